This is an optimization exercise on Yosys and OpenROAD, whose aim is small area, a short achievable clock period and few clock cycles, not a production implementation.
Where RTL was checked, it was by simulation tests only, not by an equivalence proof against the original.
The runs stand in the order in which they began. Some may have run side by side, so a run need not build on the results above it, and the first need not be the original design.
The series may have gaps, and a smaller design here may also do less where the tests do not look.
Only the layout flow was run in runs 5 to 12 and 25; the RTL was not checked for function there.

$ cat flow/config.mk
export PLATFORM = sky130hd
export DESIGN_NAME = ddr_rw
export DESIGN_NICKNAME = ddr_rw
export VERILOG_FILES = /design/flow/design.v
export SDC_FILE = /design/flow/constraint.sdc
export NUM_CORES = 4
export LEC_CHECK = 0
export CAP_MARGIN = 20
export CORE_MARGIN = 2
export CORE_UTILIZATION = 40
export PLACE_DENSITY = 0.6
export SLEW_MARGIN = 20
$ cat flow/constraint.sdc
create_clock -name core_clock -period 8.0 [get_ports {c3_clk0}]
set_input_delay 1.6000 -clock core_clock [delete_from_list [all_inputs] [get_ports {c3_clk0}]]
set_output_delay 1.6000 -clock core_clock [all_outputs]
set_load 0.01 [all_outputs]
$ cat flow/design.v
`timescale 1ns / 1ps
module ddr_rw
(
   input               c3_clk0,
   input               c3_rst0,                
   input               pic_store_done,         
   output reg          lbp_finish,             
   output reg          c3_p0_cmd_en,
   output reg [2:0]    c3_p0_cmd_instr,
   output reg [5:0]    c3_p0_cmd_bl,
   output reg [29:0]   c3_p0_cmd_byte_addr,
   input               c3_p0_cmd_full,
   output reg          c3_p0_wr_en,
   output reg [15:0]   c3_p0_wr_mask,
   output reg [127:0]  c3_p0_wr_data,
   input               c3_p0_wr_full,
   output              c3_p0_rd_en,
   input  [127:0]      c3_p0_rd_data,
   input               c3_p0_rd_empty
);
reg [5:0] ddr_write_state;
parameter write_idle=6'b000000;
parameter write_exd_idle=6'b100000;
parameter write_exd_fifo=6'b100001;
parameter write_exd_done=6'b100010;
parameter write_exdcmd=6'b100100;
parameter read_exd_idle=6'b100110;
parameter read_exdcmd_start=6'b100111;
parameter read_exdcmd=6'b101000;
parameter read_exd_done=6'b101010;
parameter read_exd_stay=6'b101100;
reg            c3_p0_lbprd_en;
assign c3_p0_rd_en = c3_p0_lbprd_en;
wire pic_store_done_w = pic_store_done;
parameter exd_n = 15;    
parameter exd_m = 126;   
reg [31:0] exd_i;
reg [31:0] exd_j;
reg exd_rd_on;
reg exd_rd_off;
reg exd_wr_on;
reg exd_wr_off;
reg exd_rd_flag;
reg exd_rd_flag1;
reg exd_wr_flag;
reg exd_wr_flag1;
reg [29:0] exd_ddr_addr [3:0];
reg [127:0] exd_ddr_data [3:0];
reg [4:0] exd_code_data [17:0];
reg [5:0] exd_code_datwo [17:0];
reg [4:0] exd_code_dathree [17:0];
reg [15:0] exd_code_cnt;
reg [7:0] exd_cnt;
reg exd_cal_sign;
reg [3:0] exd_wr_cnt;
reg exd_rd_state;
reg exd_wr_state;
reg exd_wr_data_on;
reg exd_wr_data_off;
reg [4:0] i_B;
reg [5:0] i_G;
reg [4:0] i_R;
reg [4:0] j_B;
reg [5:0] j_G;
reg [4:0] j_R;
reg [4:0] u_B;
reg [5:0] u_G;
reg [4:0] u_R;
reg [31:0] exd_addr;
reg [15:0] exdt_code_cnt;
reg [127:0] exd_line [3:0];
reg [127:0] exd_line_one;
reg [127:0] exd_line_two;
reg [127:0] exd_line_three;
reg [127:0] exd_line_four;
reg [127:0] exdt_ddr_addr [3:0];
reg [7:0] delay_cnt;
always @(posedge c3_clk0)
begin
  if(c3_rst0) begin
     c3_p0_wr_en<=1'b0;
     c3_p0_wr_mask<=16'd0;
     c3_p0_wr_data<=128'd0;
     c3_p0_cmd_en<=1'b0;
     c3_p0_cmd_instr<=3'd0;
     c3_p0_cmd_bl<=6'd0;
     c3_p0_cmd_byte_addr<=30'd0;
     ddr_write_state<=write_idle;
     exd_ddr_data[0] <= 128'd0;
     exd_ddr_data[1] <= 128'd0;
     exd_ddr_data[2] <= 128'd0;
     exd_ddr_data[3] <= 128'd0;
     exd_rd_off <= 1'b0;
     exd_cnt <= 8'd0;
     exd_wr_cnt <= 4'd0;
     exd_wr_off <= 1'b0;
     c3_p0_lbprd_en <= 0;
     delay_cnt <= 8'd0;
  end
  else begin
  case(ddr_write_state)
    write_idle:begin
            c3_p0_wr_en<=1'b0;
            c3_p0_wr_mask<=16'd0;
            if(pic_store_done_w)
            begin
               if(lbp_finish == 1'b0)
               begin
                  if(exd_wr_on == 1'b1)
                  begin
                     delay_cnt <= 0;
                     exd_wr_off <= 1'b0;
                     ddr_write_state<=write_exd_idle;
                  end
                  else if(exd_rd_on == 1'b1)
                  begin
                     delay_cnt <= 0;
                     exd_rd_off <= 1'b0;
                     ddr_write_state<=read_exd_idle;
                  end
               end
            end
    end
    read_exd_idle:begin
            c3_p0_cmd_en<=1'b0;
            c3_p0_cmd_instr<=3'd0;
            c3_p0_cmd_bl<=6'd0;
            c3_p0_lbprd_en <= 0;
            if(exd_cnt <= 3)
            begin
               ddr_write_state<=read_exdcmd_start;
               delay_cnt <= 0;
            end
            else if(exd_cnt > 3)
            begin
               exd_rd_off <= 1'b1;
               exd_cnt <= 0;
               ddr_write_state<=write_idle;
               delay_cnt <= 0;
            end
    end
    read_exdcmd_start:begin
            c3_p0_cmd_byte_addr <= 30'd16 + exd_ddr_addr[exd_cnt];
            c3_p0_cmd_en<=1'b0;
            c3_p0_cmd_instr<=3'b001;               
            c3_p0_cmd_bl<=6'd0;                    
            ddr_write_state<=read_exdcmd;
    end
    read_exdcmd:begin
            if (!c3_p0_cmd_full)
            begin
               exd_cnt <= exd_cnt + 1;
               c3_p0_cmd_en<=1'b1;
               ddr_write_state<=read_exd_done;
            end
    end
    read_exd_done:begin
            c3_p0_cmd_en<=1'b0;
            if (!c3_p0_rd_empty)
            begin
               c3_p0_lbprd_en <= 1;
               ddr_write_state<=read_exd_stay;
            end
    end
    read_exd_stay:begin
            c3_p0_lbprd_en <= 0;
            c3_p0_cmd_en<=1'b0;
            exd_ddr_data[exd_cnt-1] <= c3_p0_rd_data;
            ddr_write_state<=read_exd_idle;
    end
    write_exd_idle:begin
            c3_p0_wr_en<=1'b0;
            c3_p0_wr_mask<=16'd0;
            c3_p0_cmd_en <= 0;
            c3_p0_cmd_instr <= 0;
            c3_p0_cmd_bl <= 0;
            c3_p0_cmd_byte_addr <=0;
            if(delay_cnt <= 2)
            begin
               delay_cnt <= delay_cnt + 1;
            end
            else begin
               if(exd_wr_cnt < 4)
               begin
                  delay_cnt <= 0;
                  ddr_write_state <= write_exd_fifo;
               end
               else begin
                  delay_cnt <= 0;
                  exd_wr_off <= 1'b1;
                  exd_wr_cnt <= 0;
                  ddr_write_state<=write_idle;
               end
            end
    end
    write_exd_fifo:begin
            if(!c3_p0_wr_full) begin
               c3_p0_wr_en<=1'b1;
               c3_p0_wr_data <= exd_line[exd_wr_cnt];
               c3_p0_cmd_instr<=3'b010;                   
               c3_p0_cmd_bl<=6'd0;                        
               c3_p0_cmd_byte_addr<= exdt_ddr_addr[exd_wr_cnt];
               ddr_write_state <= write_exdcmd;
            end
    end
    write_exdcmd:begin
            c3_p0_wr_en<=1'b0;
            if (!c3_p0_cmd_full)
            begin
               c3_p0_cmd_en<=1'b1;
               ddr_write_state<=write_exd_done;
            end
    end
    write_exd_done:begin
            c3_p0_cmd_en<=1'b0;
            ddr_write_state<=write_exd_idle;
            exd_wr_cnt <= exd_wr_cnt + 1;
    end
    default:begin
            c3_p0_wr_en<=1'b0;
            c3_p0_cmd_en<=1'b0;
            c3_p0_cmd_instr<=3'd0;
            c3_p0_cmd_bl<=6'd0;
            ddr_write_state<=write_idle;
    end
  endcase
  end
end
always @(posedge c3_clk0)
begin
	if(c3_rst0)
	begin
		exd_i <= 32'd0;
		exd_j <= 32'd0;
		i_B <= 5'd0;
		i_G <= 6'd0;
		i_R <= 5'd0;
		j_B <= 5'd0;
		j_G <= 6'd0;
		j_R <= 5'd0;
		u_B <= 5'd0;
		u_G <= 6'd0;
		u_R <= 5'd0;
		exd_addr <= 266512;
		exdt_code_cnt <= 9;
		exd_line[0] <= 0;
		exd_line[1] <= 0;
		exd_line[2] <= 0;
		exd_line[3] <= 0;
		exd_line_one <= 0;
		exd_line_two <= 0;
		exd_line_three <= 0;
		exd_line_four <= 0;
		exd_rd_on <= 1'b0;
		exd_rd_flag <= 1'b0;
		exd_rd_flag1 <= 1'b0;
		exd_wr_flag <= 1'b1;
		exd_wr_flag1 <= 1'b0;
		exd_ddr_addr[0] <= 30'd0;
		exd_ddr_addr[1] <= 30'd0;
		exd_ddr_addr[2] <= 30'd0;
		exd_ddr_addr[3] <= 30'd0;
		exd_code_cnt <= 16'd0;
		exd_wr_data_on <= 1'b0;
		exd_wr_data_off <= 1'b0;
		exd_cal_sign <= 1'b0;
		exd_wr_on <= 1'b0;
		lbp_finish <= 1'b0;
		exd_rd_state <= 1'b0;
		exd_wr_state <= 1'b0;
	end
	else begin
	   if(pic_store_done_w)
		begin
		   if(exd_i <= exd_m && exd_wr_flag == 1'b1 && exd_j < exd_n)
			begin
				exd_ddr_addr[2] <= (exd_i<<11) + (exd_j<<4);
				exd_ddr_addr[3] <= (exd_i<<11) + ((exd_j+1)<<4);
				exd_ddr_addr[0] <= ((exd_i+1)<<11) + (exd_j<<4);
				exd_ddr_addr[1] <= ((exd_i+1)<<11) + ((exd_j+1)<<4);
				exd_rd_on <= 1'b1;
				exd_rd_state <= 1'b1;
				exd_wr_flag <= 1'b0;
			end
			else if(exd_i <= exd_m && exd_wr_flag == 1'b1 && exd_j == exd_n)
			begin
			   exd_ddr_addr[2] <= (exd_i<<11) + (exd_j<<4);
				exd_ddr_addr[3] <= (exd_i<<11) + ((exd_j)<<4);
				exd_ddr_addr[0] <= ((exd_i+1)<<11) + (exd_j<<4);
				exd_ddr_addr[1] <= ((exd_i+1)<<11) + ((exd_j)<<4);
				exd_rd_on <= 1'b1;
				exd_rd_state <= 1'b1;
				exd_wr_flag <= 1'b0;
			end
			else if(exd_i > exd_m && exd_wr_flag == 1'b1 && exd_j <= exd_n)
			begin
				exd_j <= exd_j + 1;
				exd_i <= 32'd0;
				exd_wr_flag <= 1'b1;
				exd_addr <= 266512 + ((exd_j+1)<<5);
				exd_code_cnt <= 16'd0;
				exdt_code_cnt <= 9;
				exd_line[0] <= 0;
				exd_line[1] <= 0;
				exd_line[2] <= 0;
				exd_line[3] <= 0;
				exd_line_one <= 0;
				exd_line_two <= 0;
				exd_line_three <= 0;
				exd_line_four <= 0;
				exdt_ddr_addr[0] <= 0;
				exdt_ddr_addr[1] <= 0;
				exdt_ddr_addr[2] <= 0;
				exdt_ddr_addr[3] <= 0;
				i_B <= 5'd0;
		      i_G <= 6'd0;
		      i_R <= 5'd0;
		      j_B <= 5'd0;
		      j_G <= 6'd0;
		      j_R <= 5'd0;
				u_B <= 5'd0;
				u_G <= 6'd0;
				u_R <= 5'd0;
            exd_ddr_addr[0] <= 30'd0;
		      exd_ddr_addr[1] <= 30'd0;
		      exd_ddr_addr[2] <= 30'd0;
		      exd_ddr_addr[3] <= 30'd0;
			end
			else if(exd_j > exd_n)
			begin
			   lbp_finish <= 1'b1;
			end
			if(exd_cnt == 1)
			begin
			   exd_rd_on <= 1'b0;
			end
			if(exd_wr_cnt == 2)
			begin
			   exd_wr_on <= 1'b0;
			end
         exd_rd_flag1 <= exd_rd_off;
			if(!exd_rd_flag1 && exd_rd_off)
			begin
				exd_rd_flag <= 1'b1;
				exd_rd_state <= 1'b0;
				exd_code_data[0] <= (exd_ddr_data[0]>>112); 
				exd_code_data[1] <= (exd_ddr_data[0]>>96);
				exd_code_data[2] <= (exd_ddr_data[0]>>80);
				exd_code_data[3] <= (exd_ddr_data[0]>>64);
				exd_code_data[4] <= (exd_ddr_data[0]>>48);
				exd_code_data[5] <= (exd_ddr_data[0]>>32);
				exd_code_data[6] <= (exd_ddr_data[0]>>16);
				exd_code_data[7] <= exd_ddr_data[0];
				exd_code_data[8] <= (exd_ddr_data[1]>>112);
				exd_code_data[9] <= (exd_ddr_data[2]>>112);
				exd_code_data[10] <= (exd_ddr_data[2]>>96);
				exd_code_data[11] <= (exd_ddr_data[2]>>80);
				exd_code_data[12] <= (exd_ddr_data[2]>>64);
				exd_code_data[13] <= (exd_ddr_data[2]>>48);
				exd_code_data[14] <= (exd_ddr_data[2]>>32);
				exd_code_data[15] <= (exd_ddr_data[2]>>16);
				exd_code_data[16] <= exd_ddr_data[2];
				exd_code_data[17] <= (exd_ddr_data[3]>>112);
				exd_code_datwo[0] <= (exd_ddr_data[0]>>117); 
				exd_code_datwo[1] <= (exd_ddr_data[0]>>101);
				exd_code_datwo[2] <= (exd_ddr_data[0]>>85);
				exd_code_datwo[3] <= (exd_ddr_data[0]>>69);
				exd_code_datwo[4] <= (exd_ddr_data[0]>>53);
				exd_code_datwo[5] <= (exd_ddr_data[0]>>37);
				exd_code_datwo[6] <= (exd_ddr_data[0]>>21);
				exd_code_datwo[7] <= (exd_ddr_data[0]>>5);
				exd_code_datwo[8] <= (exd_ddr_data[1]>>117);
				exd_code_datwo[9] <= (exd_ddr_data[2]>>117);
				exd_code_datwo[10] <= (exd_ddr_data[2]>>101);
				exd_code_datwo[11] <= (exd_ddr_data[2]>>85);
				exd_code_datwo[12] <= (exd_ddr_data[2]>>69);
				exd_code_datwo[13] <= (exd_ddr_data[2]>>53);
				exd_code_datwo[14] <= (exd_ddr_data[2]>>37);
				exd_code_datwo[15] <= (exd_ddr_data[2]>>21);
				exd_code_datwo[16] <= (exd_ddr_data[2]>>5);
				exd_code_datwo[17] <= (exd_ddr_data[3]>>117);
				exd_code_dathree[0] <= (exd_ddr_data[0]>>123); 
				exd_code_dathree[1] <= (exd_ddr_data[0]>>107);
				exd_code_dathree[2] <= (exd_ddr_data[0]>>91);
				exd_code_dathree[3] <= (exd_ddr_data[0]>>75);
				exd_code_dathree[4] <= (exd_ddr_data[0]>>59);
				exd_code_dathree[5] <= (exd_ddr_data[0]>>43);
				exd_code_dathree[6] <= (exd_ddr_data[0]>>27);
				exd_code_dathree[7] <= (exd_ddr_data[0]>>11);
				exd_code_dathree[8] <= (exd_ddr_data[1]>>123);
				exd_code_dathree[9] <= (exd_ddr_data[2]>>123);
				exd_code_dathree[10] <= (exd_ddr_data[2]>>107);
				exd_code_dathree[11] <= (exd_ddr_data[2]>>91);
				exd_code_dathree[12] <= (exd_ddr_data[2]>>75);
				exd_code_dathree[13] <= (exd_ddr_data[2]>>59);
				exd_code_dathree[14] <= (exd_ddr_data[2]>>43);
				exd_code_dathree[15] <= (exd_ddr_data[2]>>27);
				exd_code_dathree[16] <= (exd_ddr_data[2]>>11);
				exd_code_dathree[17] <= (exd_ddr_data[3]>>123);
			end
			if(exd_rd_flag == 1'b1)
			begin
			   if(exd_code_cnt <= 7)
			   begin
					i_B <= (exd_code_data[exd_code_cnt]>>1) + (exd_code_data[exdt_code_cnt]>>1);
					i_G <= (exd_code_datwo[exd_code_cnt]>>1) + (exd_code_datwo[exdt_code_cnt]>>1);
					i_R <= (exd_code_dathree[exd_code_cnt]>>1) + (exd_code_dathree[exdt_code_cnt]>>1);
					j_B <= (exd_code_data[exd_code_cnt]>>2) + (exd_code_data[exd_code_cnt+1]>>2) + (exd_code_data[exdt_code_cnt]>>2) + (exd_code_data[exdt_code_cnt+1]>>2);
					j_G <= (exd_code_datwo[exd_code_cnt]>>2) + (exd_code_datwo[exd_code_cnt+1]>>2) + (exd_code_datwo[exdt_code_cnt]>>2) + (exd_code_datwo[exdt_code_cnt+1]>>2);
					j_R <= (exd_code_dathree[exd_code_cnt]>>2) + (exd_code_dathree[exd_code_cnt+1]>>2) + (exd_code_dathree[exdt_code_cnt]>>2) + (exd_code_dathree[exdt_code_cnt+1]>>2);
					u_B <= (exd_code_data[exdt_code_cnt]>>1) + (exd_code_data[exdt_code_cnt+1]>>1);
               u_G <= (exd_code_datwo[exdt_code_cnt]>>1) + (exd_code_datwo[exdt_code_cnt+1]>>1);
					u_R <= (exd_code_dathree[exdt_code_cnt]>>1) + (exd_code_dathree[exdt_code_cnt+1]>>1);
					exd_rd_flag <= 1'b0;
					exd_cal_sign <= 1'b1;
				end
				else begin
				   exd_code_cnt <= 0;
					exdt_code_cnt <= 9;
				   exd_wr_on <= 1'b1;
					exd_wr_state <= 1'b1;
					exd_line[0] <= exd_line_one;
					exd_line[1] <= exd_line_two;
					exd_line[2] <= exd_line_three;
					exd_line[3] <= exd_line_four;
					exdt_ddr_addr[0] <= exd_addr;
				   exdt_ddr_addr[1] <= exd_addr + 16;
				   exdt_ddr_addr[2] <= exd_addr + 2048;
				   exdt_ddr_addr[3] <= exd_addr + 2064;
					exd_addr <= exd_addr + 4096;
				   exd_rd_flag <= 1'b0;
				   exd_cal_sign <= 1'b0;
				end
			end
			if(exd_cal_sign == 1'b1)
		   begin
			    if(exd_code_cnt <= 3)
			    begin
			    exd_line_one <= {exd_line_one[95:0],exd_code_dathree[exdt_code_cnt],exd_code_datwo[exdt_code_cnt],exd_code_data[exdt_code_cnt],u_R,u_G,u_B}; 
				 exd_line_three <= {exd_line_three[95:0],i_R,i_G,i_B,j_R,j_G,j_B}; 
				 end
				 else begin
				 exd_line_two <= {exd_line_two[95:0],exd_code_dathree[exdt_code_cnt],exd_code_datwo[exdt_code_cnt],exd_code_data[exdt_code_cnt],u_R,u_G,u_B}; 
				 exd_line_four <= {exd_line_four[95:0],i_R,i_G,i_B,j_R,j_G,j_B}; 
				 end
				 exd_cal_sign <= 1'b0;
				 exd_wr_data_on <= 1'b1;
				 exd_code_cnt <= exd_code_cnt + 1;
             exdt_code_cnt <= exdt_code_cnt + 1;
		   end
			if(exd_wr_data_on == 1'b1)
			begin
				exd_wr_data_on <= 1'b0;
				exd_wr_data_off <= 1'b1;
			end
			if(exd_wr_data_off == 1'b1)
			begin
				exd_wr_data_off <= 1'b0;
				exd_rd_flag <= 1'b1;
			end
			exd_wr_flag1 <= exd_wr_off;
			if(!exd_wr_flag1 && exd_wr_off)
			begin
			   exd_wr_flag <= 1'b1;
				exd_wr_state <= 1'b0;
				exd_i <= exd_i + 1;
			end
		end
	end
end
endmodule
$ cat flow/run.sh
#!/bin/bash
# synth_recipe.tcl (not shown) runs the flow's synth.tcl, then flattens the netlist and writes it again
# the make line also repeats each setting of config.mk as NAME=value (left out here)
make -C /OpenROAD-flow-scripts/flow DESIGN_CONFIG=/design/flow/config.mk WORK_HOME=/design/flow/orfs CLKGATE_MAP_FILE= SYNTH_SCRIPT=/design/flow/synth_recipe.tcl finish
==> flow_summary.yaml, run 1 <==
detailed_routing:
  top_layer: "met5"
  route.met2.wl_mm: 148
  wl_mm: 340
  drt_iter0_drc: 9959
  routed_via_density: 6.14
  wl_per_cell_um: 27.7
  drc_errors: 0
  met3_length_mm: 30.7
  ant_nets: 0
  num_vias: 75382
  drtPass1Iterations: 10
  routedLengthMet1_mm: 148
floorplan:
  core-area_um2: 227000
  rows: 175
  die_y_um: 483
  start_util: 0.403
  fp.dieW_um: 483
  dieArea_um2: 233000
  io_pins: 321
global_routing:
  antenna_found_initial: 18
  grt_usage: 0.284
  overflow: 0
  grt_max_degree: 204
  grt_pass1_wl_mm: 498
  grt_pass1_vias: 70626
critical_path:
  r2r-start: "exd_code_cnt[3]"
  arrival_ns: 6.62
  cp_data_required_time_ns: 8.77
  crit_type: "reg -> reg"
  setup.worst_path.start: "exd_code_cnt[3]"
  worstPathMaxFanout: 19
  r2r_slack_ns: 2.16
  cp-start-kind: "flop"
  endpoint_kind: "flop"
synth:
  synthSimpleGateAreaFrac: 0.145
  synth_warnings: 7
  ys_top_cells_by_count: "nor2_1, dfxtp_1, a22oi_1, edfxtp_1, clkbuf_1"
  synthAdderAreaFrac: 0.0258
  synth-compound-area-share: 0.213
  synth_area_leaders: "dfxtp_1, edfxtp_1, a22oi_1, nor2_1, a21oi_1"
  seq_area_frac_synth: 0.551
  synthMostInstantiatedCell: "nor2_1"
  synth_top_family_by_area: "compound AO/OA/AOI/OAI gates"
  synthMuxAreaShare: 0.00642
  synthesis.area_um2: 91600
  synth_cells: 9164
  yosysTopAreaCell: "dfxtp_1"
  async_flop_share: 0
  synth_top_area_share: 0.323
  ys_seq_elements: 2173
  synth-xor-area-share: 0.0211
  synth_edf_count: 696
  synth_area_per_cell_um2: 10.0
  synth_cell_types: 93
  synth-main-ff-cell: "dfxtp_1"
clock_network:
  path_clk_slew_ns: 0.06
  postCtsSetupBuffers: 0
  cts_buffer_depth: 3
  cts.hold.buffers_added: 0
  insertion_delay_ns: 0.92
  clock_tree.htree_level_count: 4
  cts_root_buffer: "clkbuf_16"
  clock_sinks: 2173
  cts_tree: "yes"
  numCtsBuffers: 220
  cts-resized-gates: 0
sta:
  fin_tns_setup_ns: 0
  finalClockSkew_ns: 0.124
  setup_viol: 0
  timing.final.crit_period_ns: 5.84
  finalCritPeriodShare: 0.731
  slew_headroom: 0.192
  worstMarginPinSlew_ns: 1.21
  max_freq_mhz: 171
  timing.final.max_slew_violations: 0
  hold_violations: 0
  setup_ws_ns: 2.16
  rsz0062_at_grt: "no"
  holdWs_ns: 0.365
run_status:
  outcome: "finished clean"
finish:
  syn2layout_area_growth_pct: 14.3
  drive_gt1_frac: 0.0650
  finalNetCount: 9384
  multiInputGateArea_um2: 38300
  final-seq-area_um2: 50500
  final_util: 0.460
  fillerInstances: 21053
min_path:
  min_from: "exd_ddr_data[2][87]"
  hp-class: "reg -> reg"
placed_design:
  gp_congestion: 0.984
  portBuffers: 297
  dp_slack_ns: 2.07
  dp_hpwl_mm: 223
run:
  maxCapViolations: 0
-- logic make-up after synthesis --
logic type / Yosys count
and+or+nand+nor: 2979
AOI/OAI and AO/OA: 2697
DFF: 2173
buffers and inverters: 866
xor gates and xnor gates: 221
adders and majority gates: 171
muxes: 56
other: 1
-- per-layer routing --
layer / GRT usage / up-vias
li1: - / 33632
met5: 0 / -
met3: 0.0576 / 579
met4: 0.110 / 18
met1: 0.406 / 37516
met2: 0.421 / 3637
-- sequential cells by signal, summed over array words and instances (netlist names), 16 cells and up --
name	flops
exd_code_data	90
exd_code_dathree	90
exd_code_cnt	16
exd_i	32
exd_line_three	128
exd_line	512
exd_line_two	128
exdt_ddr_addr	120
exd_ddr_addr	90
exd_line_four	128
exd_j	32
exd_ddr_data	288
exd_code_datwo	108
c3_p0_wr_data	128
exd_line_one	128
exd_addr	30
c3_p0_cmd_byte_addr	30
-- area by class of cell --
| cell class | count | share of cell area |
|---|---|---|
| well taps | 3009 | 0.0360 |
| clock buffers | 304 | 0.0590 |
| multi-input cells | 6147 | 0.366 |
| inverters | 86 | 0.00308 |
| repair buffers | 451 | 0.0418 |
| clock inverters | 99 | 0.0122 |
| diodes | 9 | 0.000215 |
| flip-flops and latches | 2173 | 0.482 |
-- cells in the final DEF, fill, tap and decap left out, drive strengths merged, types with 32 or more instances in the layout --
cell type      instances
a22o                 209
nor2                1736
nand2                372
xnor2                134
buf                  156
a21o                  50
a222oi               218
mux2i                 34
a221oi               104
xor2                  87
o21ai                213
ha                   141
clkdlybuf4s50        295
nor3                 100
nor4                  32
and2                 319
clkinv                68
a21oi                510
clkbuf               304
edfxtp               696
nand3                126
and3                  59
nor2b                 36
dfxtp               1477
a22oi               1203
inv                   93
nand4                 86
-- final timing paths --
check                          endpoint  depth (start not counted)
setup / recovery                 j_B[3]                         20
hold / removal    exd_code_datwo[11][2]                          0
setup reg to reg                 j_B[3]                         20
hold reg to reg   exd_code_datwo[11][2]                          0
-- worst max-delay path, stage by stage, from the launching register on --
cell and delay, ns:
dfxtp_1 0.78, nand2_1 0.31, nor2_1 0.29, ha_1 0.26, nand2_1 0.14, nor2_1 0.84
or4_1 0.26, nor3_2 0.04, buf_4 0.20, nor4_1 0.36, a21oi_1 0.12, fa_1 0.54
inv_1 0.05, fa_1 0.44, inv_1 0.08, ha_1 0.17, inv_1 0.07, fa_1 0.44
xnor2_1 0.14, a22oi_1 0.15, nor2_1 0.05
-- per-stage QoR --
step	cells	cell area [µm²]
2_1_floorplan	9186	91700
4_1_cts	12269	105000
6_report	12278	105000
3_5_place_dp	11866	97200
5_1_grt	12271	105000
3_3_place_gp	11863	97100
Testbench counts, summed over its fixed seeds: cycles 2,111,502.
Power of run 1 is not shown: the default activity estimate is doubtful for this run.
==> run 2: changes to the inputs <==
==> flow/design.v (replaced) <==
`timescale 1ns / 1ps
module ddr_rw
(
   input               c3_clk0,
   input               c3_rst0,                
   input               pic_store_done,         
   output reg          lbp_finish,             
   output reg          c3_p0_cmd_en,
   output reg [2:0]    c3_p0_cmd_instr,
   output reg [5:0]    c3_p0_cmd_bl,
   output reg [29:0]   c3_p0_cmd_byte_addr,
   input               c3_p0_cmd_full,
   output reg          c3_p0_wr_en,
   output reg [15:0]   c3_p0_wr_mask,
   output reg [127:0]  c3_p0_wr_data,
   input               c3_p0_wr_full,
   output reg          c3_p0_rd_en,
   input  [127:0]      c3_p0_rd_data,
   input               c3_p0_rd_empty
);
function [12:0] hp;
   input [15:0] p;
   hp = {p[15:12], p[10:6], p[4:1]};
endfunction
function [15:0] add2;
   input [12:0] x;
   input [12:0] y;
   add2 = {{1'b0, x[12:9]} + {1'b0, y[12:9]},
           {1'b0, x[8:4]}  + {1'b0, y[8:4]},
           {1'b0, x[3:0]}  + {1'b0, y[3:0]}};
endfunction
function [15:0] add4;
   input [12:0] a;
   input [12:0] b;
   input [12:0] c;
   input [12:0] d;
   add4 = {{2'b0, a[12:10]} + {2'b0, b[12:10]} + {2'b0, c[12:10]} + {2'b0, d[12:10]},
           {2'b0, a[8:5]}   + {2'b0, b[8:5]}   + {2'b0, c[8:5]}   + {2'b0, d[8:5]},
           {2'b0, a[3:1]}   + {2'b0, b[3:1]}   + {2'b0, c[3:1]}   + {2'b0, d[3:1]}};
endfunction
localparam PH_O0 = 3'd0,    
           PH_LD = 3'd1,    
           PH_O1 = 3'd2,    
           PH_E0 = 3'd3,    
           PH_E1 = 3'd4;    
reg        run;
reg [2:0]  ph;
reg [3:0]  dj;
reg [6:0]  dr;
reg        ddone;
reg        ld1;
reg [1:0]  pc;
reg [3:0]  rj;
reg [6:0]  rr;
reg        rdone;
reg [6:0]  ocnt;       
reg [3:0]  wj;
reg [8:0]  wrow;       
reg        wdone;
reg [63:0] pa;         
reg [63:0] tw;         
reg [51:0] pb;         
reg [12:0] p8;         
wire [15:0] hd [0:7];
genvar g;
generate for (g = 0; g < 8; g = g + 1) begin : hdsplit
   assign hd[g] = c3_p0_rd_data[127-16*g -: 16];
end endgenerate
wire hsel = (ph == PH_O1) || (ph == PH_E1);    
wire esel = (ph == PH_E0) || (ph == PH_E1);    
wire [12:0] xh [0:4];
wire [15:0] xf [0:3];
wire [12:0] yh [0:4];
generate for (g = 0; g < 4; g = g + 1) begin : win
   assign xf[g] = hsel ? tw[63-16*g -: 16] : pa[63-16*g -: 16];
   assign xh[g] = hsel ? pb[51-13*g -: 13] : hp(pa[63-16*g -: 16]);
   assign yh[g] = hsel ? hp(tw[63-16*g -: 16]) : hp(hd[g]);
end endgenerate
assign xh[4] = hsel ? p8 : hp(tw[63:48]);
assign yh[4] = hsel ? hp(hd[0]) : hp(hd[4]);
wire [127:0] word;
generate for (g = 0; g < 4; g = g + 1) begin : slot
   wire [15:0] a = add2(xh[g], esel ? xh[g+1] : yh[g]);
   wire [15:0] c = add4(xh[g], xh[g+1], yh[g], yh[g+1]);
   assign word[127-32*g -: 32] = esel ? {xf[g], a} : {a, c};
end endgenerate
wire hv  = !c3_p0_rd_empty && !c3_p0_rd_en;         
wire cr  = !pc[1] && !c3_p0_wr_full;                
wire act = run && !ddone;
wire can    = run && !lbp_finish && !wdone && !c3_p0_cmd_full && !c3_p0_cmd_en;
wire want_w = (pc != 2'd0);
wire want_r = !rdone && (ocnt <= 7'd62);
wire push_r = can && want_r && (!want_w || ocnt < 7'd32);
wire push_w = can && want_w && !push_r;
wire grp_done = act && ((ph == PH_O1 && hv && dr != 7'd0) || ph == PH_E1);
always @(posedge c3_clk0) begin
   if (c3_rst0) begin
      run <= 1'b0;
      lbp_finish <= 1'b0;
      ph <= PH_O0;
      dj <= 4'd0;
      dr <= 7'd0;
      ddone <= 1'b0;
      ld1 <= 1'b0;
      pc <= 2'd0;
      rj <= 4'd0;
      rr <= 7'd0;
      rdone <= 1'b0;
      ocnt <= 7'd0;
      wj <= 4'd0;
      wrow <= 9'd130;
      wdone <= 1'b0;
      c3_p0_cmd_en <= 1'b0;
      c3_p0_wr_en <= 1'b0;
      c3_p0_rd_en <= 1'b0;
   end else begin
      run <= pic_store_done;
      if (c3_p0_cmd_en && wdone)
         lbp_finish <= 1'b1;
      c3_p0_cmd_en <= push_r || push_w;
      if (push_r) begin
         rr <= rr + 7'd1;
         if (rr == 7'd127) begin
            rj <= rj + 4'd1;
            if (rj == 4'd15)
               rdone <= 1'b1;
         end
      end
      if (push_w) begin
         if (wrow == 9'd383) begin
            wrow <= 9'd130;
            wj <= wj + 4'd1;
            if (wj == 4'd15)
               wdone <= 1'b1;
         end else
            wrow <= wrow + 9'd1;
      end
      ocnt <= ocnt + (push_r ? ((rj == 4'd15) ? 7'd1 : 7'd2) : 7'd0) - {6'd0, c3_p0_rd_en};
      pc <= pc + {1'b0, grp_done} - {1'b0, push_w};
      c3_p0_wr_en <= 1'b0;
      c3_p0_rd_en <= 1'b0;
      ld1 <= 1'b0;
      if (act) begin
         case (ph)
            PH_O0: if (hv && (dr == 7'd0 || cr)) begin
               c3_p0_wr_en <= (dr != 7'd0);
               c3_p0_rd_en <= (dj != 4'd15);
               ph <= PH_LD;
            end
            PH_LD: ph <= PH_O1;
            PH_O1: if (hv) begin
               c3_p0_wr_en <= (dr != 7'd0);
               c3_p0_rd_en <= 1'b1;
               ld1 <= 1'b1;
               if (dr == 7'd127) begin
                  dr <= 7'd0;
                  dj <= dj + 4'd1;
                  if (dj == 4'd15)
                     ddone <= 1'b1;
                  ph <= PH_O0;
               end else
                  ph <= PH_E0;
            end
            PH_E0: if (cr) begin
               c3_p0_wr_en <= 1'b1;
               ph <= PH_E1;
            end
            default: begin
               c3_p0_wr_en <= 1'b1;
               dr <= dr + 7'd1;
               ph <= PH_O0;
            end
         endcase
      end
   end
end
always @(posedge c3_clk0) begin
   c3_p0_cmd_instr <= push_r ? 3'b001 : 3'b010;
   c3_p0_cmd_bl <= {5'd0, !(push_r && rj == 4'd15)};
   if (push_r)
      c3_p0_cmd_byte_addr <= {10'd0, 2'd0, rr, 2'd0, ({1'b0, rj} + 5'd1), 4'd0};
   else
      c3_p0_cmd_byte_addr <= {10'd0, wrow, 1'b0, wj[3], !wj[3], wj[2:0], 1'b1, 4'd0};
   c3_p0_wr_mask <= 16'd0;
   c3_p0_wr_data <= word;
   if (ph == PH_LD) begin
      pa <= c3_p0_rd_data[127:64];
      tw <= c3_p0_rd_data[63:0];
   end
   if (ld1) begin
      p8 <= hp(hd[0]);
      pb <= {hp(tw[63:48]), hp(tw[47:32]), hp(tw[31:16]), hp(tw[15:0])};
   end
end
endmodule
==> run 2 against run 1 <==
Net effect: still clean on timing, DRC and antenna; core utilization grew 4.7 points; flip-flop and latch count shrank 1778; sequential share of layout area shrank 9.7 points; critical path type unchanged; highest routed layer unchanged.
==> flow_summary.yaml, run 2 <==
critical_path:
  path_cells: "nand2b_1 > a21o_4 > buf_4 > nand2_1 > a21boi_0 > inv_1 > fa_1 > inv_1 > fa_1 > inv_1 > ha_1 > inv_1 > fa_1 > xor2_1 > o21ai_0"
  cpMaxStageDelayCell: "dfxtp_1"
  cp-start-kind: "flop"
  endpoint_kind: "flop"
  worstPathMaxFanout: 50
  rr_endpoint: "c3_p0_wr_data[99]"
  arrival_ns: 5.65
  r2r_slack_ns: 2.84
  crit_path_frequent_cell: "inv_1"
  crit_type: "reg -> reg"
  worst_path_largest_cell_delay_ns: 0.73
  reg2reg_depth: 15
  cp_data_required_time_ns: 8.49
  r2r-start: "ph[2]"
placed_design:
  dp_hpwl_mm: 39.4
  gp_congestion: 0.836
  portBuffers: 283
finish:
  largest-register: "c3_p0_wr_data"
  final_common_cell: "nand2_1"
  finalNetCount: 2606
  fillerInstances: 4575
  largest_reg_flops: 128
  drive_gt1_frac: 0.0550
  syn2layout_area_growth_pct: 24.8
  layout_common_cells: "nand2_1, clkdlybuf4s50_1, dfxtp_1"
  largestRegisters: "c3_p0_wr_data: 128 flops, pa: 64 flops, tw: 64 flops"
global_routing:
  overflow: 0
  use_met2: 0.337
  grt_pass1_wl_mm: 85.0
  grt_usage: 0.205
  grt_util_met3: 0.0421
  grt_pass1_vias: 15182
  grt_max_degree: 134
  busiest_layer: "met2"
  met1_usage: 0.271
  antenna_found_initial: 6
detailed_routing:
  wl_mm: 54.6
  wl_per_cell_um: 18.4
  drc_errors: 0
  num_vias: 14864
  drtPass1Iterations: 5
  ant_nets: 0
  drt_iter0_drc: 883
  routed_via_density: 5.01
clock_network:
  cts.hold.buffers_added: 0
  postCtsSetupBuffers: 0
  clock_tree.htree_level_count: 2
  cts_root_buffer: "clkbuf_16"
  path_clk_slew_ns: 0.06
  cts_buffer_depth: 3
  cts-resized-gates: 0
  clock_sinks: 395
  numCtsBuffers: 46
  cts_tree: "yes"
  insertion_delay_ns: 0.59
sta:
  finalCritPeriodShare: 0.645
  timing.final.max_slew_violations: 0
  timing.final.crit_period_ns: 5.16
  worstMarginPinSlew_ns: 1.03
  fin_tns_setup_ns: 0
  setup_viol: 0
  hold_violations: 0
  max_freq_mhz: 194
  slew_headroom: 0.311
  rsz0062_at_grt: "no"
  finalClockSkew_ns: 0.0178
floorplan:
  start_util: 0.407
  io_pins: 321
  rows: 82
  core-area_um2: 50400
  fp.dieW_um: 230
  dieArea_um2: 53100
  die_y_um: 230
min_path:
  min_from: "rj[0]"
  whs_path_depth: 1
  hp-class: "reg -> reg"
  whs_endpoint: "c3_p0_cmd_byte_addr[4]"
synth:
  yosysTopAreaCell: "edfxtp_1"
  synth_top_area_share: 0.283
  synth_cells: 1988
  ys_seq_elements: 395
  synth_cell_types: 65
  synth-main-ff-cell: "dfxtp_1"
  seq_area_frac_synth: 0.480
  async_flop_share: 0
  synth_warnings: 1
  ys_top_cells_by_count: "nand2_1, dfxtp_1, edfxtp_1, inv_1, ha_1"
  synthMostInstantiatedCell: "nand2_1"
  synthesis.area_um2: 20500
  synth_area_per_cell_um2: 10.3
  synth_area_leaders: "edfxtp_1, dfxtp_1, fa_1, ha_1, nand2_1"
  synth_edf_count: 193
run:
  maxCapViolations: 0
run_status:
  outcome: "finished clean"
## run 2: how the worst max path moves through the flow
stage | from | end | slack, ns | depth (start not counted)
after floorplan | ph[0] | pa[0] | 1.74 | 3
after global placement | ph[2] | c3_p0_wr_data[99] | 2.92 | 15
after detailed placement | ph[2] | c3_p0_wr_data[99] | 2.85 | 15
after CTS | ph[2] | c3_p0_wr_data[99] | 2.82 | 15
after global routing | ph[2] | c3_p0_wr_data[99] | 2.49 | 15
final | ph[2] | c3_p0_wr_data[99] | 2.84 | 15
## run 2: logic make-up after synthesis
kind of cell,Yosys count,synth area share
buffers and inverters,300,0.0624
multiplexers,44,0.0240
flip-flops,395,0.480
AND/OR/NAND/NOR,626,0.133
other,1,0.000183
adder cells (fa/ha/maj),219,0.168
XOR/XNOR,71,0.0303
AO/OA/AOI/OAI,332,0.102
## run 2: worst max-delay path, delay by kind of cell (launching register included)
kind / cells / cell delay [ns]
fa+ha+maj: 4 / 1.56
xor+xnor: 1 / 0.17
compound gates: 3 / 1.30
buf+inv: 5 / 0.79
flops: 1 / 0.73
simple gates: 2 / 0.50
## run 2: routing by layer
| metal | vias up | wire, µm |
|---|---|---|
| met3 | 91 | 3080 |
| met2 | 400 | 25700 |
| met4 | 10 | 1410 |
| met1 | 7166 | 24400 |
| li1 | 7197 | - |
| met5 | - | 63 |
## run 2: final cells by class
type / count / area, µm² / share of cell area
Timing Repair Buffer: 297 / 2960 / 0.116
Antenna cell: 1 / 2.50 / 0.0000978
Tap cell: 672 / 841 / 0.0329
Inverter: 184 / 691 / 0.0270
Sequential cell: 395 / 9840 / 0.385
Clock inverter: 26 / 368 / 0.0144
Clock buffer: 60 / 1310 / 0.0511
Multi-Input combinational cell: 1329 / 9560 / 0.374
## run 2: metrics by stage
step / area, µm² / hold WS (ns) / setup slack, ns / utilization / cells
4_1_cts: 25600 / 0.433 / 2.82 / 0.508 / 2963
6_report: 25600 / 0.430 / 2.84 / 0.508 / 2964
3_5_place_dp: 23900 / 0.417 / 2.85 / 0.474 / 2877
5_1_grt: 25600 / 0.452 / 2.49 / 0.508 / 2964
2_1_floorplan: 20600 / 0.399 / 1.74 / - / 2024
3_3_place_gp: 23900 / 0.420 / 2.92 / 0.474 / 2877
Testbench counts for the RTL of run 2, summed over its fixed seeds: cycles 79,443.
Power of run 2 is not shown: the default activity estimate is doubtful for this run.
==> run 3: changes to the inputs <==
--- a/flow/config.mk
+++ b/flow/config.mk
@@ -5,8 +5,10 @@
 export SDC_FILE = /design/flow/constraint.sdc
 export NUM_CORES = 4
 export LEC_CHECK = 0
+export ABC_CLOCK_PERIOD_IN_PS = 3000
 export CAP_MARGIN = 20
 export CORE_MARGIN = 2
 export CORE_UTILIZATION = 40
 export PLACE_DENSITY = 0.6
+export SETUP_SLACK_MARGIN = 5
 export SLEW_MARGIN = 20
==> run 3 against run 2 <==
Net effect: still clean on timing, DRC and antenna; first-iteration DRC count increased by 8.2%; non-clock buffer count up 232; core utilization up 8.4 points; synthesized cell count did not move; via count up 10%; critical path depth decreased by 3; synthesized area unchanged; global-route usage up 3.4 points; register-to-register slack improved by 1.6 ns; final area grew 17%; hold slack gained 0.0097 ns; largest cell class is now multi-input gates.
==> flow_summary.yaml, run 3 <==
finish:
  largest_reg_flops: 128
  largestRegisters: "c3_p0_wr_data: 128 flops, pa: 64 flops, tw: 64 flops"
  final_cells: 3197
  largest-register: "c3_p0_wr_data"
  drive_gt1_frac: 0.281
  layout_common_cells: "nand2_1, dfxtp_1, edfxtp_1"
  syn2layout_area_growth_pct: 45.6
  finalNetCount: 2840
  final_common_cell: "nand2_1"
critical_path:
  arrival_ns: 3.99
  cp-start-kind: "primary input"
  worstPathMaxFanout: 2
  endpoint_kind: "flop"
  setup.worst_path.start: "c3_p0_rd_data[73]"
  r2r-start: "ph[1]"
  rr_endpoint: "c3_p0_wr_data[74]"
  r2r_slack_ns: 4.49
  reg2reg_depth: 16
  crit_type: "in -> reg"
  cp_data_required_time_ns: 8.46
  endpoint: "c3_p0_wr_data[9]"
detailed_routing:
  num_vias: 16397
  drc_errors: 0
  drt_iter0_drc: 955
  routed_via_density: 5.13
  drtPass1Iterations: 5
  wl_per_cell_um: 20.6
  wl_mm: 65.7
  ant_nets: 0
sta:
  slew_headroom: 0.349
  max_freq_mhz: 283
  worstMarginPinSlew_ns: 0.975
  hold_violations: 0
  rsz0062_at_grt: "yes"
  finalCritPeriodShare: 0.441
  timing.final.crit_period_ns: 3.53
  finalClockSkew_ns: 0.0185
  setup_viol: 0
  fin_tns_setup_ns: 0
  timing.final.max_slew_violations: 0
global_routing:
  grt_usage: 0.239
  overflow: 0
  grt_pass1_wl_mm: 96.5
  grt_pass1_vias: 16699
  grt_max_degree: 129
  antenna_found_initial: 8
synth:
  ys_seq_elements: 395
  synthAdderAreaFrac: 0.168
  synth_warnings: 1
  synthesis.area_um2: 20500
  synth-xor-area-share: 0.0303
  synthSimpleGateAreaFrac: 0.133
  synth_cell_types: 65
  synthMostInstantiatedCell: "nand2_1"
  synth_edf_count: 193
  synth_top_family_by_area: "adder cells"
  synth_cells: 1988
  ys_top_cells_by_count: "nand2_1, dfxtp_1, edfxtp_1, inv_1, ha_1"
  synth_area_per_cell_um2: 10.3
  synth-main-ff-cell: "dfxtp_1"
  seq_area_frac_synth: 0.480
  synth_area_leaders: "edfxtp_1, dfxtp_1, fa_1, ha_1, nand2_1"
  yosysTopAreaCell: "edfxtp_1"
  synth_top_area_share: 0.283
  synthMuxAreaShare: 0.0240
  synth-compound-area-share: 0.102
  async_flop_share: 0
placed_design:
  portBuffers: 283
  dp_hpwl_mm: 39.2
  gp_congestion: 0.884
  place_inst: 2877
clock_network:
  insertion_delay_ns: 0.59
  clock_tree.htree_level_count: 2
  cts_root_buffer: "clkbuf_16"
  numCtsBuffers: 45
  cts_tree: "yes"
  path_clk_slew_ns: 0.06
  clock_sinks: 395
  cts_buffer_depth: 3
  cts.hold.buffers_added: 0
floorplan:
  die_y_um: 230
  fp.dieW_um: 230
  start_util: 0.407
  io_pins: 321
  core-area_um2: 50400
  dieArea_um2: 53100
  rows: 82
run_status:
  outcome: "finished clean"
run:
  maxCapViolations: 0
min_path:
  hp-class: "reg -> reg"
## run 3: cell counts after synthesis
Identical to the previous run, type by type.
## run 3: final cells by class
class | count | area [µm²]
repair buffers | 529 | 5490
well taps | 672 | 841
clock inverters | 16 | 158
diodes | 1 | 2.50
clock buffers | 68 | 1330
multi-input cells | 1332 | 11500
flip-flops and latches | 395 | 9860
inverters | 184 | 698
fillers | 4201 | 20500
## run 3: worst min-delay path by stage
stage	from	endpoint	slack, ns	depth (start not counted)
2_1_floorplan	rj[0]	c3_p0_cmd_byte_addr[4]	0.40	1
3_3_place_gp	rj[0]	c3_p0_cmd_byte_addr[4]	0.42	1
3_5_place_dp	rj[0]	c3_p0_cmd_byte_addr[4]	0.42	1
4_1_cts	rj[0]	c3_p0_cmd_byte_addr[4]	0.44	1
5_1_grt	rj[0]	c3_p0_cmd_byte_addr[4]	0.46	1
6_report	rj[0]	c3_p0_cmd_byte_addr[4]	0.44	1
## run 3: per-layer routing
layer	track usage	wire, µm	up-vias
met5	0	77	-
met4	0.0927	2300	12
met3	0.0606	4590	143
met2	0.383	30700	543
met1	0.310	28100	8021
li1	-	-	7678
## run 3: per-stage QoR
step	area, µm²	setup slack, ns	hold slack (ns)	util
finish	29800	4.47	0.439	0.592
CTS	28500	4.48	0.438	0.565
floorplan	21300	3.71	0.399	-
detailed placement	24600	2.83	0.423	0.488
global route	29800	4.37	0.455	0.592
global placement	24600	2.99	0.425	0.488
## run 3: critical path, stage by stage
cell	delay, ns
buf_2	0.13
a21boi_4	0.19
inv_2	0.07
fa_1	0.57
inv_2	0.05
fa_1	0.52
inv_1	0.06
ha_1	0.26
a21o_1	0.17
a21oi_2	0.13
xor2_1	0.17
o21ai_1	0.08
## run 3: repair_timing
action | CTS | global route
resized for setup | 515 | 186
buffers inserted | 136 | 72
endpoints found under the setup margin | 284 | 89
pin swaps | 129 | 130
gates cloned | 24 | 3
## run 3: logic make-up (layout without fill, tap and decap cells)
family,count (synthesis),in the layout
xor gates and xnor gates,71,71
DFF,395,395
adders and majority gates,219,219
buffers and inverters,300,797
muxes,44,44
other,1,38
and+or+nand+nor,626,627
AOI/OAI and AO/OA,332,334
Power of run 3 is not shown: the default activity estimate is doubtful for this run.
==> run 4: changes to the inputs <==
--- a/flow/config.mk
+++ b/flow/config.mk
@@ -5,7 +5,6 @@
 export SDC_FILE = /design/flow/constraint.sdc
 export NUM_CORES = 4
 export LEC_CHECK = 0
-export ABC_CLOCK_PERIOD_IN_PS = 3000
 export CAP_MARGIN = 20
 export CORE_MARGIN = 2
 export CORE_UTILIZATION = 40
==> run 4 against run 3 <==
Net effect: setup slack did not move; clock skew did not move; first-iteration DRC count did not move.
==> flow_summary.yaml, run 4 <==
run_status:
  outcome: "finished clean"
critical_path:
  crit_type: "in -> reg"
  cpLargestDelayFamily: "adder cells"
  cp-start-kind: "primary input"
  cp_data_required_time_ns: 8.46
  worst_path_largest_cell_delay_ns: 0.57
  worstPathMaxFanout: 2
  crit_buf_inv: 4
  setup.worst_path.start: "c3_p0_rd_data[73]"
  r2r_slack_ns: 4.49
  reg2reg_depth: 16
  path_cells: "buf_2 > a21boi_4 > inv_2 > fa_1 > inv_2 > fa_1 > inv_1 > ha_1 > a21o_1 > a21oi_2 > xor2_1 > o21ai_1"
  cp.depth: 12
  r2r-start: "ph[1]"
  cpMaxStageDelayCell: "fa_1"
  endpoint_kind: "flop"
  arrival_ns: 3.99
  endpoint: "c3_p0_wr_data[9]"
  rr_endpoint: "c3_p0_wr_data[74]"
clock_network:
  insertion_delay_ns: 0.59
  cts_buffer_depth: 3
  path_clk_slew_ns: 0.06
  clock_tree.htree_level_count: 2
  cts_root_buffer: "clkbuf_16"
  clock_sinks: 395
  numCtsBuffers: 45
  cts.hold.buffers_added: 0
  cts_tree: "yes"
synth:
  synthesis.area_um2: 20500
  ys_top_cells_by_count: "nand2_1, dfxtp_1, edfxtp_1, inv_1, ha_1"
  yosysTopAreaCell: "edfxtp_1"
  synth_area_per_cell_um2: 10.3
  synth_warnings: 1
  synth-main-ff-cell: "dfxtp_1"
  synth_cells: 1988
  synthMostInstantiatedCell: "nand2_1"
  synth_cell_types: 65
  ys_seq_elements: 395
  synth_area_leaders: "edfxtp_1, dfxtp_1, fa_1, ha_1, nand2_1"
  synth_top_area_share: 0.283
  seq_area_frac_synth: 0.480
  synth_edf_count: 193
  async_flop_share: 0
run:
  maxCapViolations: 0
detailed_routing:
  ant_nets: 0
  drc_errors: 0
  wl_per_cell_um: 20.6
  num_vias: 16397
  drtPass1Iterations: 5
  wl_mm: 65.7
  routed_via_density: 5.13
  drt_iter0_drc: 955
finish:
  finalNetCount: 2840
  syn2layout_area_growth_pct: 45.6
  final_common_cell: "nand2_1"
  drive_gt1_frac: 0.281
  fillerInstances: 4201
  multiInputGateArea_um2: 11500
  largest_reg_flops: 128
  layout_common_cells: "nand2_1, dfxtp_1, edfxtp_1"
  largestRegisters: "c3_p0_wr_data: 128 flops, pa: 64 flops, tw: 64 flops"
  final_util: 0.592
  final-seq-area_um2: 9860
  largest-register: "c3_p0_wr_data"
floorplan:
  fp.dieW_um: 230
  io_pins: 321
  core-area_um2: 50400
  dieArea_um2: 53100
  start_util: 0.407
  die_y_um: 230
  rows: 82
sta:
  worstMarginPinSlew_ns: 0.975
  hold_violations: 0
  setup_viol: 0
  slew_headroom: 0.349
  max_freq_mhz: 283
  rsz0062_at_grt: "yes"
  fin_tns_setup_ns: 0
  timing.final.max_slew_violations: 0
  timing.final.crit_period_ns: 3.53
  finalCritPeriodShare: 0.441
  finalClockSkew_ns: 0.0185
global_routing:
  grt_pass1_vias: 16699
  overflow: 0
  grt_pass1_wl_mm: 96.5
  grt_max_degree: 129
  antenna_found_initial: 8
  grt_usage: 0.239
placed_design:
  dp_hpwl_mm: 39.2
  portBuffers: 283
  gp_congestion: 0.884
min_path:
  hp-class: "reg -> reg"
==> run 4: cell counts after synthesis <==
Identical to the previous run, type by type.
==> run 4: layer usage <==
metal | global-route usage | up-vias | share of wire
met3 | 0.0606 | 143 | 0.070
met1 | 0.310 | 8021 | 0.43
met2 | 0.383 | 543 | 0.47
met4 | 0.0927 | 12 | 0.035
li1 | - | 7678 | -
met5 | 0 | - | 0.0012
==> run 4: final cells by class <==
| class | instances | share of cell area |
|---|---|---|
| multi-input combinational | 1332 | 0.384 |
| sequential | 395 | 0.330 |
| timing repair buffer | 529 | 0.184 |
| clock buffer | 68 | 0.0445 |
| tap | 672 | 0.0282 |
| inverter | 184 | 0.0234 |
| clock inverter | 16 | 0.00529 |
| antenna | 1 | 0.0000839 |
==> run 4: how the worst min path moves through the flow <==
stage                                         to  cells after the start  slack (ns)  startpoint
after floorplan           c3_p0_cmd_byte_addr[4]                      1        0.40       rj[0]
after global placement    c3_p0_cmd_byte_addr[4]                      1        0.42       rj[0]
after detailed placement  c3_p0_cmd_byte_addr[4]                      1        0.42       rj[0]
after CTS                 c3_p0_cmd_byte_addr[4]                      1        0.44       rj[0]
after global routing      c3_p0_cmd_byte_addr[4]                      1        0.46       rj[0]
final                     c3_p0_cmd_byte_addr[4]                      1        0.44       rj[0]
==> run 4: cell families (layout without fill, tap and decap cells) <==
group,count (synthesis),in the layout,synth area share
buffers and inverters,300,797,0.0624
XOR/XNOR,71,71,0.0303
AO/OA/AOI/OAI,332,334,0.102
adder cells (fa/ha/maj),219,219,0.168
other,1,38,0.000183
AND/OR/NAND/NOR,626,627,0.133
multiplexers,44,44,0.0240
flip-flops,395,395,0.480
==> run 4: through the flow <==
step / std cells / setup slack [ns] / hold slack, ns / cell area (µm²)
after floorplan: 2024 / 3.71 / 0.399 / 21300
after global placement: 2877 / 2.99 / 0.425 / 24600
after detailed placement: 2877 / 2.83 / 0.423 / 24600
after CTS: 3121 / 4.48 / 0.438 / 28500
after global routing: 3197 / 4.37 / 0.455 / 29800
final: 3197 / 4.47 / 0.439 / 29800
==> run 4: repair_timing <==
action | CTS | global route
cloned | 24 | 3
resized for setup | 515 | 186
setup endpoints to repair | 284 | 89
pin swaps | 129 | 130
setup buffers | 136 | 72
Power of run 4 is not shown: the default activity estimate is doubtful for this run.
==> run 5: changes to the inputs <==
--- a/flow/design.v
+++ b/flow/design.v
@@ -41,14 +41,14 @@
 localparam PH_O0 = 3'd0,    
            PH_LD = 3'd1,    
            PH_O1 = 3'd2,    
-           PH_E0 = 3'd3,    
-           PH_E1 = 3'd4;    
+           PH_X1 = 3'd3,    
+           PH_E0 = 3'd4,    
+           PH_E1 = 3'd5;    
 reg        run;
 reg [2:0]  ph;
 reg [3:0]  dj;
 reg [6:0]  dr;
 reg        ddone;
-reg        ld1;
 reg [1:0]  pc;
 reg [3:0]  rj;
 reg [6:0]  rr;
@@ -66,18 +66,19 @@
 generate for (g = 0; g < 8; g = g + 1) begin : hdsplit
    assign hd[g] = c3_p0_rd_data[127-16*g -: 16];
 end endgenerate
-wire hsel = (ph == PH_O1) || (ph == PH_E1);    
-wire esel = (ph == PH_E0) || (ph == PH_E1);    
+reg  hsel;             
+reg  esel;             
+reg  [64:0] yq;        
 wire [12:0] xh [0:4];
 wire [15:0] xf [0:3];
 wire [12:0] yh [0:4];
 generate for (g = 0; g < 4; g = g + 1) begin : win
    assign xf[g] = hsel ? tw[63-16*g -: 16] : pa[63-16*g -: 16];
    assign xh[g] = hsel ? pb[51-13*g -: 13] : hp(pa[63-16*g -: 16]);
-   assign yh[g] = hsel ? hp(tw[63-16*g -: 16]) : hp(hd[g]);
+   assign yh[g] = hsel ? hp(tw[63-16*g -: 16]) : yq[64-13*g -: 13];
 end endgenerate
 assign xh[4] = hsel ? p8 : hp(tw[63:48]);
-assign yh[4] = hsel ? hp(hd[0]) : hp(hd[4]);
+assign yh[4] = hsel ? yq[64:52] : yq[12:0];
 wire [127:0] word;
 generate for (g = 0; g < 4; g = g + 1) begin : slot
    wire [15:0] a = add2(xh[g], esel ? xh[g+1] : yh[g]);
@@ -92,16 +93,30 @@
 wire want_r = !rdone && (ocnt <= 7'd62);
 wire push_r = can && want_r && (!want_w || ocnt < 7'd32);
 wire push_w = can && want_w && !push_r;
-wire grp_done = act && ((ph == PH_O1 && hv && dr != 7'd0) || ph == PH_E1);
+reg [2:0] ph_n;
+always @* begin
+   ph_n = ph;
+   if (act)
+      case (ph)
+         PH_O0: if (hv && (dr == 7'd0 || cr)) ph_n = PH_LD;
+         PH_LD: ph_n = PH_O1;
+         PH_O1: if (hv) ph_n = PH_X1;
+         PH_X1: ph_n = (dr == 7'd127) ? PH_O0 : PH_E0;
+         PH_E0: if (cr) ph_n = PH_E1;
+         default: ph_n = (hv && cr) ? PH_LD : PH_O0;
+      endcase
+end
+wire grp_done = act && ((ph == PH_X1 && dr != 7'd0) || ph == PH_E1);
 always @(posedge c3_clk0) begin
    if (c3_rst0) begin
       run <= 1'b0;
       lbp_finish <= 1'b0;
       ph <= PH_O0;
+      hsel <= 1'b0;
+      esel <= 1'b0;
       dj <= 4'd0;
       dr <= 7'd0;
       ddone <= 1'b0;
-      ld1 <= 1'b0;
       pc <= 2'd0;
       rj <= 4'd0;
       rr <= 7'd0;
@@ -137,38 +152,30 @@
       end
       ocnt <= ocnt + (push_r ? ((rj == 4'd15) ? 7'd1 : 7'd2) : 7'd0) - {6'd0, c3_p0_rd_en};
       pc <= pc + {1'b0, grp_done} - {1'b0, push_w};
+      hsel <= (ph_n == PH_X1) || (ph_n == PH_E1);
+      esel <= (ph_n == PH_E0) || (ph_n == PH_E1);
       c3_p0_wr_en <= 1'b0;
       c3_p0_rd_en <= 1'b0;
-      ld1 <= 1'b0;
       if (act) begin
+         ph <= ph_n;
          case (ph)
-            PH_O0: if (hv && (dr == 7'd0 || cr)) begin
+            PH_O0: c3_p0_rd_en <= (ph_n == PH_LD) && (dj != 4'd15);
+            PH_LD: c3_p0_wr_en <= (dr != 7'd0);
+            PH_O1: c3_p0_rd_en <= (ph_n == PH_X1);
+            PH_X1: begin
                c3_p0_wr_en <= (dr != 7'd0);
-               c3_p0_rd_en <= (dj != 4'd15);
-               ph <= PH_LD;
-            end
-            PH_LD: ph <= PH_O1;
-            PH_O1: if (hv) begin
-               c3_p0_wr_en <= (dr != 7'd0);
-               c3_p0_rd_en <= 1'b1;
-               ld1 <= 1'b1;
                if (dr == 7'd127) begin
                   dr <= 7'd0;
                   dj <= dj + 4'd1;
                   if (dj == 4'd15)
                      ddone <= 1'b1;
-                  ph <= PH_O0;
-               end else
-                  ph <= PH_E0;
+               end
             end
-            PH_E0: if (cr) begin
-               c3_p0_wr_en <= 1'b1;
-               ph <= PH_E1;
-            end
+            PH_E0: c3_p0_wr_en <= (ph_n == PH_E1);
             default: begin
                c3_p0_wr_en <= 1'b1;
+               c3_p0_rd_en <= (ph_n == PH_LD) && (dj != 4'd15);
                dr <= dr + 7'd1;
-               ph <= PH_O0;
             end
          endcase
       end
@@ -187,8 +194,9 @@
       pa <= c3_p0_rd_data[127:64];
       tw <= c3_p0_rd_data[63:0];
    end
-   if (ld1) begin
-      p8 <= hp(hd[0]);
+   yq <= {hp(hd[0]), hp(hd[1]), hp(hd[2]), hp(hd[3]), hp(hd[4])};
+   if (ph == PH_X1) begin
+      p8 <= yq[64:52];
       pb <= {hp(tw[63:48]), hp(tw[47:32]), hp(tw[31:16]), hp(tw[15:0])};
    end
 end
--- a/flow/config.mk
+++ b/flow/config.mk
@@ -7,7 +7,7 @@
 export LEC_CHECK = 0
 export CAP_MARGIN = 20
 export CORE_MARGIN = 2
-export CORE_UTILIZATION = 40
-export PLACE_DENSITY = 0.6
+export CORE_UTILIZATION = 60
+export PLACE_DENSITY = 0.7
 export SETUP_SLACK_MARGIN = 5
 export SLEW_MARGIN = 20
==> run 5 against run 4 <==
Net effect: critical path depth is 3 higher; critical path type unchanged; largest cell class is now registers; routed wire length is 11% lower; maximum frequency is 4.0% lower; final cell count is 11% lower; setup slack worse by 0.15 ns.
==> flow_summary.yaml, run 5 <==
synth:
  async_flop_share: 0
  synth-main-ff-cell: "dfxtp_1"
  synth-compound-area-share: 0.0849
  seq_area_frac_synth: 0.510
  synth_area_per_cell_um2: 11.4
  synth_top_area_share: 0.266
  synth_cell_types: 56
  synth_edf_count: 193
  ys_top_cells_by_count: "dfxtp_1, edfxtp_1, inv_1, nand2_1, a21oi_1"
  ys_seq_elements: 458
  synthMuxAreaShare: 0.0706
  synth_cells: 1916
  synthSimpleGateAreaFrac: 0.0919
  yosysTopAreaCell: "edfxtp_1"
  synthAdderAreaFrac: 0.158
  synth_area_leaders: "edfxtp_1, dfxtp_1, fa_1, ha_1, mux2_2"
  synthesis.area_um2: 21800
  synth-xor-area-share: 0.0290
  synth_top_family_by_area: "adder cells"
  synthMostInstantiatedCell: "dfxtp_1"
  synth_warnings: 1
placed_design:
  portBuffers: 283
  dp_hpwl_mm: 34.5
  gp_congestion: 0.849
run:
  maxCapViolations: 0
clock_network:
  cts_root_buffer: "clkbuf_16"
  clock_tree.htree_level_count: 2
  numCtsBuffers: 48
  cts_buffer_depth: 3
  path_clk_slew_ns: 0.06
  clock_sinks: 458
  insertion_delay_ns: 0.57
  cts_tree: "yes"
  cts.hold.buffers_added: 0
finish:
  multiInputGateArea_um2: 10900
  drive_gt1_frac: 0.236
  largest-register: "c3_p0_wr_data"
  final_common_cell: "dfxtp_1"
  layout_common_cells: "dfxtp_1, edfxtp_1, dlygate4sd2_1"
  final-seq-area_um2: 11100
  finalNetCount: 2683
  fillerInstances: 2058
  syn2layout_area_growth_pct: 35.6
  largest_reg_flops: 128
  largestRegisters: "c3_p0_wr_data: 128 flops, pa: 64 flops, tw: 64 flops"
critical_path:
  cp_data_required_time_ns: 8.44
  cp-start-kind: "primary input"
  crit_type: "in -> reg"
  endpoint_kind: "flop"
  worstPathMaxFanout: 2
  path_cells: "buf_6 > or4b_4 > or2_4 > nor2_4 > buf_8 > nand2_4 > ha_4 > buf_4 > inv_2 > ha_4 > a21o_1 > a21oi_2 > buf_4 > xnor2_2 > nor2_1"
  arrival_ns: 4.11
  worst_path_largest_cell_delay_ns: 0.54
  cpMaxStageDelayCell: "or4b_4"
floorplan:
  dieArea_um2: 37800
  rows: 69
  core-area_um2: 35700
  die_y_um: 194
  io_pins: 321
  fp.dieW_um: 194
  start_util: 0.610
sta:
  holdWs_ns: 0.442
  rsz0062_at_grt: "yes"
  hold_violations: 0
  max_freq_mhz: 272
  timing.final.max_slew_violations: 0
  finalCritPeriodShare: 0.459
  timing.final.crit_period_ns: 3.68
  finalClockSkew_ns: 0.0142
  slew_headroom: 0.387
  setup_viol: 0
  worstMarginPinSlew_ns: 0.920
  fin_tns_setup_ns: 0
run_status:
  outcome: "finished clean"
detailed_routing:
  routed_via_density: 5.56
  wl_per_cell_um: 20.7
  ant_nets: 0
  num_vias: 15746
  drt_iter0_drc: 997
  drtPass1Iterations: 6
  wl_mm: 58.6
  drc_errors: 0
global_routing:
  grt_pass1_wl_mm: 88.2
  antenna_found_initial: 9
  grt_max_degree: 110
  grt_pass1_vias: 16289
  overflow: 0
  grt_usage: 0.301
min_path:
  hp-class: "reg -> reg"
## run 5: kinds of logic after synthesis
| kind of cell | count (synthesis) |
|---|---|
| buffers and inverters | 284 |
| adders and majority gates | 219 |
| muxes | 140 |
| and+or+nand+nor | 422 |
| xor gates and xnor gates | 72 |
| DFF | 458 |
| other | 1 |
| AOI/OAI and AO/OA | 320 |
## run 5: critical path: cells and delay by family
kind / cells / cell delay, ns
xor+xnor: 1 / 0.11
compound gates: 2 / 0.35
buf+inv: 5 / 0.50
simple gates: 5 / 1.07
fa+ha+maj: 2 / 0.49
## run 5: final timing paths
| check | startpoint | endpoint | slack (ns) | cells after the start |
|---|---|---|---|---|
| worst max-delay path | c3_p0_cmd_full | ocnt[3] | 4.32 | 15 |
| worst min-delay path | rj[0] | c3_p0_cmd_byte_addr[4] | 0.44 | 1 |
| worst min register to register | rj[0] | c3_p0_cmd_byte_addr[4] | 0.44 | 1 |
| worst max register to register | hsel | c3_p0_wr_data[42] | 4.82 | 14 |
## run 5: cell type report
type | count | area share
Antenna cell | 4 | 0.000339
Inverter | 171 | 0.0223
Multi-Input combinational cell | 1210 | 0.369
Tap cell | 461 | 0.0195
Clock buffer | 62 | 0.0459
Timing Repair Buffer | 441 | 0.157
Sequential cell | 458 | 0.376
Clock inverter | 26 | 0.00894
## run 5: stage by stage
stage | utilization | instance area [µm²] | setup slack, ns | cells
after floorplan | - | 22400 | 3.82 | 1952
after global placement | 0.706 | 25200 | 3.05 | 2592
after detailed placement | 0.706 | 25200 | 2.90 | 2592
after CTS | 0.809 | 28900 | 4.35 | 2787
after global routing | 0.828 | 29500 | 4.27 | 2832
final | 0.828 | 29500 | 4.32 | 2833
## run 5: timing repair
action | CTS | global route
setup endpoints to repair | 303 | 85
pin swaps | 111 | 71
gates cloned | 19 | 1
setup buffers | 88 | 40
resized for setup | 403 | 86
## run 5: layer usage
layer | GRT usage | part of all wire
met2 | 0.512 | 0.50
met4 | 0.111 | 0.034
met5 | 0 | 0.00099
met3 | 0.0710 | 0.069
met1 | 0.376 | 0.40
Power of run 5 is not shown: the default activity estimate is doubtful for this run.
==> run 6: changes to the inputs <==
--- a/flow/config.mk
+++ b/flow/config.mk
@@ -9,5 +9,5 @@
 export CORE_MARGIN = 2
 export CORE_UTILIZATION = 60
 export PLACE_DENSITY = 0.7
-export SETUP_SLACK_MARGIN = 5
+export SETUP_SLACK_MARGIN = 4.5
 export SLEW_MARGIN = 20
==> run 6 against run 5 <==
Net effect: still clean; via count shrank 6.4%; flip-flop and latch count unchanged; register-to-register slack worse by 0.21 ns; synthesized area unchanged; global-route usage is 2.8 points lower; first-iteration DRC count fell by 7.3%; clock-buffer cell count down 2.
==> flow_summary.yaml, run 6 <==
run_status:
  outcome: "finished clean"
detailed_routing:
  wl_per_cell_um: 19.3
  ant_nets: 0
  drc_errors: 0
  routed_via_density: 5.45
  wl_mm: 52.1
  drtPass1Iterations: 6
  num_vias: 14741
  drt_iter0_drc: 924
synth:
  synthesis.area_um2: 21800
  synth_cell_types: 56
  yosysTopAreaCell: "edfxtp_1"
  synth_warnings: 1
  async_flop_share: 0
  synth_edf_count: 193
  ys_top_cells_by_count: "dfxtp_1, edfxtp_1, inv_1, nand2_1, a21oi_1"
  synthMostInstantiatedCell: "dfxtp_1"
  ys_seq_elements: 458
  synth_top_area_share: 0.266
  synth_area_leaders: "edfxtp_1, dfxtp_1, fa_1, ha_1, mux2_2"
  synth_area_per_cell_um2: 11.4
  synth_cells: 1916
  seq_area_frac_synth: 0.510
  synth-main-ff-cell: "dfxtp_1"
global_routing:
  grt_max_degree: 132
  overflow: 0
  grt_usage: 0.274
  antenna_found_initial: 7
  grt_pass1_vias: 14834
  grt_pass1_wl_mm: 80.4
sta:
  worstMarginPinSlew_ns: 1.08
  finalCritPeriodShare: 0.450
  setup_viol: 0
  slew_headroom: 0.277
  max_freq_mhz: 278
  finalClockSkew_ns: 0.0228
  fin_tns_setup_ns: 0
  rsz0062_at_grt: "yes"
  timing.final.max_slew_violations: 0
  hold_violations: 0
  timing.final.crit_period_ns: 3.60
finish:
  fillerInstances: 2428
  largest_reg_flops: 128
  final_common_cell: "clkdlybuf4s50_1"
  largestRegisters: "c3_p0_wr_data: 128 flops, pa: 64 flops, tw: 64 flops"
  layout_common_cells: "clkdlybuf4s50_1, dfxtp_1, edfxtp_1"
  largest-register: "c3_p0_wr_data"
  syn2layout_area_growth_pct: 23.4
  multiInputGateArea_um2: 9780
  finalNetCount: 2554
  drive_gt1_frac: 0.105
  final-seq-area_um2: 11100
critical_path:
  cp-start-kind: "primary input"
  worst_path_largest_cell_delay_ns: 0.53
  cpMaxStageDelayCell: "or4b_4"
  arrival_ns: 4.08
  cp_data_required_time_ns: 8.47
  endpoint_kind: "flop"
  worstPathMaxFanout: 2
  crit_type: "in -> reg"
  path_cells: "buf_6 > or4b_4 > or2_4 > nor2_4 > buf_8 > nand2_4 > ha_4 > fa_2 > nor2b_4 > o21ai_2 > a21boi_2 > mux2i_1 > nand2_1"
clock_network:
  cts_tree: "yes"
  cts_root_buffer: "clkbuf_16"
  insertion_delay_ns: 0.58
  numCtsBuffers: 46
  clock_sinks: 458
  cts.hold.buffers_added: 0
  path_clk_slew_ns: 0.06
  cts_buffer_depth: 3
  clock_tree.htree_level_count: 2
floorplan:
  die_y_um: 194
  start_util: 0.610
  rows: 69
  io_pins: 321
  core-area_um2: 35700
  fp.dieW_um: 194
  dieArea_um2: 37800
run:
  maxCapViolations: 0
placed_design:
  gp_congestion: 0.893
  portBuffers: 283
  dp_hpwl_mm: 36.1
min_path:
  hp-class: "reg -> reg"
-- run 6: cell counts after synthesis --
Identical to the previous run, type by type.
-- run 6: kinds of logic (layout without fill, tap and decap cells) --
kind of cell,Yosys count,after routing,share of synthesized area
xor gates and xnor gates,72,72,0.0290
DFF,458,458,0.510
adders and majority gates,219,219,0.158
muxes,140,140,0.0706
other,1,41,0.000172
AOI/OAI and AO/OA,320,320,0.0849
and+or+nand+nor,422,422,0.0919
buffers and inverters,284,570,0.0555
-- run 6: metal layers --
metal	global-route usage	vias up	wire length (µm)
met5	0	-	30
met4	0.0821	4	1290
met3	0.0637	79	4050
met2	0.423	472	23400
met1	0.387	7131	23300
li1	-	7055	-
-- run 6: per-stage QoR --
| stage | std cells | instance area [µm²] | setup slack [ns] | hold slack, ns | util |
|---|---|---|---|---|---|
| final | 2703 | 26900 | 4.40 | 0.447 | 0.753 |
| after global routing | 2702 | 26900 | 4.31 | 0.472 | 0.753 |
| after CTS | 2690 | 26700 | 4.32 | 0.446 | 0.748 |
| after detailed placement | 2591 | 24900 | 3.02 | 0.432 | 0.699 |
| after global placement | 2591 | 24900 | 3.08 | 0.424 | 0.699 |
| after floorplan | 1952 | 22000 | 3.82 | 0.399 | - |
-- run 6: final timing paths --
| kind | startpoint | end | slack [ns] | cells after the start |
|---|---|---|---|---|
| min | tw[25] | pb[20] | 0.45 | 0 |
| max | c3_p0_cmd_full | ocnt[6] | 4.40 | 13 |
| min reg2reg | tw[25] | pb[20] | 0.45 | 0 |
| max reg2reg | hsel | c3_p0_wr_data[74] | 4.61 | 12 |
-- run 6: critical path: cells and delay by family --
kind | cells | cell delay, ns
adder cells (fa/ha/maj) | 2 | 0.61
AO/OA/AOI/OAI | 2 | 0.27
AND/OR/NAND/NOR | 6 | 1.18
buffers and inverters | 2 | 0.23
multiplexers | 1 | 0.20
-- run 6: cell type report --
type	count	share of cell area
clock inverter	25	0.00801
clock buffer	60	0.0483
antenna	4	0.000373
timing repair buffer	314	0.120
tap	461	0.0215
multi-input combinational	1210	0.364
sequential	458	0.414
inverter	171	0.0242
-- run 6: timing repair --
| action | in CTS | in global routing |
|---|---|---|
| buffers inserted | 12 | 7 |
| cloned | 2 | 2 |
| setup endpoints to repair | 86 | 44 |
| pin swaps | 14 | 7 |
| endpoints found under the hold margin | 0 | 0 |
| gates resized for setup | 22 | 31 |
Power of run 6 is not shown: the default activity estimate is doubtful for this run.
==> run 7: changes to the inputs <==
--- a/flow/design.v
+++ b/flow/design.v
@@ -75,24 +75,29 @@
 generate for (g = 0; g < 4; g = g + 1) begin : win
    assign xf[g] = hsel ? tw[63-16*g -: 16] : pa[63-16*g -: 16];
    assign xh[g] = hsel ? pb[51-13*g -: 13] : hp(pa[63-16*g -: 16]);
-   assign yh[g] = hsel ? hp(tw[63-16*g -: 16]) : yq[64-13*g -: 13];
+   assign yh[g] = yq[64-13*g -: 13];
 end endgenerate
 assign xh[4] = hsel ? p8 : hp(tw[63:48]);
-assign yh[4] = hsel ? yq[64:52] : yq[12:0];
+assign yh[4] = yq[12:0];
 wire [127:0] word;
 generate for (g = 0; g < 4; g = g + 1) begin : slot
-   wire [15:0] a = add2(xh[g], esel ? xh[g+1] : yh[g]);
+   wire [15:0] u = add2(xh[g], xh[g+1]);
+   wire [15:0] v = add2(xh[g], yh[g]);
    wire [15:0] c = add4(xh[g], xh[g+1], yh[g], yh[g+1]);
-   assign word[127-32*g -: 32] = esel ? {xf[g], a} : {a, c};
+   assign word[127-32*g -: 32] = esel ? {xf[g], u} : {v, c};
 end endgenerate
 wire hv  = !c3_p0_rd_empty && !c3_p0_rd_en;         
 wire cr  = !pc[1] && !c3_p0_wr_full;                
 wire act = run && !ddone;
-wire can    = run && !lbp_finish && !wdone && !c3_p0_cmd_full && !c3_p0_cmd_en;
+wire can    = run && !wdone && !c3_p0_cmd_en;
 wire want_w = (pc != 2'd0);
 wire want_r = !rdone && (ocnt <= 7'd62);
-wire push_r = can && want_r && (!want_w || ocnt < 7'd32);
-wire push_w = can && want_w && !push_r;
+wire sel_r  = can && want_r && (!want_w || ocnt < 7'd32);
+wire sel_w  = can && want_w && !sel_r;
+wire push_r = sel_r && !c3_p0_cmd_full;
+wire push_w = sel_w && !c3_p0_cmd_full;
+wire [6:0] ocnt_k = ocnt - {6'd0, c3_p0_rd_en};
+wire [6:0] ocnt_r = ocnt_k + ((rj == 4'd15) ? 7'd1 : 7'd2);
 reg [2:0] ph_n;
 always @* begin
    ph_n = ph;
@@ -107,6 +112,8 @@
       endcase
 end
 wire grp_done = act && ((ph == PH_X1 && dr != 7'd0) || ph == PH_E1);
+wire [1:0] pc_k   = pc + {1'b0, grp_done};
+wire [1:0] pc_w   = pc_k - 2'd1;
 always @(posedge c3_clk0) begin
    if (c3_rst0) begin
       run <= 1'b0;
@@ -150,8 +157,8 @@
          end else
             wrow <= wrow + 9'd1;
       end
-      ocnt <= ocnt + (push_r ? ((rj == 4'd15) ? 7'd1 : 7'd2) : 7'd0) - {6'd0, c3_p0_rd_en};
-      pc <= pc + {1'b0, grp_done} - {1'b0, push_w};
+      ocnt <= push_r ? ocnt_r : ocnt_k;
+      pc <= push_w ? pc_w : pc_k;
       hsel <= (ph_n == PH_X1) || (ph_n == PH_E1);
       esel <= (ph_n == PH_E0) || (ph_n == PH_E1);
       c3_p0_wr_en <= 1'b0;
@@ -182,9 +189,9 @@
    end
 end
 always @(posedge c3_clk0) begin
-   c3_p0_cmd_instr <= push_r ? 3'b001 : 3'b010;
-   c3_p0_cmd_bl <= {5'd0, !(push_r && rj == 4'd15)};
-   if (push_r)
+   c3_p0_cmd_instr <= sel_r ? 3'b001 : 3'b010;
+   c3_p0_cmd_bl <= {5'd0, !(sel_r && rj == 4'd15)};
+   if (sel_r)
       c3_p0_cmd_byte_addr <= {10'd0, 2'd0, rr, 2'd0, ({1'b0, rj} + 5'd1), 4'd0};
    else
       c3_p0_cmd_byte_addr <= {10'd0, wrow, 1'b0, wj[3], !wj[3], wj[2:0], 1'b1, 4'd0};
@@ -194,9 +201,12 @@
       pa <= c3_p0_rd_data[127:64];
       tw <= c3_p0_rd_data[63:0];
    end
-   yq <= {hp(hd[0]), hp(hd[1]), hp(hd[2]), hp(hd[3]), hp(hd[4])};
+   if (ph == PH_O1)
+      yq <= {hp(tw[63:48]), hp(tw[47:32]), hp(tw[31:16]), hp(tw[15:0]), hp(hd[0])};
+   else
+      yq <= {hp(hd[0]), hp(hd[1]), hp(hd[2]), hp(hd[3]), hp(hd[4])};
    if (ph == PH_X1) begin
-      p8 <= yq[64:52];
+      p8 <= yq[12:0];
       pb <= {hp(tw[63:48]), hp(tw[47:32]), hp(tw[31:16]), hp(tw[15:0])};
    end
 end
==> run 7 against run 6 <==
Net effect: still clean on timing, DRC and antenna; maximum frequency up 4.6%; hold slack worse by 0.043 ns; final area up 4.3%; routed wire length up 1.6%; sequential share of layout area down 1.5 points; non-clock buffer count down 11; clock-buffer cell count up 6; critical path depth down 2; flip-flop and latch count up 3; via count up 2.6%; largest cell class unchanged.
==> flow_summary.yaml, run 7 <==
detailed_routing:
  ant_nets: 0
  wl_mm: 52.9
  drt_iter0_drc: 823
  wl_per_cell_um: 18.9
  num_vias: 15121
  routed_via_density: 5.39
  drtPass1Iterations: 5
  drc_errors: 0
synth:
  synth_edf_count: 193
  async_flop_share: 0
  synth-main-ff-cell: "dfxtp_1"
  yosysTopAreaCell: "edfxtp_1"
  synth_warnings: 1
  synthMostInstantiatedCell: "dfxtp_1"
  synth_cells: 1965
  synthesis.area_um2: 23000
  synth_area_leaders: "edfxtp_1, dfxtp_1, fa_1, ha_1, mux2_2"
  ys_top_cells_by_count: "dfxtp_1, edfxtp_1, inv_1, ha_1, a21oi_1"
  ys_seq_elements: 461
  synth_cell_types: 59
  seq_area_frac_synth: 0.485
  synth_top_area_share: 0.252
  synth_area_per_cell_um2: 11.7
critical_path:
  path_cells: "buf_4 > buf_4 > buf_4 > mux2_2 > fa_1 > fa_1 > ha_1 > fa_1 > xor2_1 > nor2_1 > a21oi_1"
  crit_buf_inv: 3
  worstPathMaxFanout: 7
  cpLargestDelayFamily: "adder cells"
  arrival_ns: 3.86
  endpoint_kind: "flop"
  worst_path_largest_cell_delay_ns: 0.49
  crit_type: "reg -> reg"
  cpMaxStageDelayCell: "fa_1"
  cp-start-kind: "flop"
  cp_data_required_time_ns: 8.41
sta:
  worstMarginPinSlew_ns: 1.14
  slew_headroom: 0.243
  timing.final.crit_period_ns: 3.44
  rsz0062_at_grt: "yes"
  finalClockSkew_ns: 0.0151
  timing.final.max_slew_violations: 0
  max_freq_mhz: 290
  finalCritPeriodShare: 0.430
  hold_violations: 0
  setup_viol: 0
  fin_tns_setup_ns: 0
clock_network:
  insertion_delay_ns: 0.58
  numCtsBuffers: 48
  clock_sinks: 461
  cts_root_buffer: "clkbuf_16"
  cts_tree: "yes"
  path_clk_slew_ns: 0.06
  cts_buffer_depth: 3
  clock_tree.htree_level_count: 2
floorplan:
  fp.dieW_um: 200
  die_y_um: 200
  core-area_um2: 37800
  dieArea_um2: 40000
  rows: 71
  io_pins: 321
  start_util: 0.610
finish:
  final_common_cell: "clkdlybuf4s50_1"
  finalNetCount: 2658
  layout_common_cells: "clkdlybuf4s50_1, dfxtp_1, edfxtp_1"
  largestRegisters: "c3_p0_wr_data: 128 flops, yq: 65 flops"
  final_cells: 2805
  drive_gt1_frac: 0.104
  largest_reg_flops: 128
  largest-register: "c3_p0_wr_data"
  syn2layout_area_growth_pct: 21.6
placed_design:
  place_inst: 2702
  portBuffers: 283
  gp_congestion: 0.876
  dp_hpwl_mm: 36.8
global_routing:
  grt_max_degree: 81
  overflow: 0
  grt_usage: 0.265
  grt_pass1_wl_mm: 81.7
  grt_pass1_vias: 15678
  antenna_found_initial: 10
run:
  maxCapViolations: 0
run_status:
  outcome: "finished clean"
min_path:
  hp-class: "reg -> reg"
-- run 7: cell types whose count changed after synthesis, sizes merged, moves of 13 or more --
| cell | delta |
|---|---|
| and2 | +14 |
| ha | +42 |
| nor2b | -13 |
| a21oi | +29 |
| a21o | +17 |
| mux2 | +39 |
| nand2 | -69 |
| xnor2 | +16 |
| xor2 | +20 |
| a31oi | -22 |
| o21ai | -50 |
| nor2 | +22 |
-- run 7: metal layers --
metal  track usage  up-vias  share of wire
met5             0        -         0.0013
met4        0.0765       10          0.022
met2         0.440      344           0.48
li1              -     7260              -
met1         0.356     7423           0.44
met3        0.0514       84          0.054
-- run 7: worst paths after layout --
check,from,to,slack (ns),cells past startpoint
min,yq[0],p8[0],0.40,0
max,hsel,c3_p0_wr_data[3],4.56,11
min reg2reg,yq[0],p8[0],0.40,0
max reg2reg,hsel,c3_p0_wr_data[3],4.56,11
-- run 7: through the flow --
| stage | worst slack (ns) | cell area (µm²) | hold slack [ns] | util |
|---|---|---|---|---|
| 2_1_floorplan | 4.56 | 23200 | 0.386 | - |
| 3_3_place_gp | 3.85 | 26200 | 0.386 | 0.694 |
| 3_5_place_dp | 3.73 | 26200 | 0.392 | 0.694 |
| 4_1_cts | 4.45 | 27900 | 0.406 | 0.739 |
| 5_1_grt | 4.43 | 28000 | 0.423 | 0.742 |
| 6_report | 4.56 | 28000 | 0.405 | 0.742 |
-- run 7: cell families after synthesis --
logic type                 count (synthesis)  synth area share
buffers and inverters                    285            0.0529
AOI/OAI and AO/OA                        299            0.0778
other                                      1          0.000163
xor gates and xnor gates                 108            0.0411
DFF                                      461             0.485
and+or+nand+nor                          361            0.0777
muxes                                    177            0.0833
adders and majority gates                273             0.183
-- run 7: timing repair --
action                                  in CTS  in global routing
buffers inserted                             5                  3
gates resized for setup                     11                  8
pin swaps                                    0                  0
hold buffers                                 0                  0
endpoints found under the setup margin      50                 18
gates cloned                                 1                  1
-- run 7: final cells by class --
type                    count  area [µm²]
diodes                      5        12.5
clock buffers              66        1340
clock inverters            22         223
fillers                  2638        9750
inverters                 182         683
multi-input cells        1255       10900
flip-flops and latches    461       11200
well taps                 511         639
repair buffers            303        3080
Power of run 7 is not shown: the default activity estimate is doubtful for this run.
==> run 8: changes to the inputs <==
--- a/flow/design.v
+++ b/flow/design.v
@@ -81,10 +81,9 @@
 assign yh[4] = yq[12:0];
 wire [127:0] word;
 generate for (g = 0; g < 4; g = g + 1) begin : slot
-   wire [15:0] u = add2(xh[g], xh[g+1]);
-   wire [15:0] v = add2(xh[g], yh[g]);
+   wire [15:0] a = add2(xh[g], esel ? xh[g+1] : yh[g]);
    wire [15:0] c = add4(xh[g], xh[g+1], yh[g], yh[g+1]);
-   assign word[127-32*g -: 32] = esel ? {xf[g], u} : {v, c};
+   assign word[127-32*g -: 32] = esel ? {xf[g], a} : {a, c};
 end endgenerate
 wire hv  = !c3_p0_rd_empty && !c3_p0_rd_en;         
 wire cr  = !pc[1] && !c3_p0_wr_full;                
==> run 8 against run 7 <==
Net effect: sequential share of layout area up 1.8 points; synthesized cell count down 4.7%; highest routed layer unchanged; hold slack better by 0.0013 ns; die area shrank 4.5%.
==> flow_summary.yaml, run 8 <==
synth:
  synthMostInstantiatedCell: "dfxtp_1"
  seq_area_frac_synth: 0.508
  synth-main-ff-cell: "dfxtp_1"
  yosysTopAreaCell: "edfxtp_1"
  synthesis.area_um2: 22000
  synth_edf_count: 193
  ys_top_cells_by_count: "dfxtp_1, edfxtp_1, inv_1, a21oi_1, nor2_1"
  async_flop_share: 0
  synth_area_per_cell_um2: 11.7
  ys_seq_elements: 461
  synth_cells: 1873
  synth_warnings: 1
  synth_cell_types: 52
  synth_top_area_share: 0.264
  synth_area_leaders: "edfxtp_1, dfxtp_1, fa_1, ha_1, mux2_2"
detailed_routing:
  wl_mm: 51.5
  routed_via_density: 5.41
  wl_per_cell_um: 19.3
  drt_iter0_drc: 962
  drc_errors: 0
  num_vias: 14423
  ant_nets: 0
  drtPass1Iterations: 5
global_routing:
  grt_usage: 0.271
  grt_max_degree: 143
  antenna_found_initial: 7
  grt_pass1_wl_mm: 80.0
  overflow: 0
  grt_pass1_vias: 14402
critical_path:
  rr_endpoint: "c3_p0_wr_data[10]"
  cp_data_required_time_ns: 8.42
  crit_type: "reg -> reg"
  r2r_slack_ns: 4.60
  worstPathMaxFanout: 35
  arrival_ns: 3.83
  cp-start-kind: "flop"
  r2r-start: "hsel"
  endpoint_kind: "flop"
  reg2reg_depth: 11
min_path:
  min_from: "yq[9]"
  hp-class: "reg -> reg"
  whs_endpoint: "p8[9]"
  whs_path_depth: 0
sta:
  rsz0062_at_grt: "yes"
  setup_viol: 0
  timing.final.max_slew_violations: 0
  finalClockSkew_ns: 0.0140
  timing.final.crit_period_ns: 3.40
  finalCritPeriodShare: 0.425
  max_freq_mhz: 294
  hold_violations: 0
  fin_tns_setup_ns: 0
  slew_headroom: 0.280
  worstMarginPinSlew_ns: 1.08
clock_network:
  clock_tree.htree_level_count: 2
  numCtsBuffers: 47
  cts_buffer_depth: 3
  insertion_delay_ns: 0.58
  clock_sinks: 461
  cts_root_buffer: "clkbuf_16"
  cts_tree: "yes"
  cts.hold.buffers_added: 0
  path_clk_slew_ns: 0.06
floorplan:
  core-area_um2: 36300
  dieArea_um2: 38200
  start_util: 0.604
  fp.dieW_um: 195
  rows: 70
  die_y_um: 195
  io_pins: 321
finish:
  syn2layout_area_growth_pct: 21.9
  largestRegisters: "c3_p0_wr_data: 128 flops, yq: 65 flops"
  final_common_cell: "clkdlybuf4s50_1"
  fillerInstances: 2549
  finalNetCount: 2497
  drive_gt1_frac: 0.0981
  largest-register: "c3_p0_wr_data"
  largest_reg_flops: 128
  layout_common_cells: "clkdlybuf4s50_1, dfxtp_1, edfxtp_1"
placed_design:
  gp_congestion: 0.870
  dp_hpwl_mm: 36.1
  portBuffers: 283
run_status:
  outcome: "finished clean"
run:
  maxCapViolations: 0
[run 8: cell types whose count changed after synthesis, moves of 7 or more]
cell	before	now
fa_1	105	93
xnor2_1	52	42
nor2b_1	39	46
o21ai_0	31	41
and2_1	21	9
mux2i_1	60	102
xor2_1	56	38
a32oi_1	12	3
nand2_1	83	76
ha_1	168	116
a21oi_1	162	138
nand2b_1	21	7
mux2_2	117	104
buf_1	6	13
[run 8: worst max path at each step]
| stage | startpoint | to | slack [ns] | depth (start not counted) |
|---|---|---|---|---|
| 3_5_place_dp | hsel | c3_p0_wr_data[10] | 3.89 | 11 |
| 5_1_grt | hsel | c3_p0_wr_data[14] | 4.43 | 10 |
| 3_3_place_gp | hsel | c3_p0_wr_data[10] | 4.03 | 11 |
| 6_report | hsel | c3_p0_wr_data[10] | 4.60 | 11 |
| 2_1_floorplan | hsel | c3_p0_wr_data[106] | 4.55 | 12 |
| 4_1_cts | hsel | c3_p0_wr_data[46] | 4.52 | 10 |
[run 8: cell families (layout without fill, tap and decap cells)]
family                   after synthesis  in the layout  synth area share
flip-flops                           461            461             0.508
AND/OR/NAND/NOR                      336            336            0.0741
AO/OA/AOI/OAI                        290            290            0.0786
buffers and inverters                289            571            0.0559
adder cells (fa/ha/maj)              210            210             0.151
multiplexers                         206            206            0.0998
XOR/XNOR                              80             80            0.0319
other                                  1             42          0.000171
[run 8: per-stage QoR]
step / setup slack (ns) / hold slack, ns / cell area (µm²) / util / cells
6_report: 4.60 / 0.406 / 26800 / 0.737 / 2664
4_1_cts: 4.52 / 0.407 / 26700 / 0.735 / 2656
2_1_floorplan: 4.55 / 0.386 / 22100 / - / 1909
3_5_place_dp: 3.89 / 0.392 / 25100 / 0.691 / 2564
5_1_grt: 4.43 / 0.402 / 26800 / 0.737 / 2663
3_3_place_gp: 4.03 / 0.388 / 25100 / 0.691 / 2564
[run 8: critical path: stages, from the launching register on]
cell and delay (ns):
dfxtp_4 0.44, buf_12 0.25, nor2b_1 0.10, a21oi_2 0.24, fa_1 0.50, fa_1 0.54, inv_1 0.05, ha_1 0.23
fa_1 0.42, a21o_1 0.18, a211oi_1 0.23, a31oi_1 0.06
[run 8: final cells by class]
| class | instances | area (µm²) | area share |
|---|---|---|---|
| diodes | 5 | 12.5 | 0.000467 |
| clock buffers | 70 | 1380 | 0.0513 |
| clock inverters | 16 | 130 | 0.00486 |
| inverters | 180 | 676 | 0.0252 |
| multi-input cells | 1159 | 9770 | 0.365 |
| flip-flops and latches | 461 | 11200 | 0.417 |
| well taps | 468 | 586 | 0.0219 |
| repair buffers | 305 | 3070 | 0.115 |
[run 8: timing repair]
item | in CTS | in global routing
gates cloned | 0 | 0
gates resized for setup | 10 | 9
setup buffers | 6 | 3
endpoints found under the hold margin | 0 | 0
setup endpoints to repair | 42 | 39
[run 8: metal layers]
layer	routed length (µm)	track usage	vias up
li1	-	-	6917
met1	24800	0.411	6932
met2	21700	0.391	485
met3	3670	0.0541	87
met4	1330	0.0916	2
met5	16	0	-
Power of run 8 is not shown: the default activity estimate is doubtful for this run.
==> run 9: changes to the inputs <==
==> flow/design.v (replaced) <==
`timescale 1ns / 1ps
module ddr_rw
(
   input               c3_clk0,
   input               c3_rst0,                
   input               pic_store_done,         
   output reg          lbp_finish,             
   output reg          c3_p0_cmd_en,
   output reg [2:0]    c3_p0_cmd_instr,
   output reg [5:0]    c3_p0_cmd_bl,
   output reg [29:0]   c3_p0_cmd_byte_addr,
   input               c3_p0_cmd_full,
   output reg          c3_p0_wr_en,
   output reg [15:0]   c3_p0_wr_mask,
   output reg [127:0]  c3_p0_wr_data,
   input               c3_p0_wr_full,
   output reg          c3_p0_rd_en,
   input  [127:0]      c3_p0_rd_data,
   input               c3_p0_rd_empty
);
function [12:0] hp;
   input [15:0] p;
   hp = {p[15:12], p[10:6], p[4:1]};
endfunction
function [15:0] add2;
   input [12:0] x;
   input [12:0] y;
   add2 = {{1'b0, x[12:9]} + {1'b0, y[12:9]},
           {1'b0, x[8:4]}  + {1'b0, y[8:4]},
           {1'b0, x[3:0]}  + {1'b0, y[3:0]}};
endfunction
function [12:0] qs;
   input [12:0] x;
   input [12:0] y;
   qs = {{1'b0, x[12:10]} + {1'b0, y[12:10]},
         {1'b0, x[8:5]}   + {1'b0, y[8:5]},
         {1'b0, x[3:1]}   + {1'b0, y[3:1]}};
endfunction
function [15:0] add3;
   input [12:0] a;
   input [12:0] b;
   input [12:0] s;
   add3 = {{2'b0, a[12:10]} + {2'b0, b[12:10]} + {1'b0, s[12:9]},
           {2'b0, a[8:5]}   + {2'b0, b[8:5]}   + {1'b0, s[8:4]},
           {2'b0, a[3:1]}   + {2'b0, b[3:1]}   + {1'b0, s[3:0]}};
endfunction
localparam PH_O0 = 3'd0,    
           PH_LD = 3'd1,    
           PH_O1 = 3'd2,    
           PH_X1 = 3'd3,    
           PH_EW = 3'd4,    
           PH_E0 = 3'd5,    
           PH_E1 = 3'd6;    
reg        run;
reg [2:0]  ph;
reg [3:0]  dj;
reg [6:0]  dr;
reg        ddone;
reg [1:0]  pc;
reg [3:0]  rj;
reg [6:0]  rr;
reg        rdone;
reg [6:0]  ocnt;       
reg [3:0]  wj;
reg [8:0]  wrow;       
reg        clast;      
reg [63:0] pa;         
reg [63:0] tw;         
reg [51:0] pb;         
reg [12:0] p8;         
wire [15:0] hd [0:7];
genvar g;
generate for (g = 0; g < 8; g = g + 1) begin : hdsplit
   assign hd[g] = c3_p0_rd_data[127-16*g -: 16];
end endgenerate
reg         hsel;      
reg         esel;      
reg  [51:0] yq;
reg  [51:0] ys;        
wire [12:0] xh [0:4];
wire [15:0] xf [0:3];
generate for (g = 0; g < 4; g = g + 1) begin : win
   assign xf[g] = hsel ? tw[63-16*g -: 16] : pa[63-16*g -: 16];
   assign xh[g] = hsel ? pb[51-13*g -: 13] : hp(pa[63-16*g -: 16]);
end endgenerate
assign xh[4] = hsel ? p8 : hp(tw[63:48]);
wire [127:0] word;
generate for (g = 0; g < 4; g = g + 1) begin : slot
   wire [15:0] a = add2(xh[g], yq[51-13*g -: 13]);
   wire [15:0] c = add3(xh[g], xh[g+1], ys[51-13*g -: 13]);
   assign word[127-32*g -: 32] = esel ? {xf[g], a} : {a, c};
end endgenerate
reg [64:0] yn;
always @* begin
   case (ph)
      PH_O1:        yn = {hp(tw[63:48]), hp(tw[47:32]), hp(tw[31:16]), hp(tw[15:0]), hp(hd[0])};
      PH_X1, PH_EW: yn = {hp(pa[47:32]), hp(pa[31:16]), hp(pa[15:0]), hp(tw[63:48]), 13'd0};
      PH_E0:        yn = {pb[38:0], p8, 13'd0};
      default:      yn = {hp(hd[0]), hp(hd[1]), hp(hd[2]), hp(hd[3]), hp(hd[4])};
   endcase
end
wire hv  = !c3_p0_rd_empty && !c3_p0_rd_en;         
wire cr  = !pc[1] && !c3_p0_wr_full;                
wire act = run && !ddone;
reg [2:0] ph_n;
always @* begin
   ph_n = ph;
   if (act)
      case (ph)
         PH_O0: if (hv && (dr == 7'd0 || cr)) ph_n = PH_LD;
         PH_LD: ph_n = PH_O1;
         PH_O1: if (hv) ph_n = PH_X1;
         PH_X1: ph_n = (dr == 7'd127) ? PH_O0 : (cr ? PH_E0 : PH_EW);
         PH_EW: if (cr) ph_n = PH_E0;
         PH_E0: ph_n = PH_E1;
         default: ph_n = (hv && cr) ? PH_LD : PH_O0;
      endcase
end
wire grp_done = act && ((ph == PH_X1 && dr != 7'd0) || ph == PH_E1);
wire can    = run && !lbp_finish && !c3_p0_cmd_en;
wire want_w = (pc != 2'd0);
wire want_r = !rdone && (ocnt <= 7'd62);
wire sel_r  = can && want_r && (!want_w || ocnt < 7'd32);
wire sel_w  = can && want_w && !sel_r;
wire pushed_r = c3_p0_cmd_en && c3_p0_cmd_instr[0];
wire pushed_w = c3_p0_cmd_en && !c3_p0_cmd_instr[0];
always @(posedge c3_clk0) begin
   if (c3_rst0) begin
      run <= 1'b0;
      lbp_finish <= 1'b0;
      ph <= PH_O0;
      hsel <= 1'b0;
      esel <= 1'b0;
      dj <= 4'd0;
      dr <= 7'd0;
      ddone <= 1'b0;
      pc <= 2'd0;
      rj <= 4'd0;
      rr <= 7'd0;
      rdone <= 1'b0;
      ocnt <= 7'd0;
      wj <= 4'd0;
      wrow <= 9'd130;
      c3_p0_cmd_en <= 1'b0;
      c3_p0_wr_en <= 1'b0;
      c3_p0_rd_en <= 1'b0;
   end else begin
      run <= pic_store_done;
      if (pushed_w && clast)
         lbp_finish <= 1'b1;
      c3_p0_cmd_en <= (sel_r || sel_w) && !c3_p0_cmd_full;
      if (pushed_r) begin
         rr <= rr + 7'd1;
         if (rr == 7'd127) begin
            rj <= rj + 4'd1;
            if (rj == 4'd15)
               rdone <= 1'b1;
         end
      end
      if (pushed_w) begin
         if (wrow == 9'd383) begin
            wrow <= 9'd130;
            wj <= wj + 4'd1;
         end else
            wrow <= wrow + 9'd1;
      end
      ocnt <= ocnt - {6'd0, c3_p0_rd_en} + (pushed_r ? {5'd0, c3_p0_cmd_bl[0] ? 2'd2 : 2'd1} : 7'd0);
      pc <= pc + {1'b0, grp_done} - {1'b0, pushed_w};
      hsel <= (ph_n == PH_X1) || (ph_n == PH_E1);
      esel <= (ph_n == PH_E0) || (ph_n == PH_E1);
      c3_p0_wr_en <= 1'b0;
      c3_p0_rd_en <= 1'b0;
      if (act) begin
         ph <= ph_n;
         case (ph)
            PH_O0: c3_p0_rd_en <= (ph_n == PH_LD) && (dj != 4'd15);
            PH_LD: c3_p0_wr_en <= (dr != 7'd0);
            PH_O1: c3_p0_rd_en <= (ph_n == PH_X1);
            PH_X1: begin
               c3_p0_wr_en <= (dr != 7'd0);
               if (dr == 7'd127) begin
                  dr <= 7'd0;
                  dj <= dj + 4'd1;
                  if (dj == 4'd15)
                     ddone <= 1'b1;
               end
            end
            PH_EW: ;
            PH_E0: c3_p0_wr_en <= 1'b1;
            default: begin
               c3_p0_wr_en <= 1'b1;
               c3_p0_rd_en <= (ph_n == PH_LD) && (dj != 4'd15);
               dr <= dr + 7'd1;
            end
         endcase
      end
   end
end
always @(posedge c3_clk0) begin
   c3_p0_cmd_instr <= sel_r ? 3'b001 : 3'b010;
   c3_p0_cmd_bl <= {5'd0, !(sel_r && rj == 4'd15)};
   if (sel_r)
      c3_p0_cmd_byte_addr <= {10'd0, 2'd0, rr, 2'd0, ({1'b0, rj} + 5'd1), 4'd0};
   else
      c3_p0_cmd_byte_addr <= {10'd0, wrow, 1'b0, wj[3], !wj[3], wj[2:0], 1'b1, 4'd0};
   clast <= (wj == 4'd15) && (wrow == 9'd383);
   c3_p0_wr_mask <= 16'd0;
   c3_p0_wr_data <= word;
   yq <= yn[64:13];
   ys <= {qs(yn[64:52], yn[51:39]), qs(yn[51:39], yn[38:26]), qs(yn[38:26], yn[25:13]), qs(yn[25:13], yn[12:0])};
   if (ph == PH_LD) begin
      pa <= c3_p0_rd_data[127:64];
      tw <= c3_p0_rd_data[63:0];
   end
   if (ph == PH_X1) begin
      p8 <= hp(hd[0]);
      pb <= {hp(tw[63:48]), hp(tw[47:32]), hp(tw[31:16]), hp(tw[15:0])};
   end
end
endmodule
--- a/flow/config.mk
+++ b/flow/config.mk
@@ -9,5 +9,5 @@
 export CORE_MARGIN = 2
 export CORE_UTILIZATION = 60
 export PLACE_DENSITY = 0.7
-export SETUP_SLACK_MARGIN = 4.5
+export SETUP_SLACK_MARGIN = 5
 export SLEW_MARGIN = 20
==> run 9 against run 8 <==
Net effect: still clean; synthesized cell count is 24% higher; first-iteration DRC count up 54%; critical path depth shrank 2; final cell count increased by 18%; highest routed layer unchanged.
==> flow_summary.yaml, run 9 <==
critical_path:
  arrival_ns: 3.45
  r2r-start: "hsel"
  endpoint_kind: "flop"
  worstPathMaxFanout: 3
  cpMaxStageDelayCell: "clkdlybuf4s50_1"
  cp_data_required_time_ns: 8.48
  reg2reg_depth: 8
  cp-start-kind: "primary input"
  crit_type: "in -> reg"
  worst_path_largest_cell_delay_ns: 0.50
  rr_endpoint: "c3_p0_wr_data[14]"
  r2r_slack_ns: 5.10
  path_cells: "clkdlybuf4s50_1 > nand2_1 > o21ai_0 > nand2_1 > o21ai_2 > ha_2 > fa_1 > a21o_1 > a21o_1"
finish:
  largest_reg_flops: 128
  largestRegisters: "c3_p0_wr_data: 128 flops, pa: 64 flops, tw: 64 flops"
  fin_area_um2: 29500
  finalNetCount: 2937
  largest-register: "c3_p0_wr_data"
  layout_common_cells: "dfxtp_1, nand2_1, o21ai_0"
  fillerInstances: 3015
  drive_gt1_frac: 0.0631
  syn2layout_area_growth_pct: 19.8
  final_cells: 3149
  final_common_cell: "dfxtp_1"
detailed_routing:
  drt_iter0_drc: 1485
  routed_via_density: 5.54
  num_vias: 17438
  wl_mm: 61.4
  ant_nets: 0
  drc_errors: 0
  wl_per_cell_um: 19.5
  drtPass1Iterations: 5
clock_network:
  cts_tree: "yes"
  clock_sinks: 500
  cts_buffer_depth: 3
  clock_tree.htree_level_count: 2
  cts_root_buffer: "clkbuf_16"
  insertion_delay_ns: 0.60
  path_clk_slew_ns: 0.06
  numCtsBuffers: 52
synth:
  async_flop_share: 0
  synth_top_family_by_area: "adder cells"
  synth_area_per_cell_um2: 10.6
  synth-main-ff-cell: "dfxtp_1"
  synth_cells: 2321
  synthMostInstantiatedCell: "dfxtp_1"
  seq_area_frac_synth: 0.485
  synth_cell_types: 56
  synthAdderAreaFrac: 0.141
  synth_top_area_share: 0.250
  synthSimpleGateAreaFrac: 0.0955
  synth-compound-area-share: 0.103
  ys_top_cells_by_count: "dfxtp_1, nand2_1, o21ai_0, edfxtp_1, mux2i_1"
  synth_edf_count: 193
  synth_warnings: 1
  synthMuxAreaShare: 0.0890
  synthesis.area_um2: 24600
  ys_seq_elements: 500
  synth-xor-area-share: 0.0320
  synth_area_leaders: "dfxtp_1, edfxtp_1, ha_1, mux2i_1, fa_1"
  yosysTopAreaCell: "dfxtp_1"
run_status:
  outcome: "finished clean"
sta:
  finalCritPeriodShare: 0.371
  max_freq_mhz: 337
  finalClockSkew_ns: 0.0210
  fin_tns_setup_ns: 0
  setup_viol: 0
  rsz0062_at_grt: "yes"
  hold_violations: 0
  worstMarginPinSlew_ns: 1.04
  timing.final.crit_period_ns: 2.97
  timing.final.max_slew_violations: 0
  slew_headroom: 0.306
global_routing:
  antenna_found_initial: 6
  grt_max_degree: 95
  grt_usage: 0.285
  overflow: 0
  grt_pass1_vias: 17337
  grt_pass1_wl_mm: 93.0
floorplan:
  core-area_um2: 40600
  rows: 74
  fp.dieW_um: 207
  dieArea_um2: 42700
  die_y_um: 207
  io_pins: 321
  start_util: 0.606
placed_design:
  dp_hpwl_mm: 42.6
  place_inst: 3047
  gp_congestion: 0.846
  place_area_um2: 27700
  portBuffers: 283
min_path:
  whs_endpoint: "c3_p0_cmd_byte_addr[4]"
  min_from: "rj[0]"
  hp-class: "reg -> reg"
  whs_path_depth: 1
run:
  maxCapViolations: 0
==> run 9: cell count changes after synthesis, sizes merged, moves of 20 or more <==
cell   delta
nor2b    +20
mux2     -65
o21ai   +179
nor2     -36
dfxtp    +39
mux2i    +73
nand2   +206
ha       +38
==> run 9: what timing repair did <==
item / CTS / global route
gates resized for setup: 174 / 34
gates cloned: 0 / 1
buffers inserted: 2 / 0
pin swaps: 1 / 0
setup endpoints to repair: 283 / 46
hold buffers: 0 / 0
==> run 9: kinds of logic (layout without fill, tap and decap cells) <==
group,Yosys count,after routing
AND/OR/NAND/NOR,521,521
flip-flops,500,500
AO/OA/AOI/OAI,451,451
buffers and inverters,313,569
adder cells (fa/ha/maj),231,231
multiplexers,214,214
XOR/XNOR,90,90
other,1,41
==> run 9: critical path, delay by kind of cell <==
| kind | cells | cell delay [ns] |
|---|---|---|
| adders and majority gates | 2 | 0.62 |
| AOI/OAI and AO/OA | 4 | 0.52 |
| buffers and inverters | 1 | 0.50 |
| and+or+nand+nor | 2 | 0.20 |
==> run 9: area by class of cell <==
class,count,area [µm²],area share
clock buffers,81,1600,0.0544
clock inverters,14,145,0.00492
well taps,532,666,0.0226
inverters,173,649,0.0220
flip-flops and latches,500,12000,0.406
multi-input cells,1544,11500,0.391
diodes,4,10.0,0.000339
repair buffers,301,2920,0.0991
==> run 9: how the worst max path moves through the flow <==
| stage | from | end | slack, ns | depth (start not counted) |
|---|---|---|---|---|
| 3_3_place_gp | c3_p0_rd_data[87] | ys[34] | 4.27 | 9 |
| 5_1_grt | hsel | c3_p0_wr_data[14] | 4.95 | 8 |
| 6_report | c3_p0_rd_data[103] | ys[34] | 5.03 | 9 |
| 3_5_place_dp | c3_p0_rd_data[104] | ys[47] | 4.26 | 8 |
| 4_1_cts | ph[0] | ys[21] | 5.00 | 9 |
| 2_1_floorplan | ph[1] | pa[0] | 4.98 | 4 |
==> run 9: through the flow <==
step	utilization	hold WS (ns)	setup WS, ns
finish	0.726	0.451	5.03
detailed placement	0.682	0.422	4.26
global route	0.725	0.483	4.95
global placement	0.682	0.418	4.27
CTS	0.722	0.460	5.00
floorplan	-	0.399	4.98
==> run 9: per-layer routing <==
layer	vias to the layer above	track usage	wire length (µm)
li1	8388	-	-
met1	8398	0.371	26100
met2	533	0.470	29200
met3	113	0.0573	4170
met4	6	0.109	1950
met5	-	0	33
Power of run 9 is not shown: the default activity estimate is doubtful for this run.
==> run 10: changes to the inputs <==
--- a/flow/config.mk
+++ b/flow/config.mk
@@ -9,5 +9,5 @@
 export CORE_MARGIN = 2
 export CORE_UTILIZATION = 60
 export PLACE_DENSITY = 0.7
-export SETUP_SLACK_MARGIN = 5
+export SETUP_SLACK_MARGIN = 4.5
 export SLEW_MARGIN = 20
==> run 10 against run 9 <==
Net effect: non-clock buffer count shrank 2; synthesized cell count is the same; flip-flop and latch count is the same; register-to-register slack lost 0.39 ns; hold slack lost 0.015 ns; first-iteration DRC count shrank 10%; routed wire length shrank 2.2%; clock-buffer cell count shrank 14; critical path depth grew 1; via count shrank 0.57%; clock skew shrank 0.011 ns; global-route usage shrank 0.77 points; critical path type is now reg -> reg; critical endpoint is now ys[47]; largest cell class unchanged; highest routed layer unchanged.
==> flow_summary.yaml, run 10 <==
sta:
  setup_viol: 0
  timing.final.max_slew_violations: 0
  fin_tns_setup_ns: 0
  worstMarginPinSlew_ns: 0.920
  rsz0062_at_grt: "no"
  max_freq_mhz: 304
  finalClockSkew_ns: 0.00987
  slew_headroom: 0.380
  hold_violations: 0
  finalCritPeriodShare: 0.412
  timing.final.crit_period_ns: 3.29
floorplan:
  fp.dieW_um: 207
  rows: 74
  io_pins: 321
  start_util: 0.606
  dieArea_um2: 42700
  core-area_um2: 40600
  die_y_um: 207
detailed_routing:
  drtPass1Iterations: 5
  drc_errors: 0
  wl_per_cell_um: 19.1
  wl_mm: 60.1
  num_vias: 17339
  drt_iter0_drc: 1337
  routed_via_density: 5.50
  ant_nets: 0
clock_network:
  cts_tree: "yes"
  path_clk_slew_ns: 0.06
  clock_tree.htree_level_count: 2
  cts_root_buffer: "clkbuf_16"
  cts_buffer_depth: 3
  insertion_delay_ns: 0.59
  cts.hold.buffers_added: 0
  numCtsBuffers: 53
  clock_sinks: 500
placed_design:
  portBuffers: 283
  dp_hpwl_mm: 42.3
  gp_congestion: 0.859
critical_path:
  cp_data_required_time_ns: 8.53
  arrival_ns: 3.82
  crit_type: "reg -> reg"
  endpoint_kind: "flop"
  worstPathMaxFanout: 49
  cp-start-kind: "flop"
finish:
  finalNetCount: 2936
  syn2layout_area_growth_pct: 19.9
  final_common_cell: "dfxtp_1"
  layout_common_cells: "dfxtp_1, clkdlybuf4s50_1, nand2_1"
  drive_gt1_frac: 0.0586
  largest-register: "c3_p0_wr_data"
  largest_reg_flops: 128
  largestRegisters: "c3_p0_wr_data: 128 flops, pa: 64 flops, tw: 64 flops"
  fillerInstances: 2935
global_routing:
  grt_pass1_wl_mm: 91.0
  grt_max_degree: 86
  grt_pass1_vias: 16969
  antenna_found_initial: 7
  grt_usage: 0.277
  overflow: 0
synth:
  synthMuxAreaShare: 0.0890
  synth-main-ff-cell: "dfxtp_1"
  synth_warnings: 1
  synth-compound-area-share: 0.103
  seq_area_frac_synth: 0.485
  synth_area_leaders: "dfxtp_1, edfxtp_1, ha_1, mux2i_1, fa_1"
  yosysTopAreaCell: "dfxtp_1"
  synthMostInstantiatedCell: "dfxtp_1"
  synth-xor-area-share: 0.0320
  async_flop_share: 0
  synth_top_family_by_area: "adder cells"
  synth_top_area_share: 0.250
  ys_seq_elements: 500
  synth_edf_count: 193
  synthAdderAreaFrac: 0.141
  synth_cell_types: 56
  synthesis.area_um2: 24600
  synthSimpleGateAreaFrac: 0.0955
  ys_top_cells_by_count: "dfxtp_1, nand2_1, o21ai_0, edfxtp_1, mux2i_1"
  synth_area_per_cell_um2: 10.6
  synth_cells: 2321
run_status:
  outcome: "finished clean"
run:
  maxCapViolations: 0
min_path:
  hp-class: "reg -> reg"
run 10: final timing paths:
kind                             from                endpoint  slack (ns)  cells after the start
worst max-delay path            ph[0]                  ys[47]        4.71                     10
worst min-delay path            rj[0]  c3_p0_cmd_byte_addr[4]        0.44                      1
worst max register to register  ph[0]                  ys[47]        4.71                     10
worst min register to register  rj[0]  c3_p0_cmd_byte_addr[4]        0.44                      1
run 10: layout make-up:
type,instances,area [µm²],share of cell area
flip-flops and latches,500,12000,0.405
clock buffers,67,1470,0.0498
diodes,6,15.0,0.000508
well taps,532,666,0.0225
clock inverters,30,283,0.00958
inverters,173,649,0.0220
repair buffers,299,3000,0.101
multi-input cells,1544,11500,0.389
run 10: timing repair:
action / in CTS / in global routing
pin swaps: 0 / 0
setup endpoints to repair: 16 / 15
gates resized for setup: 3 / 2
buffers inserted: 0 / 1
run 10: critical path, stage by stage (launching register included):
cell and delay [ns]:
dfxtp_4 0.70, buf_4 0.70, mux2i_1 0.17, nand2_1 0.09
o21ai_0 0.08, o21ai_0 0.57, inv_1 0.15, fa_1 0.48
nor2b_1 0.11, o21ai_0 0.08, nand2b_1 0.07
run 10: logic make-up after synthesis:
family	Yosys count
AOI/OAI and AO/OA	451
other	1
muxes	214
buffers and inverters	313
xor gates and xnor gates	90
adders and majority gates	231
DFF	500
and+or+nand+nor	521
run 10: through the flow:
stage | cell area, µm² | setup slack (ns) | utilization | hold WS [ns] | cells
2_1_floorplan | 24800 | 4.80 | - | 0.399 | 2357
4_1_cts | 29500 | 4.57 | 0.725 | 0.433 | 3143
3_5_place_dp | 27700 | 4.14 | 0.681 | 0.415 | 3046
3_3_place_gp | 27700 | 4.21 | 0.681 | 0.418 | 3046
5_1_grt | 29500 | 4.52 | 0.726 | 0.453 | 3148
6_report | 29500 | 4.71 | 0.726 | 0.437 | 3151
run 10: layer usage:
metal / share of wire / vias up / GRT usage
li1: - / 8387 / -
met1: 0.42 / 8279 / 0.367
met2: 0.47 / 540 / 0.452
met3: 0.067 / 129 / 0.0505
met4: 0.037 / 4 / 0.113
met5: 0.00050 / - / 0
Power of run 10 is not shown: the default activity estimate is doubtful for this run.
==> run 11: changes to the inputs <==
--- a/flow/config.mk
+++ b/flow/config.mk
@@ -7,7 +7,7 @@
 export LEC_CHECK = 0
 export CAP_MARGIN = 20
 export CORE_MARGIN = 2
-export CORE_UTILIZATION = 60
-export PLACE_DENSITY = 0.7
-export SETUP_SLACK_MARGIN = 4.5
+export CORE_UTILIZATION = 75
+export PLACE_DENSITY = 0.8
+export SETUP_SLACK_MARGIN = 5
 export SLEW_MARGIN = 20
==> run 11 against run 10 <==
Net effect: non-clock buffer count is 3 higher; final cell count is 2.8% lower; clock skew is 0.0045 ns higher; register-to-register slack better by 0.34 ns; routed wire length is 20% higher; clock-buffer cell count is 9 higher; global-route usage is 13 points higher; still clean.
==> flow_summary.yaml, run 11 <==
run_status:
  outcome: "finished clean"
finish:
  fillerInstances: 1305
  largest_reg_flops: 128
  largest-register: "c3_p0_wr_data"
  finalNetCount: 2936
  largestRegisters: "c3_p0_wr_data: 128 flops, pa: 64 flops, tw: 64 flops"
  final-seq-area_um2: 12000
  syn2layout_area_growth_pct: 20.1
  layout_common_cells: "dfxtp_1, nand2_1, o21ai_0"
  drive_gt1_frac: 0.0704
  multiInputGateArea_um2: 11600
  final_common_cell: "dfxtp_1"
synth:
  synth_top_area_share: 0.250
  ys_seq_elements: 500
  synth_area_leaders: "dfxtp_1, edfxtp_1, ha_1, mux2i_1, fa_1"
  async_flop_share: 0
  ys_top_cells_by_count: "dfxtp_1, nand2_1, o21ai_0, edfxtp_1, mux2i_1"
  synth_area_per_cell_um2: 10.6
  synth-main-ff-cell: "dfxtp_1"
  synth_warnings: 1
  synth_cells: 2321
  seq_area_frac_synth: 0.485
  yosysTopAreaCell: "dfxtp_1"
  synthMostInstantiatedCell: "dfxtp_1"
  synth_cell_types: 56
  synth_edf_count: 193
  synthesis.area_um2: 24600
critical_path:
  path_cells: "clkdlybuf4s50_1 > nand2_1 > o21ai_0 > nand2_1 > o21ai_1 > ha_2 > inv_1 > fa_1 > nor2b_1 > o21ai_0 > nand2b_1"
  cpMaxStageDelayCell: "clkdlybuf4s50_1"
  cp_data_required_time_ns: 8.51
  crit_buf_inv: 2
  endpoint_kind: "flop"
  worst_path_largest_cell_delay_ns: 0.53
  arrival_ns: 3.53
  worstPathMaxFanout: 3
  crit_type: "in -> reg"
  cp-start-kind: "primary input"
  cpLargestDelayFamily: "adder cells"
detailed_routing:
  drt_iter0_drc: 2513
  drtPass1Iterations: 8
  routed_via_density: 6.39
  drc_errors: 0
  num_vias: 19574
  wl_per_cell_um: 23.5
  wl_mm: 72.0
  ant_nets: 0
run:
  maxCapViolations: 0
sta:
  slew_headroom: 0.320
  worstMarginPinSlew_ns: 1.02
  max_freq_mhz: 331
  timing.final.crit_period_ns: 3.02
  rsz0062_at_grt: "yes"
  hold_violations: 0
  timing.final.max_slew_violations: 0
  finalClockSkew_ns: 0.0143
  fin_tns_setup_ns: 0
  finalCritPeriodShare: 0.377
  setup_viol: 0
floorplan:
  io_pins: 321
  dieArea_um2: 34300
  core-area_um2: 32500
  rows: 66
  start_util: 0.759
  die_y_um: 185
  fp.dieW_um: 185
global_routing:
  antenna_found_initial: 11
  grt_usage: 0.411
  overflow: 0
  grt_max_degree: 103
  grt_pass1_wl_mm: 108
  grt_pass1_vias: 20040
placed_design:
  dp_hpwl_mm: 43.4
  portBuffers: 283
  gp_congestion: 0.890
clock_network:
  numCtsBuffers: 50
  cts_root_buffer: "clkbuf_16"
  clock_tree.htree_level_count: 2
  cts_buffer_depth: 3
  insertion_delay_ns: 0.58
  clock_sinks: 500
  cts_tree: "yes"
  path_clk_slew_ns: 0.06
min_path:
  hp-class: "reg -> reg"
[run 11: changes by cell type in the layout (fill, tap and decap cells not counted), sizes merged]
cell / before / now
bufbuf: 0 / 2
dlymetal6s2s: 0 / 17
clkbuf: 67 / 76
bufinv: 5 / 4
diode: 6 / 8
buf: 16 / 17
dlygate4sd2: 0 / 142
clkinvlp: 6 / 2
inv: 173 / 172
clkdlybuf4s50: 283 / 124
clkinv: 19 / 13
[run 11: repair_timing]
action,in CTS,in global routing
pin swaps,0,2
cloned,2,0
buffers inserted,3,3
setup endpoints to repair,421,56
hold buffers,0,0
gates resized for setup,182,47
[run 11: routing by layer]
metal / GRT usage / vias up / wire [µm] / share of wire
met2: 0.687 / 1498 / 34900 / 0.48
met3: 0.0983 / 391 / 8070 / 0.11
met5: 0 / - / 55 / 0.00076
li1: - / 8374 / - / -
met1: 0.471 / 9303 / 24200 / 0.34
met4: 0.277 / 8 / 4740 / 0.066
[run 11: stage by stage]
step	cells	area, µm²	utilization	worst slack (ns)	hold slack [ns]
floorplan	2357	24800	-	4.98	0.399
global placement	2952	27600	0.850	4.32	0.416
detailed placement	2952	27600	0.850	4.13	0.423
CTS	3051	29400	0.906	4.95	0.436
global route	3060	29600	0.911	4.90	0.450
finish	3063	29600	0.911	4.98	0.436
[run 11: path summary, 6_finish.rpt]
| path | startpoint | end | slack [ns] | cells after the start |
|---|---|---|---|---|
| setup / recovery | c3_p0_rd_data[103] | ys[47] | 4.98 | 11 |
| setup reg to reg | ph[0] | pa[46] | 5.05 | 3 |
| hold / removal | rj[0] | c3_p0_cmd_byte_addr[4] | 0.44 | 1 |
| hold reg to reg | rj[0] | c3_p0_cmd_byte_addr[4] | 0.44 | 1 |
[run 11: logic make-up (layout without fill, tap and decap cells)]
logic type                 after synthesis  count (layout)  share of synthesized area
xor gates and xnor gates                90              90                     0.0320
DFF                                    500             500                      0.485
muxes                                  214             214                     0.0890
other                                    1              45                   0.000152
and+or+nand+nor                        521             521                     0.0955
buffers and inverters                  313             569                     0.0547
adders and majority gates              231             231                      0.141
AOI/OAI and AO/OA                      451             451                      0.103
[run 11: cell type report]
class | instances | share of cell area
antenna | 8 | 0.000677
inverter | 173 | 0.0220
timing repair buffer | 302 | 0.102
sequential | 500 | 0.405
tap | 442 | 0.0187
clock inverter | 18 | 0.00685
multi-input combinational | 1544 | 0.392
clock buffer | 76 | 0.0533
[run 11: worst reg2reg max path, cell delays in order, from the launching register on]
cell and delay [ns]:
dfxtp_4 0.79, nand2b_1 0.28, nor2_4 0.84, buf_12 0.59
Power of run 11 is not shown: the default activity estimate is doubtful for this run.
==> run 12: changes to the inputs <==
==> flow/flow/run.sh (new file) <==
#!/bin/bash
# Layout flow: the standard ORFS layout (standard.sh, unchanged synthesis),
# with the input and output port buffers inserted before global placement made
# of sky130_fd_sc_hd__buf_1 cells instead of the resizer's default choice.
# Every port still gets its own buffer; later repair may resize them.
set -euo pipefail
export BUFFER_PORTS_ARGS="-buffer_cell sky130_fd_sc_hd__buf_1"
bash standard.sh finish > standard_flow.log 2>&1
==> flow/standard.sh (new file) <==
#!/bin/bash
# synth_recipe.tcl (not shown) runs the flow's synth.tcl, then flattens the netlist and writes it again
# the make line also repeats each setting of config.mk as NAME=value (left out here)
make -C /OpenROAD-flow-scripts/flow DESIGN_CONFIG=/design/flow/config.mk WORK_HOME=/design/flow/orfs CLKGATE_MAP_FILE= SYNTH_SCRIPT=/design/flow/synth_recipe.tcl "${@:-finish}"
--- a/flow/config.mk
+++ b/flow/config.mk
@@ -7,7 +7,7 @@
 export LEC_CHECK = 0
 export CAP_MARGIN = 20
 export CORE_MARGIN = 2
-export CORE_UTILIZATION = 75
-export PLACE_DENSITY = 0.8
+export CORE_UTILIZATION = 60
+export PLACE_DENSITY = 0.7
 export SETUP_SLACK_MARGIN = 5
 export SLEW_MARGIN = 20
removed: flow/run.sh
==> run 12 against run 11 <==
Net effect: critical endpoint is now ys[8]; largest cell class unchanged; hold slack improved by 0.0090 ns; core utilization fell by 23 points; critical path depth down 2; critical path type unchanged.
==> flow_summary.yaml, run 12 <==
run_status:
  outcome: "finished clean"
clock_network:
  cts_root_buffer: "clkbuf_16"
  cts.hold.buffers_added: 0
  path_clk_slew_ns: 0.06
  insertion_delay_ns: 0.60
  clock_sinks: 500
  cts_buffer_depth: 3
  numCtsBuffers: 52
  clock_tree.htree_level_count: 2
  cts_tree: "yes"
sta:
  hold_violations: 0
  rsz0062_at_grt: "yes"
  finalClockSkew_ns: 0.0199
  timing.final.max_slew_violations: 0
  fin_tns_setup_ns: 0
  setup_viol: 0
  slew_headroom: 0.263
  timing.final.crit_period_ns: 2.97
  finalCritPeriodShare: 0.371
  worstMarginPinSlew_ns: 1.11
  max_freq_mhz: 337
critical_path:
  reg2reg_depth: 11
  cp-start-kind: "primary input"
  arrival_ns: 3.50
  worstPathMaxFanout: 3
  cp_data_required_time_ns: 8.53
  rr_endpoint: "ys[8]"
  r2r-start: "ph[0]"
  r2r_slack_ns: 5.04
  endpoint_kind: "flop"
  crit_type: "in -> reg"
placed_design:
  portBuffers: 283
  gp_congestion: 0.860
  dp_hpwl_mm: 41.3
synth:
  synth_area_leaders: "dfxtp_1, edfxtp_1, ha_1, mux2i_1, fa_1"
  synthesis.area_um2: 24600
  ys_seq_elements: 500
  synth_cells: 2321
  synth_warnings: 1
  ys_top_cells_by_count: "dfxtp_1, nand2_1, o21ai_0, edfxtp_1, mux2i_1"
  seq_area_frac_synth: 0.485
  yosysTopAreaCell: "dfxtp_1"
  synth_area_per_cell_um2: 10.6
  async_flop_share: 0
  synthMostInstantiatedCell: "dfxtp_1"
  synth_top_area_share: 0.250
  synth-main-ff-cell: "dfxtp_1"
  synth_edf_count: 193
  synth_cell_types: 56
global_routing:
  grt_util_met3: 0.0532
  use_met2: 0.447
  grt_pass1_vias: 16915
  grt_usage: 0.275
  grt_pass1_wl_mm: 90.4
  overflow: 0
  busiest_layer: "met2"
  antenna_found_initial: 8
  grt_max_degree: 96
  met1_usage: 0.363
floorplan:
  dieArea_um2: 42700
  fp.dieW_um: 207
  die_y_um: 207
  core-area_um2: 40600
  rows: 74
  io_pins: 321
  start_util: 0.606
detailed_routing:
  routed_via_density: 5.49
  drt_iter0_drc: 1227
  wl_per_cell_um: 18.7
  wl_mm: 58.9
  num_vias: 17318
  drtPass1Iterations: 5
  drc_errors: 0
  ant_nets: 0
finish:
  final_util: 0.683
  final_common_cell: "dfxtp_1"
  largest_reg_flops: 128
  syn2layout_area_growth_pct: 12.7
  largestRegisters: "c3_p0_wr_data: 128 flops, pa: 64 flops, tw: 64 flops"
  final-seq-area_um2: 12000
  layout_common_cells: "dfxtp_1, nand2_1, buf_1"
  largest-register: "c3_p0_wr_data"
  drive_gt1_frac: 0.0559
  finalNetCount: 2938
  multiInputGateArea_um2: 11500
  fillerInstances: 3136
min_path:
  whs_endpoint: "c3_p0_cmd_byte_addr[4]"
  hp-class: "reg -> reg"
  min_from: "rj[0]"
  whs_path_depth: 1
run:
  maxCapViolations: 0
[run 12: cell counts after synthesis]
No cell type changed its count.
[run 12: what timing repair did]
action,CTS,global route
gates resized for setup,14,4
setup endpoints to repair,269,11
setup buffers,5,0
[run 12: worst max-delay path by stage]
| stage | endpoint | start | cells past startpoint | slack, ns |
|---|---|---|---|---|
| 2_1_floorplan | pa[0] | ph[1] | 4 | 4.98 |
| 3_3_place_gp | ys[21] | ph[0] | 10 | 4.32 |
| 3_5_place_dp | ys[47] | ph[0] | 10 | 4.16 |
| 4_1_cts | c3_p0_wr_data[78] | hsel | 8 | 5.08 |
| 5_1_grt | ys[21] | ph[0] | 10 | 4.94 |
| 6_report | ys[8] | c3_p0_rd_data[71] | 9 | 5.03 |
[run 12: area by class of cell]
type / instances / area share
clock inverter: 20 / 0.00617
clock buffer: 74 / 0.0532
sequential: 500 / 0.431
tap: 532 / 0.0240
antenna: 8 / 0.000721
inverter: 173 / 0.0234
multi-input combinational: 1544 / 0.414
timing repair buffer: 302 / 0.0479
[run 12: kinds of logic after synthesis]
logic type,count (synthesis),share of synthesized area
XOR/XNOR,90,0.0320
AO/OA/AOI/OAI,451,0.103
multiplexers,214,0.0890
adder cells (fa/ha/maj),231,0.141
buffers and inverters,313,0.0547
AND/OR/NAND/NOR,521,0.0955
flip-flops,500,0.485
other,1,0.000152
[run 12: critical path, cell delays in order]
cell	delay, ns
buf_1	0.22
o21ai_0	0.11
o21ai_0	0.48
ha_1	0.29
inv_1	0.07
fa_1	0.43
nor2b_1	0.14
o21ai_0	0.09
nand2b_1	0.08
[run 12: stage by stage]
| step | cells | hold slack [ns] | worst slack [ns] | area [µm²] |
|---|---|---|---|---|
| after floorplan | 2357 | 0.399 | 4.98 | 24800 |
| after global placement | 3046 | 0.423 | 4.32 | 25900 |
| after detailed placement | 3046 | 0.429 | 4.16 | 25900 |
| after CTS | 3145 | 0.449 | 5.08 | 27700 |
| after global routing | 3147 | 0.461 | 4.94 | 27700 |
| final | 3153 | 0.445 | 5.03 | 27800 |
[run 12: per-layer routing]
layer	share of wire	wire length [µm]
met3	0.073	4280
met1	0.42	24900
met4	0.034	1980
met2	0.47	27700
met5	0.00065	38
Power of run 12 is not shown: the default activity estimate is doubtful for this run.
==> run 13: changes to the inputs <==
--- a/flow/design.v
+++ b/flow/design.v
@@ -90,15 +90,17 @@
    wire [15:0] c = add3(xh[g], xh[g+1], ys[51-13*g -: 13]);
    assign word[127-32*g -: 32] = esel ? {xf[g], a} : {a, c};
 end endgenerate
-reg [64:0] yn;
+reg [51:0] yn;
 always @* begin
    case (ph)
-      PH_O1:        yn = {hp(tw[63:48]), hp(tw[47:32]), hp(tw[31:16]), hp(tw[15:0]), hp(hd[0])};
-      PH_X1, PH_EW: yn = {hp(pa[47:32]), hp(pa[31:16]), hp(pa[15:0]), hp(tw[63:48]), 13'd0};
-      PH_E0:        yn = {pb[38:0], p8, 13'd0};
-      default:      yn = {hp(hd[0]), hp(hd[1]), hp(hd[2]), hp(hd[3]), hp(hd[4])};
+      PH_O1:        yn = {hp(tw[63:48]), hp(tw[47:32]), hp(tw[31:16]), hp(tw[15:0])};
+      PH_X1, PH_EW: yn = {hp(pa[47:32]), hp(pa[31:16]), hp(pa[15:0]), hp(tw[63:48])};
+      PH_E0:        yn = {pb[38:0], p8};
+      default:      yn = {hp(hd[0]), hp(hd[1]), hp(hd[2]), hp(hd[3])};
    endcase
 end
+wire [64:0] ys_w = (ph == PH_O1) ? {hp(tw[63:48]), hp(tw[47:32]), hp(tw[31:16]), hp(tw[15:0]), hp(hd[0])}
+                                 : {hp(hd[0]), hp(hd[1]), hp(hd[2]), hp(hd[3]), hp(hd[4])};
 wire hv  = !c3_p0_rd_empty && !c3_p0_rd_en;         
 wire cr  = !pc[1] && !c3_p0_wr_full;                
 wire act = run && !ddone;
@@ -206,8 +208,8 @@
    clast <= (wj == 4'd15) && (wrow == 9'd383);
    c3_p0_wr_mask <= 16'd0;
    c3_p0_wr_data <= word;
-   yq <= yn[64:13];
-   ys <= {qs(yn[64:52], yn[51:39]), qs(yn[51:39], yn[38:26]), qs(yn[38:26], yn[25:13]), qs(yn[25:13], yn[12:0])};
+   yq <= yn;
+   ys <= {qs(ys_w[64:52], ys_w[51:39]), qs(ys_w[51:39], ys_w[38:26]), qs(ys_w[38:26], ys_w[25:13]), qs(ys_w[25:13], ys_w[12:0])};
    if (ph == PH_LD) begin
       pa <= c3_p0_rd_data[127:64];
       tw <= c3_p0_rd_data[63:0];
==> run 13 against run 12 <==
Net effect: still clean on timing, DRC and antenna; final cell count increased by 0.13%; die area increased by 1.7%; non-clock buffer count increased by 2; final area increased by 1.9%; maximum frequency increased by 1.2%; critical endpoint is now c3_p0_wr_data[99].
==> flow_summary.yaml, run 13 <==
finish:
  largestRegisters: "c3_p0_wr_data: 128 flops, pa: 64 flops, tw: 64 flops"
  fillerInstances: 3183
  multiInputGateArea_um2: 11900
  syn2layout_area_growth_pct: 12.9
  largest-register: "c3_p0_wr_data"
  drive_gt1_frac: 0.0817
  largest_reg_flops: 128
  final-seq-area_um2: 12000
  layout_common_cells: "dfxtp_1, buf_1, nand2_1"
  final_common_cell: "dfxtp_1"
  finalNetCount: 2941
run:
  maxCapViolations: 0
synth:
  synthMostInstantiatedCell: "dfxtp_1"
  synth_cells: 2326
  ys_seq_elements: 500
  synthesis.area_um2: 25000
  synth_area_leaders: "dfxtp_1, edfxtp_1, ha_1, mux2i_1, fa_1"
  async_flop_share: 0
  seq_area_frac_synth: 0.477
  synth-main-ff-cell: "dfxtp_1"
  yosysTopAreaCell: "dfxtp_1"
  ys_top_cells_by_count: "dfxtp_1, nand2_1, o21ai_0, edfxtp_1, mux2i_1"
  synth_top_area_share: 0.245
  synth_warnings: 1
  synth_cell_types: 60
  synth_edf_count: 193
  synth_area_per_cell_um2: 10.8
detailed_routing:
  routedLengthMet1_mm: 27.1
  drt_iter0_drc: 1123
  routed_via_density: 5.55
  top_layer: "met5"
  num_vias: 17525
  route.met2.wl_mm: 29.2
  drtPass1Iterations: 6
  wl_mm: 62.2
  met3_length_mm: 4.45
  wl_per_cell_um: 19.7
  ant_nets: 0
  drc_errors: 0
min_path:
  min_from: "rj[0]"
  hp-class: "reg -> reg"
  whs_path_depth: 1
  whs_endpoint: "c3_p0_cmd_byte_addr[4]"
global_routing:
  antenna_found_initial: 6
  grt_pass1_wl_mm: 96.4
  grt_max_degree: 98
  grt_pass1_vias: 17397
  overflow: 0
  grt_usage: 0.285
critical_path:
  rr_endpoint: "c3_p0_wr_data[99]"
  cp_data_required_time_ns: 8.51
  r2r_slack_ns: 5.07
  crit_type: "reg -> reg"
  cpMaxStageDelayCell: "fa_1"
  worstPathMaxFanout: 77
  reg2reg_depth: 8
  arrival_ns: 3.44
  worst_path_largest_cell_delay_ns: 0.52
  endpoint_kind: "flop"
  cp-start-kind: "flop"
  r2r-start: "hsel"
  crit_path_frequent_cell: "fa_1"
  path_cells: "buf_16 > mux2_2 > fa_1 > ha_1 > inv_1 > fa_1 > xor2_1 > o21ai_0"
placed_design:
  portBuffers: 283
  dp_hpwl_mm: 42.9
  gp_congestion: 0.906
sta:
  rsz0062_at_grt: "yes"
  slew_headroom: 0.302
  finalClockSkew_ns: 0.0154
  timing.final.crit_period_ns: 2.93
  hold_violations: 0
  setup_viol: 0
  max_freq_mhz: 341
  fin_tns_setup_ns: 0
  finalCritPeriodShare: 0.367
  timing.final.max_slew_violations: 0
  worstMarginPinSlew_ns: 1.05
clock_network:
  insertion_delay_ns: 0.61
  path_clk_slew_ns: 0.06
  clock_tree.htree_level_count: 2
  clock_sinks: 500
  numCtsBuffers: 52
  cts_root_buffer: "clkbuf_16"
  cts.hold.buffers_added: 0
  cts_tree: "yes"
  cts_buffer_depth: 3
floorplan:
  start_util: 0.611
  core-area_um2: 41000
  dieArea_um2: 43400
  fp.dieW_um: 208
  io_pins: 321
  die_y_um: 208
  rows: 74
run_status:
  outcome: "finished clean"
run 13: how the worst max path moves through the flow:
stage	start	end	slack [ns]	cells past startpoint
finish	hsel	c3_p0_wr_data[99]	5.07	8
global route	hsel	c3_p0_wr_data[99]	4.98	8
CTS	hsel	c3_p0_wr_data[99]	4.95	8
detailed placement	hsel	c3_p0_wr_data[99]	3.92	8
global placement	hsel	c3_p0_wr_data[99]	4.01	8
floorplan	ph[1]	pa[0]	5.02	4
run 13: through the flow:
step           hold slack, ns  setup WS [ns]   util  std cells  area [µm²]
2_1_floorplan           0.399           5.02      -       2362       25200
3_3_place_gp            0.420           4.01  0.641       3047       26300
3_5_place_dp            0.439           3.92  0.641       3047       26300
4_1_cts                 0.465           4.95  0.689       3151       28200
5_1_grt                 0.484           4.98  0.690       3156       28300
6_report                0.467           5.07  0.690       3157       28300
run 13: kinds of logic after synthesis:
kind of cell | share of synthesized area
simple gates | 0.0925
buf+inv | 0.0552
mux | 0.109
other cells | 0.000150
fa+ha+maj | 0.138
xor+xnor | 0.0315
flops | 0.477
compound gates | 0.0962
run 13: timing repair:
action                     CTS  global route
buffers inserted             5             1
cloned                       1             0
pin swaps                    1             0
gates resized for setup      7             3
setup endpoints to repair  213            36
run 13: critical path, delay by kind of cell (launching register included):
family	cells	cell delay [ns]
adders and majority gates	3	1.14
DFF	1	0.50
muxes	1	0.44
buffers and inverters	2	0.42
AOI/OAI and AO/OA	1	0.17
xor gates and xnor gates	1	0.15
run 13: layout make-up:
class,count,share of cell area
sequential,500,0.423
antenna,5,0.000442
inverter,164,0.0218
multi-input combinational,1554,0.421
clock buffer,66,0.0508
timing repair buffer,304,0.0460
tap,532,0.0235
clock inverter,32,0.0141
run 13: metal layers:
layer	vias up	track usage
li1	8433	-
met1	8455	0.382
met2	545	0.464
met3	90	0.0598
met4	2	0.0896
met5	-	0
Testbench counts for the RTL of run 13, summed over its fixed seeds: cycles 79,446.
Power of run 13 is not shown: the default activity estimate is doubtful for this run.
==> run 14: changes to the inputs <==
--- a/flow/flow/run.sh
+++ b/flow/flow/run.sh
@@ -5,4 +5,4 @@
 # Every port still gets its own buffer; later repair may resize them.
 set -euo pipefail
 export BUFFER_PORTS_ARGS="-buffer_cell sky130_fd_sc_hd__buf_1"
-bash standard.sh finish > standard_flow.log 2>&1
+bash standard.sh SETUP_SLACK_MARGIN=5.6 finish > standard_flow.log 2>&1
==> run 14 against run 13 <==
Net effect: still clean; global-route usage increased by 3.5 points; flip-flop and latch count unchanged; final area increased by 14%; routed wire length increased by 17%; non-clock buffer count increased by 106; sequential share of layout area decreased by 4.7 points; critical path depth increased by 1; register-to-register slack improved by 0.25 ns; critical endpoint is now c3_p0_wr_data[66].
==> flow_summary.yaml, run 14 <==
critical_path:
  worstPathMaxFanout: 7
  rr_endpoint: "c3_p0_wr_data[66]"
  endpoint: "c3_p0_wr_data[66]"
  reg2reg_depth: 9
  arrival_ns: 3.17
  cp-start-kind: "flop"
  crit_type: "reg -> reg"
  r2r-start: "hsel"
  cp_data_required_time_ns: 8.48
  endpoint_kind: "flop"
  r2r_slack_ns: 5.31
  setup.worst_path.start: "hsel"
run:
  maxCapViolations: 0
floorplan:
  rows: 74
  dieArea_um2: 43400
  die_y_um: 208
  core-area_um2: 41000
  fp.dieW_um: 208
  start_util: 0.611
  io_pins: 321
finish:
  finalNetCount: 3049
  syn2layout_area_growth_pct: 28.2
  drive_gt1_frac: 0.295
  largestRegisters: "c3_p0_wr_data: 128 flops, pa: 64 flops, tw: 64 flops"
  final_common_cell: "nand2_1"
  layout_common_cells: "nand2_1, dfxtp_1, edfxtp_1"
  largest-register: "c3_p0_wr_data"
  largest_reg_flops: 128
sta:
  hold_violations: 0
  timing.final.max_slew_violations: 0
  setup_viol: 0
  timing.final.crit_period_ns: 2.69
  finalClockSkew_ns: 0.0110
  worstMarginPinSlew_ns: 0.913
  fin_tns_setup_ns: 0
  finalCritPeriodShare: 0.336
  slew_headroom: 0.391
  max_freq_mhz: 372
  rsz0062_at_grt: "yes"
detailed_routing:
  drc_errors: 0
  wl_per_cell_um: 22.2
  ant_nets: 0
  routed_via_density: 5.76
  wl_mm: 72.6
  num_vias: 18822
  drt_iter0_drc: 1562
  drtPass1Iterations: 5
synth:
  synth_area_per_cell_um2: 10.8
  async_flop_share: 0
  yosysTopAreaCell: "dfxtp_1"
  synth_edf_count: 193
  synth-main-ff-cell: "dfxtp_1"
  synth_cell_types: 60
  ys_seq_elements: 500
  synth_area_leaders: "dfxtp_1, edfxtp_1, ha_1, mux2i_1, fa_1"
  synthesis.area_um2: 25000
  seq_area_frac_synth: 0.477
  synth_top_area_share: 0.245
  synth_cells: 2326
  synth_warnings: 1
  ys_top_cells_by_count: "dfxtp_1, nand2_1, o21ai_0, edfxtp_1, mux2i_1"
  synthMostInstantiatedCell: "dfxtp_1"
clock_network:
  path_clk_slew_ns: 0.06
  cts_tree: "yes"
  clock_sinks: 500
  numCtsBuffers: 54
  insertion_delay_ns: 0.61
  cts_buffer_depth: 3
  cts_root_buffer: "clkbuf_16"
  clock_tree.htree_level_count: 2
placed_design:
  gp_congestion: 0.858
  dp_hpwl_mm: 44.3
  portBuffers: 283
global_routing:
  grt_max_degree: 86
  overflow: 0
  grt_pass1_vias: 18801
  grt_usage: 0.320
  antenna_found_initial: 9
  grt_pass1_wl_mm: 107
min_path:
  hp-class: "reg -> reg"
run_status:
  outcome: "finished clean"
## run 14: cell counts after synthesis
Identical to the previous run, type by type.
## run 14: kinds of logic after synthesis
family,count (synthesis),synth area share
buffers and inverters,309,0.0552
adder cells (fa/ha/maj),231,0.138
AND/OR/NAND/NOR,505,0.0925
XOR/XNOR,90,0.0315
other,1,0.000150
flip-flops,500,0.477
AO/OA/AOI/OAI,427,0.0962
multiplexers,263,0.109
## run 14: final cells by class
type                            instances  area (µm²)
Clock buffer                           77        1510
Antenna cell                            5        12.5
Tap cell                              532         666
Inverter                              164         616
Fill cell                            2589        8900
Clock inverter                         25         243
Sequential cell                       500       12100
Multi-Input combinational cell       1554       13400
Timing Repair Buffer                  410        3580
## run 14: worst min-delay path by stage
stage	from	end	cells after the start
after CTS	rj[0]	c3_p0_cmd_byte_addr[4]	1
after detailed placement	rj[0]	c3_p0_cmd_byte_addr[4]	1
after floorplan	rj[0]	c3_p0_cmd_byte_addr[4]	1
final	rj[0]	c3_p0_cmd_byte_addr[4]	1
after global placement	rj[0]	c3_p0_cmd_byte_addr[4]	1
after global routing	rj[0]	c3_p0_cmd_byte_addr[4]	1
## run 14: what timing repair did
action                                 CTS  global route
endpoints found under the hold margin    0             0
pin swaps                               82            86
cloned                                  15             5
hold buffers                             0             0
resized for setup                      495           197
buffers inserted                        57            35
setup endpoints to repair              527           303
## run 14: metrics by stage
stage | hold slack, ns | setup WS, ns | utilization | cell area (µm²) | cells
5_1_grt | 0.467 | 5.28 | 0.783 | 32100 | 3265
4_1_cts | 0.440 | 5.29 | 0.755 | 31000 | 3222
3_5_place_dp | 0.425 | 4.37 | 0.653 | 26800 | 3048
3_3_place_gp | 0.426 | 4.51 | 0.653 | 26800 | 3048
6_report | 0.444 | 5.31 | 0.783 | 32100 | 3267
2_1_floorplan | 0.399 | 5.02 | - | 25800 | 2362
## run 14: routing by layer
layer  track usage  vias to the layer above  wire length [µm]
li1              -                     8664                 -
met1         0.430                     9135             30100
met2         0.506                      838             33000
met3        0.0762                      175              6730
met4         0.115                       10              2750
met5             0                        -                62
## run 14: critical path, stage by stage (launching register included)
cell and delay [ns]:
dfxtp_4 0.45, buf_12 0.17, buf_16 0.16, mux2_4 0.32
buf_4 0.15, fa_1 0.48, ha_2 0.19, inv_2 0.04
fa_2 0.52, mux2i_1 0.06
Power of run 14 is not shown: the default activity estimate is doubtful for this run.
==> run 15: changes to the inputs <==
--- a/flow/flow/run.sh
+++ b/flow/flow/run.sh
@@ -5,4 +5,4 @@
 # Every port still gets its own buffer; later repair may resize them.
 set -euo pipefail
 export BUFFER_PORTS_ARGS="-buffer_cell sky130_fd_sc_hd__buf_1"
-bash standard.sh SETUP_SLACK_MARGIN=5.6 finish > standard_flow.log 2>&1
+bash standard.sh finish > standard_flow.log 2>&1
--- a/flow/config.mk
+++ b/flow/config.mk
@@ -8,6 +8,7 @@
 export CAP_MARGIN = 20
 export CORE_MARGIN = 2
 export CORE_UTILIZATION = 60
+export CTS_BUF_LIST = sky130_fd_sc_hd__clkbuf_4 sky130_fd_sc_hd__clkbuf_8
 export PLACE_DENSITY = 0.7
 export SETUP_SLACK_MARGIN = 5
 export SLEW_MARGIN = 20
==> run 15 against run 14 <==
Net effect: die area did not move; final area decreased by 12%; synthesized area unchanged; first-iteration DRC count fell by 22%; global-route usage fell by 3.3 points; non-clock buffer count is 103 lower; critical path type is now reg -> out; clock-buffer cell count rose by 60; critical path depth shrank 8.
==> flow_summary.yaml, run 15 <==
floorplan:
  io_pins: 321
  start_util: 0.611
  fp.dieW_um: 208
  die_y_um: 208
  dieArea_um2: 43400
  core-area_um2: 41000
  rows: 74
synth:
  yosysTopAreaCell: "dfxtp_1"
  synthesis.area_um2: 25000
  ys_seq_elements: 500
  synth_edf_count: 193
  synthMostInstantiatedCell: "dfxtp_1"
  seq_area_frac_synth: 0.477
  async_flop_share: 0
  synth_warnings: 1
  synth_top_area_share: 0.245
  synth_area_per_cell_um2: 10.8
  synth_cell_types: 60
  synth_cells: 2326
  synth-main-ff-cell: "dfxtp_1"
  ys_top_cells_by_count: "dfxtp_1, nand2_1, o21ai_0, edfxtp_1, mux2i_1"
  synth_area_leaders: "dfxtp_1, edfxtp_1, ha_1, mux2i_1, fa_1"
global_routing:
  grt_pass1_vias: 17757
  antenna_found_initial: 10
  grt_max_degree: 98
  grt_pass1_wl_mm: 97.1
  grt_usage: 0.287
  overflow: 0
placed_design:
  place_area_um2: 26300
  gp_congestion: 0.906
  dp_hpwl_mm: 42.9
  portBuffers: 283
clock_network:
  path_clk_slew_ns: 0.06
  cts_buffer_depth: 3
  cts_root_buffer: "clkbuf_8"
  numCtsBuffers: 84
  cts_tree: "yes"
  clock_sinks: 500
  insertion_delay_ns: 0.65
  clock_tree.htree_level_count: 3
finish:
  final_common_cell: "dfxtp_1"
  fin_area_um2: 28300
  layout_common_cells: "dfxtp_1, buf_1, nand2_1"
  largest-register: "c3_p0_wr_data"
  syn2layout_area_growth_pct: 13.2
  largestRegisters: "c3_p0_wr_data: 128 flops, pa: 64 flops, tw: 64 flops"
  drive_gt1_frac: 0.107
  largest_reg_flops: 128
  finalNetCount: 2976
sta:
  rsz0062_at_grt: "no"
  timing.final.crit_period_ns: 2.87
  timing.final.max_slew_violations: 0
  worstMarginPinSlew_ns: 0.986
  max_freq_mhz: 349
  fin_tns_setup_ns: 0
  holdWs_ns: 0.453
  finalClockSkew_ns: 0.0185
  slew_headroom: 0.342
  finalCritPeriodShare: 0.358
  setup_viol: 0
  hold_violations: 0
detailed_routing:
  num_vias: 17790
  routed_via_density: 5.52
  wl_per_cell_um: 19.5
  wl_mm: 62.9
  ant_nets: 0
  drc_errors: 0
  drtPass1Iterations: 7
  drt_iter0_drc: 1211
min_path:
  min_from: "rj[0]"
  whs_path_depth: 1
  whs_endpoint: "c3_p0_cmd_byte_addr[4]"
  hp-class: "reg -> reg"
critical_path:
  crit_buf_inv: 1
  path_cells: "buf_1"
  arrival_ns: 1.27
  rr_endpoint: "ys[25]"
  worstPathMaxFanout: 6
  cp-start-kind: "flop"
  worst_path_largest_cell_delay_ns: 0.44
  cp_data_required_time_ns: 6.40
  reg2reg_depth: 8
  cpMaxStageDelayCell: "dfxtp_1"
  r2r_slack_ns: 5.14
  r2r-start: "ph[0]"
  endpoint_kind: "output pin"
  crit_type: "reg -> out"
  cpLargestDelayFamily: "flip-flops"
run:
  maxCapViolations: 0
run_status:
  outcome: "finished clean"
[run 15: cell counts after synthesis]
No cell type changed its count.
[run 15: worst max path at each step]
stage | end | cells past startpoint | from | slack [ns]
floorplan | pa[0] | 4 | ph[1] | 5.02
global placement | c3_p0_wr_data[99] | 8 | hsel | 4.01
detailed placement | c3_p0_wr_data[99] | 8 | hsel | 3.92
CTS | c3_p0_cmd_en | 1 | c3_p0_cmd_en | 5.02
global route | ys[29] | 8 | ph[0] | 5.00
finish | c3_p0_cmd_instr[0] | 1 | c3_p0_cmd_instr[0] | 5.13
[run 15: cell families (layout without fill, tap and decap cells)]
family,count (synthesis),count (layout),share of synthesized area
simple gates,505,506,0.0925
fa+ha+maj,231,231,0.138
buf+inv,309,629,0.0552
xor+xnor,90,90,0.0315
flops,500,500,0.477
other cells,1,44,0.000150
compound gates,427,427,0.0962
mux,263,263,0.109
[run 15: per-stage QoR]
stage,cells,util,setup WS (ns)
floorplan,2362,-,5.02
global placement,3047,0.641,4.01
detailed placement,3047,0.641,3.92
CTS,3209,0.689,5.02
global route,3220,0.691,5.00
finish,3222,0.691,5.13
[run 15: layout make-up]
| class | count | area, µm² |
|---|---|---|
| Antenna cell | 7 | 17.5 |
| Clock buffer | 137 | 1720 |
| Clock inverter | 21 | 110 |
| Fill cell | 3217 | 12700 |
| Inverter | 164 | 616 |
| Multi-Input combinational cell | 1554 | 11900 |
| Sequential cell | 500 | 12000 |
| Tap cell | 532 | 666 |
| Timing Repair Buffer | 307 | 1360 |
[run 15: what timing repair did]
action | 4_1_cts | 5_1_grt
pin swaps | 1 | 1
resized for setup | 7 | 5
setup buffers | 2 | 6
gates cloned | 2 | 0
setup endpoints to repair | 231 | 63
hold buffers | 0 | 0
[run 15: metal layers]
layer | routed length (µm) | global-route usage
met2 | 29000 | 0.457
met1 | 27100 | 0.378
met4 | 2150 | 0.121
met3 | 4650 | 0.0672
met5 | 34 | 0
Power of run 15 is not shown: the default activity estimate is doubtful for this run.
==> run 16: changes to the inputs <==
--- a/flow/config.mk
+++ b/flow/config.mk
@@ -8,7 +8,7 @@
 export CAP_MARGIN = 20
 export CORE_MARGIN = 2
 export CORE_UTILIZATION = 60
-export CTS_BUF_LIST = sky130_fd_sc_hd__clkbuf_4 sky130_fd_sc_hd__clkbuf_8
+export CTS_BUF_LIST = sky130_fd_sc_hd__clkbuf_2 sky130_fd_sc_hd__clkbuf_4
 export PLACE_DENSITY = 0.7
 export SETUP_SLACK_MARGIN = 5
 export SLEW_MARGIN = 20
==> run 16 against run 15 <==
Net effect: non-clock buffer count rose by 3; core utilization rose by 2.2 points; via count rose by 2.1%; critical path depth did not move; clock skew rose by 0.030 ns; maximum frequency fell by 6.4%; final area rose by 3.3%; largest cell class unchanged.
==> flow_summary.yaml, run 16 <==
critical_path:
  cpLargestDelayFamily: "flip-flops"
  rr_endpoint: "c3_p0_wr_data[99]"
  cp-start-kind: "flop"
  path_cells: "buf_6"
  reg2reg_depth: 8
  cpMaxStageDelayCell: "dfxtp_4"
  endpoint: "c3_p0_cmd_instr[0]"
  worstPathMaxFanout: 2
  endpoint_kind: "output pin"
  crit_buf_inv: 1
  r2r_slack_ns: 5.10
  crit_type: "reg -> out"
  setup.worst_path.start: "c3_p0_cmd_instr[0]"
  cp_data_required_time_ns: 6.40
  worst_path_largest_cell_delay_ns: 0.35
  cp.depth: 1
  r2r-start: "hsel"
  arrival_ns: 1.46
floorplan:
  start_util: 0.611
  rows: 74
  dieArea_um2: 43400
  core-area_um2: 41000
  io_pins: 321
  fp.dieW_um: 208
  die_y_um: 208
synth:
  synth_cell_types: 60
  synthSimpleGateAreaFrac: 0.0925
  synth_cells: 2326
  synth-xor-area-share: 0.0315
  synth_area_leaders: "dfxtp_1, edfxtp_1, ha_1, mux2i_1, fa_1"
  yosysTopAreaCell: "dfxtp_1"
  async_flop_share: 0
  synth_edf_count: 193
  synth_top_family_by_area: "adder cells"
  synthMostInstantiatedCell: "dfxtp_1"
  ys_seq_elements: 500
  synth_warnings: 1
  ys_top_cells_by_count: "dfxtp_1, nand2_1, o21ai_0, edfxtp_1, mux2i_1"
  synth_area_per_cell_um2: 10.8
  synth-main-ff-cell: "dfxtp_1"
  synthesis.area_um2: 25000
  synthAdderAreaFrac: 0.138
  synth-compound-area-share: 0.0962
  synthMuxAreaShare: 0.109
  synth_top_area_share: 0.245
  seq_area_frac_synth: 0.477
placed_design:
  dp_hpwl_mm: 42.9
  gp_congestion: 0.906
  portBuffers: 283
  dp_slack_ns: 3.92
sta:
  setup_ws_ns: 4.94
  holdWs_ns: 0.452
  timing.final.crit_period_ns: 3.06
  hold_violations: 0
  max_freq_mhz: 326
  finalCritPeriodShare: 0.383
  worstMarginPinSlew_ns: 1.12
  rsz0062_at_grt: "yes"
  timing.final.max_slew_violations: 0
  setup_viol: 0
  fin_tns_setup_ns: 0
  finalClockSkew_ns: 0.0480
  slew_headroom: 0.251
detailed_routing:
  drt_iter0_drc: 1419
  ant_nets: 0
  drc_errors: 0
  routed_via_density: 5.48
  wl_mm: 64.1
  wl_per_cell_um: 19.3
  drtPass1Iterations: 5
  num_vias: 18166
finish:
  fillerInstances: 3117
  layout_common_cells: "nand2_1, dfxtp_1, o21ai_0"
  final_util: 0.714
  largest-register: "c3_p0_wr_data"
  largest_reg_flops: 128
  drive_gt1_frac: 0.216
  finalNetCount: 3028
  syn2layout_area_growth_pct: 16.8
  final-seq-area_um2: 12100
  final_common_cell: "nand2_1"
  multiInputGateArea_um2: 11900
  largestRegisters: "c3_p0_wr_data: 128 flops, pa: 64 flops, tw: 64 flops"
clock_network:
  path_clk_slew_ns: 0.06
  cts_root_buffer: "clkbuf_4"
  clock_tree.htree_level_count: 4
  cts_buffer_depth: 3
  insertion_delay_ns: 1.00
  clock_sinks: 500
  cts_tree: "yes"
  numCtsBuffers: 133
  cts.hold.buffers_added: 0
min_path:
  hp-class: "reg -> reg"
global_routing:
  grt_usage: 0.296
  grt_max_degree: 98
  overflow: 0
  grt_pass1_vias: 18304
  antenna_found_initial: 10
  grt_pass1_wl_mm: 98.9
run:
  maxCapViolations: 0
run_status:
  outcome: "finished clean"
-- run 16: worst min path at each step --
stage / start / slack (ns) / to / cells past startpoint
CTS: rj[0] / 0.45 / c3_p0_cmd_byte_addr[4] / 1
global route: rj[0] / 0.47 / c3_p0_cmd_byte_addr[4] / 1
detailed placement: rj[0] / 0.44 / c3_p0_cmd_byte_addr[4] / 1
finish: rj[0] / 0.45 / c3_p0_cmd_byte_addr[4] / 1
floorplan: rj[0] / 0.40 / c3_p0_cmd_byte_addr[4] / 1
global placement: rj[0] / 0.42 / c3_p0_cmd_byte_addr[4] / 1
-- run 16: cells by family (layout without fill, tap and decap cells) --
logic type / Yosys count / count (layout)
simple gates: 505 / 506
flops: 500 / 500
compound gates: 427 / 427
buf+inv: 309 / 715
mux: 263 / 263
fa+ha+maj: 231 / 231
xor+xnor: 90 / 90
other cells: 1 / 50
-- run 16: metal layers --
| layer | global-route usage | vias up | part of all wire |
|---|---|---|---|
| met4 | 0.123 | 4 | 0.027 |
| li1 | - | 8713 | - |
| met3 | 0.0878 | 104 | 0.085 |
| met2 | 0.471 | 663 | 0.47 |
| met5 | 0 | - | 0.00037 |
| met1 | 0.379 | 8682 | 0.42 |
-- run 16: timing repair --
item | 4_1_cts | 5_1_grt
gates resized for setup | 280 | 69
buffers inserted | 7 | 4
endpoints found under the setup margin | 379 | 270
pin swaps | 1 | 1
cloned | 2 | 0
-- run 16: layout make-up --
type	instances	share of cell area
inverter	164	0.0210
multi-input combinational	1554	0.407
clock inverter	34	0.0103
antenna	13	0.00111
tap	532	0.0227
sequential	500	0.413
timing repair buffer	310	0.0723
clock buffer	207	0.0531
-- run 16: per-stage QoR --
step / cells / instance area [µm²]
after floorplan: 2362 / 25200
after global placement: 3047 / 26300
after detailed placement: 3047 / 26300
after CTS: 3297 / 28900
after global routing: 3307 / 29300
final: 3314 / 29300
Power of run 16 is not shown: the default activity estimate is doubtful for this run.
==> run 17: changes to the inputs <==
==> flow/config.mk (replaced) <==
export PLATFORM = sky130hd
export DESIGN_NAME = ddr_rw
export DESIGN_NICKNAME = ddr_rw
export VERILOG_FILES = /design/flow/design.v
export SDC_FILE = /design/flow/constraint.sdc
export NUM_CORES = 4
export LEC_CHECK = 0
export ABC_AREA = 1
export CAP_MARGIN = 20
export CORE_MARGIN = 2
export CORE_UTILIZATION = 60
export CTS_BUF_LIST = sky130_fd_sc_hd__clkbuf_4 sky130_fd_sc_hd__clkbuf_8
export PLACE_DENSITY = 0.7
export SETUP_SLACK_MARGIN = 5
export SLEW_MARGIN = 20
==> run 17 against run 16 <==
Net effect: non-clock buffer count down 7; flip-flop and latch count unchanged; maximum frequency up 5.5%; critical path depth unchanged; final cell count down 0.48%; synthesized area down 6.6%; global-route usage up 0.60 points; register-to-register slack better by 0.09 ns; synthesized cell count up 3.1%; hold slack better by 0.0014 ns; first-iteration DRC count down 5.2%; clock-buffer cell count down 74; critical endpoint is now c3_p0_rd_en.
==> flow_summary.yaml, run 17 <==
run_status:
  outcome: "finished clean"
detailed_routing:
  num_vias: 18033
  ant_nets: 0
  drtPass1Iterations: 7
  routed_via_density: 5.47
  wl_mm: 62.4
  drc_errors: 0
  drt_iter0_drc: 1345
  wl_per_cell_um: 18.9
critical_path:
  worst_path_largest_cell_delay_ns: 0.47
  arrival_ns: 1.30
  crit_type: "reg -> out"
  cpLargestDelayFamily: "flip-flops"
  cp_data_required_time_ns: 6.40
  path_cells: "buf_1"
  r2r-start: "hsel"
  endpoint_kind: "output pin"
  worstPathMaxFanout: 4
  r2r_slack_ns: 5.19
  cp-start-kind: "flop"
  reg2reg_depth: 13
  crit_buf_inv: 1
  rr_endpoint: "c3_p0_wr_data[74]"
  cpMaxStageDelayCell: "dfxtp_1"
sta:
  worstMarginPinSlew_ns: 1.06
  timing.final.max_slew_violations: 0
  setup_viol: 0
  fin_tns_setup_ns: 0
  hold_violations: 0
  finalClockSkew_ns: 0.0262
  max_freq_mhz: 344
  slew_headroom: 0.293
  finalCritPeriodShare: 0.363
  rsz0062_at_grt: "no"
  timing.final.crit_period_ns: 2.90
clock_network:
  cts_tree: "yes"
  cts_root_buffer: "clkbuf_8"
  cts_buffer_depth: 3
  numCtsBuffers: 83
  clock_sinks: 500
  path_clk_slew_ns: 0.06
  insertion_delay_ns: 0.65
  clock_tree.htree_level_count: 3
  cts.hold.buffers_added: 0
finish:
  final_common_cell: "nand2_1"
  fillerInstances: 3138
  layout_common_cells: "nand2_1, dfxtp_1, buf_1"
  syn2layout_area_growth_pct: 14.1
  drive_gt1_frac: 0.0814
  largest-register: "c3_p0_wr_data"
  largest_reg_flops: 128
  finalNetCount: 3070
  largestRegisters: "c3_p0_wr_data: 128 flops, pa: 64 flops, tw: 64 flops"
global_routing:
  grt_max_degree: 102
  grt_usage: 0.302
  grt_pass1_wl_mm: 95.1
  antenna_found_initial: 7
  overflow: 0
  grt_pass1_vias: 18149
synth:
  async_flop_share: 0
  synth_cell_types: 48
  synth_edf_count: 193
  synth_area_leaders: "dfxtp_1, edfxtp_1, nand2_1, ha_1, fa_1"
  yosysTopAreaCell: "dfxtp_1"
  synth_top_area_share: 0.263
  ys_seq_elements: 500
  synth_warnings: 1
  ys_top_cells_by_count: "nand2_1, dfxtp_1, inv_1, o21ai_0, edfxtp_1"
  synth_cells: 2397
  synthMostInstantiatedCell: "nand2_1"
  synth-main-ff-cell: "dfxtp_1"
  synthesis.area_um2: 23400
  synth_area_per_cell_um2: 9.76
  seq_area_frac_synth: 0.511
placed_design:
  portBuffers: 283
  dp_hpwl_mm: 41.7
  gp_congestion: 0.924
floorplan:
  die_y_um: 201
  core-area_um2: 38600
  dieArea_um2: 40600
  fp.dieW_um: 201
  rows: 72
  io_pins: 321
  start_util: 0.607
run:
  maxCapViolations: 0
min_path:
  whs_endpoint: "pb[22]"
  min_from: "tw[28]"
  hp-class: "reg -> reg"
  whs_path_depth: 0
==> run 17: worst max-delay path by stage <==
stage	start	end	slack, ns	cells after the start
3_5_place_dp	hsel	c3_p0_wr_data[74]	4.25	15
5_1_grt	hsel	c3_p0_wr_data[74]	5.01	13
4_1_cts	hsel	c3_p0_wr_data[74]	4.98	13
2_1_floorplan	ph[2]	pa[0]	5.10	3
6_report	c3_p0_rd_en	c3_p0_rd_en	5.10	1
3_3_place_gp	hsel	c3_p0_wr_data[74]	4.33	15
==> run 17: cell type report <==
class | count | area (µm²) | share of cell area
clock buffers | 133 | 1610 | 0.0604
clock inverters | 22 | 139 | 0.00520
diodes | 5 | 12.5 | 0.000469
flip-flops and latches | 500 | 11900 | 0.448
repair inverters | 1 | 8.76 | 0.000328
inverters | 287 | 1090 | 0.0410
multi-input cells | 1529 | 9900 | 0.371
repair buffers | 303 | 1330 | 0.0498
well taps | 518 | 648 | 0.0243
==> run 17: logic make-up after synthesis <==
| kind of cell | Yosys count | synth area share |
|---|---|---|
| fa+ha+maj | 231 | 0.148 |
| mux | 8 | 0.00342 |
| buf+inv | 406 | 0.0733 |
| flops | 500 | 0.511 |
| simple gates | 737 | 0.130 |
| compound gates | 458 | 0.114 |
| other cells | 1 | 0.000160 |
| xor+xnor | 56 | 0.0210 |
==> run 17: layer usage <==
metal / global-route usage / vias up / wire, µm
met4: 0.153 / 4 / 2850
met1: 0.388 / 8498 / 25300
li1: - / 8508 / -
met3: 0.0637 / 175 / 5420
met2: 0.487 / 848 / 28800
met5: 0 / - / 21
==> run 17: through the flow <==
step	setup WS [ns]	hold WS, ns	area (µm²)	std cells	utilization
CTS	4.98	0.451	26600	3287	0.689
finish	5.10	0.454	26700	3298	0.692
detailed placement	4.25	0.434	24700	3127	0.641
floorplan	5.10	0.405	23500	2433	-
global placement	4.33	0.429	24700	3127	0.641
global route	5.01	0.469	26700	3296	0.692
==> run 17: timing repair <==
| item | in CTS | in global routing |
|---|---|---|
| pin swaps | 1 | 0 |
| gates resized for setup | 10 | 8 |
| setup endpoints to repair | 123 | 33 |
| gates cloned | 3 | 2 |
| buffers inserted | 2 | 4 |
Power of run 17 is not shown: the default activity estimate is doubtful for this run.
==> run 18: changes to the inputs <==
--- a/flow/design.v
+++ b/flow/design.v
@@ -57,7 +57,7 @@
 reg [6:0]  dr;
 reg        ddone;
 reg [1:0]  pc;
-reg [3:0]  rj;
+reg [4:0]  rj;         
 reg [6:0]  rr;
 reg        rdone;
 reg [6:0]  ocnt;       
@@ -90,17 +90,15 @@
    wire [15:0] c = add3(xh[g], xh[g+1], ys[51-13*g -: 13]);
    assign word[127-32*g -: 32] = esel ? {xf[g], a} : {a, c};
 end endgenerate
-reg [51:0] yn;
+reg [64:0] yn;
 always @* begin
    case (ph)
-      PH_O1:        yn = {hp(tw[63:48]), hp(tw[47:32]), hp(tw[31:16]), hp(tw[15:0])};
-      PH_X1, PH_EW: yn = {hp(pa[47:32]), hp(pa[31:16]), hp(pa[15:0]), hp(tw[63:48])};
-      PH_E0:        yn = {pb[38:0], p8};
-      default:      yn = {hp(hd[0]), hp(hd[1]), hp(hd[2]), hp(hd[3])};
+      PH_O1:        yn = {hp(tw[63:48]), hp(tw[47:32]), hp(tw[31:16]), hp(tw[15:0]), hp(hd[0])};
+      PH_X1, PH_EW: yn = {hp(pa[47:32]), hp(pa[31:16]), hp(pa[15:0]), hp(tw[63:48]), 13'd0};
+      PH_E0:        yn = {pb[38:0], p8, 13'd0};
+      default:      yn = {hp(hd[0]), hp(hd[1]), hp(hd[2]), hp(hd[3]), hp(hd[4])};
    endcase
 end
-wire [64:0] ys_w = (ph == PH_O1) ? {hp(tw[63:48]), hp(tw[47:32]), hp(tw[31:16]), hp(tw[15:0]), hp(hd[0])}
-                                 : {hp(hd[0]), hp(hd[1]), hp(hd[2]), hp(hd[3]), hp(hd[4])};
 wire hv  = !c3_p0_rd_empty && !c3_p0_rd_en;         
 wire cr  = !pc[1] && !c3_p0_wr_full;                
 wire act = run && !ddone;
@@ -137,7 +135,7 @@
       dr <= 7'd0;
       ddone <= 1'b0;
       pc <= 2'd0;
-      rj <= 4'd0;
+      rj <= 5'd1;
       rr <= 7'd0;
       rdone <= 1'b0;
       ocnt <= 7'd0;
@@ -154,8 +152,8 @@
       if (pushed_r) begin
          rr <= rr + 7'd1;
          if (rr == 7'd127) begin
-            rj <= rj + 4'd1;
-            if (rj == 4'd15)
+            rj <= rj + 5'd1;
+            if (rj == 5'd16)
                rdone <= 1'b1;
          end
       end
@@ -200,16 +198,16 @@
 end
 always @(posedge c3_clk0) begin
    c3_p0_cmd_instr <= sel_r ? 3'b001 : 3'b010;
-   c3_p0_cmd_bl <= {5'd0, !(sel_r && rj == 4'd15)};
+   c3_p0_cmd_bl <= {5'd0, !(sel_r && rj[4])};
    if (sel_r)
-      c3_p0_cmd_byte_addr <= {10'd0, 2'd0, rr, 2'd0, ({1'b0, rj} + 5'd1), 4'd0};
+      c3_p0_cmd_byte_addr <= {10'd0, 2'd0, rr, 2'd0, rj, 4'd0};
    else
       c3_p0_cmd_byte_addr <= {10'd0, wrow, 1'b0, wj[3], !wj[3], wj[2:0], 1'b1, 4'd0};
    clast <= (wj == 4'd15) && (wrow == 9'd383);
    c3_p0_wr_mask <= 16'd0;
    c3_p0_wr_data <= word;
-   yq <= yn;
-   ys <= {qs(ys_w[64:52], ys_w[51:39]), qs(ys_w[51:39], ys_w[38:26]), qs(ys_w[38:26], ys_w[25:13]), qs(ys_w[25:13], ys_w[12:0])};
+   yq <= yn[64:13];
+   ys <= {qs(yn[64:52], yn[51:39]), qs(yn[51:39], yn[38:26]), qs(yn[38:26], yn[25:13]), qs(yn[25:13], yn[12:0])};
    if (ph == PH_LD) begin
       pa <= c3_p0_rd_data[127:64];
       tw <= c3_p0_rd_data[63:0];
--- a/flow/config.mk
+++ b/flow/config.mk
@@ -5,7 +5,6 @@
 export SDC_FILE = /design/flow/constraint.sdc
 export NUM_CORES = 4
 export LEC_CHECK = 0
-export ABC_AREA = 1
 export CAP_MARGIN = 20
 export CORE_MARGIN = 2
 export CORE_UTILIZATION = 60
==> run 18 against run 17 <==
Net effect: clock-buffer cell count is 16 lower; synthesized area is 1.5% higher; core utilization is 0.52 points higher; die area is 1.5% higher; first-iteration DRC count is 17% lower; hold slack better by 0.017 ns; clock skew is 0.00070 ns lower; global-route usage is 1.3 points lower; sequential share of layout area is 0.54 points lower; register-to-register slack worse by 0.04 ns.
==> flow_summary.yaml, run 18 <==
run_status:
  outcome: "finished clean"
placed_design:
  dp_hpwl_mm: 41.3
  portBuffers: 283
  dp_slack_ns: 4.10
  gp_congestion: 0.895
clock_network:
  path_clk_slew_ns: 0.06
  cts_tree: "yes"
  cts_buffer_depth: 3
  numCtsBuffers: 82
  cts_root_buffer: "clkbuf_8"
  insertion_delay_ns: 0.63
  clock_tree.htree_level_count: 3
  clock_sinks: 501
  cts.hold.buffers_added: 0
sta:
  timing.final.max_slew_violations: 0
  setup_ws_ns: 5.11
  finalCritPeriodShare: 0.362
  worstMarginPinSlew_ns: 1.07
  holdWs_ns: 0.470
  finalClockSkew_ns: 0.0255
  timing.final.crit_period_ns: 2.89
  setup_viol: 0
  fin_tns_setup_ns: 0
  max_freq_mhz: 346
  slew_headroom: 0.289
  rsz0062_at_grt: "no"
  hold_violations: 0
detailed_routing:
  wl_per_cell_um: 20.2
  drt_iter0_drc: 1118
  drtPass1Iterations: 5
  routed_via_density: 5.67
  wl_mm: 59.9
  drc_errors: 0
  ant_nets: 0
  num_vias: 16769
critical_path:
  endpoint_kind: "output pin"
  crit_buf_inv: 1
  worst_path_largest_cell_delay_ns: 0.48
  cpMaxStageDelayCell: "dfxtp_1"
  cp-start-kind: "flop"
  arrival_ns: 1.29
  cpLargestDelayFamily: "flip-flops"
  cp_data_required_time_ns: 6.40
  r2r-start: "ph[1]"
  setup.worst_path.start: "c3_p0_cmd_en"
  path_cells: "buf_1"
  worstPathMaxFanout: 6
  crit_type: "reg -> out"
finish:
  largest-register: "c3_p0_wr_data"
  largest_reg_flops: 128
  final_common_cell: "dfxtp_1"
  syn2layout_area_growth_pct: 14.0
  drive_gt1_frac: 0.101
  largestRegisters: "c3_p0_wr_data: 128 flops, pa: 64 flops, tw: 64 flops"
  finalNetCount: 2733
  layout_common_cells: "dfxtp_1, buf_1, edfxtp_1"
synth:
  synth_cell_types: 63
  synth-main-ff-cell: "dfxtp_1"
  async_flop_share: 0
  synth_area_leaders: "dfxtp_1, edfxtp_1, ha_1, fa_1, mux2i_1"
  synth_area_per_cell_um2: 11.5
  synthMostInstantiatedCell: "dfxtp_1"
  synth_warnings: 1
  seq_area_frac_synth: 0.504
  ys_seq_elements: 501
  synth_top_area_share: 0.260
  synth_edf_count: 193
  yosysTopAreaCell: "dfxtp_1"
  ys_top_cells_by_count: "dfxtp_1, edfxtp_1, inv_1, ha_1, a21oi_1"
  synth_cells: 2065
  synthesis.area_um2: 23700
min_path:
  min_from: "rj[4]"
  hp-class: "reg -> reg"
floorplan:
  die_y_um: 203
  dieArea_um2: 41200
  core-area_um2: 38800
  fp.dieW_um: 203
  io_pins: 321
  start_util: 0.612
  rows: 72
global_routing:
  grt_usage: 0.290
  grt_max_degree: 82
  overflow: 0
  grt_pass1_vias: 16608
  grt_pass1_wl_mm: 91.7
  antenna_found_initial: 7
run:
  maxCapViolations: 0
## run 18: worst paths after layout
kind | endpoint | slack (ns) | depth (start not counted)
setup / recovery | c3_p0_cmd_en | 5.11 | 1
hold / removal | c3_p0_cmd_bl[0] | 0.47 | 1
setup reg to reg | ys[47] | 5.15 | 7
hold reg to reg | c3_p0_cmd_bl[0] | 0.47 | 1
## run 18: final cells by class
cell class	instances	area, µm²
inverters	181	679
clock buffers	117	1470
well taps	518	648
fillers	2985	11700
clock inverters	37	289
diodes	5	12.5
multi-input cells	1294	10700
flip-flops and latches	501	12000
repair buffers	307	1340
## run 18: routing by layer
| layer | wire [µm] | global-route usage | up-vias |
|---|---|---|---|
| met5 | 11 | 0 | - |
| li1 | - | - | 7864 |
| met4 | 1680 | 0.115 | 2 |
| met3 | 5710 | 0.0770 | 107 |
| met1 | 26300 | 0.409 | 8091 |
| met2 | 26200 | 0.425 | 705 |
## run 18: through the flow
stage                     area [µm²]   util  instances
final                          27100  0.698       2960
after global routing           27100  0.697       2959
after CTS                      27000  0.695       2948
after detailed placement       25100  0.645       2784
after global placement         25100  0.645       2784
after floorplan                23900      -       2101
## run 18: timing repair
item / in CTS / in global routing
setup buffers: 5 / 6
pin swaps: 2 / 0
gates resized for setup: 16 / 12
cloned: 5 / 0
endpoints found under the setup margin: 223 / 48
## run 18: cells by family (layout without fill, tap and decap cells)
logic type,Yosys count,count (layout),synth area share
DFF,501,501,0.504
AOI/OAI and AO/OA,449,449,0.128
and+or+nand+nor,347,352,0.0724
buffers and inverters,311,642,0.0568
adders and majority gates,232,232,0.147
muxes,136,136,0.0595
xor gates and xnor gates,88,88,0.0325
other,1,42,0.000158
Testbench counts for the RTL of run 18, summed over its fixed seeds: cycles 79,446.
Power of run 18 is not shown: the default activity estimate is doubtful for this run.
==> run 19: changes to the inputs <==
--- a/flow/config.mk
+++ b/flow/config.mk
@@ -5,6 +5,7 @@
 export SDC_FILE = /design/flow/constraint.sdc
 export NUM_CORES = 4
 export LEC_CHECK = 0
+export ABC_AREA = 1
 export CAP_MARGIN = 20
 export CORE_MARGIN = 2
 export CORE_UTILIZATION = 60
@@ -12,3 +13,4 @@
 export PLACE_DENSITY = 0.7
 export SETUP_SLACK_MARGIN = 5
 export SLEW_MARGIN = 20
+export TNS_END_PERCENT = 0
==> run 19 against run 18 <==
Net effect: still clean on timing, DRC and antenna; final cell count is 9.5% higher; setup slack worse by 0.087 ns; die area is 2.9% lower; synthesized cell count is 13% higher; critical endpoint is now ys[34].
==> flow_summary.yaml, run 19 <==
finish:
  drive_gt1_frac: 0.0797
  fillerInstances: 2979
  multiInputGateArea_um2: 9450
  largestRegisters: "c3_p0_wr_data: 128 flops, pa: 64 flops, tw: 64 flops"
  layout_common_cells: "nand2_1, inv_1, dfxtp_1"
  final_common_cell: "nand2_1"
  syn2layout_area_growth_pct: 14.8
  largest-register: "c3_p0_wr_data"
  finalNetCount: 3020
  final-seq-area_um2: 12000
  largest_reg_flops: 128
detailed_routing:
  drtPass1Iterations: 6
  drc_errors: 0
  wl_per_cell_um: 19.4
  routed_via_density: 5.51
  ant_nets: 0
  wl_mm: 63.0
  drt_iter0_drc: 1424
  num_vias: 17848
floorplan:
  start_util: 0.610
  die_y_um: 200
  dieArea_um2: 40000
  io_pins: 321
  rows: 71
  core-area_um2: 37800
  fp.dieW_um: 200
critical_path:
  worstPathMaxFanout: 43
  endpoint_kind: "flop"
  r2r_slack_ns: 5.02
  cp-start-kind: "flop"
  reg2reg_depth: 13
  arrival_ns: 3.49
  cp_data_required_time_ns: 8.51
  crit_type: "reg -> reg"
synth:
  synth-compound-area-share: 0.111
  synth_warnings: 1
  synthMostInstantiatedCell: "nand2_1"
  synth_area_leaders: "dfxtp_1, edfxtp_1, ha_1, nand2_1, fa_1"
  synth_cells: 2340
  synth_area_per_cell_um2: 9.85
  synth_edf_count: 193
  synth-xor-area-share: 0.0201
  synthMuxAreaShare: 0.00348
  synth-main-ff-cell: "dfxtp_1"
  async_flop_share: 0
  synth_cell_types: 47
  ys_top_cells_by_count: "nand2_1, inv_1, dfxtp_1, o21ai_0, edfxtp_1"
  synthAdderAreaFrac: 0.151
  synthesis.area_um2: 23000
  ys_seq_elements: 501
  synth_top_family_by_area: "adder cells"
  synth_top_area_share: 0.268
  synthSimpleGateAreaFrac: 0.116
  seq_area_frac_synth: 0.519
  yosysTopAreaCell: "dfxtp_1"
min_path:
  whs_path_depth: 0
  hp-class: "reg -> reg"
global_routing:
  grt_usage: 0.315
  antenna_found_initial: 9
  grt_pass1_vias: 17563
  overflow: 0
  grt_max_degree: 77
  grt_pass1_wl_mm: 95.0
run:
  maxCapViolations: 0
clock_network:
  cts.hold.buffers_added: 0
  insertion_delay_ns: 0.64
  cts_buffer_depth: 3
  numCtsBuffers: 83
  clock_sinks: 501
  cts_tree: "yes"
  path_clk_slew_ns: 0.05
  cts_root_buffer: "clkbuf_8"
  clock_tree.htree_level_count: 3
sta:
  setup_viol: 0
  max_freq_mhz: 336
  hold_violations: 0
  fin_tns_setup_ns: 0
  timing.final.max_slew_violations: 0
  timing.final.crit_period_ns: 2.98
  rsz0062_at_grt: "yes"
  finalClockSkew_ns: 0.0224
  slew_headroom: 0.382
  worstMarginPinSlew_ns: 0.926
  finalCritPeriodShare: 0.373
run_status:
  outcome: "finished clean"
placed_design:
  gp_congestion: 0.966
  portBuffers: 283
  dp_hpwl_mm: 43.5
run 19: area by class of cell:
| type | count | share of cell area |
|---|---|---|
| Sequential cell | 501 | 0.453 |
| Multi-Input combinational cell | 1441 | 0.357 |
| Clock buffer | 132 | 0.0597 |
| Timing Repair Buffer | 307 | 0.0544 |
| Inverter | 320 | 0.0474 |
| Tap cell | 511 | 0.0242 |
| Clock inverter | 21 | 0.00379 |
| Antenna cell | 7 | 0.000662 |
run 19: path summary, 6_finish.rpt:
kind | start | end
worst min register to register | tw[29] | pb[23]
worst min-delay path | tw[29] | pb[23]
worst max register to register | ph[0] | ys[34]
worst max-delay path | ph[0] | ys[34]
run 19: kinds of logic after synthesis:
kind of cell | after synthesis
compound gates | 462
simple gates | 649
buf+inv | 434
fa+ha+maj | 232
flops | 501
mux | 8
xor+xnor | 53
other cells | 1
run 19: critical path: stages (launching register included):
cell and delay [ns]:
dfxtp_1 0.40, inv_1 0.14, nand2_1 0.17, nor2_4 0.07
inv_8 0.21, nand3_4 0.20, clkinv_8 0.17, buf_12 0.26
nand2_1 0.08, nand3_1 0.23, ha_1 0.22, inv_1 0.06
fa_1 0.39, o21ai_0 0.25
run 19: stage by stage:
stage,utilization,cells,setup WS (ns),hold slack [ns],cell area (µm²)
after floorplan,-,2376,4.82,0.407,23200
after global placement,0.646,3069,3.71,0.429,24400
after detailed placement,0.646,3069,3.59,0.434,24400
after CTS,0.696,3228,4.88,0.448,26300
after global routing,0.700,3236,4.91,0.462,26400
final,0.700,3240,5.02,0.447,26400
run 19: per-layer routing:
layer / global-route usage / wire, µm / vias to the layer above
li1: - / - / 8341
met1: 0.428 / 26000 / 8474
met2: 0.478 / 27800 / 885
met3: 0.0879 / 7010 / 140
met4: 0.131 / 2070 / 8
met5: 0 / 51 / -
run 19: repair_timing:
item	4_1_cts	5_1_grt
pin swaps	0	1
setup buffers	4	2
gates cloned	2	3
gates resized for setup	29	20
endpoints found under the setup margin	238	109
Power of run 19 is not shown: the default activity estimate is doubtful for this run.
==> run 20: changes to the inputs <==
--- a/flow/config.mk
+++ b/flow/config.mk
@@ -6,11 +6,10 @@
 export NUM_CORES = 4
 export LEC_CHECK = 0
 export ABC_AREA = 1
-export CAP_MARGIN = 20
+export CAP_MARGIN = 0
 export CORE_MARGIN = 2
 export CORE_UTILIZATION = 60
 export CTS_BUF_LIST = sky130_fd_sc_hd__clkbuf_4 sky130_fd_sc_hd__clkbuf_8
 export PLACE_DENSITY = 0.7
 export SETUP_SLACK_MARGIN = 5
-export SLEW_MARGIN = 20
-export TNS_END_PERCENT = 0
+export SLEW_MARGIN = 0
==> run 20 against run 19 <==
Net effect: die area is the same; clock-buffer cell count is 3 lower; synthesized cell count is the same; sequential share of layout area shrank 0.21 points; non-clock buffer count decreased by 4; still clean on timing, DRC and antenna; clock skew grew 0.0036 ns; critical path depth is the same; critical endpoint is now ys[18].
==> flow_summary.yaml, run 20 <==
min_path:
  hp-class: "reg -> reg"
  whs_path_depth: 0
  min_from: "tw[1]"
  whs_endpoint: "pb[0]"
finish:
  fillerInstances: 2975
  largest-register: "c3_p0_wr_data"
  layout_common_cells: "nand2_1, inv_1, dfxtp_1"
  drive_gt1_frac: 0.0874
  largest_reg_flops: 128
  largestRegisters: "c3_p0_wr_data: 128 flops, pa: 64 flops, tw: 64 flops"
  final_common_cell: "nand2_1"
  multiInputGateArea_um2: 9490
  finalNetCount: 3019
  final-seq-area_um2: 12000
  syn2layout_area_growth_pct: 15.3
placed_design:
  gp_congestion: 0.919
  dp_slack_ns: 3.77
  portBuffers: 283
  dp_hpwl_mm: 42.9
synth:
  synth_area_leaders: "dfxtp_1, edfxtp_1, ha_1, nand2_1, fa_1"
  synth_cell_types: 47
  yosysTopAreaCell: "dfxtp_1"
  ys_seq_elements: 501
  synth_top_area_share: 0.268
  synthMostInstantiatedCell: "nand2_1"
  async_flop_share: 0
  seq_area_frac_synth: 0.519
  synth_cells: 2340
  synth_edf_count: 193
  ys_top_cells_by_count: "nand2_1, inv_1, dfxtp_1, o21ai_0, edfxtp_1"
  synth_area_per_cell_um2: 9.85
  synthesis.area_um2: 23000
  synth-main-ff-cell: "dfxtp_1"
  synth_warnings: 1
clock_network:
  cts_buffer_depth: 3
  cts_tree: "yes"
  clock_sinks: 501
  cts_root_buffer: "clkbuf_8"
  clock_tree.htree_level_count: 3
  path_clk_slew_ns: 0.07
  cts.hold.buffers_added: 0
  numCtsBuffers: 83
  insertion_delay_ns: 0.63
detailed_routing:
  drc_errors: 0
  ant_nets: 0
  top_layer: "met5"
  wl_mm: 63.8
  drt_iter0_drc: 1653
  routedLengthMet1_mm: 26.3
  drtPass1Iterations: 6
  routed_via_density: 5.49
  met3_length_mm: 6.76
  wl_per_cell_um: 19.7
  route.met2.wl_mm: 28.8
  num_vias: 17787
critical_path:
  cp_data_required_time_ns: 8.52
  worstPathMaxFanout: 32
  r2r-start: "ph[2]"
  arrival_ns: 3.40
  crit_type: "reg -> reg"
  endpoint_kind: "flop"
  r2r_slack_ns: 5.12
  rr_endpoint: "ys[18]"
  reg2reg_depth: 13
  cp-start-kind: "flop"
sta:
  fin_tns_setup_ns: 0
  max_freq_mhz: 347
  setup_ws_ns: 5.12
  finalCritPeriodShare: 0.361
  setup_viol: 0
  slew_headroom: 0.254
  timing.final.max_slew_violations: 0
  hold_violations: 0
  timing.final.crit_period_ns: 2.88
  worstMarginPinSlew_ns: 1.12
  finalClockSkew_ns: 0.0260
  rsz0062_at_grt: "no"
floorplan:
  rows: 71
  core-area_um2: 37800
  die_y_um: 200
  fp.dieW_um: 200
  io_pins: 321
  start_util: 0.610
  dieArea_um2: 40000
global_routing:
  grt_max_degree: 84
  grt_pass1_wl_mm: 94.2
  grt_usage: 0.312
  overflow: 0
  antenna_found_initial: 12
  grt_pass1_vias: 17256
run_status:
  outcome: "finished clean"
run:
  maxCapViolations: 0
-- run 20: area by class of cell --
type,instances,share of cell area
sequential,501,0.451
clock inverter,25,0.00650
tap,511,0.0241
timing repair buffer,303,0.0514
clock buffer,129,0.0612
timing repair inverter,3,0.00118
multi-input combinational,1441,0.357
inverter,320,0.0472
antenna,8,0.000753
-- run 20: timing repair --
action / 4_1_cts / 5_1_grt
hold endpoints to repair: 0 / 0
gates cloned: 2 / 5
setup endpoints to repair: 210 / 31
gates resized for setup: 26 / 19
pin swaps: 0 / 1
setup buffers: 2 / 3
-- run 20: kinds of logic after synthesis --
group           synth area share
other cells             0.000163
mux                      0.00348
flops                      0.519
fa+ha+maj                  0.151
simple gates               0.116
xor+xnor                  0.0201
buf+inv                   0.0786
compound gates             0.111
-- run 20: how the worst max path moves through the flow --
stage,from,endpoint,slack [ns],depth (start not counted)
final,ph[2],ys[18],5.12,13
after global routing,hsel,c3_p0_wr_data[106],5.00,15
after CTS,ph[0],ys[34],5.05,14
after detailed placement,hsel,c3_p0_wr_data[105],3.77,12
after global placement,hsel,c3_p0_wr_data[105],3.91,12
after floorplan,ph[2],ys[18],4.94,14
-- run 20: critical path, cell delays in order, from the launching register on --
cell	delay, ns
dfxtp_2	0.34
inv_2	0.07
nor2_1	0.15
inv_2	0.08
nor2_2	0.11
buf_8	0.32
inv_4	0.24
o22ai_1	0.39
a21oi_1	0.07
nand2_1	0.17
ha_2	0.21
inv_1	0.05
fa_2	0.51
inv_1	0.03
-- run 20: stage by stage --
| step | util | hold WS (ns) | instance area (µm²) | std cells |
|---|---|---|---|---|
| after CTS | 0.699 | 0.446 | 26400 | 3225 |
| final | 0.704 | 0.448 | 26600 | 3241 |
| after global placement | 0.647 | 0.432 | 24400 | 3067 |
| after floorplan | - | 0.407 | 23200 | 2376 |
| after global routing | 0.704 | 0.453 | 26600 | 3238 |
| after detailed placement | 0.647 | 0.434 | 24400 | 3067 |
-- run 20: routing by layer --
| layer | vias up | track usage |
|---|---|---|
| li1 | 8342 | - |
| met1 | 8417 | 0.432 |
| met2 | 901 | 0.481 |
| met3 | 119 | 0.0711 |
| met4 | 8 | 0.117 |
| met5 | - | 0 |
Power of run 20 is not shown: the default activity estimate is doubtful for this run.
==> run 21: changes to the inputs <==
--- a/flow/config.mk
+++ b/flow/config.mk
@@ -6,10 +6,10 @@
 export NUM_CORES = 4
 export LEC_CHECK = 0
 export ABC_AREA = 1
-export CAP_MARGIN = 0
+export CAP_MARGIN = 20
 export CORE_MARGIN = 2
 export CORE_UTILIZATION = 60
 export CTS_BUF_LIST = sky130_fd_sc_hd__clkbuf_4 sky130_fd_sc_hd__clkbuf_8
 export PLACE_DENSITY = 0.7
 export SETUP_SLACK_MARGIN = 5
-export SLEW_MARGIN = 0
+export SLEW_MARGIN = 20
==> run 21 against run 20 <==
Net effect: non-clock buffer count unchanged; die area unchanged; still clean on timing, DRC and antenna; flip-flop and latch count did not move; synthesized area unchanged; final cell count unchanged; final area did not move; clock-buffer cell count unchanged; critical path depth is the same; sequential share of layout area unchanged; hold slack unchanged; setup slack did not move.
==> flow_summary.yaml, run 21 <==
run_status:
  outcome: "finished clean"
sta:
  rsz0062_at_grt: "no"
  finalClockSkew_ns: 0.0260
  fin_tns_setup_ns: 0
  setup_viol: 0
  timing.final.crit_period_ns: 2.88
  max_freq_mhz: 347
  finalCritPeriodShare: 0.361
  worstMarginPinSlew_ns: 1.12
  hold_violations: 0
  timing.final.max_slew_violations: 0
  slew_headroom: 0.254
  setup_ws_ns: 5.12
detailed_routing:
  drtPass1Iterations: 6
  wl_mm: 63.8
  ant_nets: 0
  num_vias: 17787
  drt_iter0_drc: 1653
  drc_errors: 0
  wl_per_cell_um: 19.7
  routed_via_density: 5.49
finish:
  largest_reg_flops: 128
  multiInputGateArea_um2: 9490
  finalNetCount: 3019
  fin_area_um2: 26600
  layout_common_cells: "nand2_1, inv_1, dfxtp_1"
  final-seq-area_um2: 12000
  largest-register: "c3_p0_wr_data"
  fillerInstances: 2975
  syn2layout_area_growth_pct: 15.3
  drive_gt1_frac: 0.0874
  final_common_cell: "nand2_1"
  largestRegisters: "c3_p0_wr_data: 128 flops, pa: 64 flops, tw: 64 flops"
floorplan:
  die_y_um: 200
  core-area_um2: 37800
  dieArea_um2: 40000
  start_util: 0.610
  io_pins: 321
  rows: 71
  fp.dieW_um: 200
min_path:
  hp-class: "reg -> reg"
synth:
  synth_edf_count: 193
  synth_top_area_share: 0.268
  synth_warnings: 1
  synth-main-ff-cell: "dfxtp_1"
  synthMostInstantiatedCell: "nand2_1"
  seq_area_frac_synth: 0.519
  synthesis.area_um2: 23000
  synth_area_leaders: "dfxtp_1, edfxtp_1, ha_1, nand2_1, fa_1"
  synth_area_per_cell_um2: 9.85
  ys_seq_elements: 501
  ys_top_cells_by_count: "nand2_1, inv_1, dfxtp_1, o21ai_0, edfxtp_1"
  synth_cells: 2340
  yosysTopAreaCell: "dfxtp_1"
  synth_cell_types: 47
  async_flop_share: 0
clock_network:
  path_clk_slew_ns: 0.07
  insertion_delay_ns: 0.63
  cts_root_buffer: "clkbuf_8"
  numCtsBuffers: 83
  cts.hold.buffers_added: 0
  cts_buffer_depth: 3
  cts_tree: "yes"
  clock_sinks: 501
  clock_tree.htree_level_count: 3
global_routing:
  grt_pass1_vias: 17256
  busiest_layer: "met2"
  use_met2: 0.481
  overflow: 0
  antenna_found_initial: 12
  grt_max_degree: 84
  grt_pass1_wl_mm: 94.2
  met1_usage: 0.432
  grt_usage: 0.312
  grt_util_met3: 0.0711
placed_design:
  gp_congestion: 0.919
  dp_slack_ns: 3.77
  portBuffers: 283
  dp_hpwl_mm: 42.9
  place_area_um2: 24400
critical_path:
  crit_type: "reg -> reg"
  arrival_ns: 3.40
  cp-start-kind: "flop"
  cp_data_required_time_ns: 8.52
  worstPathMaxFanout: 32
  endpoint_kind: "flop"
run:
  maxCapViolations: 0
run 21: final timing paths:
kind         startpoint     end  slack (ns)  cells past startpoint
min reg2reg       tw[1]   pb[0]        0.45                      0
min               tw[1]   pb[0]        0.45                      0
max               ph[2]  ys[18]        5.12                     13
max reg2reg       ph[2]  ys[18]        5.12                     13
run 21: layer usage:
metal / vias up / share of wire
met5: - / 0.00080
met4: 8 / 0.028
met3: 119 / 0.11
met2: 901 / 0.45
met1: 8417 / 0.41
li1: 8342 / -
run 21: final cells by class:
class / instances / area share
clock buffer: 129 / 0.0612
timing repair buffer: 303 / 0.0514
clock inverter: 25 / 0.00650
antenna: 8 / 0.000753
inverter: 320 / 0.0472
multi-input combinational: 1441 / 0.357
tap: 511 / 0.0241
timing repair inverter: 3 / 0.00118
sequential: 501 / 0.451
run 21: repair_timing:
item,in CTS,in global routing
gates resized for setup,26,19
pin swaps,0,1
endpoints found under the hold margin,0,0
setup buffers,2,3
endpoints found under the setup margin,210,31
cloned,2,5
run 21: per-stage QoR:
step	util	hold slack [ns]	instances
finish	0.704	0.448	3241
global route	0.704	0.453	3238
CTS	0.699	0.446	3225
detailed placement	0.647	0.434	3067
global placement	0.647	0.432	3067
floorplan	-	0.407	2376
run 21: cell families after synthesis:
| family | Yosys count | synth area share |
|---|---|---|
| compound gates | 462 | 0.111 |
| buf+inv | 434 | 0.0786 |
| flops | 501 | 0.519 |
| mux | 8 | 0.00348 |
| xor+xnor | 53 | 0.0201 |
| simple gates | 649 | 0.116 |
| fa+ha+maj | 232 | 0.151 |
| other cells | 1 | 0.000163 |
run 21: critical path, stage by stage, from the launching register on:
cell,delay (ns)
dfxtp_2,0.34
inv_2,0.07
nor2_1,0.15
inv_2,0.08
nor2_2,0.11
buf_8,0.32
inv_4,0.24
o22ai_1,0.39
a21oi_1,0.07
nand2_1,0.17
ha_2,0.21
inv_1,0.05
fa_2,0.51
inv_1,0.03
Power of run 21 is not shown: the default activity estimate is doubtful for this run.
==> run 22: changes to the inputs <==
==> flow/flow/run.sh (replaced) <==
#!/bin/bash
# Layout flow: the standard ORFS layout (standard.sh, unchanged synthesis),
# with two changes to how the layout is made:
#  - the input and output port buffers inserted before global placement are
#    sky130_fd_sc_hd__buf_1 cells instead of the resizer's default choice
#    (every port still gets its own buffer; later repair may resize them);
#  - clock tree synthesis clusters up to CLUSTER sinks per leaf buffer and
#    inserts no dummy loads.
set -euo pipefail
export BUFFER_PORTS_ARGS="-buffer_cell sky130_fd_sc_hd__buf_1"
export CTS_ARGS="-sink_clustering_enable -repair_clock_nets -buf_list {sky130_fd_sc_hd__clkbuf_4 sky130_fd_sc_hd__clkbuf_8} -dont_use_dummy_load"
bash standard.sh finish > standard_flow.log 2>&1
--- a/flow/config.mk
+++ b/flow/config.mk
@@ -9,7 +9,6 @@
 export CAP_MARGIN = 20
 export CORE_MARGIN = 2
 export CORE_UTILIZATION = 60
-export CTS_BUF_LIST = sky130_fd_sc_hd__clkbuf_4 sky130_fd_sc_hd__clkbuf_8
 export PLACE_DENSITY = 0.7
 export SETUP_SLACK_MARGIN = 5
 export SLEW_MARGIN = 20
==> run 22 against run 21 <==
Net effect: still clean; critical path depth is the same; routed wire length shrank 1.1%; synthesized cell count is the same; critical endpoint is now c3_p0_wr_data[74]; highest routed layer unchanged.
==> flow_summary.yaml, run 22 <==
run_status:
  outcome: "finished clean"
critical_path:
  cp-start-kind: "flop"
  worst_path_largest_cell_delay_ns: 0.54
  crit_path_frequent_cell: "nor2_1"
  crit_type: "reg -> reg"
  cp_data_required_time_ns: 8.53
  reg2reg_depth: 13
  worstPathMaxFanout: 41
  arrival_ns: 3.37
  endpoint_kind: "flop"
  cpMaxStageDelayCell: "fa_1"
  path_cells: "clkinv_16 > buf_8 > nand2_1 > nand2_1 > fa_1 > ha_1 > inv_1 > fa_1 > nor2_1 > nor2_1 > nor2_1 > o21ai_0 > o21ai_0"
detailed_routing:
  ant_nets: 0
  routed_via_density: 5.53
  wl_per_cell_um: 19.9
  num_vias: 17538
  drt_iter0_drc: 1561
  drtPass1Iterations: 6
  wl_mm: 63.0
  drc_errors: 0
synth:
  synthesis.area_um2: 23000
  synth-main-ff-cell: "dfxtp_1"
  ys_top_cells_by_count: "nand2_1, inv_1, dfxtp_1, o21ai_0, edfxtp_1"
  synth_cells: 2340
  async_flop_share: 0
  yosysTopAreaCell: "dfxtp_1"
  synth_area_leaders: "dfxtp_1, edfxtp_1, ha_1, nand2_1, fa_1"
  ys_seq_elements: 501
  synth_edf_count: 193
  synth_top_area_share: 0.268
  synthMostInstantiatedCell: "nand2_1"
  seq_area_frac_synth: 0.519
  synth_area_per_cell_um2: 9.85
  synth_warnings: 1
  synth_cell_types: 47
clock_network:
  cts_buffer_depth: 3
  insertion_delay_ns: 0.62
  cts_tree: "yes"
  clock_tree.htree_level_count: 3
  clock_sinks: 501
  numCtsBuffers: 83
  cts.hold.buffers_added: 0
  cts_root_buffer: "clkbuf_8"
  path_clk_slew_ns: 0.06
placed_design:
  portBuffers: 283
  gp_congestion: 0.919
  dp_hpwl_mm: 42.9
  dp_slack_ns: 3.77
  place_area_um2: 24400
global_routing:
  grt_max_degree: 84
  antenna_found_initial: 13
  grt_usage: 0.310
  grt_pass1_vias: 17218
  overflow: 0
  grt_pass1_wl_mm: 93.7
min_path:
  whs_path_depth: 0
  hp-class: "reg -> reg"
sta:
  worstMarginPinSlew_ns: 1.12
  timing.final.crit_period_ns: 2.84
  setup_ws_ns: 5.16
  hold_violations: 0
  finalCritPeriodShare: 0.355
  max_freq_mhz: 352
  timing.final.max_slew_violations: 0
  fin_tns_setup_ns: 0
  slew_headroom: 0.254
  setup_viol: 0
  rsz0062_at_grt: "no"
  finalClockSkew_ns: 0.0317
floorplan:
  rows: 71
  dieArea_um2: 40000
  core-area_um2: 37800
  die_y_um: 200
  start_util: 0.610
  fp.dieW_um: 200
  io_pins: 321
finish:
  finalNetCount: 3018
  drive_gt1_frac: 0.0649
  largest-register: "c3_p0_wr_data"
  largest_reg_flops: 128
  layout_common_cells: "nand2_1, inv_1, dfxtp_1"
  final_common_cell: "nand2_1"
  fillerInstances: 3029
  largestRegisters: "c3_p0_wr_data: 128 flops, pa: 64 flops, tw: 64 flops"
  syn2layout_area_growth_pct: 12.4
  fin_area_um2: 25900
run:
  maxCapViolations: 0
run 22: cell types whose count changed in the layout (fill, tap and decap cells not counted), sizes merged:
cell | previous run | this run
buf | 299 | 300
bufinv | 2 | 0
clkbuf | 132 | 86
clkinv | 24 | 5
clkinvlp | 2 | 0
inv | 320 | 316
run 22: metrics by stage:
step,cells,utilization,hold slack (ns)
6_report,3169,0.686,0.447
5_1_grt,3166,0.686,0.452
4_1_cts,3153,0.681,0.443
3_5_place_dp,3067,0.647,0.434
3_3_place_gp,3067,0.647,0.432
2_1_floorplan,2376,-,0.407
run 22: area by class of cell:
cell class	instances	area (µm²)	share of cell area
diodes	8	20.0	0.000773
clock buffers	83	1140	0.0441
inverters	320	1260	0.0488
multi-input cells	1441	9480	0.366
flip-flops and latches	501	12000	0.462
well taps	511	639	0.0247
repair buffers	304	1370	0.0530
repair inverters	1	11.3	0.000435
run 22: worst paths after layout:
| check | from | end | slack, ns |
|---|---|---|---|
| max reg2reg | hsel | c3_p0_wr_data[74] | 5.16 |
| min | tw[1] | pb[0] | 0.45 |
| min reg2reg | tw[1] | pb[0] | 0.45 |
| max | hsel | c3_p0_wr_data[74] | 5.16 |
run 22: cell families (layout without fill, tap and decap cells):
logic type | Yosys count | in the layout | share of synthesized area
flops | 501 | 501 | 0.519
mux | 8 | 8 | 0.00348
buf+inv | 434 | 708 | 0.0786
compound gates | 462 | 462 | 0.111
fa+ha+maj | 232 | 232 | 0.151
xor+xnor | 53 | 53 | 0.0201
simple gates | 649 | 649 | 0.116
other cells | 1 | 45 | 0.000163
run 22: layer usage:
| layer | share of wire | wire [µm] | track usage | up-vias |
|---|---|---|---|---|
| met1 | 0.42 | 26200 | 0.426 | 8302 |
| met3 | 0.10 | 6480 | 0.0776 | 114 |
| met5 | 0.00081 | 51 | 0 | - |
| met2 | 0.45 | 28600 | 0.479 | 850 |
| li1 | - | - | - | 8264 |
| met4 | 0.028 | 1750 | 0.113 | 8 |
run 22: critical path: cells and delay by family, from the launching register on:
kind	cells	cell delay [ns]
compound gates	2	0.18
fa+ha+maj	3	1.09
buf+inv	3	0.45
flops	1	0.45
simple gates	5	0.57
run 22: what timing repair did:
action | 4_1_cts | 5_1_grt
gates cloned | 1 | 4
setup endpoints to repair | 208 | 35
buffers inserted | 2 | 4
pin swaps | 0 | 1
resized for setup | 26 | 17
Power of run 22 is not shown: the default activity estimate is doubtful for this run.
==> run 23: changes to the inputs <==
==> flow/flow/run.sh (replaced) <==
#!/bin/bash
# Layout flow: the standard ORFS layout (standard.sh, unchanged synthesis),
# with two changes to how the layout is made:
#  - the input and output port buffers inserted before global placement are
#    sky130_fd_sc_hd__buf_1 cells instead of the resizer's default choice
#    (every port still gets its own buffer; later repair may resize them);
#  - clock tree synthesis clusters up to 24 sinks per leaf buffer and
#    inserts no dummy loads.
set -euo pipefail
export BUFFER_PORTS_ARGS="-buffer_cell sky130_fd_sc_hd__buf_1"
export CTS_ARGS="-sink_clustering_enable -repair_clock_nets -sink_clustering_size 24 -sink_clustering_max_diameter 60 -buf_list {sky130_fd_sc_hd__clkbuf_8 sky130_fd_sc_hd__clkbuf_16} -dont_use_dummy_load"
bash standard.sh finish > standard_flow.log 2>&1
==> run 23 against run 22 <==
Net effect: maximum frequency down 2.2%; flip-flop and latch count unchanged; first-iteration DRC count up 2.4%; critical path type unchanged; final cell count down 1.5%; via count down 1.1%; global-route usage down 0.40 points; sequential share of layout area up 0.35 points; synthesized area unchanged; highest routed layer unchanged; routed wire length down 1.7%; still clean; hold slack worse by 0.0059 ns; non-clock buffer count down 2.
==> flow_summary.yaml, run 23 <==
finish:
  layout_common_cells: "nand2_1, inv_1, dfxtp_1"
  drive_gt1_frac: 0.0503
  final_common_cell: "nand2_1"
  final_util: 0.681
  finalNetCount: 2972
  syn2layout_area_growth_pct: 11.6
  largest_reg_flops: 128
  largest-register: "c3_p0_wr_data"
  largestRegisters: "c3_p0_wr_data: 128 flops, pa: 64 flops, tw: 64 flops"
critical_path:
  setup.worst_path.start: "hsel"
  cp_data_required_time_ns: 8.46
  r2r_slack_ns: 5.10
  crit_type: "reg -> reg"
  arrival_ns: 3.36
  rr_endpoint: "c3_p0_wr_data[10]"
  cp-start-kind: "flop"
  reg2reg_depth: 11
  endpoint_kind: "flop"
  r2r-start: "hsel"
  worstPathMaxFanout: 59
synth:
  ys_top_cells_by_count: "nand2_1, inv_1, dfxtp_1, o21ai_0, edfxtp_1"
  synth_cells: 2340
  synth_warnings: 1
  synth_top_area_share: 0.268
  seq_area_frac_synth: 0.519
  yosysTopAreaCell: "dfxtp_1"
  async_flop_share: 0
  synthMostInstantiatedCell: "nand2_1"
  synth_area_per_cell_um2: 9.85
  synthesis.area_um2: 23000
  synth_area_leaders: "dfxtp_1, edfxtp_1, ha_1, nand2_1, fa_1"
  synth_cell_types: 47
  synth_edf_count: 193
  synth-main-ff-cell: "dfxtp_1"
  ys_seq_elements: 501
detailed_routing:
  drt_iter0_drc: 1598
  wl_mm: 61.9
  routed_via_density: 5.56
  num_vias: 17352
  drc_errors: 0
  drtPass1Iterations: 5
  wl_per_cell_um: 19.8
  ant_nets: 0
min_path:
  whs_path_depth: 0
  hp-class: "reg -> reg"
  whs_endpoint: "pb[23]"
  min_from: "tw[29]"
floorplan:
  fp.dieW_um: 200
  dieArea_um2: 40000
  die_y_um: 200
  start_util: 0.610
  io_pins: 321
  rows: 71
  core-area_um2: 37800
sta:
  rsz0062_at_grt: "yes"
  max_freq_mhz: 345
  timing.final.max_slew_violations: 0
  timing.final.crit_period_ns: 2.90
  setup_viol: 0
  slew_headroom: 0.253
  fin_tns_setup_ns: 0
  holdWs_ns: 0.441
  hold_violations: 0
  worstMarginPinSlew_ns: 1.12
  finalCritPeriodShare: 0.363
  finalClockSkew_ns: 0.0414
clock_network:
  clock_sinks: 501
  cts_root_buffer: "clkbuf_16"
  cts_tree: "yes"
  path_clk_slew_ns: 0.08
  insertion_delay_ns: 0.57
  numCtsBuffers: 38
  clock_tree.htree_level_count: 2
  cts_buffer_depth: 3
global_routing:
  antenna_found_initial: 12
  grt_util_met3: 0.0633
  met1_usage: 0.430
  use_met2: 0.478
  overflow: 0
  grt_pass1_wl_mm: 92.4
  grt_usage: 0.306
  grt_pass1_vias: 16750
  busiest_layer: "met2"
  grt_max_degree: 84
run:
  maxCapViolations: 0
placed_design:
  dp_hpwl_mm: 42.9
  portBuffers: 283
  gp_congestion: 0.919
run_status:
  outcome: "finished clean"
run 23: layer usage:
layer	up-vias	share of wire
met1	8228	0.42
met3	101	0.10
met4	8	0.027
li1	8175	-
met5	-	0.00082
met2	840	0.45
run 23: area by class of cell:
type	instances	area (µm²)
Timing Repair Buffer	302	1350
Fill cell	3027	12000
Clock buffer	38	951
Antenna cell	8	20.0
Timing Repair inverter	2	22.5
Multi-Input combinational cell	1441	9500
Tap cell	511	639
Inverter	320	1260
Sequential cell	501	12000
run 23: repair_timing:
action | 4_1_cts | 5_1_grt
setup buffers | 2 | 3
setup endpoints to repair | 200 | 49
gates resized for setup | 24 | 24
hold buffers | 0 | 0
cloned | 1 | 4
run 23: worst max-delay path by stage:
stage	end	slack, ns	cells after the start
floorplan	ys[18]	4.94	14
global placement	c3_p0_wr_data[105]	3.91	12
detailed placement	c3_p0_wr_data[105]	3.77	12
CTS	ys[34]	5.01	14
global route	c3_p0_wr_data[10]	4.89	11
finish	c3_p0_wr_data[10]	5.10	11
run 23: logic make-up after synthesis:
group / after synthesis / share of synthesized area
compound gates: 462 / 0.111
xor+xnor: 53 / 0.0201
fa+ha+maj: 232 / 0.151
buf+inv: 434 / 0.0786
flops: 501 / 0.519
mux: 8 / 0.00348
other cells: 1 / 0.000163
simple gates: 649 / 0.116
run 23: metrics by stage:
step / cell area [µm²] / setup WS, ns / instances
after floorplan: 23200 / 4.94 / 2376
after global placement: 24400 / 3.91 / 3067
after detailed placement: 24400 / 3.77 / 3067
after CTS: 25500 / 5.01 / 3108
after global routing: 25700 / 4.89 / 3119
final: 25700 / 5.10 / 3123
run 23: worst max-delay path, cell delays in order, from the launching register on:
cell     delay, ns
dfxtp_4       0.52
buf_16        0.31
o21ai_0       0.27
fa_1          0.55
ha_1          0.18
inv_1         0.06
fa_1          0.39
nor2_1        0.16
nor2_1        0.05
nor2_1        0.09
o21ai_0       0.08
o21ai_0       0.11
Power of run 23 is not shown: the default activity estimate is doubtful for this run.
==> run 24: changes to the inputs <==
==> flow/flow/run.sh (replaced) <==
#!/bin/bash
# Layout flow: the standard ORFS layout (standard.sh, unchanged synthesis),
# with two changes to how the layout is made:
#  - the input and output port buffers inserted before global placement are
#    sky130_fd_sc_hd__buf_1 cells instead of the resizer's default choice
#    (every port still gets its own buffer; later repair may resize them);
#  - clock tree synthesis clusters up to 16 sinks per leaf buffer and
#    inserts no dummy loads.
set -euo pipefail
export BUFFER_PORTS_ARGS="-buffer_cell sky130_fd_sc_hd__buf_1"
export CTS_ARGS="-sink_clustering_enable -repair_clock_nets -sink_clustering_size 16 -sink_clustering_max_diameter 50 -buf_list {sky130_fd_sc_hd__clkbuf_8} -dont_use_dummy_load"
bash standard.sh finish > standard_flow.log 2>&1
==> run 24 against run 23 <==
Net effect: flip-flop and latch count unchanged; register-to-register slack hardly changed; clock-buffer cell count rose by 6; via count barely moved; routed wire length increased by 1.3%; sequential share of layout area is 0.50 points higher; global-route usage about the same; non-clock buffer count grew 4; setup slack improved by 0.013 ns; core utilization is 0.72 points lower; critical path type unchanged.
==> flow_summary.yaml, run 24 <==
critical_path:
  cp_data_required_time_ns: 8.52
  endpoint_kind: "flop"
  r2r_slack_ns: 5.11
  crit_type: "reg -> reg"
  cp-start-kind: "flop"
  r2r-start: "hsel"
  arrival_ns: 3.41
  setup.worst_path.start: "hsel"
  endpoint: "c3_p0_wr_data[74]"
  reg2reg_depth: 13
  rr_endpoint: "c3_p0_wr_data[74]"
  worstPathMaxFanout: 41
synth:
  async_flop_share: 0
  synthesis.area_um2: 23000
  seq_area_frac_synth: 0.519
  synth_area_leaders: "dfxtp_1, edfxtp_1, ha_1, nand2_1, fa_1"
  synthMostInstantiatedCell: "nand2_1"
  synth_warnings: 1
  ys_top_cells_by_count: "nand2_1, inv_1, dfxtp_1, o21ai_0, edfxtp_1"
  yosysTopAreaCell: "dfxtp_1"
  ys_seq_elements: 501
  synth_area_per_cell_um2: 9.85
  synth-main-ff-cell: "dfxtp_1"
  synth_edf_count: 193
  synth_cells: 2340
  synth_cell_types: 47
  synth_top_area_share: 0.268
detailed_routing:
  num_vias: 17359
  routed_via_density: 5.54
  ant_nets: 0
  drtPass1Iterations: 5
  drt_iter0_drc: 1595
  wl_per_cell_um: 20.0
  drc_errors: 0
  wl_mm: 62.8
finish:
  layout_common_cells: "nand2_1, inv_1, dfxtp_1"
  final_util: 0.674
  final_common_cell: "nand2_1"
  drive_gt1_frac: 0.0551
  finalNetCount: 2983
  largest_reg_flops: 128
  largest-register: "c3_p0_wr_data"
  fillerInstances: 3062
  syn2layout_area_growth_pct: 10.4
  largestRegisters: "c3_p0_wr_data: 128 flops, pa: 64 flops, tw: 64 flops"
clock_network:
  insertion_delay_ns: 0.65
  path_clk_slew_ns: 0.09
  numCtsBuffers: 44
  cts_root_buffer: "clkbuf_8"
  cts_tree: "yes"
  clock_sinks: 501
  cts_buffer_depth: 3
  clock_tree.htree_level_count: 2
  cts.hold.buffers_added: 0
floorplan:
  core-area_um2: 37800
  io_pins: 321
  rows: 71
  dieArea_um2: 40000
  start_util: 0.610
  die_y_um: 200
  fp.dieW_um: 200
sta:
  worstMarginPinSlew_ns: 1.11
  finalClockSkew_ns: 0.0569
  timing.final.crit_period_ns: 2.89
  slew_headroom: 0.257
  max_freq_mhz: 346
  setup_ws_ns: 5.11
  finalCritPeriodShare: 0.361
  rsz0062_at_grt: "yes"
  setup_viol: 0
  timing.final.max_slew_violations: 0
  hold_violations: 0
  fin_tns_setup_ns: 0
placed_design:
  dp_slack_ns: 3.77
  gp_congestion: 0.919
  dp_hpwl_mm: 42.9
  portBuffers: 283
global_routing:
  overflow: 0
  grt_usage: 0.306
  grt_pass1_wl_mm: 92.4
  grt_max_degree: 84
  grt_pass1_vias: 16778
  antenna_found_initial: 13
run:
  maxCapViolations: 0
min_path:
  hp-class: "reg -> reg"
  whs_path_depth: 0
run_status:
  outcome: "finished clean"
## run 24: cell count changes in the layout (fill, tap and decap cells not counted), sizes merged
cell / previous run / this run
clkbuf: 40 / 48
clkinv: 5 / 3
inv: 317 / 320
buf: 299 / 301
## run 24: worst min path at each step
stage	startpoint	endpoint	slack, ns
2_1_floorplan	rj[4]	c3_p0_cmd_bl[0]	0.41
3_5_place_dp	tw[1]	pb[0]	0.43
5_1_grt	tw[40]	pb[32]	0.44
6_report	tw[40]	pb[32]	0.45
4_1_cts	tw[42]	pb[34]	0.44
3_3_place_gp	clast	lbp_finish	0.43
## run 24: final cells by class
cell class                      count  area (µm²)  share of cell area
Sequential cell                   501       12000               0.471
Multi-Input combinational cell   1441        9510               0.374
Timing Repair Buffer              306        1410              0.0553
Inverter                          320        1260              0.0494
Tap cell                          511         639              0.0251
Clock buffer                       44         606              0.0238
Timing Repair inverter              3        31.3             0.00123
Antenna cell                        8        20.0            0.000787
## run 24: layer usage
metal  up-vias  GRT usage  wire length, µm
met5         -          0               51
met4         8      0.111             1790
met3       106     0.0633             6200
met2       807      0.474            28300
met1      8253      0.430            26500
li1       8185          -                -
## run 24: stage by stage
stage,std cells,cell area [µm²],hold WS (ns)
after global placement,3067,24400,0.432
after global routing,3131,25400,0.438
after floorplan,2376,23200,0.407
after detailed placement,3067,24400,0.434
final,3134,25400,0.451
after CTS,3115,25200,0.438
## run 24: critical path: stages (launching register included)
cell       delay (ns)
dfxtp_4          0.54
clkinv_16        0.16
buf_12           0.21
nand2_1          0.12
nand2_2          0.10
fa_1             0.52
ha_1             0.16
inv_1            0.06
fa_1             0.40
nor2_2           0.16
nor2_1           0.05
nor2_1           0.07
o21ai_0          0.07
o21ai_0          0.11
## run 24: logic make-up (layout without fill, tap and decap cells)
family | Yosys count | in the layout | share of synthesized area
flip-flops | 501 | 501 | 0.519
XOR/XNOR | 53 | 53 | 0.0201
AND/OR/NAND/NOR | 649 | 649 | 0.116
AO/OA/AOI/OAI | 462 | 462 | 0.111
other | 1 | 45 | 0.000163
buffers and inverters | 434 | 673 | 0.0786
adder cells (fa/ha/maj) | 232 | 232 | 0.151
multiplexers | 8 | 8 | 0.00348
## run 24: repair_timing
action / 4_1_cts / 5_1_grt
endpoints found under the setup margin: 209 / 41
buffers inserted: 2 / 5
hold endpoints to repair: 0 / 0
cloned: 2 / 6
pin swaps: 0 / 1
resized for setup: 26 / 23
Power of run 24 is not shown: the default activity estimate is doubtful for this run.
==> run 25: changes to the inputs <==
--- a/flow/design.v
+++ b/flow/design.v
@@ -44,13 +44,13 @@
            {2'b0, a[8:5]}   + {2'b0, b[8:5]}   + {1'b0, s[8:4]},
            {2'b0, a[3:1]}   + {2'b0, b[3:1]}   + {1'b0, s[3:0]}};
 endfunction
-localparam PH_O0 = 3'd0,    
-           PH_LD = 3'd1,    
-           PH_O1 = 3'd2,    
-           PH_X1 = 3'd3,    
-           PH_EW = 3'd4,    
-           PH_E0 = 3'd5,    
-           PH_E1 = 3'd6;    
+localparam PH_LD = 3'b000,    
+           PH_X1 = 3'b001,    
+           PH_E0 = 3'b010,    
+           PH_E1 = 3'b011,    
+           PH_O0 = 3'b100,    
+           PH_O1 = 3'b101,    
+           PH_EW = 3'b110;    
 reg        run;
 reg [2:0]  ph;
 reg [3:0]  dj;
@@ -73,8 +73,8 @@
 generate for (g = 0; g < 8; g = g + 1) begin : hdsplit
    assign hd[g] = c3_p0_rd_data[127-16*g -: 16];
 end endgenerate
-reg         hsel;      
-reg         esel;      
+wire        hsel = ph[0];    
+wire        esel = ph[1];    
 reg  [51:0] yq;
 reg  [51:0] ys;        
 wire [12:0] xh [0:4];
@@ -129,8 +129,6 @@
       run <= 1'b0;
       lbp_finish <= 1'b0;
       ph <= PH_O0;
-      hsel <= 1'b0;
-      esel <= 1'b0;
       dj <= 4'd0;
       dr <= 7'd0;
       ddone <= 1'b0;
@@ -166,8 +164,6 @@
       end
       ocnt <= ocnt - {6'd0, c3_p0_rd_en} + (pushed_r ? {5'd0, c3_p0_cmd_bl[0] ? 2'd2 : 2'd1} : 7'd0);
       pc <= pc + {1'b0, grp_done} - {1'b0, pushed_w};
-      hsel <= (ph_n == PH_X1) || (ph_n == PH_E1);
-      esel <= (ph_n == PH_E0) || (ph_n == PH_E1);
       c3_p0_wr_en <= 1'b0;
       c3_p0_rd_en <= 1'b0;
       if (act) begin
==> run 25 against run 24 <==
Net effect: still clean on timing, DRC and antenna; hold slack lost 0.035 ns; global-route usage barely moved; maximum frequency down 1.5%; flip-flop and latch count fell by 2; die area grew 1.8%; first-iteration DRC count up 5.1%; clock skew is 0.026 ns higher; sequential share of layout area down 1.0 points; clock-buffer cell count up 4; via count up 2.2%; critical endpoint is now ys[14].
==> flow_summary.yaml, run 25 <==
clock_network:
  cts_buffer_depth: 3
  cts_root_buffer: "clkbuf_8"
  insertion_delay_ns: 0.67
  cts.hold.buffers_added: 0
  clock_tree.htree_level_count: 2
  cts_tree: "yes"
  path_clk_slew_ns: 0.10
  numCtsBuffers: 48
  clock_sinks: 499
detailed_routing:
  wl_mm: 63.3
  num_vias: 17749
  drc_errors: 0
  wl_per_cell_um: 19.8
  drtPass1Iterations: 7
  routed_via_density: 5.54
  drt_iter0_drc: 1677
  ant_nets: 0
finish:
  final_common_cell: "nand2_1"
  largest_reg_flops: 128
  syn2layout_area_growth_pct: 10.4
  finalNetCount: 3057
  largestRegisters: "c3_p0_wr_data: 128 flops, pa: 64 flops, tw: 64 flops"
  layout_common_cells: "nand2_1, inv_1, dfxtp_1"
  drive_gt1_frac: 0.0559
  fillerInstances: 3151
  largest-register: "c3_p0_wr_data"
run_status:
  outcome: "finished clean"
global_routing:
  grt_usage: 0.306
  antenna_found_initial: 2
  grt_pass1_vias: 17375
  overflow: 0
  grt_max_degree: 99
  grt_pass1_wl_mm: 96.1
critical_path:
  setup.worst_path.start: "ph[0]"
  crit_type: "reg -> reg"
  worstPathMaxFanout: 35
  cp_data_required_time_ns: 8.60
  arrival_ns: 3.53
  cp-start-kind: "flop"
  r2r-start: "ph[0]"
  endpoint_kind: "flop"
sta:
  setup_viol: 0
  slew_headroom: 0.499
  hold_violations: 0
  timing.final.max_slew_violations: 0
  fin_tns_setup_ns: 0
  timing.final.crit_period_ns: 2.93
  worstMarginPinSlew_ns: 0.751
  max_freq_mhz: 341
  rsz0062_at_grt: "yes"
  finalClockSkew_ns: 0.0830
  finalCritPeriodShare: 0.366
floorplan:
  die_y_um: 202
  io_pins: 321
  core-area_um2: 38600
  start_util: 0.607
  rows: 72
  fp.dieW_um: 202
  dieArea_um2: 40700
placed_design:
  portBuffers: 283
  dp_hpwl_mm: 44.0
  gp_congestion: 0.896
synth:
  seq_area_frac_synth: 0.508
  synthMostInstantiatedCell: "nand2_1"
  ys_seq_elements: 499
  synth_edf_count: 193
  synth_area_leaders: "dfxtp_1, edfxtp_1, ha_1, nand2_1, fa_1"
  synth_area_per_cell_um2: 9.77
  async_flop_share: 0
  ys_top_cells_by_count: "nand2_1, inv_1, dfxtp_1, o21ai_0, edfxtp_1"
  synth_top_area_share: 0.261
  synth_warnings: 1
  synthesis.area_um2: 23500
  synth_cell_types: 51
  synth-main-ff-cell: "dfxtp_1"
  synth_cells: 2401
  yosysTopAreaCell: "dfxtp_1"
min_path:
  min_from: "rj[4]"
  hp-class: "reg -> reg"
run:
  maxCapViolations: 0
==> run 25: cell type report <==
class / count / area (µm²) / area share
inverters: 323 / 1290 / 0.0499
diodes: 2 / 5.00 / 0.000193
well taps: 518 / 648 / 0.0250
multi-input cells: 1496 / 9900 / 0.382
clock buffers: 48 / 661 / 0.0255
flip-flops and latches: 499 / 11900 / 0.460
repair inverters: 2 / 17.5 / 0.000676
repair buffers: 315 / 1460 / 0.0564
==> run 25: critical path, cell delays in order (launching register included) <==
cell and delay, ns:
dfxtp_4 0.41, buf_4 0.19, ha_4 0.20, nand2_8 0.16, clkinv_16 0.17, nor2_4 0.16
buf_4 0.17, buf_4 0.12, nor2_1 0.04, a221oi_1 0.28, a21oi_2 0.15, ha_1 0.26
inv_1 0.08, fa_1 0.41, inv_1 0.06
==> run 25: per-stage QoR <==
stage	hold slack (ns)	area (µm²)	setup slack [ns]	util	cells
global route	0.446	25900	4.97	0.670	3201
floorplan	0.379	23700	4.61	-	2437
finish	0.416	25900	5.07	0.670	3203
detailed placement	0.401	24800	3.10	0.642	3130
global placement	0.386	24800	3.24	0.642	3130
CTS	0.411	25700	5.01	0.665	3193
==> run 25: per-layer routing <==
metal / routed length [µm] / vias to the layer above / track usage / share of wire
met1: 26300 / 8424 / 0.418 / 0.42
met3: 5700 / 123 / 0.0659 / 0.090
met2: 29400 / 793 / 0.493 / 0.46
met4: 1870 / 2 / 0.0935 / 0.029
met5: 13 / - / 0 / 0.00021
li1: - / 8407 / - / -
==> run 25: what timing repair did <==
item / in CTS / in global routing
gates cloned: 2 / 3
pin swaps: 1 / 3
endpoints found under the hold margin: 0 / 0
setup buffers: 13 / 5
setup endpoints to repair: 313 / 48
resized for setup: 31 / 20
==> run 25: path summary, 6_finish.rpt <==
path	cells after the start	endpoint	slack, ns
setup / recovery	14	ys[14]	5.07
hold / removal	1	c3_p0_cmd_bl[0]	0.42
setup reg to reg	14	ys[14]	5.07
hold reg to reg	1	c3_p0_cmd_bl[0]	0.42
==> run 25: kinds of logic (layout without fill, tap and decap cells) <==
logic type               after synthesis  after routing  synth area share
AND/OR/NAND/NOR                      688            689             0.120
flip-flops                           499            499             0.508
AO/OA/AOI/OAI                        466            466             0.116
other                                  1             39          0.000160
buffers and inverters                443            688            0.0796
adder cells (fa/ha/maj)              238            238             0.152
XOR/XNOR                              57             57            0.0213
multiplexers                           9              9           0.00384
Power of run 25 is not shown: the default activity estimate is doubtful for this run.
==> run 26: changes to the inputs <==
--- a/flow/design.v
+++ b/flow/design.v
@@ -44,13 +44,13 @@
            {2'b0, a[8:5]}   + {2'b0, b[8:5]}   + {1'b0, s[8:4]},
            {2'b0, a[3:1]}   + {2'b0, b[3:1]}   + {1'b0, s[3:0]}};
 endfunction
-localparam PH_LD = 3'b000,    
-           PH_X1 = 3'b001,    
-           PH_E0 = 3'b010,    
-           PH_E1 = 3'b011,    
-           PH_O0 = 3'b100,    
-           PH_O1 = 3'b101,    
-           PH_EW = 3'b110;    
+localparam PH_O0 = 3'd0,    
+           PH_LD = 3'd1,    
+           PH_O1 = 3'd2,    
+           PH_X1 = 3'd3,    
+           PH_EW = 3'd4,    
+           PH_E0 = 3'd5,    
+           PH_E1 = 3'd6;    
 reg        run;
 reg [2:0]  ph;
 reg [3:0]  dj;
@@ -73,8 +73,8 @@
 generate for (g = 0; g < 8; g = g + 1) begin : hdsplit
    assign hd[g] = c3_p0_rd_data[127-16*g -: 16];
 end endgenerate
-wire        hsel = ph[0];    
-wire        esel = ph[1];    
+reg         hsel;      
+reg         esel;      
 reg  [51:0] yq;
 reg  [51:0] ys;        
 wire [12:0] xh [0:4];
@@ -129,6 +129,8 @@
       run <= 1'b0;
       lbp_finish <= 1'b0;
       ph <= PH_O0;
+      hsel <= 1'b0;
+      esel <= 1'b0;
       dj <= 4'd0;
       dr <= 7'd0;
       ddone <= 1'b0;
@@ -164,6 +166,8 @@
       end
       ocnt <= ocnt - {6'd0, c3_p0_rd_en} + (pushed_r ? {5'd0, c3_p0_cmd_bl[0] ? 2'd2 : 2'd1} : 7'd0);
       pc <= pc + {1'b0, grp_done} - {1'b0, pushed_w};
+      hsel <= (ph_n == PH_X1) || (ph_n == PH_E1);
+      esel <= (ph_n == PH_E0) || (ph_n == PH_E1);
       c3_p0_wr_en <= 1'b0;
       c3_p0_rd_en <= 1'b0;
       if (act) begin
--- a/flow/flow/run.sh
+++ b/flow/flow/run.sh
@@ -9,4 +9,4 @@
 set -euo pipefail
 export BUFFER_PORTS_ARGS="-buffer_cell sky130_fd_sc_hd__buf_1"
 export CTS_ARGS="-sink_clustering_enable -repair_clock_nets -sink_clustering_size 16 -sink_clustering_max_diameter 50 -buf_list {sky130_fd_sc_hd__clkbuf_8} -dont_use_dummy_load"
-bash standard.sh finish > standard_flow.log 2>&1
+bash standard.sh SETUP_SLACK_MARGIN=5.25 finish > standard_flow.log 2>&1
==> run 26 against run 25 <==
Net effect: global-route usage rose by 0.68 points; clock skew fell by 0.021 ns; sequential share of layout area fell by 0.36 points; synthesized cell count fell by 2.5%; first-iteration DRC count fell by 10%; critical path depth fell by 13; non-clock buffer count rose by 4; critical endpoint is now c3_p0_wr_data[16].
==> flow_summary.yaml, run 26 <==
synth:
  synth_top_area_share: 0.268
  synth_area_leaders: "dfxtp_1, edfxtp_1, ha_1, nand2_1, fa_1"
  synthesis.area_um2: 23000
  ys_seq_elements: 501
  ys_top_cells_by_count: "nand2_1, inv_1, dfxtp_1, o21ai_0, edfxtp_1"
  synth-main-ff-cell: "dfxtp_1"
  synth_edf_count: 193
  yosysTopAreaCell: "dfxtp_1"
  seq_area_frac_synth: 0.519
  synth_cells: 2340
  synthMostInstantiatedCell: "nand2_1"
  synth_area_per_cell_um2: 9.85
  synth_cell_types: 47
  synth_warnings: 1
  async_flop_share: 0
sta:
  slew_headroom: 0.272
  hold_violations: 0
  timing.final.crit_period_ns: 2.75
  finalCritPeriodShare: 0.344
  worstMarginPinSlew_ns: 1.09
  finalClockSkew_ns: 0.0618
  setup_viol: 0
  rsz0062_at_grt: "yes"
  fin_tns_setup_ns: 0
  timing.final.max_slew_violations: 0
  max_freq_mhz: 363
critical_path:
  crit_type: "reg -> out"
  r2r-start: "hsel"
  worst_path_largest_cell_delay_ns: 0.38
  cp_data_required_time_ns: 6.40
  cpLargestDelayFamily: "flip-flops"
  rr_endpoint: "c3_p0_wr_data[46]"
  cp-start-kind: "flop"
  worstPathMaxFanout: 1
  reg2reg_depth: 12
  endpoint_kind: "output pin"
  path_cells: "buf_6"
  r2r_slack_ns: 5.29
  arrival_ns: 1.15
  crit_buf_inv: 1
  cpMaxStageDelayCell: "dfxtp_2"
floorplan:
  io_pins: 321
  core-area_um2: 37800
  start_util: 0.610
  rows: 71
  dieArea_um2: 40000
  die_y_um: 200
  fp.dieW_um: 200
detailed_routing:
  wl_mm: 65.5
  routed_via_density: 5.62
  num_vias: 17673
  wl_per_cell_um: 20.8
  drtPass1Iterations: 5
  drt_iter0_drc: 1508
  ant_nets: 0
  drc_errors: 0
finish:
  final_common_cell: "nand2_1"
  finalNetCount: 3000
  final-seq-area_um2: 12000
  fillerInstances: 2934
  multiInputGateArea_um2: 9770
  largestRegisters: "c3_p0_wr_data: 128 flops, pa: 64 flops, tw: 64 flops"
  syn2layout_area_growth_pct: 14.5
  layout_common_cells: "nand2_1, inv_1, dfxtp_1"
  drive_gt1_frac: 0.149
  largest-register: "c3_p0_wr_data"
  largest_reg_flops: 128
clock_network:
  cts_buffer_depth: 3
  cts_root_buffer: "clkbuf_8"
  path_clk_slew_ns: 0.11
  numCtsBuffers: 45
  insertion_delay_ns: 0.66
  cts_tree: "yes"
  clock_sinks: 501
  clock_tree.htree_level_count: 2
min_path:
  whs_endpoint: "pb[11]"
  whs_path_depth: 0
  min_from: "tw[14]"
  hp-class: "reg -> reg"
global_routing:
  overflow: 0
  grt_pass1_wl_mm: 94.2
  grt_usage: 0.313
  grt_pass1_vias: 17008
  antenna_found_initial: 7
  grt_max_degree: 102
placed_design:
  dp_hpwl_mm: 43.1
  gp_congestion: 0.908
  portBuffers: 283
run_status:
  outcome: "finished clean"
run:
  maxCapViolations: 0
[run 26: cell count changes in the layout (fill, tap and decap cells not counted), sizes merged, moves of 7 or more]
cell | previous run | this run
a22oi | 4 | 30
nand2 | 429 | 440
o21ai | 233 | 240
clkbuf | 50 | 86
xnor2 | 39 | 31
a41oi | 11 | 0
nor2 | 168 | 110
a22o | 0 | 7
a221oi | 24 | 6
buf | 313 | 278
nand3 | 58 | 69
o221ai | 15 | 0
[run 26: repair_timing]
action	4_1_cts	5_1_grt
cloned	3	11
hold endpoints to repair	0	0
resized for setup	178	183
hold buffers	0	0
setup endpoints to repair	239	147
setup buffers	5	13
pin swaps	0	2
[run 26: logic make-up after synthesis]
logic type      synth area share
fa+ha+maj                  0.151
flops                      0.519
mux                      0.00348
xor+xnor                  0.0201
compound gates             0.111
other cells             0.000163
simple gates               0.116
buf+inv                   0.0786
[run 26: how the worst max path moves through the flow]
stage,startpoint,to,slack (ns),cells after the start
after global placement,hsel,c3_p0_wr_data[13],4.41,8
final,c3_p0_wr_data[16],c3_p0_wr_data[16],5.25,1
after CTS,hsel,c3_p0_wr_data[46],5.19,11
after floorplan,ph[2],ys[19],4.96,14
after global routing,c3_p0_rd_en,c3_p0_rd_en,5.20,1
after detailed placement,hsel,c3_p0_wr_data[46],4.28,11
[run 26: metal layers]
metal	GRT usage	routed length, µm
met3	0.0617	6170
met1	0.430	26900
met4	0.117	2400
met5	0	60
met2	0.496	30000
[run 26: area by class of cell]
cell class / count / area share
timing repair inverter: 4 / 0.00199
sequential: 501 / 0.457
clock buffer: 45 / 0.0235
timing repair buffer: 319 / 0.0752
inverter: 320 / 0.0475
multi-input combinational: 1443 / 0.371
antenna: 3 / 0.000285
tap: 511 / 0.0242
[run 26: per-stage QoR]
step                      instance area [µm²]   util  instances  hold slack, ns  setup slack [ns]
after CTS                               25600  0.678       3119           0.448              5.19
after detailed placement                24500  0.649       3066           0.435              4.28
after global placement                  24500  0.649       3066           0.433              4.41
final                                   26400  0.699       3146           0.449              5.25
after global routing                    26400  0.698       3145           0.463              5.20
after floorplan                         23400      -       2376           0.407              4.96
Testbench counts for the RTL of run 26, summed over its fixed seeds: cycles 79,446.
Power of run 26 is not shown: the default activity estimate is doubtful for this run.
==> run 27: changes to the inputs <==
--- a/flow/flow/run.sh
+++ b/flow/flow/run.sh
@@ -9,4 +9,4 @@
 set -euo pipefail
 export BUFFER_PORTS_ARGS="-buffer_cell sky130_fd_sc_hd__buf_1"
 export CTS_ARGS="-sink_clustering_enable -repair_clock_nets -sink_clustering_size 16 -sink_clustering_max_diameter 50 -buf_list {sky130_fd_sc_hd__clkbuf_8} -dont_use_dummy_load"
-bash standard.sh SETUP_SLACK_MARGIN=5.25 finish > standard_flow.log 2>&1
+bash standard.sh finish > standard_flow.log 2>&1
--- a/flow/config.mk
+++ b/flow/config.mk
@@ -9,6 +9,6 @@
 export CAP_MARGIN = 20
 export CORE_MARGIN = 2
 export CORE_UTILIZATION = 60
-export PLACE_DENSITY = 0.7
+export PLACE_DENSITY = 0.85
 export SETUP_SLACK_MARGIN = 5
 export SLEW_MARGIN = 20
==> run 27 against run 26 <==
Net effect: still clean on timing, DRC and antenna; core utilization decreased by 3.2 points; synthesized area did not move; clock skew is 0.011 ns lower; hold slack better by 0.0013 ns; non-clock buffer count down 17; first-iteration DRC count rose by 11%; maximum frequency fell by 4.4%; flip-flop and latch count unchanged; critical path depth rose by 12.
==> flow_summary.yaml, run 27 <==
detailed_routing:
  drt_iter0_drc: 1668
  ant_nets: 0
  wl_mm: 61.9
  drtPass1Iterations: 8
  routed_via_density: 5.72
  num_vias: 17874
  drc_errors: 0
  wl_per_cell_um: 19.8
placed_design:
  portBuffers: 283
  dp_hpwl_mm: 44.8
  place_inst: 3070
  gp_congestion: 0.952
clock_network:
  path_clk_slew_ns: 0.10
  cts.hold.buffers_added: 0
  cts_tree: "yes"
  cts_buffer_depth: 3
  numCtsBuffers: 44
  clock_tree.htree_level_count: 2
  insertion_delay_ns: 0.64
  cts_root_buffer: "clkbuf_8"
  clock_sinks: 501
critical_path:
  crit_path_frequent_cell: "nor2_1"
  r2r_slack_ns: 5.12
  worstPathMaxFanout: 45
  cp-start-kind: "flop"
  cpLargestDelayFamily: "adder cells"
  cpMaxStageDelayCell: "fa_1"
  crit_type: "reg -> reg"
  crit_buf_inv: 3
  arrival_ns: 3.44
  cp_data_required_time_ns: 8.56
  worst_path_largest_cell_delay_ns: 0.55
  endpoint_kind: "flop"
  path_cells: "clkinv_2 > buf_12 > nand2_2 > nand2_2 > fa_1 > ha_1 > inv_1 > fa_1 > nor2_1 > nor2_1 > nor2_1 > o21ai_0 > o21ai_0"
floorplan:
  core-area_um2: 37800
  rows: 71
  start_util: 0.610
  dieArea_um2: 40000
  fp.dieW_um: 200
  die_y_um: 200
  io_pins: 321
finish:
  fillerInstances: 2890
  final_cells: 3123
  largest-register: "c3_p0_wr_data"
  final_common_cell: "nand2_1"
  layout_common_cells: "nand2_1, inv_1, dfxtp_1"
  largestRegisters: "c3_p0_wr_data: 128 flops, pa: 64 flops, tw: 64 flops"
  drive_gt1_frac: 0.0506
  syn2layout_area_growth_pct: 9.30
  finalNetCount: 2976
  largest_reg_flops: 128
sta:
  fin_tns_setup_ns: 0
  slew_headroom: 0.279
  timing.final.max_slew_violations: 0
  hold_violations: 0
  finalClockSkew_ns: 0.0505
  timing.final.crit_period_ns: 2.88
  rsz0062_at_grt: "yes"
  worstMarginPinSlew_ns: 1.08
  max_freq_mhz: 347
  finalCritPeriodShare: 0.360
  setup_viol: 0
synth:
  synth_area_per_cell_um2: 9.85
  synthMostInstantiatedCell: "nand2_1"
  synthesis.area_um2: 23000
  synth_top_area_share: 0.268
  synth_warnings: 1
  async_flop_share: 0
  ys_top_cells_by_count: "nand2_1, inv_1, dfxtp_1, o21ai_0, edfxtp_1"
  synth_edf_count: 193
  synth_area_leaders: "dfxtp_1, edfxtp_1, ha_1, nand2_1, fa_1"
  synth_cells: 2340
  ys_seq_elements: 501
  seq_area_frac_synth: 0.519
  synth_cell_types: 47
  synth-main-ff-cell: "dfxtp_1"
  yosysTopAreaCell: "dfxtp_1"
global_routing:
  grt_pass1_vias: 17742
  grt_max_degree: 96
  grt_pass1_wl_mm: 93.7
  grt_usage: 0.307
  antenna_found_initial: 7
  overflow: 0
min_path:
  hp-class: "reg -> reg"
run:
  maxCapViolations: 0
run_status:
  outcome: "finished clean"
run 27: cell counts after synthesis:
No cell type changed its count.
run 27: cell type report:
type                    instances  area [µm²]  share of cell area
flip-flops and latches        501       12000               0.475
multi-input cells            1441        9490               0.377
repair buffers                302        1250              0.0498
inverters                     320        1210              0.0482
well taps                     511         639              0.0254
clock buffers                  44         606              0.0240
diodes                          4        10.0            0.000397
run 27: per-layer routing:
metal / track usage / wire length (µm)
met3: 0.0741 / 6740
met5: 0 / 68
met2: 0.497 / 28600
met1: 0.391 / 23600
met4: 0.146 / 2920
run 27: worst reg2reg max path, stage by stage, from the launching register on:
cell and delay (ns):
dfxtp_4 0.43, clkinv_2 0.15, buf_12 0.20, nand2_2 0.17, nand2_2 0.11, fa_1 0.55, ha_1 0.19, inv_1 0.07
fa_1 0.40, nor2_1 0.17, nor2_1 0.06, nor2_1 0.10, o21ai_0 0.08, o21ai_0 0.13
run 27: cell families after synthesis:
kind of cell	share of synthesized area
simple gates	0.116
flops	0.519
compound gates	0.111
buf+inv	0.0786
fa+ha+maj	0.151
xor+xnor	0.0201
mux	0.00348
other cells	0.000163
run 27: path summary, 6_finish.rpt:
check | startpoint | to | depth (start not counted)
max | hsel | c3_p0_wr_data[74] | 13
max reg2reg | hsel | c3_p0_wr_data[74] | 13
min | tw[57] | pb[46] | 0
min reg2reg | tw[57] | pb[46] | 0
run 27: repair_timing:
action,in CTS,in global routing
setup buffers,1,4
resized for setup,11,31
endpoints found under the setup margin,53,40
cloned,0,0
run 27: through the flow:
step                hold slack [ns]  area [µm²]  setup WS, ns   util
floorplan                     0.407       23200          4.94      -
global placement              0.430       24400          4.76  0.647
detailed placement            0.434       24400          4.67  0.647
CTS                           0.447       25100          5.00  0.664
global route                  0.451       25200          4.97  0.667
finish                        0.450       25200          5.12  0.667
Power of run 27 is not shown: the default activity estimate is doubtful for this run.
==> run 28: changes to the inputs <==
--- a/flow/design.v
+++ b/flow/design.v
@@ -29,20 +29,14 @@
            {1'b0, x[8:4]}  + {1'b0, y[8:4]},
            {1'b0, x[3:0]}  + {1'b0, y[3:0]}};
 endfunction
-function [12:0] qs;
-   input [12:0] x;
-   input [12:0] y;
-   qs = {{1'b0, x[12:10]} + {1'b0, y[12:10]},
-         {1'b0, x[8:5]}   + {1'b0, y[8:5]},
-         {1'b0, x[3:1]}   + {1'b0, y[3:1]}};
-endfunction
-function [15:0] add3;
+function [15:0] add4;
    input [12:0] a;
    input [12:0] b;
-   input [12:0] s;
-   add3 = {{2'b0, a[12:10]} + {2'b0, b[12:10]} + {1'b0, s[12:9]},
-           {2'b0, a[8:5]}   + {2'b0, b[8:5]}   + {1'b0, s[8:4]},
-           {2'b0, a[3:1]}   + {2'b0, b[3:1]}   + {1'b0, s[3:0]}};
+   input [12:0] c;
+   input [12:0] d;
+   add4 = {{2'b0, a[12:10]} + {2'b0, b[12:10]} + {2'b0, c[12:10]} + {2'b0, d[12:10]},
+           {2'b0, a[8:5]}   + {2'b0, b[8:5]}   + {2'b0, c[8:5]}   + {2'b0, d[8:5]},
+           {2'b0, a[3:1]}   + {2'b0, b[3:1]}   + {2'b0, c[3:1]}   + {2'b0, d[3:1]}};
 endfunction
 localparam PH_O0 = 3'd0,    
            PH_LD = 3'd1,    
@@ -75,30 +69,28 @@
 end endgenerate
 reg         hsel;      
 reg         esel;      
-reg  [51:0] yq;
-reg  [51:0] ys;        
+reg  [64:0] xw;
+reg  [64:0] yq;
 wire [12:0] xh [0:4];
+wire [12:0] yh [0:4];
 wire [15:0] xf [0:3];
-generate for (g = 0; g < 4; g = g + 1) begin : win
+generate for (g = 0; g < 5; g = g + 1) begin : win
+   assign xh[g] = xw[64-13*g -: 13];
+   assign yh[g] = yq[64-13*g -: 13];
+end endgenerate
+generate for (g = 0; g < 4; g = g + 1) begin : pass
    assign xf[g] = hsel ? tw[63-16*g -: 16] : pa[63-16*g -: 16];
-   assign xh[g] = hsel ? pb[51-13*g -: 13] : hp(pa[63-16*g -: 16]);
-end endgenerate
-assign xh[4] = hsel ? p8 : hp(tw[63:48]);
+end endgenerate
 wire [127:0] word;
 generate for (g = 0; g < 4; g = g + 1) begin : slot
-   wire [15:0] a = add2(xh[g], yq[51-13*g -: 13]);
-   wire [15:0] c = add3(xh[g], xh[g+1], ys[51-13*g -: 13]);
+   wire [15:0] a = add2(xh[g], esel ? xh[g+1] : yh[g]);
+   wire [15:0] c = add4(xh[g], xh[g+1], yh[g], yh[g+1]);
    assign word[127-32*g -: 32] = esel ? {xf[g], a} : {a, c};
 end endgenerate
-reg [64:0] yn;
-always @* begin
-   case (ph)
-      PH_O1:        yn = {hp(tw[63:48]), hp(tw[47:32]), hp(tw[31:16]), hp(tw[15:0]), hp(hd[0])};
-      PH_X1, PH_EW: yn = {hp(pa[47:32]), hp(pa[31:16]), hp(pa[15:0]), hp(tw[63:48]), 13'd0};
-      PH_E0:        yn = {pb[38:0], p8, 13'd0};
-      default:      yn = {hp(hd[0]), hp(hd[1]), hp(hd[2]), hp(hd[3]), hp(hd[4])};
-   endcase
-end
+wire [64:0] xn = (ph == PH_O1 || ph == PH_E0) ? {pb, p8}
+                : {hp(pa[63:48]), hp(pa[47:32]), hp(pa[31:16]), hp(pa[15:0]), hp(tw[63:48])};
+wire [64:0] yn = (ph == PH_O1) ? {hp(tw[63:48]), hp(tw[47:32]), hp(tw[31:16]), hp(tw[15:0]), hp(hd[0])}
+                : {hp(hd[0]), hp(hd[1]), hp(hd[2]), hp(hd[3]), hp(hd[4])};
 wire hv  = !c3_p0_rd_empty && !c3_p0_rd_en;         
 wire cr  = !pc[1] && !c3_p0_wr_full;                
 wire act = run && !ddone;
@@ -206,8 +198,8 @@
    clast <= (wj == 4'd15) && (wrow == 9'd383);
    c3_p0_wr_mask <= 16'd0;
    c3_p0_wr_data <= word;
-   yq <= yn[64:13];
-   ys <= {qs(yn[64:52], yn[51:39]), qs(yn[51:39], yn[38:26]), qs(yn[38:26], yn[25:13]), qs(yn[25:13], yn[12:0])};
+   xw <= xn;
+   yq <= yn;
    if (ph == PH_LD) begin
       pa <= c3_p0_rd_data[127:64];
       tw <= c3_p0_rd_data[63:0];
--- a/flow/flow/run.sh
+++ b/flow/flow/run.sh
@@ -9,4 +9,4 @@
 set -euo pipefail
 export BUFFER_PORTS_ARGS="-buffer_cell sky130_fd_sc_hd__buf_1"
 export CTS_ARGS="-sink_clustering_enable -repair_clock_nets -sink_clustering_size 16 -sink_clustering_max_diameter 50 -buf_list {sky130_fd_sc_hd__clkbuf_8} -dont_use_dummy_load"
-bash standard.sh finish > standard_flow.log 2>&1
+bash standard.sh SETUP_SLACK_MARGIN=5.55 finish > standard_flow.log 2>&1
--- a/flow/config.mk
+++ b/flow/config.mk
@@ -9,6 +9,6 @@
 export CAP_MARGIN = 20
 export CORE_MARGIN = 2
 export CORE_UTILIZATION = 60
-export PLACE_DENSITY = 0.85
+export PLACE_DENSITY = 0.7
 export SETUP_SLACK_MARGIN = 5
 export SLEW_MARGIN = 20
==> run 28 against run 27 <==
Net effect: synthesized area is 0.27% higher; synthesized cell count down 1.6%; routed wire length up 2.5%; setup slack better by 0.13 ns; still clean on timing, DRC and antenna; final cell count down 0.29%; final area rose by 7.2%.
==> flow_summary.yaml, run 28 <==
detailed_routing:
  num_vias: 16981
  drc_errors: 0
  routed_via_density: 5.45
  ant_nets: 0
  wl_mm: 63.4
  drt_iter0_drc: 1251
  top_layer: "met5"
  met3_length_mm: 5.34
  wl_per_cell_um: 20.4
  routedLengthMet1_mm: 25.5
  route.met2.wl_mm: 29.7
  drtPass1Iterations: 5
synth:
  synth-compound-area-share: 0.103
  synthSimpleGateAreaFrac: 0.114
  ys_top_cells_by_count: "nand2_1, dfxtp_1, o21ai_0, inv_1, edfxtp_1"
  yosysTopAreaCell: "dfxtp_1"
  seq_area_frac_synth: 0.538
  synth_cells: 2303
  synthAdderAreaFrac: 0.149
  synthMostInstantiatedCell: "nand2_1"
  synth_cell_types: 45
  synth_edf_count: 193
  synth_area_per_cell_um2: 10.0
  async_flop_share: 0
  synthesis.area_um2: 23100
  synth_area_leaders: "dfxtp_1, edfxtp_1, fa_1, nand2_1, ha_1"
  synth_top_area_share: 0.287
  synthMuxAreaShare: 0.0114
  synth_warnings: 1
  synth_top_family_by_area: "adder cells"
  synth-xor-area-share: 0.0144
  synth-main-ff-cell: "dfxtp_1"
  ys_seq_elements: 524
placed_design:
  gp_congestion: 0.886
  dp_hpwl_mm: 42.4
  portBuffers: 283
finish:
  drive_gt1_frac: 0.202
  layout_common_cells: "nand2_1, o21ai_0, inv_1"
  final_common_cell: "nand2_1"
  fillerInstances: 2867
  largest-register: "c3_p0_wr_data"
  largest_reg_flops: 128
  syn2layout_area_growth_pct: 16.8
  largestRegisters: "c3_p0_wr_data: 128 flops, xw: 65 flops"
  finalNetCount: 2954
global_routing:
  grt_pass1_vias: 16558
  grt_max_degree: 83
  grt_pass1_wl_mm: 92.5
  overflow: 0
  grt_usage: 0.301
  antenna_found_initial: 9
run_status:
  outcome: "finished clean"
floorplan:
  fp.dieW_um: 200
  io_pins: 321
  start_util: 0.612
  die_y_um: 200
  rows: 71
  dieArea_um2: 40100
  core-area_um2: 37800
critical_path:
  setup.worst_path.start: "c3_p0_wr_data[119]"
  r2r-start: "xw[32]"
  r2r_slack_ns: 5.46
  path_cells: "buf_6"
  endpoint_kind: "output pin"
  cp-start-kind: "flop"
  worst_path_largest_cell_delay_ns: 0.37
  cpMaxStageDelayCell: "dfxtp_2"
  arrival_ns: 1.15
  cpLargestDelayFamily: "flip-flops"
  worstPathMaxFanout: 1
  crit_type: "reg -> out"
  crit_buf_inv: 1
  cp_data_required_time_ns: 6.40
sta:
  timing.final.max_slew_violations: 0
  rsz0062_at_grt: "yes"
  timing.final.crit_period_ns: 2.75
  slew_headroom: 0.450
  setup_viol: 0
  finalClockSkew_ns: 0.0839
  hold_violations: 0
  finalCritPeriodShare: 0.344
  fin_tns_setup_ns: 0
  worstMarginPinSlew_ns: 0.821
  max_freq_mhz: 364
clock_network:
  numCtsBuffers: 47
  clock_tree.htree_level_count: 2
  cts.hold.buffers_added: 0
  insertion_delay_ns: 0.67
  cts_root_buffer: "clkbuf_8"
  path_clk_slew_ns: 0.10
  cts_tree: "yes"
  clock_sinks: 524
  cts_buffer_depth: 3
run:
  maxCapViolations: 0
min_path:
  hp-class: "reg -> reg"
  min_from: "pb[22]"
-- run 28: layout make-up --
cell class | instances | area [µm²] | share of cell area
diodes | 5 | 12.5 | 0.000464
clock buffers | 47 | 647 | 0.0240
inverters | 260 | 1040 | 0.0385
multi-input cells | 1433 | 9460 | 0.350
flip-flops and latches | 524 | 12600 | 0.469
well taps | 511 | 639 | 0.0237
repair buffers | 330 | 2510 | 0.0932
repair inverters | 4 | 27.5 | 0.00102
-- run 28: what timing repair did --
action,CTS,global route
setup buffers,15,13
setup endpoints to repair,356,227
cloned,2,9
endpoints found under the hold margin,0,0
pin swaps,30,44
resized for setup,419,149
-- run 28: cell families after synthesis --
logic type / count (synthesis)
AOI/OAI and AO/OA: 463
xor gates and xnor gates: 38
adders and majority gates: 220
buffers and inverters: 382
DFF: 524
muxes: 20
other: 1
and+or+nand+nor: 655
-- run 28: routing by layer --
layer  global-route usage  up-vias
met5                    0        -
met4                0.143        8
met3               0.0709      134
met2                0.480      687
met1                0.390     8119
li1                     -     8033
-- run 28: metrics by stage --
| stage | utilization | cell area, µm² | worst slack [ns] | hold WS (ns) | std cells |
|---|---|---|---|---|---|
| floorplan | - | 23300 | 4.08 | 0.394 | 2339 |
| global placement | 0.647 | 24400 | 4.95 | 0.413 | 3023 |
| detailed placement | 0.647 | 24400 | 4.84 | 0.423 | 3023 |
| CTS | 0.695 | 26200 | 5.20 | 0.437 | 3087 |
| global route | 0.715 | 27000 | 5.20 | 0.449 | 3112 |
| finish | 0.715 | 27000 | 5.25 | 0.429 | 3114 |
-- run 28: final timing paths --
check	endpoint	cells past startpoint
setup / recovery	c3_p0_wr_data[119]	1
hold / removal	xw[35]	2
setup reg to reg	c3_p0_wr_data[74]	10
hold reg to reg	xw[35]	2
-- run 28: tightest hold or removal path, stage by stage, from the launching register on --
cell	delay, ns
edfxtp_1	0.32
nand2_1	0.05
o21ai_0	0.06
Testbench counts for the RTL of run 28, summed over its fixed seeds: cycles 79,446.
Power of run 28 is not shown: the default activity estimate is doubtful for this run.
==> run 29: changes to the inputs <==
--- a/flow/flow/run.sh
+++ b/flow/flow/run.sh
@@ -9,4 +9,4 @@
 set -euo pipefail
 export BUFFER_PORTS_ARGS="-buffer_cell sky130_fd_sc_hd__buf_1"
 export CTS_ARGS="-sink_clustering_enable -repair_clock_nets -sink_clustering_size 16 -sink_clustering_max_diameter 50 -buf_list {sky130_fd_sc_hd__clkbuf_8} -dont_use_dummy_load"
-bash standard.sh SETUP_SLACK_MARGIN=5.55 finish > standard_flow.log 2>&1
+bash standard.sh SETUP_SLACK_MARGIN=5.4 finish > standard_flow.log 2>&1
==> run 29 against run 28 <==
Net effect: first-iteration DRC count shrank 6.8%; synthesized cell count is the same; still clean on timing, DRC and antenna; global-route usage shrank 0.33 points; critical path type unchanged; non-clock buffer count shrank 17; final area shrank 1.8%; critical path depth is the same; clock-buffer cell count shrank 1; synthesized area is the same; clock skew shrank 0.026 ns; die area is the same.
==> flow_summary.yaml, run 29 <==
run_status:
  outcome: "finished clean"
sta:
  slew_headroom: 0.457
  timing.final.crit_period_ns: 2.74
  max_freq_mhz: 365
  timing.final.max_slew_violations: 0
  rsz0062_at_grt: "yes"
  fin_tns_setup_ns: 0
  holdWs_ns: 0.428
  worstMarginPinSlew_ns: 0.814
  finalCritPeriodShare: 0.342
  setup_ws_ns: 5.26
  finalClockSkew_ns: 0.0583
  setup_viol: 0
  hold_violations: 0
clock_network:
  insertion_delay_ns: 0.66
  clock_sinks: 524
  cts_tree: "yes"
  cts.hold.buffers_added: 0
  clock_tree.htree_level_count: 2
  path_clk_slew_ns: 0.09
  numCtsBuffers: 46
  cts_buffer_depth: 3
  cts_root_buffer: "clkbuf_8"
floorplan:
  dieArea_um2: 40100
  rows: 71
  start_util: 0.612
  fp.dieW_um: 200
  io_pins: 321
  die_y_um: 200
  core-area_um2: 37800
critical_path:
  crit_buf_inv: 1
  cpLargestDelayFamily: "flip-flops"
  arrival_ns: 1.14
  endpoint_kind: "output pin"
  worstPathMaxFanout: 1
  worst_path_largest_cell_delay_ns: 0.37
  crit_type: "reg -> out"
  cp-start-kind: "flop"
  path_cells: "buf_6"
  cp_data_required_time_ns: 6.40
  cpMaxStageDelayCell: "dfxtp_4"
finish:
  syn2layout_area_growth_pct: 14.7
  drive_gt1_frac: 0.175
  layout_common_cells: "nand2_1, o21ai_0, inv_1"
  largest_reg_flops: 128
  largest-register: "c3_p0_wr_data"
  final_cells: 3092
  final_common_cell: "nand2_1"
  finalNetCount: 2934
  largestRegisters: "c3_p0_wr_data: 128 flops, xw: 65 flops"
  fillerInstances: 2922
synth:
  synthAdderAreaFrac: 0.149
  synth_top_family_by_area: "adder cells"
  synth_cells: 2303
  synthMuxAreaShare: 0.0114
  synth_top_area_share: 0.287
  synth-main-ff-cell: "dfxtp_1"
  yosysTopAreaCell: "dfxtp_1"
  seq_area_frac_synth: 0.538
  synth_area_per_cell_um2: 10.0
  synth-xor-area-share: 0.0144
  synthMostInstantiatedCell: "nand2_1"
  synth_warnings: 1
  synthesis.area_um2: 23100
  ys_seq_elements: 524
  synth_edf_count: 193
  synth-compound-area-share: 0.103
  synth_cell_types: 45
  async_flop_share: 0
  synthSimpleGateAreaFrac: 0.114
  synth_area_leaders: "dfxtp_1, edfxtp_1, fa_1, nand2_1, ha_1"
  ys_top_cells_by_count: "nand2_1, dfxtp_1, o21ai_0, inv_1, edfxtp_1"
detailed_routing:
  routed_via_density: 5.37
  drc_errors: 0
  wl_per_cell_um: 19.8
  drt_iter0_drc: 1166
  ant_nets: 0
  drtPass1Iterations: 5
  num_vias: 16612
  wl_mm: 61.1
placed_design:
  place_inst: 3022
  portBuffers: 283
  dp_slack_ns: 4.76
  dp_hpwl_mm: 42.3
  gp_congestion: 0.905
run:
  maxCapViolations: 0
global_routing:
  antenna_found_initial: 7
  grt_pass1_vias: 16649
  grt_usage: 0.298
  grt_max_degree: 129
  overflow: 0
  grt_pass1_wl_mm: 92.1
min_path:
  hp-class: "reg -> reg"
run 29: cell counts after synthesis:
Identical to the previous run, type by type.
run 29: what timing repair did:
item                                    4_1_cts  5_1_grt
buffers inserted                              9        8
resized for setup                           345      132
endpoints found under the setup margin      272      207
cloned                                        0        4
pin swaps                                     6       20
run 29: final cells by class:
| class | count | area (µm²) | area share |
|---|---|---|---|
| antenna | 3 | 7.51 | 0.000283 |
| clock buffer | 46 | 633 | 0.0239 |
| inverter | 260 | 1020 | 0.0386 |
| multi-input combinational | 1433 | 9310 | 0.351 |
| sequential | 524 | 12600 | 0.476 |
| tap | 511 | 639 | 0.0241 |
| timing repair buffer | 313 | 2260 | 0.0852 |
| timing repair inverter | 2 | 16.3 | 0.000614 |
run 29: worst min-delay path, cell delays in order, from the launching register on:
cell and delay (ns):
edfxtp_1 0.32, nand2_1 0.05, o21ai_0 0.05
run 29: path summary, 6_finish.rpt:
check	start	end	slack, ns	cells past startpoint
setup / recovery	c3_p0_wr_data[42]	c3_p0_wr_data[42]	5.26	1
hold / removal	pb[15]	xw[28]	0.43	2
setup reg to reg	xw[20]	c3_p0_wr_data[9]	5.46	11
hold reg to reg	pb[15]	xw[28]	0.43	2
run 29: per-layer routing:
layer	global-route usage	up-vias	wire length, µm
met2	0.498	542	29500
met4	0.110	8	2000
met1	0.385	7977	25300
met5	0	-	57
li1	-	7976	-
met3	0.0607	109	4190
run 29: logic make-up (layout without fill, tap and decap cells):
group,Yosys count,in the layout
compound gates,463,463
xor+xnor,38,38
fa+ha+maj,220,220
buf+inv,382,621
flops,524,524
mux,20,20
other cells,1,40
simple gates,655,655
run 29: through the flow:
stage / instance area, µm² / util
final: 26500 / 0.702
after global routing: 26500 / 0.702
after CTS: 25900 / 0.687
after detailed placement: 24400 / 0.647
after global placement: 24400 / 0.647
after floorplan: 23300 / -
Power of run 29 is not shown: the default activity estimate is doubtful for this run.
==> run 30: changes to the inputs <==
--- a/flow/flow/run.sh
+++ b/flow/flow/run.sh
@@ -9,4 +9,4 @@
 set -euo pipefail
 export BUFFER_PORTS_ARGS="-buffer_cell sky130_fd_sc_hd__buf_1"
 export CTS_ARGS="-sink_clustering_enable -repair_clock_nets -sink_clustering_size 16 -sink_clustering_max_diameter 50 -buf_list {sky130_fd_sc_hd__clkbuf_8} -dont_use_dummy_load"
-bash standard.sh SETUP_SLACK_MARGIN=5.4 finish > standard_flow.log 2>&1
+bash standard.sh SETUP_SLACK_MARGIN=5.25 finish > standard_flow.log 2>&1
==> run 30 against run 29 <==
Net effect: synthesized cell count is the same; highest routed layer unchanged; clock-buffer cell count shrank 1; global-route usage is essentially flat; non-clock buffer count shrank 7; maximum frequency grew 0.39%; via count shrank 0.28%.
==> flow_summary.yaml, run 30 <==
critical_path:
  path_cells: "buf_6"
  worstPathMaxFanout: 1
  cp-start-kind: "flop"
  r2r-start: "xw[33]"
  cp.depth: 1
  cp_data_required_time_ns: 6.40
  reg2reg_depth: 11
  rr_endpoint: "c3_p0_wr_data[73]"
  crit_type: "reg -> out"
  endpoint_kind: "output pin"
  cpLargestDelayFamily: "flip-flops"
  crit_buf_inv: 1
  arrival_ns: 1.13
  worst_path_largest_cell_delay_ns: 0.37
  cpMaxStageDelayCell: "dfxtp_4"
  r2r_slack_ns: 5.35
placed_design:
  dp_slack_ns: 4.93
  portBuffers: 283
  gp_congestion: 0.925
  place_area_um2: 24400
  dp_hpwl_mm: 42.4
  place_inst: 3023
synth:
  synthesis.area_um2: 23100
  ys_top_cells_by_count: "nand2_1, dfxtp_1, o21ai_0, inv_1, edfxtp_1"
  async_flop_share: 0
  yosysTopAreaCell: "dfxtp_1"
  synthMostInstantiatedCell: "nand2_1"
  synth_area_per_cell_um2: 10.0
  synth_area_leaders: "dfxtp_1, edfxtp_1, fa_1, nand2_1, ha_1"
  seq_area_frac_synth: 0.538
  synth_cell_types: 45
  ys_seq_elements: 524
  synth_cells: 2303
  synth_top_area_share: 0.287
  synth_edf_count: 193
  synth_warnings: 1
  synth-main-ff-cell: "dfxtp_1"
clock_network:
  numCtsBuffers: 45
  clock_sinks: 524
  cts_buffer_depth: 3
  cts_root_buffer: "clkbuf_8"
  insertion_delay_ns: 0.65
  clock_tree.htree_level_count: 2
  path_clk_slew_ns: 0.10
  cts.hold.buffers_added: 0
  cts_tree: "yes"
floorplan:
  fp.dieW_um: 200
  rows: 71
  die_y_um: 200
  core-area_um2: 37800
  io_pins: 321
  start_util: 0.612
  dieArea_um2: 40100
detailed_routing:
  wl_mm: 60.1
  drt_iter0_drc: 1077
  wl_per_cell_um: 19.5
  drtPass1Iterations: 5
  num_vias: 16566
  routed_via_density: 5.38
  drc_errors: 0
  ant_nets: 0
sta:
  worstMarginPinSlew_ns: 1.04
  setup_viol: 0
  setup_ws_ns: 5.27
  finalCritPeriodShare: 0.341
  max_freq_mhz: 367
  timing.final.max_slew_violations: 0
  fin_tns_setup_ns: 0
  timing.final.crit_period_ns: 2.73
  slew_headroom: 0.309
  rsz0062_at_grt: "yes"
  hold_violations: 0
  finalClockSkew_ns: 0.0474
global_routing:
  grt_max_degree: 93
  grt_pass1_vias: 16504
  antenna_found_initial: 7
  overflow: 0
  grt_pass1_wl_mm: 91.7
  grt_usage: 0.297
min_path:
  hp-class: "reg -> reg"
  min_from: "pb[8]"
  whs_endpoint: "xw[21]"
  whs_path_depth: 2
finish:
  largest_reg_flops: 128
  syn2layout_area_growth_pct: 10.7
  largestRegisters: "c3_p0_wr_data: 128 flops, xw: 65 flops"
  final_common_cell: "nand2_1"
  finalNetCount: 2924
  drive_gt1_frac: 0.114
  largest-register: "c3_p0_wr_data"
  fin_area_um2: 25600
  final_cells: 3080
  layout_common_cells: "nand2_1, o21ai_0, dfxtp_1"
run_status:
  outcome: "finished clean"
run:
  maxCapViolations: 0
[run 30: cell counts after synthesis]
Identical to the previous run, type by type.
[run 30: how the worst max path moves through the flow]
stage	startpoint	slack, ns	endpoint
finish	c3_p0_wr_data[113]	5.27	c3_p0_wr_data[113]
global route	yq[19]	5.22	c3_p0_wr_data[42]
CTS	xw[45]	5.23	c3_p0_wr_data[74]
detailed placement	c3_rst0	4.93	wrow[2]
global placement	c3_rst0	4.95	wrow[2]
floorplan	ph[0]	4.08	pa[0]
[run 30: routing by layer]
layer	GRT usage	up-vias	part of all wire
li1	-	7953	-
met2	0.491	633	0.47
met5	0	-	0.0012
met3	0.0737	121	0.083
met1	0.382	7847	0.41
met4	0.107	12	0.037
[run 30: layout make-up]
type	instances	area, µm²
fill	3022	12200
multi-input combinational	1433	9220
antenna	1	2.50
clock buffer	45	619
timing repair buffer	306	1600
tap	511	639
inverter	260	991
sequential	524	12500
[run 30: cell families after synthesis]
group / after synthesis / synth area share
AND/OR/NAND/NOR: 655 / 0.114
flip-flops: 524 / 0.538
AO/OA/AOI/OAI: 463 / 0.103
buffers and inverters: 382 / 0.0701
adder cells (fa/ha/maj): 220 / 0.149
XOR/XNOR: 38 / 0.0144
multiplexers: 20 / 0.0114
other: 1 / 0.000162
[run 30: repair_timing]
action,in CTS,in global routing
setup endpoints to repair,185,96
pin swaps,0,4
gates cloned,1,1
setup buffers,5,4
resized for setup,136,82
[run 30: metrics by stage]
stage	utilization	hold slack (ns)
6_report	0.677	0.440
2_1_floorplan	-	0.394
4_1_cts	0.673	0.443
5_1_grt	0.677	0.457
3_3_place_gp	0.647	0.421
3_5_place_dp	0.647	0.424
Power of run 30 is not shown: the default activity estimate is doubtful for this run.
==> run 31: changes to the inputs <==
--- a/flow/flow/run.sh
+++ b/flow/flow/run.sh
@@ -8,5 +8,5 @@
 #    inserts no dummy loads.
 set -euo pipefail
 export BUFFER_PORTS_ARGS="-buffer_cell sky130_fd_sc_hd__buf_1"
-export CTS_ARGS="-sink_clustering_enable -repair_clock_nets -sink_clustering_size 16 -sink_clustering_max_diameter 50 -buf_list {sky130_fd_sc_hd__clkbuf_8} -dont_use_dummy_load"
+export CTS_ARGS="-sink_clustering_enable -repair_clock_nets -sink_clustering_size 16 -sink_clustering_max_diameter 50 -root_buf sky130_fd_sc_hd__clkbuf_16 -buf_list {sky130_fd_sc_hd__clkbuf_8} -dont_use_dummy_load"
 bash standard.sh SETUP_SLACK_MARGIN=5.25 finish > standard_flow.log 2>&1
==> run 31 against run 30 <==
Net effect: final area shrank 1.2%; routed wire length shrank 0.48%; synthesized cell count is the same; first-iteration DRC count grew 6.8%; setup slack gained 0.0076 ns; clock skew shrank 0.0040 ns; maximum frequency grew 0.28%; global-route usage shrank 0.15 points; register-to-register slack is essentially flat; largest cell class unchanged.
==> flow_summary.yaml, run 31 <==
synth:
  synthesis.area_um2: 23100
  synth-main-ff-cell: "dfxtp_1"
  async_flop_share: 0
  synthMostInstantiatedCell: "nand2_1"
  ys_seq_elements: 524
  synth_edf_count: 193
  synth_cells: 2303
  seq_area_frac_synth: 0.538
  yosysTopAreaCell: "dfxtp_1"
  synth_top_area_share: 0.287
  synth_cell_types: 45
  synth_warnings: 1
  ys_top_cells_by_count: "nand2_1, dfxtp_1, o21ai_0, inv_1, edfxtp_1"
  synth_area_leaders: "dfxtp_1, edfxtp_1, fa_1, nand2_1, ha_1"
  synth_area_per_cell_um2: 10.0
detailed_routing:
  routed_via_density: 5.37
  wl_mm: 59.8
  drtPass1Iterations: 5
  drc_errors: 0
  wl_per_cell_um: 19.4
  num_vias: 16510
  ant_nets: 0
  drt_iter0_drc: 1150
placed_design:
  portBuffers: 283
  gp_congestion: 0.925
  dp_hpwl_mm: 42.4
sta:
  finalCritPeriodShare: 0.340
  rsz0062_at_grt: "yes"
  slew_headroom: 0.301
  worstMarginPinSlew_ns: 1.05
  setup_viol: 0
  timing.final.crit_period_ns: 2.72
  fin_tns_setup_ns: 0
  finalClockSkew_ns: 0.0435
  timing.final.max_slew_violations: 0
  hold_violations: 0
  max_freq_mhz: 368
clock_network:
  cts_tree: "yes"
  cts_buffer_depth: 3
  numCtsBuffers: 45
  path_clk_slew_ns: 0.10
  insertion_delay_ns: 0.55
  clock_tree.htree_level_count: 2
  cts_root_buffer: "clkbuf_16"
  cts.hold.buffers_added: 0
  clock_sinks: 524
critical_path:
  cpLargestDelayFamily: "flip-flops"
  r2r-start: "xw[33]"
  r2r_slack_ns: 5.36
  reg2reg_depth: 11
  rr_endpoint: "c3_p0_wr_data[73]"
  arrival_ns: 1.12
  crit_type: "reg -> out"
  cpMaxStageDelayCell: "dfxtp_1"
  cp.depth: 1
  worstPathMaxFanout: 1
  cp_data_required_time_ns: 6.40
  crit_buf_inv: 1
  path_cells: "buf_2"
  worst_path_largest_cell_delay_ns: 0.40
  cp-start-kind: "flop"
  endpoint_kind: "output pin"
finish:
  finalNetCount: 2920
  largest-register: "c3_p0_wr_data"
  syn2layout_area_growth_pct: 9.37
  final_common_cell: "nand2_1"
  largestRegisters: "c3_p0_wr_data: 128 flops, xw: 65 flops"
  fillerInstances: 3059
  drive_gt1_frac: 0.0558
  layout_common_cells: "nand2_1, dfxtp_1, o21ai_0"
  largest_reg_flops: 128
min_path:
  min_from: "pb[8]"
  hp-class: "reg -> reg"
  whs_endpoint: "xw[21]"
  whs_path_depth: 2
run:
  maxCapViolations: 0
global_routing:
  antenna_found_initial: 7
  grt_util_met3: 0.0701
  use_met2: 0.485
  grt_pass1_vias: 16451
  overflow: 0
  grt_usage: 0.296
  busiest_layer: "met2"
  grt_pass1_wl_mm: 91.1
  grt_max_degree: 93
  met1_usage: 0.379
floorplan:
  start_util: 0.612
  dieArea_um2: 40100
  core-area_um2: 37800
  rows: 71
  io_pins: 321
  die_y_um: 200
  fp.dieW_um: 200
run_status:
  outcome: "finished clean"
run 31: cell counts after synthesis:
No cell type changed its count.
run 31: worst max path at each step:
stage | from | slack, ns | to
floorplan | ph[0] | 4.08 | pa[0]
detailed placement | c3_rst0 | 4.93 | wrow[2]
global placement | c3_rst0 | 4.95 | wrow[2]
global route | yq[19] | 5.22 | c3_p0_wr_data[42]
finish | c3_p0_wr_data[113] | 5.28 | c3_p0_wr_data[113]
CTS | c3_p0_wr_data[113] | 5.25 | c3_p0_wr_data[113]
run 31: metrics by stage:
stage          instance area (µm²)  utilization  hold slack [ns]  instances  setup slack, ns
3_5_place_dp                 24400        0.647            0.424       3023             4.93
3_3_place_gp                 24400        0.647            0.421       3023             4.95
2_1_floorplan                23300            -            0.394       2339             4.08
6_report                     25300        0.669            0.439       3076             5.28
4_1_cts                      25200        0.667            0.443       3071             5.25
5_1_grt                      25300        0.669            0.457       3075             5.22
run 31: repair_timing:
item                       in CTS  in global routing
resized for setup              11                 32
gates cloned                    1                  1
pin swaps                       0                  4
setup endpoints to repair     113                 44
setup buffers                   2                  3
run 31: final cells by class:
cell class | count | area, µm² | area share
repair buffers | 302 | 1300 | 0.0514
flip-flops and latches | 524 | 12400 | 0.492
clock buffers | 45 | 676 | 0.0267
diodes | 1 | 2.50 | 0.0000990
well taps | 511 | 639 | 0.0253
inverters | 260 | 991 | 0.0392
multi-input cells | 1433 | 9220 | 0.365
run 31: tightest hold or removal path: stages, from the launching register on:
cell,delay [ns]
edfxtp_1,0.33
nand2_1,0.04
o21ai_0,0.05
run 31: metal layers:
| layer | vias up | share of wire | routed length, µm |
|---|---|---|---|
| li1 | 7942 | - | - |
| met1 | 7801 | 0.41 | 24300 |
| met2 | 629 | 0.47 | 28000 |
| met3 | 126 | 0.084 | 4990 |
| met4 | 12 | 0.040 | 2390 |
| met5 | - | 0.0012 | 71 |
run 31: cells by family after synthesis:
kind of cell / synth area share
AOI/OAI and AO/OA: 0.103
xor gates and xnor gates: 0.0144
adders and majority gates: 0.149
buffers and inverters: 0.0701
DFF: 0.538
muxes: 0.0114
other: 0.000162
and+or+nand+nor: 0.114
Power of run 31 is not shown: the default activity estimate is doubtful for this run.
==> run 32: changes to the inputs <==
--- a/flow/flow/run.sh
+++ b/flow/flow/run.sh
@@ -8,5 +8,5 @@
 #    inserts no dummy loads.
 set -euo pipefail
 export BUFFER_PORTS_ARGS="-buffer_cell sky130_fd_sc_hd__buf_1"
-export CTS_ARGS="-sink_clustering_enable -repair_clock_nets -sink_clustering_size 16 -sink_clustering_max_diameter 50 -root_buf sky130_fd_sc_hd__clkbuf_16 -buf_list {sky130_fd_sc_hd__clkbuf_8} -dont_use_dummy_load"
+export CTS_ARGS="-sink_clustering_enable -repair_clock_nets -sink_clustering_size 20 -sink_clustering_max_diameter 60 -root_buf sky130_fd_sc_hd__clkbuf_16 -buf_list {sky130_fd_sc_hd__clkbuf_8 sky130_fd_sc_hd__clkbuf_16} -dont_use_dummy_load"
 bash standard.sh SETUP_SLACK_MARGIN=5.25 finish > standard_flow.log 2>&1
==> run 32 against run 31 <==
Net effect: via count is 0.21% higher; sequential share of layout area shrank 0.52 points; register-to-register slack got worse by 0.04 ns; global-route usage up 0.087 points; core utilization up 0.73 points; synthesized cell count stayed put; hold slack lost 0.0012 ns; critical path depth did not move; maximum frequency about the same.
==> flow_summary.yaml, run 32 <==
run_status:
  outcome: "finished clean"
critical_path:
  setup.worst_path.start: "c3_p0_wr_data[125]"
  cpLargestDelayFamily: "flip-flops"
  cp_data_required_time_ns: 6.40
  crit_type: "reg -> out"
  path_cells: "buf_1"
  r2r-start: "xw[33]"
  worstPathMaxFanout: 1
  cp-start-kind: "flop"
  arrival_ns: 1.12
  cpMaxStageDelayCell: "dfxtp_1"
  worst_path_largest_cell_delay_ns: 0.39
  crit_buf_inv: 1
  endpoint_kind: "output pin"
sta:
  timing.final.crit_period_ns: 2.72
  fin_tns_setup_ns: 0
  hold_violations: 0
  slew_headroom: 0.307
  worstMarginPinSlew_ns: 1.04
  timing.final.max_slew_violations: 0
  max_freq_mhz: 368
  finalClockSkew_ns: 0.0359
  setup_viol: 0
  finalCritPeriodShare: 0.340
  rsz0062_at_grt: "yes"
  holdWs_ns: 0.438
global_routing:
  antenna_found_initial: 7
  use_met2: 0.479
  overflow: 0
  grt_util_met3: 0.0683
  grt_max_degree: 93
  grt_pass1_vias: 16382
  grt_usage: 0.297
  met1_usage: 0.384
  grt_pass1_wl_mm: 91.2
  busiest_layer: "met2"
clock_network:
  cts_tree: "yes"
  clock_tree.htree_level_count: 2
  clock_sinks: 524
  cts_root_buffer: "clkbuf_16"
  numCtsBuffers: 37
  insertion_delay_ns: 0.57
  path_clk_slew_ns: 0.06
  cts.hold.buffers_added: 0
  cts_buffer_depth: 3
synth:
  synth_cells: 2303
  async_flop_share: 0
  synth_cell_types: 45
  yosysTopAreaCell: "dfxtp_1"
  synth_area_per_cell_um2: 10.0
  synthesis.area_um2: 23100
  synth_top_area_share: 0.287
  seq_area_frac_synth: 0.538
  ys_seq_elements: 524
  ys_top_cells_by_count: "nand2_1, dfxtp_1, o21ai_0, inv_1, edfxtp_1"
  synth_edf_count: 193
  synth-main-ff-cell: "dfxtp_1"
  synth_area_leaders: "dfxtp_1, edfxtp_1, fa_1, nand2_1, ha_1"
  synthMostInstantiatedCell: "nand2_1"
  synth_warnings: 1
finish:
  fillerInstances: 3012
  largestRegisters: "c3_p0_wr_data: 128 flops, xw: 65 flops"
  largest-register: "c3_p0_wr_data"
  syn2layout_area_growth_pct: 10.6
  layout_common_cells: "nand2_1, dfxtp_1, o21ai_0"
  largest_reg_flops: 128
  drive_gt1_frac: 0.0532
  final_util: 0.677
  finalNetCount: 2912
  final_common_cell: "nand2_1"
detailed_routing:
  wl_per_cell_um: 19.6
  ant_nets: 0
  wl_mm: 60.1
  drt_iter0_drc: 1328
  routed_via_density: 5.39
  drtPass1Iterations: 7
  num_vias: 16544
  drc_errors: 0
floorplan:
  start_util: 0.612
  io_pins: 321
  core-area_um2: 37800
  die_y_um: 200
  fp.dieW_um: 200
  rows: 71
  dieArea_um2: 40100
run:
  maxCapViolations: 0
placed_design:
  dp_hpwl_mm: 42.4
  gp_congestion: 0.925
  portBuffers: 283
min_path:
  min_from: "rj[4]"
  hp-class: "reg -> reg"
## run 32: cell types whose count changed in the layout (fill, tap and decap cells not counted), moves of 2 or more
cell	before	now
fa_2	0	2
clkbuf_8	40	0
buf_2	3	6
o21ai_1	6	4
clkbuf_16	6	38
clkbuf_2	5	2
o21ai_0	304	306
buf_12	0	2
fa_1	93	91
## run 32: final timing paths
kind         cells after the start                  to  slack [ns]
min reg2reg                      1     c3_p0_cmd_bl[0]        0.44
max                              1  c3_p0_wr_data[125]        5.28
max reg2reg                     11   c3_p0_wr_data[73]        5.32
min                              1     c3_p0_cmd_bl[0]        0.44
## run 32: cell families (layout without fill, tap and decap cells)
| logic type | Yosys count | after routing | share of synthesized area |
|---|---|---|---|
| AND/OR/NAND/NOR | 655 | 655 | 0.114 |
| flip-flops | 524 | 524 | 0.538 |
| AO/OA/AOI/OAI | 463 | 463 | 0.103 |
| buffers and inverters | 382 | 599 | 0.0701 |
| adder cells (fa/ha/maj) | 220 | 220 | 0.149 |
| XOR/XNOR | 38 | 38 | 0.0144 |
| multiplexers | 20 | 20 | 0.0114 |
| other | 1 | 38 | 0.000162 |
## run 32: timing repair
| action | CTS | global route |
|---|---|---|
| cloned | 1 | 1 |
| hold endpoints to repair | 0 | 0 |
| setup buffers | 2 | 3 |
| endpoints found under the setup margin | 115 | 37 |
| resized for setup | 15 | 29 |
| pin swaps | 0 | 2 |
## run 32: final cells by class
class	instances	area (µm²)	area share
sequential	524	12400	0.487
clock buffer	37	926	0.0362
timing repair buffer	302	1320	0.0516
inverter	260	991	0.0388
antenna	1	2.50	0.0000980
multi-input combinational	1433	9220	0.361
tap	511	639	0.0250
## run 32: per-stage QoR
step	worst slack, ns	instance area (µm²)	instances
6_report	5.28	25500	3068
5_1_grt	5.18	25500	3067
4_1_cts	5.25	25500	3063
3_5_place_dp	4.93	24400	3023
3_3_place_gp	4.95	24400	3023
2_1_floorplan	4.08	23300	2339
## run 32: layer usage
| layer | part of all wire | vias to the layer above |
|---|---|---|
| met4 | 0.043 | 12 |
| met5 | 0.0012 | - |
| met1 | 0.41 | 7907 |
| met2 | 0.47 | 571 |
| met3 | 0.078 | 122 |
| li1 | - | 7932 |
Power of run 32 is not shown: the default activity estimate is doubtful for this run.
==> run 33: changes to the inputs <==
--- a/flow/flow/run.sh
+++ b/flow/flow/run.sh
@@ -8,5 +8,5 @@
 #    inserts no dummy loads.
 set -euo pipefail
 export BUFFER_PORTS_ARGS="-buffer_cell sky130_fd_sc_hd__buf_1"
-export CTS_ARGS="-sink_clustering_enable -repair_clock_nets -sink_clustering_size 20 -sink_clustering_max_diameter 60 -root_buf sky130_fd_sc_hd__clkbuf_16 -buf_list {sky130_fd_sc_hd__clkbuf_8 sky130_fd_sc_hd__clkbuf_16} -dont_use_dummy_load"
-bash standard.sh SETUP_SLACK_MARGIN=5.25 finish > standard_flow.log 2>&1
+export CTS_ARGS="-sink_clustering_enable -repair_clock_nets -sink_clustering_size 16 -sink_clustering_max_diameter 50 -root_buf sky130_fd_sc_hd__clkbuf_16 -buf_list {sky130_fd_sc_hd__clkbuf_8} -dont_use_dummy_load"
+bash standard.sh SETUP_SLACK_MARGIN=5.35 finish > standard_flow.log 2>&1
==> run 33 against run 32 <==
Net effect: core utilization rose by 0.90 points; hold slack got worse by 0.0093 ns; clock skew is 0.021 ns higher; via count barely moved; routed wire length decreased by 0.56%; critical path depth did not move; clock-buffer cell count is 9 higher; die area did not move; maximum frequency increased by 2.8%; final area rose by 1.3%; critical path type unchanged; largest cell class unchanged.
==> flow_summary.yaml, run 33 <==
run_status:
  outcome: "finished clean"
floorplan:
  dieArea_um2: 40100
  start_util: 0.612
  fp.dieW_um: 200
  rows: 71
  io_pins: 321
  die_y_um: 200
  core-area_um2: 37800
global_routing:
  grt_usage: 0.296
  grt_max_degree: 129
  grt_pass1_vias: 16543
  overflow: 0
  grt_pass1_wl_mm: 91.8
  antenna_found_initial: 8
critical_path:
  crit_type: "reg -> out"
  endpoint_kind: "output pin"
  worst_path_largest_cell_delay_ns: 0.37
  setup.worst_path.start: "c3_p0_wr_data[42]"
  cpMaxStageDelayCell: "dfxtp_2"
  worstPathMaxFanout: 1
  reg2reg_depth: 11
  cpLargestDelayFamily: "flip-flops"
  crit_buf_inv: 1
  cp-start-kind: "flop"
  arrival_ns: 1.05
  path_cells: "buf_6"
  cp_data_required_time_ns: 6.40
  r2r-start: "xw[46]"
  cp.depth: 1
finish:
  final_common_cell: "nand2_1"
  syn2layout_area_growth_pct: 12.0
  largest-register: "c3_p0_wr_data"
  fin_area_um2: 25900
  layout_common_cells: "nand2_1, o21ai_0, dfxtp_1"
  largest_reg_flops: 128
  finalNetCount: 2926
  largestRegisters: "c3_p0_wr_data: 128 flops, xw: 65 flops"
  drive_gt1_frac: 0.129
  fillerInstances: 3024
  final-seq-area_um2: 12500
  multiInputGateArea_um2: 9240
synth:
  synth_area_per_cell_um2: 10.0
  synth_cells: 2303
  synth_top_area_share: 0.287
  synth_warnings: 1
  synth_edf_count: 193
  yosysTopAreaCell: "dfxtp_1"
  synthesis.area_um2: 23100
  ys_seq_elements: 524
  synth-main-ff-cell: "dfxtp_1"
  synth_area_leaders: "dfxtp_1, edfxtp_1, fa_1, nand2_1, ha_1"
  synthMostInstantiatedCell: "nand2_1"
  synth_cell_types: 45
  ys_top_cells_by_count: "nand2_1, dfxtp_1, o21ai_0, inv_1, edfxtp_1"
  async_flop_share: 0
  seq_area_frac_synth: 0.538
detailed_routing:
  num_vias: 16530
  routed_via_density: 5.36
  drt_iter0_drc: 1108
  wl_mm: 59.8
  drc_errors: 0
  drtPass1Iterations: 5
  wl_per_cell_um: 19.4
  ant_nets: 0
sta:
  timing.final.crit_period_ns: 2.65
  worstMarginPinSlew_ns: 0.837
  fin_tns_setup_ns: 0
  slew_headroom: 0.442
  max_freq_mhz: 378
  finalClockSkew_ns: 0.0571
  setup_viol: 0
  timing.final.max_slew_violations: 0
  finalCritPeriodShare: 0.331
  rsz0062_at_grt: "yes"
  hold_violations: 0
clock_network:
  insertion_delay_ns: 0.57
  numCtsBuffers: 46
  cts.hold.buffers_added: 0
  clock_tree.htree_level_count: 2
  path_clk_slew_ns: 0.09
  cts_buffer_depth: 3
  cts_root_buffer: "clkbuf_16"
  clock_sinks: 524
  cts_tree: "yes"
placed_design:
  place_area_um2: 24400
  gp_congestion: 0.905
  dp_hpwl_mm: 42.3
  portBuffers: 283
min_path:
  hp-class: "reg -> reg"
  min_from: "pb[15]"
  whs_path_depth: 2
run:
  maxCapViolations: 0
run 33: path summary, 6_finish.rpt:
kind	slack [ns]	to
max	5.35	c3_p0_wr_data[42]
min	0.43	xw[28]
max reg2reg	5.37	c3_p0_wr_data[105]
min reg2reg	0.43	xw[28]
run 33: cell type report:
cell class                 count  area share
tap                          511      0.0247
inverter                     260      0.0394
sequential                   524       0.484
clock buffer                  46      0.0266
antenna                        3    0.000290
timing repair inverter         1    0.000193
timing repair buffer         306      0.0672
multi-input combinational   1433       0.357
run 33: cells by family (layout without fill, tap and decap cells):
logic type | count (synthesis) | in the layout | synth area share
AOI/OAI and AO/OA | 463 | 463 | 0.103
DFF | 524 | 524 | 0.538
muxes | 20 | 20 | 0.0114
and+or+nand+nor | 655 | 655 | 0.114
adders and majority gates | 220 | 220 | 0.149
xor gates and xnor gates | 38 | 38 | 0.0144
buffers and inverters | 382 | 613 | 0.0701
other | 1 | 40 | 0.000162
run 33: per-layer routing:
layer	track usage	wire [µm]	up-vias	share of wire
met5	0	65	-	0.0011
met1	0.385	24800	7927	0.42
met3	0.0649	4260	121	0.071
li1	-	-	7955	-
met2	0.492	28600	517	0.48
met4	0.102	2030	10	0.034
run 33: metrics by stage:
stage,worst slack [ns],hold slack [ns],instances,util
finish,5.35,0.428,3084,0.686
floorplan,4.08,0.394,2339,-
global route,5.26,0.429,3082,0.685
CTS,5.33,0.432,3073,0.676
detailed placement,4.76,0.426,3022,0.647
global placement,4.85,0.422,3022,0.647
run 33: timing repair:
item                       in CTS  in global routing
setup endpoints to repair     209                124
buffers inserted                5                  6
pin swaps                       1                  7
gates cloned                    0                  2
gates resized for setup       183                110
Power of run 33 is not shown: the default activity estimate is doubtful for this run.
==> run 34: changes to the inputs <==
--- a/flow/flow/run.sh
+++ b/flow/flow/run.sh
@@ -9,4 +9,4 @@
 set -euo pipefail
 export BUFFER_PORTS_ARGS="-buffer_cell sky130_fd_sc_hd__buf_1"
 export CTS_ARGS="-sink_clustering_enable -repair_clock_nets -sink_clustering_size 16 -sink_clustering_max_diameter 50 -root_buf sky130_fd_sc_hd__clkbuf_16 -buf_list {sky130_fd_sc_hd__clkbuf_8} -dont_use_dummy_load"
-bash standard.sh SETUP_SLACK_MARGIN=5.35 finish > standard_flow.log 2>&1
+bash standard.sh SETUP_SLACK_MARGIN=5.25 RECOVER_POWER=100 finish > standard_flow.log 2>&1
==> run 34 against run 33 <==
Net effect: the layout now fails its checks (capacitance limit, slew limit); critical endpoint is now c3_p0_wr_data[30]; die area is the same; first-iteration DRC count grew 8.4%; critical path type is now reg -> reg; hold slack gained 0.0086 ns.
==> flow_summary.yaml, run 34 <==
global_routing:
  grt_pass1_wl_mm: 91.1
  grt_pass1_vias: 16451
  antenna_found_initial: 7
  grt_max_degree: 93
  overflow: 0
  grt_usage: 0.296
synth:
  synth-main-ff-cell: "dfxtp_1"
  synth_area_leaders: "dfxtp_1, edfxtp_1, fa_1, nand2_1, ha_1"
  ys_seq_elements: 524
  synth_cells: 2303
  synth_cell_types: 45
  seq_area_frac_synth: 0.538
  yosysTopAreaCell: "dfxtp_1"
  async_flop_share: 0
  synth_top_area_share: 0.287
  ys_top_cells_by_count: "nand2_1, dfxtp_1, o21ai_0, inv_1, edfxtp_1"
  synth_edf_count: 193
  synth_area_per_cell_um2: 10.0
  synth_warnings: 1
  synthesis.area_um2: 23100
  synthMostInstantiatedCell: "nand2_1"
finish:
  layout_common_cells: "nand2_1, dfxtp_1, o21ai_0"
  drive_gt1_frac: 0.0410
  largest-register: "c3_p0_wr_data"
  syn2layout_area_growth_pct: 8.86
  final_common_cell: "nand2_1"
  largestRegisters: "c3_p0_wr_data: 128 flops, xw: 65 flops"
  largest_reg_flops: 128
  finalNetCount: 2920
critical_path:
  r2r_slack_ns: 3.09
  cp-start-kind: "flop"
  worst_path_largest_cell_delay_ns: 1.64
  endpoint_kind: "flop"
  path_cells: "clkinvlp_2 > buf_16 > or2_2 > o21ai_0 > inv_1 > ha_1 > a21oi_1 > o21ai_0 > xnor2_1 > o22ai_1"
  arrival_ns: 5.24
  cpMaxStageDelayCell: "clkinvlp_2"
  worstPathMaxFanout: 46
  rr_endpoint: "c3_p0_wr_data[30]"
  r2r-start: "esel"
  cp_data_required_time_ns: 8.33
  reg2reg_depth: 10
  crit_path_frequent_cell: "o21ai_0"
  crit_type: "reg -> reg"
floorplan:
  dieArea_um2: 40100
  start_util: 0.612
  die_y_um: 200
  io_pins: 321
  rows: 71
  core-area_um2: 37800
  fp.dieW_um: 200
clock_network:
  clock_sinks: 524
  path_clk_slew_ns: 0.10
  cts_root_buffer: "clkbuf_16"
  clock_tree.htree_level_count: 2
  cts_buffer_depth: 3
  insertion_delay_ns: 0.55
  cts.hold.buffers_added: 0
  cts_tree: "yes"
  numCtsBuffers: 45
placed_design:
  dp_hpwl_mm: 42.4
  portBuffers: 283
  gp_congestion: 0.925
detailed_routing:
  drt_iter0_drc: 1201
  wl_mm: 60.0
  drtPass1Iterations: 5
  routed_via_density: 5.38
  wl_per_cell_um: 19.5
  ant_nets: 0
  drc_errors: 0
  num_vias: 16544
min_path:
  whs_endpoint: "xw[21]"
  hp-class: "reg -> reg"
  min_from: "pb[8]"
  whs_path_depth: 2
sta:
  setup_viol: 0
  slew_headroom: -1.39
  worstMarginPinSlew_ns: 3.58
  holdWs_ns: 0.437
  finalClockSkew_ns: 0.0437
  max_freq_mhz: 204
  hold_violations: 0
  rsz0062_at_grt: "yes"
  finalCritPeriodShare: 0.613
  timing.final.crit_period_ns: 4.91
  fin_tns_setup_ns: 0
  timing.final.max_slew_violations: 252
run_status:
  outcome: "failed layout checks"
  violations: "capacitance limit, slew limit"
run:
  maxCapViolations: 5
run 34: changes by cell type in the layout (fill, tap and decap cells not counted), sizes merged:
cell	delta
clkbuf	-5
diode	-2
clkinv	-1
clkinvlp	-1
buf	-1
inv	+1
bufbuf	+1
run 34: critical path: cells and delay by family, from the launching register on:
kind                     cells  cell delay (ns)
AND/OR/NAND/NOR              1             0.31
flip-flops                   1             0.77
adder cells (fa/ha/maj)      1             0.29
buffers and inverters        3             2.45
AO/OA/AOI/OAI                4             0.55
XOR/XNOR                     1             0.27
run 34: logic make-up (layout without fill, tap and decap cells):
group / after synthesis / after routing / share of synthesized area
fa+ha+maj: 220 / 220 / 0.149
buf+inv: 382 / 607 / 0.0701
simple gates: 655 / 655 / 0.114
flops: 524 / 524 / 0.538
compound gates: 463 / 463 / 0.103
other cells: 1 / 38 / 0.000162
mux: 20 / 20 / 0.0114
xor+xnor: 38 / 38 / 0.0144
run 34: metal layers:
layer	up-vias	wire length [µm]	GRT usage
met5	-	71	0
met4	12	2410	0.122
met3	130	4990	0.0701
met2	601	28000	0.485
met1	7857	24600	0.379
li1	7944	-	-
run 34: final cells by class:
cell class                      instances  area (µm²)
Sequential cell                       524       12400
Clock buffer                           45         676
Tap cell                              511         639
Timing Repair Buffer                  302        1270
Fill cell                            3090       12600
Multi-Input combinational cell       1433        9140
Inverter                              260         986
Antenna cell                            1        2.50
run 34: timing repair:
| action | CTS | global route |
|---|---|---|
| endpoints found under the hold margin | 0 | 0 |
| pin swaps | 0 | 4 |
| gates resized for setup | 11 | 32 |
| endpoints found under the setup margin | 113 | 44 |
| cloned | 1 | 1 |
| buffers inserted | 2 | 3 |
run 34: worst max-delay path by stage:
stage | start | endpoint | slack (ns)
floorplan | ph[0] | pa[0] | 4.08
CTS | c3_p0_wr_data[113] | c3_p0_wr_data[113] | 5.25
finish | esel | c3_p0_wr_data[30] | 3.09
global placement | c3_rst0 | wrow[2] | 4.95
detailed placement | c3_rst0 | wrow[2] | 4.93
global route | esel | c3_p0_wr_data[30] | 2.89
run 34: stage by stage:
step,utilization,cell area [µm²],instances,setup WS [ns]
floorplan,-,23300,2339,4.08
global placement,0.647,24400,3023,4.95
detailed placement,0.647,24400,3023,4.93
CTS,0.667,25200,3071,5.25
global route,0.666,25100,3075,2.89
finish,0.666,25200,3076,3.09
Power of run 34 is not shown: the default activity estimate is doubtful for this run.
==> run 35: changes to the inputs <==
--- a/flow/flow/run.sh
+++ b/flow/flow/run.sh
@@ -9,4 +9,4 @@
 set -euo pipefail
 export BUFFER_PORTS_ARGS="-buffer_cell sky130_fd_sc_hd__buf_1"
 export CTS_ARGS="-sink_clustering_enable -repair_clock_nets -sink_clustering_size 16 -sink_clustering_max_diameter 50 -root_buf sky130_fd_sc_hd__clkbuf_16 -buf_list {sky130_fd_sc_hd__clkbuf_8} -dont_use_dummy_load"
-bash standard.sh SETUP_SLACK_MARGIN=5.25 RECOVER_POWER=100 finish > standard_flow.log 2>&1
+bash standard.sh SETUP_SLACK_MARGIN=5.25 finish > standard_flow.log 2>&1
--- a/flow/config.mk
+++ b/flow/config.mk
@@ -8,7 +8,7 @@
 export ABC_AREA = 1
 export CAP_MARGIN = 20
 export CORE_MARGIN = 2
-export CORE_UTILIZATION = 60
-export PLACE_DENSITY = 0.7
+export CORE_UTILIZATION = 70
+export PLACE_DENSITY = 0.8
 export SETUP_SLACK_MARGIN = 5
 export SLEW_MARGIN = 20
==> run 35 against run 34 <==
Net effect: the run now finishes clean; die area down 14%; first-iteration DRC count grew 22%; register-to-register slack improved by 2.2 ns; largest cell class unchanged; synthesized cell count stayed put; final area rose by 0.16%; final cell count down 2.1%; critical path depth fell by 9; core utilization grew 11 points; non-clock buffer count decreased by 1; clock skew grew 0.0027 ns; hold slack better by 0.0054 ns; synthesized area stayed put.
==> flow_summary.yaml, run 35 <==
finish:
  layout_common_cells: "nand2_1, dfxtp_1, o21ai_0"
  largestRegisters: "c3_p0_wr_data: 128 flops, xw: 65 flops"
  final_common_cell: "nand2_1"
  largest_reg_flops: 128
  final-seq-area_um2: 12400
  multiInputGateArea_um2: 9230
  drive_gt1_frac: 0.0535
  final_cells: 3010
  finalNetCount: 2919
  syn2layout_area_growth_pct: 9.04
  fillerInstances: 2283
  largest-register: "c3_p0_wr_data"
detailed_routing:
  drc_errors: 0
  top_layer: "met5"
  ant_nets: 0
  met3_length_mm: 6.41
  drtPass1Iterations: 5
  routed_via_density: 5.67
  route.met2.wl_mm: 27.1
  num_vias: 17055
  wl_per_cell_um: 19.9
  routedLengthMet1_mm: 24.2
  wl_mm: 60.0
  drt_iter0_drc: 1468
global_routing:
  grt_max_degree: 94
  grt_pass1_wl_mm: 90.6
  grt_usage: 0.349
  grt_pass1_vias: 16811
  antenna_found_initial: 6
  overflow: 0
sta:
  max_freq_mhz: 366
  timing.final.crit_period_ns: 2.73
  timing.final.max_slew_violations: 0
  finalClockSkew_ns: 0.0464
  finalCritPeriodShare: 0.341
  slew_headroom: 0.267
  hold_violations: 0
  fin_tns_setup_ns: 0
  setup_viol: 0
  worstMarginPinSlew_ns: 1.10
  rsz0062_at_grt: "yes"
critical_path:
  worstPathMaxFanout: 1
  crit_type: "reg -> out"
  cp_data_required_time_ns: 6.40
  path_cells: "buf_1"
  cp-start-kind: "flop"
  crit_buf_inv: 1
  arrival_ns: 1.13
  setup.worst_path.start: "c3_p0_wr_data[126]"
  r2r-start: "xw[50]"
  endpoint_kind: "output pin"
  cpLargestDelayFamily: "flip-flops"
  worst_path_largest_cell_delay_ns: 0.43
  cpMaxStageDelayCell: "dfxtp_1"
synth:
  synthAdderAreaFrac: 0.149
  synthMuxAreaShare: 0.0114
  synth-xor-area-share: 0.0144
  yosysTopAreaCell: "dfxtp_1"
  synth_warnings: 1
  synth_top_area_share: 0.287
  synth_area_per_cell_um2: 10.0
  synth_cells: 2303
  ys_top_cells_by_count: "nand2_1, dfxtp_1, o21ai_0, inv_1, edfxtp_1"
  synth-main-ff-cell: "dfxtp_1"
  synth_edf_count: 193
  synthMostInstantiatedCell: "nand2_1"
  synth_cell_types: 45
  seq_area_frac_synth: 0.538
  async_flop_share: 0
  synth_area_leaders: "dfxtp_1, edfxtp_1, fa_1, nand2_1, ha_1"
  ys_seq_elements: 524
  synthSimpleGateAreaFrac: 0.114
  synthesis.area_um2: 23100
  synth-compound-area-share: 0.103
  synth_top_family_by_area: "adder cells"
min_path:
  min_from: "pb[17]"
  hp-class: "reg -> reg"
clock_network:
  clock_sinks: 524
  cts_tree: "yes"
  path_clk_slew_ns: 0.10
  cts_buffer_depth: 3
  insertion_delay_ns: 0.54
  numCtsBuffers: 45
  cts_root_buffer: "clkbuf_16"
  clock_tree.htree_level_count: 2
  cts.hold.buffers_added: 0
floorplan:
  rows: 66
  dieArea_um2: 34500
  io_pins: 321
  start_util: 0.710
  die_y_um: 186
  core-area_um2: 32500
  fp.dieW_um: 186
placed_design:
  gp_congestion: 0.936
  dp_hpwl_mm: 41.3
  portBuffers: 283
  place_inst: 2952
run_status:
  outcome: "finished clean"
run:
  maxCapViolations: 0
-- run 35: cell counts after synthesis --
No cell type changed its count.
-- run 35: kinds of logic after synthesis --
group           after synthesis
fa+ha+maj                   220
mux                          20
compound gates              463
other cells                   1
xor+xnor                     38
flops                       524
buf+inv                     382
simple gates                655
-- run 35: area by class of cell --
cell class                      count  area share
Tap cell                          442      0.0220
Clock buffer                       45      0.0268
Multi-Input combinational cell   1433       0.366
Sequential cell                   524       0.494
Inverter                          260      0.0391
Timing Repair Buffer              301      0.0515
Antenna cell                        5    0.000497
-- run 35: worst reg2reg max path, delay by kind of cell, from the launching register on --
family / cells / cell delay (ns)
fa+ha+maj: 4 / 1.65
flops: 1 / 0.57
xor+xnor: 1 / 0.15
compound gates: 1 / 0.09
simple gates: 1 / 0.08
-- run 35: repair_timing --
action | in CTS | in global routing
endpoints found under the setup margin | 137 | 117
buffers inserted | 2 | 4
pin swaps | 0 | 4
gates resized for setup | 9 | 25
cloned | 1 | 1
-- run 35: path summary, 6_finish.rpt --
kind / endpoint / slack (ns) / depth (start not counted)
setup / recovery: c3_p0_wr_data[126] / 5.27 / 1
hold / removal: xw[30] / 0.44 / 2
setup reg to reg: c3_p0_wr_data[110] / 5.33 / 7
hold reg to reg: xw[30] / 0.44 / 2
-- run 35: metrics by stage --
step | cell area (µm²) | hold WS, ns | setup WS (ns) | util
after CTS | 25100 | 0.437 | 5.25 | 0.771
after global routing | 25200 | 0.446 | 5.20 | 0.774
after global placement | 24300 | 0.427 | 4.89 | 0.748
final | 25200 | 0.442 | 5.27 | 0.774
after detailed placement | 24300 | 0.433 | 4.80 | 0.748
after floorplan | 23300 | 0.394 | 4.08 | -
-- run 35: routing by layer --
metal | track usage | vias to the layer above
li1 | - | 7947
met3 | 0.0822 | 162
met4 | 0.135 | 4
met2 | 0.559 | 885
met1 | 0.465 | 8057
met5 | 0 | -
Power of run 35 is not shown: the default activity estimate is doubtful for this run.
==> run 36: changes to the inputs <==
==> flow/flow/run.sh (replaced) <==
#!/bin/bash
# Layout flow: the standard ORFS layout (standard.sh, with the standard
# synthesis unchanged), with these changes to how the layout is made:
#  - the input and output port buffers inserted before global placement are
#    sky130_fd_sc_hd__buf_1 cells instead of the resizer's default choice
#    (every port still gets its own buffer; later repair may resize them);
#  - clock tree synthesis clusters up to 16 sinks per leaf buffer
#    (clkbuf_8 leaves, clkbuf_16 root) and inserts no dummy loads;
#  - the resizer's setup repair aims for 5.25 ns of slack at the design's
#    8 ns clock (the clock and its constraints are unchanged).
# The ORFS logs are under orfs/logs; standard.sh's own output goes to
# standard_flow.log.
set -euo pipefail
export BUFFER_PORTS_ARGS="-buffer_cell sky130_fd_sc_hd__buf_1"
export CTS_ARGS="-sink_clustering_enable -repair_clock_nets -sink_clustering_size 16 -sink_clustering_max_diameter 50 -root_buf sky130_fd_sc_hd__clkbuf_16 -buf_list {sky130_fd_sc_hd__clkbuf_8} -dont_use_dummy_load"
bash standard.sh SETUP_SLACK_MARGIN=5.25 finish > standard_flow.log 2>&1
--- a/flow/config.mk
+++ b/flow/config.mk
@@ -8,7 +8,7 @@
 export ABC_AREA = 1
 export CAP_MARGIN = 20
 export CORE_MARGIN = 2
-export CORE_UTILIZATION = 70
-export PLACE_DENSITY = 0.8
+export CORE_UTILIZATION = 60
+export PLACE_DENSITY = 0.7
 export SETUP_SLACK_MARGIN = 5
 export SLEW_MARGIN = 20
==> run 36 against run 35 <==
Net effect: routed wire length down 0.45%; die area up 16%; setup slack better by 0.013 ns; via count down 3.2%; still clean; final area up 0.31%; critical endpoint is now c3_p0_wr_data[113].
==> flow_summary.yaml, run 36 <==
run_status:
  outcome: "finished clean"
critical_path:
  cpMaxStageDelayCell: "dfxtp_1"
  endpoint_kind: "output pin"
  worstPathMaxFanout: 1
  crit_buf_inv: 1
  path_cells: "buf_2"
  cpLargestDelayFamily: "flip-flops"
  crit_type: "reg -> out"
  cp-start-kind: "flop"
  worst_path_largest_cell_delay_ns: 0.40
  arrival_ns: 1.12
  cp_data_required_time_ns: 6.40
synth:
  synthesis.area_um2: 23100
  seq_area_frac_synth: 0.538
  synth-main-ff-cell: "dfxtp_1"
  synthSimpleGateAreaFrac: 0.114
  synth_edf_count: 193
  ys_top_cells_by_count: "nand2_1, dfxtp_1, o21ai_0, inv_1, edfxtp_1"
  synth_top_family_by_area: "adder cells"
  yosysTopAreaCell: "dfxtp_1"
  synth_warnings: 1
  synth_cell_types: 45
  synth-xor-area-share: 0.0144
  async_flop_share: 0
  synth_area_per_cell_um2: 10.0
  synth_top_area_share: 0.287
  synthAdderAreaFrac: 0.149
  synth_area_leaders: "dfxtp_1, edfxtp_1, fa_1, nand2_1, ha_1"
  ys_seq_elements: 524
  synthMuxAreaShare: 0.0114
  synthMostInstantiatedCell: "nand2_1"
  synth-compound-area-share: 0.103
  synth_cells: 2303
finish:
  layout_common_cells: "nand2_1, dfxtp_1, o21ai_0"
  largest_reg_flops: 128
  largestRegisters: "c3_p0_wr_data: 128 flops, xw: 65 flops"
  final_cells: 3076
  syn2layout_area_growth_pct: 9.37
  largest-register: "c3_p0_wr_data"
  drive_gt1_frac: 0.0558
  fillerInstances: 3059
  final_common_cell: "nand2_1"
  finalNetCount: 2920
detailed_routing:
  wl_per_cell_um: 19.4
  drtPass1Iterations: 5
  wl_mm: 59.8
  drt_iter0_drc: 1150
  num_vias: 16510
  routed_via_density: 5.37
  drc_errors: 0
  ant_nets: 0
min_path:
  hp-class: "reg -> reg"
run:
  maxCapViolations: 0
sta:
  finalClockSkew_ns: 0.0435
  max_freq_mhz: 368
  finalCritPeriodShare: 0.340
  worstMarginPinSlew_ns: 1.05
  setup_viol: 0
  timing.final.max_slew_violations: 0
  rsz0062_at_grt: "yes"
  hold_violations: 0
  fin_tns_setup_ns: 0
  slew_headroom: 0.301
  timing.final.crit_period_ns: 2.72
clock_network:
  clock_tree.htree_level_count: 2
  numCtsBuffers: 45
  cts_buffer_depth: 3
  path_clk_slew_ns: 0.10
  cts_tree: "yes"
  cts_root_buffer: "clkbuf_16"
  clock_sinks: 524
  cts.hold.buffers_added: 0
  insertion_delay_ns: 0.55
placed_design:
  place_inst: 3023
  portBuffers: 283
  dp_hpwl_mm: 42.4
  gp_congestion: 0.925
global_routing:
  grt_max_degree: 93
  grt_usage: 0.296
  antenna_found_initial: 7
  grt_pass1_wl_mm: 91.1
  grt_pass1_vias: 16451
  overflow: 0
floorplan:
  die_y_um: 200
  start_util: 0.612
  rows: 71
  core-area_um2: 37800
  fp.dieW_um: 200
  dieArea_um2: 40100
  io_pins: 321
-- run 36: cell types whose count changed in the layout (fill, tap and decap cells not counted), sizes merged --
cell,delta
buf,-1
diode,-4
clkbuf,+2
-- run 36: cell type report --
type                       count  area [µm²]  area share
antenna                        1        2.50   0.0000990
clock buffer                  45         676      0.0267
inverter                     260         991      0.0392
multi-input combinational   1433        9220       0.365
sequential                   524       12400       0.492
tap                          511         639      0.0253
timing repair buffer         302        1300      0.0514
-- run 36: logic make-up (layout without fill, tap and decap cells) --
logic type                 count (synthesis)  count (layout)
AOI/OAI and AO/OA                        463             463
DFF                                      524             524
and+or+nand+nor                          655             655
buffers and inverters                    382             607
xor gates and xnor gates                  38              38
muxes                                     20              20
other                                      1              38
adders and majority gates                220             220
-- run 36: per-stage QoR --
step	area [µm²]	hold slack (ns)	utilization	worst slack, ns
2_1_floorplan	23300	0.394	-	4.08
3_3_place_gp	24400	0.421	0.647	4.95
3_5_place_dp	24400	0.424	0.647	4.93
4_1_cts	25200	0.443	0.667	5.25
5_1_grt	25300	0.457	0.669	5.22
6_report	25300	0.439	0.669	5.28
-- run 36: what timing repair did --
| action | CTS | global route |
|---|---|---|
| cloned | 1 | 1 |
| setup endpoints to repair | 113 | 44 |
| buffers inserted | 2 | 3 |
| endpoints found under the hold margin | 0 | 0 |
| pin swaps | 0 | 4 |
| gates resized for setup | 11 | 32 |
-- run 36: path summary, 6_finish.rpt --
| path | from | endpoint | slack (ns) | cells after the start |
|---|---|---|---|---|
| worst max-delay path | c3_p0_wr_data[113] | c3_p0_wr_data[113] | 5.28 | 1 |
| worst min-delay path | pb[8] | xw[21] | 0.44 | 2 |
| worst max register to register | xw[33] | c3_p0_wr_data[73] | 5.36 | 11 |
| worst min register to register | pb[8] | xw[21] | 0.44 | 2 |
-- run 36: metal layers --
| layer | routed length, µm | vias to the layer above | global-route usage |
|---|---|---|---|
| met1 | 24300 | 7801 | 0.379 |
| met2 | 28000 | 629 | 0.485 |
| li1 | - | 7942 | - |
| met3 | 4990 | 126 | 0.0701 |
| met5 | 71 | - | 0 |
| met4 | 2390 | 12 | 0.122 |
Power of run 36 is not shown: the default activity estimate is doubtful for this run.
==> run 37: changes to the inputs <==
--- a/flow/flow/run.sh
+++ b/flow/flow/run.sh
@@ -12,5 +12,5 @@
 # standard_flow.log.
 set -euo pipefail
 export BUFFER_PORTS_ARGS="-buffer_cell sky130_fd_sc_hd__buf_1"
-export CTS_ARGS="-sink_clustering_enable -repair_clock_nets -sink_clustering_size 16 -sink_clustering_max_diameter 50 -root_buf sky130_fd_sc_hd__clkbuf_16 -buf_list {sky130_fd_sc_hd__clkbuf_8} -dont_use_dummy_load"
+export CTS_ARGS="-sink_clustering_enable -repair_clock_nets -sink_clustering_size 30 -sink_clustering_max_diameter 80 -root_buf sky130_fd_sc_hd__clkbuf_16 -buf_list {sky130_fd_sc_hd__clkbuf_16} -dont_use_dummy_load"
 bash standard.sh SETUP_SLACK_MARGIN=5.25 finish > standard_flow.log 2>&1
==> run 37 against run 36 <==
Net effect: sequential share of layout area about the same; clock skew rose by 0.021 ns; register-to-register slack got worse by 0.02 ns; global-route usage down 0.20 points; core utilization increased by 0.070 points; die area unchanged; synthesized area is the same; via count fell by 0.17%; final cell count is 0.55% lower.
==> flow_summary.yaml, run 37 <==
clock_network:
  insertion_delay_ns: 0.59
  numCtsBuffers: 25
  cts_root_buffer: "clkbuf_16"
  clock_tree.htree_level_count: 1
  cts_tree: "yes"
  path_clk_slew_ns: 0.11
  cts_buffer_depth: 3
  clock_sinks: 524
global_routing:
  grt_usage: 0.294
  overflow: 0
  grt_max_degree: 93
  grt_pass1_vias: 16323
  antenna_found_initial: 7
  grt_pass1_wl_mm: 91.1
finish:
  finalNetCount: 2903
  syn2layout_area_growth_pct: 9.49
  final_cells: 3059
  final_common_cell: "nand2_1"
  largestRegisters: "c3_p0_wr_data: 128 flops, xw: 65 flops"
  drive_gt1_frac: 0.0601
  layout_common_cells: "nand2_1, dfxtp_1, o21ai_0"
  largest-register: "c3_p0_wr_data"
  largest_reg_flops: 128
detailed_routing:
  routed_via_density: 5.39
  num_vias: 16482
  wl_per_cell_um: 19.4
  ant_nets: 0
  drc_errors: 0
  drtPass1Iterations: 5
  wl_mm: 59.4
  drt_iter0_drc: 1155
run_status:
  outcome: "finished clean"
synth:
  synth_area_per_cell_um2: 10.0
  synth_edf_count: 193
  ys_seq_elements: 524
  synthesis.area_um2: 23100
  async_flop_share: 0
  ys_top_cells_by_count: "nand2_1, dfxtp_1, o21ai_0, inv_1, edfxtp_1"
  synth_cells: 2303
  seq_area_frac_synth: 0.538
  synth-main-ff-cell: "dfxtp_1"
  synth_cell_types: 45
  synthMostInstantiatedCell: "nand2_1"
  synth_warnings: 1
  synth_area_leaders: "dfxtp_1, edfxtp_1, fa_1, nand2_1, ha_1"
  yosysTopAreaCell: "dfxtp_1"
  synth_top_area_share: 0.287
critical_path:
  cp_data_required_time_ns: 6.40
  endpoint_kind: "output pin"
  crit_type: "reg -> out"
  worst_path_largest_cell_delay_ns: 0.40
  worstPathMaxFanout: 1
  rr_endpoint: "c3_p0_wr_data[73]"
  cpLargestDelayFamily: "flip-flops"
  path_cells: "buf_2"
  arrival_ns: 1.12
  r2r-start: "xw[33]"
  crit_buf_inv: 1
  cpMaxStageDelayCell: "dfxtp_1"
  reg2reg_depth: 11
  cp-start-kind: "flop"
  r2r_slack_ns: 5.34
min_path:
  hp-class: "reg -> reg"
  whs_path_depth: 2
  whs_endpoint: "xw[49]"
  min_from: "pb[36]"
floorplan:
  core-area_um2: 37800
  dieArea_um2: 40100
  fp.dieW_um: 200
  io_pins: 321
  start_util: 0.612
  rows: 71
  die_y_um: 200
sta:
  finalCritPeriodShare: 0.341
  setup_viol: 0
  worstMarginPinSlew_ns: 1.03
  timing.final.max_slew_violations: 0
  rsz0062_at_grt: "yes"
  fin_tns_setup_ns: 0
  slew_headroom: 0.315
  finalClockSkew_ns: 0.0648
  max_freq_mhz: 367
  timing.final.crit_period_ns: 2.72
  hold_violations: 0
placed_design:
  place_inst: 3023
  gp_congestion: 0.925
  dp_hpwl_mm: 42.4
  portBuffers: 283
run:
  maxCapViolations: 0
run 37: cell type report:
cell class | instances | area (µm²)
Tap cell | 511 | 639
Inverter | 260 | 997
Clock buffer | 25 | 626
Sequential cell | 524 | 12500
Antenna cell | 1 | 2.50
Fill cell | 3071 | 12500
Multi-Input combinational cell | 1433 | 9240
Timing Repair Buffer | 305 | 1340
run 37: how the worst max path moves through the flow:
stage,startpoint,end,slack (ns),cells after the start
after global routing,xw[19],c3_p0_wr_data[42],5.20,10
after floorplan,ph[0],pa[0],4.08,2
after detailed placement,c3_rst0,wrow[2],4.93,7
after CTS,xw[45],c3_p0_wr_data[74],5.18,10
final,c3_p0_wr_data[113],c3_p0_wr_data[113],5.28,1
after global placement,c3_rst0,wrow[2],4.95,7
run 37: per-layer routing:
layer | GRT usage | vias up | wire length, µm
met1 | 0.383 | 7813 | 24300
met5 | 0 | - | 70
li1 | - | 7918 | -
met4 | 0.111 | 12 | 2490
met2 | 0.481 | 620 | 27700
met3 | 0.0677 | 119 | 4910
run 37: logic make-up (layout without fill, tap and decap cells):
| group | count (synthesis) | count (layout) | synth area share |
|---|---|---|---|
| other cells | 1 | 38 | 0.000162 |
| compound gates | 463 | 463 | 0.103 |
| xor+xnor | 38 | 38 | 0.0144 |
| simple gates | 655 | 655 | 0.114 |
| fa+ha+maj | 220 | 220 | 0.149 |
| buf+inv | 382 | 590 | 0.0701 |
| mux | 20 | 20 | 0.0114 |
| flops | 524 | 524 | 0.538 |
run 37: metrics by stage:
step           setup WS [ns]   util  cell area [µm²]  hold slack [ns]
6_report                5.28  0.670            25300            0.415
5_1_grt                 5.20  0.670            25300            0.440
4_1_cts                 5.18  0.666            25200            0.420
3_5_place_dp            4.93  0.647            24400            0.424
3_3_place_gp            4.95  0.647            24400            0.421
2_1_floorplan           4.08      -            23300            0.394
run 37: what timing repair did:
action	4_1_cts	5_1_grt
pin swaps	0	9
hold buffers	0	0
setup endpoints to repair	122	56
cloned	1	0
resized for setup	21	57
buffers inserted	2	7
Power of run 37 is not shown: the default activity estimate is doubtful for this run.
==> run 38: changes to the inputs <==
--- a/flow/flow/run.sh
+++ b/flow/flow/run.sh
@@ -12,5 +12,5 @@
 # standard_flow.log.
 set -euo pipefail
 export BUFFER_PORTS_ARGS="-buffer_cell sky130_fd_sc_hd__buf_1"
-export CTS_ARGS="-sink_clustering_enable -repair_clock_nets -sink_clustering_size 30 -sink_clustering_max_diameter 80 -root_buf sky130_fd_sc_hd__clkbuf_16 -buf_list {sky130_fd_sc_hd__clkbuf_16} -dont_use_dummy_load"
+export CTS_ARGS="-sink_clustering_enable -repair_clock_nets -sink_clustering_size 16 -sink_clustering_max_diameter 50 -root_buf sky130_fd_sc_hd__clkbuf_16 -buf_list {sky130_fd_sc_hd__clkbuf_8} -dont_use_dummy_load"
 bash standard.sh SETUP_SLACK_MARGIN=5.25 finish > standard_flow.log 2>&1
--- a/flow/config.mk
+++ b/flow/config.mk
@@ -9,6 +9,6 @@
 export CAP_MARGIN = 20
 export CORE_MARGIN = 2
 export CORE_UTILIZATION = 60
-export PLACE_DENSITY = 0.7
+export PLACE_DENSITY = 0.55
 export SETUP_SLACK_MARGIN = 5
 export SLEW_MARGIN = 20
==> run 38 against run 37 <==
Net effect: still clean; critical path depth did not move; non-clock buffer count shrank 8; hold slack worse by 0.010 ns; routed wire length decreased by 0.92%; sequential share of layout area shrank 0.058 points; first-iteration DRC count shrank 6.1%; maximum frequency grew 0.31%; flip-flop and latch count stayed put; register-to-register slack improved by 0.03 ns; critical path type unchanged; critical endpoint unchanged.
==> flow_summary.yaml, run 38 <==
sta:
  fin_tns_setup_ns: 0
  setup_viol: 0
  timing.final.max_slew_violations: 0
  hold_violations: 0
  setup_ws_ns: 5.28
  finalClockSkew_ns: 0.0755
  worstMarginPinSlew_ns: 0.950
  timing.final.crit_period_ns: 2.72
  slew_headroom: 0.367
  rsz0062_at_grt: "yes"
  finalCritPeriodShare: 0.339
  max_freq_mhz: 368
critical_path:
  cp_data_required_time_ns: 6.40
  endpoint_kind: "output pin"
  worstPathMaxFanout: 1
  path_cells: "buf_1"
  crit_buf_inv: 1
  cpLargestDelayFamily: "flip-flops"
  r2r_slack_ns: 5.37
  arrival_ns: 1.12
  crit_type: "reg -> out"
  cp-start-kind: "flop"
  worst_path_largest_cell_delay_ns: 0.39
  cpMaxStageDelayCell: "dfxtp_1"
floorplan:
  core-area_um2: 37800
  fp.dieW_um: 200
  die_y_um: 200
  rows: 71
  io_pins: 321
  dieArea_um2: 40100
  start_util: 0.612
finish:
  fillerInstances: 3117
  largest-register: "c3_p0_wr_data"
  fin_area_um2: 25300
  final_common_cell: "nand2_1"
  finalNetCount: 2917
  drive_gt1_frac: 0.0558
  final_cells: 3078
  largest_reg_flops: 128
  layout_common_cells: "nand2_1, dfxtp_1, o21ai_0"
  syn2layout_area_growth_pct: 9.62
  largestRegisters: "c3_p0_wr_data: 128 flops, xw: 65 flops"
min_path:
  hp-class: "reg -> reg"
clock_network:
  cts.hold.buffers_added: 0
  cts_tree: "yes"
  insertion_delay_ns: 0.58
  cts_root_buffer: "clkbuf_16"
  postCtsSetupBuffers: 0
  path_clk_slew_ns: 0.09
  clock_sinks: 524
  clock_tree.htree_level_count: 2
  cts_buffer_depth: 3
  numCtsBuffers: 47
detailed_routing:
  drtPass1Iterations: 5
  drc_errors: 0
  routed_via_density: 5.31
  wl_mm: 58.9
  wl_per_cell_um: 19.1
  ant_nets: 0
  num_vias: 16358
  drt_iter0_drc: 1084
synth:
  synth_edf_count: 193
  synth_area_per_cell_um2: 10.0
  synth_area_leaders: "dfxtp_1, edfxtp_1, fa_1, nand2_1, ha_1"
  synthMostInstantiatedCell: "nand2_1"
  synthesis.area_um2: 23100
  synth_cells: 2303
  synth_warnings: 1
  async_flop_share: 0
  synth_top_area_share: 0.287
  ys_top_cells_by_count: "nand2_1, dfxtp_1, o21ai_0, inv_1, edfxtp_1"
  synth-main-ff-cell: "dfxtp_1"
  seq_area_frac_synth: 0.538
  synth_cell_types: 45
  yosysTopAreaCell: "dfxtp_1"
  ys_seq_elements: 524
placed_design:
  place_inst: 3023
  place_area_um2: 24400
  portBuffers: 283
  gp_congestion: 0.874
  dp_slack_ns: 4.66
  dp_hpwl_mm: 41.8
global_routing:
  overflow: 0
  met1_usage: 0.405
  busiest_layer: "met2"
  grt_pass1_wl_mm: 89.6
  grt_util_met3: 0.0639
  grt_max_degree: 89
  antenna_found_initial: 7
  grt_usage: 0.290
  grt_pass1_vias: 15929
  use_met2: 0.449
run_status:
  outcome: "finished clean"
run:
  maxCapViolations: 0
-- run 38: path summary, 6_finish.rpt --
path,depth (start not counted),endpoint,start
worst max-delay path,1,c3_p0_wr_data[113],c3_p0_wr_data[113]
worst min-delay path,2,lbp_finish,clast
worst max register to register,10,c3_p0_wr_data[42],xw[19]
worst min register to register,2,lbp_finish,clast
-- run 38: layer usage --
| metal | vias to the layer above | routed length, µm |
|---|---|---|
| li1 | 7939 | - |
| met1 | 7717 | 26200 |
| met2 | 600 | 26300 |
| met3 | 100 | 4390 |
| met4 | 2 | 2050 |
| met5 | - | 13 |
-- run 38: cells by family after synthesis --
family	after synthesis	share of synthesized area
AO/OA/AOI/OAI	463	0.103
buffers and inverters	382	0.0701
AND/OR/NAND/NOR	655	0.114
XOR/XNOR	38	0.0144
flip-flops	524	0.538
multiplexers	20	0.0114
adder cells (fa/ha/maj)	220	0.149
other	1	0.000162
-- run 38: repair_timing --
item                       4_1_cts  5_1_grt
pin swaps                        1        5
resized for setup               29       35
setup endpoints to repair      136      125
cloned                           0        2
-- run 38: area by class of cell --
cell class / count / area [µm²] / area share
sequential: 524 / 12500 / 0.492
multi-input combinational: 1433 / 9230 / 0.364
timing repair buffer: 297 / 1280 / 0.0505
inverter: 260 / 1000 / 0.0396
clock buffer: 47 / 703 / 0.0278
tap: 511 / 639 / 0.0252
antenna: 6 / 15.0 / 0.000593
-- run 38: per-stage QoR --
step                utilization  hold WS [ns]
finish                    0.671         0.405
global route              0.671         0.427
CTS                       0.667         0.410
detailed placement        0.647         0.419
global placement          0.647         0.417
floorplan                     -         0.394
Power of run 38 is not shown: the default activity estimate is doubtful for this run.
==> run 39: changes to the inputs <==
--- a/flow/config.mk
+++ b/flow/config.mk
@@ -9,6 +9,7 @@
 export CAP_MARGIN = 20
 export CORE_MARGIN = 2
 export CORE_UTILIZATION = 60
-export PLACE_DENSITY = 0.55
+export GPL_TIMING_DRIVEN = 0
+export PLACE_DENSITY = 0.7
 export SETUP_SLACK_MARGIN = 5
 export SLEW_MARGIN = 20
==> run 39 against run 38 <==
Net effect: global-route usage up 6.4 points; critical endpoint is now c3_p0_wr_data[4]; maximum frequency shrank 0.26%; still clean; first-iteration DRC count increased by 42%; core utilization grew 1.7 points; routed wire length is 20% higher; highest routed layer unchanged.
==> flow_summary.yaml, run 39 <==
critical_path:
  r2r-start: "esel"
  cpMaxStageDelayCell: "fa_1"
  endpoint_kind: "flop"
  rr_endpoint: "c3_p0_wr_data[4]"
  reg2reg_depth: 13
  worstPathMaxFanout: 10
  arrival_ns: 3.20
  cp_data_required_time_ns: 8.47
  worst_path_largest_cell_delay_ns: 0.40
  crit_type: "reg -> reg"
  crit_path_frequent_cell: "nand2_1"
  r2r_slack_ns: 5.28
  cp-start-kind: "flop"
  path_cells: "inv_1 > buf_4 > buf_8 > buf_4 > nand2_1 > nand2_1 > ha_1 > inv_1 > fa_1 > or2_2 > nand2_1 > a21oi_1 > o21ai_0"
clock_network:
  clock_tree.htree_level_count: 2
  cts_buffer_depth: 3
  clock_sinks: 524
  cts_root_buffer: "clkbuf_16"
  path_clk_slew_ns: 0.09
  cts_tree: "yes"
  insertion_delay_ns: 0.58
  numCtsBuffers: 46
sta:
  slew_headroom: 0.260
  finalClockSkew_ns: 0.0737
  setup_viol: 0
  finalCritPeriodShare: 0.340
  fin_tns_setup_ns: 0
  max_freq_mhz: 367
  timing.final.max_slew_violations: 0
  hold_violations: 0
  rsz0062_at_grt: "yes"
  timing.final.crit_period_ns: 2.72
  worstMarginPinSlew_ns: 1.11
synth:
  synth_edf_count: 193
  synth-main-ff-cell: "dfxtp_1"
  synth_cell_types: 45
  synthesis.area_um2: 23100
  ys_top_cells_by_count: "nand2_1, dfxtp_1, o21ai_0, inv_1, edfxtp_1"
  synth_warnings: 1
  synth_area_per_cell_um2: 10.0
  synth_cells: 2303
  yosysTopAreaCell: "dfxtp_1"
  async_flop_share: 0
  synth_area_leaders: "dfxtp_1, edfxtp_1, fa_1, nand2_1, ha_1"
  synthMostInstantiatedCell: "nand2_1"
  ys_seq_elements: 524
  synth_top_area_share: 0.287
  seq_area_frac_synth: 0.538
floorplan:
  die_y_um: 200
  fp.dieW_um: 200
  io_pins: 321
  rows: 71
  start_util: 0.612
  dieArea_um2: 40100
  core-area_um2: 37800
finish:
  largest-register: "c3_p0_wr_data"
  finalNetCount: 3038
  largestRegisters: "c3_p0_wr_data: 128 flops, xw: 65 flops"
  antennaDiodeCount: 0
  largest_reg_flops: 128
  layout_common_cells: "nand2_1, dfxtp_1, o21ai_0"
  final-seq-area_um2: 12500
  syn2layout_area_growth_pct: 12.5
  drive_gt1_frac: 0.0843
  final_common_cell: "nand2_1"
  fin_area_um2: 26000
  fillerInstances: 3071
  multiInputGateArea_um2: 9240
global_routing:
  grt_pass1_wl_mm: 105
  grt_pass1_vias: 17730
  grt_max_degree: 46
  grt_usage: 0.354
  overflow: 0
  antenna_found_initial: 5
detailed_routing:
  routedLengthMet1_mm: 27.2
  wl_per_cell_um: 22.2
  ant_nets: 0
  routed_via_density: 5.57
  wl_mm: 70.9
  drtPass1Iterations: 6
  top_layer: "met5"
  drt_iter0_drc: 1538
  met3_length_mm: 7.08
  route.met2.wl_mm: 32.1
  num_vias: 17793
  drc_errors: 0
placed_design:
  gp_congestion: 0.953
  portBuffers: 282
  dp_hpwl_mm: 54.1
  place_area_um2: 25100
run_status:
  outcome: "finished clean"
min_path:
  hp-class: "reg -> reg"
  whs_path_depth: 2
  whs_endpoint: "xw[36]"
  min_from: "pb[23]"
run:
  maxCapViolations: 0
-- run 39: cells by family (layout without fill, tap and decap cells) --
group / count (synthesis) / in the layout / share of synthesized area
adders and majority gates: 220 / 220 / 0.149
xor gates and xnor gates: 38 / 38 / 0.0144
DFF: 524 / 524 / 0.538
and+or+nand+nor: 655 / 655 / 0.114
AOI/OAI and AO/OA: 463 / 463 / 0.103
muxes: 20 / 20 / 0.0114
buffers and inverters: 382 / 725 / 0.0701
other: 1 / 37 / 0.000162
-- run 39: worst max path at each step --
stage | from | end | cells past startpoint
6_report | esel | c3_p0_wr_data[4] | 13
5_1_grt | esel | c3_p0_wr_data[4] | 13
3_5_place_dp | esel | c3_p0_wr_data[41] | 11
4_1_cts | xw[33] | c3_p0_wr_data[41] | 11
2_1_floorplan | ph[0] | pa[0] | 2
3_3_place_gp | ph[2] | pa[19] | 1
-- run 39: area by class of cell --
class                   count  share of cell area
clock buffers              46              0.0265
plain buffers             122              0.0273
well taps                 511              0.0246
repair buffers            297              0.0486
inverters                 260              0.0378
multi-input cells        1433               0.356
flip-flops and latches    524               0.480
-- run 39: metrics by stage --
stage | setup WS (ns) | cells | hold slack [ns] | utilization
5_1_grt | 5.19 | 3193 | 0.456 | 0.688
2_1_floorplan | 4.08 | 2339 | 0.394 | -
6_report | 5.28 | 3193 | 0.426 | 0.688
3_5_place_dp | 4.42 | 3143 | 0.433 | 0.665
3_3_place_gp | 2.21 | 3132 | 0.426 | 0.661
4_1_cts | 5.15 | 3190 | 0.431 | 0.686
-- run 39: routing by layer --
metal	GRT usage	up-vias
met4	0.204	6
met1	0.454	8429
li1	-	8181
met2	0.560	951
met3	0.0744	226
met5	0	-
-- run 39: worst max-delay path: cells and delay by family, from the launching register on --
| family | cells | cell delay [ns] |
|---|---|---|
| adder cells (fa/ha/maj) | 2 | 0.57 |
| buffers and inverters | 5 | 0.82 |
| flip-flops | 1 | 0.39 |
| AND/OR/NAND/NOR | 4 | 0.52 |
| AO/OA/AOI/OAI | 2 | 0.29 |
-- run 39: repair_timing --
action | CTS | global route
hold buffers | 0 | 0
gates resized for setup | 45 | 49
pin swaps | 0 | 8
buffers inserted | 1 | 3
setup endpoints to repair | 108 | 45
gates cloned | 0 | 0
Power of run 39 is not shown: the default activity estimate is doubtful for this run.

==> port drivers added, routing unchanged <==
The results above use ideal ports. As a check the final layouts listed here were re-extracted and re-timed, cells and wires unchanged.
Step 1 assumes that a clkbuf_16 drives the clock port and a buf_2 every other input.
Step 2, shift: input delay + t, output delay - t, t = (earliest + latest rising clock arrival at the registers) / 2. This alone moves slack from input paths to output paths.
Slacks: no drivers / after step 1 / after step 2; pairs: no drivers / after step 1.
| run | t, ns | setup slack, ns | worst setup path at the end | clock arrival spread, ns |
|---|---|---|---|---|
| run 1 | 0.960 | 2.155 / 2.155 / 2.155 | register to register | 0.132 / 0.133 |
| run 2 | 0.637 | 2.840 / 2.840 / 2.840 | register to register | 0.018 / 0.018 |
| run 3 | 0.636 | 4.471 / 4.488 / 3.874 | input to register | 0.020 / 0.020 |
| run 4 | 0.636 | 4.471 / 4.488 / 3.874 | input to register | 0.020 / 0.020 |
| run 5 | 0.623 | 4.324 / 4.348 / 3.725 | input to register | 0.017 / 0.017 |
| run 6 | 0.626 | 4.398 / 4.418 / 3.792 | input to register | 0.025 / 0.024 |
| run 7 | 0.631 | 4.556 / 4.556 / 4.217 | input to register | 0.015 / 0.015 |
| run 8 | 0.625 | 4.600 / 4.600 / 4.109 | input to register | 0.015 / 0.015 |
| run 9 | 0.646 | 5.030 / 5.066 / 4.420 | input to register | 0.024 / 0.024 |
| run 10 | 0.645 | 4.705 / 4.705 / 4.138 | input to register | 0.010 / 0.010 |
| run 11 | 0.621 | 4.982 / 4.963 / 4.342 | input to register | 0.021 / 0.021 |
| run 12 | 0.645 | 5.030 / 5.037 / 4.420 | input to register | 0.023 / 0.023 |
| run 13 | 0.656 | 5.067 / 5.049 / 4.805 | input to register | 0.018 / 0.018 |
| run 14 | 0.668 | 5.313 / 5.253 / 4.937 | input to register | 0.016 / 0.016 |
| run 15 | 0.693 | 5.133 / 5.079 / 4.793 | input to register | 0.022 / 0.022 |
| run 16 | 1.030 | 4.936 / 4.881 / 4.804 | input to register | 0.055 / 0.055 |
| run 17 | 0.690 | 5.097 / 5.043 / 4.690 | input to register | 0.033 / 0.033 |
| run 18 | 0.672 | 5.107 / 5.054 / 4.841 | input to register | 0.029 / 0.030 |
| run 19 | 0.678 | 5.019 / 5.019 / 4.794 | input to register | 0.030 / 0.031 |
| run 20 | 0.667 | 5.115 / 5.115 / 4.767 | input to register | 0.027 / 0.027 |
| run 21 | 0.667 | 5.115 / 5.115 / 4.767 | input to register | 0.027 / 0.027 |
| run 22 | 0.658 | 5.162 / 5.156 / 4.800 | input to register | 0.036 / 0.036 |
| run 23 | 0.607 | 5.099 / 5.099 / 4.787 | input to register | 0.046 / 0.046 |
| run 24 | 0.679 | 5.113 / 5.092 / 4.792 | input to register | 0.066 / 0.065 |
| run 25 | 0.686 | 5.069 / 5.069 / 4.544 | input to register | 0.084 / 0.084 |
| run 26 | 0.685 | 5.247 / 5.194 / 4.803 | input to register | 0.062 / 0.062 |
| run 27 | 0.663 | 5.119 / 5.118 / 4.752 | input to register | 0.063 / 0.063 |
| run 28 | 0.681 | 5.251 / 5.200 / 5.065 | input to register | 0.085 / 0.084 |
| run 29 | 0.677 | 5.264 / 5.211 / 4.909 | input to register | 0.071 / 0.070 |
| run 30 | 0.674 | 5.274 / 5.222 / 4.968 | input to register | 0.060 / 0.060 |
| run 31 | 0.587 | 5.282 / 5.227 / 4.963 | input to register | 0.045 / 0.044 |
| run 32 | 0.612 | 5.281 / 5.226 / 4.959 | input to register | 0.037 / 0.036 |
| run 33 | 0.597 | 5.354 / 5.295 / 4.946 | input to register | 0.072 / 0.072 |
| run 34 | 0.588 | 3.094 / 3.094 / 3.094 | register to register | 0.048 / 0.048 |
| run 35 | 0.575 | 5.269 / 5.213 / 4.901 | input to register | 0.056 / 0.056 |
| run 36 | 0.587 | 5.282 / 5.227 / 4.963 | input to register | 0.045 / 0.044 |
| run 37 | 0.614 | 5.276 / 5.223 / 5.003 | input to register | 0.071 / 0.070 |
| run 38 | 0.601 | 5.284 / 5.227 / 4.947 | input to register | 0.076 / 0.076 |
| run 39 | 0.601 | 5.277 / 5.237 / 5.035 | input to register | 0.078 / 0.077 |
For run 11, which loses most, drivers alone change the setup slack by -0.019 ns; drivers and shift together by -0.640 ns.
